Context: an optimization exercise on an open-source flow, tuned for small area. The choices shown serve that exercise and are no tape-out recipe. At most, simulation tests tie the RTL to the original design; equivalence was not proved. Order is by start time. A run may have started before the one above it ended, and the first run may already hold edits. Some runs may be left out. An edit can pass the tests and still lose a function that they never use. Only the layout flow was run in runs 16, 20, 21, 23, 24, 33 and 34; the RTL was not checked for function there.

==> design/flow/config.mk <==
export PLATFORM = sky130hd
export DESIGN_NAME = FFT_8pt
export DESIGN_NICKNAME = FFT_8pt
export VERILOG_FILES = /design/flow/design.v
export SDC_FILE = /design/flow/constraint.sdc
export NUM_CORES = 4
export LEC_CHECK = 0
export CAP_MARGIN = 20
export CORE_MARGIN = 2
export CORE_UTILIZATION = 40
export SLEW_MARGIN = 20
==> design/flow/design.v <==
`timescale 1ns / 1ps
module FFT_8pt(
    input clk, reset,
    input [11:0] real_in, imag_in,
    input [2:0] addr_real, addr_imag,
    input wr_en_real, wr_en_imag,
    output [23:0] fft_real_out, fft_imag_out
);
    wire [11:0] mem_real_out, mem_imag_out;
    wire [11:0] parallel_real[0:7], parallel_imag[0:7];
    wire [23:0] fft_result_real[0:7], fft_result_imag[0:7];
    FFT_Memory memory_unit (
        .clk(clk),
        .real_in(real_in),
        .imag_in(imag_in),
        .addr_real(addr_real),
        .addr_imag(addr_imag),
        .wr_en_real(wr_en_real),
        .wr_en_imag(wr_en_imag),
        .real_out(mem_real_out),
        .imag_out(mem_imag_out)
    );
    S2P_Converter s2p_unit (
        .clk(clk),
        .reset(reset),
        .serial_real(mem_real_out),
        .serial_imag(mem_imag_out),
        .parallel_real_0(parallel_real[0]), .parallel_imag_0(parallel_imag[0]),
        .parallel_real_1(parallel_real[1]), .parallel_imag_1(parallel_imag[1]),
        .parallel_real_2(parallel_real[2]), .parallel_imag_2(parallel_imag[2]),
        .parallel_real_3(parallel_real[3]), .parallel_imag_3(parallel_imag[3]),
        .parallel_real_4(parallel_real[4]), .parallel_imag_4(parallel_imag[4]),
        .parallel_real_5(parallel_real[5]), .parallel_imag_5(parallel_imag[5]),
        .parallel_real_6(parallel_real[6]), .parallel_imag_6(parallel_imag[6]),
        .parallel_real_7(parallel_real[7]), .parallel_imag_7(parallel_imag[7])
    );
    FFT_Engine fft_core (
        .in0_real(parallel_real[0]), .in0_imag(parallel_imag[0]),
        .in1_real(parallel_real[1]), .in1_imag(parallel_imag[1]),
        .in2_real(parallel_real[2]), .in2_imag(parallel_imag[2]),
        .in3_real(parallel_real[3]), .in3_imag(parallel_imag[3]),
        .in4_real(parallel_real[4]), .in4_imag(parallel_imag[4]),
        .in5_real(parallel_real[5]), .in5_imag(parallel_imag[5]),
        .in6_real(parallel_real[6]), .in6_imag(parallel_imag[6]),
        .in7_real(parallel_real[7]), .in7_imag(parallel_imag[7]),
        .out0_real(fft_result_real[0]), .out0_imag(fft_result_imag[0]),
        .out1_real(fft_result_real[1]), .out1_imag(fft_result_imag[1]),
        .out2_real(fft_result_real[2]), .out2_imag(fft_result_imag[2]),
        .out3_real(fft_result_real[3]), .out3_imag(fft_result_imag[3]),
        .out4_real(fft_result_real[4]), .out4_imag(fft_result_imag[4]),
        .out5_real(fft_result_real[5]), .out5_imag(fft_result_imag[5]),
        .out6_real(fft_result_real[6]), .out6_imag(fft_result_imag[6]),
        .out7_real(fft_result_real[7]), .out7_imag(fft_result_imag[7])
    );
    P2S_Converter p2s_unit (
        .clk(clk),
        .reset(reset),
        .parallel_real_0(fft_result_real[0]), .parallel_imag_0(fft_result_imag[0]),
        .parallel_real_1(fft_result_real[1]), .parallel_imag_1(fft_result_imag[1]),
        .parallel_real_2(fft_result_real[2]), .parallel_imag_2(fft_result_imag[2]),
        .parallel_real_3(fft_result_real[3]), .parallel_imag_3(fft_result_imag[3]),
        .parallel_real_4(fft_result_real[4]), .parallel_imag_4(fft_result_imag[4]),
        .parallel_real_5(fft_result_real[5]), .parallel_imag_5(fft_result_imag[5]),
        .parallel_real_6(fft_result_real[6]), .parallel_imag_6(fft_result_imag[6]),
        .parallel_real_7(fft_result_real[7]), .parallel_imag_7(fft_result_imag[7]),
        .serial_real(fft_real_out),
        .serial_imag(fft_imag_out)
    );
endmodule
module FFT_Memory(
    input clk,
    input [11:0] real_in, imag_in,
    input [2:0] addr_real, addr_imag,
    input wr_en_real, wr_en_imag,
    output [11:0] real_out, imag_out
);
    reg [11:0] real_mem [0:7];
    reg [11:0] imag_mem [0:7];
    reg [2:0] read_addr_real, read_addr_imag;
    always @(posedge clk) begin
        if(wr_en_real) real_mem[addr_real] <= real_in;
        else read_addr_real <= addr_real;
        if(wr_en_imag) imag_mem[addr_imag] <= imag_in;
        else read_addr_imag <= addr_imag;
    end
    assign real_out = real_mem[read_addr_real];
    assign imag_out = imag_mem[read_addr_imag];
endmodule
module S2P_Converter(
    input clk, reset,
    input [11:0] serial_real, serial_imag,
    output [11:0] parallel_real_0, parallel_imag_0,
    output [11:0] parallel_real_1, parallel_imag_1,
    output [11:0] parallel_real_2, parallel_imag_2,
    output [11:0] parallel_real_3, parallel_imag_3,
    output [11:0] parallel_real_4, parallel_imag_4,
    output [11:0] parallel_real_5, parallel_imag_5,
    output [11:0] parallel_real_6, parallel_imag_6,
    output [11:0] parallel_real_7, parallel_imag_7
);
    reg [3:0] counter;
    reg [11:0] real_shift_reg [0:7];
    reg [11:0] imag_shift_reg [0:7];
    integer i;
    always @(posedge clk or posedge reset) begin
        if(reset) begin
            counter <= 0;
            for(i=0; i<8; i=i+1) begin
                real_shift_reg[i] <= 0;
                imag_shift_reg[i] <= 0;
            end
        end else if(counter < 8) begin
            for(i=7; i>0; i=i-1) begin
                real_shift_reg[i] <= real_shift_reg[i-1];
                imag_shift_reg[i] <= imag_shift_reg[i-1];
            end
            real_shift_reg[0] <= serial_real;
            imag_shift_reg[0] <= serial_imag;
            counter <= counter + 1;
        end
    end
    assign parallel_real_0 = real_shift_reg[7];
    assign parallel_imag_0 = imag_shift_reg[7];
    assign parallel_real_1 = real_shift_reg[6];
    assign parallel_imag_1 = imag_shift_reg[6];
    assign parallel_real_2 = real_shift_reg[5];
    assign parallel_imag_2 = imag_shift_reg[5];
    assign parallel_real_3 = real_shift_reg[4];
    assign parallel_imag_3 = imag_shift_reg[4];
    assign parallel_real_4 = real_shift_reg[3];
    assign parallel_imag_4 = imag_shift_reg[3];
    assign parallel_real_5 = real_shift_reg[2];
    assign parallel_imag_5 = imag_shift_reg[2];
    assign parallel_real_6 = real_shift_reg[1];
    assign parallel_imag_6 = imag_shift_reg[1];
    assign parallel_real_7 = real_shift_reg[0];
    assign parallel_imag_7 = imag_shift_reg[0];
endmodule
module FFT_Engine(
    input [11:0] in0_real, in0_imag,
    input [11:0] in1_real, in1_imag,
    input [11:0] in2_real, in2_imag,
    input [11:0] in3_real, in3_imag,
    input [11:0] in4_real, in4_imag,
    input [11:0] in5_real, in5_imag,
    input [11:0] in6_real, in6_imag,
    input [11:0] in7_real, in7_imag,
    output [23:0] out0_real, out0_imag,
    output [23:0] out1_real, out1_imag,
    output [23:0] out2_real, out2_imag,
    output [23:0] out3_real, out3_imag,
    output [23:0] out4_real, out4_imag,
    output [23:0] out5_real, out5_imag,
    output [23:0] out6_real, out6_imag,
    output [23:0] out7_real, out7_imag
);
    wire signed [12:0] s1_0r, s1_0i, s1_1r, s1_1i;   
    wire signed [12:0] s1_2r, s1_2i, s1_3r, s1_3i;   
    wire signed [12:0] s1_4r, s1_4i, s1_5r, s1_5i;   
    wire signed [12:0] s1_6r, s1_6i, s1_7r, s1_7i;   
    Butterfly_Stage1 bf1_0(
        .in_real_a(in0_real), .in_imag_a(in0_imag),
        .in_real_b(in4_real), .in_imag_b(in4_imag),
        .sum_real(s1_0r), .sum_imag(s1_0i),
        .diff_real(s1_1r), .diff_imag(s1_1i)
    );
    Butterfly_Stage1 bf1_1(
        .in_real_a(in2_real), .in_imag_a(in2_imag),
        .in_real_b(in6_real), .in_imag_b(in6_imag),
        .sum_real(s1_2r), .sum_imag(s1_2i),
        .diff_real(s1_3r), .diff_imag(s1_3i)
    );
    Butterfly_Stage1 bf1_2(
        .in_real_a(in1_real), .in_imag_a(in1_imag),
        .in_real_b(in5_real), .in_imag_b(in5_imag),
        .sum_real(s1_4r), .sum_imag(s1_4i),
        .diff_real(s1_5r), .diff_imag(s1_5i)
    );
    Butterfly_Stage1 bf1_3(
        .in_real_a(in3_real), .in_imag_a(in3_imag),
        .in_real_b(in7_real), .in_imag_b(in7_imag),
        .sum_real(s1_6r), .sum_imag(s1_6i),
        .diff_real(s1_7r), .diff_imag(s1_7i)
    );
    wire signed [13:0] e0r = s1_0r + s1_2r, e0i = s1_0i + s1_2i;
    wire signed [13:0] e2r = s1_0r - s1_2r, e2i = s1_0i - s1_2i;
    wire signed [13:0] e1r = s1_1r + s1_3i, e1i = s1_1i - s1_3r;   
    wire signed [13:0] e3r = s1_1r - s1_3i, e3i = s1_1i + s1_3r;
    wire signed [13:0] o0r = s1_4r + s1_6r, o0i = s1_4i + s1_6i;
    wire signed [13:0] o2r = s1_4r - s1_6r, o2i = s1_4i - s1_6i;
    wire signed [13:0] o1r = s1_5r + s1_7i, o1i = s1_5i - s1_7r;
    wire signed [13:0] o3r = s1_5r - s1_7i, o3i = s1_5i + s1_7r;
    wire signed [26:0] e0r_s = e0r <<< 11, e0i_s = e0i <<< 11;
    wire signed [26:0] e1r_s = e1r <<< 11, e1i_s = e1i <<< 11;
    wire signed [26:0] e2r_s = e2r <<< 11, e2i_s = e2i <<< 11;
    wire signed [26:0] e3r_s = e3r <<< 11, e3i_s = e3i <<< 11;
    wire signed [26:0] t0r = o0r <<< 11, t0i = o0i <<< 11;           
    wire signed [14:0] w1a = o1r + o1i, w1b = o1i - o1r;
    wire signed [26:0] t1r = w1a * 27'sd1448, t1i = w1b * 27'sd1448;  
    wire signed [26:0] t2r = o2i <<< 11, t2i = -(o2r <<< 11);        
    wire signed [14:0] w3a = o3i - o3r, w3b = -(o3r + o3i);
    wire signed [26:0] t3r = w3a * 27'sd1448, t3i = w3b * 27'sd1448;  
    wire signed [26:0] x0r = e0r_s + t0r, x0i = e0i_s + t0i;
    wire signed [26:0] x1r = e1r_s + t1r, x1i = e1i_s + t1i;
    wire signed [26:0] x2r = e2r_s + t2r, x2i = e2i_s + t2i;
    wire signed [26:0] x3r = e3r_s + t3r, x3i = e3i_s + t3i;
    wire signed [26:0] x4r = e0r_s - t0r, x4i = e0i_s - t0i;
    wire signed [26:0] x5r = e1r_s - t1r, x5i = e1i_s - t1i;
    wire signed [26:0] x6r = e2r_s - t2r, x6i = e2i_s - t2i;
    wire signed [26:0] x7r = e3r_s - t3r, x7i = e3i_s - t3i;
    assign out0_real = x0r[26:3]; assign out0_imag = x0i[26:3];
    assign out1_real = x1r[26:3]; assign out1_imag = x1i[26:3];
    assign out2_real = x2r[26:3]; assign out2_imag = x2i[26:3];
    assign out3_real = x3r[26:3]; assign out3_imag = x3i[26:3];
    assign out4_real = x4r[26:3]; assign out4_imag = x4i[26:3];
    assign out5_real = x5r[26:3]; assign out5_imag = x5i[26:3];
    assign out6_real = x6r[26:3]; assign out6_imag = x6i[26:3];
    assign out7_real = x7r[26:3]; assign out7_imag = x7i[26:3];
endmodule
module Butterfly_Stage1(
    input [11:0] in_real_a, in_imag_a,
    input [11:0] in_real_b, in_imag_b,
    output [12:0] sum_real, sum_imag,
    output [12:0] diff_real, diff_imag
);
    assign sum_real = $signed(in_real_a) + $signed(in_real_b);
    assign sum_imag = $signed(in_imag_a) + $signed(in_imag_b);
    assign diff_real = $signed(in_real_a) - $signed(in_real_b);
    assign diff_imag = $signed(in_imag_a) - $signed(in_imag_b);
endmodule
module P2S_Converter(
    input clk, reset,
    input [23:0] parallel_real_0, parallel_imag_0,
    input [23:0] parallel_real_1, parallel_imag_1,
    input [23:0] parallel_real_2, parallel_imag_2,
    input [23:0] parallel_real_3, parallel_imag_3,
    input [23:0] parallel_real_4, parallel_imag_4,
    input [23:0] parallel_real_5, parallel_imag_5,
    input [23:0] parallel_real_6, parallel_imag_6,
    input [23:0] parallel_real_7, parallel_imag_7,
    output reg [23:0] serial_real, serial_imag
);
    reg [2:0] count;
    always @(posedge clk or posedge reset) begin
        if(reset) count <= 0;
        else count <= (count == 7) ? 0 : count + 1;
    end
    always @(*) begin
        case(count)
            0: begin serial_real = parallel_real_0; serial_imag = parallel_imag_0; end
            1: begin serial_real = parallel_real_1; serial_imag = parallel_imag_1; end
            2: begin serial_real = parallel_real_2; serial_imag = parallel_imag_2; end
            3: begin serial_real = parallel_real_3; serial_imag = parallel_imag_3; end
            4: begin serial_real = parallel_real_4; serial_imag = parallel_imag_4; end
            5: begin serial_real = parallel_real_5; serial_imag = parallel_imag_5; end
            6: begin serial_real = parallel_real_6; serial_imag = parallel_imag_6; end
            7: begin serial_real = parallel_real_7; serial_imag = parallel_imag_7; end
        endcase
    end
endmodule
==> design/flow/run.sh <==
#!/bin/bash
# synth_recipe.tcl (not shown) runs the flow's synth.tcl, then flattens the netlist and writes it again
# the make line also repeats each setting of config.mk as NAME=value (left out here)
make -C /OpenROAD-flow-scripts/flow DESIGN_CONFIG=/design/flow/config.mk WORK_HOME=/design/flow/orfs CLKGATE_MAP_FILE= SYNTH_SCRIPT=/design/flow/synth_recipe.tcl finish
==> design/flow/constraint.sdc <==
create_clock -name core_clock -period 16.0 [get_ports {clk}]
set_input_delay 3.2000 -clock core_clock [delete_from_list [all_inputs] [get_ports {clk}]]
set_output_delay 3.2000 -clock core_clock [all_outputs]
set_load 0.01 [all_outputs]
==> impl.org, run 1 <==
** Run status
- Run status :: timing/DRC/antenna clean

** Global route
- The number of antenna violations at the first check in global routing is 2.
- Largest net degree at the start of global routing :: 208
- met2 is the most crowded layer.
- Number of global-route vias before repair :: 42863
- Global-route met1 utilization :: 33.6%
- The first global-routing pass estimated 261 mm of wire.
- Total gr overflow :: 0
- Global routing used 24.4% of the available tracks across all layers.
- M3 GR Usage :: 2.35%
- Met2 global-route usage :: 39.5%

** Synth
- Number of enable flip-flop cells after synthesis :: 198
- The most used flip-flop cell after synthesis is dfrtp_1.
- Library cells used by synthesis :: 103
- After synthesis, flip-flops and latches occupy 20.0% of the total area.
- Cell area after synthesis :: 54700 um2
- The synthesized design contains 397 register bits.
- Synthesized area per cell :: 8.79 um2
- Synthesis produced 6230 cells.
- Yosys warning count :: 6
- Of all flip-flops after synthesis, the portion carrying an async set or reset was 50.1%.

** Placed design
- Area after DPL :: 57700 um2
- Input and output buffers added on the ports amount to 81.
- Half-perimeter wire length of the detailed placement result :: 147 mm
- At the end of routability-driven placement, the weighted congestion stood at 0.995.
- Placed cell count :: 7996

** Clock network
- Counting the buffers created by CTS gives 45.
- The clock net in this run drives a total of 397 sinks.
- The H-tree generated during clock tree synthesis spans 2 levels.
- Hold_buf cts :: 0
- Clock-pin slew was measured on the worst setup and hold paths at 0.06 ns.
- Source-to-sink clock delay at the later pin of the worst-skew pair :: 0.60 ns
- TritonCTS clock tree :: done
- Number of buffers on the longest clock path :: 3
- Cell at the root of the clock tree :: clkbuf_16

** Timing
- Transition time at the pin with the least slew margin :: 1.14 ns
- Measured against its own limit, the worst slew margin works out to 23.4%.
- Fin crit share :: 96.2%
- Number of setup violations in the final report :: 0
- Setup clock skew after layout :: 0.0194 ns
- For the finished layout, the period the worst path requires is 15.40 ns.
- The max-slew violation count was 0.
- Total count of hold-check failures in the final report :: 0
- FMAX :: 0.0650 GHz

** Die
- # rows :: 135
- The core region is 136000 um2.
- Once the floorplan was initialized, standard cells occupied 40.4% of the core.
- The floorplan step defined a die boundary enclosing 140000 um2.
- The floorplan step set the die height to 374 um.
- Die width :: 374 um
- During I/O placement, the number of pins put on the boundary was 82.

** Worst setup path
- Crit path kind :: reg -> out
- Critical path's slowest cell :: clkdlybuf4s50_1
- The worst setup path is launched from a register.
- Delay contributed by the slowest stage of the critical path :: 0.59 ns
- Data on the critical path is required at its endpoint by 12.80 ns.
- Along the worst path, the maximum fanout reaches 14.
- The most numerous cell type found on the critical path is inv_1.
- Broken down by cell family, the worst path's largest delay share belongs to compound AO/OA/AOI/OAI gates.
- The number of buffers and inverters on the critical path is 8.
- For the worst setup path, the data arrival time is 12.20 ns.
- The worst setup path is captured at an output port.

** Routing
- DRC :: 0
- 1st-iter DRT viols :: 3618
- Number of iterations in the first detailed-routing pass :: 6
- WL final :: 174 mm
- Total via count after detailed routing :: 44162
- Dividing the detail-routed wire length by the instance count gives 21.5 um.
- Vias per std cell :: 5.46
- Post-route ant nets :: 0

** Finish
- Multi-input logic area :: 39500 um2
- The top cell types in the final layout, fill and taps aside, are 1073 x inv_1, 981 x ha_1, 516 x a21oi_1.
- 0 antenna diodes ended up in the layout.
- Nets :: 7493
- Layout cells sized above 1 :: 5.82%
- The finished layout holds 8084 standard cells, fillers aside.
- The sequential cells in the finished layout cover a total of 10900 um2.
- The filler cells instantiated in the layout total 13254.
- Measured on the finished design, the core utilization comes to 43.8%.
- Design Area, Final :: 59500 um2
- The area growth from synthesis to layout is 8.64%.
- Commonest non-fill, non-tap cell in the layout :: inv_1

** Run
- The tool flagged a number of max-cap violations equal to 0.

** Min path
- The path class of the tightest hold or removal check is reg -> reg.
[kinds of logic (layout without fill, tap and decap cells)]
group           Yosys count  in the layout  share of synthesized area, %
xor+xnor                634            634                          10.2
fa+ha+maj              1191           1191                          30.0
flops                   397            397                          20.0
simple gates           1040           1040                          8.94
mux                     154            154                          4.08
compound gates         1580           1580                          18.4
buf+inv                1234           1307                          8.50
[Yosys cell counts (all sizes together), types with 123 or more instances]
library cell	number	area share, %
inv	1077	7.4
ha	990	23
a21oi	523	4.8
xnor2	482	7.7
o21ai	330	3.0
nor2	328	2.2
nand2	300	2.1
o21bai	204	2.8
fa	201	7.4
dfrtp	199	9.1
edfxtp	198	11
xor2	151	2.4
clkbuf	123	0.85
[what timing repair did]
item                                    CTS  global route
endpoints found under the setup margin    0            16
buffers inserted                          0             5
gates resized for setup                   0            56
[final cells by class]
class                   count  share of cell area, %
clock buffers              58                   2.03
clock inverters            24                  0.423
inverters                1079                   6.82
multi-input cells        4599                   66.4
flip-flops and latches    397                   18.4
well taps                1781                   3.75
repair buffers            146                   2.24
[final timing paths]
| check | startpoint | end | slack (ns) | cells after the start |
|---|---|---|---|---|
| worst max-delay path | s2p_unit.real_shift_reg[4][0] | fft_real_out[23] | 0.60 | 51 |
| worst min-delay path | s2p_unit.counter[2] | s2p_unit.counter[2] | 0.50 | 1 |
| worst max register to register | memory_unit.read_addr_real[0] | s2p_unit.real_shift_reg[0][0] | 13.82 | 4 |
| worst min register to register | s2p_unit.counter[2] | s2p_unit.counter[2] | 0.50 | 1 |
| max in group asynchronous | reset | p2s_unit.count[2] | 11.52 | 3 |
| min in group asynchronous | reset | s2p_unit.counter[0] | 3.17 | 2 |
[metal layers]
layer	vias up	part of all wire [%]
li1	21195	-
met1	21443	45
met2	1292	44
met3	230	5.8
met4	2	4.3
met5	-	0.0075
[metrics by stage]
step / hold slack (ns) / setup WS, ns / TNS [ns]
finish: 0.495 / 0.605 / 0
CTS: 0.500 / 0.00816 / 0
global placement: 0.464 / 0.763 / 0
detailed placement: 0.489 / 0.713 / 0
floorplan: 0.446 / 2.76 / 0
global route: 0.515 / -0.00805 / -0.0149
Power of run 1 is not shown: default switching activity piles up to over one toggle a cycle in this logic, so the estimate is an artifact.
==> inputs of run 2 (changes only) <==
==> design/flow/design.v (replaced) <==
`timescale 1ns / 1ps
module FFT_8pt(
    input clk, reset,
    input [11:0] real_in, imag_in,
    input [2:0] addr_real, addr_imag,
    input wr_en_real, wr_en_imag,
    output [23:0] fft_real_out, fft_imag_out
);
    reg [11:0] real_mem [0:7];
    reg [11:0] imag_mem [0:7];
    reg [2:0] read_addr_real, read_addr_imag;
    always @(posedge clk) begin
        if (wr_en_real) real_mem[addr_real] <= real_in;
        else read_addr_real <= addr_real;
        if (wr_en_imag) imag_mem[addr_imag] <= imag_in;
        else read_addr_imag <= addr_imag;
    end
    wire [11:0] mem_real_out = real_mem[read_addr_real];
    wire [11:0] mem_imag_out = imag_mem[read_addr_imag];
    reg [2:0] k;
    reg run;
    always @(posedge clk or posedge reset) begin
        if (reset) begin
            k <= 3'd0;
            run <= 1'b0;
        end else begin
            k <= k + 3'd1;
            if (k == 3'd7) run <= 1'b1;
        end
    end
    reg [11:0] rr [0:7];
    reg [11:0] ri [0:7];
    integer q;
    always @(posedge clk) begin
        for (q = 0; q < 7; q = q + 1) begin
            rr[q] <= rr[q+1];
            ri[q] <= ri[q+1];
        end
        rr[7] <= run ? rr[0] : mem_real_out;
        ri[7] <= run ? ri[0] : mem_imag_out;
    end
    wire odd = k[0];
    wire [12:0] b0r, b0i, b1r, b1i, b2r, b2i, b3r, b3i;
    addsub #(13) s10r(.a({rr[0][11], rr[0]}), .b({rr[4][11], rr[4]}), .sub(odd), .s(b0r));
    addsub #(13) s10i(.a({ri[0][11], ri[0]}), .b({ri[4][11], ri[4]}), .sub(odd), .s(b0i));
    addsub #(13) s11r(.a({rr[1][11], rr[1]}), .b({rr[5][11], rr[5]}), .sub(odd), .s(b1r));
    addsub #(13) s11i(.a({ri[1][11], ri[1]}), .b({ri[5][11], ri[5]}), .sub(odd), .s(b1i));
    addsub #(13) s12r(.a({rr[2][11], rr[2]}), .b({rr[6][11], rr[6]}), .sub(odd), .s(b2r));
    addsub #(13) s12i(.a({ri[2][11], ri[2]}), .b({ri[6][11], ri[6]}), .sub(odd), .s(b2i));
    addsub #(13) s13r(.a({rr[3][11], rr[3]}), .b({rr[7][11], rr[7]}), .sub(odd), .s(b3r));
    addsub #(13) s13i(.a({ri[3][11], ri[3]}), .b({ri[7][11], ri[7]}), .sub(odd), .s(b3i));
    wire [12:0] m2r = odd ? b2i : b2r;
    wire [12:0] m2i = odd ? b2r : b2i;
    wire [12:0] m3r = odd ? b3i : b3r;
    wire [12:0] m3i = odd ? b3r : b3i;
    wire nr = k[1], ni = k[1] ^ k[0];
    wire [13:0] c0r, c0i, c1r, c1i;
    addsub #(14) s20r(.a({b0r[12], b0r}), .b({m2r[12], m2r}), .sub(nr), .s(c0r));
    addsub #(14) s20i(.a({b0i[12], b0i}), .b({m2i[12], m2i}), .sub(ni), .s(c0i));
    addsub #(14) s21r(.a({b1r[12], b1r}), .b({m3r[12], m3r}), .sub(nr), .s(c1r));
    addsub #(14) s21i(.a({b1i[12], b1i}), .b({m3i[12], m3i}), .sub(ni), .s(c1i));
    reg [1:0] r;
    always @(*) begin
        case (k)
            3'd0: r = 2'd0; 3'd1: r = 2'd1; 3'd2: r = 2'd3; 3'd3: r = 2'd2;
            3'd4: r = 2'd2; 3'd5: r = 2'd3; 3'd6: r = 2'd1; default: r = 2'd0;
        endcase
    end
    wire [13:0] er = r[0] ? c1i : c1r;
    wire [13:0] ei = r[0] ? c1r : c1i;
    wire ner = r[1], nei = r[1] ^ r[0];
    wire [14:0] dr, di;
    addsub #(15) s3r(.a({c0r[13], c0r}), .b(odd ? {c0i[13], c0i} : 15'd0), .sub(1'b0), .s(dr));
    addsub #(15) s3i(.a({c0i[13], c0i}), .b(odd ? {c0r[13], c0r} : 15'd0), .sub(odd), .s(di));
    wire ng = ~odd & k[1];
    wire [14:0] gr = (odd ? 15'd0 : dr) ^ {15{ng}};
    wire [14:0] gi = (odd ? 15'd0 : di) ^ {15{ng}};
    wire [15:0] ar, ai;
    addsub #(16) s4r(.a({gr[14], gr}), .b({er[13], er[13], er}), .sub(ner), .s(ar));
    addsub #(16) s4i(.a({gi[14], gi}), .b({ei[13], ei[13], ei}), .sub(nei), .s(ai));
    wire [14:0] br = odd ? dr : 15'd0;
    wire [14:0] bi = odd ? di : 15'd0;
    mac181 m_r(.b(br), .a(ar), .c(ng), .y(fft_real_out));
    mac181 m_i(.b(bi), .a(ai), .c(ng), .y(fft_imag_out));
endmodule
module addsub #(parameter W = 8) (
    input [W-1:0] a, b,
    input sub,
    output [W-1:0] s
);
    wire [W-1:0] bx = b ^ {W{sub}};
    wire [W:0] c;
    assign c[0] = sub;
    genvar i;
    generate for (i = 0; i < W; i = i + 1) begin : g
        assign s[i] = a[i] ^ bx[i] ^ c[i];
        assign c[i+1] = (a[i] & bx[i]) | (a[i] & c[i]) | (bx[i] & c[i]);
    end endgenerate
endmodule
module rca #(parameter W = 8) (
    input [W-1:0] a, b,
    input ci,
    output [W-1:0] s
);
    wire [W:0] c;
    assign c[0] = ci;
    genvar i;
    generate for (i = 0; i < W; i = i + 1) begin : g
        assign s[i] = a[i] ^ b[i] ^ c[i];
        assign c[i+1] = (a[i] & b[i]) | (a[i] & c[i]) | (b[i] & c[i]);
    end endgenerate
endmodule
module mac181(
    input [14:0] b,
    input [15:0] a,
    input c,
    output [23:0] y
);
    wire [17:0] t5;
    rca #(18) u0(.a({{3{b[14]}}, b}), .b({b[14], b, 2'b00}), .ci(1'b0), .s(t5));
    wire [20:0] t45;
    rca #(21) u1(.a({{3{t5[17]}}, t5}), .b({t5, 3'b000}), .ci(1'b0), .s(t45));
    wire [23:0] t181;
    rca #(22) u2(.a({t45[20], t45}), .b({{9{b[14]}}, b[14:2]}), .ci(1'b0), .s(t181[23:2]));
    assign t181[1:0] = b[1:0];
    assign y[7:0] = t181[7:0];
    rca #(16) u3(.a(t181[23:8]), .b(a), .ci(c), .s(y[23:8]));
endmodule
==> run 2 against run 1 <==
Compared with the run above: die area fell by 58%; the layout now fails its checks (negative setup slack); via count down 73%; synthesized cell count decreased by 74%; critical path depth shrank 13; critical path type unchanged; largest cell class unchanged.
==> impl.org, run 2 <==
** Run status
- Run status :: finished with violations
- Layout violations :: negative setup slack

** Finish
- The layout cell share with drive strength beyond 1 is 27.4% (+22 points).
- The area growth from synthesis to layout is 20.5%.
- The post-layout utilization of the core is 48.5% (+4.6 points).
- The final net count is 2165 (-71%).
- Diodes inserted :: 0 (unchanged)
- The top cell types in the final layout, fill and taps aside, are 198 x dfxtp_1, 198 x edfxtp_1, 178 x inv_1.
- Filler Cells Inserted :: 4901 (-63%)

** Global route
- Wire length of the first global-routing pass :: 73.4 mm (-72%)
- Total gr overflow :: 0 (unchanged)
- The via count of the first global-routing pass was 13347 (-69%).
- Largest net degree at the start of global routing :: 73 (-65%)
- All-layer global routing usage :: 16.2% (-8.2 points)
- Number of antenna violations at the first check in global routing :: 0 (-2)

** Min path
- Class of the tightest hold or removal check :: reg -> reg

** Timing
- Number of setup violations in the final report :: 4 (+4)
- The total count of hold-check failures in the final report was 0 (unchanged).
- Fin crit share :: 102% (+5.7 points)
- The highest achievable clock rate was 0.0613 GHz (-5.6%).
- Transition time at the pin with the least slew margin :: 0.988 ns (-0.153 ns)
- Final TNS setup :: -0.927 ns (-0.927 ns)
- The remaining max-slew budget at the tightest pin was 34.1% (+11 points).
- The final setup skew is 0.0195 ns (+0.0000812 ns).
- Setup repair after global routing could not meet its margin everywhere.
- Clock period minus worst slack :: 16.30 ns (+0.907 ns)
- The max-slew violation count was 0 (unchanged).
- Worst Setup Slack, final :: -0.302 ns (-0.907 ns)

** Die
- The area of the placeable core was 56200 um2 (-59%).
- The number of top-level design ports came to 82 (unchanged).
- Effective utilization at floorplan :: 40.2% (-0.11 points)
- The horizontal extent of the die is 242 um (-35%).
- Die boundary height :: 242 um (-35%)
- The count of standard-cell rows was 87 (-36%).
- The die area was 58400 um2 (-58%).

** Run
- The count of max-cap constraint violations came to 0 (unchanged).

** Routing
- WL final :: 46.1 mm (-73%)
- Total via count after detailed routing :: 11843 (-73%)
- 1st-iter DRT viols :: 508 (-86%)
- The remaining antenna violation count after routing came to 0 (unchanged).
- Number of iterations in the first detailed-routing pass :: 4 (-2)
- The average detailed-routed wire length per instance came to 17.8 um (-17%).
- The mean number of vias per cell is 4.57 (-16%).
- The number of design rule violations left after detail routing came to 0 (unchanged).

** Synth
- Dominant combinational cell family by area after synthesis :: adder cells
- Multiplexer fraction of the synthesized cell area :: 9.36% (+5.3 points)
- Portion of the post-synthesis area used by sequential elements :: 44.3% (+24 points)
- Post-synthesis simple-gate area fraction :: 3.50% (-5.4 points)
- The xor/xnor share of the synthesized area was 8.43% (-1.7 points).
- The average footprint of a synthesized cell was 14.2 um2 (+61%).
- By instance count, the leading cell after synthesis is fa_1.
- Library cells used by synthesis :: 37 (-64%)
- The fraction of registers with async set or reset after synthesis is 1.00% (-49 points).
- Fraction of synthesized cell area taken by the top area cell type :: 27.8% (+5.2 points)
- The number of flops mapped to enable cells by yosys was 198 (unchanged).
- The commonest cells after synthesis are 314 x fa_1, 201 x inv_1, 198 x dfxtp_1, 198 x edfxtp_1, 125 x xnor2_1.
- Yosys warning count :: 3 (-3)
- The synthesis-stage register bit count is 400 (+0.76%).
- The compound-gate portion of the synthesized area came to 1.42% (-17 points).
- Summed over all instances, the cell type with the most area after synthesis is fa_1.
- Gate count of the mapped netlist :: 1596 (-74%)
- For this run, the leading register cell type out of synthesis is edfxtp_1.
- The total standard cell area after synthesis was 22600 um2 (-59%).
- Main area contributors after synthesis :: fa_1 28%, edfxtp_1 26%, dfxtp_1 18%
- Area share of fa/ha/maj cells after synthesis :: 28.4% (-1.6 points)

** Worst setup path
- The endpoint identified for the worst register-to-register timing path is ri[7][0].
- The worst reg-to-reg path cell count came to 4 (unchanged).
- Startpoint Class :: register
- The critical path is of the reg -> out type.
- Endpoint type of the worst setup path :: output port
- Data required time of the critical path :: 12.80 ns (about the same)
- Arrival time at the worst endpoint :: 13.10 ns (+0.90 ns)
- Cell repeated most along the worst path :: fa_2
- Capture point of the worst path :: fft_imag_out[23]
- Flop2flop setup slack :: 13.94 ns (+0.12 ns)
- The worst-path maximum fanout was 6 (-8).
- CP Launch Point :: k[0]
- Delay contributed by the slowest stage of the critical path :: 0.58 ns (about the same)
- Among all stages on the critical path, the largest delay is contributed by fa_2.

** Clock network
- Number of buffers on the longest clock path :: 3 (unchanged)
- Clock transition time at the flip-flop clock pins of the worst setup and hold paths :: 0.06 ns (about the same)
- TritonCTS clock tree :: done
- The CTS sink count came to 400 (+0.76%).
- TritonCTS buffer count :: 41 (-8.9%)
- The clock latency on the worst-skew pair came to 0.54 ns (-0.06 ns).
- The cell sitting at the root of the clock tree is a clkbuf_16.
- Max H-tree Level :: 2 (unchanged)

** Placed design
- The placed wire-length estimate after detailed placement was 35.6 mm (-76%).
- The weighted congestion reported at the end of routability-driven placement is 0.861 (-13%).
- The count of port buffers added during placement came to 81 (unchanged).
==> run 2: cell types whose count changed after synthesis, moves of 113 or more <==
| cell | delta |
|---|---|
| ha_1 | -979 |
| inv_1 | -874 |
| a21oi_1 | -501 |
| xnor2_1 | -357 |
| o21ai_0 | -282 |
| nand2_1 | -250 |
| nor2_1 | -250 |
| o21bai_1 | -202 |
| dfxtp_1 | +198 |
| dfrtp_1 | -195 |
| fa_1 | +113 |
==> run 2: cell type report <==
| cell class | count | area [um2] | share of cell area [%] |
|---|---|---|---|
| Clock buffer | 59 | 1180 | 4.32 |
| Clock inverter | 16 | 141 | 0.519 |
| Inverter | 204 | 768 | 2.82 |
| Multi-Input combinational cell | 930 | 12300 | 45.0 |
| Sequential cell | 400 | 10000 | 36.8 |
| Tap cell | 756 | 946 | 3.47 |
| Timing Repair Buffer | 229 | 1940 | 7.11 |
==> run 2: worst min-delay path by stage <==
stage	start	to	slack (ns)	cells past startpoint
6_report	ri[6][7]	ri[5][7]	0.34	0
5_1_grt	ri[6][7]	ri[5][7]	0.36	0
4_1_cts	ri[6][7]	ri[5][7]	0.35	0
3_5_place_dp	ri[1][1]	ri[0][1]	0.34	0
3_3_place_gp	rr[2][1]	rr[1][1]	0.34	0
2_1_floorplan	ri[1][1]	ri[0][1]	0.33	0
==> run 2: per-stage QoR <==
stage                     worst slack (ns)  hold slack (ns)  instances  instance area [um2]
final                               -0.302            0.343       2594                27200
after global routing                -0.683            0.360       2594                27200
after CTS                           -0.503            0.346       2592                27200
after detailed placement            -0.791            0.339       2511                25500
after global placement              -0.667            0.339       2511                25500
after floorplan                   -0.00613            0.331       1596                23000
==> run 2: what timing repair did <==
action / CTS / global route
gates cloned: 0 / 0
setup buffers: 6 / 2
endpoints found under the hold margin: 0 / 0
gates resized for setup: 119 / 27
setup endpoints to repair: 9 / 8
hold buffers: 0 / 0
pin swaps: 69 / 20
==> run 2: worst max-delay path, delay by kind of cell (launching register included) <==
family,cells,cell delay [ns]
XOR/XNOR,4,0.63
adder cells (fa/ha/maj),26,10.56
buffers and inverters,5,0.38
flip-flops,1,0.56
multiplexers,1,0.19
AND/OR/NAND/NOR,2,0.23
==> run 2: kinds of logic (layout without fill, tap and decap cells) <==
logic type,after synthesis,in the layout
AOI/OAI and AO/OA,61,61
muxes,149,149
xor gates and xnor gates,216,216
adders and majority gates,325,325
DFF,400,400
buffers and inverters,266,508
and+or+nand+nor,179,179
==> run 2: layer usage <==
metal  share of wire (%)  GRT usage [%]  up-vias  routed length, um
met5                   0              0        -                  0
li1                    -              -     5540                  -
met3                 2.7           1.69       55               1230
met2                  50           27.8      178              23200
met1                  45           22.1     6070              20800
met4                 2.0           3.81        0                903
Power of run 2 is left out for the same reason.
==> inputs of run 3 (changes only) <==
==> design/flow/design.v (replaced) <==
`timescale 1ns / 1ps
module FFT_8pt(
    input clk, reset,
    input [11:0] real_in, imag_in,
    input [2:0] addr_real, addr_imag,
    input wr_en_real, wr_en_imag,
    output [23:0] fft_real_out, fft_imag_out
);
    reg [95:0] real_mem, imag_mem;
    reg [2:0] read_addr_real, read_addr_imag;
    integer a;
    always @(posedge clk) begin
        for (a = 0; a < 8; a = a + 1) begin
            if (wr_en_real && addr_real == a) real_mem[a*12 +: 12] <= real_in;
            if (wr_en_imag && addr_imag == a) imag_mem[a*12 +: 12] <= imag_in;
        end
        if (!wr_en_real) read_addr_real <= addr_real;
        if (!wr_en_imag) read_addr_imag <= addr_imag;
    end
    wire [11:0] mem_real_out = real_mem[read_addr_real*12 +: 12];
    wire [11:0] mem_imag_out = imag_mem[read_addr_imag*12 +: 12];
    reg [2:0] k;
    reg run;
    always @(posedge clk or posedge reset) begin
        if (reset) begin
            k <= 3'd0;
            run <= 1'b0;
        end else begin
            k <= k + 3'd1;
            if (k == 3'd7) run <= 1'b1;
        end
    end
    reg [11:0] rr [0:7];
    reg [11:0] ri [0:7];
    wire [11:0] er = run ? rr[0] : {~mem_real_out[11], mem_real_out[10:0]};
    wire [11:0] ei = run ? ri[0] : {~mem_imag_out[11], mem_imag_out[10:0]};
    integer q;
    always @(posedge clk) begin
        for (q = 0; q < 7; q = q + 1) begin
            rr[q] <= rr[q+1];
            ri[q] <= ri[q+1];
        end
        rr[7] <= er;
        ri[7] <= ei;
    end
    wire [2:0] j = k + 3'd1;
    wire [11:0] nr0 = rr[1];
    wire [11:0] nr1 = rr[2];
    wire [11:0] nr2 = rr[3];
    wire [11:0] nr3 = rr[4];
    wire [11:0] nr4 = rr[5];
    wire [11:0] nr5 = rr[6];
    wire [11:0] nr6 = rr[7];
    wire [11:0] nr7 = er;
    wire [11:0] ni0 = ri[1];
    wire [11:0] ni1 = ri[2];
    wire [11:0] ni2 = ri[3];
    wire [11:0] ni3 = ri[4];
    wire [11:0] ni4 = ri[5];
    wire [11:0] ni5 = ri[6];
    wire [11:0] ni6 = ri[7];
    wire [11:0] ni7 = ei;
    wire odd = j[0];                  
    wire nr = j[1], ni = j[1] ^ j[0];   
    wire r0 = j[0] ^ j[1];            
    wire r1 = j[1] ^ j[2];
    wire ner = r1, nei = r1 ^ r0;
    wire ng = ~j[0] & j[1];           
    wire [23:0] yr, yi;
    wire w0, w1, w2, w3, w4, w5, w6, w7, w8, w9, w10, w11, w12, w13, w14, w15, w16, w17, w18, w19, w20, w21, w22, w23, w24, w25, w26, w27, w28, w29, w30, w31, w32, w33, w34, w35, w36, w37, w38, w39, w40, w41, w42, w43, w44, w45, w46, w47, w48, w49, w50, w51, w52, w53, w54, w55, w56, w57, w58, w59, w60, w61, w62, w63, w64, w65, w66, w67, w68, w69, w70, w71, w72, w73, w74, w75, w76, w77, w78, w79, w80, w81, w82, w83, w84, w85, w86, w87, w88, w89, w90, w91, w92, w93, w94, w95, w96, w97, w98, w99, w100, w101, w102, w103, w104, w105, w106, w107, w108, w109, w110, w111, w112, w113, w114, w115, w116, w117, w118, w119, w120, w121, w122, w123, w124, w125, w126, w127, w128, w129, w130, w131, w132, w133, w134, w135, w136, w137, w138, w139, w140, w141, w142, w143, w144, w145, w146, w147, w148, w149, w150, w151, w152, w153, w154, w155, w156, w157, w158, w159, w160, w161, w162, w163, w164, w165, w166, w167, w168, w169, w170, w171, w172, w173, w174, w175, w176, w177, w178, w179, w180, w181, w182, w183, w184, w185, w186, w187, w188, w189, w190, w191, w192, w193, w194, w195, w196, w197, w198, w199, w200, w201, w202, w203, w204, w205, w206, w207, w208, w209, w210, w211, w212, w213, w214, w215, w216, w217, w218, w219, w220, w221, w222, w223, w224, w225, w226, w227, w228, w229, w230, w231, w232, w233, w234, w235, w236, w237, w238, w239, w240, w241, w242, w243, w244, w245, w246, w247, w248, w249, w250, w251, w252, w253, w254, w255, w256, w257, w258, w259, w260, w261, w262, w263, w264, w265, w266, w267, w268, w269, w270, w271, w272, w273, w274, w275, w276, w277, w278, w279, w280, w281, w282, w283, w284, w285, w286, w287, w288, w289, w290, w291, w292, w293, w294, w295, w296, w297, w298, w299, w300, w301, w302, w303, w304, w305, w306, w307, w308, w309, w310, w311, w312, w313, w314, w315, w316, w317, w318, w319, w320, w321, w322, w323, w324, w325, w326, w327, w328, w329, w330, w331, w332, w333, w334, w335, w336, w337, w338, w339, w340, w341, w342, w343, w344, w345, w346, w347, w348, w349, w350, w351, w352, w353, w354, w355, w356, w357, w358, w359, w360, w361, w362, w363, w364, w365, w366, w367, w368, w369, w370, w371, w372, w373, w374, w375, w376, w377, w378, w379, w380, w381, w382, w383, w384, w385, w386, w387, w388, w389, w390, w391, w392, w393, w394, w395, w396, w397, w398, w399, w400, w401, w402, w403, w404, w405, w406, w407, w408, w409, w410, w411, w412, w413, w414, w415, w416, w417, w418, w419, w420, w421, w422, w423, w424, w425, w426, w427, w428, w429, w430, w431, w432, w433, w434, w435, w436, w437, w438, w439, w440, w441, w442, w443, w444, w445, w446, w447, w448, w449, w450, w451, w452, w453, w454, w455, w456, w457, w458, w459, w460, w461, w462, w463, w464, w465, w466, w467, w468, w469, w470, w471, w472, w473, w474, w475, w476, w477, w478, w479, w480, w481, w482, w483, w484, w485, w486, w487, w488, w489, w490, w491, w492, w493, w494, w495, w496, w497, w498, w499, w500, w501, w502, w503, w504, w505, w506, w507, w508, w509, w510, w511, w512, w513, w514, w515, w516, w517, w518, w519, w520, w521, w522, w523, w524, w525, w526, w527, w528, w529, w530, w531, w532, w533, w534, w535, w536, w537, w538, w539, w540, w541, w542, w543, w544, w545, w546, w547, w548, w549, w550, w551, w552, w553, w554, w555, w556, w557, w558, w559, w560, w561, w562, w563, w564, w565, w566, w567, w568, w569, w570, w571, w572, w573, w574, w575, w576, w577, w578, w579, w580, w581, w582, w583, w584, w585, w586, w587, w588, w589, w590, w591, w592, w593, w594, w595, w596, w597, w598, w599, w600, w601, w602, w603, w604, w605, w606, w607, w608, w609, w610, w611, w612, w613, w614, w615, w616, w617, w618, w619, w620, w621, w622, w623, w624, w625, w626, w627, w628, w629, w630, w631, w632, w633, w634, w635, w636, w637, w638, w639, w640, w641, w642, w643, w644, w645, w646, w647, w648, w649, w650, w651, w652, w653, w654, w655, w656, w657, w658, w659, w660, w661, w662, w663, w664, w665, w666, w667, w668, w669, w670, w671, w672, w673, w674, w675, w676, w677, w678, w679, w680, w681, w682, w683, w684, w685, w686, w687, w688, w689, w690, w691, w692, w693, w694, w695, w696, w697, w698, w699, w700, w701, w702, w703, w704, w705, w706, w707, w708, w709, w710, w711, w712, w713, w714, w715, w716, w717, w718, w719, w720, w721, w722, w723, w724, w725, w726, w727, w728, w729, w730, w731, w732, w733, w734, w735, w736, w737, w738, w739, w740, w741, w742, w743, w744, w745, w746, w747, w748, w749, w750, w751, w752, w753, w754, w755, w756, w757, w758, w759, w760, w761, w762, w763, w764, w765, w766, w767, w768, w769, w770, w771, w772, w773, w774, w775, w776, w777, w778, w779, w780, w781, w782, w783, w784, w785, w786, w787, w788, w789, w790, w791, w792, w793, w794, w795, w796, w797, w798, w799, w800, w801, w802, w803, w804, w805, w806, w807, w808, w809, w810, w811, w812, w813, w814, w815, w816, w817, w818, w819, w820, w821, w822, w823, w824, w825, w826, w827, w828, w829, w830, w831, w832, w833, w834, w835, w836, w837, w838, w839, w840, w841, w842, w843, w844, w845, w846, w847, w848, w849, w850, w851, w852, w853, w854, w855, w856, w857, w858, w859, w860, w861, w862, w863, w864, w865, w866, w867, w868, w869, w870, w871, w872, w873, w874, w875, w876, w877, w878, w879, w880, w881, w882, w883, w884, w885, w886, w887, w888, w889, w890, w891, w892, w893, w894, w895, w896, w897, w898, w899, w900, w901, w902, w903, w904, w905, w906, w907, w908, w909, w910, w911, w912, w913, w914, w915, w916, w917, w918, w919, w920, w921, w922, w923, w924, w925, w926, w927, w928, w929, w930, w931, w932, w933, w934, w935, w936, w937, w938, w939, w940, w941, w942, w943, w944, w945, w946, w947, w948, w949, w950, w951, w952, w953, w954, w955, w956, w957, w958, w959, w960, w961, w962, w963, w964, w965, w966, w967, w968, w969, w970, w971, w972, w973, w974, w975, w976, w977, w978, w979, w980, w981, w982, w983, w984, w985, w986, w987, w988, w989, w990, w991, w992, w993, w994, w995, w996, w997, w998, w999, w1000, w1001, w1002, w1003, w1004, w1005, w1006, w1007, w1008, w1009, w1010, w1011, w1012, w1013, w1014, w1015, w1016, w1017, w1018, w1019, w1020, w1021, w1022;
    assign w0 = nr4[0] ^ odd;
    assign w1 = nr4[1] ^ odd;
    assign w2 = nr4[2] ^ odd;
    assign w3 = nr4[3] ^ odd;
    assign w4 = nr4[4] ^ odd;
    assign w5 = nr4[5] ^ odd;
    assign w6 = nr4[6] ^ odd;
    assign w7 = nr4[7] ^ odd;
    assign w8 = nr4[8] ^ odd;
    assign w9 = nr4[9] ^ odd;
    assign w10 = nr4[10] ^ odd;
    assign w11 = nr4[11] ^ odd;
    fft_fa uw12 (.a(nr0[0]), .b(w0), .c(odd), .s(w12), .co(w13));
    fft_fa uw14 (.a(nr0[1]), .b(w1), .c(w13), .s(w14), .co(w15));
    fft_fa uw16 (.a(nr0[2]), .b(w2), .c(w15), .s(w16), .co(w17));
    fft_fa uw18 (.a(nr0[3]), .b(w3), .c(w17), .s(w18), .co(w19));
    fft_fa uw20 (.a(nr0[4]), .b(w4), .c(w19), .s(w20), .co(w21));
    fft_fa uw22 (.a(nr0[5]), .b(w5), .c(w21), .s(w22), .co(w23));
    fft_fa uw24 (.a(nr0[6]), .b(w6), .c(w23), .s(w24), .co(w25));
    fft_fa uw26 (.a(nr0[7]), .b(w7), .c(w25), .s(w26), .co(w27));
    fft_fa uw28 (.a(nr0[8]), .b(w8), .c(w27), .s(w28), .co(w29));
    fft_fa uw30 (.a(nr0[9]), .b(w9), .c(w29), .s(w30), .co(w31));
    fft_fa uw32 (.a(nr0[10]), .b(w10), .c(w31), .s(w32), .co(w33));
    fft_fa uw34 (.a(nr0[11]), .b(w11), .c(w33), .s(w34), .co(w35));
    assign w36 = nr5[0] ^ odd;
    assign w37 = nr5[1] ^ odd;
    assign w38 = nr5[2] ^ odd;
    assign w39 = nr5[3] ^ odd;
    assign w40 = nr5[4] ^ odd;
    assign w41 = nr5[5] ^ odd;
    assign w42 = nr5[6] ^ odd;
    assign w43 = nr5[7] ^ odd;
    assign w44 = nr5[8] ^ odd;
    assign w45 = nr5[9] ^ odd;
    assign w46 = nr5[10] ^ odd;
    assign w47 = nr5[11] ^ odd;
    fft_fa uw48 (.a(nr1[0]), .b(w36), .c(odd), .s(w48), .co(w49));
    fft_fa uw50 (.a(nr1[1]), .b(w37), .c(w49), .s(w50), .co(w51));
    fft_fa uw52 (.a(nr1[2]), .b(w38), .c(w51), .s(w52), .co(w53));
    fft_fa uw54 (.a(nr1[3]), .b(w39), .c(w53), .s(w54), .co(w55));
    fft_fa uw56 (.a(nr1[4]), .b(w40), .c(w55), .s(w56), .co(w57));
    fft_fa uw58 (.a(nr1[5]), .b(w41), .c(w57), .s(w58), .co(w59));
    fft_fa uw60 (.a(nr1[6]), .b(w42), .c(w59), .s(w60), .co(w61));
    fft_fa uw62 (.a(nr1[7]), .b(w43), .c(w61), .s(w62), .co(w63));
    fft_fa uw64 (.a(nr1[8]), .b(w44), .c(w63), .s(w64), .co(w65));
    fft_fa uw66 (.a(nr1[9]), .b(w45), .c(w65), .s(w66), .co(w67));
    fft_fa uw68 (.a(nr1[10]), .b(w46), .c(w67), .s(w68), .co(w69));
    fft_fa uw70 (.a(nr1[11]), .b(w47), .c(w69), .s(w70), .co(w71));
    assign w72 = nr6[0] ^ odd;
    assign w73 = nr6[1] ^ odd;
    assign w74 = nr6[2] ^ odd;
    assign w75 = nr6[3] ^ odd;
    assign w76 = nr6[4] ^ odd;
    assign w77 = nr6[5] ^ odd;
    assign w78 = nr6[6] ^ odd;
    assign w79 = nr6[7] ^ odd;
    assign w80 = nr6[8] ^ odd;
    assign w81 = nr6[9] ^ odd;
    assign w82 = nr6[10] ^ odd;
    assign w83 = nr6[11] ^ odd;
    fft_fa uw84 (.a(nr2[0]), .b(w72), .c(odd), .s(w84), .co(w85));
    fft_fa uw86 (.a(nr2[1]), .b(w73), .c(w85), .s(w86), .co(w87));
    fft_fa uw88 (.a(nr2[2]), .b(w74), .c(w87), .s(w88), .co(w89));
    fft_fa uw90 (.a(nr2[3]), .b(w75), .c(w89), .s(w90), .co(w91));
    fft_fa uw92 (.a(nr2[4]), .b(w76), .c(w91), .s(w92), .co(w93));
    fft_fa uw94 (.a(nr2[5]), .b(w77), .c(w93), .s(w94), .co(w95));
    fft_fa uw96 (.a(nr2[6]), .b(w78), .c(w95), .s(w96), .co(w97));
    fft_fa uw98 (.a(nr2[7]), .b(w79), .c(w97), .s(w98), .co(w99));
    fft_fa uw100 (.a(nr2[8]), .b(w80), .c(w99), .s(w100), .co(w101));
    fft_fa uw102 (.a(nr2[9]), .b(w81), .c(w101), .s(w102), .co(w103));
    fft_fa uw104 (.a(nr2[10]), .b(w82), .c(w103), .s(w104), .co(w105));
    fft_fa uw106 (.a(nr2[11]), .b(w83), .c(w105), .s(w106), .co(w107));
    assign w108 = nr7[0] ^ odd;
    assign w109 = nr7[1] ^ odd;
    assign w110 = nr7[2] ^ odd;
    assign w111 = nr7[3] ^ odd;
    assign w112 = nr7[4] ^ odd;
    assign w113 = nr7[5] ^ odd;
    assign w114 = nr7[6] ^ odd;
    assign w115 = nr7[7] ^ odd;
    assign w116 = nr7[8] ^ odd;
    assign w117 = nr7[9] ^ odd;
    assign w118 = nr7[10] ^ odd;
    assign w119 = nr7[11] ^ odd;
    fft_fa uw120 (.a(nr3[0]), .b(w108), .c(odd), .s(w120), .co(w121));
    fft_fa uw122 (.a(nr3[1]), .b(w109), .c(w121), .s(w122), .co(w123));
    fft_fa uw124 (.a(nr3[2]), .b(w110), .c(w123), .s(w124), .co(w125));
    fft_fa uw126 (.a(nr3[3]), .b(w111), .c(w125), .s(w126), .co(w127));
    fft_fa uw128 (.a(nr3[4]), .b(w112), .c(w127), .s(w128), .co(w129));
    fft_fa uw130 (.a(nr3[5]), .b(w113), .c(w129), .s(w130), .co(w131));
    fft_fa uw132 (.a(nr3[6]), .b(w114), .c(w131), .s(w132), .co(w133));
    fft_fa uw134 (.a(nr3[7]), .b(w115), .c(w133), .s(w134), .co(w135));
    fft_fa uw136 (.a(nr3[8]), .b(w116), .c(w135), .s(w136), .co(w137));
    fft_fa uw138 (.a(nr3[9]), .b(w117), .c(w137), .s(w138), .co(w139));
    fft_fa uw140 (.a(nr3[10]), .b(w118), .c(w139), .s(w140), .co(w141));
    fft_fa uw142 (.a(nr3[11]), .b(w119), .c(w141), .s(w142), .co(w143));
    assign w144 = ni4[0] ^ odd;
    assign w145 = ni4[1] ^ odd;
    assign w146 = ni4[2] ^ odd;
    assign w147 = ni4[3] ^ odd;
    assign w148 = ni4[4] ^ odd;
    assign w149 = ni4[5] ^ odd;
    assign w150 = ni4[6] ^ odd;
    assign w151 = ni4[7] ^ odd;
    assign w152 = ni4[8] ^ odd;
    assign w153 = ni4[9] ^ odd;
    assign w154 = ni4[10] ^ odd;
    assign w155 = ni4[11] ^ odd;
    fft_fa uw156 (.a(ni0[0]), .b(w144), .c(odd), .s(w156), .co(w157));
    fft_fa uw158 (.a(ni0[1]), .b(w145), .c(w157), .s(w158), .co(w159));
    fft_fa uw160 (.a(ni0[2]), .b(w146), .c(w159), .s(w160), .co(w161));
    fft_fa uw162 (.a(ni0[3]), .b(w147), .c(w161), .s(w162), .co(w163));
    fft_fa uw164 (.a(ni0[4]), .b(w148), .c(w163), .s(w164), .co(w165));
    fft_fa uw166 (.a(ni0[5]), .b(w149), .c(w165), .s(w166), .co(w167));
    fft_fa uw168 (.a(ni0[6]), .b(w150), .c(w167), .s(w168), .co(w169));
    fft_fa uw170 (.a(ni0[7]), .b(w151), .c(w169), .s(w170), .co(w171));
    fft_fa uw172 (.a(ni0[8]), .b(w152), .c(w171), .s(w172), .co(w173));
    fft_fa uw174 (.a(ni0[9]), .b(w153), .c(w173), .s(w174), .co(w175));
    fft_fa uw176 (.a(ni0[10]), .b(w154), .c(w175), .s(w176), .co(w177));
    fft_fa uw178 (.a(ni0[11]), .b(w155), .c(w177), .s(w178), .co(w179));
    assign w180 = ni5[0] ^ odd;
    assign w181 = ni5[1] ^ odd;
    assign w182 = ni5[2] ^ odd;
    assign w183 = ni5[3] ^ odd;
    assign w184 = ni5[4] ^ odd;
    assign w185 = ni5[5] ^ odd;
    assign w186 = ni5[6] ^ odd;
    assign w187 = ni5[7] ^ odd;
    assign w188 = ni5[8] ^ odd;
    assign w189 = ni5[9] ^ odd;
    assign w190 = ni5[10] ^ odd;
    assign w191 = ni5[11] ^ odd;
    fft_fa uw192 (.a(ni1[0]), .b(w180), .c(odd), .s(w192), .co(w193));
    fft_fa uw194 (.a(ni1[1]), .b(w181), .c(w193), .s(w194), .co(w195));
    fft_fa uw196 (.a(ni1[2]), .b(w182), .c(w195), .s(w196), .co(w197));
    fft_fa uw198 (.a(ni1[3]), .b(w183), .c(w197), .s(w198), .co(w199));
    fft_fa uw200 (.a(ni1[4]), .b(w184), .c(w199), .s(w200), .co(w201));
    fft_fa uw202 (.a(ni1[5]), .b(w185), .c(w201), .s(w202), .co(w203));
    fft_fa uw204 (.a(ni1[6]), .b(w186), .c(w203), .s(w204), .co(w205));
    fft_fa uw206 (.a(ni1[7]), .b(w187), .c(w205), .s(w206), .co(w207));
    fft_fa uw208 (.a(ni1[8]), .b(w188), .c(w207), .s(w208), .co(w209));
    fft_fa uw210 (.a(ni1[9]), .b(w189), .c(w209), .s(w210), .co(w211));
    fft_fa uw212 (.a(ni1[10]), .b(w190), .c(w211), .s(w212), .co(w213));
    fft_fa uw214 (.a(ni1[11]), .b(w191), .c(w213), .s(w214), .co(w215));
    assign w216 = ni6[0] ^ odd;
    assign w217 = ni6[1] ^ odd;
    assign w218 = ni6[2] ^ odd;
    assign w219 = ni6[3] ^ odd;
    assign w220 = ni6[4] ^ odd;
    assign w221 = ni6[5] ^ odd;
    assign w222 = ni6[6] ^ odd;
    assign w223 = ni6[7] ^ odd;
    assign w224 = ni6[8] ^ odd;
    assign w225 = ni6[9] ^ odd;
    assign w226 = ni6[10] ^ odd;
    assign w227 = ni6[11] ^ odd;
    fft_fa uw228 (.a(ni2[0]), .b(w216), .c(odd), .s(w228), .co(w229));
    fft_fa uw230 (.a(ni2[1]), .b(w217), .c(w229), .s(w230), .co(w231));
    fft_fa uw232 (.a(ni2[2]), .b(w218), .c(w231), .s(w232), .co(w233));
    fft_fa uw234 (.a(ni2[3]), .b(w219), .c(w233), .s(w234), .co(w235));
    fft_fa uw236 (.a(ni2[4]), .b(w220), .c(w235), .s(w236), .co(w237));
    fft_fa uw238 (.a(ni2[5]), .b(w221), .c(w237), .s(w238), .co(w239));
    fft_fa uw240 (.a(ni2[6]), .b(w222), .c(w239), .s(w240), .co(w241));
    fft_fa uw242 (.a(ni2[7]), .b(w223), .c(w241), .s(w242), .co(w243));
    fft_fa uw244 (.a(ni2[8]), .b(w224), .c(w243), .s(w244), .co(w245));
    fft_fa uw246 (.a(ni2[9]), .b(w225), .c(w245), .s(w246), .co(w247));
    fft_fa uw248 (.a(ni2[10]), .b(w226), .c(w247), .s(w248), .co(w249));
    fft_fa uw250 (.a(ni2[11]), .b(w227), .c(w249), .s(w250), .co(w251));
    assign w252 = ni7[0] ^ odd;
    assign w253 = ni7[1] ^ odd;
    assign w254 = ni7[2] ^ odd;
    assign w255 = ni7[3] ^ odd;
    assign w256 = ni7[4] ^ odd;
    assign w257 = ni7[5] ^ odd;
    assign w258 = ni7[6] ^ odd;
    assign w259 = ni7[7] ^ odd;
    assign w260 = ni7[8] ^ odd;
    assign w261 = ni7[9] ^ odd;
    assign w262 = ni7[10] ^ odd;
    assign w263 = ni7[11] ^ odd;
    fft_fa uw264 (.a(ni3[0]), .b(w252), .c(odd), .s(w264), .co(w265));
    fft_fa uw266 (.a(ni3[1]), .b(w253), .c(w265), .s(w266), .co(w267));
    fft_fa uw268 (.a(ni3[2]), .b(w254), .c(w267), .s(w268), .co(w269));
    fft_fa uw270 (.a(ni3[3]), .b(w255), .c(w269), .s(w270), .co(w271));
    fft_fa uw272 (.a(ni3[4]), .b(w256), .c(w271), .s(w272), .co(w273));
    fft_fa uw274 (.a(ni3[5]), .b(w257), .c(w273), .s(w274), .co(w275));
    fft_fa uw276 (.a(ni3[6]), .b(w258), .c(w275), .s(w276), .co(w277));
    fft_fa uw278 (.a(ni3[7]), .b(w259), .c(w277), .s(w278), .co(w279));
    fft_fa uw280 (.a(ni3[8]), .b(w260), .c(w279), .s(w280), .co(w281));
    fft_fa uw282 (.a(ni3[9]), .b(w261), .c(w281), .s(w282), .co(w283));
    fft_fa uw284 (.a(ni3[10]), .b(w262), .c(w283), .s(w284), .co(w285));
    fft_fa uw286 (.a(ni3[11]), .b(w263), .c(w285), .s(w286), .co(w287));
    assign w288 = odd ? w228 : w84;
    assign w289 = odd ? w230 : w86;
    assign w290 = odd ? w232 : w88;
    assign w291 = odd ? w234 : w90;
    assign w292 = odd ? w236 : w92;
    assign w293 = odd ? w238 : w94;
    assign w294 = odd ? w240 : w96;
    assign w295 = odd ? w242 : w98;
    assign w296 = odd ? w244 : w100;
    assign w297 = odd ? w246 : w102;
    assign w298 = odd ? w248 : w104;
    assign w299 = odd ? w250 : w106;
    assign w300 = odd ? w251 : w107;
    assign w301 = odd ? w84 : w228;
    assign w302 = odd ? w86 : w230;
    assign w303 = odd ? w88 : w232;
    assign w304 = odd ? w90 : w234;
    assign w305 = odd ? w92 : w236;
    assign w306 = odd ? w94 : w238;
    assign w307 = odd ? w96 : w240;
    assign w308 = odd ? w98 : w242;
    assign w309 = odd ? w100 : w244;
    assign w310 = odd ? w102 : w246;
    assign w311 = odd ? w104 : w248;
    assign w312 = odd ? w106 : w250;
    assign w313 = odd ? w107 : w251;
    assign w314 = w288 ^ nr;
    assign w315 = w289 ^ nr;
    assign w316 = w290 ^ nr;
    assign w317 = w291 ^ nr;
    assign w318 = w292 ^ nr;
    assign w319 = w293 ^ nr;
    assign w320 = w294 ^ nr;
    assign w321 = w295 ^ nr;
    assign w322 = w296 ^ nr;
    assign w323 = w297 ^ nr;
    assign w324 = w298 ^ nr;
    assign w325 = w299 ^ nr;
    assign w326 = w300 ^ nr;
    fft_fa uw327 (.a(w12), .b(w314), .c(nr), .s(w327), .co(w328));
    fft_fa uw329 (.a(w14), .b(w315), .c(w328), .s(w329), .co(w330));
    fft_fa uw331 (.a(w16), .b(w316), .c(w330), .s(w331), .co(w332));
    fft_fa uw333 (.a(w18), .b(w317), .c(w332), .s(w333), .co(w334));
    fft_fa uw335 (.a(w20), .b(w318), .c(w334), .s(w335), .co(w336));
    fft_fa uw337 (.a(w22), .b(w319), .c(w336), .s(w337), .co(w338));
    fft_fa uw339 (.a(w24), .b(w320), .c(w338), .s(w339), .co(w340));
    fft_fa uw341 (.a(w26), .b(w321), .c(w340), .s(w341), .co(w342));
    fft_fa uw343 (.a(w28), .b(w322), .c(w342), .s(w343), .co(w344));
    fft_fa uw345 (.a(w30), .b(w323), .c(w344), .s(w345), .co(w346));
    fft_fa uw347 (.a(w32), .b(w324), .c(w346), .s(w347), .co(w348));
    fft_fa uw349 (.a(w34), .b(w325), .c(w348), .s(w349), .co(w350));
    fft_fa uw351 (.a(w35), .b(w326), .c(w350), .s(w351), .co(w352));
    assign w353 = w301 ^ ni;
    assign w354 = w302 ^ ni;
    assign w355 = w303 ^ ni;
    assign w356 = w304 ^ ni;
    assign w357 = w305 ^ ni;
    assign w358 = w306 ^ ni;
    assign w359 = w307 ^ ni;
    assign w360 = w308 ^ ni;
    assign w361 = w309 ^ ni;
    assign w362 = w310 ^ ni;
    assign w363 = w311 ^ ni;
    assign w364 = w312 ^ ni;
    assign w365 = w313 ^ ni;
    fft_fa uw366 (.a(w156), .b(w353), .c(ni), .s(w366), .co(w367));
    fft_fa uw368 (.a(w158), .b(w354), .c(w367), .s(w368), .co(w369));
    fft_fa uw370 (.a(w160), .b(w355), .c(w369), .s(w370), .co(w371));
    fft_fa uw372 (.a(w162), .b(w356), .c(w371), .s(w372), .co(w373));
    fft_fa uw374 (.a(w164), .b(w357), .c(w373), .s(w374), .co(w375));
    fft_fa uw376 (.a(w166), .b(w358), .c(w375), .s(w376), .co(w377));
    fft_fa uw378 (.a(w168), .b(w359), .c(w377), .s(w378), .co(w379));
    fft_fa uw380 (.a(w170), .b(w360), .c(w379), .s(w380), .co(w381));
    fft_fa uw382 (.a(w172), .b(w361), .c(w381), .s(w382), .co(w383));
    fft_fa uw384 (.a(w174), .b(w362), .c(w383), .s(w384), .co(w385));
    fft_fa uw386 (.a(w176), .b(w363), .c(w385), .s(w386), .co(w387));
    fft_fa uw388 (.a(w178), .b(w364), .c(w387), .s(w388), .co(w389));
    fft_fa uw390 (.a(w179), .b(w365), .c(w389), .s(w390), .co(w391));
    assign w392 = odd ? w264 : w120;
    assign w393 = odd ? w266 : w122;
    assign w394 = odd ? w268 : w124;
    assign w395 = odd ? w270 : w126;
    assign w396 = odd ? w272 : w128;
    assign w397 = odd ? w274 : w130;
    assign w398 = odd ? w276 : w132;
    assign w399 = odd ? w278 : w134;
    assign w400 = odd ? w280 : w136;
    assign w401 = odd ? w282 : w138;
    assign w402 = odd ? w284 : w140;
    assign w403 = odd ? w286 : w142;
    assign w404 = odd ? w287 : w143;
    assign w405 = odd ? w120 : w264;
    assign w406 = odd ? w122 : w266;
    assign w407 = odd ? w124 : w268;
    assign w408 = odd ? w126 : w270;
    assign w409 = odd ? w128 : w272;
    assign w410 = odd ? w130 : w274;
    assign w411 = odd ? w132 : w276;
    assign w412 = odd ? w134 : w278;
    assign w413 = odd ? w136 : w280;
    assign w414 = odd ? w138 : w282;
    assign w415 = odd ? w140 : w284;
    assign w416 = odd ? w142 : w286;
    assign w417 = odd ? w143 : w287;
    assign w418 = w392 ^ nr;
    assign w419 = w393 ^ nr;
    assign w420 = w394 ^ nr;
    assign w421 = w395 ^ nr;
    assign w422 = w396 ^ nr;
    assign w423 = w397 ^ nr;
    assign w424 = w398 ^ nr;
    assign w425 = w399 ^ nr;
    assign w426 = w400 ^ nr;
    assign w427 = w401 ^ nr;
    assign w428 = w402 ^ nr;
    assign w429 = w403 ^ nr;
    assign w430 = w404 ^ nr;
    fft_fa uw431 (.a(w48), .b(w418), .c(nr), .s(w431), .co(w432));
    fft_fa uw433 (.a(w50), .b(w419), .c(w432), .s(w433), .co(w434));
    fft_fa uw435 (.a(w52), .b(w420), .c(w434), .s(w435), .co(w436));
    fft_fa uw437 (.a(w54), .b(w421), .c(w436), .s(w437), .co(w438));
    fft_fa uw439 (.a(w56), .b(w422), .c(w438), .s(w439), .co(w440));
    fft_fa uw441 (.a(w58), .b(w423), .c(w440), .s(w441), .co(w442));
    fft_fa uw443 (.a(w60), .b(w424), .c(w442), .s(w443), .co(w444));
    fft_fa uw445 (.a(w62), .b(w425), .c(w444), .s(w445), .co(w446));
    fft_fa uw447 (.a(w64), .b(w426), .c(w446), .s(w447), .co(w448));
    fft_fa uw449 (.a(w66), .b(w427), .c(w448), .s(w449), .co(w450));
    fft_fa uw451 (.a(w68), .b(w428), .c(w450), .s(w451), .co(w452));
    fft_fa uw453 (.a(w70), .b(w429), .c(w452), .s(w453), .co(w454));
    fft_fa uw455 (.a(w71), .b(w430), .c(w454), .s(w455), .co(w456));
    assign w457 = w405 ^ ni;
    assign w458 = w406 ^ ni;
    assign w459 = w407 ^ ni;
    assign w460 = w408 ^ ni;
    assign w461 = w409 ^ ni;
    assign w462 = w410 ^ ni;
    assign w463 = w411 ^ ni;
    assign w464 = w412 ^ ni;
    assign w465 = w413 ^ ni;
    assign w466 = w414 ^ ni;
    assign w467 = w415 ^ ni;
    assign w468 = w416 ^ ni;
    assign w469 = w417 ^ ni;
    fft_fa uw470 (.a(w192), .b(w457), .c(ni), .s(w470), .co(w471));
    fft_fa uw472 (.a(w194), .b(w458), .c(w471), .s(w472), .co(w473));
    fft_fa uw474 (.a(w196), .b(w459), .c(w473), .s(w474), .co(w475));
    fft_fa uw476 (.a(w198), .b(w460), .c(w475), .s(w476), .co(w477));
    fft_fa uw478 (.a(w200), .b(w461), .c(w477), .s(w478), .co(w479));
    fft_fa uw480 (.a(w202), .b(w462), .c(w479), .s(w480), .co(w481));
    fft_fa uw482 (.a(w204), .b(w463), .c(w481), .s(w482), .co(w483));
    fft_fa uw484 (.a(w206), .b(w464), .c(w483), .s(w484), .co(w485));
    fft_fa uw486 (.a(w208), .b(w465), .c(w485), .s(w486), .co(w487));
    fft_fa uw488 (.a(w210), .b(w466), .c(w487), .s(w488), .co(w489));
    fft_fa uw490 (.a(w212), .b(w467), .c(w489), .s(w490), .co(w491));
    fft_fa uw492 (.a(w214), .b(w468), .c(w491), .s(w492), .co(w493));
    fft_fa uw494 (.a(w215), .b(w469), .c(w493), .s(w494), .co(w495));
    assign w496 = (r0 ? w470 : w431) ^ ner;
    assign w497 = (r0 ? w472 : w433) ^ ner;
    assign w498 = (r0 ? w474 : w435) ^ ner;
    assign w499 = (r0 ? w476 : w437) ^ ner;
    assign w500 = (r0 ? w478 : w439) ^ ner;
    assign w501 = (r0 ? w480 : w441) ^ ner;
    assign w502 = (r0 ? w482 : w443) ^ ner;
    assign w503 = (r0 ? w484 : w445) ^ ner;
    assign w504 = (r0 ? w486 : w447) ^ ner;
    assign w505 = (r0 ? w488 : w449) ^ ner;
    assign w506 = (r0 ? w490 : w451) ^ ner;
    assign w507 = (r0 ? w492 : w453) ^ ner;
    assign w508 = (r0 ? w494 : w455) ^ ner;
    assign w509 = (r0 ? w495 : w456) ^ ner;
    assign w510 = (r0 ? w431 : w470) ^ nei;
    assign w511 = (r0 ? w433 : w472) ^ nei;
    assign w512 = (r0 ? w435 : w474) ^ nei;
    assign w513 = (r0 ? w437 : w476) ^ nei;
    assign w514 = (r0 ? w439 : w478) ^ nei;
    assign w515 = (r0 ? w441 : w480) ^ nei;
    assign w516 = (r0 ? w443 : w482) ^ nei;
    assign w517 = (r0 ? w445 : w484) ^ nei;
    assign w518 = (r0 ? w447 : w486) ^ nei;
    assign w519 = (r0 ? w449 : w488) ^ nei;
    assign w520 = (r0 ? w451 : w490) ^ nei;
    assign w521 = (r0 ? w453 : w492) ^ nei;
    assign w522 = (r0 ? w455 : w494) ^ nei;
    assign w523 = (r0 ? w456 : w495) ^ nei;
    assign w524 = w327 ^ ng;
    assign w525 = w329 ^ ng;
    assign w526 = w331 ^ ng;
    assign w527 = w333 ^ ng;
    assign w528 = w335 ^ ng;
    assign w529 = w337 ^ ng;
    assign w530 = w339 ^ ng;
    assign w531 = w341 ^ ng;
    assign w532 = w343 ^ ng;
    assign w533 = w345 ^ ng;
    assign w534 = w347 ^ ng;
    assign w535 = w349 ^ ng;
    assign w536 = w351 ^ ng;
    assign w537 = w352 ^ ng;
    assign w538 = odd & w366;
    assign w539 = odd & w368;
    assign w540 = odd & w370;
    assign w541 = odd & w372;
    assign w542 = odd & w374;
    assign w543 = odd & w376;
    assign w544 = odd & w378;
    assign w545 = odd & w380;
    assign w546 = odd & w382;
    assign w547 = odd & w384;
    assign w548 = odd & w386;
    assign w549 = odd & w388;
    assign w550 = odd & w390;
    assign w551 = ~odd | w391;
    fft_fa uw552 (.a(w524), .b(w538), .c(ng), .s(w552), .co(w553));
    fft_fa uw554 (.a(w525), .b(w539), .c(w553), .s(w554), .co(w555));
    fft_fa uw556 (.a(w526), .b(w540), .c(w555), .s(w556), .co(w557));
    fft_fa uw558 (.a(w527), .b(w541), .c(w557), .s(w558), .co(w559));
    fft_fa uw560 (.a(w528), .b(w542), .c(w559), .s(w560), .co(w561));
    fft_fa uw562 (.a(w529), .b(w543), .c(w561), .s(w562), .co(w563));
    fft_fa uw564 (.a(w530), .b(w544), .c(w563), .s(w564), .co(w565));
    fft_fa uw566 (.a(w531), .b(w545), .c(w565), .s(w566), .co(w567));
    fft_fa uw568 (.a(w532), .b(w546), .c(w567), .s(w568), .co(w569));
    fft_fa uw570 (.a(w533), .b(w547), .c(w569), .s(w570), .co(w571));
    fft_fa uw572 (.a(w534), .b(w548), .c(w571), .s(w572), .co(w573));
    fft_fa uw574 (.a(w535), .b(w549), .c(w573), .s(w574), .co(w575));
    fft_fa uw576 (.a(w536), .b(w550), .c(w575), .s(w576), .co(w577));
    fft_fa uw578 (.a(w537), .b(w551), .c(w577), .s(w578), .co(w579));
    assign w580 = w366 ^ ng;
    assign w581 = w368 ^ ng;
    assign w582 = w370 ^ ng;
    assign w583 = w372 ^ ng;
    assign w584 = w374 ^ ng;
    assign w585 = w376 ^ ng;
    assign w586 = w378 ^ ng;
    assign w587 = w380 ^ ng;
    assign w588 = w382 ^ ng;
    assign w589 = w384 ^ ng;
    assign w590 = w386 ^ ng;
    assign w591 = w388 ^ ng;
    assign w592 = w390 ^ ng;
    assign w593 = w391 ^ ng;
    assign w594 = odd & ~w327;
    assign w595 = odd & ~w329;
    assign w596 = odd & ~w331;
    assign w597 = odd & ~w333;
    assign w598 = odd & ~w335;
    assign w599 = odd & ~w337;
    assign w600 = odd & ~w339;
    assign w601 = odd & ~w341;
    assign w602 = odd & ~w343;
    assign w603 = odd & ~w345;
    assign w604 = odd & ~w347;
    assign w605 = odd & ~w349;
    assign w606 = odd & ~w351;
    assign w607 = ~(odd & w352);
    assign w608 = ng | odd;
    fft_fa uw609 (.a(w580), .b(w594), .c(w608), .s(w609), .co(w610));
    fft_fa uw611 (.a(w581), .b(w595), .c(w610), .s(w611), .co(w612));
    fft_fa uw613 (.a(w582), .b(w596), .c(w612), .s(w613), .co(w614));
    fft_fa uw615 (.a(w583), .b(w597), .c(w614), .s(w615), .co(w616));
    fft_fa uw617 (.a(w584), .b(w598), .c(w616), .s(w617), .co(w618));
    fft_fa uw619 (.a(w585), .b(w599), .c(w618), .s(w619), .co(w620));
    fft_fa uw621 (.a(w586), .b(w600), .c(w620), .s(w621), .co(w622));
    fft_fa uw623 (.a(w587), .b(w601), .c(w622), .s(w623), .co(w624));
    fft_fa uw625 (.a(w588), .b(w602), .c(w624), .s(w625), .co(w626));
    fft_fa uw627 (.a(w589), .b(w603), .c(w626), .s(w627), .co(w628));
    fft_fa uw629 (.a(w590), .b(w604), .c(w628), .s(w629), .co(w630));
    fft_fa uw631 (.a(w591), .b(w605), .c(w630), .s(w631), .co(w632));
    fft_fa uw633 (.a(w592), .b(w606), .c(w632), .s(w633), .co(w634));
    fft_fa uw635 (.a(w593), .b(w607), .c(w634), .s(w635), .co(w636));
    assign w637 = odd & w552;
    assign w638 = odd & w554;
    assign w639 = odd & w556;
    assign w640 = odd & w558;
    assign w641 = odd & w560;
    assign w642 = odd & w562;
    assign w643 = odd & w564;
    assign w644 = odd & w566;
    assign w645 = odd & w568;
    assign w646 = odd & w570;
    assign w647 = odd & w572;
    assign w648 = odd & w574;
    assign w649 = odd & w576;
    assign w650 = odd & w578;
    assign w651 = odd & w579;
    fft_ha uw652 (.a(w639), .b(w637), .s(w652), .co(w653));
    fft_fa uw654 (.a(w640), .b(w638), .c(w653), .s(w654), .co(w655));
    fft_fa uw656 (.a(w641), .b(w639), .c(w655), .s(w656), .co(w657));
    fft_fa uw658 (.a(w642), .b(w640), .c(w657), .s(w658), .co(w659));
    fft_fa uw660 (.a(w643), .b(w641), .c(w659), .s(w660), .co(w661));
    fft_fa uw662 (.a(w644), .b(w642), .c(w661), .s(w662), .co(w663));
    fft_fa uw664 (.a(w645), .b(w643), .c(w663), .s(w664), .co(w665));
    fft_fa uw666 (.a(w646), .b(w644), .c(w665), .s(w666), .co(w667));
    fft_fa uw668 (.a(w647), .b(w645), .c(w667), .s(w668), .co(w669));
    fft_fa uw670 (.a(w648), .b(w646), .c(w669), .s(w670), .co(w671));
    fft_fa uw672 (.a(w649), .b(w647), .c(w671), .s(w672), .co(w673));
    fft_fa uw674 (.a(w650), .b(w648), .c(w673), .s(w674), .co(w675));
    fft_fa uw676 (.a(w651), .b(w649), .c(w675), .s(w676), .co(w677));
    fft_ha uw678 (.a(w650), .b(w677), .s(w678), .co(w679));
    fft_ha uw680 (.a(w651), .b(w679), .s(w680), .co(w681));
    assign w682 = ~w637;
    assign w683 = ~w638;
    assign w684 = ~w652;
    assign w685 = ~w654;
    assign w686 = ~w656;
    assign w687 = ~w658;
    assign w688 = ~w660;
    assign w689 = ~w662;
    assign w690 = ~w664;
    assign w691 = ~w666;
    assign w692 = ~w668;
    assign w693 = ~w670;
    assign w694 = ~w672;
    assign w695 = ~w674;
    assign w696 = ~w676;
    assign w697 = ~w678;
    assign w698 = ~w680;
    assign w699 = ~w681;
    assign w700 = (ner & ~odd) | (ner & odd);
    assign w701 = (~ner & odd) | (ner & odd);
    assign w702 = (~ner & odd) | (ner & odd);
    assign w703 = (~ner & odd) | (ner & odd);
    assign w704 = (~ner & odd) | (ner & odd);
    fft_ha uw705 (.a(w496), .b(w552), .s(w705), .co(w706));
    fft_ha uw707 (.a(w497), .b(w554), .s(w707), .co(w708));
    fft_ha uw709 (.a(w498), .b(w556), .s(w709), .co(w710));
    fft_ha uw711 (.a(w499), .b(w558), .s(w711), .co(w712));
    fft_ha uw713 (.a(w500), .b(w560), .s(w713), .co(w714));
    fft_ha uw715 (.a(w501), .b(w562), .s(w715), .co(w716));
    fft_fa uw717 (.a(w502), .b(w564), .c(w676), .s(w717), .co(w718));
    fft_fa uw719 (.a(w503), .b(w566), .c(w678), .s(w719), .co(w720));
    fft_ha uw721 (.a(w504), .b(w568), .s(w721), .co(w722));
    fft_fa uw723 (.a(w505), .b(w570), .c(w681), .s(w723), .co(w724));
    fft_ha uw725 (.a(w705), .b(w664), .s(w725), .co(w726));
    fft_fa uw727 (.a(w707), .b(w666), .c(w687), .s(w727), .co(w728));
    fft_fa uw729 (.a(w709), .b(w668), .c(w688), .s(w729), .co(w730));
    fft_fa uw731 (.a(w711), .b(w670), .c(w689), .s(w731), .co(w732));
    fft_fa uw733 (.a(w713), .b(w672), .c(w690), .s(w733), .co(w734));
    fft_fa uw735 (.a(w715), .b(w674), .c(w691), .s(w735), .co(w736));
    fft_fa uw737 (.a(w717), .b(w692), .c(w701), .s(w737), .co(w738));
    fft_fa uw739 (.a(w719), .b(w693), .c(w702), .s(w739), .co(w740));
    fft_fa uw741 (.a(w721), .b(w680), .c(w694), .s(w741), .co(w742));
    fft_fa uw743 (.a(w723), .b(w695), .c(w703), .s(w743), .co(w744));
    fft_fa uw745 (.a(w506), .b(w572), .c(w696), .s(w745), .co(w746));
    fft_ha uw747 (.a(w507), .b(w574), .s(w747), .co(w748));
    fft_fa uw749 (.a(w508), .b(w576), .c(w698), .s(w749), .co(w750));
    fft_fa uw751 (.a(w509), .b(w578), .c(w699), .s(w751), .co(w752));
    fft_ha uw753 (.a(w656), .b(w682), .s(w753), .co(w754));
    fft_ha uw755 (.a(w658), .b(w683), .s(w755), .co(w756));
    fft_ha uw757 (.a(w660), .b(w684), .s(w757), .co(w758));
    fft_ha uw759 (.a(w662), .b(w685), .s(w759), .co(w760));
    fft_fa uw761 (.a(w725), .b(w686), .c(w700), .s(w761), .co(w762));
    fft_fa uw763 (.a(w727), .b(w706), .c(w726), .s(w763), .co(w764));
    fft_fa uw765 (.a(w729), .b(w708), .c(w728), .s(w765), .co(w766));
    fft_fa uw767 (.a(w731), .b(w710), .c(w730), .s(w767), .co(w768));
    fft_fa uw769 (.a(w733), .b(w712), .c(w732), .s(w769), .co(w770));
    fft_fa uw771 (.a(w735), .b(w714), .c(w734), .s(w771), .co(w772));
    fft_fa uw773 (.a(w737), .b(w716), .c(w736), .s(w773), .co(w774));
    fft_fa uw775 (.a(w739), .b(w718), .c(w738), .s(w775), .co(w776));
    fft_fa uw777 (.a(w741), .b(w720), .c(w740), .s(w777), .co(w778));
    fft_fa uw779 (.a(w743), .b(w722), .c(w742), .s(w779), .co(w780));
    fft_fa uw781 (.a(w745), .b(w724), .c(w744), .s(w781), .co(w782));
    fft_fa uw783 (.a(w747), .b(w697), .c(w746), .s(w783), .co(w784));
    fft_fa uw785 (.a(w749), .b(w704), .c(w748), .s(w785), .co(w786));
    assign w787 = ~(w751 ^ w750);
    assign w788 = w751 | w750;
    assign w789 = ~(w579 ^ w752);
    assign w790 = w579 | w752;
    assign w791 = ~w753;
    fft_fa uw792 (.a(w755), .b(w754), .c(w753), .s(w792), .co(w793));
    fft_fa uw794 (.a(w757), .b(w756), .c(w793), .s(w794), .co(w795));
    fft_fa uw796 (.a(w759), .b(w758), .c(w795), .s(w796), .co(w797));
    fft_fa uw798 (.a(w761), .b(w760), .c(w797), .s(w798), .co(w799));
    fft_fa uw800 (.a(w763), .b(w762), .c(w799), .s(w800), .co(w801));
    fft_fa uw802 (.a(w765), .b(w764), .c(w801), .s(w802), .co(w803));
    fft_fa uw804 (.a(w767), .b(w766), .c(w803), .s(w804), .co(w805));
    fft_fa uw806 (.a(w769), .b(w768), .c(w805), .s(w806), .co(w807));
    fft_fa uw808 (.a(w771), .b(w770), .c(w807), .s(w808), .co(w809));
    fft_fa uw810 (.a(w773), .b(w772), .c(w809), .s(w810), .co(w811));
    fft_fa uw812 (.a(w775), .b(w774), .c(w811), .s(w812), .co(w813));
    fft_fa uw814 (.a(w777), .b(w776), .c(w813), .s(w814), .co(w815));
    fft_fa uw816 (.a(w779), .b(w778), .c(w815), .s(w816), .co(w817));
    fft_fa uw818 (.a(w781), .b(w780), .c(w817), .s(w818), .co(w819));
    fft_fa uw820 (.a(w783), .b(w782), .c(w819), .s(w820), .co(w821));
    fft_fa uw822 (.a(w785), .b(w784), .c(w821), .s(w822), .co(w823));
    fft_fa uw824 (.a(w787), .b(w786), .c(w823), .s(w824), .co(w825));
    fft_fa uw826 (.a(w789), .b(w788), .c(w825), .s(w826), .co(w827));
    fft_ha uw828 (.a(w790), .b(w827), .s(w828), .co(w829));
    assign yr[0] = w637;
    assign yr[1] = w638;
    assign yr[2] = w652;
    assign yr[3] = w654;
    assign yr[4] = w791;
    assign yr[5] = w792;
    assign yr[6] = w794;
    assign yr[7] = w796;
    assign yr[8] = w798;
    assign yr[9] = w800;
    assign yr[10] = w802;
    assign yr[11] = w804;
    assign yr[12] = w806;
    assign yr[13] = w808;
    assign yr[14] = w810;
    assign yr[15] = w812;
    assign yr[16] = w814;
    assign yr[17] = w816;
    assign yr[18] = w818;
    assign yr[19] = w820;
    assign yr[20] = w822;
    assign yr[21] = w824;
    assign yr[22] = w826;
    assign yr[23] = w828;
    assign w830 = odd & w609;
    assign w831 = odd & w611;
    assign w832 = odd & w613;
    assign w833 = odd & w615;
    assign w834 = odd & w617;
    assign w835 = odd & w619;
    assign w836 = odd & w621;
    assign w837 = odd & w623;
    assign w838 = odd & w625;
    assign w839 = odd & w627;
    assign w840 = odd & w629;
    assign w841 = odd & w631;
    assign w842 = odd & w633;
    assign w843 = odd & w635;
    assign w844 = odd & w636;
    fft_ha uw845 (.a(w832), .b(w830), .s(w845), .co(w846));
    fft_fa uw847 (.a(w833), .b(w831), .c(w846), .s(w847), .co(w848));
    fft_fa uw849 (.a(w834), .b(w832), .c(w848), .s(w849), .co(w850));
    fft_fa uw851 (.a(w835), .b(w833), .c(w850), .s(w851), .co(w852));
    fft_fa uw853 (.a(w836), .b(w834), .c(w852), .s(w853), .co(w854));
    fft_fa uw855 (.a(w837), .b(w835), .c(w854), .s(w855), .co(w856));
    fft_fa uw857 (.a(w838), .b(w836), .c(w856), .s(w857), .co(w858));
    fft_fa uw859 (.a(w839), .b(w837), .c(w858), .s(w859), .co(w860));
    fft_fa uw861 (.a(w840), .b(w838), .c(w860), .s(w861), .co(w862));
    fft_fa uw863 (.a(w841), .b(w839), .c(w862), .s(w863), .co(w864));
    fft_fa uw865 (.a(w842), .b(w840), .c(w864), .s(w865), .co(w866));
    fft_fa uw867 (.a(w843), .b(w841), .c(w866), .s(w867), .co(w868));
    fft_fa uw869 (.a(w844), .b(w842), .c(w868), .s(w869), .co(w870));
    fft_ha uw871 (.a(w843), .b(w870), .s(w871), .co(w872));
    fft_ha uw873 (.a(w844), .b(w872), .s(w873), .co(w874));
    assign w875 = ~w830;
    assign w876 = ~w831;
    assign w877 = ~w845;
    assign w878 = ~w847;
    assign w879 = ~w849;
    assign w880 = ~w851;
    assign w881 = ~w853;
    assign w882 = ~w855;
    assign w883 = ~w857;
    assign w884 = ~w859;
    assign w885 = ~w861;
    assign w886 = ~w863;
    assign w887 = ~w865;
    assign w888 = ~w867;
    assign w889 = ~w869;
    assign w890 = ~w871;
    assign w891 = ~w873;
    assign w892 = ~w874;
    assign w893 = (nei & ~odd) | (nei & odd);
    assign w894 = (~nei & odd) | (nei & odd);
    assign w895 = (~nei & odd) | (nei & odd);
    assign w896 = (~nei & odd) | (nei & odd);
    assign w897 = (~nei & odd) | (nei & odd);
    fft_ha uw898 (.a(w510), .b(w609), .s(w898), .co(w899));
    fft_ha uw900 (.a(w511), .b(w611), .s(w900), .co(w901));
    fft_ha uw902 (.a(w512), .b(w613), .s(w902), .co(w903));
    fft_ha uw904 (.a(w513), .b(w615), .s(w904), .co(w905));
    fft_ha uw906 (.a(w514), .b(w617), .s(w906), .co(w907));
    fft_ha uw908 (.a(w515), .b(w619), .s(w908), .co(w909));
    fft_fa uw910 (.a(w516), .b(w621), .c(w869), .s(w910), .co(w911));
    fft_fa uw912 (.a(w517), .b(w623), .c(w871), .s(w912), .co(w913));
    fft_ha uw914 (.a(w518), .b(w625), .s(w914), .co(w915));
    fft_fa uw916 (.a(w519), .b(w627), .c(w874), .s(w916), .co(w917));
    fft_ha uw918 (.a(w898), .b(w857), .s(w918), .co(w919));
    fft_fa uw920 (.a(w900), .b(w859), .c(w880), .s(w920), .co(w921));
    fft_fa uw922 (.a(w902), .b(w861), .c(w881), .s(w922), .co(w923));
    fft_fa uw924 (.a(w904), .b(w863), .c(w882), .s(w924), .co(w925));
    fft_fa uw926 (.a(w906), .b(w865), .c(w883), .s(w926), .co(w927));
    fft_fa uw928 (.a(w908), .b(w867), .c(w884), .s(w928), .co(w929));
    fft_fa uw930 (.a(w910), .b(w885), .c(w894), .s(w930), .co(w931));
    fft_fa uw932 (.a(w912), .b(w886), .c(w895), .s(w932), .co(w933));
    fft_fa uw934 (.a(w914), .b(w873), .c(w887), .s(w934), .co(w935));
    fft_fa uw936 (.a(w916), .b(w888), .c(w896), .s(w936), .co(w937));
    fft_fa uw938 (.a(w520), .b(w629), .c(w889), .s(w938), .co(w939));
    fft_ha uw940 (.a(w521), .b(w631), .s(w940), .co(w941));
    fft_fa uw942 (.a(w522), .b(w633), .c(w891), .s(w942), .co(w943));
    fft_fa uw944 (.a(w523), .b(w635), .c(w892), .s(w944), .co(w945));
    fft_ha uw946 (.a(w849), .b(w875), .s(w946), .co(w947));
    fft_ha uw948 (.a(w851), .b(w876), .s(w948), .co(w949));
    fft_ha uw950 (.a(w853), .b(w877), .s(w950), .co(w951));
    fft_ha uw952 (.a(w855), .b(w878), .s(w952), .co(w953));
    fft_fa uw954 (.a(w918), .b(w879), .c(w893), .s(w954), .co(w955));
    fft_fa uw956 (.a(w920), .b(w899), .c(w919), .s(w956), .co(w957));
    fft_fa uw958 (.a(w922), .b(w901), .c(w921), .s(w958), .co(w959));
    fft_fa uw960 (.a(w924), .b(w903), .c(w923), .s(w960), .co(w961));
    fft_fa uw962 (.a(w926), .b(w905), .c(w925), .s(w962), .co(w963));
    fft_fa uw964 (.a(w928), .b(w907), .c(w927), .s(w964), .co(w965));
    fft_fa uw966 (.a(w930), .b(w909), .c(w929), .s(w966), .co(w967));
    fft_fa uw968 (.a(w932), .b(w911), .c(w931), .s(w968), .co(w969));
    fft_fa uw970 (.a(w934), .b(w913), .c(w933), .s(w970), .co(w971));
    fft_fa uw972 (.a(w936), .b(w915), .c(w935), .s(w972), .co(w973));
    fft_fa uw974 (.a(w938), .b(w917), .c(w937), .s(w974), .co(w975));
    fft_fa uw976 (.a(w940), .b(w890), .c(w939), .s(w976), .co(w977));
    fft_fa uw978 (.a(w942), .b(w897), .c(w941), .s(w978), .co(w979));
    assign w980 = ~(w944 ^ w943);
    assign w981 = w944 | w943;
    assign w982 = ~(w636 ^ w945);
    assign w983 = w636 | w945;
    assign w984 = ~w946;
    fft_fa uw985 (.a(w948), .b(w947), .c(w946), .s(w985), .co(w986));
    fft_fa uw987 (.a(w950), .b(w949), .c(w986), .s(w987), .co(w988));
    fft_fa uw989 (.a(w952), .b(w951), .c(w988), .s(w989), .co(w990));
    fft_fa uw991 (.a(w954), .b(w953), .c(w990), .s(w991), .co(w992));
    fft_fa uw993 (.a(w956), .b(w955), .c(w992), .s(w993), .co(w994));
    fft_fa uw995 (.a(w958), .b(w957), .c(w994), .s(w995), .co(w996));
    fft_fa uw997 (.a(w960), .b(w959), .c(w996), .s(w997), .co(w998));
    fft_fa uw999 (.a(w962), .b(w961), .c(w998), .s(w999), .co(w1000));
    fft_fa uw1001 (.a(w964), .b(w963), .c(w1000), .s(w1001), .co(w1002));
    fft_fa uw1003 (.a(w966), .b(w965), .c(w1002), .s(w1003), .co(w1004));
    fft_fa uw1005 (.a(w968), .b(w967), .c(w1004), .s(w1005), .co(w1006));
    fft_fa uw1007 (.a(w970), .b(w969), .c(w1006), .s(w1007), .co(w1008));
    fft_fa uw1009 (.a(w972), .b(w971), .c(w1008), .s(w1009), .co(w1010));
    fft_fa uw1011 (.a(w974), .b(w973), .c(w1010), .s(w1011), .co(w1012));
    fft_fa uw1013 (.a(w976), .b(w975), .c(w1012), .s(w1013), .co(w1014));
    fft_fa uw1015 (.a(w978), .b(w977), .c(w1014), .s(w1015), .co(w1016));
    fft_fa uw1017 (.a(w980), .b(w979), .c(w1016), .s(w1017), .co(w1018));
    fft_fa uw1019 (.a(w982), .b(w981), .c(w1018), .s(w1019), .co(w1020));
    fft_ha uw1021 (.a(w983), .b(w1020), .s(w1021), .co(w1022));
    assign yi[0] = w830;
    assign yi[1] = w831;
    assign yi[2] = w845;
    assign yi[3] = w847;
    assign yi[4] = w984;
    assign yi[5] = w985;
    assign yi[6] = w987;
    assign yi[7] = w989;
    assign yi[8] = w991;
    assign yi[9] = w993;
    assign yi[10] = w995;
    assign yi[11] = w997;
    assign yi[12] = w999;
    assign yi[13] = w1001;
    assign yi[14] = w1003;
    assign yi[15] = w1005;
    assign yi[16] = w1007;
    assign yi[17] = w1009;
    assign yi[18] = w1011;
    assign yi[19] = w1013;
    assign yi[20] = w1015;
    assign yi[21] = w1017;
    assign yi[22] = w1019;
    assign yi[23] = w1021;
    reg [23:0] out_r, out_i;
    always @(posedge clk) begin
        out_r <= yr;
        out_i <= yi;
    end
    assign fft_real_out = out_r;
    assign fft_imag_out = out_i;
endmodule
module fft_fa(input a, b, c, output s, co);
    assign s = a ^ b ^ c;
    assign co = (a & b) | (a & c) | (b & c);
endmodule
module fft_ha(input a, b, output s, co);
    assign s = a ^ b;
    assign co = a & b;
endmodule
--- a/design/flow/config.mk
+++ b/design/flow/config.mk
@@ -10,2 +10,3 @@
 export CORE_UTILIZATION = 40
 export SLEW_MARGIN = 20
+export SYNTH_HIERARCHICAL = 1
==> run 3 against run 2 <==
Compared with the run above: the run now finishes clean; cell area fell by 5.7%; area after synthesis down 0.75%; critical path depth shrank 3; final cell count shrank 11%; worst setup slack gained 1.3 ns; sequential cell count grew 42; register-to-register slack worse by 13 ns; non-clock buffer count down 114; global-route usage up 0.37 points; via count shrank 8.6%; sequential share of layout area rose by 5.5 points; routed wire length hardly changed; critical endpoint is now out_i[23]; largest cell class unchanged.
==> impl.org, run 3 <==
** Placed design
- Half-perimeter wire length of the detailed placement result :: 35.6 mm (-0.17%)
- The weighted congestion reported at the end of routability-driven placement is 0.880 (+2.2%).
- The count of port buffers added during placement came to 81 (unchanged).

** Clock network
- Cell at the root of the clock tree :: clkbuf_16
- The maximum level of the CTS H-tree is 2 (unchanged).
- TritonCTS built the clock tree.
- TritonCTS buffer count :: 48 (+17%)
- The count of hold buffers inserted by post-cts repair is 0 (unchanged).
- Sinks on the clock net :: 442 (+11%)
- The number of gates resized after cts was 0 (-100%).
- Number of buffers on the longest clock path :: 3 (unchanged)
- Clock transition time at the flip-flop clock pins of the worst setup and hold paths :: 0.06 ns (about the same)
- Source-to-sink clock delay at the later pin of the worst-skew pair :: 0.59 ns (+0.05 ns)
- Postcts setup bufs :: 0 (-6)

** Routing
- The DRC violation total after the first TritonRoute iteration came to 680 (+34%).
- The remaining antenna violation count after routing came to 0 (unchanged).
- The mean number of vias per cell came to 4.66 (+2.1%).
- The routed wire length was 46.1 mm (about the same).
- Number of iterations in the first detailed-routing pass :: 4 (unchanged)
- Average detailed-routed wire length per instance :: 19.9 um (+12%)
- Total via count after detailed routing :: 10819 (-8.6%)
- The number of design rule violations left after detail routing came to 0 (unchanged).

** Synth
- Proportion of register bits with asynchronous set or reset after synthesis :: 0.905% (-0.095 points)
- Prevailing post-synth register cell :: dfxtp_1
- Portion of the post-synthesis area used by sequential elements :: 48.4% (+4.1 points)
- Summed over all instances, the cell type with the most area after synthesis is edfxtp_1.
- By count the netlist is led by 292 x fa_1, 240 x dfxtp_1, 198 x edfxtp_1.
- The synthesis-stage register bit count came to 442 (+11%).
- The average footprint of a synthesized cell came to 15.7 um2 (+11%).
- The number of flops mapped to enable cells by yosys is 198 (unchanged).
- Library cells used by synthesis :: 29 (-22%)
- Cell area after synthesis :: 22400 um2 (-0.75%)
- Leading cell type by number of instances after synthesis :: fa_1
- Main area contributors after synthesis :: edfxtp_1 26%, fa_1 26%, dfxtp_1 21%
- Yosys warning count :: 9 (+6)
- Gate count of the mapped netlist :: 1429 (-10%)
- The share of the synthesized area in the top cell type was 26.5% (-1.3 points).

** Finish
- The library cell used most frequently in the layout, excluding fill and tap cells, is fa_1.
- Multi-input logic area :: 11000 um2 (-10%)
- Compared with the post-synthesis result, the final layout area differs by 14.5%.
- The post-layout utilization of the core is 46.4% (-2.0 points).
- Layout cells sized above 1 :: 12.1% (-15 points)
- The number of fill cells in the layout came to 4953 (+1.1%).
- Commonest cells after routing, fill and taps aside :: 292 x fa_1, 240 x dfxtp_1, 198 x edfxtp_1
- Sequential cell area :: 10900 um2 (+8.4%)
- Nets :: 1902 (-12%)
- Diodes inserted :: 0 (unchanged)

** Die
- The number of top-level design ports was 82 (unchanged).
- Area of the core region :: 55300 um2 (-1.5%)
- Die boundary height :: 241 um (-0.37%)
- Die width :: 241 um (-0.37%)
- The effective utilization at floorplan was 40.6% (+0.32 points).
- The die area is 58000 um2 (-0.73%).
- The count of standard-cell rows came to 86 (-1.1%).

** Worst setup path
- The data arrival time of the critical path was 15.49 ns (+2.39 ns).
- CP delay by family, top :: adder cells
- Endpoint type of the worst setup path :: register
- The worst-path maximum fanout came to 20 (+14).
- Worst path bufs/invs :: 1 (-4)
- The worst setup path is of the reg -> reg kind.
- Data required time of the critical path :: 16.45 ns (+3.65 ns)
- Counting stages on the worst path, the most repeated cell is fa_1.
- Startpoint Class :: register
- Delay contributed by the slowest stage of the critical path :: 0.63 ns (+0.05 ns)
- On the critical path, the stage with the largest delay is an instance of dfrtp_4.

** Timing
- Clock period minus worst slack :: 15.04 ns (-1.26 ns)
- The max-slew violation count is 0 (unchanged).
- Worst rel slew slack :: 50.5% (+16 points)
- The actual slew at the worst max-slew pin is 0.743 ns (-0.245 ns).
- The highest achievable clock rate came to 0.0665 GHz (+8.4%).
- Fin Hold WS :: 0.361 ns (+0.0171 ns)
- Number of setup violations in the final report :: 0 (-4)
- Setup clock skew after layout :: 0.0333 ns (+0.0138 ns)
- Total count of hold-check failures in the final report :: 0 (unchanged)
- Fin crit share :: 94.0% (-7.9 points)
- Setup repair after global routing left no endpoint under its margin.
- Final TNS setup :: 0 ns (+0.927 ns)

** Global route
- The number of antenna violations at the first check in global routing was 0 (unchanged).
- The largest net degree at the start of global routing is 87 (+19%).
- Number of global-route vias before repair :: 11946 (-10%)
- Total gr overflow :: 0 (unchanged)
- All-layer global routing usage :: 16.5% (+0.37 points)
- The wire length of the first global-routing pass came to 70.3 mm (-4.2%).

** Run status
- The flow ran to the end and the layout has no timing, DRC or antenna violations.

** Run
- Maximum Capacitance Violations :: 0 (unchanged)

** Min path
- Class of the tightest hold or removal check :: reg -> reg
run 3: cell types whose count changed after synthesis, sizes merged, moves of 20 or more:
cell	before	now
dfxtp	198	240
xnor2	127	164
nand2b	36	6
nor2b	4	37
xor2	89	43
fa	314	292
inv	203	63
ha	11	42
a21oi	20	40
mux2i	94	64
run 3: area by class of cell:
type / count / area share (%)
Inverter: 63 / 0.921
Clock inverter: 18 / 0.633
Multi-Input combinational cell: 864 / 42.8
Sequential cell: 442 / 42.3
Timing Repair Buffer: 115 / 4.21
Clock buffer: 70 / 5.48
Tap cell: 748 / 3.64
run 3: worst paths after layout:
| check | from | slack (ns) | depth (start not counted) | to |
|---|---|---|---|---|
| max in group asynchronous | reset | 12.87 | 2 | k[0] |
| min reg2reg | rr[5][4] | 0.36 | 0 | rr[4][4] |
| max reg2reg | k[0] | 0.96 | 35 | out_i[23] |
| min | rr[5][4] | 0.36 | 0 | rr[4][4] |
| max | k[0] | 0.96 | 35 | out_i[23] |
| min in group asynchronous | reset | 2.85 | 2 | k[1] |
run 3: metal layers:
layer	share of wire, %	wire (um)	GRT usage [%]
met2	51	23500	29.0
met3	3.2	1480	2.34
met1	42	19500	20.8
met5	0	0	0
met4	3.4	1590	6.25
run 3: Yosys stat by module, one instance, submodules excluded:
module   flops+latches  area, um2  copies in the design
FFT_8pt            442      16200                     1
fft_ha               0       12.5                    34
fft_fa               0       20.0                   292
run 3: through the flow:
stage	cells	setup slack, ns	cell area [um2]
after floorplan	1429	1.34	22400
after global placement	2231	1.08	24100
after detailed placement	2231	0.940	24100
after CTS	2319	0.938	25700
after global routing	2320	0.475	25700
final	2320	0.958	25700
run 3: cells by family after synthesis:
| logic type | share of synthesized area [%] |
|---|---|
| and+or+nand+nor | 2.98 |
| adders and majority gates | 28.4 |
| xor gates and xnor gates | 8.11 |
| muxes | 7.77 |
| buffers and inverters | 2.68 |
| DFF | 48.4 |
| AOI/OAI and AO/OA | 1.70 |
Power of run 3 is left out for the same reason.
==> inputs of run 4 (changes only) <==
--- a/design/flow/design.v
+++ b/design/flow/design.v
@@ -44,21 +44,21 @@
         ri[7] <= ei;
     end
-    wire [2:0] j = k + 3'd1;
-    wire [11:0] nr0 = rr[1];
-    wire [11:0] nr1 = rr[2];
-    wire [11:0] nr2 = rr[3];
-    wire [11:0] nr3 = rr[4];
-    wire [11:0] nr4 = rr[5];
-    wire [11:0] nr5 = rr[6];
-    wire [11:0] nr6 = rr[7];
-    wire [11:0] nr7 = er;
-    wire [11:0] ni0 = ri[1];
-    wire [11:0] ni1 = ri[2];
-    wire [11:0] ni2 = ri[3];
-    wire [11:0] ni3 = ri[4];
-    wire [11:0] ni4 = ri[5];
-    wire [11:0] ni5 = ri[6];
-    wire [11:0] ni6 = ri[7];
-    wire [11:0] ni7 = ei;
+    wire [2:0] j = k;
+    wire [11:0] sr0 = rr[0];
+    wire [11:0] sr1 = rr[1];
+    wire [11:0] sr2 = rr[2];
+    wire [11:0] sr3 = rr[3];
+    wire [11:0] sr4 = rr[4];
+    wire [11:0] sr5 = rr[5];
+    wire [11:0] sr6 = rr[6];
+    wire [11:0] sr7 = rr[7];
+    wire [11:0] si0 = ri[0];
+    wire [11:0] si1 = ri[1];
+    wire [11:0] si2 = ri[2];
+    wire [11:0] si3 = ri[3];
+    wire [11:0] si4 = ri[4];
+    wire [11:0] si5 = ri[5];
+    wire [11:0] si6 = ri[6];
+    wire [11:0] si7 = ri[7];
     wire odd = j[0];                  
     wire nr = j[1], ni = j[1] ^ j[0];   
@@ -69,196 +69,196 @@
     wire [23:0] yr, yi;
     wire w0, w1, w2, w3, w4, w5, w6, w7, w8, w9, w10, w11, w12, w13, w14, w15, w16, w17, w18, w19, w20, w21, w22, w23, w24, w25, w26, w27, w28, w29, w30, w31, w32, w33, w34, w35, w36, w37, w38, w39, w40, w41, w42, w43, w44, w45, w46, w47, w48, w49, w50, w51, w52, w53, w54, w55, w56, w57, w58, w59, w60, w61, w62, w63, w64, w65, w66, w67, w68, w69, w70, w71, w72, w73, w74, w75, w76, w77, w78, w79, w80, w81, w82, w83, w84, w85, w86, w87, w88, w89, w90, w91, w92, w93, w94, w95, w96, w97, w98, w99, w100, w101, w102, w103, w104, w105, w106, w107, w108, w109, w110, w111, w112, w113, w114, w115, w116, w117, w118, w119, w120, w121, w122, w123, w124, w125, w126, w127, w128, w129, w130, w131, w132, w133, w134, w135, w136, w137, w138, w139, w140, w141, w142, w143, w144, w145, w146, w147, w148, w149, w150, w151, w152, w153, w154, w155, w156, w157, w158, w159, w160, w161, w162, w163, w164, w165, w166, w167, w168, w169, w170, w171, w172, w173, w174, w175, w176, w177, w178, w179, w180, w181, w182, w183, w184, w185, w186, w187, w188, w189, w190, w191, w192, w193, w194, w195, w196, w197, w198, w199, w200, w201, w202, w203, w204, w205, w206, w207, w208, w209, w210, w211, w212, w213, w214, w215, w216, w217, w218, w219, w220, w221, w222, w223, w224, w225, w226, w227, w228, w229, w230, w231, w232, w233, w234, w235, w236, w237, w238, w239, w240, w241, w242, w243, w244, w245, w246, w247, w248, w249, w250, w251, w252, w253, w254, w255, w256, w257, w258, w259, w260, w261, w262, w263, w264, w265, w266, w267, w268, w269, w270, w271, w272, w273, w274, w275, w276, w277, w278, w279, w280, w281, w282, w283, w284, w285, w286, w287, w288, w289, w290, w291, w292, w293, w294, w295, w296, w297, w298, w299, w300, w301, w302, w303, w304, w305, w306, w307, w308, w309, w310, w311, w312, w313, w314, w315, w316, w317, w318, w319, w320, w321, w322, w323, w324, w325, w326, w327, w328, w329, w330, w331, w332, w333, w334, w335, w336, w337, w338, w339, w340, w341, w342, w343, w344, w345, w346, w347, w348, w349, w350, w351, w352, w353, w354, w355, w356, w357, w358, w359, w360, w361, w362, w363, w364, w365, w366, w367, w368, w369, w370, w371, w372, w373, w374, w375, w376, w377, w378, w379, w380, w381, w382, w383, w384, w385, w386, w387, w388, w389, w390, w391, w392, w393, w394, w395, w396, w397, w398, w399, w400, w401, w402, w403, w404, w405, w406, w407, w408, w409, w410, w411, w412, w413, w414, w415, w416, w417, w418, w419, w420, w421, w422, w423, w424, w425, w426, w427, w428, w429, w430, w431, w432, w433, w434, w435, w436, w437, w438, w439, w440, w441, w442, w443, w444, w445, w446, w447, w448, w449, w450, w451, w452, w453, w454, w455, w456, w457, w458, w459, w460, w461, w462, w463, w464, w465, w466, w467, w468, w469, w470, w471, w472, w473, w474, w475, w476, w477, w478, w479, w480, w481, w482, w483, w484, w485, w486, w487, w488, w489, w490, w491, w492, w493, w494, w495, w496, w497, w498, w499, w500, w501, w502, w503, w504, w505, w506, w507, w508, w509, w510, w511, w512, w513, w514, w515, w516, w517, w518, w519, w520, w521, w522, w523, w524, w525, w526, w527, w528, w529, w530, w531, w532, w533, w534, w535, w536, w537, w538, w539, w540, w541, w542, w543, w544, w545, w546, w547, w548, w549, w550, w551, w552, w553, w554, w555, w556, w557, w558, w559, w560, w561, w562, w563, w564, w565, w566, w567, w568, w569, w570, w571, w572, w573, w574, w575, w576, w577, w578, w579, w580, w581, w582, w583, w584, w585, w586, w587, w588, w589, w590, w591, w592, w593, w594, w595, w596, w597, w598, w599, w600, w601, w602, w603, w604, w605, w606, w607, w608, w609, w610, w611, w612, w613, w614, w615, w616, w617, w618, w619, w620, w621, w622, w623, w624, w625, w626, w627, w628, w629, w630, w631, w632, w633, w634, w635, w636, w637, w638, w639, w640, w641, w642, w643, w644, w645, w646, w647, w648, w649, w650, w651, w652, w653, w654, w655, w656, w657, w658, w659, w660, w661, w662, w663, w664, w665, w666, w667, w668, w669, w670, w671, w672, w673, w674, w675, w676, w677, w678, w679, w680, w681, w682, w683, w684, w685, w686, w687, w688, w689, w690, w691, w692, w693, w694, w695, w696, w697, w698, w699, w700, w701, w702, w703, w704, w705, w706, w707, w708, w709, w710, w711, w712, w713, w714, w715, w716, w717, w718, w719, w720, w721, w722, w723, w724, w725, w726, w727, w728, w729, w730, w731, w732, w733, w734, w735, w736, w737, w738, w739, w740, w741, w742, w743, w744, w745, w746, w747, w748, w749, w750, w751, w752, w753, w754, w755, w756, w757, w758, w759, w760, w761, w762, w763, w764, w765, w766, w767, w768, w769, w770, w771, w772, w773, w774, w775, w776, w777, w778, w779, w780, w781, w782, w783, w784, w785, w786, w787, w788, w789, w790, w791, w792, w793, w794, w795, w796, w797, w798, w799, w800, w801, w802, w803, w804, w805, w806, w807, w808, w809, w810, w811, w812, w813, w814, w815, w816, w817, w818, w819, w820, w821, w822, w823, w824, w825, w826, w827, w828, w829, w830, w831, w832, w833, w834, w835, w836, w837, w838, w839, w840, w841, w842, w843, w844, w845, w846, w847, w848, w849, w850, w851, w852, w853, w854, w855, w856, w857, w858, w859, w860, w861, w862, w863, w864, w865, w866, w867, w868, w869, w870, w871, w872, w873, w874, w875, w876, w877, w878, w879, w880, w881, w882, w883, w884, w885, w886, w887, w888, w889, w890, w891, w892, w893, w894, w895, w896, w897, w898, w899, w900, w901, w902, w903, w904, w905, w906, w907, w908, w909, w910, w911, w912, w913, w914, w915, w916, w917, w918, w919, w920, w921, w922, w923, w924, w925, w926, w927, w928, w929, w930, w931, w932, w933, w934, w935, w936, w937, w938, w939, w940, w941, w942, w943, w944, w945, w946, w947, w948, w949, w950, w951, w952, w953, w954, w955, w956, w957, w958, w959, w960, w961, w962, w963, w964, w965, w966, w967, w968, w969, w970, w971, w972, w973, w974, w975, w976, w977, w978, w979, w980, w981, w982, w983, w984, w985, w986, w987, w988, w989, w990, w991, w992, w993, w994, w995, w996, w997, w998, w999, w1000, w1001, w1002, w1003, w1004, w1005, w1006, w1007, w1008, w1009, w1010, w1011, w1012, w1013, w1014, w1015, w1016, w1017, w1018, w1019, w1020, w1021, w1022;
-    assign w0 = nr4[0] ^ odd;
-    assign w1 = nr4[1] ^ odd;
-    assign w2 = nr4[2] ^ odd;
-    assign w3 = nr4[3] ^ odd;
-    assign w4 = nr4[4] ^ odd;
-    assign w5 = nr4[5] ^ odd;
-    assign w6 = nr4[6] ^ odd;
-    assign w7 = nr4[7] ^ odd;
-    assign w8 = nr4[8] ^ odd;
-    assign w9 = nr4[9] ^ odd;
-    assign w10 = nr4[10] ^ odd;
-    assign w11 = nr4[11] ^ odd;
-    fft_fa uw12 (.a(nr0[0]), .b(w0), .c(odd), .s(w12), .co(w13));
-    fft_fa uw14 (.a(nr0[1]), .b(w1), .c(w13), .s(w14), .co(w15));
-    fft_fa uw16 (.a(nr0[2]), .b(w2), .c(w15), .s(w16), .co(w17));
-    fft_fa uw18 (.a(nr0[3]), .b(w3), .c(w17), .s(w18), .co(w19));
-    fft_fa uw20 (.a(nr0[4]), .b(w4), .c(w19), .s(w20), .co(w21));
-    fft_fa uw22 (.a(nr0[5]), .b(w5), .c(w21), .s(w22), .co(w23));
-    fft_fa uw24 (.a(nr0[6]), .b(w6), .c(w23), .s(w24), .co(w25));
-    fft_fa uw26 (.a(nr0[7]), .b(w7), .c(w25), .s(w26), .co(w27));
-    fft_fa uw28 (.a(nr0[8]), .b(w8), .c(w27), .s(w28), .co(w29));
-    fft_fa uw30 (.a(nr0[9]), .b(w9), .c(w29), .s(w30), .co(w31));
-    fft_fa uw32 (.a(nr0[10]), .b(w10), .c(w31), .s(w32), .co(w33));
-    fft_fa uw34 (.a(nr0[11]), .b(w11), .c(w33), .s(w34), .co(w35));
-    assign w36 = nr5[0] ^ odd;
-    assign w37 = nr5[1] ^ odd;
-    assign w38 = nr5[2] ^ odd;
-    assign w39 = nr5[3] ^ odd;
-    assign w40 = nr5[4] ^ odd;
-    assign w41 = nr5[5] ^ odd;
-    assign w42 = nr5[6] ^ odd;
-    assign w43 = nr5[7] ^ odd;
-    assign w44 = nr5[8] ^ odd;
-    assign w45 = nr5[9] ^ odd;
-    assign w46 = nr5[10] ^ odd;
-    assign w47 = nr5[11] ^ odd;
-    fft_fa uw48 (.a(nr1[0]), .b(w36), .c(odd), .s(w48), .co(w49));
-    fft_fa uw50 (.a(nr1[1]), .b(w37), .c(w49), .s(w50), .co(w51));
-    fft_fa uw52 (.a(nr1[2]), .b(w38), .c(w51), .s(w52), .co(w53));
-    fft_fa uw54 (.a(nr1[3]), .b(w39), .c(w53), .s(w54), .co(w55));
-    fft_fa uw56 (.a(nr1[4]), .b(w40), .c(w55), .s(w56), .co(w57));
-    fft_fa uw58 (.a(nr1[5]), .b(w41), .c(w57), .s(w58), .co(w59));
-    fft_fa uw60 (.a(nr1[6]), .b(w42), .c(w59), .s(w60), .co(w61));
-    fft_fa uw62 (.a(nr1[7]), .b(w43), .c(w61), .s(w62), .co(w63));
-    fft_fa uw64 (.a(nr1[8]), .b(w44), .c(w63), .s(w64), .co(w65));
-    fft_fa uw66 (.a(nr1[9]), .b(w45), .c(w65), .s(w66), .co(w67));
-    fft_fa uw68 (.a(nr1[10]), .b(w46), .c(w67), .s(w68), .co(w69));
-    fft_fa uw70 (.a(nr1[11]), .b(w47), .c(w69), .s(w70), .co(w71));
-    assign w72 = nr6[0] ^ odd;
-    assign w73 = nr6[1] ^ odd;
-    assign w74 = nr6[2] ^ odd;
-    assign w75 = nr6[3] ^ odd;
-    assign w76 = nr6[4] ^ odd;
-    assign w77 = nr6[5] ^ odd;
-    assign w78 = nr6[6] ^ odd;
-    assign w79 = nr6[7] ^ odd;
-    assign w80 = nr6[8] ^ odd;
-    assign w81 = nr6[9] ^ odd;
-    assign w82 = nr6[10] ^ odd;
-    assign w83 = nr6[11] ^ odd;
-    fft_fa uw84 (.a(nr2[0]), .b(w72), .c(odd), .s(w84), .co(w85));
-    fft_fa uw86 (.a(nr2[1]), .b(w73), .c(w85), .s(w86), .co(w87));
-    fft_fa uw88 (.a(nr2[2]), .b(w74), .c(w87), .s(w88), .co(w89));
-    fft_fa uw90 (.a(nr2[3]), .b(w75), .c(w89), .s(w90), .co(w91));
-    fft_fa uw92 (.a(nr2[4]), .b(w76), .c(w91), .s(w92), .co(w93));
-    fft_fa uw94 (.a(nr2[5]), .b(w77), .c(w93), .s(w94), .co(w95));
-    fft_fa uw96 (.a(nr2[6]), .b(w78), .c(w95), .s(w96), .co(w97));
-    fft_fa uw98 (.a(nr2[7]), .b(w79), .c(w97), .s(w98), .co(w99));
-    fft_fa uw100 (.a(nr2[8]), .b(w80), .c(w99), .s(w100), .co(w101));
-    fft_fa uw102 (.a(nr2[9]), .b(w81), .c(w101), .s(w102), .co(w103));
-    fft_fa uw104 (.a(nr2[10]), .b(w82), .c(w103), .s(w104), .co(w105));
-    fft_fa uw106 (.a(nr2[11]), .b(w83), .c(w105), .s(w106), .co(w107));
-    assign w108 = nr7[0] ^ odd;
-    assign w109 = nr7[1] ^ odd;
-    assign w110 = nr7[2] ^ odd;
-    assign w111 = nr7[3] ^ odd;
-    assign w112 = nr7[4] ^ odd;
-    assign w113 = nr7[5] ^ odd;
-    assign w114 = nr7[6] ^ odd;
-    assign w115 = nr7[7] ^ odd;
-    assign w116 = nr7[8] ^ odd;
-    assign w117 = nr7[9] ^ odd;
-    assign w118 = nr7[10] ^ odd;
-    assign w119 = nr7[11] ^ odd;
-    fft_fa uw120 (.a(nr3[0]), .b(w108), .c(odd), .s(w120), .co(w121));
-    fft_fa uw122 (.a(nr3[1]), .b(w109), .c(w121), .s(w122), .co(w123));
-    fft_fa uw124 (.a(nr3[2]), .b(w110), .c(w123), .s(w124), .co(w125));
-    fft_fa uw126 (.a(nr3[3]), .b(w111), .c(w125), .s(w126), .co(w127));
-    fft_fa uw128 (.a(nr3[4]), .b(w112), .c(w127), .s(w128), .co(w129));
-    fft_fa uw130 (.a(nr3[5]), .b(w113), .c(w129), .s(w130), .co(w131));
-    fft_fa uw132 (.a(nr3[6]), .b(w114), .c(w131), .s(w132), .co(w133));
-    fft_fa uw134 (.a(nr3[7]), .b(w115), .c(w133), .s(w134), .co(w135));
-    fft_fa uw136 (.a(nr3[8]), .b(w116), .c(w135), .s(w136), .co(w137));
-    fft_fa uw138 (.a(nr3[9]), .b(w117), .c(w137), .s(w138), .co(w139));
-    fft_fa uw140 (.a(nr3[10]), .b(w118), .c(w139), .s(w140), .co(w141));
-    fft_fa uw142 (.a(nr3[11]), .b(w119), .c(w141), .s(w142), .co(w143));
-    assign w144 = ni4[0] ^ odd;
-    assign w145 = ni4[1] ^ odd;
-    assign w146 = ni4[2] ^ odd;
-    assign w147 = ni4[3] ^ odd;
-    assign w148 = ni4[4] ^ odd;
-    assign w149 = ni4[5] ^ odd;
-    assign w150 = ni4[6] ^ odd;
-    assign w151 = ni4[7] ^ odd;
-    assign w152 = ni4[8] ^ odd;
-    assign w153 = ni4[9] ^ odd;
-    assign w154 = ni4[10] ^ odd;
-    assign w155 = ni4[11] ^ odd;
-    fft_fa uw156 (.a(ni0[0]), .b(w144), .c(odd), .s(w156), .co(w157));
-    fft_fa uw158 (.a(ni0[1]), .b(w145), .c(w157), .s(w158), .co(w159));
-    fft_fa uw160 (.a(ni0[2]), .b(w146), .c(w159), .s(w160), .co(w161));
-    fft_fa uw162 (.a(ni0[3]), .b(w147), .c(w161), .s(w162), .co(w163));
-    fft_fa uw164 (.a(ni0[4]), .b(w148), .c(w163), .s(w164), .co(w165));
-    fft_fa uw166 (.a(ni0[5]), .b(w149), .c(w165), .s(w166), .co(w167));
-    fft_fa uw168 (.a(ni0[6]), .b(w150), .c(w167), .s(w168), .co(w169));
-    fft_fa uw170 (.a(ni0[7]), .b(w151), .c(w169), .s(w170), .co(w171));
-    fft_fa uw172 (.a(ni0[8]), .b(w152), .c(w171), .s(w172), .co(w173));
-    fft_fa uw174 (.a(ni0[9]), .b(w153), .c(w173), .s(w174), .co(w175));
-    fft_fa uw176 (.a(ni0[10]), .b(w154), .c(w175), .s(w176), .co(w177));
-    fft_fa uw178 (.a(ni0[11]), .b(w155), .c(w177), .s(w178), .co(w179));
-    assign w180 = ni5[0] ^ odd;
-    assign w181 = ni5[1] ^ odd;
-    assign w182 = ni5[2] ^ odd;
-    assign w183 = ni5[3] ^ odd;
-    assign w184 = ni5[4] ^ odd;
-    assign w185 = ni5[5] ^ odd;
-    assign w186 = ni5[6] ^ odd;
-    assign w187 = ni5[7] ^ odd;
-    assign w188 = ni5[8] ^ odd;
-    assign w189 = ni5[9] ^ odd;
-    assign w190 = ni5[10] ^ odd;
-    assign w191 = ni5[11] ^ odd;
-    fft_fa uw192 (.a(ni1[0]), .b(w180), .c(odd), .s(w192), .co(w193));
-    fft_fa uw194 (.a(ni1[1]), .b(w181), .c(w193), .s(w194), .co(w195));
-    fft_fa uw196 (.a(ni1[2]), .b(w182), .c(w195), .s(w196), .co(w197));
-    fft_fa uw198 (.a(ni1[3]), .b(w183), .c(w197), .s(w198), .co(w199));
-    fft_fa uw200 (.a(ni1[4]), .b(w184), .c(w199), .s(w200), .co(w201));
-    fft_fa uw202 (.a(ni1[5]), .b(w185), .c(w201), .s(w202), .co(w203));
-    fft_fa uw204 (.a(ni1[6]), .b(w186), .c(w203), .s(w204), .co(w205));
-    fft_fa uw206 (.a(ni1[7]), .b(w187), .c(w205), .s(w206), .co(w207));
-    fft_fa uw208 (.a(ni1[8]), .b(w188), .c(w207), .s(w208), .co(w209));
-    fft_fa uw210 (.a(ni1[9]), .b(w189), .c(w209), .s(w210), .co(w211));
-    fft_fa uw212 (.a(ni1[10]), .b(w190), .c(w211), .s(w212), .co(w213));
-    fft_fa uw214 (.a(ni1[11]), .b(w191), .c(w213), .s(w214), .co(w215));
-    assign w216 = ni6[0] ^ odd;
-    assign w217 = ni6[1] ^ odd;
-    assign w218 = ni6[2] ^ odd;
-    assign w219 = ni6[3] ^ odd;
-    assign w220 = ni6[4] ^ odd;
-    assign w221 = ni6[5] ^ odd;
-    assign w222 = ni6[6] ^ odd;
-    assign w223 = ni6[7] ^ odd;
-    assign w224 = ni6[8] ^ odd;
-    assign w225 = ni6[9] ^ odd;
-    assign w226 = ni6[10] ^ odd;
-    assign w227 = ni6[11] ^ odd;
-    fft_fa uw228 (.a(ni2[0]), .b(w216), .c(odd), .s(w228), .co(w229));
-    fft_fa uw230 (.a(ni2[1]), .b(w217), .c(w229), .s(w230), .co(w231));
-    fft_fa uw232 (.a(ni2[2]), .b(w218), .c(w231), .s(w232), .co(w233));
-    fft_fa uw234 (.a(ni2[3]), .b(w219), .c(w233), .s(w234), .co(w235));
-    fft_fa uw236 (.a(ni2[4]), .b(w220), .c(w235), .s(w236), .co(w237));
-    fft_fa uw238 (.a(ni2[5]), .b(w221), .c(w237), .s(w238), .co(w239));
-    fft_fa uw240 (.a(ni2[6]), .b(w222), .c(w239), .s(w240), .co(w241));
-    fft_fa uw242 (.a(ni2[7]), .b(w223), .c(w241), .s(w242), .co(w243));
-    fft_fa uw244 (.a(ni2[8]), .b(w224), .c(w243), .s(w244), .co(w245));
-    fft_fa uw246 (.a(ni2[9]), .b(w225), .c(w245), .s(w246), .co(w247));
-    fft_fa uw248 (.a(ni2[10]), .b(w226), .c(w247), .s(w248), .co(w249));
-    fft_fa uw250 (.a(ni2[11]), .b(w227), .c(w249), .s(w250), .co(w251));
-    assign w252 = ni7[0] ^ odd;
-    assign w253 = ni7[1] ^ odd;
-    assign w254 = ni7[2] ^ odd;
-    assign w255 = ni7[3] ^ odd;
-    assign w256 = ni7[4] ^ odd;
-    assign w257 = ni7[5] ^ odd;
-    assign w258 = ni7[6] ^ odd;
-    assign w259 = ni7[7] ^ odd;
-    assign w260 = ni7[8] ^ odd;
-    assign w261 = ni7[9] ^ odd;
-    assign w262 = ni7[10] ^ odd;
-    assign w263 = ni7[11] ^ odd;
-    fft_fa uw264 (.a(ni3[0]), .b(w252), .c(odd), .s(w264), .co(w265));
-    fft_fa uw266 (.a(ni3[1]), .b(w253), .c(w265), .s(w266), .co(w267));
-    fft_fa uw268 (.a(ni3[2]), .b(w254), .c(w267), .s(w268), .co(w269));
-    fft_fa uw270 (.a(ni3[3]), .b(w255), .c(w269), .s(w270), .co(w271));
-    fft_fa uw272 (.a(ni3[4]), .b(w256), .c(w271), .s(w272), .co(w273));
-    fft_fa uw274 (.a(ni3[5]), .b(w257), .c(w273), .s(w274), .co(w275));
-    fft_fa uw276 (.a(ni3[6]), .b(w258), .c(w275), .s(w276), .co(w277));
-    fft_fa uw278 (.a(ni3[7]), .b(w259), .c(w277), .s(w278), .co(w279));
-    fft_fa uw280 (.a(ni3[8]), .b(w260), .c(w279), .s(w280), .co(w281));
-    fft_fa uw282 (.a(ni3[9]), .b(w261), .c(w281), .s(w282), .co(w283));
-    fft_fa uw284 (.a(ni3[10]), .b(w262), .c(w283), .s(w284), .co(w285));
-    fft_fa uw286 (.a(ni3[11]), .b(w263), .c(w285), .s(w286), .co(w287));
+    assign w0 = sr4[0] ^ odd;
+    assign w1 = sr4[1] ^ odd;
+    assign w2 = sr4[2] ^ odd;
+    assign w3 = sr4[3] ^ odd;
+    assign w4 = sr4[4] ^ odd;
+    assign w5 = sr4[5] ^ odd;
+    assign w6 = sr4[6] ^ odd;
+    assign w7 = sr4[7] ^ odd;
+    assign w8 = sr4[8] ^ odd;
+    assign w9 = sr4[9] ^ odd;
+    assign w10 = sr4[10] ^ odd;
+    assign w11 = sr4[11] ^ odd;
+    fft_fa uw12 (.a(sr0[0]), .b(w0), .c(odd), .s(w12), .co(w13));
+    fft_fa uw14 (.a(sr0[1]), .b(w1), .c(w13), .s(w14), .co(w15));
+    fft_fa uw16 (.a(sr0[2]), .b(w2), .c(w15), .s(w16), .co(w17));
+    fft_fa uw18 (.a(sr0[3]), .b(w3), .c(w17), .s(w18), .co(w19));
+    fft_fa uw20 (.a(sr0[4]), .b(w4), .c(w19), .s(w20), .co(w21));
+    fft_fa uw22 (.a(sr0[5]), .b(w5), .c(w21), .s(w22), .co(w23));
+    fft_fa uw24 (.a(sr0[6]), .b(w6), .c(w23), .s(w24), .co(w25));
+    fft_fa uw26 (.a(sr0[7]), .b(w7), .c(w25), .s(w26), .co(w27));
+    fft_fa uw28 (.a(sr0[8]), .b(w8), .c(w27), .s(w28), .co(w29));
+    fft_fa uw30 (.a(sr0[9]), .b(w9), .c(w29), .s(w30), .co(w31));
+    fft_fa uw32 (.a(sr0[10]), .b(w10), .c(w31), .s(w32), .co(w33));
+    fft_fa uw34 (.a(sr0[11]), .b(w11), .c(w33), .s(w34), .co(w35));
+    assign w36 = sr5[0] ^ odd;
+    assign w37 = sr5[1] ^ odd;
+    assign w38 = sr5[2] ^ odd;
+    assign w39 = sr5[3] ^ odd;
+    assign w40 = sr5[4] ^ odd;
+    assign w41 = sr5[5] ^ odd;
+    assign w42 = sr5[6] ^ odd;
+    assign w43 = sr5[7] ^ odd;
+    assign w44 = sr5[8] ^ odd;
+    assign w45 = sr5[9] ^ odd;
+    assign w46 = sr5[10] ^ odd;
+    assign w47 = sr5[11] ^ odd;
+    fft_fa uw48 (.a(sr1[0]), .b(w36), .c(odd), .s(w48), .co(w49));
+    fft_fa uw50 (.a(sr1[1]), .b(w37), .c(w49), .s(w50), .co(w51));
+    fft_fa uw52 (.a(sr1[2]), .b(w38), .c(w51), .s(w52), .co(w53));
+    fft_fa uw54 (.a(sr1[3]), .b(w39), .c(w53), .s(w54), .co(w55));
+    fft_fa uw56 (.a(sr1[4]), .b(w40), .c(w55), .s(w56), .co(w57));
+    fft_fa uw58 (.a(sr1[5]), .b(w41), .c(w57), .s(w58), .co(w59));
+    fft_fa uw60 (.a(sr1[6]), .b(w42), .c(w59), .s(w60), .co(w61));
+    fft_fa uw62 (.a(sr1[7]), .b(w43), .c(w61), .s(w62), .co(w63));
+    fft_fa uw64 (.a(sr1[8]), .b(w44), .c(w63), .s(w64), .co(w65));
+    fft_fa uw66 (.a(sr1[9]), .b(w45), .c(w65), .s(w66), .co(w67));
+    fft_fa uw68 (.a(sr1[10]), .b(w46), .c(w67), .s(w68), .co(w69));
+    fft_fa uw70 (.a(sr1[11]), .b(w47), .c(w69), .s(w70), .co(w71));
+    assign w72 = sr6[0] ^ odd;
+    assign w73 = sr6[1] ^ odd;
+    assign w74 = sr6[2] ^ odd;
+    assign w75 = sr6[3] ^ odd;
+    assign w76 = sr6[4] ^ odd;
+    assign w77 = sr6[5] ^ odd;
+    assign w78 = sr6[6] ^ odd;
+    assign w79 = sr6[7] ^ odd;
+    assign w80 = sr6[8] ^ odd;
+    assign w81 = sr6[9] ^ odd;
+    assign w82 = sr6[10] ^ odd;
+    assign w83 = sr6[11] ^ odd;
+    fft_fa uw84 (.a(sr2[0]), .b(w72), .c(odd), .s(w84), .co(w85));
+    fft_fa uw86 (.a(sr2[1]), .b(w73), .c(w85), .s(w86), .co(w87));
+    fft_fa uw88 (.a(sr2[2]), .b(w74), .c(w87), .s(w88), .co(w89));
+    fft_fa uw90 (.a(sr2[3]), .b(w75), .c(w89), .s(w90), .co(w91));
+    fft_fa uw92 (.a(sr2[4]), .b(w76), .c(w91), .s(w92), .co(w93));
+    fft_fa uw94 (.a(sr2[5]), .b(w77), .c(w93), .s(w94), .co(w95));
+    fft_fa uw96 (.a(sr2[6]), .b(w78), .c(w95), .s(w96), .co(w97));
+    fft_fa uw98 (.a(sr2[7]), .b(w79), .c(w97), .s(w98), .co(w99));
+    fft_fa uw100 (.a(sr2[8]), .b(w80), .c(w99), .s(w100), .co(w101));
+    fft_fa uw102 (.a(sr2[9]), .b(w81), .c(w101), .s(w102), .co(w103));
+    fft_fa uw104 (.a(sr2[10]), .b(w82), .c(w103), .s(w104), .co(w105));
+    fft_fa uw106 (.a(sr2[11]), .b(w83), .c(w105), .s(w106), .co(w107));
+    assign w108 = sr7[0] ^ odd;
+    assign w109 = sr7[1] ^ odd;
+    assign w110 = sr7[2] ^ odd;
+    assign w111 = sr7[3] ^ odd;
+    assign w112 = sr7[4] ^ odd;
+    assign w113 = sr7[5] ^ odd;
+    assign w114 = sr7[6] ^ odd;
+    assign w115 = sr7[7] ^ odd;
+    assign w116 = sr7[8] ^ odd;
+    assign w117 = sr7[9] ^ odd;
+    assign w118 = sr7[10] ^ odd;
+    assign w119 = sr7[11] ^ odd;
+    fft_fa uw120 (.a(sr3[0]), .b(w108), .c(odd), .s(w120), .co(w121));
+    fft_fa uw122 (.a(sr3[1]), .b(w109), .c(w121), .s(w122), .co(w123));
+    fft_fa uw124 (.a(sr3[2]), .b(w110), .c(w123), .s(w124), .co(w125));
+    fft_fa uw126 (.a(sr3[3]), .b(w111), .c(w125), .s(w126), .co(w127));
+    fft_fa uw128 (.a(sr3[4]), .b(w112), .c(w127), .s(w128), .co(w129));
+    fft_fa uw130 (.a(sr3[5]), .b(w113), .c(w129), .s(w130), .co(w131));
+    fft_fa uw132 (.a(sr3[6]), .b(w114), .c(w131), .s(w132), .co(w133));
+    fft_fa uw134 (.a(sr3[7]), .b(w115), .c(w133), .s(w134), .co(w135));
+    fft_fa uw136 (.a(sr3[8]), .b(w116), .c(w135), .s(w136), .co(w137));
+    fft_fa uw138 (.a(sr3[9]), .b(w117), .c(w137), .s(w138), .co(w139));
+    fft_fa uw140 (.a(sr3[10]), .b(w118), .c(w139), .s(w140), .co(w141));
+    fft_fa uw142 (.a(sr3[11]), .b(w119), .c(w141), .s(w142), .co(w143));
+    assign w144 = si4[0] ^ odd;
+    assign w145 = si4[1] ^ odd;
+    assign w146 = si4[2] ^ odd;
+    assign w147 = si4[3] ^ odd;
+    assign w148 = si4[4] ^ odd;
+    assign w149 = si4[5] ^ odd;
+    assign w150 = si4[6] ^ odd;
+    assign w151 = si4[7] ^ odd;
+    assign w152 = si4[8] ^ odd;
+    assign w153 = si4[9] ^ odd;
+    assign w154 = si4[10] ^ odd;
+    assign w155 = si4[11] ^ odd;
+    fft_fa uw156 (.a(si0[0]), .b(w144), .c(odd), .s(w156), .co(w157));
+    fft_fa uw158 (.a(si0[1]), .b(w145), .c(w157), .s(w158), .co(w159));
+    fft_fa uw160 (.a(si0[2]), .b(w146), .c(w159), .s(w160), .co(w161));
+    fft_fa uw162 (.a(si0[3]), .b(w147), .c(w161), .s(w162), .co(w163));
+    fft_fa uw164 (.a(si0[4]), .b(w148), .c(w163), .s(w164), .co(w165));
+    fft_fa uw166 (.a(si0[5]), .b(w149), .c(w165), .s(w166), .co(w167));
+    fft_fa uw168 (.a(si0[6]), .b(w150), .c(w167), .s(w168), .co(w169));
+    fft_fa uw170 (.a(si0[7]), .b(w151), .c(w169), .s(w170), .co(w171));
+    fft_fa uw172 (.a(si0[8]), .b(w152), .c(w171), .s(w172), .co(w173));
+    fft_fa uw174 (.a(si0[9]), .b(w153), .c(w173), .s(w174), .co(w175));
+    fft_fa uw176 (.a(si0[10]), .b(w154), .c(w175), .s(w176), .co(w177));
+    fft_fa uw178 (.a(si0[11]), .b(w155), .c(w177), .s(w178), .co(w179));
+    assign w180 = si5[0] ^ odd;
+    assign w181 = si5[1] ^ odd;
+    assign w182 = si5[2] ^ odd;
+    assign w183 = si5[3] ^ odd;
+    assign w184 = si5[4] ^ odd;
+    assign w185 = si5[5] ^ odd;
+    assign w186 = si5[6] ^ odd;
+    assign w187 = si5[7] ^ odd;
+    assign w188 = si5[8] ^ odd;
+    assign w189 = si5[9] ^ odd;
+    assign w190 = si5[10] ^ odd;
+    assign w191 = si5[11] ^ odd;
+    fft_fa uw192 (.a(si1[0]), .b(w180), .c(odd), .s(w192), .co(w193));
+    fft_fa uw194 (.a(si1[1]), .b(w181), .c(w193), .s(w194), .co(w195));
+    fft_fa uw196 (.a(si1[2]), .b(w182), .c(w195), .s(w196), .co(w197));
+    fft_fa uw198 (.a(si1[3]), .b(w183), .c(w197), .s(w198), .co(w199));
+    fft_fa uw200 (.a(si1[4]), .b(w184), .c(w199), .s(w200), .co(w201));
+    fft_fa uw202 (.a(si1[5]), .b(w185), .c(w201), .s(w202), .co(w203));
+    fft_fa uw204 (.a(si1[6]), .b(w186), .c(w203), .s(w204), .co(w205));
+    fft_fa uw206 (.a(si1[7]), .b(w187), .c(w205), .s(w206), .co(w207));
+    fft_fa uw208 (.a(si1[8]), .b(w188), .c(w207), .s(w208), .co(w209));
+    fft_fa uw210 (.a(si1[9]), .b(w189), .c(w209), .s(w210), .co(w211));
+    fft_fa uw212 (.a(si1[10]), .b(w190), .c(w211), .s(w212), .co(w213));
+    fft_fa uw214 (.a(si1[11]), .b(w191), .c(w213), .s(w214), .co(w215));
+    assign w216 = si6[0] ^ odd;
+    assign w217 = si6[1] ^ odd;
+    assign w218 = si6[2] ^ odd;
+    assign w219 = si6[3] ^ odd;
+    assign w220 = si6[4] ^ odd;
+    assign w221 = si6[5] ^ odd;
+    assign w222 = si6[6] ^ odd;
+    assign w223 = si6[7] ^ odd;
+    assign w224 = si6[8] ^ odd;
+    assign w225 = si6[9] ^ odd;
+    assign w226 = si6[10] ^ odd;
+    assign w227 = si6[11] ^ odd;
+    fft_fa uw228 (.a(si2[0]), .b(w216), .c(odd), .s(w228), .co(w229));
+    fft_fa uw230 (.a(si2[1]), .b(w217), .c(w229), .s(w230), .co(w231));
+    fft_fa uw232 (.a(si2[2]), .b(w218), .c(w231), .s(w232), .co(w233));
+    fft_fa uw234 (.a(si2[3]), .b(w219), .c(w233), .s(w234), .co(w235));
+    fft_fa uw236 (.a(si2[4]), .b(w220), .c(w235), .s(w236), .co(w237));
+    fft_fa uw238 (.a(si2[5]), .b(w221), .c(w237), .s(w238), .co(w239));
+    fft_fa uw240 (.a(si2[6]), .b(w222), .c(w239), .s(w240), .co(w241));
+    fft_fa uw242 (.a(si2[7]), .b(w223), .c(w241), .s(w242), .co(w243));
+    fft_fa uw244 (.a(si2[8]), .b(w224), .c(w243), .s(w244), .co(w245));
+    fft_fa uw246 (.a(si2[9]), .b(w225), .c(w245), .s(w246), .co(w247));
+    fft_fa uw248 (.a(si2[10]), .b(w226), .c(w247), .s(w248), .co(w249));
+    fft_fa uw250 (.a(si2[11]), .b(w227), .c(w249), .s(w250), .co(w251));
+    assign w252 = si7[0] ^ odd;
+    assign w253 = si7[1] ^ odd;
+    assign w254 = si7[2] ^ odd;
+    assign w255 = si7[3] ^ odd;
+    assign w256 = si7[4] ^ odd;
+    assign w257 = si7[5] ^ odd;
+    assign w258 = si7[6] ^ odd;
+    assign w259 = si7[7] ^ odd;
+    assign w260 = si7[8] ^ odd;
+    assign w261 = si7[9] ^ odd;
+    assign w262 = si7[10] ^ odd;
+    assign w263 = si7[11] ^ odd;
+    fft_fa uw264 (.a(si3[0]), .b(w252), .c(odd), .s(w264), .co(w265));
+    fft_fa uw266 (.a(si3[1]), .b(w253), .c(w265), .s(w266), .co(w267));
+    fft_fa uw268 (.a(si3[2]), .b(w254), .c(w267), .s(w268), .co(w269));
+    fft_fa uw270 (.a(si3[3]), .b(w255), .c(w269), .s(w270), .co(w271));
+    fft_fa uw272 (.a(si3[4]), .b(w256), .c(w271), .s(w272), .co(w273));
+    fft_fa uw274 (.a(si3[5]), .b(w257), .c(w273), .s(w274), .co(w275));
+    fft_fa uw276 (.a(si3[6]), .b(w258), .c(w275), .s(w276), .co(w277));
+    fft_fa uw278 (.a(si3[7]), .b(w259), .c(w277), .s(w278), .co(w279));
+    fft_fa uw280 (.a(si3[8]), .b(w260), .c(w279), .s(w280), .co(w281));
+    fft_fa uw282 (.a(si3[9]), .b(w261), .c(w281), .s(w282), .co(w283));
+    fft_fa uw284 (.a(si3[10]), .b(w262), .c(w283), .s(w284), .co(w285));
+    fft_fa uw286 (.a(si3[11]), .b(w263), .c(w285), .s(w286), .co(w287));
     assign w288 = odd ? w228 : w84;
     assign w289 = odd ? w230 : w86;
@@ -814,11 +814,6 @@
     assign yi[22] = w1019;
     assign yi[23] = w1021;
-    reg [23:0] out_r, out_i;
-    always @(posedge clk) begin
-        out_r <= yr;
-        out_i <= yi;
-    end
-    assign fft_real_out = out_r;
-    assign fft_imag_out = out_i;
+    assign fft_real_out = yr;
+    assign fft_imag_out = yi;
 endmodule
 module fft_fa(input a, b, c, output s, co);
==> run 4 against run 3 <==
Compared with the run above: the layout now fails its checks (negative setup slack); final cell count grew 1.5%; routed wire length increased by 0.71%; area after synthesis down 1.8%; non-clock buffer count increased by 92; clock skew decreased by 0.026 ns; sequential share of layout area shrank 3.8 points; highest routed layer unchanged.
==> impl.org, run 4 <==
** Worst setup path
- The worst-path maximum fanout came to 5 (-75%).
- The worst register-to-register path begins at k[0].
- The critical path is of the reg -> out type.
- The worst reg-to-reg path cell count is 5 (-86%).
- Arrival time at the worst endpoint :: 14.48 ns (-1.01 ns)
- The required time at the worst-slack endpoint was 12.80 ns (-3.65 ns).
- Among the stages of the critical path, the cell type that occurs most often is fa_2.
- CP delay by family, top :: adder cells
- The number of gates on the worst path with buffers counted came to 37 (+5.7%).
- Endpoint type of the worst setup path :: output port
- The most critical setup path has its endpoint at fft_real_out[23].
- STA classifies the critical path startpoint as a register.
- RR Endpoint :: k[1]
- The number of buffers and inverters on the critical path is 1 (unchanged).
- Critical path's slowest cell :: fa_2
- Flop2flop setup slack :: 13.87 ns (+12.91 ns)
- Delay contributed by the slowest stage of the critical path :: 0.58 ns (-0.05 ns)
- CP Launch Point :: k[0]

** Clock network
- Max H-tree Level :: 2 (unchanged)
- The CTS sink count is 394 (-11%).
- The tree is rooted in a clkbuf_16.
- The clock-pin slew reported for the worst setup and hold paths after clock tree synthesis was 0.07 ns (about the same).
- The clock latency on the worst-skew pair came to 0.52 ns (-0.07 ns).
- TritonCTS buffer count :: 38 (-21%)
- TritonCTS clock tree :: done
- The largest buffer count on any clock path is 3 (unchanged).
- The count of hold buffers inserted by post-cts repair was 0 (unchanged).

** Placed design
- The count of port buffers added during placement came to 81 (unchanged).
- Half-perimeter wire length of the detailed placement result :: 36.9 mm (+3.7%)
- The weighted congestion reported at the end of routability-driven placement was 0.872 (-0.91%).

** Synth
- Yosys instantiated no cell more often than fa_1.
- Yosys warning count :: 9 (unchanged)
- The distinct cell type count after synthesis was 33 (+14%).
- The number of flops mapped to enable cells by yosys came to 198 (unchanged).
- Post-synthesis simple-gate area fraction :: 2.57% (-0.41 points)
- The multiplexer share of the synthesized area is 8.26% (+0.49 points).
- Dominant combinational cell family by area after synthesis :: adder cells
- Of all cell types, the one taking the most synthesized area is edfxtp_1.
- Proportion of register bits with asynchronous set or reset after synthesis :: 1.02% (+0.11 points)
- Main area contributors after synthesis :: edfxtp_1 27%, fa_1 27%, dfxtp_1 17%
- Prevailing post-synth register cell :: edfxtp_1
- Top cells by count, synth :: 292 x fa_1, 198 x edfxtp_1, 192 x dfxtp_1
- The register area share after synthesis was 44.9% (-3.5 points).
- The synthesis-stage register bit count was 394 (-11%).
- The total standard cell area after synthesis came to 22000 um2 (-1.8%).
- The adder-cell area share of the yosys netlist is 28.9% (+0.51 points).
- Synthesized area per cell :: 14.8 um2 (-5.5%)
- The compound-gate portion of the synthesized area is 2.59% (+0.89 points).
- Gate count of the mapped netlist :: 1485 (+3.9%)
- The xor/xnor share of the synthesized area came to 8.18% (+0.071 points).
- The share of the synthesized area in the top cell type came to 27.0% (+0.47 points).

** Die
- Die width :: 239 um (-0.87%)
- # rows :: 86 (unchanged)
- The die area is 57000 um2 (-1.7%).
- The area of the placeable core is 54800 um2 (-0.97%).
- Effective utilization at floorplan :: 40.2% (-0.32 points)
- The number of top-level design ports was 82 (unchanged).
- Die boundary height :: 239 um (-0.87%)

** Timing
- The worst hold slack came to 0.354 ns (-0.00639 ns).
- RSZ-0062 raised after global routing :: yes
- The time the worst path needs with I/O delays and setup is 17.68 ns (+2.64 ns).
- The setup-violating endpoint count in the final report is 12 (+12).
- Setup clock skew after layout :: 0.00776 ns (-0.0255 ns)
- Fin crit share :: 111% (+16 points)
- Total count of hold-check failures in the final report :: 0 (unchanged)
- FMAX :: 0.0566 GHz (-15%)
- The post-layout worst setup margin is -1.68 ns (-2.64 ns).
- The actual slew at the worst max-slew pin is 1.02 ns (+0.277 ns).
- Worst rel slew slack :: 31.7% (-19 points)
- The max-slew violation count is 0 (unchanged).

** Finish
- Commonest non-fill, non-tap cell in the layout :: edfxtp_1
- The layout cell share with drive strength beyond 1 is 24.4% (+12 points).
- Compared with the post-synthesis result, the final layout area differs by 16.5%.
- Nets :: 1989 (+4.6%)
- Diodes inserted :: 0 (unchanged)
- Commonest cells after routing, fill and taps aside :: 198 x edfxtp_1, 192 x dfxtp_1, 189 x fa_1

** Routing
- The average detailed-routed wire length per instance came to 19.7 um (-0.75%).
- The total via count in the routed design came to 11111 (+2.7%).
- The number of design rule violations left after detail routing is 0 (unchanged).
- The mean number of vias per cell came to 4.72 (+1.2%).
- 1st-iter DRT viols :: 532 (-22%)
- The remaining antenna violation count after routing came to 0 (unchanged).
- Number of iterations in the first detailed-routing pass :: 4 (unchanged)
- The routed wire length came to 46.4 mm (+0.71%).

** Global route
- The largest net degree at the start of global routing is 49 (-44%).
- M3 GR Usage :: 1.67% (-0.67 points)
- Global-route met1 utilization :: 21.3% (+0.44 points)
- The global routing usage summed across all routing layers is 16.8% (+0.29 points).
- Global route hottest layer :: met2
- The total grt overflow came to 0 (unchanged).
- The met2 usage in global routing was 31.1% (+2.2 points).
- Number of antenna violations at the first check in global routing :: 0 (unchanged)
- The wire length of the first global-routing pass is 71.9 mm (+2.2%).
- The via count of the first global-routing pass was 12546 (+5.0%).

** Min path
- In this run the worst hold path is classified as reg -> reg.

** Run status
- In this run the layout check failures are negative setup slack.
- The flow ran to the end, but the layout failed its checks.

** Run
- Maximum Capacitance Violations :: 0 (unchanged)
==> run 4: cell count changes after synthesis, moves of 40 or more <==
cell and change:
a21oi_1 -40, buf_4 +53, dfxtp_1 -48, mux2_2 +45
mux2i_1 +64, mux4_2 -48, xnor2_1 -84, xor2_1 +84
==> run 4: modules after synthesis, one instance, submodules excluded <==
module   times used  cell area (um2)  flops+latches
fft_fa          292             20.0              0
fft_ha           34             12.5              0
FFT_8pt           1            15800            394
==> run 4: cells by family after synthesis <==
kind of cell,count (synthesis)
flip-flops,394
XOR/XNOR,206
adder cells (fa/ha/maj),334
AND/OR/NAND/NOR,117
AO/OA/AOI/OAI,72
multiplexers,176
buffers and inverters,186
==> run 4: worst min-delay path by stage <==
stage / startpoint / to / slack [ns] / cells past startpoint
finish: ri[6][7] / ri[5][7] / 0.35 / 0
global route: rr[5][7] / rr[4][7] / 0.36 / 0
CTS: ri[6][7] / ri[5][7] / 0.36 / 0
detailed placement: ri[6][3] / ri[5][3] / 0.35 / 0
global placement: rr[5][0] / rr[4][0] / 0.35 / 0
floorplan: ri[4][0] / ri[3][0] / 0.35 / 0
==> run 4: repair_timing <==
action | 4_1_cts | 5_1_grt
gates cloned | 0 | 0
resized for setup | 73 | 25
pin swaps | 22 | 44
endpoints found under the setup margin | 15 | 16
endpoints found under the hold margin | 0 | 0
buffers inserted | 4 | 2
==> run 4: area by class of cell <==
class	instances	area [um2]
Clock buffer	59	1120
Clock inverter	10	109
Fill cell	4735	29100
Inverter	75	282
Multi-Input combinational cell	905	11600
Sequential cell	394	9890
Tap cell	704	881
Timing Repair Buffer	207	1790
==> run 4: through the flow <==
stage	util [%]	worst slack [ns]	instances	TNS [ns]	instance area, um2
finish	46.9	-1.68	2354	-11.29	25700
global route	46.9	-2.04	2354	-15.68	25700
CTS	46.7	-1.69	2352	-11.69	25600
detailed placement	44.4	-1.61	2279	-11.02	24300
global placement	44.4	-1.51	2279	-10.08	24300
floorplan	-	-1.04	1485	-5.47	22500
==> run 4: routing by layer <==
layer  up-vias  routed length (um)  share of wire, %
met3        50                1070               2.3
met4         0                 782               1.7
met1      5764               20000                43
met5         -                   0                 0
met2       136               24600                53
li1       5161                   -                 -
Power of run 4 is left out for the same reason.
==> inputs of run 5 (changes only) <==
==> design/flow/design.v: back to that of run 3 <==
--- a/design/flow/config.mk
+++ b/design/flow/config.mk
@@ -9,4 +9,5 @@
 export CORE_MARGIN = 2
 export CORE_UTILIZATION = 40
+export CTS_BUF_LIST = sky130_fd_sc_hd__clkbuf_8
 export SLEW_MARGIN = 20
 export SYNTH_HIERARCHICAL = 1
==> run 5 against run 4 <==
Compared with the run above: highest routed layer unchanged; core utilization is 0.19 points lower; the run now finishes clean; maximum frequency is 18% higher; die area is 1.8% higher; sequential cell count is 48 higher; worst setup slack better by 2.6 ns; final cell count is 0.72% higher; clock skew is 0.022 ns higher; sequential share of layout area is 3.5 points higher; critical path depth is 2 lower; non-clock buffer count is 92 lower; register-to-register slack worse by 13 ns; global-route usage hardly changed.
==> impl.org, run 5 <==
** Global route
- The total grt overflow is 0 (unchanged).
- Number of antenna violations at the first check in global routing :: 0 (unchanged)
- Largest net degree at the start of global routing :: 87 (+78%)
- The wire length of the first global-routing pass is 71.2 mm (-1.0%).
- Number of global-route vias before repair :: 12195 (-2.8%)
- The global routing usage summed across all routing layers came to 16.8% (-0.021 points).

** Worst setup path
- The data arrival time of the critical path came to 15.57 ns (+1.09 ns).
- The cell family contributing the most delay on the critical path is adder cells.
- The worst-path maximum fanout is 20 (+15).
- Cell repeated most along the worst path :: fa_1
- Among all stages on the critical path, the largest delay is contributed by dfrtp_4.
- Flop2flop setup slack :: 0.96 ns (-12.91 ns)
- The number of buffers and inverters on the critical path was 1 (unchanged).
- FF-to-FF path depth :: 35 (+30)
- Data required time of the critical path :: 16.54 ns (+3.74 ns)
- The critical path's largest stage delay came to 0.64 ns (+0.06 ns).
- The worst setup path is captured at a register.
- In this run the critical register-to-register path is launched from k[0].
- RR Endpoint :: out_i[23]
- Crit path kind :: reg -> reg
- The worst setup path is launched from a register.

** Finish
- Layout cells sized above 1 :: 14.1% (-10 points)
- Commonest non-fill, non-tap cell in the layout :: fa_1
- Relative to the synthesized area, the layout overhead comes to 15.2%.
- The count of placed standard cells in the final layout, fillers left out is 2371 (+0.72%).
- The number of antenna diodes was 0 (unchanged).
- The final net count is 1931 (-2.9%).
- Leaving out fill and tap cells, the most frequent cells in the layout are 292 x fa_1, 240 x dfxtp_1, 198 x edfxtp_1.

** Routing
- Vias per std cell :: 4.64 (-1.7%)
- The routed wire length was 46.6 mm (+0.43%).
- Total via count after detailed routing :: 11005 (-0.95%)
- DRC :: 0 (unchanged)
- Average detailed-routed wire length per instance :: 19.7 um (-0.29%)
- The remaining antenna violation count after routing came to 0 (unchanged).
- Number of iterations in the first detailed-routing pass :: 5 (+1)
- 1st-iter DRT viols :: 715 (+34%)

** Clock network
- Postcts setup bufs :: 0 (-4)
- Sinks on the clock net :: 442 (+12%)
- The largest buffer count on any clock path came to 3 (unchanged).
- TritonCTS buffer count :: 77 (+100%)
- Post-CTS sizing :: 0 (-100%)
- Hold_buf cts :: 0 (unchanged)
- Source-to-sink clock delay at the later pin of the worst-skew pair :: 0.66 ns (+0.14 ns)
- In this run the clock root is driven by a clkbuf_8.
- The clock-pin slew reported for the worst setup and hold paths after clock tree synthesis is 0.06 ns (about the same).
- The maximum level of the CTS H-tree is 3 (+1).
- TritonCTS clock tree :: done

** Synth
- In the synthesized netlist the dominant register cell turns out to be dfxtp_1.
- Among all cell types in the netlist, the one instantiated most often is fa_1.
- Top cells by count, synth :: 292 x fa_1, 240 x dfxtp_1, 198 x edfxtp_1
- Main area contributors after synthesis :: edfxtp_1 26%, fa_1 26%, dfxtp_1 21%
- The number of warnings printed during yosys synthesis came to 9 (unchanged).
- Library cells used by synthesis :: 29 (-12%)
- The biggest area contributor in the post-synthesis netlist is edfxtp_1.
- The synthesis-stage register bit count is 442 (+12%).
- Cell area after synthesis :: 22400 um2 (+1.8%)
- Portion of the post-synthesis area used by sequential elements :: 48.4% (+3.5 points)
- The share of the synthesized area in the top cell type came to 26.5% (-0.47 points).
- Proportion of register bits with asynchronous set or reset after synthesis :: 0.905% (-0.11 points)
- The number of flops mapped to enable cells by yosys came to 198 (unchanged).
- The synthesized netlist cell count is 1429 (-3.8%).
- Synthesized area per cell :: 15.7 um2 (+5.8%)

** Placed design
- The placed wire-length estimate after detailed placement was 35.6 mm (-3.6%).
- Pre-CTS setup slack :: 0.940 ns (+2.55 ns)
- The count of port buffers added during placement was 81 (unchanged).
- Placed cell count :: 2231 (-2.1%)
- RD Place Congestion :: 0.880 (+0.92%)

** Timing
- The final setup skew came to 0.0299 ns (+0.0222 ns).
- FMAX :: 0.0665 GHz (+18%)
- Worst Setup Slack, final :: 0.963 ns (+2.64 ns)
- The period utilization is 94.0% (-17 points).
- Transition time at the pin with the least slew margin :: 0.744 ns (-0.276 ns)
- The max-slew violation count is 0 (unchanged).
- Final TNS setup :: 0 ns (+11.29 ns)
- Number of setup violations in the final report :: 0 (-12)
- Worst rel slew slack :: 50.4% (+19 points)
- RSZ-0062 raised after global routing :: no
- The time the worst path needs with I/O delays and setup was 15.04 ns (-2.64 ns).
- Total count of hold-check failures in the final report :: 0 (unchanged)

** Run
- Maximum Capacitance Violations :: 0 (unchanged)

** Min path
- The startpoint identified for the worst hold timing path is ri[7][7].
- The worst hold path stage count was 0 (unchanged).
- Worst Hold Endpoint :: ri[6][7]
- Class of the tightest hold or removal check :: reg -> reg

** Die
- The effective utilization at floorplan was 40.6% (+0.32 points).
- Die width :: 241 um (+0.88%)
- Top-level port count :: 82 (unchanged)
- The floorplan die height is 241 um (+0.88%).
- Area of the core region :: 55300 um2 (+0.98%)
- The die area was 58000 um2 (+1.8%).
- The count of standard-cell rows was 86 (unchanged).

** Run status
- The flow ran to the end and the layout has no timing, DRC or antenna violations.
run 5: worst max path at each step:
stage / start / endpoint / slack, ns / cells after the start
2_1_floorplan: k[0] / out_i[23] / 1.34 / 39
3_3_place_gp: k[0] / out_r[23] / 1.08 / 35
3_5_place_dp: k[0] / out_r[23] / 0.94 / 36
4_1_cts: k[0] / out_r[23] / 0.90 / 36
5_1_grt: k[0] / out_i[23] / 0.49 / 35
6_report: k[0] / out_i[23] / 0.96 / 35
run 5: kinds of logic (layout without fill, tap and decap cells):
family,after synthesis,count (layout),share of synthesized area [%]
DFF,442,442,48.4
adders and majority gates,334,334,28.4
xor gates and xnor gates,207,207,8.11
and+or+nand+nor,147,147,2.98
buffers and inverters,123,317,2.68
muxes,114,114,7.77
AOI/OAI and AO/OA,62,62,1.70
run 5: worst register-to-register path, delay by kind of cell, from the launching register on:
kind,cells,cell delay (ns)
DFF,1,0.64
adders and majority gates,31,13.38
and+or+nand+nor,1,0.21
buffers and inverters,1,0.34
xor gates and xnor gates,2,0.39
run 5: area by class of cell:
cell class / count / area [um2]
Clock buffer: 94 / 1290
Multi-Input combinational cell: 864 / 11000
Sequential cell: 442 / 10900
Clock inverter: 45 / 430
Timing Repair Buffer: 115 / 1080
Fill cell: 4959 / 29500
Inverter: 63 / 236
Tap cell: 748 / 936
run 5: stage by stage:
stage | hold slack, ns | utilization (%) | cell area, um2
floorplan | 0.350 | - | 22400
global placement | 0.352 | 43.6 | 24100
detailed placement | 0.356 | 43.6 | 24100
CTS | 0.335 | 46.7 | 25800
global route | 0.338 | 46.7 | 25800
finish | 0.344 | 46.7 | 25800
run 5: Yosys stat by module (local to each module, per instance):
module	cells inside	cell area, um2	flip-flops and latches	times used
FFT_8pt	1103	16200	442	1
fft_fa	1	20.0	0	292
fft_ha	1	12.5	0	34
run 5: layer usage:
layer | routed length, um | up-vias | GRT usage, %
met5 | 0 | - | 0
met4 | 1630 | 0 | 7.05
met3 | 1930 | 88 | 3.48
met2 | 23500 | 233 | 29.0
met1 | 19600 | 5629 | 20.5
li1 | - | 5055 | -
Power of run 5 is left out for the same reason.
==> inputs of run 6 (changes only) <==
--- a/design/flow/config.mk
+++ b/design/flow/config.mk
@@ -9,5 +9,6 @@
 export CORE_MARGIN = 2
 export CORE_UTILIZATION = 40
-export CTS_BUF_LIST = sky130_fd_sc_hd__clkbuf_8
+export CTS_BUF_LIST = sky130_fd_sc_hd__clkbuf_4 sky130_fd_sc_hd__clkbuf_8
+export CTS_CLUSTER_SIZE = 16
 export SLEW_MARGIN = 20
 export SYNTH_HIERARCHICAL = 1
==> run 6 against run 5 <==
Compared with the run above: still clean; die area unchanged; final cell count unchanged; sequential share of layout area decreased by 0.097 points; critical path type unchanged; largest cell class unchanged; highest routed layer unchanged.
==> impl.org, run 6 <==
** Timing
- Setup repair after global routing left no endpoint under its margin.
- The final setup skew is 0.0308 ns (+0.000878 ns).
- The final total negative setup slack is 0 ns (unchanged).
- The highest achievable clock rate was 0.0665 GHz (about the same).
- Fin crit share :: 94.0% (about the same)
- The post-layout worst setup margin came to 0.960 ns (-0.00331 ns).
- Final Slew Violations :: 0 (unchanged)
- Worst rel slew slack :: 49.8% (-0.56 points)
- The total count of hold-check failures in the final report came to 0 (unchanged).
- The time the worst path needs with I/O delays and setup came to 15.04 ns (+0.00331 ns).
- The actual slew at the worst max-slew pin came to 0.753 ns (+0.00837 ns).
- Number of setup violations in the final report :: 0 (unchanged)

** Finish
- Layout cells sized above 1 :: 15.1% (+0.99 points)
- The number of antenna diodes is 0 (unchanged).
- The library cells used most frequently in the layout, excluding fill and tap cells, are 292 x fa_1, 240 x dfxtp_1, 198 x edfxtp_1.
- Commonest non-fill, non-tap cell in the layout :: fa_1
- The final net count is 1931 (unchanged).
- The area growth from synthesis to layout is 15.4%.
- The count of placed standard cells in the final layout, fillers left out was 2371 (unchanged).
- Filler Cells Inserted :: 4953 (-0.12%)

** Global route
- Total gr overflow :: 0 (unchanged)
- Wire length of the first global-routing pass :: 71.2 mm (about the same)
- Number of global-route vias before repair :: 12213 (+0.15%)
- The number of antenna violations at the first check in global routing was 0 (unchanged).
- The global routing usage summed across all routing layers was 16.8% (about the same).
- Largest net degree at the start of global routing :: 87 (unchanged)

** Min path
- The worst hold path stage count came to 0 (unchanged).
- The worst hold path begins at ri[7][7].
- Class of the tightest hold or removal check :: reg -> reg
- Worst Hold Endpoint :: ri[6][7]

** Routing
- The number of design rule violations left after detail routing is 0 (unchanged).
- 1st-iter DRT viols :: 661 (-7.6%)
- Average detailed-routed wire length per instance :: 19.7 um (+0.12%)
- WL final :: 46.7 mm (+0.12%)
- Total via count after detailed routing :: 11019 (+0.13%)
- Vias per std cell :: 4.65 (+0.13%)
- Number of iterations in the first detailed-routing pass :: 7 (+2)
- Post-route ant nets :: 0 (unchanged)

** Clock network
- The clock latency on the worst-skew pair is 0.66 ns (about the same).
- The maximum level of the CTS H-tree is 3 (unchanged).
- The count of hold buffers inserted by post-cts repair was 0 (unchanged).
- The number of buffers created by CTS came to 77 (unchanged).
- Clock transition time at the flip-flop clock pins of the worst setup and hold paths :: 0.06 ns (about the same)
- The buffer count from post-CTS setup fixing is 0 (unchanged).
- Cell at the root of the clock tree :: clkbuf_8
- Sinks on the clock net :: 442 (unchanged)
- Post-CTS sizing :: 0 (unchanged)
- TritonCTS clock tree :: done
- Number of buffers on the longest clock path :: 3 (unchanged)

** Placed design
- Count of input and output buffers :: 81 (unchanged)
- The weighted congestion reported at the end of routability-driven placement was 0.880 (unchanged).
- The pre-CTS setup slack came to 0.940 ns (unchanged).
- The placed wire-length estimate after detailed placement came to 35.6 mm (unchanged).
- The number of placed instances with taps included came to 2231 (unchanged).

** Die
- Die width :: 241 um (unchanged)
- The effective utilization at floorplan is 40.6% (unchanged).
- The die area came to 58000 um2 (unchanged).
- Top-level port count :: 82 (unchanged)
- # rows :: 86 (unchanged)
- Area of the core region :: 55300 um2 (unchanged)
- Die boundary height :: 241 um (unchanged)

** Synth
- The number of warnings printed during yosys synthesis was 9 (unchanged).
- After synthesis, the largest family of logic cells by area is adder cells.
- Proportion of register bits with asynchronous set or reset after synthesis :: 0.905% (unchanged)
- The multiplexer share of the synthesized area came to 7.77% (unchanged).
- Library cells used by synthesis :: 29 (unchanged)
- Number of enable flip-flop cells after synthesis :: 198 (unchanged)
- Fraction of synthesized cell area taken by the top area cell type :: 26.5% (unchanged)
- The most common cell in the synthesized netlist is fa_1.
- Post-synthesis simple-gate area fraction :: 2.98% (unchanged)
- Synthesized area per cell :: 15.7 um2 (unchanged)
- In the synthesized netlist, the cells that appear most often are 292 x fa_1, 240 x dfxtp_1, 198 x edfxtp_1.
- The register area share after synthesis was 48.4% (unchanged).
- Area share of fa/ha/maj cells after synthesis :: 28.4% (unchanged)
- The compound-gate portion of the synthesized area is 1.70% (unchanged).
- Prevailing post-synth register cell :: dfxtp_1
- The xor/xnor share of the synthesized area was 8.11% (unchanged).
- Post-synthesis register bit count :: 442 (unchanged)
- Cell type with the largest total area after synthesis :: edfxtp_1
- Gate count of the mapped netlist :: 1429 (unchanged)
- Main area contributors after synthesis :: edfxtp_1 26%, fa_1 26%, dfxtp_1 21%
- Cell area after synthesis :: 22400 um2 (unchanged)

** Run
- The count of max-cap constraint violations came to 0 (unchanged).

** Worst setup path
- The cell that appears most often on the critical path is fa_1.
- The slowest stage of the critical path belongs to the cell dfrtp_4.
- Delay contributed by the slowest stage of the critical path :: 0.64 ns (about the same)
- Maximum net fanout on the critical path :: 20 (unchanged)
- The worst setup path is launched from a register.
- In this run the critical register-to-register path is captured at out_i[23].
- In this run the critical register-to-register path is launched from k[0].
- Arrival time at the worst endpoint :: 15.58 ns (about the same)
- The number of gates on the worst path with buffers counted came to 35 (unchanged).
- The kind of cell with the highest combined delay along the critical path is adder cells.
- The setup path with the least slack is of type reg -> reg.
- FF-to-FF path depth :: 35 (unchanged)
- The required time at the worst-slack endpoint came to 16.54 ns (about the same).
- The worst-case register-to-register setup slack is 0.96 ns (about the same).
- The number of buffers and inverters on the critical path was 1 (unchanged).
- Endpoint type of the worst setup path :: register

** Run status
- Run status :: timing/DRC/antenna clean
==> run 6: worst max-delay path by stage <==
stage	start	end	slack (ns)
floorplan	k[0]	out_i[23]	1.34
global placement	k[0]	out_r[23]	1.08
detailed placement	k[0]	out_r[23]	0.94
CTS	k[0]	out_r[23]	0.91
global route	k[0]	out_i[23]	0.49
finish	k[0]	out_i[23]	0.96
==> run 6: cell families (layout without fill, tap and decap cells) <==
group / Yosys count / in the layout
buffers and inverters: 123 / 317
xor gates and xnor gates: 207 / 207
DFF: 442 / 442
muxes: 114 / 114
AOI/OAI and AO/OA: 62 / 62
and+or+nand+nor: 147 / 147
adders and majority gates: 334 / 334
==> run 6: worst register-to-register path: cells and delay by family, from the launching register on <==
kind,cells,cell delay (ns)
adders and majority gates,31,13.37
DFF,1,0.64
xor gates and xnor gates,2,0.39
buffers and inverters,1,0.34
and+or+nand+nor,1,0.21
==> run 6: layer usage <==
layer | track usage (%) | vias up | wire (um)
li1 | - | 5056 | -
met1 | 20.5 | 5631 | 19600
met2 | 29.0 | 243 | 23500
met3 | 3.48 | 89 | 1950
met4 | 7.05 | 0 | 1640
met5 | 0 | - | 0
==> run 6: final cells by class <==
class	instances	area (um2)	area share, %
clock buffers	110	1410	5.46
repair buffers	115	1080	4.18
clock inverters	29	370	1.43
inverters	63	236	0.913
well taps	748	936	3.61
multi-input cells	864	11000	42.5
flip-flops and latches	442	10900	41.9
==> run 6: per-module statistics from Yosys (local to each module, per instance) <==
| module | cells | copies in the design |
|---|---|---|
| FFT_8pt | 1103 | 1 |
| fft_fa | 1 | 292 |
| fft_ha | 1 | 34 |
==> run 6: metrics by stage <==
stage,hold WS (ns),cell area (um2),util (%)
2_1_floorplan,0.350,22400,-
3_3_place_gp,0.352,24100,43.6
3_5_place_dp,0.356,24100,43.6
4_1_cts,0.334,25900,46.8
5_1_grt,0.337,25900,46.8
6_report,0.341,25900,46.8
Power of run 6 is left out for the same reason.
==> inputs of run 7 (changes only) <==
--- a/design/flow/config.mk
+++ b/design/flow/config.mk
@@ -8,7 +8,7 @@
 export CAP_MARGIN = 20
 export CORE_MARGIN = 2
-export CORE_UTILIZATION = 40
-export CTS_BUF_LIST = sky130_fd_sc_hd__clkbuf_4 sky130_fd_sc_hd__clkbuf_8
-export CTS_CLUSTER_SIZE = 16
+export CORE_UTILIZATION = 65
+export CTS_CLUSTER_DIAMETER = 150
+export CTS_CLUSTER_SIZE = 30
 export SLEW_MARGIN = 20
 export SYNTH_HIERARCHICAL = 1
==> run 7 against run 6 <==
Compared with the run above: still clean; critical path depth unchanged; final cell count decreased by 17%; non-clock buffer count unchanged; core utilization increased by 24 points; worst setup slack got worse by 0.090 ns; via count decreased by 3.4%; maximum frequency decreased by 0.60%; die area decreased by 38%; synthesized cell count unchanged; sequential share of layout area increased by 2.8 points; register-to-register slack got worse by 0.09 ns; routed wire length decreased by 9.2%; critical endpoint is now out_r[23]; largest cell class unchanged; highest routed layer unchanged.
==> impl.org, run 7 <==
** Routing
- Number of iterations in the first detailed-routing pass :: 7 (unchanged)
- The average detailed-routed wire length per instance is 21.5 um (+9.4%).
- The mean number of vias per cell was 5.41 (+16%).
- The remaining antenna violation count after routing was 0 (unchanged).
- WL final :: 42.4 mm (-9.2%)
- The total via count in the routed design came to 10648 (-3.4%).
- The DRC violation total after the first TritonRoute iteration came to 475 (-28%).
- DRC :: 0 (unchanged)

** Synth
- Prevailing post-synth register cell :: dfxtp_1
- Yosys warning count :: 9 (unchanged)
- Library cells used by synthesis :: 29 (unchanged)
- By count the netlist is led by 292 x fa_1, 240 x dfxtp_1, 198 x edfxtp_1.
- Gate count of the mapped netlist :: 1429 (unchanged)
- The synthesis-stage register bit count is 442 (unchanged).
- Number of enable flip-flop cells after synthesis :: 198 (unchanged)
- The share of the synthesized area in the top cell type is 26.5% (unchanged).
- Proportion of register bits with asynchronous set or reset after synthesis :: 0.905% (unchanged)
- Main area contributors after synthesis :: edfxtp_1 26%, fa_1 26%, dfxtp_1 21%
- Cell area after synthesis :: 22400 um2 (unchanged)
- The synthesized design spends more area on one cell type than any other, namely edfxtp_1.
- Synthesized area per cell :: 15.7 um2 (unchanged)
- The register area share after synthesis came to 48.4% (unchanged).
- Leading cell type by number of instances after synthesis :: fa_1

** Clock network
- The CTS sink count is 442 (unchanged).
- The maximum level of the CTS H-tree is 1 (-2).
- The clock latency on the worst-skew pair is 0.56 ns (-0.10 ns).
- TritonCTS buffer count :: 18 (-77%)
- TritonCTS built the clock tree.
- The largest buffer count on any clock path came to 3 (unchanged).
- Cell at the root of the clock tree :: clkbuf_16
- The buffer count from post-CTS setup fixing is 0 (unchanged).
- The count of hold buffers inserted by post-cts repair was 0 (unchanged).
- Clock transition time at the flip-flop clock pins of the worst setup and hold paths :: 0.12 ns (+0.06 ns)
- Post-CTS sizing :: 0 (unchanged)

** Worst setup path
- Cell repeated most along the worst path :: fa_1
- FF-to-FF path depth :: 35 (unchanged)
- Among all stages on the critical path, the largest delay is contributed by dfrtp_4.
- The required time at the worst-slack endpoint is 16.43 ns (-0.11 ns).
- Endpoint type of the worst setup path :: register
- Maximum net fanout on the critical path :: 35 (+75%)
- The data arrival time of the critical path came to 15.56 ns (-0.02 ns).
- In this run the critical register-to-register path is captured at out_r[23].
- In this run the critical register-to-register path is launched from k[0].
- Crit path kind :: reg -> reg
- Flop2flop setup slack :: 0.87 ns (-0.09 ns)
- Delay contributed by the slowest stage of the critical path :: 0.63 ns (about the same)
- Startpoint Class :: register

** Timing
- Transition time at the pin with the least slew margin :: 0.805 ns (+0.0524 ns)
- Worst rel slew slack :: 46.3% (-3.5 points)
- The period utilization was 94.6% (+0.56 points).
- Total count of hold-check failures in the final report :: 0 (unchanged)
- The time the worst path needs with I/O delays and setup was 15.13 ns (+0.0902 ns).
- FMAX :: 0.0661 GHz (-0.60%)
- The post-layout worst setup margin came to 0.870 ns (-0.0902 ns).
- Final TNS setup :: 0 ns (unchanged)
- The max-slew violation count was 0 (unchanged).
- Fin Hold WS :: 0.354 ns (+0.0134 ns)
- RSZ-0062 raised after global routing :: no
- The final setup skew is 0.0408 ns (+0.00993 ns).
- Number of setup violations in the final report :: 0 (unchanged)

** Min path
- The startpoint identified for the worst hold timing path is ri[4][2].
- Class of the tightest hold or removal check :: reg -> reg
- Worst Hold Endpoint :: ri[3][2]
- The worst hold path stage count is 0 (unchanged).

** Finish
- Commonest non-fill, non-tap cell in the layout :: fa_1
- The top cell types in the final layout, fill and taps aside, are 292 x fa_1, 240 x dfxtp_1, 198 x edfxtp_1.
- Diodes inserted :: 0 (unchanged)
- The final non-filler cell area came to 24300 um2 (-6.4%).
- The number of fill cells in the layout came to 2304 (-53%).
- Relative to the synthesized area, the layout overhead comes to 8.07%.
- The layout cell share with drive strength beyond 1 was 8.66% (-6.4 points).
- The final net count is 1872 (-3.1%).
- Multi-input logic area :: 11000 um2 (unchanged)
- The storage element area came to 10900 um2 (unchanged).

** Global route
- Largest net degree at the start of global routing :: 60 (-31%)
- The total grt overflow is 0 (unchanged).
- The via count of the first global-routing pass is 11823 (-3.2%).
- Number of antenna violations at the first check in global routing :: 0 (unchanged)
- Wire length of the first global-routing pass :: 66.4 mm (-6.8%)
- The global routing usage summed across all routing layers is 24.9% (+8.1 points).

** Die
- Effective utilization at floorplan :: 65.4% (+25 points)
- # rows :: 68 (-21%)
- Die Footprint :: 36000 um2 (-38%)
- Top-level port count :: 82 (unchanged)
- Die boundary height :: 190 um (-21%)
- The area of the placeable core is 34300 um2 (-38%).
- Die width :: 190 um (-21%)

** Placed design
- The count of port buffers added during placement is 81 (unchanged).
- Area after DPL :: 23700 um2 (-1.5%)
- The placed wire-length estimate after detailed placement was 33.1 mm (-6.9%).
- Pre-CTS setup slack :: 0.812 ns (-0.128 ns)
- RD Place Congestion :: 0.857 (-2.6%)

** Run
- Maximum Capacitance Violations :: 0 (unchanged)

** Run status
- The run finished with no timing, DRC or antenna violations.
==> run 7: cell count changes in the layout (fill, tap and decap cells not counted), moves of 2 or more <==
cell | before | now
clkbuf_1 | 0 | 9
clkbuf_16 | 0 | 19
clkinv_1 | 5 | 0
bufinv_16 | 7 | 0
clkinv_2 | 10 | 0
clkbuf_4 | 16 | 0
buf_4 | 32 | 34
clkinv_8 | 2 | 0
inv_8 | 3 | 0
clkbuf_8 | 94 | 0
==> run 7: worst max path at each step <==
stage / start / cells after the start / end
6_report: k[0] / 35 / out_r[23]
5_1_grt: k[0] / 35 / out_r[23]
4_1_cts: k[0] / 35 / out_i[23]
3_5_place_dp: k[0] / 35 / out_i[23]
3_3_place_gp: k[0] / 35 / out_r[23]
2_1_floorplan: k[0] / 39 / out_i[23]
==> run 7: cells by family (layout without fill, tap and decap cells) <==
| group | count (synthesis) | after routing | synth area share (%) |
|---|---|---|---|
| compound gates | 62 | 62 | 1.70 |
| xor+xnor | 207 | 207 | 8.11 |
| fa+ha+maj | 334 | 334 | 28.4 |
| buf+inv | 123 | 207 | 2.68 |
| flops | 442 | 442 | 48.4 |
| mux | 114 | 114 | 7.77 |
| simple gates | 147 | 147 | 2.98 |
==> run 7: per-stage QoR <==
stage | std cells | utilization [%]
after floorplan | 1429 | -
after global placement | 1939 | 69.2
after detailed placement | 1939 | 69.2
after CTS | 1968 | 70.7
after global routing | 1968 | 70.7
final | 1968 | 70.7
==> run 7: cell type report <==
type | instances | area share, %
multi-input cells | 864 | 45.4
flip-flops and latches | 442 | 44.8
repair buffers | 115 | 4.40
well taps | 455 | 2.35
clock buffers | 28 | 2.10
inverters | 63 | 0.975
clock inverters | 1 | 0.0361
==> run 7: worst max-delay path, delay by kind of cell, from the launching register on <==
kind                       cells  cell delay, ns
adders and majority gates     31           13.19
DFF                            1            0.63
buffers and inverters          1            0.55
xor gates and xnor gates       2            0.42
and+or+nand+nor                1            0.21
==> run 7: layer usage <==
layer / routed length, um / GRT usage, % / up-vias
met1: 17000 / 31.1 / 5517
li1: - / - / 4884
met2: 22800 / 46.2 / 184
met5: 0 / 0 / -
met4: 1380 / 7.45 / 0
met3: 1250 / 2.34 / 63
==> run 7: per-module statistics from Yosys (local to each module, per instance) <==
module   times used  cell area (um2)  cells inside
fft_fa          292             20.0             1
FFT_8pt           1            16200          1103
fft_ha           34             12.5             1
Power of run 7 is left out for the same reason.
==> inputs of run 8 (changes only) <==
==> design/flow/flow/run.sh (new file) <==
#!/bin/bash
# Standard layout, with two changes: ports are buffered with the smallest
# buffer, and the clock tree uses larger sink clusters and no dummy loads.
set -euo pipefail
export BUFFER_PORTS_ARGS="-buffer_cell sky130_fd_sc_hd__buf_1"
export CTS_ARGS="-sink_clustering_enable -repair_clock_nets -dont_use_dummy_load -sink_clustering_size 30 -sink_clustering_max_diameter 150"
bash standard.sh > standard.log 2>&1
==> design/flow/standard.sh (new file) <==
#!/bin/bash
# synth_recipe.tcl (not shown) runs the flow's synth.tcl, then flattens the netlist and writes it again
# the make line also repeats each setting of config.mk as NAME=value (left out here)
make -C /OpenROAD-flow-scripts/flow DESIGN_CONFIG=/design/flow/config.mk WORK_HOME=/design/flow/orfs CLKGATE_MAP_FILE= SYNTH_SCRIPT=/design/flow/synth_recipe.tcl "${@:-finish}"
--- a/design/flow/config.mk
+++ b/design/flow/config.mk
@@ -9,6 +9,4 @@
 export CORE_MARGIN = 2
 export CORE_UTILIZATION = 65
-export CTS_CLUSTER_DIAMETER = 150
-export CTS_CLUSTER_SIZE = 30
 export SLEW_MARGIN = 20
 export SYNTH_HIERARCHICAL = 1
removed: design/flow/run.sh
==> run 8 against run 7 <==
Compared with the run above: die area did not move; non-clock buffer count fell by 3; sequential share of layout area rose by 1.1 points; cell area fell by 2.4%; register-to-register slack improved by 0.13 ns; global-route usage rose by 0.44 points; critical path depth rose by 2; via count fell by 0.97%; critical path type unchanged; worst hold slack improved by 0.0077 ns; largest cell class unchanged.
==> impl.org, run 8 <==
** Run status
- Run status :: timing/DRC/antenna clean

** Clock network
- The number of gates resized after cts came to 0 (unchanged).
- The clock latency on the worst-skew pair is 0.53 ns (-0.03 ns).
- Sinks on the clock net :: 442 (unchanged)
- TritonCTS buffer count :: 18 (unchanged)
- The clock-pin slew reported for the worst setup and hold paths after clock tree synthesis is 0.11 ns (about the same).
- TritonCTS built the clock tree.
- Hold_buf cts :: 0 (unchanged)
- Number of buffers on the longest clock path :: 3 (unchanged)
- The cell sitting at the root of the clock tree is a clkbuf_16.
- Max H-tree Level :: 1 (unchanged)
- The buffer count from post-CTS setup fixing was 0 (unchanged).

** Global route
- All-layer global routing usage :: 25.3% (+0.44 points)
- Number of global-route vias before repair :: 11848 (+0.21%)
- Total gr overflow :: 0 (unchanged)
- The largest net degree at the start of global routing came to 81 (+35%).
- The number of antenna violations at the first check in global routing came to 1 (+1).
- The wire length of the first global-routing pass was 67.3 mm (+1.4%).

** Timing
- Final Slew Violations :: 0 (unchanged)
- Transition time at the pin with the least slew margin :: 0.814 ns (+0.00878 ns)
- Total count of hold-check failures in the final report :: 0 (unchanged)
- The setup-violating endpoint count in the final report came to 0 (unchanged).
- The remaining max-slew budget at the tightest pin was 45.7% (-0.59 points).
- FMAX :: 0.0666 GHz (+0.84%)
- Setup clock skew after layout :: 0.0307 ns (-0.0100 ns)
- Fin crit share :: 93.8% (-0.78 points)
- RSZ-0062 raised after global routing :: no
- The time the worst path needs with I/O delays and setup was 15.00 ns (-0.125 ns).
- The final total negative setup slack came to 0 ns (unchanged).
- Worst Setup Slack, final :: 0.995 ns (+0.125 ns)

** Synth
- Yosys attributes the largest share of cell area to edfxtp_1 26%, fa_1 26%, dfxtp_1 21%.
- Leading cell type by number of instances after synthesis :: fa_1
- Ranked by instance count, the synthesized netlist is headed by 292 x fa_1, 240 x dfxtp_1, 198 x edfxtp_1.
- Library cells used by synthesis :: 29 (unchanged)
- Portion of the post-synthesis area used by sequential elements :: 48.4% (unchanged)
- Number of enable flip-flop cells after synthesis :: 198 (unchanged)
- Cell type with the largest total area after synthesis :: edfxtp_1
- In the synthesized netlist the dominant register cell turns out to be dfxtp_1.
- Synthesized area per cell :: 15.7 um2 (unchanged)
- Proportion of register bits with asynchronous set or reset after synthesis :: 0.905% (unchanged)
- Fraction of synthesized cell area taken by the top area cell type :: 26.5% (unchanged)
- Cell area after synthesis :: 22400 um2 (unchanged)
- Post-synthesis register bit count :: 442 (unchanged)
- Gate count of the mapped netlist :: 1429 (unchanged)
- The number of warnings printed during yosys synthesis is 9 (unchanged).

** Routing
- The remaining antenna violation count after routing is 0 (unchanged).
- The number of design rule violations left after detail routing is 0 (unchanged).
- Total via count after detailed routing :: 10545 (-0.97%)
- Number of iterations in the first detailed-routing pass :: 4 (-3)
- The mean number of vias per cell is 5.40 (-0.26%).
- The routed wire length was 42.9 mm (+1.1%).
- The average detailed-routed wire length per instance came to 21.9 um (+1.8%).
- The DRC violation total after the first TritonRoute iteration is 492 (+3.6%).

** Placed design
- Area after DPL :: 23200 um2 (-2.2%)
- RD Place Congestion :: 0.858 (about the same)
- The placed wire-length estimate after detailed placement is 33.7 mm (+1.9%).
- Count of input and output buffers :: 81 (unchanged)
- Pre-CTS setup slack :: 0.935 ns (+0.123 ns)

** Finish
- The layout cell share with drive strength beyond 1 is 8.47% (-0.19 points).
- P&R area growth vs syn :: 5.49%
- The final net count came to 1869 (-0.16%).
- Design Area, Final :: 23700 um2 (-2.4%)
- The library cell used most frequently in the layout, excluding fill and tap cells, is fa_1.
- Diodes inserted :: 0 (unchanged)
- The number of fill cells in the layout is 2444 (+6.1%).
- The top cell types in the final layout, fill and taps aside, are 292 x fa_1, 240 x dfxtp_1, 198 x edfxtp_1.

** Die
- Effective utilization at floorplan :: 65.4% (unchanged)
- Area of the core region :: 34300 um2 (unchanged)
- Die Footprint :: 36000 um2 (unchanged)
- Die width :: 190 um (unchanged)
- The count of standard-cell rows came to 68 (unchanged).
- Die boundary height :: 190 um (unchanged)
- Top-level port count :: 82 (unchanged)

** Worst setup path
- The critical path's largest stage delay was 0.59 ns (-0.04 ns).
- The required time at the worst-slack endpoint was 16.42 ns (about the same).
- The data arrival time of the critical path was 15.43 ns (-0.13 ns).
- In this design, the critical path's most frequently occurring cell is fa_1.
- STA classifies the critical path startpoint as a register.
- The worst setup path is of the reg -> reg kind.
- The slowest stage of the critical path is the fa_1 cell.
- STA classifies the critical path endpoint as a register.
- The worst-path maximum fanout came to 80 (+130%).
- The worst reg-to-reg path cell count was 37 (+5.7%).

** Run
- The count of max-cap constraint violations came to 0 (unchanged).

** Min path
- The worst hold path belongs to the class reg -> reg.
- Number of cells traversed by the worst hold path :: 0 (unchanged)
[run 8: cell types whose count changed in the layout (fill, tap and decap cells not counted), moves of 4 or more]
cell | before | now
buf_1 | 0 | 81
clkdlybuf4s50_1 | 81 | 0
clkbuf_1 | 9 | 0
buf_4 | 34 | 30
[run 8: cell families (layout without fill, tap and decap cells)]
group / after synthesis / in the layout / synth area share (%)
adder cells (fa/ha/maj): 334 / 334 / 28.4
flip-flops: 442 / 442 / 48.4
multiplexers: 114 / 114 / 7.77
AND/OR/NAND/NOR: 147 / 147 / 2.98
XOR/XNOR: 207 / 207 / 8.11
buffers and inverters: 123 / 193 / 2.68
AO/OA/AOI/OAI: 62 / 62 / 1.70
[run 8: critical path, delay by kind of cell, from the launching register on]
family | cells | cell delay, ns
AND/OR/NAND/NOR | 2 | 0.29
XOR/XNOR | 3 | 0.62
buffers and inverters | 1 | 0.38
flip-flops | 1 | 0.49
adder cells (fa/ha/maj) | 30 | 12.81
AO/OA/AOI/OAI | 1 | 0.22
[run 8: final timing paths]
path / startpoint / end / slack [ns]
setup reg to reg: k[0] / out_i[23] / 1.0
hold / removal: ri[7][5] / ri[6][5] / 0.36
hold reg to reg: ri[7][5] / ri[6][5] / 0.36
setup / recovery: k[0] / out_i[23] / 1.0
max in group asynchronous: reset / k[0] / 13.28
min in group asynchronous: reset / k[1] / 2.53
[run 8: cell type report]
| class | count | area [um2] | share of cell area, % |
|---|---|---|---|
| clock buffer | 18 | 450 | 1.90 |
| inverter | 63 | 236 | 0.999 |
| multi-input combinational | 864 | 11000 | 46.5 |
| sequential | 442 | 10900 | 45.9 |
| tap | 455 | 569 | 2.40 |
| timing repair buffer | 112 | 549 | 2.32 |
[run 8: per-module statistics from Yosys, one instance, submodules excluded]
module	area [um2]	times used	flops+latches	cells inside
FFT_8pt	16200	1	442	1103
fft_fa	20.0	292	0	1
fft_ha	12.5	34	0	1
[run 8: metal layers]
| layer | track usage [%] | share of wire [%] | wire length [um] |
|---|---|---|---|
| met5 | 0 | 0.030 | 13 |
| met1 | 32.3 | 41 | 17400 |
| met2 | 46.4 | 54 | 22900 |
| met4 | 7.57 | 3.2 | 1350 |
| met3 | 2.27 | 2.8 | 1190 |
[run 8: metrics by stage]
stage	utilization, %	instances	hold WS, ns
after CTS	69.0	1954	0.364
after global placement	67.7	1936	0.351
after global routing	69.0	1954	0.374
after detailed placement	67.7	1936	0.355
final	69.0	1954	0.362
after floorplan	-	1429	0.350
Power of run 8 is left out for the same reason.
==> inputs of run 9 (changes only) <==
==> design/flow/flow/run.sh (replaced) <==
#!/bin/bash
# Standard layout, with two changes: ports are buffered with the smallest
# buffer, and the clock tree uses larger sink clusters and no dummy loads.
set -euo pipefail
export BUFFER_PORTS_ARGS="-buffer_cell sky130_fd_sc_hd__buf_1"
export CTS_ARGS="-sink_clustering_enable -repair_clock_nets -dont_use_dummy_load -sink_clustering_size 24 -sink_clustering_max_diameter 120"
bash standard.sh > standard.log 2>&1
==> run 9 against run 8 <==
Compared with the run above: worst setup slack lost 0.015 ns; via count increased by 0.59%; non-clock buffer count did not move; clock skew is 0.0054 ns higher; count of clock-buffer cells in the layout up 4; synthesized cell count unchanged; sequential share of layout area decreased by 0.19 points.
==> impl.org, run 9 <==
** Synth
- The synthesis-stage register bit count is 442 (unchanged).
- The total standard cell area after synthesis is 22400 um2 (unchanged).
- The average footprint of a synthesized cell came to 15.7 um2 (unchanged).
- Leading cell type by number of instances after synthesis :: fa_1
- Fraction of synthesized cell area taken by the top area cell type :: 26.5% (unchanged)
- Number of enable flip-flop cells after synthesis :: 198 (unchanged)
- By area the synthesized netlist is led by edfxtp_1 26%, fa_1 26%, dfxtp_1 21%.
- Portion of the post-synthesis area used by sequential elements :: 48.4% (unchanged)
- Library cells used by synthesis :: 29 (unchanged)
- The synthesized netlist cell count was 1429 (unchanged).
- The fraction of registers with async set or reset after synthesis came to 0.905% (unchanged).
- By count the netlist is led by 292 x fa_1, 240 x dfxtp_1, 198 x edfxtp_1.
- In the synthesized netlist the dominant register cell turns out to be dfxtp_1.
- Yosys warning count :: 9 (unchanged)
- Cell type with the largest total area after synthesis :: edfxtp_1

** Routing
- The remaining antenna violation count after routing came to 0 (unchanged).
- Total via count after detailed routing :: 10607 (+0.59%)
- Vias per std cell :: 5.42 (+0.38%)
- The DRC violation total after the first TritonRoute iteration came to 527 (+7.1%).
- Average detailed-routed wire length per instance :: 22.1 um (+0.57%)
- The routed wire length is 43.2 mm (+0.77%).
- DRC :: 0 (unchanged)
- The number of detailed-route iterations in the first pass is 5 (+1).

** Global route
- Number of global-route vias before repair :: 11860 (+0.10%)
- The largest net degree at the start of global routing came to 81 (unchanged).
- Global route hottest layer :: met2
- The global routing usage summed across all routing layers came to 25.4% (+0.13 points).
- Total gr overflow :: 0 (unchanged)
- The met2 usage in global routing came to 46.4% (+0.056 points).
- Number of antenna violations at the first check in global routing :: 1 (unchanged)
- Wire length of the first global-routing pass :: 67.7 mm (+0.57%)
- M3 GR Usage :: 2.27% (unchanged)
- The met1 track demand over resource in global routing was 32.7% (+0.41 points).

** Worst setup path
- Cell repeated most along the worst path :: fa_1
- Critical path's slowest cell :: fa_1
- STA classifies the critical path endpoint as a register.
- The data arrival time of the critical path was 15.45 ns (+0.02 ns).
- The required time at the worst-slack endpoint is 16.43 ns (about the same).
- The worst-path maximum fanout is 7 (-91%).
- The critical path's largest stage delay was 0.61 ns (+0.02 ns).
- FF-to-FF path depth :: 37 (unchanged)
- STA classifies the critical path startpoint as a register.
- The critical path is of the reg -> reg type.

** Clock network
- The tree is rooted in a clkbuf_16.
- The count of hold buffers inserted by post-cts repair was 0 (unchanged).
- The number of buffers created by CTS is 22 (+4).
- TritonCTS clock tree :: done
- Source-to-sink clock delay at the later pin of the worst-skew pair :: 0.54 ns (about the same)
- Postcts setup bufs :: 0 (unchanged)
- The CTS sink count is 442 (unchanged).
- Number of buffers on the longest clock path :: 3 (unchanged)
- The maximum level of the CTS H-tree came to 1 (unchanged).
- The number of gates resized after cts came to 0 (unchanged).
- The clock-pin slew reported for the worst setup and hold paths after clock tree synthesis was 0.11 ns (about the same).

** Die
- The effective utilization at floorplan was 65.4% (unchanged).
- The die area came to 36000 um2 (unchanged).
- The floorplan die height was 190 um (unchanged).
- Area of the core region :: 34300 um2 (unchanged)
- # rows :: 68 (unchanged)
- Die width :: 190 um (unchanged)
- The number of top-level design ports is 82 (unchanged).

** Timing
- The post-layout worst setup margin was 0.980 ns (-0.0155 ns).
- FMAX :: 0.0666 GHz (-0.10%)
- Number of setup violations in the final report :: 0 (unchanged)
- The remaining max-slew budget at the tightest pin is 45.6% (-0.10 points).
- Clock period minus worst slack :: 15.02 ns (+0.0155 ns)
- The actual slew at the worst max-slew pin is 0.815 ns (+0.00157 ns).
- Final Slew Violations :: 0 (unchanged)
- RSZ-0062 raised after global routing :: no
- The final setup skew came to 0.0361 ns (+0.00542 ns).
- The final total negative setup slack came to 0 ns (unchanged).
- Total count of hold-check failures in the final report :: 0 (unchanged)
- Fin crit share :: 93.9% (+0.097 points)

** Placed design
- RD Place Congestion :: 0.858 (unchanged)
- The placed wire-length estimate after detailed placement was 33.7 mm (unchanged).
- Pre-CTS setup slack :: 0.935 ns (unchanged)
- The count of port buffers added during placement is 81 (unchanged).

** Finish
- P&R area growth vs syn :: 5.94%
- Filler Cells Inserted :: 2433 (-0.45%)
- Leaving out fill and tap cells, the most frequent cell in the layout is fa_1.
- Layout cells sized above 1 :: 8.72% (+0.24 points)
- Diodes inserted :: 0 (unchanged)
- Nets :: 1873 (+0.21%)
- Final cell utilization of the core :: 69.3% (+0.29 points)
- In the layout the commonest cells are 292 x fa_1, 240 x dfxtp_1, 198 x edfxtp_1.

** Run
- Maximum Capacitance Violations :: 0 (unchanged)

** Run status
- Run status :: timing/DRC/antenna clean

** Min path
- The min-delay analysis places its worst path in the category reg -> reg.
- The worst hold path stage count is 0 (unchanged).
==> run 9: cell counts after synthesis <==
No cell type changed its count.
==> run 9: routing by layer <==
| metal | share of wire, % | wire [um] |
|---|---|---|
| met5 | 0.030 | 13 |
| met3 | 2.8 | 1220 |
| met1 | 41 | 17600 |
| met4 | 3.2 | 1400 |
| met2 | 53 | 23000 |
==> run 9: through the flow <==
| step | instance area [um2] | cells | hold slack, ns |
|---|---|---|---|
| after floorplan | 22400 | 1429 | 0.350 |
| after global placement | 23200 | 1936 | 0.351 |
| after detailed placement | 23200 | 1936 | 0.355 |
| after CTS | 23800 | 1958 | 0.356 |
| after global routing | 23800 | 1958 | 0.372 |
| final | 23800 | 1958 | 0.348 |
==> run 9: cell type report <==
type                       count  area (um2)  area share [%]
sequential                   442       10900            45.7
clock buffer                  22         551            2.32
multi-input combinational    864       11000            46.3
inverter                      63         236           0.995
tap                          455         569            2.39
timing repair buffer         112         549            2.31
==> run 9: cell families after synthesis <==
family | synth area share, %
fa+ha+maj | 28.4
buf+inv | 2.68
simple gates | 2.98
compound gates | 1.70
xor+xnor | 8.11
mux | 7.77
flops | 48.4
==> run 9: path summary, 6_finish.rpt <==
| kind | startpoint | slack (ns) | to |
|---|---|---|---|
| min in group asynchronous | reset | 2.54 | k[0] |
| max in group asynchronous | reset | 13.27 | k[0] |
| setup / recovery | k[0] | 0.98 | out_i[23] |
| setup reg to reg | k[0] | 0.98 | out_i[23] |
| hold reg to reg | ri[7][5] | 0.35 | ri[6][5] |
| hold / removal | ri[7][5] | 0.35 | ri[6][5] |
==> run 9: critical path, delay by kind of cell, from the launching register on <==
kind                       cells  cell delay, ns
adders and majority gates     31           13.27
xor gates and xnor gates       3            0.60
DFF                            1            0.53
and+or+nand+nor                2            0.28
AOI/OAI and AO/OA              1            0.22
==> run 9: per-module statistics from Yosys, one instance, submodules excluded <==
| module | cells inside | copies in the design | flops+latches | cell area, um2 |
|---|---|---|---|---|
| FFT_8pt | 1103 | 1 | 442 | 16200 |
| fft_fa | 1 | 292 | 0 | 20.0 |
| fft_ha | 1 | 34 | 0 | 12.5 |
Power of run 9 is left out for the same reason.
==> run 10: too many edits to list; what changed since run 9 <==
design/flow/design.v: 831 -> 752 lines; modules unchanged: 2
  FFT_8pt: edited, 822 -> 743 lines, shown in part
==> module FFT_8pt, changes in run 10, first 46 of 1491 lines <==
@@ -11,12 +11,12 @@
     always @(posedge clk) begin
         for (a = 0; a < 8; a = a + 1) begin
-            if (wr_en_real && addr_real == a) real_mem[a*12 +: 12] <= real_in;
-            if (wr_en_imag && addr_imag == a) imag_mem[a*12 +: 12] <= imag_in;
+            if (wr_en_real && addr_real == a) real_mem[a*12 +: 12] <= {~real_in[11], real_in[10:0]};
+            if (wr_en_imag && addr_imag == a) imag_mem[a*12 +: 12] <= {~imag_in[11], imag_in[10:0]};
         end
         if (!wr_en_real) read_addr_real <= addr_real;
         if (!wr_en_imag) read_addr_imag <= addr_imag;
     end
-    wire [11:0] mem_real_out = real_mem[read_addr_real*12 +: 12];
-    wire [11:0] mem_imag_out = imag_mem[read_addr_imag*12 +: 12];
+    wire [11:0] mr = real_mem[read_addr_real*12 +: 12];
+    wire [11:0] mi = imag_mem[read_addr_imag*12 +: 12];
     reg [2:0] k;
     reg run;
@@ -30,8 +30,12 @@
         end
     end
+    wire sw = k[0] & k[1];
+    wire ng = k[2] & ~k[0];
+    wire [11:0] cr = sw ? mi : (mr ^ {12{ng}});
+    wire [11:0] ci = (sw ? mr : mi) ^ {12{sw | ng}};
     reg [11:0] rr [0:7];
     reg [11:0] ri [0:7];
-    wire [11:0] er = run ? rr[0] : {~mem_real_out[11], mem_real_out[10:0]};
-    wire [11:0] ei = run ? ri[0] : {~mem_imag_out[11], mem_imag_out[10:0]};
+    wire [11:0] er = run ? rr[0] : cr;
+    wire [11:0] ei = run ? ri[0] : ci;
     integer q;
     always @(posedge clk) begin
@@ -44,773 +48,690 @@
     end
     wire [2:0] j = k + 3'd1;
-    wire [11:0] nr0 = rr[1];
-    wire [11:0] nr1 = rr[2];
-    wire [11:0] nr2 = rr[3];
-    wire [11:0] nr3 = rr[4];
-    wire [11:0] nr4 = rr[5];
-    wire [11:0] nr5 = rr[6];
-    wire [11:0] nr6 = rr[7];
-    wire [11:0] nr7 = er;
-    wire [11:0] ni0 = ri[1];
-    wire [11:0] ni1 = ri[2];
-    wire [11:0] ni2 = ri[3];
==> run 10 against run 9 <==
Compared with the run above: die area fell by 3.9%; clock skew rose by 0.026 ns; worst setup slack got worse by 0.16 ns; count of clock-buffer cells in the layout did not move; cell area fell by 3.4%; final cell count fell by 7.3%; synthesized cell count fell by 10%; critical endpoint is now out_r[23].
==> impl.org, run 10 <==
** Run status
- The flow ran to the end and the layout has no timing, DRC or antenna violations.

** Global route
- The number of antenna violations at the first check in global routing is 0 (-1).
- Number of global-route vias before repair :: 10931 (-7.8%)
- Total gr overflow :: 0 (unchanged)
- The global routing usage summed across all routing layers came to 23.9% (-1.5 points).
- The largest net degree at the start of global routing is 43 (-47%).
- The wire length of the first global-routing pass is 60.6 mm (-10%).

** Die
- Die boundary height :: 186 um (-1.9%)
- The effective utilization at floorplan came to 66.1% (+0.64 points).
- Die Footprint :: 34600 um2 (-3.9%)
- The horizontal extent of the die was 186 um (-1.9%).
- The area of the placeable core is 32600 um2 (-4.9%).
- Top-level port count :: 82 (unchanged)
- The count of standard-cell rows is 66 (-2.9%).

** Timing
- The max-slew violation count came to 0 (unchanged).
- Setup repair after global routing left no endpoint under its margin.
- Setup clock skew after layout :: 0.0624 ns (+0.0263 ns)
- Worst rel slew slack :: 34.7% (-11 points)
- The period utilization was 94.9% (+0.99 points).
- Clock period minus worst slack :: 15.18 ns (+0.159 ns)
- FMAX :: 0.0659 GHz (-1.0%)
- Total count of hold-check failures in the final report :: 0 (unchanged)
- The final total negative setup slack was 0 ns (unchanged).
- Transition time at the pin with the least slew margin :: 0.979 ns (+0.164 ns)
- The setup-violating endpoint count in the final report is 0 (unchanged).

** Placed design
- The weighted congestion reported at the end of routability-driven placement was 0.826 (-3.7%).
- The placed wire-length estimate after detailed placement was 30.0 mm (-11%).
- The count of port buffers added during placement was 81 (unchanged).

** Finish
- The number of antenna diodes came to 0 (unchanged).
- Compared with the post-synthesis result, the final layout area differs by 6.51%.
- Nets :: 1729 (-7.7%)
- Commonest cells after routing, fill and taps aside :: 296 x fa_1, 240 x dfxtp_1, 198 x edfxtp_1
- Layout cells sized above 1 :: 10.2% (+1.5 points)
- The library cell used most frequently in the layout, excluding fill and tap cells, is fa_1.

** Synth
- Among all flip-flop cells after synthesis, the most frequent one is dfxtp_1.
- Gate count of the mapped netlist :: 1284 (-10%)
- Summed over all instances, the cell type with the most area after synthesis is edfxtp_1.
- The share of the synthesized area in the top cell type was 27.6% (+1.1 points).
- Post-synthesis register bit count :: 442 (unchanged)
- Main area contributors after synthesis :: edfxtp_1 28%, fa_1 27%, dfxtp_1 22%
- Leading cell type by number of instances after synthesis :: fa_1
- Synthesized area per cell :: 16.8 um2 (+6.9%)
- Cell area after synthesis :: 21600 um2 (-3.9%)
- Sorting the synthesized cells by how often they occur yields 296 x fa_1, 240 x dfxtp_1, 198 x edfxtp_1.
- Number of enable flip-flop cells after synthesis :: 198 (unchanged)
- Library cells used by synthesis :: 28 (-3.4%)
- The register area share after synthesis is 50.3% (+2.0 points).
- Yosys warning count :: 9 (unchanged)
- Proportion of register bits with asynchronous set or reset after synthesis :: 0.905% (unchanged)

** Worst setup path
- For this design, the slowest cell found on the critical path is fa_1.
- The data arrival time of the critical path came to 15.56 ns (+0.11 ns).
- Endpoint type of the worst setup path :: register
- Cell repeated most along the worst path :: fa_1
- Data required time of the critical path :: 16.38 ns (-0.05 ns)
- The worst-path maximum fanout was 6 (-1).
- The critical path is of the reg -> reg type.
- The critical path's largest stage delay came to 0.56 ns (-0.05 ns).
- The worst setup path is launched from a register.

** Run
- Maximum Capacitance Violations :: 0 (unchanged)

** Clock network
- TritonCTS built the clock tree.
- The CTS sink count was 442 (unchanged).
- The clock latency on the worst-skew pair came to 0.56 ns (+0.02 ns).
- The largest buffer count on any clock path is 3 (unchanged).
- Max H-tree Level :: 1 (unchanged)
- The clock-pin slew reported for the worst setup and hold paths after clock tree synthesis was 0.09 ns (-0.02 ns).
- The tree is rooted in a clkbuf_16.
- Post-CTS sizing :: 0 (unchanged)
- Hold_buf cts :: 0 (unchanged)
- TritonCTS buffer count :: 22 (unchanged)
- The buffer count from post-CTS setup fixing is 0 (unchanged).

** Routing
- Total via count after detailed routing :: 9750 (-8.1%)
- The mean number of vias per cell came to 5.37 (-0.89%).
- The number of design rule violations left after detail routing is 0 (unchanged).
- The number of detailed-route iterations in the first pass was 5 (unchanged).
- The routed wire length came to 38.3 mm (-11%).
- 1st-iter DRT viols :: 498 (-5.5%)
- The average detailed-routed wire length per instance is 21.1 um (-4.3%).
- The remaining antenna violation count after routing is 0 (unchanged).

** Min path
- In this run the worst hold path is classified as reg -> reg.
## run 10: changes by cell type after synthesis, sizes merged, moves of 23 or more
cell   before  now
nor2       67   13
xnor2     164   82
inv        63  109
buf        46   23
xor2       43   15
a21oi      40    0
## run 10: through the flow
stage / hold WS [ns] / setup slack (ns) / cell area (um2) / cells / util [%]
2_1_floorplan: 0.331 / 1.29 / 21600 / 1284 / -
3_3_place_gp: 0.335 / 1.08 / 22400 / 1794 / 68.7
3_5_place_dp: 0.335 / 0.913 / 22400 / 1794 / 68.7
4_1_cts: 0.314 / 0.793 / 23000 / 1816 / 70.4
5_1_grt: 0.327 / 0.338 / 23000 / 1816 / 70.4
6_report: 0.325 / 0.821 / 23000 / 1816 / 70.4
## run 10: layer usage
layer / part of all wire (%) / routed length [um] / GRT usage [%]
met5: 0 / 0 / 0
met4: 2.7 / 1020 / 5.86
met3: 3.0 / 1160 / 2.60
met2: 52 / 19800 / 41.8
met1: 43 / 16400 / 32.7
## run 10: worst paths after layout
check | slack [ns] | to | cells after the start | startpoint
min reg2reg | 0.32 | rr[4][6] | 0 | rr[5][6]
min in group asynchronous | 2.49 | run | 2 | reset
min | 0.32 | rr[4][6] | 0 | rr[5][6]
max | 0.82 | out_r[23] | 36 | k[0]
max reg2reg | 0.82 | out_r[23] | 36 | k[0]
max in group asynchronous | 13.31 | k[2] | 2 | reset
## run 10: critical path, delay by kind of cell, from the launching register on
| kind | cells | cell delay, ns |
|---|---|---|
| XOR/XNOR | 1 | 0.17 |
| adder cells (fa/ha/maj) | 32 | 13.70 |
| flip-flops | 1 | 0.48 |
| multiplexers | 1 | 0.37 |
| AND/OR/NAND/NOR | 2 | 0.29 |
## run 10: cells by family (layout without fill, tap and decap cells)
| family | after synthesis | count (layout) | synth area share (%) |
|---|---|---|---|
| adder cells (fa/ha/maj) | 319 | 319 | 28.8 |
| multiplexers | 128 | 128 | 9.88 |
| buffers and inverters | 151 | 241 | 2.97 |
| AO/OA/AOI/OAI | 12 | 12 | 0.836 |
| XOR/XNOR | 97 | 97 | 3.94 |
| flip-flops | 442 | 442 | 50.3 |
| AND/OR/NAND/NOR | 135 | 135 | 3.21 |
## run 10: final cells by class
cell class	count	area [um2]
Clock buffer	22	551
Fill cell	2192	9660
Inverter	109	409
Multi-Input combinational cell	691	10100
Sequential cell	442	10900
Tap cell	442	553
Timing Repair Buffer	110	522
## run 10: Yosys stat by module (local to each module, per instance)
| module | flops+latches | area (um2) | cells inside |
|---|---|---|---|
| FFT_8pt | 442 | 15500 | 974 |
| fft_fa | 0 | 20.0 | 1 |
| fft_ha | 0 | 12.5 | 1 |
Power of run 10 is left out for the same reason.
==> inputs of run 11 (changes only) <==
==> design/flow/flow/run.sh (replaced) <==
#!/bin/bash
# Standard layout, with two changes: ports are buffered with the smallest
# buffer, and the clock tree uses larger sink clusters and no dummy loads.
set -euo pipefail
export BUFFER_PORTS_ARGS="-buffer_cell sky130_fd_sc_hd__buf_1"
export CTS_ARGS="-sink_clustering_enable -repair_clock_nets -dont_use_dummy_load -sink_clustering_size 24 -sink_clustering_max_diameter 100 -buf_list {sky130_fd_sc_hd__clkbuf_8 sky130_fd_sc_hd__clkbuf_16}"
bash standard.sh > standard.log 2>&1
--- a/design/flow/config.mk
+++ b/design/flow/config.mk
@@ -8,5 +8,5 @@
 export CAP_MARGIN = 20
 export CORE_MARGIN = 2
-export CORE_UTILIZATION = 65
+export CORE_UTILIZATION = 80
 export SLEW_MARGIN = 20
 export SYNTH_HIERARCHICAL = 1
==> run 11 against run 10 <==
Compared with the run above: core utilization up 15 points; maximum frequency decreased by 0.58%; critical endpoint unchanged; first-iteration DRC count rose by 67%; final cell count is 5.6% lower; global-route usage up 8.8 points; critical path depth unchanged; highest routed layer unchanged; worst hold slack better by 0.016 ns; critical path type unchanged.
==> impl.org, run 11 <==
** Worst setup path
- Crit path kind :: reg -> reg
- Cell repeated most along the worst path :: fa_1
- Tracing the worst setup path back leads to its startpoint at k[0].
- The worst-case register-to-register setup slack was 0.73 ns (-0.09 ns).
- FF-to-FF path depth :: 36 (unchanged)
- R2R Path Start :: k[0]
- The required time at the worst-slack endpoint is 16.40 ns (+0.02 ns).
- The worst register-to-register path ends at out_r[23].
- The worst setup path is launched from a register.
- The largest individual stage delay along the critical path comes from the cell fa_1.
- Arrival time at the worst endpoint :: 15.67 ns (+0.11 ns)
- Delay contributed by the slowest stage of the critical path :: 0.56 ns (about the same)
- STA classifies the critical path endpoint as a register.
- The worst-path maximum fanout came to 7 (+1).

** Global route
- The number of antenna violations at the first check in global routing came to 0 (unchanged).
- All-layer global routing usage :: 32.7% (+8.8 points)
- Largest net degree at the start of global routing :: 43 (unchanged)
- Wire length of the first global-routing pass :: 67.6 mm (+11%)
- The via count of the first global-routing pass came to 11890 (+8.8%).
- Total gr overflow :: 0 (unchanged)

** Min path
- The tightest min-delay check is of the reg -> reg type.
- For hold timing, the worst endpoint is ri[6][7].
- Worst Hold Launch :: ri[7][7]
- Number of cells traversed by the worst hold path :: 0 (unchanged)

** Timing
- Worst rel slew slack :: 30.1% (-4.6 points)
- The post-layout worst setup margin was 0.732 ns (-0.0885 ns).
- The max-slew violation count came to 0 (unchanged).
- The period utilization was 95.4% (+0.55 points).
- Setup clock skew after layout :: 0.0464 ns (-0.0160 ns)
- The setup-violating endpoint count in the final report is 0 (unchanged).
- The worst hold slack was 0.341 ns (+0.0164 ns).
- Total count of hold-check failures in the final report :: 0 (unchanged)
- The highest achievable clock rate was 0.0655 GHz (-0.58%).
- Final TNS setup :: 0 ns (unchanged)
- RSZ-0062 raised after global routing :: no
- Transition time at the pin with the least slew margin :: 1.04 ns (+0.0609 ns)
- Clock period minus worst slack :: 15.27 ns (+0.0885 ns)

** Clock network
- The count of hold buffers inserted by post-cts repair was 0 (unchanged).
- Cell at the root of the clock tree :: clkbuf_16
- The clock latency on the worst-skew pair was 0.55 ns (about the same).
- Sinks on the clock net :: 442 (unchanged)
- The number of gates resized after cts is 0 (unchanged).
- Number of buffers on the longest clock path :: 3 (unchanged)
- The number of buffers created by CTS was 22 (unchanged).
- The maximum level of the CTS H-tree was 1 (unchanged).
- Clock transition time at the flip-flop clock pins of the worst setup and hold paths :: 0.10 ns (about the same)
- TritonCTS clock tree :: done
- The buffer count from post-CTS setup fixing came to 0 (unchanged).

** Run status
- Run status :: timing/DRC/antenna clean

** Synth
- Post-synthesis register bit count :: 442 (unchanged)
- Synthesized area per cell :: 16.8 um2 (unchanged)
- The register area share after synthesis was 50.3% (unchanged).
- The number of flops mapped to enable cells by yosys is 198 (unchanged).
- Among all flip-flop cells after synthesis, the most frequent one is dfxtp_1.
- The share of the synthesized area in the top cell type was 27.6% (unchanged).
- Gate count of the mapped netlist :: 1284 (unchanged)
- Of all cell types, the one taking the most synthesized area is edfxtp_1.
- Top cells by count, synth :: 296 x fa_1, 240 x dfxtp_1, 198 x edfxtp_1
- The distinct cell type count after synthesis came to 28 (unchanged).
- Cell area after synthesis :: 21600 um2 (unchanged)
- Yosys warning count :: 9 (unchanged)
- Leading cell type by number of instances after synthesis :: fa_1
- Proportion of register bits with asynchronous set or reset after synthesis :: 0.905% (unchanged)
- Sorting the synthesized cells by area gives the leading types as edfxtp_1 28%, fa_1 27%, dfxtp_1 22%.

** Die
- Effective utilization at floorplan :: 80.7% (+15 points)
- # rows :: 60 (-9.1%)
- Die boundary height :: 168 um (-9.6%)
- Top-level port count :: 82 (unchanged)
- Area of the core region :: 26700 um2 (-18%)
- The die area is 28300 um2 (-18%).
- Die width :: 168 um (-9.6%)

** Finish
- Multi-input logic area :: 10100 um2 (unchanged)
- Filler Cells Inserted :: 1176 (-46%)
- The library cell used most frequently in the layout, excluding fill and tap cells, is fa_1.
- The storage element area was 10900 um2 (unchanged).
- The post-layout utilization of the core is 85.4% (+15 points).
- P&R area growth vs syn :: 5.93%
- Layout cells sized above 1 :: 10.2% (unchanged)
- Commonest cells after routing, fill and taps aside :: 296 x fa_1, 240 x dfxtp_1, 198 x edfxtp_1
- Nets :: 1729 (unchanged)
- Diodes inserted :: 0 (unchanged)

** Routing
- The total via count in the routed design is 10471 (+7.4%).
- The routed wire length was 43.7 mm (+14%).
- Post-route ant nets :: 0 (unchanged)
- Vias per std cell :: 6.11 (+14%)
- Number of iterations in the first detailed-routing pass :: 5 (unchanged)
- DRC :: 0 (unchanged)
- The DRC violation total after the first TritonRoute iteration was 833 (+67%).
- Average detailed-routed wire length per instance :: 25.5 um (+21%)

** Placed design
- The placed wire-length estimate after detailed placement came to 31.9 mm (+6.3%).
- RD Place Congestion :: 0.869 (+5.2%)
- The pre-CTS setup slack is 0.819 ns (-0.0937 ns).
- Count of input and output buffers :: 81 (unchanged)

** Run
- Maximum Capacitance Violations :: 0 (unchanged)
run 11: cell counts after synthesis:
Identical to the previous run, type by type.
run 11: layer usage:
metal	vias to the layer above	part of all wire, %	GRT usage (%)
met5	-	0	0
met4	0	3.1	10.2
met3	64	5.4	3.95
met2	453	53	58.1
met1	5536	38	43.4
li1	4418	-	-
run 11: cells by family (layout without fill, tap and decap cells):
logic type	Yosys count	in the layout	share of synthesized area, %
flip-flops	442	442	50.3
adder cells (fa/ha/maj)	319	319	28.8
buffers and inverters	151	241	2.97
AND/OR/NAND/NOR	135	135	3.21
multiplexers	128	128	9.88
XOR/XNOR	97	97	3.94
AO/OA/AOI/OAI	12	12	0.836
run 11: worst max-delay path by stage:
stage                      endpoint  slack, ns
final                     out_r[23]       0.73
after global routing      out_i[23]       0.26
after CTS                 out_r[23]       0.74
after detailed placement  out_r[23]       0.82
after global placement    out_r[23]       1.11
after floorplan           out_i[23]       1.29
run 11: worst max-delay path: cells and delay by family, from the launching register on:
family | cells | cell delay [ns]
AND/OR/NAND/NOR | 2 | 0.30
multiplexers | 1 | 0.36
flip-flops | 1 | 0.50
XOR/XNOR | 1 | 0.25
adder cells (fa/ha/maj) | 32 | 13.70
run 11: modules after synthesis, one instance, submodules excluded:
module   area [um2]  flops+latches
FFT_8pt       15500            442
fft_fa         20.0              0
fft_ha         12.5              0
run 11: final cells by class:
cell class	count	share of cell area, %
well taps	341	1.87
clock buffers	22	2.41
inverters	109	1.79
multi-input cells	691	44.1
repair buffers	110	2.29
flip-flops and latches	442	47.5
run 11: through the flow:
stage,instances,cell area (um2)
4_1_cts,1715,22800
3_5_place_dp,1693,22300
5_1_grt,1715,22800
6_report,1715,22800
2_1_floorplan,1284,21600
3_3_place_gp,1693,22300
Power of run 11 is left out for the same reason.
==> inputs of run 12 (changes only) <==
==> design/flow/flow/run.sh (replaced) <==
#!/bin/bash
# Standard layout, with three changes: ports are buffered with the smallest
# buffer, the clock tree uses larger sink clusters and no dummy loads, and
# after global routing cells on paths with slack are downsized.
set -euo pipefail
export BUFFER_PORTS_ARGS="-buffer_cell sky130_fd_sc_hd__buf_1"
export CTS_ARGS="-sink_clustering_enable -repair_clock_nets -dont_use_dummy_load -sink_clustering_size 24 -sink_clustering_max_diameter 120"
export RECOVER_POWER=100
bash standard.sh > standard.log 2>&1
--- a/design/flow/config.mk
+++ b/design/flow/config.mk
@@ -8,5 +8,5 @@
 export CAP_MARGIN = 20
 export CORE_MARGIN = 2
-export CORE_UTILIZATION = 80
+export CORE_UTILIZATION = 65
 export SLEW_MARGIN = 20
 export SYNTH_HIERARCHICAL = 1
==> run 12 against run 11 <==
Compared with the run above: now fails the layout checks on max-capacitance violations, max-slew violations; die area rose by 22%; final cell count increased by 5.9%; count of clock-buffer cells in the layout did not move; area after synthesis is the same; highest routed layer unchanged.
==> impl.org, run 12 <==
** Finish
- The final non-filler cell area is 22800 um2 (-0.25%).
- Commonest non-fill, non-tap cell in the layout :: fa_1
- The final net count was 1729 (unchanged).
- The layout cell share with drive strength beyond 1 was 7.86% (-2.3 points).
- Compared with the post-synthesis result, the final layout area differs by 5.67%.
- The number of antenna diodes came to 0 (unchanged).
- Commonest cells after routing, fill and taps aside :: 296 x fa_1, 240 x dfxtp_1, 198 x edfxtp_1
- Filler Cells Inserted :: 2232 (+90%)

** Die
- Top-level port count :: 82 (unchanged)
- Die boundary height :: 186 um (+11%)
- Area of the core region :: 32600 um2 (+22%)
- Effective utilization at floorplan :: 66.1% (-15 points)
- Die width :: 186 um (+11%)
- Die Footprint :: 34600 um2 (+22%)
- The count of standard-cell rows is 66 (+10%).

** Clock network
- Number of buffers on the longest clock path :: 3 (unchanged)
- The tree is rooted in a clkbuf_16.
- TritonCTS built the clock tree.
- Sinks on the clock net :: 442 (unchanged)
- Postcts setup bufs :: 0 (unchanged)
- Post-CTS sizing :: 0 (unchanged)
- Max H-tree Level :: 1 (unchanged)
- The count of hold buffers inserted by post-cts repair is 0 (unchanged).
- TritonCTS buffer count :: 22 (unchanged)
- The clock-pin slew reported for the worst setup and hold paths after clock tree synthesis is 0.09 ns (about the same).
- The clock latency on the worst-skew pair is 0.56 ns (about the same).

** Routing
- The mean number of vias per cell was 5.35 (-12%).
- The DRC violation total after the first TritonRoute iteration came to 473 (-43%).
- DRC :: 0 (unchanged)
- The average detailed-routed wire length per instance was 21.2 um (-17%).
- Post-route ant nets :: 0 (unchanged)
- Number of iterations in the first detailed-routing pass :: 4 (-1)
- Total via count after detailed routing :: 9716 (-7.2%)
- WL final :: 38.5 mm (-12%)

** Timing
- Transition time at the pin with the least slew margin :: 2.04 ns (+0.999 ns)
- The max-slew violation count is 25 (+25).
- Setup clock skew after layout :: 0.0612 ns (+0.0148 ns)
- The highest achievable clock rate is 0.0659 GHz (+0.69%).
- Number of setup violations in the final report :: 0 (unchanged)
- RSZ-0062 raised after global routing :: no
- Total count of hold-check failures in the final report :: 0 (unchanged)
- The period utilization was 94.8% (-0.65 points).
- The final total negative setup slack was 0 ns (unchanged).
- Clock period minus worst slack :: 15.16 ns (-0.105 ns)
- The remaining max-slew budget at the tightest pin is -35.9% (-66 points).

** Placed design
- The placed wire-length estimate after detailed placement came to 30.0 mm (-5.9%).
- The total cell area at the placement stage is 22400 um2 (+0.57%).
- The weighted congestion reported at the end of routability-driven placement was 0.826 (-4.9%).
- The count of port buffers added during placement was 81 (unchanged).

** Synth
- Cell area after synthesis :: 21600 um2 (unchanged)
- Ranked by total cell area, the synthesized netlist is headed by edfxtp_1 28%, fa_1 27%, dfxtp_1 22%.
- The synthesis-stage register bit count is 442 (unchanged).
- Gate count of the mapped netlist :: 1284 (unchanged)
- Portion of the post-synthesis area used by sequential elements :: 50.3% (unchanged)
- The most common cell in the synthesized netlist is fa_1.
- Proportion of register bits with asynchronous set or reset after synthesis :: 0.905% (unchanged)
- Yosys warning count :: 9 (unchanged)
- Counting instances in the post-synthesis netlist gives the leading cell types as 296 x fa_1, 240 x dfxtp_1, 198 x edfxtp_1.
- The share of the synthesized area in the top cell type is 27.6% (unchanged).
- Number of enable flip-flop cells after synthesis :: 198 (unchanged)
- The distinct cell type count after synthesis was 28 (unchanged).
- Prevailing post-synth register cell :: dfxtp_1
- Cell type with the largest total area after synthesis :: edfxtp_1
- Synthesized area per cell :: 16.8 um2 (unchanged)

** Worst setup path
- Startpoint Class :: register
- The critical path in this run is classified as reg -> reg.
- Critical path's slowest cell :: fa_1
- Flop2flop setup slack :: 0.84 ns (+0.10 ns)
- Cell repeated most along the worst path :: fa_1
- FF-to-FF path depth :: 36 (unchanged)
- The worst register-to-register path ends at out_r[23].
- R2R Path Start :: k[0]
- Endpoint type of the worst setup path :: register
- Maximum net fanout on the critical path :: 6 (-1)
- Data required time of the critical path :: 16.39 ns (about the same)
- The critical path's largest stage delay came to 0.56 ns (about the same).
- The data arrival time of the critical path is 15.55 ns (-0.12 ns).

** Global route
- Wire length of the first global-routing pass :: 60.6 mm (-10%)
- The number of antenna violations at the first check in global routing came to 0 (unchanged).
- The largest net degree at the start of global routing is 43 (unchanged).
- All-layer global routing usage :: 23.9% (-8.8 points)
- The via count of the first global-routing pass is 10931 (-8.1%).
- The total grt overflow was 0 (unchanged).

** Run status
- The checks that failed: max-capacitance violations, max-slew violations.
- The run finished, with violations left.

** Min path
- The worst hold path stage count is 0 (unchanged).
- Worst Hold Endpoint :: rr[4][6]
- Class of the tightest hold or removal check :: reg -> reg
- The startpoint identified for the worst hold timing path is rr[5][6].

** Run
- Maximum Capacitance Violations :: 1 (+1)
## run 12: cell counts after synthesis
Identical to the previous run, type by type.
## run 12: area by class of cell
cell class              count  area (um2)  area share, %
flip-flops and latches    442       10900           47.6
multi-input cells         691        9950           43.7
clock buffers              22         551           2.42
inverters                 109         409           1.80
repair buffers            110         458           2.01
well taps                 442         553           2.43
## run 12: layer usage
metal / routed length, um / global-route usage, %
met1: 16500 / 32.7
met2: 19700 / 41.8
met3: 1220 / 2.60
met4: 1030 / 5.86
met5: 0 / 0
## run 12: modules after synthesis (local to each module, per instance)
module,cells,cell area [um2],copies in the design,flops+latches
FFT_8pt,974,15500,1,442
fft_ha,1,12.5,14,0
fft_fa,1,20.0,296,0
## run 12: worst max path at each step
stage                     from        end  slack [ns]  cells past startpoint
final                     k[0]  out_r[23]        0.84                     36
after global routing      k[0]  out_i[23]        0.34                     36
after CTS                 k[0]  out_r[23]        0.79                     36
after detailed placement  k[0]  out_r[23]        0.91                     36
after global placement    k[0]  out_r[23]        1.08                     36
after floorplan           k[0]  out_i[23]        1.29                     37
## run 12: logic make-up after synthesis
group           after synthesis  synth area share (%)
simple gates                135                  3.21
buf+inv                     151                  2.97
flops                       442                  50.3
xor+xnor                     97                  3.94
fa+ha+maj                   319                  28.8
mux                         128                  9.88
compound gates               12                 0.836
## run 12: worst max-delay path: cells and delay by family, from the launching register on
family,cells,cell delay (ns)
xor gates and xnor gates,1,0.17
adders and majority gates,32,13.68
DFF,1,0.48
muxes,1,0.37
and+or+nand+nor,2,0.29
## run 12: per-stage QoR
step / utilization (%) / hold WS, ns / std cells / worst slack (ns)
2_1_floorplan: - / 0.331 / 1284 / 1.29
3_3_place_gp: 68.7 / 0.335 / 1794 / 1.08
3_5_place_dp: 68.7 / 0.335 / 1794 / 0.913
4_1_cts: 70.4 / 0.314 / 1816 / 0.793
5_1_grt: 69.8 / 0.327 / 1816 / 0.338
6_report: 69.8 / 0.330 / 1816 / 0.837
Power of run 12 is left out for the same reason.
==> inputs of run 13 (changes only) <==
==> design/flow/flow/run.sh (replaced) <==
#!/bin/bash
# Standard layout, with two changes: ports are buffered with the smallest
# buffer, and the clock tree uses smaller buffers and no dummy loads.
set -euo pipefail
export BUFFER_PORTS_ARGS="-buffer_cell sky130_fd_sc_hd__buf_1"
export CTS_ARGS="-sink_clustering_enable -repair_clock_nets -dont_use_dummy_load -sink_clustering_size 16 -sink_clustering_max_diameter 80 -buf_list sky130_fd_sc_hd__clkbuf_8 -root_buf sky130_fd_sc_hd__clkbuf_16"
bash standard.sh > standard.log 2>&1
==> run 13 against run 12 <==
Compared with the run above: now clean on timing, DRC and antenna; die area unchanged; routed wire length down 0.57%; synthesized cell count unchanged; register-to-register slack better by 0.07 ns.
==> impl.org, run 13 <==
** Clock network
- The clock-pin slew reported for the worst setup and hold paths after clock tree synthesis was 0.10 ns (about the same).
- Sinks on the clock net :: 442 (unchanged)
- Cell at the root of the clock tree :: clkbuf_16
- Source-to-sink clock delay at the later pin of the worst-skew pair :: 0.52 ns (-0.04 ns)
- The count of hold buffers inserted by post-cts repair came to 0 (unchanged).
- Number of buffers on the longest clock path :: 3 (unchanged)
- The buffer count from post-CTS setup fixing was 0 (unchanged).
- The maximum level of the CTS H-tree came to 2 (+1).
- The number of buffers created by CTS is 35 (+59%).
- TritonCTS built the clock tree.
- Post-CTS sizing :: 0 (unchanged)

** Min path
- Worst Hold Launch :: rr[5][4]
- Number of cells traversed by the worst hold path :: 0 (unchanged)
- In this run the worst hold path is classified as reg -> reg.
- Worst Hold Endpoint :: rr[4][4]

** Die
- Area of the core region :: 32600 um2 (unchanged)
- The effective utilization at floorplan came to 66.1% (unchanged).
- The number of top-level design ports is 82 (unchanged).
- The die area is 34600 um2 (unchanged).
- # rows :: 66 (unchanged)
- Die boundary height :: 186 um (unchanged)
- Die width :: 186 um (unchanged)

** Worst setup path
- By startpoint and endpoint, the worst setup path is classified as reg -> reg.
- Among the stages of the critical path, the cell type that occurs most often is fa_1.
- In this design, the largest share of critical-path delay is due to adder cells.
- Flop2flop setup slack :: 0.91 ns (+0.07 ns)
- The critical path's largest stage delay came to 0.56 ns (about the same).
- The worst-path maximum fanout came to 6 (unchanged).
- R2R Path Start :: k[0]
- Crit. path cell count :: 36 (unchanged)
- The required time at the worst-slack endpoint is 16.38 ns (about the same).
- The data arrival time of the critical path is 15.47 ns (-0.08 ns).
- STA classifies the critical path startpoint as a register.
- The number of buffers and inverters on the critical path came to 0 (unchanged).
- RR Endpoint :: out_r[23]
- Critical path's slowest cell :: fa_1
- FF-to-FF path depth :: 36 (unchanged)
- Endpoint type of the worst setup path :: register

** Global route
- The largest net degree at the start of global routing was 43 (unchanged).
- The wire length of the first global-routing pass came to 60.4 mm (-0.28%).
- The global routing usage summed across all routing layers was 23.9% (+0.052 points).
- Total gr overflow :: 0 (unchanged)
- The via count of the first global-routing pass came to 10984 (+0.48%).
- The number of antenna violations at the first check in global routing came to 0 (unchanged).

** Finish
- The layout cell share with drive strength beyond 1 is 11.0% (+3.2 points).
- The number of fill cells in the layout was 2189 (-1.9%).
- Diodes inserted :: 0 (unchanged)
- Commonest non-fill, non-tap cell in the layout :: fa_1
- The final non-filler cell area came to 22900 um2 (+0.75%).
- Commonest cells after routing, fill and taps aside :: 296 x fa_1, 240 x dfxtp_1, 198 x edfxtp_1
- P&R area growth vs syn :: 6.46%
- Nets :: 1742 (+0.75%)

** Placed design
- The weighted congestion reported at the end of routability-driven placement is 0.826 (unchanged).
- The total cell area at the placement stage is 22400 um2 (unchanged).
- The pre-CTS setup slack came to 0.913 ns (unchanged).
- Half-perimeter wire length of the detailed placement result :: 30.0 mm (unchanged)
- The count of port buffers added during placement was 81 (unchanged).

** Synth
- The fraction of registers with async set or reset after synthesis came to 0.905% (unchanged).
- Cell type with the largest total area after synthesis :: edfxtp_1
- In the synthesized netlist the dominant register cell turns out to be dfxtp_1.
- Gate count of the mapped netlist :: 1284 (unchanged)
- By count the netlist is led by 296 x fa_1, 240 x dfxtp_1, 198 x edfxtp_1.
- Cell area after synthesis :: 21600 um2 (unchanged)
- Fraction of synthesized cell area taken by the top area cell type :: 27.6% (unchanged)
- Leading cell type by number of instances after synthesis :: fa_1
- Portion of the post-synthesis area used by sequential elements :: 50.3% (unchanged)
- Number of enable flip-flop cells after synthesis :: 198 (unchanged)
- The number of warnings printed during yosys synthesis was 9 (unchanged).
- Post-synthesis register bit count :: 442 (unchanged)
- After synthesis, the cell types taking the most area are edfxtp_1 28%, fa_1 27%, dfxtp_1 22%.
- The distinct cell type count after synthesis came to 28 (unchanged).
- Synthesized area per cell :: 16.8 um2 (unchanged)

** Timing
- RSZ-0062 raised after global routing :: no
- Final Slew Violations :: 0 (-100%)
- Transition time at the pin with the least slew margin :: 0.980 ns (-1.06 ns)
- Setup clock skew after layout :: 0.0706 ns (+0.00932 ns)
- Number of setup violations in the final report :: 0 (unchanged)
- The final total negative setup slack is 0 ns (unchanged).
- Worst Setup Slack, final :: 0.911 ns (+0.0736 ns)
- Worst rel slew slack :: 34.7% (+71 points)
- Fin crit share :: 94.3% (-0.46 points)
- The highest achievable clock rate came to 0.0663 GHz (+0.49%).
- The time the worst path needs with I/O delays and setup was 15.09 ns (-0.0736 ns).
- The total count of hold-check failures in the final report was 0 (unchanged).

** Routing
- The routed wire length was 38.3 mm (-0.57%).
- Average detailed-routed wire length per instance :: 20.9 um (-1.3%)
- Vias per std cell :: 5.32 (-0.57%)
- Total via count after detailed routing :: 9730 (+0.14%)
- The remaining antenna violation count after routing came to 0 (unchanged).
- The number of detailed-route iterations in the first pass came to 4 (unchanged).
- DRC :: 0 (unchanged)
- The DRC violation total after the first TritonRoute iteration was 436 (-7.8%).

** Run status
- The run finished with no timing, DRC or antenna violations.

** Run
- The count of max-cap constraint violations is 0 (-1).
## run 13: worst max path at each step
stage                     startpoint        end  slack, ns
after CTS                       k[0]  out_r[23]       0.88
after global placement          k[0]  out_r[23]       1.08
after detailed placement        k[0]  out_r[23]       0.91
final                           k[0]  out_r[23]       0.91
after global routing            k[0]  out_i[23]       0.39
after floorplan                 k[0]  out_i[23]       1.29
## run 13: Yosys stat by module (local to each module, per instance)
module   cells inside  flops+latches
FFT_8pt           974            442
fft_fa              1              0
fft_ha              1              0
## run 13: stage by stage
step | util, % | cells | hold WS (ns)
floorplan | - | 1284 | 0.331
global placement | 68.7 | 1794 | 0.335
detailed placement | 68.7 | 1794 | 0.335
CTS | 70.3 | 1829 | 0.334
global route | 70.3 | 1829 | 0.352
finish | 70.3 | 1829 | 0.329
## run 13: metal layers
metal | up-vias | global-route usage (%) | wire (um)
met5 | - | 0 | 0
met4 | 0 | 8.31 | 1330
met3 | 60 | 3.72 | 1480
met2 | 188 | 40.4 | 19300
met1 | 5048 | 32.3 | 16200
li1 | 4434 | - | -
## run 13: cell families after synthesis
logic type | after synthesis | share of synthesized area [%]
muxes | 128 | 9.88
buffers and inverters | 151 | 2.97
and+or+nand+nor | 135 | 3.21
AOI/OAI and AO/OA | 12 | 0.836
DFF | 442 | 50.3
adders and majority gates | 319 | 28.8
xor gates and xnor gates | 97 | 3.94
## run 13: worst register-to-register path, delay by kind of cell (launching register included)
family	cells	cell delay, ns
multiplexers	1	0.37
flip-flops	1	0.48
AND/OR/NAND/NOR	2	0.29
adder cells (fa/ha/maj)	32	13.67
XOR/XNOR	1	0.18
## run 13: cell type report
type / instances / area (um2) / area share, %
flip-flops and latches: 442 / 10900 / 47.3
multi-input cells: 691 / 10100 / 43.9
well taps: 442 / 553 / 2.41
inverters: 109 / 409 / 1.78
repair buffers: 110 / 522 / 2.27
clock buffers: 35 / 538 / 2.34
Power of run 13 is left out for the same reason.
==> inputs of run 14 (changes only) <==
==> design/flow/flow/run.sh (replaced) <==
#!/bin/bash
# Standard layout, with these changes: ports are buffered with the smallest
# buffer; the clock tree uses clkbuf_8 leaves and no dummy loads; buffers
# that synthesis added are removed and its upsized cells set back to drive 1
# after floorplanning (repair_design and repair_timing resize as needed).
set -euo pipefail
export BUFFER_PORTS_ARGS="-buffer_cell sky130_fd_sc_hd__buf_1"
export CTS_ARGS="-sink_clustering_enable -repair_clock_nets -dont_use_dummy_load -sink_clustering_size 16 -sink_clustering_max_diameter 80 -buf_list sky130_fd_sc_hd__clkbuf_8 -root_buf sky130_fd_sc_hd__clkbuf_16"
export REMOVE_ABC_BUFFERS=1
export POST_FLOORPLAN_TCL="$PWD/flow/downsize.tcl"
bash standard.sh > standard.log 2>&1
==> design/flow/flow/downsize.tcl (new file) <==
# Replace every combinational cell that synthesis sized up with the drive-1
# version of the same cell; placement's repair_design and repair_timing size
# back up what the layout needs.
set db [ord::get_db]
set block [ord::get_db_block]
set n 0
foreach inst [$block getInsts] {
  set name [[$inst getMaster] getName]
  if {[regexp {^(sky130_fd_sc_hd__[a-z0-9]+)_([0-9]+)$} $name -> base drv]} {
    if {$drv > 1 && ![string match "*__df*" $base] && ![string match "*__edf*" $base] \
        && ![string match "*clk*" $base] && ![string match "*conb*" $base]} {
      set new [$db findMaster ${base}_1]
      if {$new != "NULL" && $new != ""} {
        $inst swapMaster $new
        incr n
      }
    }
  }
}
puts "downsize.tcl: $n instances set to drive 1"
==> run 14 against run 13 <==
Compared with the run above: area after synthesis did not move; cell area fell by 0.70%; global-route usage rose by 0.18 points; via count rose by 0.72%; final cell count barely moved; routed wire length rose by 1.1%; register-to-register slack got worse by 0.35 ns; worst hold slack improved by 0.016 ns; count of clock-buffer cells in the layout fell by 1; sequential cell count did not move; core utilization fell by 0.49 points; worst setup slack got worse by 0.35 ns; largest cell class unchanged; highest routed layer unchanged.
==> impl.org, run 14 <==
** Synth
- The synthesis-stage register bit count was 442 (unchanged).
- Fraction of synthesized cell area taken by the top area cell type :: 27.6% (unchanged)
- The synthesized netlist cell count was 1284 (unchanged).
- Post-synthesis simple-gate area fraction :: 3.21% (unchanged)
- Yosys warning count :: 9 (unchanged)
- The xor/xnor share of the synthesized area came to 3.94% (unchanged).
- Top cells by count, synth :: 296 x fa_1, 240 x dfxtp_1, 198 x edfxtp_1
- The most used flip-flop cell after synthesis is dfxtp_1.
- Dominant combinational cell family by area after synthesis :: adder cells
- Synthesized area per cell :: 16.8 um2 (unchanged)
- The compound-gate portion of the synthesized area is 0.836% (unchanged).
- Ranked by total cell area, the synthesized netlist is headed by edfxtp_1 28%, fa_1 27%, dfxtp_1 22%.
- Cell area after synthesis :: 21600 um2 (unchanged)
- Cell type with the largest total area after synthesis :: edfxtp_1
- Portion of the post-synthesis area used by sequential elements :: 50.3% (unchanged)
- Number of enable flip-flop cells after synthesis :: 198 (unchanged)
- Library cells used by synthesis :: 28 (unchanged)
- The multiplexer share of the synthesized area came to 9.88% (unchanged).
- fa_1 is the most common cell in the netlist.
- The adder-cell area share of the yosys netlist came to 28.8% (unchanged).
- The fraction of registers with async set or reset after synthesis is 0.905% (unchanged).

** Global route
- The number of antenna violations at the first check in global routing came to 0 (unchanged).
- The via count of the first global-routing pass was 11000 (+0.15%).
- The global routing usage summed across all routing layers was 24.1% (+0.18 points).
- Wire length of the first global-routing pass :: 60.6 mm (+0.23%)
- The largest net degree at the start of global routing was 47 (+9.3%).
- Total gr overflow :: 0 (unchanged)

** Worst setup path
- Flop2flop setup slack :: 0.56 ns (-0.35 ns)
- Delay contributed by the slowest stage of the critical path :: 0.60 ns (+0.04 ns)
- The worst setup path is captured at a register.
- The required time at the worst-slack endpoint was 16.37 ns (about the same).
- Cell repeated most along the worst path :: fa_1
- Arrival time at the worst endpoint :: 15.81 ns (+0.34 ns)
- Maximum net fanout on the critical path :: 7 (+1)
- STA classifies the critical path startpoint as a register.
- Critical path's slowest cell :: fa_1
- The setup path with the least slack is of type reg -> reg.

** Die
- The number of top-level design ports is 82 (unchanged).
- Area of the core region :: 32600 um2 (unchanged)
- The die area was 34600 um2 (unchanged).
- The horizontal extent of the die came to 186 um (unchanged).
- The count of standard-cell rows is 66 (unchanged).
- The effective utilization at floorplan came to 66.1% (unchanged).
- The floorplan die height was 186 um (unchanged).

** Timing
- The final setup skew is 0.0752 ns (+0.00463 ns).
- The highest achievable clock rate came to 0.0648 GHz (-2.3%).
- The final total negative setup slack is 0 ns (unchanged).
- Total count of hold-check failures in the final report :: 0 (unchanged)
- Number of setup violations in the final report :: 0 (unchanged)
- Worst rel slew slack :: 37.4% (+2.8 points)
- Fin crit share :: 96.5% (+2.2 points)
- Clock period minus worst slack :: 15.44 ns (+0.348 ns)
- Final Slew Violations :: 0 (unchanged)
- Transition time at the pin with the least slew margin :: 0.939 ns (-0.0413 ns)
- Setup repair after global routing left no endpoint under its margin.

** Clock network
- The clock latency on the worst-skew pair is 0.53 ns (about the same).
- Hold_buf cts :: 0 (unchanged)
- Postcts setup bufs :: 0 (unchanged)
- TritonCTS clock tree :: done
- CTS placed an instance of clkbuf_16 at the clock tree root.
- The CTS sink count was 442 (unchanged).
- The maximum level of the CTS H-tree is 2 (unchanged).
- The largest buffer count on any clock path was 3 (unchanged).
- The number of gates resized after cts was 0 (unchanged).
- The clock-pin slew reported for the worst setup and hold paths after clock tree synthesis is 0.10 ns (about the same).
- The number of buffers created by CTS is 34 (-2.9%).

** Run
- The count of max-cap constraint violations was 0 (unchanged).

** Placed design
- RD Place Congestion :: 0.785 (-5.0%)
- The count of port buffers added during placement came to 81 (unchanged).
- The placed wire-length estimate after detailed placement was 30.0 mm (about the same).

** Run status
- The run finished with no timing, DRC or antenna violations.

** Finish
- From synthesis to final layout, the design area changed by 5.71%.
- The final net count came to 1741 (-0.057%).
- Commonest non-fill, non-tap cell in the layout :: fa_1
- Diodes inserted :: 0 (unchanged)
- Commonest cells after routing, fill and taps aside :: 296 x fa_1, 240 x dfxtp_1, 198 x edfxtp_1
- The layout cell share with drive strength beyond 1 came to 4.83% (-6.2 points).

** Routing
- DRC :: 0 (unchanged)
- Post-route ant nets :: 0 (unchanged)
- Total via count after detailed routing :: 9800 (+0.72%)
- Average detailed-routed wire length per instance :: 21.2 um (+1.2%)
- WL final :: 38.7 mm (+1.1%)
- Vias per std cell :: 5.36 (+0.77%)
- Number of iterations in the first detailed-routing pass :: 4 (unchanged)
- The DRC violation total after the first TritonRoute iteration is 431 (-1.1%).

** Min path
- Class of the tightest hold or removal check :: reg -> reg
==> run 14: cell types whose count changed in the layout (fill, tap and decap cells not counted), sizes merged <==
| cell | delta |
|---|---|
| clkbuf | -1 |
==> run 14: final cells by class <==
class	count	area, um2
Clock buffer	34	524
Timing Repair Buffer	110	522
Sequential cell	442	10900
Inverter	109	409
Tap cell	442	553
Fill cell	2229	9830
Multi-Input combinational cell	691	9930
==> run 14: logic make-up (layout without fill, tap and decap cells) <==
family	Yosys count	in the layout
DFF	442	442
xor gates and xnor gates	97	97
and+or+nand+nor	135	135
buffers and inverters	151	253
muxes	128	128
AOI/OAI and AO/OA	12	12
adders and majority gates	319	319
==> run 14: final timing paths <==
path	cells after the start	end	from
hold reg to reg	0	ri[4][5]	ri[5][5]
setup / recovery	36	out_r[23]	k[1]
hold / removal	0	ri[4][5]	ri[5][5]
max in group asynchronous	2	k[1]	reset
min in group asynchronous	2	run	reset
setup reg to reg	36	out_r[23]	k[1]
==> run 14: Yosys stat by module, one instance, submodules excluded <==
module	area, um2	copies in the design	cells	flops+latches
FFT_8pt	15500	1	974	442
fft_ha	12.5	14	1	0
fft_fa	20.0	296	1	0
==> run 14: layer usage <==
metal	wire length [um]	share of wire (%)	global-route usage [%]
met3	1290	3.3	3.50
met2	19300	50	40.3
met4	890	2.3	6.17
met5	0	0	0
met1	17300	45	34.0
==> run 14: through the flow <==
| stage | util, % | area (um2) | hold WS, ns | instances | setup WS (ns) |
|---|---|---|---|---|---|
| 5_1_grt | 69.9 | 22800 | 0.335 | 1828 | 0.136 |
| 4_1_cts | 69.9 | 22800 | 0.340 | 1828 | 0.496 |
| 6_report | 69.9 | 22800 | 0.345 | 1828 | 0.562 |
| 3_3_place_gp | 68.2 | 22300 | 0.335 | 1794 | 0.623 |
| 3_5_place_dp | 68.2 | 22300 | 0.335 | 1794 | 0.527 |
| 2_1_floorplan | - | 21300 | 0.331 | 1242 | 0.0694 |
==> run 14: worst max-delay path: cells and delay by family, from the launching register on <==
kind	cells	cell delay, ns
fa+ha+maj	32	14.02
flops	1	0.46
mux	1	0.33
simple gates	2	0.32
xor+xnor	1	0.18
Power of run 14 is left out for the same reason.
==> inputs of run 15 (changes only) <==
==> design/flow/flow/downsize.tcl (replaced) <==
# Set every combinational cell to the smallest-area drive strength of the
# same cell, and let placement's repair_design and repair_timing size back up
# what the layout needs.
set db [ord::get_db]
set block [ord::get_db_block]
set n 0
foreach inst [$block getInsts] {
  set m [$inst getMaster]
  set name [$m getName]
  if {![regexp {^(sky130_fd_sc_hd__[a-z0-9]+)_([0-9]+)$} $name -> base drv]} { continue }
  if {[string match "*__df*" $base] || [string match "*__edf*" $base] \
      || [string match "*clk*" $base] || [string match "*conb*" $base]} { continue }
  set best $m
  set barea [expr {[$m getWidth] * [$m getHeight]}]
  foreach d {0 1 2} {
    set c [$db findMaster ${base}_$d]
    if {$c == "NULL" || $c == ""} { continue }
    set a [expr {[$c getWidth] * [$c getHeight]}]
    if {$a < $barea} { set best $c; set barea $a }
  }
  if {$best != $m} {
    $inst swapMaster $best
    incr n
  }
}
puts "downsize.tcl: $n instances resized"
==> run 15 against run 14 <==
Compared with the run above: count of clock-buffer cells in the layout unchanged; sequential share of layout area up 0.37 points; register-to-register slack lost 0.02 ns; worst setup slack worse by 0.021 ns; maximum frequency shrank 0.14%; first-iteration DRC count grew 44%; sequential cell count did not move; critical path depth stayed put; critical path type unchanged; core utilization shrank 0.54 points; highest routed layer unchanged.
==> impl.org, run 15 <==
** Global route
- Number of global-route vias before repair :: 10699 (-2.7%)
- Global-route met1 utilization :: 35.0% (+0.96 points)
- Met2 global-route usage :: 39.0% (-1.3 points)
- The met3 capacity usage during global routing is 3.09% (-0.41 points).
- All-layer global routing usage :: 24.2% (+0.062 points)
- Wire length of the first global-routing pass :: 60.5 mm (-0.17%)
- Global route hottest layer :: met2
- The number of antenna violations at the first check in global routing is 0 (unchanged).
- Largest net degree at the start of global routing :: 47 (unchanged)
- Total gr overflow :: 0 (unchanged)

** Die
- Top-level port count :: 82 (unchanged)
- The area of the placeable core is 32600 um2 (unchanged).
- The effective utilization at floorplan is 66.1% (unchanged).
- # rows :: 66 (unchanged)
- Die Footprint :: 34600 um2 (unchanged)
- The horizontal extent of the die is 186 um (unchanged).
- Die boundary height :: 186 um (unchanged)

** Run
- Maximum Capacitance Violations :: 0 (unchanged)

** Synth
- The distinct cell type count after synthesis came to 28 (unchanged).
- In the post-synthesis netlist, the cell with the most instances is fa_1.
- Portion of the post-synthesis area used by sequential elements :: 50.3% (unchanged)
- Proportion of register bits with asynchronous set or reset after synthesis :: 0.905% (unchanged)
- Synthesized area per cell :: 16.8 um2 (unchanged)
- The synthesis-stage register bit count came to 442 (unchanged).
- The synthesized design spends more area on one cell type than any other, namely edfxtp_1.
- The total standard cell area after synthesis is 21600 um2 (unchanged).
- The number of warnings printed during yosys synthesis came to 9 (unchanged).
- Top cells by count, synth :: 296 x fa_1, 240 x dfxtp_1, 198 x edfxtp_1
- Among all flip-flop cells after synthesis, the most frequent one is dfxtp_1.
- The share of the synthesized area in the top cell type is 27.6% (unchanged).
- Gate count of the mapped netlist :: 1284 (unchanged)
- The number of flops mapped to enable cells by yosys came to 198 (unchanged).
- Main area contributors after synthesis :: edfxtp_1 28%, fa_1 27%, dfxtp_1 22%

** Timing
- Final Slew Violations :: 0 (unchanged)
- The setup-violating endpoint count in the final report came to 0 (unchanged).
- The actual slew at the worst max-slew pin was 0.917 ns (-0.0220 ns).
- Setup clock skew after layout :: 0.0402 ns (-0.0350 ns)
- The total count of hold-check failures in the final report is 0 (unchanged).
- The period utilization came to 96.6% (+0.13 points).
- The remaining max-slew budget at the tightest pin came to 38.9% (+1.5 points).
- FMAX :: 0.0647 GHz (-0.14%)
- Setup repair after global routing left no endpoint under its margin.
- Clock period minus worst slack :: 15.46 ns (+0.0211 ns)
- Final TNS setup :: 0 ns (unchanged)

** Min path
- The worst hold path stage count came to 0 (unchanged).
- Worst Hold Launch :: ri[7][8]
- In this run the worst hold path is classified as reg -> reg.

** Clock network
- Number of buffers on the longest clock path :: 3 (unchanged)
- Post-CTS sizing :: 0 (unchanged)
- The maximum level of the CTS H-tree came to 2 (unchanged).
- Sinks on the clock net :: 442 (unchanged)
- Source-to-sink clock delay at the later pin of the worst-skew pair :: 0.52 ns (about the same)
- TritonCTS built the clock tree.
- Clock transition time at the flip-flop clock pins of the worst setup and hold paths :: 0.10 ns (about the same)
- The number of buffers created by CTS is 34 (unchanged).
- Cell at the root of the clock tree :: clkbuf_16
- Hold_buf cts :: 0 (unchanged)
- Postcts setup bufs :: 0 (unchanged)

** Routing
- 1st-iter DRT viols :: 621 (+44%)
- Total via count after detailed routing :: 9686 (-1.2%)
- The routed wire length is 38.8 mm (about the same).
- The number of detailed-route iterations in the first pass is 4 (unchanged).
- The number of design rule violations left after detail routing is 0 (unchanged).
- The mean number of vias per cell is 5.30 (-1.2%).
- The average detailed-routed wire length per instance came to 21.2 um (about the same).
- Post-route ant nets :: 0 (unchanged)

** Worst setup path
- Endpoint type of the worst setup path :: register
- Arrival time at the worst endpoint :: 15.82 ns (about the same)
- The required time at the worst-slack endpoint was 16.36 ns (about the same).
- The worst reg-to-reg path cell count came to 36 (unchanged).
- The worst setup path is of the reg -> reg kind.
- R2R Path Start :: k[1]
- The critical path's largest stage delay was 0.61 ns (about the same).
- The worst-path maximum fanout was 7 (unchanged).
- Critical path's slowest cell :: fa_1
- STA classifies the critical path startpoint as a register.
- CP Launch Point :: k[1]
- Cell repeated most along the worst path :: fa_1

** Finish
- Diodes inserted :: 0 (unchanged)
- The final non-filler cell area was 22600 um2 (-0.77%).
- Layout cells sized above 1 :: 8.51% (+3.7 points)
- Nets :: 1741 (unchanged)
- Commonest non-fill, non-tap cell in the layout :: fa_1
- Final cell utilization of the core :: 69.3% (-0.54 points)
- Commonest cells after routing, fill and taps aside :: 296 x fa_1, 240 x dfxtp_1, 198 x edfxtp_1
- The area growth from synthesis to layout is 4.90%.

** Placed design
- Area after DPL :: 22100 um2 (-0.79%)
- Half-perimeter wire length of the detailed placement result :: 30.3 mm (+0.85%)
- Count of input and output buffers :: 81 (unchanged)
- RD Place Congestion :: 0.812 (+3.5%)

** Run status
- The flow ran to the end and the layout has no timing, DRC or antenna violations.
[run 15: logic make-up (layout without fill, tap and decap cells)]
kind of cell	after synthesis	after routing	synth area share, %
multiplexers	128	128	9.88
XOR/XNOR	97	97	3.94
adder cells (fa/ha/maj)	319	319	28.8
AO/OA/AOI/OAI	12	12	0.836
AND/OR/NAND/NOR	135	135	3.21
buffers and inverters	151	253	2.97
flip-flops	442	442	50.3
[run 15: layout make-up]
cell class                      count  area, um2
Clock buffer                       34        524
Sequential cell                   442      10900
Multi-Input combinational cell    691       9750
Fill cell                        2251      10000
Tap cell                          442        553
Inverter                          109        409
Timing Repair Buffer              110        522
[run 15: path summary, 6_finish.rpt]
check                            end  slack [ns]
max                        out_r[23]        0.54
min reg2reg                 ri[6][8]        0.34
max in group asynchronous       k[1]       13.32
max reg2reg                out_r[23]        0.54
min                         ri[6][8]        0.34
min in group asynchronous       k[0]        2.52
[run 15: Yosys stat by module (local to each module, per instance)]
module   times used  flip-flops and latches  cells  area (um2)
FFT_8pt           1                     442    974       15500
fft_fa          296                       0      1        20.0
fft_ha           14                       0      1        12.5
[run 15: metal layers]
metal / vias to the layer above / share of wire (%) / routed length (um)
li1: 4444 / - / -
met1: 5013 / 46 / 17700
met2: 175 / 49 / 18800
met3: 54 / 3.3 / 1270
met4: 0 / 2.5 / 969
met5: - / 0 / 0
[run 15: metrics by stage]
step	instances	worst slack (ns)	hold WS [ns]
3_5_place_dp	1794	0.563	0.335
2_1_floorplan	1242	0.0694	0.331
4_1_cts	1828	0.499	0.349
6_report	1828	0.541	0.345
3_3_place_gp	1794	0.666	0.336
5_1_grt	1828	0.106	0.362
[run 15: critical path: cells and delay by family (launching register included)]
| kind | cells | cell delay (ns) |
|---|---|---|
| xor gates and xnor gates | 1 | 0.18 |
| muxes | 1 | 0.33 |
| adders and majority gates | 32 | 13.98 |
| DFF | 1 | 0.48 |
| and+or+nand+nor | 2 | 0.32 |
Power of run 15 is left out for the same reason.
==> run 16: too many edits to list; what changed since run 15 <==
design/flow/design.v: 752 -> 765 lines; modules unchanged: 2
  FFT_8pt: edited, 743 -> 756 lines, shown in part
==> module FFT_8pt, changes in run 16, first 42 of 481 lines <==
@@ -47,21 +47,21 @@
         ri[7] <= ei;
     end
-    wire [2:0] j = k + 3'd1;
-    wire [11:0] sr0 = rr[1];
-    wire [11:0] sr1 = rr[2];
-    wire [11:0] sr2 = rr[3];
-    wire [11:0] sr3 = rr[4];
-    wire [11:0] sr4 = rr[5];
-    wire [11:0] sr5 = rr[6];
-    wire [11:0] sr6 = rr[7];
-    wire [11:0] sr7 = er;
-    wire [11:0] si0 = ri[1];
-    wire [11:0] si1 = ri[2];
-    wire [11:0] si2 = ri[3];
-    wire [11:0] si3 = ri[4];
-    wire [11:0] si4 = ri[5];
-    wire [11:0] si5 = ri[6];
-    wire [11:0] si6 = ri[7];
-    wire [11:0] si7 = ei;
+    wire [2:0] j = k;
+    wire [11:0] sr0 = rr[0];
+    wire [11:0] sr1 = rr[1];
+    wire [11:0] sr2 = rr[2];
+    wire [11:0] sr3 = rr[3];
+    wire [11:0] sr4 = rr[4];
+    wire [11:0] sr5 = rr[5];
+    wire [11:0] sr6 = rr[6];
+    wire [11:0] sr7 = rr[7];
+    wire [11:0] si0 = ri[0];
+    wire [11:0] si1 = ri[1];
+    wire [11:0] si2 = ri[2];
+    wire [11:0] si3 = ri[3];
+    wire [11:0] si4 = ri[4];
+    wire [11:0] si5 = ri[5];
+    wire [11:0] si6 = ri[6];
+    wire [11:0] si7 = ri[7];
     wire odd = j[0];
     wire sn = ~j[0] & (j[1] ^ j[2]);
@@ -104,5 +104,5 @@
     assign kc[3] = tab_kc3[j];
     wire [23:0] yr, yi;
==> run 16 against run 15 <==
Compared with the run above: the layout now fails its checks (negative setup slack); sequential share of layout area decreased by 5.8 points; sequential cell count down 48; clock skew is 0.014 ns lower; worst setup slack got worse by 2.3 ns; area after synthesis fell by 1.2%; first-iteration DRC count down 33%; register-to-register slack improved by 12 ns; core utilization rose by 3.1 points; count of clock-buffer cells in the layout decreased by 6; final cell count up 4.6%; worst hold slack improved by 0.0043 ns; cell area increased by 3.6%; critical endpoint is now fft_real_out[23]; largest cell class is now multi-input gates; highest routed layer unchanged.
==> impl.org, run 16 <==
** Global route
- The global routing usage summed across all routing layers came to 24.0% (-0.19 points).
- Largest net degree at the start of global routing :: 78 (+66%)
- Global route hottest layer :: met2
- The wire length of the first global-routing pass is 61.0 mm (+0.85%).
- M3 GR Usage :: 2.42% (-0.67 points)
- Number of global-route vias before repair :: 11360 (+6.2%)
- The total grt overflow was 0 (unchanged).
- The met2 usage in global routing was 42.5% (+3.4 points).
- The number of antenna violations at the first check in global routing is 0 (unchanged).
- Global-route met1 utilization :: 32.3% (-2.7 points)

** Die
- The number of top-level design ports came to 82 (unchanged).
- The die area is 34200 um2 (-1.2%).
- Effective utilization at floorplan :: 65.8% (-0.31 points)
- Die width :: 185 um (-0.60%)
- The count of standard-cell rows came to 66 (unchanged).
- The area of the placeable core was 32400 um2 (-0.76%).
- The floorplan die height was 185 um (-0.60%).

** Synth
- Cell type with the largest total area after synthesis :: fa_1
- The basic-gate share of the synthesized area counting and, or, nand and nor cells was 3.19% (-0.019 points).
- The adder-cell area share of the yosys netlist is 30.3% (+1.5 points).
- The average footprint of a synthesized cell was 16.3 um2 (-2.7%).
- Cell area after synthesis :: 21300 um2 (-1.2%)
- The number of warnings printed during yosys synthesis is 9 (unchanged).
- Gate count of the mapped netlist :: 1303 (+1.5%)
- Library cells used by synthesis :: 29 (+3.6%)
- Portion of the post-synthesis area used by sequential elements :: 46.5% (-3.9 points)
- Synth Area in Compound Gates :: 0.846% (+0.010 points)
- Number of enable flip-flop cells after synthesis :: 198 (unchanged)
- After synthesis, the largest family of logic cells by area is adder cells.
- Multiplexer fraction of the synthesized cell area :: 10.3% (+0.45 points)
- Leading cell type by number of instances after synthesis :: fa_1
- The xor/xnor share of the synthesized area came to 4.07% (+0.13 points).
- The share of the synthesized area in the top cell type is 28.0% (+0.44 points).
- Ranked by total cell area, the synthesized netlist is headed by fa_1 28%, edfxtp_1 28%, dfxtp_1 18%.
- The commonest cells after synthesis are 298 x fa_1, 198 x edfxtp_1, 192 x dfxtp_1.
- Post-synthesis register bit count :: 394 (-11%)
- Proportion of register bits with asynchronous set or reset after synthesis :: 1.02% (+0.11 points)
- Prevailing post-synth register cell :: edfxtp_1

** Min path
- The path class of the tightest hold or removal check is reg -> reg.

** Finish
- Filler Cells Inserted :: 2166 (-3.8%)
- Commonest non-fill, non-tap cell in the layout :: edfxtp_1
- Fin cells :: 1913 (+4.6%)
- The final net count was 1844 (+5.9%).
- Relative to the synthesized area, the layout overhead comes to 10.1%.
- The number of antenna diodes is 0 (unchanged).
- Layout cells sized above 1 :: 29.1% (+21 points)
- Commonest cells after routing, fill and taps aside :: 198 x edfxtp_1, 192 x dfxtp_1, 178 x fa_1

** Routing
- 1st-iter DRT viols :: 414 (-33%)
- DRC :: 0 (unchanged)
- The total via count in the routed design came to 10091 (+4.2%).
- The number of detailed-route iterations in the first pass came to 4 (unchanged).
- The routed wire length came to 38.8 mm (+0.19%).
- The mean number of vias per cell is 5.27 (-0.45%).
- Average detailed-routed wire length per instance :: 20.3 um (-4.3%)
- Post-route ant nets :: 0 (unchanged)

** Placed design
- RD Place Congestion :: 0.787 (-3.1%)
- The count of port buffers added during placement is 81 (unchanged).
- Half-perimeter wire length of the detailed placement result :: 30.5 mm (+0.69%)
- Placed cell count :: 1871 (+4.3%)

** Timing
- RSZ-0062 raised after global routing :: yes
- Worst rel slew slack :: 27.0% (-12 points)
- Setup clock skew after layout :: 0.0263 ns (-0.0139 ns)
- The worst hold slack is 0.349 ns (+0.00429 ns).
- The total count of hold-check failures in the final report came to 0 (unchanged).
- The time the worst path needs with I/O delays and setup is 17.80 ns (+2.34 ns).
- Final Slew Violations :: 0 (unchanged)
- Transition time at the pin with the least slew margin :: 1.09 ns (+0.175 ns)
- Fin crit share :: 111% (+15 points)
- Worst Setup Slack, final :: -1.80 ns (-2.34 ns)
- The setup-violating endpoint count in the final report came to 12 (+12).
- The highest achievable clock rate is 0.0562 GHz (-13%).

** Worst setup path
- For this design, the slowest cell found on the critical path is fa_2.
- Data required time of the critical path :: 12.80 ns (-3.56 ns)
- Endpoint type of the worst setup path :: output port
- The critical path's largest stage delay is 0.59 ns (-0.02 ns).
- Cell repeated most along the worst path :: fa_2
- Arrival time at the worst endpoint :: 14.60 ns (-1.22 ns)
- Worst path bufs/invs :: 3 (+3)
- The setup path with the least slack is of type reg -> out.
- Maximum net fanout on the critical path :: 2 (-5)
- CP delay by family, top :: adder cells
- STA classifies the critical path startpoint as a register.

** Run
- The count of max-cap constraint violations was 0 (unchanged).

** Clock network
- Max H-tree Level :: 1 (-1)
- Sinks on the clock net :: 394 (-11%)
- TritonCTS built the clock tree.
- Number of buffers on the longest clock path :: 3 (unchanged)
- Source-to-sink clock delay at the later pin of the worst-skew pair :: 0.53 ns (about the same)
- Cell at the root of the clock tree :: clkbuf_16
- Clock transition time at the flip-flop clock pins of the worst setup and hold paths :: 0.10 ns (about the same)
- TritonCTS buffer count :: 28 (-18%)

** Run status
- Run status :: finished with violations
- The run did not pass the layout checks because of negative setup slack.
==> run 16: final timing paths <==
kind                       slack [ns]  cells after the start  startpoint               end
setup / recovery                -1.80                     38        k[0]  fft_real_out[23]
hold / removal                   0.35                      0    rr[6][1]          rr[5][1]
setup reg to reg                12.12                      9        k[0]         ri[7][11]
hold reg to reg                  0.35                      0    rr[6][1]          rr[5][1]
max in group asynchronous       13.31                      2       reset              k[0]
min in group asynchronous        2.52                      2       reset              k[1]
==> run 16: logic make-up (layout without fill, tap and decap cells) <==
group	Yosys count	count (layout)
AO/OA/AOI/OAI	12	12
buffers and inverters	199	367
XOR/XNOR	98	98
multiplexers	128	128
flip-flops	394	394
adder cells (fa/ha/maj)	337	337
AND/OR/NAND/NOR	135	135
==> run 16: Yosys stat by module, one instance, submodules excluded <==
module,area [um2],cells,times used,flip-flops and latches
fft_ha,12.5,1,32,0
fft_fa,20.0,1,298,0
FFT_8pt,14900,973,1,394
==> run 16: area by class of cell <==
class | count | area, um2 | area share [%]
Timing Repair Buffer | 231 | 1550 | 6.63
Clock buffer | 28 | 419 | 1.79
Multi-Input combinational cell | 710 | 10600 | 45.3
Inverter | 108 | 408 | 1.74
Sequential cell | 394 | 9890 | 42.2
Tap cell | 442 | 553 | 2.36
==> run 16: stage by stage <==
step	cell area [um2]	setup slack (ns)	utilization, %	TNS [ns]
finish	23400	-1.80	72.4	-10.99
global route	23400	-2.09	72.4	-14.64
global placement	22200	-2.37	68.5	-14.82
detailed placement	22200	-2.49	68.6	-16.61
CTS	23100	-2.37	71.2	-16.22
floorplan	20700	-3.52	-	-36.18
==> run 16: repair_timing <==
item,CTS,global route
hold buffers,0,0
cloned,0,0
setup buffers,9,4
endpoints found under the setup margin,16,15
pin swaps,49,55
gates resized for setup,136,79
==> run 16: worst register-to-register path: cells and delay by family (launching register included) <==
family,cells,cell delay (ns)
simple gates,3,1.51
buf+inv,4,1.07
fa+ha+maj,1,0.43
flops,1,0.41
mux,1,0.36
==> run 16: layer usage <==
metal	wire (um)	up-vias
li1	-	4575
met4	991	0
met2	20200	179
met5	0	-
met3	1190	60
met1	16500	5277
Power of run 16 is left out for the same reason.
==> inputs of run 17 (changes only) <==
==> design/flow/design.v: back to that of run 10 <==
==> design/flow/flow/run.sh (replaced) <==
#!/bin/bash
# Standard layout, with these changes: ports are buffered with the smallest
# buffer; the clock tree uses clkbuf_4 leaves and no dummy loads; buffers
# that synthesis added are removed and its upsized cells set back to drive 1
# after floorplanning (repair_design and repair_timing resize as needed).
set -euo pipefail
export BUFFER_PORTS_ARGS="-buffer_cell sky130_fd_sc_hd__buf_1"
export CTS_ARGS="-sink_clustering_enable -repair_clock_nets -dont_use_dummy_load -sink_clustering_size 10 -sink_clustering_max_diameter 50 -buf_list sky130_fd_sc_hd__clkbuf_4 -root_buf sky130_fd_sc_hd__clkbuf_16"
export REMOVE_ABC_BUFFERS=1
export POST_FLOORPLAN_TCL="$PWD/flow/downsize.tcl"
bash standard.sh > standard.log 2>&1
--- a/design/flow/config.mk
+++ b/design/flow/config.mk
@@ -6,7 +6,7 @@
 export NUM_CORES = 4
 export LEC_CHECK = 0
-export CAP_MARGIN = 20
+export CAP_MARGIN = 10
 export CORE_MARGIN = 2
 export CORE_UTILIZATION = 65
-export SLEW_MARGIN = 20
+export SLEW_MARGIN = 10
 export SYNTH_HIERARCHICAL = 1
==> run 17 against run 16 <==
Compared with the run above: now clean on timing, DRC and antenna; maximum frequency increased by 15%; critical path depth decreased by 2; count of clock-buffer cells in the layout up 25; first-iteration DRC count increased by 29%; via count is 2.1% lower; non-clock buffer count fell by 121; sequential share of layout area rose by 5.9 points; worst hold slack got worse by 0.039 ns; clock skew is 0.032 ns higher; cell area shrank 3.7%; synthesized cell count decreased by 1.5%.
==> impl.org, run 17 <==
** Run status
- Run status :: timing/DRC/antenna clean

** Synth
- Yosys warning count :: 9 (unchanged)
- The share of the synthesized area in the top cell type is 27.6% (-0.44 points).
- The distinct cell type count after synthesis came to 28 (-3.4%).
- Top cells by count, synth :: 296 x fa_1, 240 x dfxtp_1, 198 x edfxtp_1
- Post-synthesis register bit count :: 442 (+12%)
- Portion of the post-synthesis area used by sequential elements :: 50.3% (+3.9 points)
- Proportion of register bits with asynchronous set or reset after synthesis :: 0.905% (-0.11 points)
- Yosys instantiated no cell more often than fa_1.
- Synthesized area per cell :: 16.8 um2 (+2.7%)
- In the synthesized netlist the dominant register cell turns out to be dfxtp_1.
- Number of enable flip-flop cells after synthesis :: 198 (unchanged)
- Cell area after synthesis :: 21600 um2 (+1.2%)
- Main area contributors after synthesis :: edfxtp_1 28%, fa_1 27%, dfxtp_1 22%
- Cell type with the largest total area after synthesis :: edfxtp_1
- Gate count of the mapped netlist :: 1284 (-1.5%)

** Die
- The horizontal extent of the die is 186 um (+0.61%).
- The floorplan die height is 186 um (+0.61%).
- # rows :: 66 (unchanged)
- Area of the core region :: 32600 um2 (+0.77%)
- Top-level port count :: 82 (unchanged)
- The die area is 34600 um2 (+1.2%).
- Effective utilization at floorplan :: 66.1% (+0.31 points)

** Timing
- The total count of hold-check failures in the final report is 0 (unchanged).
- The time the worst path needs with I/O delays and setup is 15.48 ns (-2.32 ns).
- The remaining max-slew budget at the tightest pin was 39.5% (+12 points).
- RSZ-0062 raised after global routing :: no
- FMAX :: 0.0646 GHz (+15%)
- The setup-violating endpoint count in the final report is 0 (-12).
- Transition time at the pin with the least slew margin :: 0.907 ns (-0.185 ns)
- Final TNS setup :: 0 ns (+10.99 ns)
- The max-slew violation count was 0 (unchanged).
- The final setup skew came to 0.0578 ns (+0.0315 ns).
- The period utilization was 96.8% (-14 points).

** Finish
- Relative to the synthesized area, the layout overhead comes to 4.72%.
- The layout cell share with drive strength beyond 1 came to 9.75% (-19 points).
- The library cells used most frequently in the layout, excluding fill and tap cells, are 296 x fa_1, 240 x dfxtp_1, 198 x edfxtp_1.
- The number of fill cells in the layout is 2256 (+4.2%).
- Nets :: 1760 (-4.6%)
- The number of antenna diodes is 0 (unchanged).
- Commonest non-fill, non-tap cell in the layout :: fa_1

** Routing
- 1st-iter DRT viols :: 532 (+29%)
- WL final :: 39.1 mm (+0.71%)
- DRC :: 0 (unchanged)
- Post-route ant nets :: 0 (unchanged)
- Total via count after detailed routing :: 9878 (-2.1%)
- Number of iterations in the first detailed-routing pass :: 5 (+1)
- The average detailed-routed wire length per instance is 21.2 um (+4.3%).
- The mean number of vias per cell came to 5.35 (+1.4%).

** Worst setup path
- The data arrival time of the critical path came to 15.84 ns (+1.24 ns).
- The required time at the worst-slack endpoint came to 16.35 ns (+3.55 ns).
- Crit path kind :: reg -> reg
- On the critical path, the stage with the largest delay is an instance of fa_1.
- Among the stages of the critical path, the cell type that occurs most often is fa_1.
- The worst-path maximum fanout came to 7 (+5).
- The critical path's largest stage delay was 0.61 ns (+0.02 ns).
- Startpoint Class :: register
- The worst setup path is captured at a register.

** Global route
- The total grt overflow was 0 (unchanged).
- The global routing usage summed across all routing layers is 24.4% (+0.42 points).
- Number of antenna violations at the first check in global routing :: 0 (unchanged)
- Wire length of the first global-routing pass :: 61.3 mm (+0.58%)
- Number of global-route vias before repair :: 10940 (-3.7%)
- The largest net degree at the start of global routing is 47 (-40%).

** Placed design
- RD Place Congestion :: 0.812 (+3.2%)
- Half-perimeter wire length of the detailed placement result :: 30.3 mm (-0.60%)
- Count of input and output buffers :: 81 (unchanged)

** Clock network
- The largest buffer count on any clock path is 3 (unchanged).
- Hold_buf cts :: 0 (unchanged)
- The clock-pin slew reported for the worst setup and hold paths after clock tree synthesis was 0.10 ns (about the same).
- The buffer count from post-CTS setup fixing is 0 (-9).
- The tree is rooted in a clkbuf_16.
- TritonCTS clock tree :: done
- The number of gates resized after cts came to 0 (-100%).
- The CTS sink count came to 442 (+12%).
- The clock latency on the worst-skew pair is 0.54 ns (about the same).
- Max H-tree Level :: 2 (+1)
- TritonCTS buffer count :: 53 (+89%)

** Min path
- Class of the tightest hold or removal check :: reg -> reg

** Run
- The count of max-cap constraint violations is 0 (unchanged).
-- run 17: cell count changes after synthesis, sizes merged, moves of 2 or more --
cell / before / now
nor2b: 25 / 53
ha: 39 / 23
xor2: 28 / 15
buf: 73 / 23
or2: 4 / 1
fa: 298 / 296
dfxtp: 192 / 240
and2: 26 / 0
nor2: 15 / 13
nand2b: 6 / 10
xnor2: 70 / 82
-- run 17: cell type report --
cell class	instances	area (um2)	area share, %
sequential	442	10900	48.1
tap	442	553	2.45
multi-input combinational	691	9750	43.2
clock buffer	53	485	2.15
inverter	109	409	1.81
timing repair buffer	110	522	2.31
-- run 17: metrics by stage --
stage          hold WS [ns]  std cells  setup slack [ns]  cell area (um2)  util [%]
2_1_floorplan         0.331       1242            0.0694            21300         -
3_3_place_gp          0.336       1794             0.666            22100      67.7
3_5_place_dp          0.335       1794             0.529            22100      67.7
4_1_cts               0.318       1847             0.481            22600      69.2
5_1_grt               0.321       1847            0.0895            22600      69.2
6_report              0.311       1847             0.517            22600      69.2
-- run 17: per-module statistics from Yosys (local to each module, per instance) --
module | area, um2 | flops+latches
fft_ha | 12.5 | 0
fft_fa | 20.0 | 0
FFT_8pt | 15500 | 442
-- run 17: per-layer routing --
metal	wire, um	vias up	global-route usage, %
met4	993	0	7.72
met3	1590	66	3.93
li1	-	4495	-
met2	19100	208	39.6
met5	0	-	0
met1	17400	5109	34.7
-- run 17: cell families after synthesis --
kind of cell | Yosys count | share of synthesized area, %
flops | 442 | 50.3
fa+ha+maj | 319 | 28.8
simple gates | 135 | 3.21
compound gates | 12 | 0.836
buf+inv | 151 | 2.97
mux | 128 | 9.88
xor+xnor | 97 | 3.94
-- run 17: final timing paths --
kind	depth (start not counted)	startpoint	slack (ns)	end
max reg2reg	36	k[1]	0.52	out_r[23]
min reg2reg	0	ri[5][6]	0.31	ri[4][6]
max in group asynchronous	2	reset	13.31	k[1]
min	0	ri[5][6]	0.31	ri[4][6]
max	36	k[1]	0.52	out_r[23]
min in group asynchronous	2	reset	2.50	run
-- run 17: critical path, delay by kind of cell (launching register included) --
family | cells | cell delay, ns
xor gates and xnor gates | 1 | 0.18
DFF | 1 | 0.46
adders and majority gates | 32 | 14.01
and+or+nand+nor | 2 | 0.33
muxes | 1 | 0.33
Power of run 17 is left out for the same reason.
==> inputs of run 18 (changes only) <==
--- a/design/flow/config.mk
+++ b/design/flow/config.mk
@@ -6,7 +6,7 @@
 export NUM_CORES = 4
 export LEC_CHECK = 0
-export CAP_MARGIN = 10
+export CAP_MARGIN = 0
 export CORE_MARGIN = 2
 export CORE_UTILIZATION = 65
-export SLEW_MARGIN = 10
+export SLEW_MARGIN = 0
 export SYNTH_HIERARCHICAL = 1
==> run 18 against run 17 <==
Compared with the run above: via count shrank 0.18%; register-to-register slack is essentially flat; global-route usage is the same; routed wire length is essentially flat; clock skew is essentially flat; non-clock buffer count is the same; core utilization is essentially flat; worst setup slack is essentially flat; sequential cell count is the same.
==> impl.org, run 18 <==
** Run status
- The flow ran to the end and the layout has no timing, DRC or antenna violations.

** Timing
- Setup repair after global routing left no endpoint under its margin.
- Worst rel slew slack :: 20.0% (-19 points)
- The setup-violating endpoint count in the final report is 0 (unchanged).
- Final TNS setup :: 0 ns (unchanged)
- The final setup skew is 0.0578 ns (-0.00000230 ns).
- The actual slew at the worst max-slew pin is 1.19 ns (+0.283 ns).
- FMAX :: 0.0646 GHz (about the same)
- Clock period minus worst slack :: 15.48 ns (+0.000309 ns)
- The period utilization was 96.8% (about the same).
- Total count of hold-check failures in the final report :: 0 (unchanged)
- The max-slew violation count came to 0 (unchanged).

** Worst setup path
- Cell repeated most along the worst path :: fa_1
- Crit path kind :: reg -> reg
- Maximum net fanout on the critical path :: 7 (unchanged)
- Grouping stages by cell kind, the critical path spends the most delay in adder cells.
- The worst setup path is captured at a register.
- On the critical path, the stage with the largest delay is an instance of fa_1.
- Delay contributed by the slowest stage of the critical path :: 0.61 ns (about the same)
- The data arrival time of the critical path is 15.84 ns (about the same).
- Data required time of the critical path :: 16.35 ns (about the same)
- The number of buffers and inverters on the critical path came to 0 (unchanged).
- Startpoint Class :: register

** Synth
- By instance count, the leading cell after synthesis is fa_1.
- The average footprint of a synthesized cell was 16.8 um2 (unchanged).
- Portion of the post-synthesis area used by sequential elements :: 50.3% (unchanged)
- Post-synthesis simple-gate area fraction :: 3.21% (unchanged)
- Sorting the synthesized cells by area gives the leading types as edfxtp_1 28%, fa_1 27%, dfxtp_1 22%.
- Cell area after synthesis :: 21600 um2 (unchanged)
- Cell type with the largest total area after synthesis :: edfxtp_1
- Library cells used by synthesis :: 28 (unchanged)
- The synthesis-stage register bit count was 442 (unchanged).
- The number of flops mapped to enable cells by yosys is 198 (unchanged).
- The compound-gate portion of the synthesized area is 0.836% (unchanged).
- The multiplexer share of the synthesized area was 9.88% (unchanged).
- Yosys warning count :: 9 (unchanged)
- The fraction of registers with async set or reset after synthesis is 0.905% (unchanged).
- In the synthesized netlist the dominant register cell turns out to be dfxtp_1.
- Area share of fa/ha/maj cells after synthesis :: 28.8% (unchanged)
- Fraction of synthesized cell area taken by the top area cell type :: 27.6% (unchanged)
- The xor/xnor share of the synthesized area came to 3.94% (unchanged).
- Dominant combinational cell family by area after synthesis :: adder cells
- The commonest cells after synthesis are 296 x fa_1, 240 x dfxtp_1, 198 x edfxtp_1.
- The synthesized netlist cell count is 1284 (unchanged).

** Routing
- The mean number of vias per cell was 5.34 (-0.18%).
- The number of design rule violations left after detail routing is 0 (unchanged).
- The routed wire length was 39.1 mm (about the same).
- Number of iterations in the first detailed-routing pass :: 5 (unchanged)
- 1st-iter DRT viols :: 549 (+3.2%)
- Post-route ant nets :: 0 (unchanged)
- Average detailed-routed wire length per instance :: 21.2 um (about the same)
- The total via count in the routed design was 9860 (-0.18%).

** Global route
- The wire length of the first global-routing pass came to 61.3 mm (unchanged).
- The total grt overflow is 0 (unchanged).
- The largest net degree at the start of global routing was 47 (unchanged).
- The global routing usage summed across all routing layers came to 24.4% (unchanged).
- Number of global-route vias before repair :: 10940 (unchanged)
- The number of antenna violations at the first check in global routing is 0 (unchanged).

** Finish
- The layout overhead on the synthesized area came to 4.70% (about the same).
- Filler Cells Inserted :: 2258 (+0.089%)
- Nets :: 1760 (unchanged)
- Commonest non-fill, non-tap cell in the layout :: fa_1
- The number of antenna diodes was 0 (unchanged).
- Commonest cells after routing, fill and taps aside :: 296 x fa_1, 240 x dfxtp_1, 198 x edfxtp_1
- Layout cells sized above 1 :: 9.68% (-0.071 points)

** Clock network
- TritonCTS clock tree :: done
- Hold_buf cts :: 0 (unchanged)
- The clock-pin slew reported for the worst setup and hold paths after clock tree synthesis is 0.10 ns (about the same).
- The largest buffer count on any clock path is 3 (unchanged).
- TritonCTS buffer count :: 53 (unchanged)
- Postcts setup bufs :: 0 (unchanged)
- Source-to-sink clock delay at the later pin of the worst-skew pair :: 0.54 ns (about the same)
- The tree is rooted in a clkbuf_16.
- The maximum level of the CTS H-tree is 2 (unchanged).
- The number of gates resized after cts is 0 (unchanged).
- The CTS sink count is 442 (unchanged).

** Placed design
- The count of port buffers added during placement came to 81 (unchanged).
- Half-perimeter wire length of the detailed placement result :: 30.3 mm (unchanged)
- The weighted congestion reported at the end of routability-driven placement was 0.812 (unchanged).

** Run
- The count of max-cap constraint violations was 0 (unchanged).

** Min path
- The tightest min-delay check is of the reg -> reg type.

** Die
- The effective utilization at floorplan is 66.1% (unchanged).
- Top-level port count :: 82 (unchanged)
- The horizontal extent of the die is 186 um (unchanged).
- The floorplan die height came to 186 um (unchanged).
- Area of the core region :: 32600 um2 (unchanged)
- The count of standard-cell rows came to 66 (unchanged).
- Die Footprint :: 34600 um2 (unchanged)
## run 18: metal layers
metal  global-route usage, %  vias to the layer above  share of wire, %
met5                       0                        -                 0
met2                    39.6                      226                49
li1                        -                     4496                 -
met3                    3.93                       60               4.3
met4                    7.72                        0               2.5
met1                    34.7                     5078                44
## run 18: modules after synthesis, one instance, submodules excluded
module / flip-flops and latches / area (um2) / copies in the design / cells inside
FFT_8pt: 442 / 15500 / 1 / 974
fft_fa: 0 / 20.0 / 296 / 1
fft_ha: 0 / 12.5 / 14 / 1
## run 18: worst paths after layout
check                           startpoint   endpoint  slack (ns)  cells past startpoint
min in group asynchronous            reset        run        2.50                      2
worst min register to register    ri[5][6]   ri[4][6]        0.31                      0
worst max-delay path                  k[1]  out_r[23]        0.52                     36
max in group asynchronous            reset       k[1]       13.31                      2
worst max register to register        k[1]  out_r[23]        0.52                     36
worst min-delay path              ri[5][6]   ri[4][6]        0.31                      0
## run 18: cells by family (layout without fill, tap and decap cells)
| logic type | after synthesis | after routing |
|---|---|---|
| flip-flops | 442 | 442 |
| adder cells (fa/ha/maj) | 319 | 319 |
| buffers and inverters | 151 | 272 |
| AND/OR/NAND/NOR | 135 | 135 |
| multiplexers | 128 | 128 |
| XOR/XNOR | 97 | 97 |
| AO/OA/AOI/OAI | 12 | 12 |
## run 18: layout make-up
cell class | count | area [um2] | share of cell area (%)
well taps | 442 | 553 | 2.45
inverters | 109 | 409 | 1.81
clock buffers | 53 | 485 | 2.15
repair buffers | 110 | 522 | 2.31
flip-flops and latches | 442 | 10900 | 48.1
multi-input cells | 691 | 9750 | 43.2
## run 18: worst reg2reg max path, delay by kind of cell, from the launching register on
kind | cells | cell delay (ns)
simple gates | 2 | 0.32
xor+xnor | 1 | 0.18
fa+ha+maj | 32 | 14.02
flops | 1 | 0.46
mux | 1 | 0.33
## run 18: stage by stage
step / hold WS [ns] / area, um2 / util [%] / instances / setup slack (ns)
after CTS: 0.318 / 22600 / 69.2 / 1847 / 0.481
after detailed placement: 0.335 / 22100 / 67.7 / 1794 / 0.529
after floorplan: 0.331 / 21300 / - / 1242 / 0.0694
after global placement: 0.336 / 22100 / 67.7 / 1794 / 0.666
final: 0.310 / 22600 / 69.2 / 1847 / 0.516
after global routing: 0.321 / 22600 / 69.2 / 1847 / 0.0895
Power of run 18 is left out for the same reason.
## Run 19: large edit since run 18, in outline
design/flow/design.v: 752 -> 782 lines; modules unchanged: 2
  FFT_8pt: edited, 743 -> 773 lines, shown in part
==> module FFT_8pt, changes in run 19, first 37 of 1412 lines <==
@@ -34,34 +34,215 @@
     wire [11:0] cr = sw ? mi : (mr ^ {12{ng}});
     wire [11:0] ci = (sw ? mr : mi) ^ {12{sw | ng}};
-    reg [11:0] rr [0:7];
-    reg [11:0] ri [0:7];
-    wire [11:0] er = run ? rr[0] : cr;
-    wire [11:0] ei = run ? ri[0] : ci;
+    wire ph1 = ~run & ~k[2];         
+    wire ph2 = ~run & k[2];          
+    wire nph1 = ~ph1, nrun = ~run;
+    wire cqr = ph2 & ~k[0];
+    wire cqi = ph2 & (~k[0] | k[1]);
+    wire cpc = k[0];
+    reg [12:0] qrr [0:3];
+    reg [12:0] qri [0:3];
+    reg [12:0] prr [0:3];
+    reg [12:0] pri [0:3];
+    wire [12:0] qer, qei, per, pei;    
     integer q;
     always @(posedge clk) begin
-        for (q = 0; q < 7; q = q + 1) begin
-            rr[q] <= rr[q+1];
-            ri[q] <= ri[q+1];
+        for (q = 0; q < 3; q = q + 1) begin
+            qrr[q] <= qrr[q+1];
+            qri[q] <= qri[q+1];
+            prr[q] <= prr[q+1];
+            pri[q] <= pri[q+1];
         end
-        rr[7] <= er;
-        ri[7] <= ei;
+        qrr[3] <= qer;
+        qri[3] <= qei;
+        prr[3] <= per;
+        pri[3] <= pei;
     end
+    wire [12:0] q0r = qrr[0], q0i = qri[0], p0r = prr[0], p0i = pri[0];
--- a/design/flow/config.mk
+++ b/design/flow/config.mk
@@ -6,7 +6,7 @@
 export NUM_CORES = 4
 export LEC_CHECK = 0
-export CAP_MARGIN = 0
+export CAP_MARGIN = 10
 export CORE_MARGIN = 2
 export CORE_UTILIZATION = 65
-export SLEW_MARGIN = 0
+export SLEW_MARGIN = 10
 export SYNTH_HIERARCHICAL = 1
==> run 19 against run 18 <==
Compared with the run above: non-clock buffer count grew 1; final cell count decreased by 1.7%; core utilization grew 0.90 points; critical path depth is 2 lower; worst setup slack better by 0.51 ns; critical path type unchanged; critical endpoint unchanged.
==> impl.org, run 19 <==
** Clock network
- Sinks on the clock net :: 458 (+3.6%)
- Cell at the root of the clock tree :: clkbuf_16
- The number of buffers created by CTS is 54 (+1.9%).
- Max H-tree Level :: 2 (unchanged)
- TritonCTS built the clock tree.
- Postcts setup bufs :: 0 (unchanged)
- The count of hold buffers inserted by post-cts repair is 0 (unchanged).
- The largest buffer count on any clock path came to 3 (unchanged).
- The clock latency on the worst-skew pair is 0.56 ns (+0.02 ns).
- Post-CTS sizing :: 0 (unchanged)
- The clock-pin slew reported for the worst setup and hold paths after clock tree synthesis came to 0.10 ns (about the same).

** Finish
- The area growth from synthesis to layout is 5.67%.
- The layout cell share with drive strength beyond 1 was 11.6% (+1.9 points).
- Commonest cells after routing, fill and taps aside :: 256 x dfxtp_1, 252 x fa_1, 198 x edfxtp_1
- Biggest registers after layout :: imag_mem: 96 flops, real_mem: 96 flops
- The final net count is 1729 (-1.8%).
- The number of antenna diodes was 0 (unchanged).
- Leaving out fill and tap cells, the most frequent cell in the layout is dfxtp_1.
- Filler Cells Inserted :: 2208 (-2.2%)

** Worst setup path
- The required time at the worst-slack endpoint came to 16.41 ns (+0.06 ns).
- The worst setup path is launched from a register.
- Delay contributed by the slowest stage of the critical path :: 0.87 ns (+0.26 ns)
- Critical path's slowest cell :: ha_1
- Flop2flop setup slack :: 1.02 ns (+0.51 ns)
- The worst-path maximum fanout came to 44 (+37).
- Arrival time at the worst endpoint :: 15.38 ns (-0.46 ns)
- By startpoint and endpoint, the worst setup path is classified as reg -> reg.
- Cell repeated most along the worst path :: fa_1
- Endpoint type of the worst setup path :: register
- The most critical setup path has its startpoint at k[0].
- R2R Path Start :: k[0]

** Timing
- Fin crit share :: 93.6% (-3.2 points)
- The actual slew at the worst max-slew pin came to 0.909 ns (-0.281 ns).
- Setup clock skew after layout :: 0.0854 ns (+0.0276 ns)
- The highest achievable clock rate was 0.0668 GHz (+3.4%).
- Total count of hold-check failures in the final report :: 0 (unchanged)
- Worst rel slew slack :: 39.4% (+19 points)
- The final total negative setup slack is 0 ns (unchanged).
- The max-slew violation count came to 0 (unchanged).
- RSZ-0062 raised after global routing :: no
- The setup-violating endpoint count in the final report is 0 (unchanged).
- The time the worst path needs with I/O delays and setup came to 14.98 ns (-0.508 ns).

** Routing
- The DRC violation total after the first TritonRoute iteration came to 648 (+18%).
- Post-route ant nets :: 0 (unchanged)
- DRC :: 0 (unchanged)
- The total via count in the routed design came to 9879 (+0.19%).
- The number of detailed-route iterations in the first pass came to 5 (unchanged).
- Average detailed-routed wire length per instance :: 20.6 um (-2.6%)
- The mean number of vias per cell was 5.44 (+1.9%).
- The routed wire length was 37.5 mm (-4.2%).

** Synth
- Leading cell type by number of instances after synthesis :: dfxtp_1
- The total standard cell area after synthesis was 21000 um2 (-2.7%).
- Prevailing post-synth register cell :: dfxtp_1
- Yosys warning count :: 11 (+2)
- Top cells by count, synth :: 256 x dfxtp_1, 252 x fa_1, 198 x edfxtp_1
- Fraction of synthesized cell area taken by the top area cell type :: 28.3% (+0.75 points)
- Library cells used by synthesis :: 29 (+3.6%)
- Main area contributors after synthesis :: edfxtp_1 28%, dfxtp_1 24%, fa_1 24%
- Proportion of register bits with asynchronous set or reset after synthesis :: 0.873% (-0.032 points)
- The synthesis-stage register bit count came to 458 (+3.6%).
- The number of flops mapped to enable cells by yosys came to 198 (unchanged).
- The largest total area in the synthesized netlist belongs to edfxtp_1.
- The average footprint of a synthesized cell is 16.1 um2 (-3.9%).
- Gate count of the mapped netlist :: 1300 (+1.2%)
- The register area share after synthesis was 53.2% (+2.9 points).

** Global route
- The wire length of the first global-routing pass was 60.1 mm (-2.0%).
- The global routing usage summed across all routing layers is 24.0% (-0.41 points).
- The largest net degree at the start of global routing is 55 (+17%).
- The via count of the first global-routing pass came to 11073 (+1.2%).
- Total gr overflow :: 0 (unchanged)
- The number of antenna violations at the first check in global routing came to 0 (unchanged).

** Placed design
- The count of port buffers added during placement was 81 (unchanged).
- RD Place Congestion :: 0.837 (+3.0%)
- The placed wire-length estimate after detailed placement was 28.0 mm (-7.7%).

** Run
- The count of max-cap constraint violations came to 0 (unchanged).

** Min path
- The worst hold path begins at qrr[3][8].
- The min-delay analysis places its worst path in the category reg -> reg.

** Die
- Die width :: 184 um (-1.3%)
- Effective utilization at floorplan :: 66.3% (+0.24 points)
- The die area was 33700 um2 (-2.6%).
- The number of top-level design ports is 82 (unchanged).
- The count of standard-cell rows was 65 (-1.5%).
- Area of the core region :: 31600 um2 (-3.0%)
- The floorplan die height was 184 um (-1.3%).

** Run status
- The run finished with no timing, DRC or antenna violations.
[run 19: changes by cell type in the layout (fill, tap and decap cells not counted), sizes merged, moves of 16 or more]
cell,previous run,this run
dfxtp,240,256
o21ai,0,38
nand2,42,89
mux2i,79,53
fa,296,252
mux2,1,24
inv,109,64
[run 19: layer usage]
layer	global-route usage [%]	wire length (um)
met5	0	0
met1	32.4	16200
met3	4.22	1690
met4	9.09	1130
met2	39.7	18500
[run 19: worst max-delay path: cells and delay by family (launching register included)]
kind / cells / cell delay, ns
XOR/XNOR: 1 / 0.21
adder cells (fa/ha/maj): 29 / 13.06
buffers and inverters: 3 / 0.90
flip-flops: 1 / 0.40
AND/OR/NAND/NOR: 1 / 0.23
[run 19: modules after synthesis (local to each module, per instance)]
module	cells inside	area, um2	times used	flops+latches
FFT_8pt	1031	15700	1	458
fft_fa	1	20.0	252	0
fft_ha	1	12.5	17	0
[run 19: cells by family after synthesis]
| family | after synthesis | share of synthesized area (%) |
|---|---|---|
| flops | 458 | 53.2 |
| simple gates | 186 | 4.26 |
| mux | 125 | 9.33 |
| xor+xnor | 86 | 3.59 |
| buf+inv | 115 | 2.43 |
| compound gates | 51 | 1.50 |
| fa+ha+maj | 279 | 25.7 |
[run 19: path summary, 6_finish.rpt]
path	depth (start not counted)	to
worst min-delay path	0	qrr[2][8]
max in group asynchronous	2	k[2]
min in group asynchronous	2	k[0]
worst max-delay path	34	out_r[23]
worst min register to register	0	qrr[2][8]
worst max register to register	34	out_r[23]
[run 19: per-stage QoR]
step           hold slack [ns]  std cells  worst slack [ns]  area, um2  utilization, %
2_1_floorplan            0.310       1249             0.321      20700               -
3_3_place_gp             0.310       1762              1.16      21700            68.5
3_5_place_dp             0.312       1762              1.04      21700            68.5
4_1_cts                  0.301       1816              1.01      22200            70.1
5_1_grt                  0.308       1816             0.653      22200            70.1
6_report                 0.308       1816              1.02      22200            70.1
[run 19: layout make-up]
cell class	count	area [um2]	area share (%)
Sequential cell	458	11200	50.4
Multi-Input combinational cell	727	9240	41.7
Timing Repair Buffer	111	529	2.39
Tap cell	402	503	2.27
Inverter	64	240	1.08
Clock buffer	54	493	2.22
Power of run 19 is left out for the same reason.
==> run 20: too many edits to list; what changed since run 19 <==
design/flow/design.v: 782 -> 792 lines; modules unchanged: 2
  FFT_8pt: edited, 773 -> 783 lines, shown in part
==> module FFT_8pt, changes in run 20, first 26 of 479 lines <==
@@ -236,13 +236,13 @@
     assign pei[11] = run ? ~p0i[11] : c170;
     assign pei[12] = run ? ~p0i[12] : c171;
-    wire [2:0] j = k + 3'd1;
-    wire [12:0] br0 = prr[1];
-    wire [12:0] br2 = prr[3];
-    wire [12:0] br1 = qrr[2];
-    wire [12:0] br3 = qer;
-    wire [12:0] bi0 = pri[1];
-    wire [12:0] bi2 = pri[3];
-    wire [12:0] bi1 = qri[2];
-    wire [12:0] bi3 = qei;
+    wire [2:0] j = k;
+    wire [12:0] br0 = prr[0];
+    wire [12:0] br2 = prr[2];
+    wire [12:0] br1 = qrr[1];
+    wire [12:0] br3 = qrr[3];
+    wire [12:0] bi0 = pri[0];
+    wire [12:0] bi2 = pri[2];
+    wire [12:0] bi1 = qri[1];
+    wire [12:0] bi3 = qri[3];
     wire odd = j[0];
     wire sn = ~j[0] & (j[1] ^ j[2]);
@@ -271,5 +271,5 @@
     assign kc[4] = tab_kc4[j];
     wire [23:0] yr, yi;
==> run 20 against run 19 <==
Compared with the run above: now fails the layout checks on negative setup slack; critical path depth rose by 3; critical path type is now reg -> out; cell area rose by 1.8%; register-to-register slack improved by 7.4 ns; non-clock buffer count is 92 higher; area after synthesis fell by 2.0%; global-route usage fell by 0.19 points; critical endpoint is now fft_imag_out[23].
==> impl.org, run 20 <==
** Run status
- Run status :: finished with violations
- A clean result was blocked by negative setup slack.

** Worst setup path
- Endpoint type of the worst setup path :: output port
- The required time at the worst-slack endpoint was 12.80 ns (-3.61 ns).
- Maximum net fanout on the critical path :: 2 (-95%)
- The slowest stage of the critical path belongs to the cell fa_2.
- Arrival time at the worst endpoint :: 13.59 ns (-1.79 ns)
- Cell repeated most along the worst path :: fa_2
- STA classifies the critical path startpoint as a register.
- The critical path's largest stage delay is 0.58 ns (-0.29 ns).
- The worst setup path is of the reg -> out kind.

** Routing
- WL final :: 37.0 mm (-1.4%)
- The average detailed-routed wire length per instance came to 19.8 um (-4.2%).
- DRC :: 0 (unchanged)
- The number of detailed-route iterations in the first pass was 4 (-1).
- The total via count in the routed design came to 9965 (+0.87%).
- Post-route ant nets :: 0 (unchanged)
- The DRC violation total after the first TritonRoute iteration was 438 (-32%).
- The mean number of vias per cell was 5.33 (-1.9%).

** Synth
- Synthesized area per cell :: 15.6 um2 (-3.1%)
- The distinct cell type count after synthesis came to 34 (+17%).
- In the post-synthesis netlist, the cell with the most instances is fa_1.
- Cell type with the largest total area after synthesis :: edfxtp_1
- Cell area after synthesis :: 20600 um2 (-2.0%)
- Among all flip-flop cells after synthesis, the most frequent one is dfxtp_1.
- Top cells by count, synth :: 253 x fa_1, 208 x dfxtp_1, 198 x edfxtp_1
- Number of enable flip-flop cells after synthesis :: 198 (unchanged)
- Proportion of register bits with asynchronous set or reset after synthesis :: 0.976% (+0.10 points)
- Post-synthesis register bit count :: 410 (-10%)
- Portion of the post-synthesis area used by sequential elements :: 49.7% (-3.6 points)
- The synthesized netlist cell count was 1315 (+1.2%).
- Yosys warning count :: 11 (unchanged)
- After synthesis, the cell types taking the most area are edfxtp_1 29%, fa_1 25%, dfxtp_1 20%.
- The share of the synthesized area in the top cell type came to 28.9% (+0.58 points).

** Timing
- The worst hold slack is 0.318 ns (+0.0108 ns).
- Setup clock skew after layout :: 0.0325 ns (-0.0529 ns)
- Transition time at the pin with the least slew margin :: 1.12 ns (+0.207 ns)
- Total count of hold-check failures in the final report :: 0 (unchanged)
- The time the worst path needs with I/O delays and setup came to 16.79 ns (+1.81 ns).
- The period utilization was 105% (+11 points).
- Final Slew Violations :: 0 (unchanged)
- Worst Setup Slack, final :: -0.786 ns (-1.81 ns)
- The setup-violating endpoint count in the final report is 6 (+6).
- FMAX :: 0.0596 GHz (-11%)
- The remaining max-slew budget at the tightest pin came to 25.6% (-14 points).
- Setup repair after global routing could not meet its margin everywhere.

** Finish
- Compared with the post-synthesis result, the final layout area differs by 9.72%.
- Final cell utilization of the core :: 71.9% (+1.8 points)
- Filler Cells Inserted :: 2103 (-4.8%)
- The count of placed standard cells in the final layout, fillers left out was 1868 (+2.9%).
- Commonest non-fill, non-tap cell in the layout :: dfxtp_1
- The final net count came to 1794 (+3.8%).
- Biggest registers after layout :: imag_mem: 96 flops, real_mem: 96 flops
- The number of antenna diodes came to 0 (unchanged).
- Commonest cells after routing, fill and taps aside :: 208 x dfxtp_1, 198 x edfxtp_1, 165 x fa_1
- The layout cell share with drive strength beyond 1 is 26.9% (+15 points).

** Clock network
- The count of hold buffers inserted by post-cts repair came to 0 (unchanged).
- TritonCTS clock tree :: done
- The clock latency on the worst-skew pair came to 0.50 ns (-0.06 ns).
- Max H-tree Level :: 2 (unchanged)
- TritonCTS buffer count :: 47 (-13%)
- Cell at the root of the clock tree :: clkbuf_16
- Sinks on the clock net :: 410 (-10%)
- The largest buffer count on any clock path was 3 (unchanged).
- Clock transition time at the flip-flop clock pins of the worst setup and hold paths :: 0.10 ns (about the same)

** Die
- The area of the placeable core is 31400 um2 (-0.77%).
- The horizontal extent of the die came to 182 um (-0.99%).
- Effective utilization at floorplan :: 65.5% (-0.82 points)
- The count of standard-cell rows is 65 (unchanged).
- Die boundary height :: 182 um (-0.99%)
- The die area was 33100 um2 (-2.0%).
- The number of top-level design ports came to 82 (unchanged).

** Placed design
- Count of input and output buffers :: 81 (unchanged)
- The weighted congestion reported at the end of routability-driven placement came to 0.844 (+0.85%).
- The placed wire-length estimate after detailed placement came to 27.7 mm (-1.1%).
- Placed cell count :: 1809 (+2.7%)

** Global route
- Wire length of the first global-routing pass :: 59.8 mm (-0.54%)
- The global routing usage summed across all routing layers is 23.8% (-0.19 points).
- The via count of the first global-routing pass is 11024 (-0.44%).
- The largest net degree at the start of global routing came to 70 (+27%).
- The total grt overflow came to 0 (unchanged).
- The number of antenna violations at the first check in global routing is 0 (unchanged).

** Min path
- Class of the tightest hold or removal check :: reg -> reg

** Run
- Maximum Capacitance Violations :: 0 (unchanged)
run 20: changes by cell type after synthesis, sizes merged, moves of 9 or more:
cell    before  now
dfxtp      256  208
clkbuf      31   22
buf         20   77
ha          27   39
and2         2   26
nor2b       53   24
run 20: what timing repair did:
action | in CTS | in global routing
resized for setup | 140 | 19
cloned | 0 | 0
pin swaps | 42 | 23
endpoints found under the setup margin | 11 | 8
buffers inserted | 9 | 3
run 20: cell families (layout without fill, tap and decap cells):
| logic type | Yosys count | after routing | share of synthesized area (%) |
|---|---|---|---|
| xor+xnor | 86 | 86 | 3.66 |
| fa+ha+maj | 292 | 292 | 27.0 |
| mux | 124 | 124 | 9.40 |
| buf+inv | 167 | 318 | 4.42 |
| flops | 410 | 410 | 49.7 |
| compound gates | 54 | 54 | 1.62 |
| simple gates | 182 | 182 | 4.25 |
run 20: worst max-delay path, delay by kind of cell (launching register included):
| kind | cells | cell delay [ns] |
|---|---|---|
| xor+xnor | 1 | 0.20 |
| simple gates | 2 | 0.27 |
| flops | 1 | 0.41 |
| fa+ha+maj | 31 | 11.96 |
| buf+inv | 3 | 0.26 |
run 20: final cells by class:
cell class	count	area, um2	share of cell area (%)
Multi-Input combinational cell	738	9900	43.9
Clock buffer	47	440	1.95
Sequential cell	410	10200	45.3
Tap cell	402	503	2.23
Timing Repair Buffer	203	1250	5.53
Inverter	68	255	1.13
run 20: Yosys stat by module (local to each module, per instance):
module	area, um2	cells inside	copies in the design	flip-flops and latches
fft_fa	20.0	1	253	0
fft_ha	12.5	1	32	0
FFT_8pt	15100	1030	1	410
run 20: path summary, 6_finish.rpt:
kind | start | to | slack (ns) | depth (start not counted)
worst max-delay path | k[2] | fft_imag_out[23] | -0.79 | 37
worst min-delay path | qri[2][6] | qri[1][6] | 0.32 | 0
worst max register to register | k[1] | qri[3][12] | 8.47 | 19
worst min register to register | qri[2][6] | qri[1][6] | 0.32 | 0
max in group asynchronous | reset | k[0] | 13.29 | 2
min in group asynchronous | reset | run | 2.54 | 2
run 20: routing by layer:
metal  part of all wire, %  vias up  track usage, %
met2                    50      181            40.5
li1                      -     4661               -
met1                    44     5076            33.1
met4                   2.4        0            6.74
met5                     0        -               0
met3                   3.2       47            2.91
run 20: stage by stage:
| stage | setup TNS, ns | cell area [um2] | setup WS (ns) |
|---|---|---|---|
| after global routing | -4.57 | 22600 | -1.10 |
| after global placement | -5.98 | 21500 | -1.45 |
| after detailed placement | -6.93 | 21500 | -1.56 |
| after floorplan | -28.92 | 19900 | -3.54 |
| final | -2.47 | 22600 | -0.786 |
| after CTS | -3.46 | 22500 | -0.945 |
Power of run 20 is left out for the same reason.
## Run 21: large edit since run 20, in outline
design/flow/design.v: 792 -> 821 lines; modules unchanged: 2
  FFT_8pt: edited, 783 -> 812 lines, shown in part
==> module FFT_8pt, changes in run 21, first 22 of 575 lines <==
@@ -259,17 +259,19 @@
     wire [7:0] tab_cc1i = 8'b01000100;
     wire cc1i = tab_cc1i[j];
-    wire [4:0] kc;
+    wire [5:0] kc;
     wire [7:0] tab_kc0 = 8'b00100000;
     assign kc[0] = tab_kc0[j];
-    wire [7:0] tab_kc1 = 8'b00100100;
+    wire [7:0] tab_kc1 = 8'b11011111;
     assign kc[1] = tab_kc1[j];
-    wire [7:0] tab_kc2 = 8'b10101010;
+    wire [7:0] tab_kc2 = 8'b00100100;
     assign kc[2] = tab_kc2[j];
-    wire [7:0] tab_kc3 = 8'b01010101;
+    wire [7:0] tab_kc3 = 8'b10101010;
     assign kc[3] = tab_kc3[j];
-    wire [7:0] tab_kc4 = 8'b00100110;
+    wire [7:0] tab_kc4 = 8'b01010101;
     assign kc[4] = tab_kc4[j];
+    wire [7:0] tab_kc5 = 8'b00100110;
+    assign kc[5] = tab_kc5[j];
     wire [23:0] yr, yi;
==> run 21 against run 20 <==
Compared with the run above: still fails the layout checks on negative setup slack; sequential cell count did not move; critical path depth shrank 1; first-iteration DRC count down 25%; worst setup slack better by 0.76 ns; global-route usage barely moved; core utilization decreased by 0.16 points; critical endpoint is now fft_imag_out[22]; highest routed layer unchanged.
==> impl.org, run 21 <==
** Run status
- Run status :: finished with violations
- Layout violations :: negative setup slack

** Timing
- Setup clock skew after layout :: 0.0456 ns (+0.0131 ns)
- The actual slew at the worst max-slew pin came to 1.15 ns (+0.0326 ns).
- The max-slew violation count came to 0 (unchanged).
- Worst rel slew slack :: 23.4% (-2.2 points)
- The setup-violating endpoint count in the final report was 2 (-4).
- The time the worst path needs with I/O delays and setup is 16.02 ns (-0.763 ns).
- The post-layout worst setup margin is -0.0233 ns (+0.763 ns).
- Fin crit share :: 100% (-4.8 points)
- Final TNS setup :: -0.0426 ns (+2.43 ns)
- The total count of hold-check failures in the final report was 0 (unchanged).
- Setup repair after global routing could not meet its margin everywhere.
- The highest achievable clock rate came to 0.0624 GHz (+4.8%).

** Placed design
- Pre-CTS setup slack :: -0.629 ns (+0.932 ns)
- RD Place Congestion :: 0.914 (+8.2%)
- The total cell area at the placement stage is 21900 um2 (+1.8%).
- The placed wire-length estimate after detailed placement is 28.5 mm (+2.9%).
- The count of port buffers added during placement was 81 (unchanged).

** Routing
- The average detailed-routed wire length per instance was 19.9 um (+0.81%).
- The number of design rule violations left after detail routing is 0 (unchanged).
- Vias per std cell :: 5.44 (+2.0%)
- Total via count after detailed routing :: 10313 (+3.5%)
- 1st-iter DRT viols :: 327 (-25%)
- Number of iterations in the first detailed-routing pass :: 4 (unchanged)
- WL final :: 37.8 mm (+2.3%)
- Post-route ant nets :: 0 (unchanged)

** Finish
- The layout cell share with drive strength beyond 1 is 23.9% (-3.0 points).
- Final cell utilization of the core :: 71.7% (-0.16 points)
- Commonest cells after routing, fill and taps aside :: 208 x dfxtp_1, 198 x edfxtp_1, 188 x fa_1
- Commonest non-fill, non-tap cell in the layout :: dfxtp_1
- Design Area, Final :: 22700 um2 (+0.82%)
- Diodes inserted :: 0 (unchanged)
- Biggest registers after layout :: imag_mem: 96 flops, real_mem: 96 flops
- Nets :: 1849 (+3.1%)
- From synthesis to final layout, the design area changed by 8.23%.

** Worst setup path
- RR Endpoint :: qri[3][12]
- Maximum net fanout on the critical path :: 2 (unchanged)
- Crit path kind :: reg -> out
- STA classifies the critical path startpoint as a register.
- The worst register-to-register path begins at k[1].
- Delay contributed by the slowest stage of the critical path :: 0.57 ns (about the same)
- By instance count, the cell type seen most on the critical path is fa_2.
- FF-to-FF path depth :: 19 (unchanged)
- Arrival time at the worst endpoint :: 12.82 ns (-0.77 ns)
- Critical path's slowest cell :: fa_2
- CP Launch Point :: k[1]
- Data required time of the critical path :: 12.80 ns (about the same)
- The worst setup path is captured at an output port.
- Flop2flop setup slack :: 8.41 ns (-0.06 ns)

** Synth
- The total standard cell area after synthesis came to 21000 um2 (+2.2%).
- Synthesized-area fraction occupied by xor and xnor cells :: 3.67% (+0.0044 points)
- The synthesized design spends more area on one cell type than any other, namely edfxtp_1.
- The multiplexer share of the synthesized area came to 9.19% (-0.20 points).
- The average footprint of a synthesized cell came to 15.6 um2 (-0.45%).
- Top cells by count, synth :: 271 x fa_1, 208 x dfxtp_1, 198 x edfxtp_1
- After synthesis, the largest family of logic cells by area is adder cells.
- Prevailing post-synth register cell :: dfxtp_1
- Proportion of register bits with asynchronous set or reset after synthesis :: 0.976% (unchanged)
- The number of warnings printed during yosys synthesis was 11 (unchanged).
- The register area share after synthesis is 48.6% (-1.1 points).
- Area share of fa/ha/maj cells after synthesis :: 28.7% (+1.7 points)
- Number of enable flip-flop cells after synthesis :: 198 (unchanged)
- The share of the synthesized area in the top cell type is 28.3% (-0.62 points).
- Synth Area in Compound Gates :: 1.60% (-0.023 points)
- The synthesis-stage register bit count is 410 (unchanged).
- The synthesized netlist cell count is 1350 (+2.7%).
- Library cells used by synthesis :: 33 (-2.9%)
- The basic-gate share of the synthesized area counting and, or, nand and nor cells was 3.85% (-0.40 points).
- Ranked by total cell area, the synthesized netlist is headed by edfxtp_1 28%, fa_1 26%, dfxtp_1 20%.
- Leading cell type by number of instances after synthesis :: fa_1

** Clock network
- The number of buffers created by CTS is 48 (+2.1%).
- Source-to-sink clock delay at the later pin of the worst-skew pair :: 0.51 ns (about the same)
- Number of buffers on the longest clock path :: 3 (unchanged)
- The maximum level of the CTS H-tree was 2 (unchanged).
- Cell at the root of the clock tree :: clkbuf_16
- The count of hold buffers inserted by post-cts repair is 0 (unchanged).
- Sinks on the clock net :: 410 (unchanged)
- The clock-pin slew reported for the worst setup and hold paths after clock tree synthesis was 0.10 ns (about the same).
- TritonCTS clock tree :: done

** Die
- The count of standard-cell rows is 65 (unchanged).
- Area of the core region :: 31700 um2 (+1.0%)
- Die width :: 184 um (+1.1%)
- Effective utilization at floorplan :: 66.3% (+0.76 points)
- The number of top-level design ports is 82 (unchanged).
- The die area was 33800 um2 (+2.2%).
- The floorplan die height came to 184 um (+1.1%).

** Global route
- All-layer global routing usage :: 23.8% (-0.025 points)
- Wire length of the first global-routing pass :: 60.7 mm (+1.4%)
- Number of antenna violations at the first check in global routing :: 0 (unchanged)
- The via count of the first global-routing pass came to 11526 (+4.6%).
- The total grt overflow was 0 (unchanged).
- The largest net degree at the start of global routing came to 78 (+11%).

** Min path
- Class of the tightest hold or removal check :: reg -> reg
- The worst hold path begins at qri[2][6].
- Number of cells traversed by the worst hold path :: 0 (unchanged)
- The path with the worst hold slack has its endpoint at qri[1][6].

** Run
- The count of max-cap constraint violations was 0 (unchanged).
-- run 21: metal layers --
metal	GRT usage (%)	part of all wire, %	wire length (um)	up-vias
li1	-	-	-	4756
met1	32.0	44	16500	5332
met2	41.6	51	19300	178
met3	3.19	3.4	1270	47
met4	5.89	1.8	681	0
met5	0	0	0	-
-- run 21: cell families after synthesis --
kind of cell             Yosys count
AO/OA/AOI/OAI                     54
XOR/XNOR                          88
adder cells (fa/ha/maj)          319
buffers and inverters            173
flip-flops                       410
multiplexers                     124
AND/OR/NAND/NOR                  182
-- run 21: repair_timing --
| action | in CTS | in global routing |
|---|---|---|
| endpoints found under the setup margin | 8 | 6 |
| pin swaps | 53 | 28 |
| hold endpoints to repair | 0 | 0 |
| resized for setup | 107 | 19 |
| setup buffers | 7 | 3 |
-- run 21: through the flow --
stage               std cells  hold slack (ns)
floorplan                1251            0.310
detailed placement       1838            0.312
finish                   1896            0.286
global placement         1838            0.310
global route             1896            0.287
CTS                      1893            0.290
-- run 21: how the worst max path moves through the flow --
stage	cells after the start	slack, ns	to
after floorplan	33	-2.78	fft_imag_out[23]
after global placement	37	-0.58	fft_imag_out[23]
after detailed placement	37	-0.63	fft_imag_out[23]
after CTS	37	-0.13	fft_real_out[23]
after global routing	36	-0.31	fft_imag_out[22]
final	36	-0.02	fft_imag_out[22]
-- run 21: critical path: cells and delay by family (launching register included) --
family	cells	cell delay [ns]
adders and majority gates	29	11.21
DFF	1	0.40
buffers and inverters	4	0.35
xor gates and xnor gates	1	0.19
and+or+nand+nor	2	0.18
-- run 21: final cells by class --
type / instances / area [um2]
Clock buffer: 48 / 448
Multi-Input combinational cell: 767 / 10100
Inverter: 74 / 278
Fill cell: 2120 / 8970
Tap cell: 402 / 503
Timing Repair Buffer: 195 / 1170
Sequential cell: 410 / 10200
-- run 21: Yosys stat by module, one instance, submodules excluded --
module   cell area (um2)  copies in the design  cells inside
FFT_8pt            15100                     1          1043
fft_fa              20.0                   271             1
fft_ha              12.5                    36             1
Power of run 21 is left out for the same reason.
==> inputs of run 22 (changes only) <==
==> design/flow/design.v: back to that of run 19 <==
--- a/design/flow/flow/run.sh
+++ b/design/flow/flow/run.sh
@@ -6,5 +6,5 @@
 set -euo pipefail
 export BUFFER_PORTS_ARGS="-buffer_cell sky130_fd_sc_hd__buf_1"
-export CTS_ARGS="-sink_clustering_enable -repair_clock_nets -dont_use_dummy_load -sink_clustering_size 10 -sink_clustering_max_diameter 50 -buf_list sky130_fd_sc_hd__clkbuf_4 -root_buf sky130_fd_sc_hd__clkbuf_16"
+export CTS_ARGS="-sink_clustering_enable -repair_clock_nets -dont_use_dummy_load -sink_clustering_size 8 -sink_clustering_max_diameter 45 -buf_list sky130_fd_sc_hd__clkbuf_4 -root_buf sky130_fd_sc_hd__clkbuf_16"
 export REMOVE_ABC_BUFFERS=1
 export POST_FLOORPLAN_TCL="$PWD/flow/downsize.tcl"
==> run 22 against run 21 <==
Compared with the run above: now clean on timing, DRC and antenna; final cell count shrank 3.5%; sequential share of layout area is 5.1 points higher; worst hold slack gained 0.025 ns; die area is 0.15% lower; via count fell by 3.6%; routed wire length about the same; highest routed layer unchanged.
==> impl.org, run 22 <==
** Synth
- For this run, the leading register cell type out of synthesis is dfxtp_1.
- Post-synthesis register bit count :: 458 (+12%)
- By count the netlist is led by 256 x dfxtp_1, 252 x fa_1, 198 x edfxtp_1.
- Leading cell type by number of instances after synthesis :: dfxtp_1
- Fraction of synthesized cell area taken by the top area cell type :: 28.3% (+0.044 points)
- The largest total area in the synthesized netlist belongs to edfxtp_1.
- The distinct cell type count after synthesis was 29 (-12%).
- The xor/xnor share of the synthesized area is 3.59% (-0.078 points).
- Yosys warning count :: 11 (unchanged)
- Multiplexer fraction of the synthesized cell area :: 9.33% (+0.13 points)
- By area the synthesized netlist is led by edfxtp_1 28%, dfxtp_1 24%, fa_1 24%.
- The synthesized netlist cell count is 1300 (-3.7%).
- Post-synthesis simple-gate area fraction :: 4.26% (+0.41 points)
- The fraction of registers with async set or reset after synthesis was 0.873% (-0.10 points).
- Portion of the post-synthesis area used by sequential elements :: 53.2% (+4.7 points)
- The average footprint of a synthesized cell came to 16.1 um2 (+3.7%).
- Synth Area in Compound Gates :: 1.50% (-0.093 points)
- Number of enable flip-flop cells after synthesis :: 198 (unchanged)
- After synthesis, the largest family of logic cells by area is adder cells.
- Area share of fa/ha/maj cells after synthesis :: 25.7% (-3.0 points)
- The total standard cell area after synthesis came to 21000 um2 (-0.15%).

** Global route
- All-layer global routing usage :: 24.3% (+0.48 points)
- The total grt overflow was 0 (unchanged).
- The wire length of the first global-routing pass is 60.6 mm (-0.11%).
- The via count of the first global-routing pass is 11189 (-2.9%).
- Number of antenna violations at the first check in global routing :: 0 (unchanged)
- Largest net degree at the start of global routing :: 55 (-29%)

** Timing
- Final TNS setup :: 0 ns (+0.0426 ns)
- Total count of hold-check failures in the final report :: 0 (unchanged)
- FMAX :: 0.0669 GHz (+7.2%)
- Transition time at the pin with the least slew margin :: 0.907 ns (-0.242 ns)
- Setup clock skew after layout :: 0.0474 ns (+0.00181 ns)
- The setup-violating endpoint count in the final report was 0 (-2).
- Setup repair after global routing left no endpoint under its margin.
- Fin crit share :: 93.4% (-6.7 points)
- The remaining max-slew budget at the tightest pin came to 39.5% (+16 points).
- Clock period minus worst slack :: 14.95 ns (-1.08 ns)
- Final Slew Violations :: 0 (unchanged)

** Die
- Die Footprint :: 33700 um2 (-0.15%)
- Die boundary height :: 184 um (about the same)
- The count of standard-cell rows was 65 (unchanged).
- Effective utilization at floorplan :: 66.3% (+0.067 points)
- Die width :: 184 um (about the same)
- The area of the placeable core was 31600 um2 (-0.26%).
- The number of top-level design ports came to 82 (unchanged).

** Clock network
- The tree is rooted in a clkbuf_16.
- Source-to-sink clock delay at the later pin of the worst-skew pair :: 0.54 ns (+0.03 ns)
- Number of buffers on the longest clock path :: 3 (unchanged)
- Hold_buf cts :: 0 (unchanged)
- TritonCTS buffer count :: 68 (+42%)
- Sinks on the clock net :: 458 (+12%)
- Max H-tree Level :: 3 (+1)
- The number of gates resized after cts is 0 (-100%).
- The clock-pin slew reported for the worst setup and hold paths after clock tree synthesis came to 0.09 ns (about the same).
- Postcts setup bufs :: 0 (-7)
- TritonCTS clock tree :: done

** Finish
- Commonest cells after routing, fill and taps aside :: 256 x dfxtp_1, 252 x fa_1, 198 x edfxtp_1
- Commonest non-fill, non-tap cell in the layout :: dfxtp_1
- Nets :: 1743 (-5.7%)
- The number of antenna diodes was 0 (unchanged).
- The layout cell share with drive strength beyond 1 came to 12.5% (-11 points).
- Biggest registers after layout :: imag_mem: 96 flops, real_mem: 96 flops
- P&R area growth vs syn :: 6.50%
- The post-layout utilization of the core was 70.6% (-1.1 points).
- Filler Cells Inserted :: 2194 (+3.5%)

** Worst setup path
- Tracing the worst setup path back leads to its startpoint at k[0].
- Crit path kind :: reg -> reg
- Capture point of the worst path :: out_r[23]
- FF-to-FF path depth :: 34 (+15)
- Startpoint Class :: register
- Arrival time at the worst endpoint :: 15.36 ns (+2.54 ns)
- Maximum net fanout on the critical path :: 44 (+42)
- The cell that appears most often on the critical path is fa_1.
- Endpoint type of the worst setup path :: register
- Data required time of the critical path :: 16.41 ns (+3.61 ns)
- Critical path's slowest cell :: ha_1
- The startpoint identified for the worst register-to-register timing path is k[0].
- In this run the critical register-to-register path is captured at out_r[23].
- The critical path's largest stage delay was 0.88 ns (+0.31 ns).
- The worst-case register-to-register setup slack is 1.05 ns (-7.36 ns).

** Routing
- Post-route ant nets :: 0 (unchanged)
- WL final :: 37.8 mm (about the same)
- Total via count after detailed routing :: 9938 (-3.6%)
- The average detailed-routed wire length per instance was 20.6 um (+3.6%).
- The number of detailed-route iterations in the first pass is 4 (unchanged).
- The mean number of vias per cell came to 5.43 (-0.16%).
- The number of design rule violations left after detail routing was 0 (unchanged).
- Met3 layer wire length in the routed design :: 1.67 mm (+31%)
- Top metal layer carrying routed signals :: met4
- The met1 routed wirelength after detailed routing came to 16.3 mm (-1.3%).
- The met2 routed wirelength was 18.6 mm (-3.9%).
- The DRC violation total after the first TritonRoute iteration is 551 (+69%).

** Run
- Maximum Capacitance Violations :: 0 (unchanged)

** Run status
- Run status :: timing/DRC/antenna clean

** Placed design
- The count of port buffers added during placement is 81 (unchanged).
- The placed wire-length estimate after detailed placement came to 28.0 mm (-1.7%).
- The weighted congestion reported at the end of routability-driven placement is 0.837 (-8.4%).

** Min path
- The worst hold path belongs to the class reg -> reg.
==> run 22: per-layer routing <==
layer | track usage (%) | vias to the layer above
li1 | - | 4617
met1 | 32.3 | 5022
met2 | 40.0 | 227
met3 | 4.60 | 72
met4 | 9.95 | 0
met5 | 0 | -
==> run 22: final cells by class <==
type / count / area, um2 / area share [%]
inverters: 64 / 240 / 1.08
repair buffers: 111 / 529 / 2.37
multi-input cells: 727 / 9240 / 41.3
well taps: 402 / 503 / 2.25
clock buffers: 68 / 668 / 2.99
flip-flops and latches: 458 / 11200 / 50.0
==> run 22: worst min path at each step <==
stage                  to        from  cells after the start
5_1_grt         qrr[2][8]   qrr[3][8]                      0
4_1_cts         qrr[2][8]   qrr[3][8]                      0
6_report        qrr[2][8]   qrr[3][8]                      0
3_3_place_gp   qrr[2][12]  qrr[3][12]                      0
3_5_place_dp    prr[1][3]   prr[2][3]                      0
2_1_floorplan   pri[1][0]   pri[2][0]                      0
==> run 22: worst max-delay path, delay by kind of cell (launching register included) <==
| kind | cells | cell delay (ns) |
|---|---|---|
| and+or+nand+nor | 1 | 0.24 |
| adders and majority gates | 29 | 13.07 |
| DFF | 1 | 0.39 |
| buffers and inverters | 3 | 0.91 |
| xor gates and xnor gates | 1 | 0.21 |
==> run 22: per-module statistics from Yosys (local to each module, per instance) <==
module	copies in the design	area, um2
fft_fa	252	20.0
fft_ha	17	12.5
FFT_8pt	1	15700
==> run 22: kinds of logic after synthesis <==
logic type,after synthesis
buffers and inverters,115
muxes,125
xor gates and xnor gates,86
DFF,458
AOI/OAI and AO/OA,51
adders and majority gates,279
and+or+nand+nor,186
==> run 22: through the flow <==
stage,worst slack [ns],cell area (um2),std cells,hold WS [ns]
finish,1.05,22300,1830,0.310
global route,0.644,22300,1830,0.313
CTS,1.03,22300,1830,0.305
detailed placement,1.04,21700,1762,0.312
global placement,1.16,21700,1762,0.310
floorplan,0.321,20700,1249,0.310
Power of run 22 is left out for the same reason.
==> inputs of run 23 (changes only) <==
--- a/design/flow/design.v
+++ b/design/flow/design.v
@@ -43,7 +43,8 @@
     reg [12:0] qrr [0:3];
     reg [12:0] qri [0:3];
-    reg [12:0] prr [0:3];
-    reg [12:0] pri [0:3];
-    wire [12:0] qer, qei, per, pei;    
+    reg [12:1] prr [0:3];
+    reg [12:1] pri [0:3];
+    wire [12:0] qer, qei;              
+    wire [12:1] per, pei;
     integer q;
     always @(posedge clk) begin
@@ -59,6 +60,7 @@
         pri[3] <= pei;
     end
-    wire [12:0] q0r = qrr[0], q0i = qri[0], p0r = prr[0], p0i = pri[0];
-    wire c0, c1, c2, c3, c4, c5, c6, c7, c8, c9, c10, c11, c12, c13, c14, c15, c16, c17, c18, c19, c20, c21, c22, c23, c24, c25, c26, c27, c28, c29, c30, c31, c32, c33, c34, c35, c36, c37, c38, c39, c40, c41, c42, c43, c44, c45, c46, c47, c48, c49, c50, c51, c52, c53, c54, c55, c56, c57, c58, c59, c60, c61, c62, c63, c64, c65, c66, c67, c68, c69, c70, c71, c72, c73, c74, c75, c76, c77, c78, c79, c80, c81, c82, c83, c84, c85, c86, c87, c88, c89, c90, c91, c92, c93, c94, c95, c96, c97, c98, c99, c100, c101, c102, c103, c104, c105, c106, c107, c108, c109, c110, c111, c112, c113, c114, c115, c116, c117, c118, c119, c120, c121, c122, c123, c124, c125, c126, c127, c128, c129, c130, c131, c132, c133, c134, c135, c136, c137, c138, c139, c140, c141, c142, c143, c144, c145, c146, c147, c148, c149, c150, c151, c152, c153, c154, c155, c156, c157, c158, c159, c160, c161, c162, c163, c164, c165, c166, c167, c168, c169, c170, c171;
+    wire [12:0] q0r = qrr[0], q0i = qri[0];
+    wire [12:1] p0r = prr[0], p0i = pri[0];
+    wire c0, c1, c2, c3, c4, c5, c6, c7, c8, c9, c10, c11, c12, c13, c14, c15, c16, c17, c18, c19, c20, c21, c22, c23, c24, c25, c26, c27, c28, c29, c30, c31, c32, c33, c34, c35, c36, c37, c38, c39, c40, c41, c42, c43, c44, c45, c46, c47, c48, c49, c50, c51, c52, c53, c54, c55, c56, c57, c58, c59, c60, c61, c62, c63, c64, c65, c66, c67, c68, c69, c70, c71, c72, c73, c74, c75, c76, c77, c78, c79, c80, c81, c82, c83, c84, c85, c86, c87, c88, c89, c90, c91, c92, c93, c94, c95, c96, c97, c98, c99, c100, c101, c102, c103, c104, c105, c106, c107, c108, c109, c110, c111, c112, c113, c114, c115, c116, c117, c118, c119, c120, c121, c122, c123, c124, c125, c126, c127, c128, c129, c130, c131, c132, c133, c134, c135, c136, c137, c138, c139, c140, c141, c142, c143, c144, c145, c146, c147, c148, c149, c150, c151, c152, c153, c154, c155, c156, c157, c158, c159, c160, c161, c162, c163, c164, c165, c166, c167, c168, c169, c170, c171, c172, c173, c174, c175;
     assign c0 = q0r[0] & nph1;
     assign c1 = q0r[1] & nph1;
@@ -111,16 +113,19 @@
     assign c60 = ~cr[10];
     assign c61 = ~cr[11];
-    fft_fa uc62 (.a(q0r[0]), .b(c50), .c(cpc), .s(c62), .co(c63));
-    fft_fa uc64 (.a(q0r[1]), .b(c51), .c(c63), .s(c64), .co(c65));
-    fft_fa uc66 (.a(q0r[2]), .b(c52), .c(c65), .s(c66), .co(c67));
-    fft_fa uc68 (.a(q0r[3]), .b(c53), .c(c67), .s(c68), .co(c69));
-    fft_fa uc70 (.a(q0r[4]), .b(c54), .c(c69), .s(c70), .co(c71));
-    fft_fa uc72 (.a(q0r[5]), .b(c55), .c(c71), .s(c72), .co(c73));
-    fft_fa uc74 (.a(q0r[6]), .b(c56), .c(c73), .s(c74), .co(c75));
-    fft_fa uc76 (.a(q0r[7]), .b(c57), .c(c75), .s(c76), .co(c77));
-    fft_fa uc78 (.a(q0r[8]), .b(c58), .c(c77), .s(c78), .co(c79));
-    fft_fa uc80 (.a(q0r[9]), .b(c59), .c(c79), .s(c80), .co(c81));
-    fft_fa uc82 (.a(q0r[10]), .b(c60), .c(c81), .s(c82), .co(c83));
-    fft_fa uc84 (.a(q0r[11]), .b(c61), .c(c83), .s(c84), .co(c85));
+    assign c62 = q0r[0] & c50;
+    assign c63 = q0r[0] | c50;
+    assign c64 = cpc & c63;
+    assign c65 = c62 | c64;
+    fft_fa uc66 (.a(q0r[1]), .b(c51), .c(c65), .s(c66), .co(c67));
+    fft_fa uc68 (.a(q0r[2]), .b(c52), .c(c67), .s(c68), .co(c69));
+    fft_fa uc70 (.a(q0r[3]), .b(c53), .c(c69), .s(c70), .co(c71));
+    fft_fa uc72 (.a(q0r[4]), .b(c54), .c(c71), .s(c72), .co(c73));
+    fft_fa uc74 (.a(q0r[5]), .b(c55), .c(c73), .s(c74), .co(c75));
+    fft_fa uc76 (.a(q0r[6]), .b(c56), .c(c75), .s(c76), .co(c77));
+    fft_fa uc78 (.a(q0r[7]), .b(c57), .c(c77), .s(c78), .co(c79));
+    fft_fa uc80 (.a(q0r[8]), .b(c58), .c(c79), .s(c80), .co(c81));
+    fft_fa uc82 (.a(q0r[9]), .b(c59), .c(c81), .s(c82), .co(c83));
+    fft_fa uc84 (.a(q0r[10]), .b(c60), .c(c83), .s(c84), .co(c85));
+    fft_fa uc86 (.a(q0r[11]), .b(c61), .c(c85), .s(c86), .co(c87));
     assign qer[0] = c24;
     assign qer[1] = c26;
@@ -136,112 +141,117 @@
     assign qer[11] = c46;
     assign qer[12] = c49;
-    assign per[0] = run ? ~p0r[0] : c62;
-    assign per[1] = run ? ~p0r[1] : c64;
-    assign per[2] = run ? ~p0r[2] : c66;
-    assign per[3] = run ? ~p0r[3] : c68;
-    assign per[4] = run ? ~p0r[4] : c70;
-    assign per[5] = run ? ~p0r[5] : c72;
-    assign per[6] = run ? ~p0r[6] : c74;
-    assign per[7] = run ? ~p0r[7] : c76;
-    assign per[8] = run ? ~p0r[8] : c78;
-    assign per[9] = run ? ~p0r[9] : c80;
-    assign per[10] = run ? ~p0r[10] : c82;
-    assign per[11] = run ? ~p0r[11] : c84;
-    assign per[12] = run ? ~p0r[12] : c85;
-    assign c86 = q0i[0] & nph1;
-    assign c87 = q0i[1] & nph1;
-    assign c88 = q0i[2] & nph1;
-    assign c89 = q0i[3] & nph1;
-    assign c90 = q0i[4] & nph1;
-    assign c91 = q0i[5] & nph1;
-    assign c92 = q0i[6] & nph1;
-    assign c93 = q0i[7] & nph1;
-    assign c94 = q0i[8] & nph1;
-    assign c95 = q0i[9] & nph1;
-    assign c96 = q0i[10] & nph1;
-    assign c97 = q0i[11] & nph1;
-    assign c98 = ci[0] & nrun;
-    assign c99 = ci[1] & nrun;
-    assign c100 = ci[2] & nrun;
-    assign c101 = ci[3] & nrun;
-    assign c102 = ci[4] & nrun;
-    assign c103 = ci[5] & nrun;
-    assign c104 = ci[6] & nrun;
-    assign c105 = ci[7] & nrun;
-    assign c106 = ci[8] & nrun;
-    assign c107 = ci[9] & nrun;
-    assign c108 = ci[10] & nrun;
-    assign c109 = ci[11] & nrun;
-    fft_fa uc110 (.a(c86), .b(c98), .c(cqi), .s(c110), .co(c111));
-    fft_fa uc112 (.a(c87), .b(c99), .c(c111), .s(c112), .co(c113));
-    fft_fa uc114 (.a(c88), .b(c100), .c(c113), .s(c114), .co(c115));
-    fft_fa uc116 (.a(c89), .b(c101), .c(c115), .s(c116), .co(c117));
-    fft_fa uc118 (.a(c90), .b(c102), .c(c117), .s(c118), .co(c119));
-    fft_fa uc120 (.a(c91), .b(c103), .c(c119), .s(c120), .co(c121));
-    fft_fa uc122 (.a(c92), .b(c104), .c(c121), .s(c122), .co(c123));
-    fft_fa uc124 (.a(c93), .b(c105), .c(c123), .s(c124), .co(c125));
-    fft_fa uc126 (.a(c94), .b(c106), .c(c125), .s(c126), .co(c127));
-    fft_fa uc128 (.a(c95), .b(c107), .c(c127), .s(c128), .co(c129));
-    fft_fa uc130 (.a(c96), .b(c108), .c(c129), .s(c130), .co(c131));
-    fft_fa uc132 (.a(c97), .b(c109), .c(c131), .s(c132), .co(c133));
-    assign c134 = q0i[12] & run;
-    assign c135 = c134 ^ c133;
-    assign c136 = ~ci[0];
-    assign c137 = ~ci[1];
-    assign c138 = ~ci[2];
-    assign c139 = ~ci[3];
-    assign c140 = ~ci[4];
-    assign c141 = ~ci[5];
-    assign c142 = ~ci[6];
-    assign c143 = ~ci[7];
-    assign c144 = ~ci[8];
-    assign c145 = ~ci[9];
-    assign c146 = ~ci[10];
-    assign c147 = ~ci[11];
-    fft_fa uc148 (.a(q0i[0]), .b(c136), .c(cpc), .s(c148), .co(c149));
-    fft_fa uc150 (.a(q0i[1]), .b(c137), .c(c149), .s(c150), .co(c151));
-    fft_fa uc152 (.a(q0i[2]), .b(c138), .c(c151), .s(c152), .co(c153));
-    fft_fa uc154 (.a(q0i[3]), .b(c139), .c(c153), .s(c154), .co(c155));
-    fft_fa uc156 (.a(q0i[4]), .b(c140), .c(c155), .s(c156), .co(c157));
-    fft_fa uc158 (.a(q0i[5]), .b(c141), .c(c157), .s(c158), .co(c159));
-    fft_fa uc160 (.a(q0i[6]), .b(c142), .c(c159), .s(c160), .co(c161));
-    fft_fa uc162 (.a(q0i[7]), .b(c143), .c(c161), .s(c162), .co(c163));
-    fft_fa uc164 (.a(q0i[8]), .b(c144), .c(c163), .s(c164), .co(c165));
-    fft_fa uc166 (.a(q0i[9]), .b(c145), .c(c165), .s(c166), .co(c167));
-    fft_fa uc168 (.a(q0i[10]), .b(c146), .c(c167), .s(c168), .co(c169));
-    fft_fa uc170 (.a(q0i[11]), .b(c147), .c(c169), .s(c170), .co(c171));
-    assign qei[0] = c110;
-    assign qei[1] = c112;
-    assign qei[2] = c114;
-    assign qei[3] = c116;
-    assign qei[4] = c118;
-    assign qei[5] = c120;
-    assign qei[6] = c122;
-    assign qei[7] = c124;
-    assign qei[8] = c126;
-    assign qei[9] = c128;
-    assign qei[10] = c130;
-    assign qei[11] = c132;
-    assign qei[12] = c135;
-    assign pei[0] = run ? ~p0i[0] : c148;
-    assign pei[1] = run ? ~p0i[1] : c150;
-    assign pei[2] = run ? ~p0i[2] : c152;
-    assign pei[3] = run ? ~p0i[3] : c154;
-    assign pei[4] = run ? ~p0i[4] : c156;
-    assign pei[5] = run ? ~p0i[5] : c158;
-    assign pei[6] = run ? ~p0i[6] : c160;
-    assign pei[7] = run ? ~p0i[7] : c162;
-    assign pei[8] = run ? ~p0i[8] : c164;
-    assign pei[9] = run ? ~p0i[9] : c166;
-    assign pei[10] = run ? ~p0i[10] : c168;
-    assign pei[11] = run ? ~p0i[11] : c170;
-    assign pei[12] = run ? ~p0i[12] : c171;
+    assign per[1] = run ? ~p0r[1] : c66;
+    assign per[2] = run ? ~p0r[2] : c68;
+    assign per[3] = run ? ~p0r[3] : c70;
+    assign per[4] = run ? ~p0r[4] : c72;
+    assign per[5] = run ? ~p0r[5] : c74;
+    assign per[6] = run ? ~p0r[6] : c76;
+    assign per[7] = run ? ~p0r[7] : c78;
+    assign per[8] = run ? ~p0r[8] : c80;
+    assign per[9] = run ? ~p0r[9] : c82;
+    assign per[10] = run ? ~p0r[10] : c84;
+    assign per[11] = run ? ~p0r[11] : c86;
+    assign per[12] = run ? ~p0r[12] : c87;
+    assign c88 = q0i[0] & nph1;
+    assign c89 = q0i[1] & nph1;
+    assign c90 = q0i[2] & nph1;
+    assign c91 = q0i[3] & nph1;
+    assign c92 = q0i[4] & nph1;
+    assign c93 = q0i[5] & nph1;
+    assign c94 = q0i[6] & nph1;
+    assign c95 = q0i[7] & nph1;
+    assign c96 = q0i[8] & nph1;
+    assign c97 = q0i[9] & nph1;
+    assign c98 = q0i[10] & nph1;
+    assign c99 = q0i[11] & nph1;
+    assign c100 = ci[0] & nrun;
+    assign c101 = ci[1] & nrun;
+    assign c102 = ci[2] & nrun;
+    assign c103 = ci[3] & nrun;
+    assign c104 = ci[4] & nrun;
+    assign c105 = ci[5] & nrun;
+    assign c106 = ci[6] & nrun;
+    assign c107 = ci[7] & nrun;
+    assign c108 = ci[8] & nrun;
+    assign c109 = ci[9] & nrun;
+    assign c110 = ci[10] & nrun;
+    assign c111 = ci[11] & nrun;
+    fft_fa uc112 (.a(c88), .b(c100), .c(cqi), .s(c112), .co(c113));
+    fft_fa uc114 (.a(c89), .b(c101), .c(c113), .s(c114), .co(c115));
+    fft_fa uc116 (.a(c90), .b(c102), .c(c115), .s(c116), .co(c117));
+    fft_fa uc118 (.a(c91), .b(c103), .c(c117), .s(c118), .co(c119));
+    fft_fa uc120 (.a(c92), .b(c104), .c(c119), .s(c120), .co(c121));
+    fft_fa uc122 (.a(c93), .b(c105), .c(c121), .s(c122), .co(c123));
+    fft_fa uc124 (.a(c94), .b(c106), .c(c123), .s(c124), .co(c125));
+    fft_fa uc126 (.a(c95), .b(c107), .c(c125), .s(c126), .co(c127));
+    fft_fa uc128 (.a(c96), .b(c108), .c(c127), .s(c128), .co(c129));
+    fft_fa uc130 (.a(c97), .b(c109), .c(c129), .s(c130), .co(c131));
+    fft_fa uc132 (.a(c98), .b(c110), .c(c131), .s(c132), .co(c133));
+    fft_fa uc134 (.a(c99), .b(c111), .c(c133), .s(c134), .co(c135));
+    assign c136 = q0i[12] & run;
+    assign c137 = c136 ^ c135;
+    assign c138 = ~ci[0];
+    assign c139 = ~ci[1];
+    assign c140 = ~ci[2];
+    assign c141 = ~ci[3];
+    assign c142 = ~ci[4];
+    assign c143 = ~ci[5];
+    assign c144 = ~ci[6];
+    assign c145 = ~ci[7];
+    assign c146 = ~ci[8];
+    assign c147 = ~ci[9];
+    assign c148 = ~ci[10];
+    assign c149 = ~ci[11];
+    assign c150 = q0i[0] & c138;
+    assign c151 = q0i[0] | c138;
+    assign c152 = cpc & c151;
+    assign c153 = c150 | c152;
+    fft_fa uc154 (.a(q0i[1]), .b(c139), .c(c153), .s(c154), .co(c155));
+    fft_fa uc156 (.a(q0i[2]), .b(c140), .c(c155), .s(c156), .co(c157));
+    fft_fa uc158 (.a(q0i[3]), .b(c141), .c(c157), .s(c158), .co(c159));
+    fft_fa uc160 (.a(q0i[4]), .b(c142), .c(c159), .s(c160), .co(c161));
+    fft_fa uc162 (.a(q0i[5]), .b(c143), .c(c161), .s(c162), .co(c163));
+    fft_fa uc164 (.a(q0i[6]), .b(c144), .c(c163), .s(c164), .co(c165));
+    fft_fa uc166 (.a(q0i[7]), .b(c145), .c(c165), .s(c166), .co(c167));
+    fft_fa uc168 (.a(q0i[8]), .b(c146), .c(c167), .s(c168), .co(c169));
+    fft_fa uc170 (.a(q0i[9]), .b(c147), .c(c169), .s(c170), .co(c171));
+    fft_fa uc172 (.a(q0i[10]), .b(c148), .c(c171), .s(c172), .co(c173));
+    fft_fa uc174 (.a(q0i[11]), .b(c149), .c(c173), .s(c174), .co(c175));
+    assign qei[0] = c112;
+    assign qei[1] = c114;
+    assign qei[2] = c116;
+    assign qei[3] = c118;
+    assign qei[4] = c120;
+    assign qei[5] = c122;
+    assign qei[6] = c124;
+    assign qei[7] = c126;
+    assign qei[8] = c128;
+    assign qei[9] = c130;
+    assign qei[10] = c132;
+    assign qei[11] = c134;
+    assign qei[12] = c137;
+    assign pei[1] = run ? ~p0i[1] : c154;
+    assign pei[2] = run ? ~p0i[2] : c156;
+    assign pei[3] = run ? ~p0i[3] : c158;
+    assign pei[4] = run ? ~p0i[4] : c160;
+    assign pei[5] = run ? ~p0i[5] : c162;
+    assign pei[6] = run ? ~p0i[6] : c164;
+    assign pei[7] = run ? ~p0i[7] : c166;
+    assign pei[8] = run ? ~p0i[8] : c168;
+    assign pei[9] = run ? ~p0i[9] : c170;
+    assign pei[10] = run ? ~p0i[10] : c172;
+    assign pei[11] = run ? ~p0i[11] : c174;
+    assign pei[12] = run ? ~p0i[12] : c175;
     wire [2:0] j = k + 3'd1;
-    wire [12:0] br0 = prr[1];
-    wire [12:0] br2 = prr[3];
+    wire [7:0] tab_lp0r = 8'b11110000;
+    wire [7:0] tab_lp2r = 8'b00111100;
+    wire [7:0] tab_lp0i = 8'b01111000;
+    wire [7:0] tab_lp2i = 8'b00011110;
+    wire [12:0] br0 = {prr[1], qrr[1][0] ^ tab_lp0r[j]};
+    wire [12:0] br2 = {prr[3], qrr[3][0] ^ tab_lp2r[j]};
     wire [12:0] br1 = qrr[2];
     wire [12:0] br3 = qer;
-    wire [12:0] bi0 = pri[1];
-    wire [12:0] bi2 = pri[3];
+    wire [12:0] bi0 = {pri[1], qri[1][0] ^ tab_lp0i[j]};
+    wire [12:0] bi2 = {pri[3], qri[3][0] ^ tab_lp2i[j]};
     wire [12:0] bi1 = qri[2];
     wire [12:0] bi3 = qei;
--- a/design/flow/flow/run.sh
+++ b/design/flow/flow/run.sh
@@ -6,5 +6,5 @@
 set -euo pipefail
 export BUFFER_PORTS_ARGS="-buffer_cell sky130_fd_sc_hd__buf_1"
-export CTS_ARGS="-sink_clustering_enable -repair_clock_nets -dont_use_dummy_load -sink_clustering_size 8 -sink_clustering_max_diameter 45 -buf_list sky130_fd_sc_hd__clkbuf_4 -root_buf sky130_fd_sc_hd__clkbuf_16"
+export CTS_ARGS="-sink_clustering_enable -repair_clock_nets -dont_use_dummy_load -sink_clustering_size 10 -sink_clustering_max_diameter 50 -buf_list sky130_fd_sc_hd__clkbuf_4 -root_buf sky130_fd_sc_hd__clkbuf_16"
 export REMOVE_ABC_BUFFERS=1
 export POST_FLOORPLAN_TCL="$PWD/flow/downsize.tcl"
==> run 23 against run 22 <==
Compared with the run above: still clean on timing, DRC and antenna; final cell count grew 2.7%; synthesized cell count grew 2.1%; global-route usage shrank 0.80 points.
==> impl.org, run 23 <==
** Routing
- The number of design rule violations left after detail routing was 0 (unchanged).
- The total via count in the routed design came to 9987 (+0.49%).
- WL final :: 37.7 mm (-0.23%)
- The DRC violation total after the first TritonRoute iteration came to 454 (-18%).
- The number of detailed-route iterations in the first pass came to 5 (+1).
- Average detailed-routed wire length per instance :: 20.1 um (-2.8%)
- The mean number of vias per cell came to 5.32 (-2.1%).
- The remaining antenna violation count after routing is 0 (unchanged).

** Synth
- Proportion of register bits with asynchronous set or reset after synthesis :: 0.889% (+0.016 points)
- Leading cell type by number of instances after synthesis :: fa_1
- Yosys warning count :: 11 (unchanged)
- The register area share after synthesis was 51.3% (-2.0 points).
- The compound-gate portion of the synthesized area is 2.11% (+0.61 points).
- For this run, the leading register cell type out of synthesis is dfxtp_1.
- Library cells used by synthesis :: 39 (+34%)
- The basic-gate share of the synthesized area counting and, or, nand and nor cells came to 3.18% (-1.1 points).
- The share of the synthesized area in the top cell type is 27.7% (-0.65 points).
- Post-synthesis register bit count :: 450 (-1.7%)
- Dominant combinational cell family by area after synthesis :: adder cells
- The multiplexer share of the synthesized area came to 10.7% (+1.3 points).
- The biggest area contributor in the post-synthesis netlist is edfxtp_1.
- The number of flops mapped to enable cells by yosys is 198 (unchanged).
- Synthesized-area fraction occupied by xor and xnor cells :: 4.73% (+1.1 points)
- Top cells by count, synth :: 250 x fa_1, 248 x dfxtp_1, 198 x edfxtp_1
- Gate count of the mapped netlist :: 1327 (+2.1%)
- The adder-cell area share of the yosys netlist was 24.9% (-0.71 points).
- The total standard cell area after synthesis was 21500 um2 (+2.3%).
- By area the synthesized netlist is led by edfxtp_1 28%, fa_1 23%, dfxtp_1 23%.
- The average footprint of a synthesized cell came to 16.2 um2 (+0.26%).

** Worst setup path
- Startpoint Class :: register
- Data required time of the critical path :: 16.41 ns (about the same)
- The slowest stage of the critical path belongs to the cell fa_1.
- FF-to-FF path depth :: 37 (+8.8%)
- Delay contributed by the slowest stage of the critical path :: 0.58 ns (-0.30 ns)
- Maximum net fanout on the critical path :: 11 (-75%)
- Arrival time at the worst endpoint :: 15.49 ns (+0.13 ns)
- The critical path is of the reg -> reg type.
- The cell that appears most often on the critical path is fa_1.
- Endpoint type of the worst setup path :: register

** Timing
- RSZ-0062 raised after global routing :: no
- The max-slew violation count is 0 (unchanged).
- The total count of hold-check failures in the final report came to 0 (unchanged).
- The setup-violating endpoint count in the final report is 0 (unchanged).
- Worst rel slew slack :: 37.4% (-2.2 points)
- FMAX :: 0.0663 GHz (-0.85%)
- The actual slew at the worst max-slew pin came to 0.913 ns (+0.00664 ns).
- The post-layout worst setup margin is 0.926 ns (-0.129 ns).
- Clock period minus worst slack :: 15.07 ns (+0.129 ns)
- Fin crit share :: 94.2% (+0.81 points)
- Setup clock skew after layout :: 0.0477 ns (+0.000240 ns)

** Placed design
- The weighted congestion reported at the end of routability-driven placement was 0.920 (+9.9%).
- Placed cell count :: 1827 (+3.7%)
- The total cell area at the placement stage is 21900 um2 (+1.1%).
- Pre-CTS setup slack :: 0.849 ns (-0.195 ns)
- Count of input and output buffers :: 81 (unchanged)
- Half-perimeter wire length of the detailed placement result :: 28.0 mm (+0.15%)

** Global route
- Number of global-route vias before repair :: 10872 (-2.8%)
- The total grt overflow was 0 (unchanged).
- The number of antenna violations at the first check in global routing came to 0 (unchanged).
- Largest net degree at the start of global routing :: 62 (+13%)
- The global routing usage summed across all routing layers is 23.5% (-0.80 points).
- The wire length of the first global-routing pass was 59.8 mm (-1.2%).

** Die
- The number of top-level design ports came to 82 (unchanged).
- The effective utilization at floorplan is 66.0% (-0.33 points).
- The die area is 34500 um2 (+2.3%).
- The horizontal extent of the die was 186 um (+1.1%).
- The area of the placeable core came to 32500 um2 (+2.8%).
- The floorplan die height is 186 um (+1.1%).
- The count of standard-cell rows came to 66 (+1.5%).

** Clock network
- Max H-tree Level :: 2 (-1)
- TritonCTS buffer count :: 52 (-24%)
- The number of gates resized after cts is 0 (unchanged).
- The buffer count from post-CTS setup fixing was 0 (unchanged).
- The clock-pin slew reported for the worst setup and hold paths after clock tree synthesis is 0.12 ns (+0.03 ns).
- The largest buffer count on any clock path was 3 (unchanged).
- The cell sitting at the root of the clock tree is a clkbuf_16.
- TritonCTS built the clock tree.
- Sinks on the clock net :: 450 (-1.7%)
- The count of hold buffers inserted by post-cts repair was 0 (unchanged).
- Source-to-sink clock delay at the later pin of the worst-skew pair :: 0.56 ns (+0.02 ns)

** Min path
- The worst hold path stage count was 0 (unchanged).
- Class of the tightest hold or removal check :: reg -> reg

** Finish
- The final net count is 1751 (+0.46%).
- Fin cells :: 1879 (+2.7%)
- Commonest cells after routing, fill and taps aside :: 250 x fa_1, 248 x dfxtp_1, 198 x edfxtp_1
- Leaving out fill and tap cells, the most frequent cell in the layout is fa_1.
- The number of antenna diodes was 0 (unchanged).
- The final non-filler cell area is 22400 um2 (+0.26%).
- Biggest registers after layout :: imag_mem: 96 flops, real_mem: 96 flops
- The layout cell share with drive strength beyond 1 came to 9.67% (-2.8 points).
- From synthesis to final layout, the design area changed by 4.34%.

** Run
- The count of max-cap constraint violations came to 0 (unchanged).

** Run status
- Run status :: timing/DRC/antenna clean
-- run 23: cell type report --
| class | count | area [um2] |
|---|---|---|
| flip-flops and latches | 450 | 11000 |
| fillers | 2252 | 10100 |
| clock buffers | 52 | 478 |
| repair buffers | 112 | 537 |
| multi-input cells | 735 | 9490 |
| inverters | 88 | 330 |
| well taps | 442 | 553 |
-- run 23: critical path, delay by kind of cell (launching register included) --
family,cells,cell delay (ns)
fa+ha+maj,32,13.66
xor+xnor,2,0.35
buf+inv,1,0.09
flops,1,0.50
simple gates,2,0.33
-- run 23: kinds of logic (layout without fill, tap and decap cells) --
kind of cell             after synthesis  count (layout)
flip-flops                           450             450
adder cells (fa/ha/maj)              278             278
AND/OR/NAND/NOR                      139             139
multiplexers                         138             138
buffers and inverters                142             252
XOR/XNOR                             116             116
AO/OA/AOI/OAI                         64              64
-- run 23: worst paths after layout --
| kind | end | slack, ns | startpoint |
|---|---|---|---|
| worst max-delay path | out_i[23] | 0.93 | k[0] |
| worst min-delay path | qrr[2][8] | 0.30 | qrr[3][8] |
| worst max register to register | out_i[23] | 0.93 | k[0] |
| worst min register to register | qrr[2][8] | 0.30 | qrr[3][8] |
| max in group asynchronous | k[0] | 13.31 | reset |
| min in group asynchronous | k[1] | 2.50 | reset |
-- run 23: per-layer routing --
| metal | GRT usage (%) | share of wire [%] |
|---|---|---|
| met3 | 4.93 | 4.5 |
| met4 | 7.56 | 3.2 |
| met5 | 0 | 0 |
| met1 | 32.1 | 44 |
| met2 | 38.2 | 48 |
-- run 23: metrics by stage --
step	setup TNS [ns]	utilization, %	hold slack (ns)
6_report	0	68.9	0.298
5_1_grt	0	68.9	0.312
4_1_cts	0	68.9	0.301
3_5_place_dp	0	67.4	0.312
3_3_place_gp	0	67.4	0.310
2_1_floorplan	-0.666	-	0.310
-- run 23: per-module statistics from Yosys (local to each module, per instance) --
module | cells inside | copies in the design | area [um2] | flops+latches
FFT_8pt | 1060 | 1 | 16300 | 450
fft_fa | 1 | 250 | 20.0 | 0
fft_ha | 1 | 17 | 12.5 | 0
Power of run 23 is left out for the same reason.
--- run 24: outline of the changes from run 23 ---
design/flow/design.v: 792 -> 750 lines; modules unchanged: 2
  FFT_8pt: edited, 783 -> 732 lines, shown in part
  fft_mxn: new, 3 lines
  fft_pmx: new, 3 lines
  fft_axr: new, 3 lines
==> module FFT_8pt, changes in run 24, first 39 of 882 lines <==
@@ -32,6 +32,11 @@
     wire sw = k[0] & k[1];
     wire ng = k[2] & ~k[0];
-    wire [11:0] cr = sw ? mi : (mr ^ {12{ng}});
-    wire [11:0] ci = (sw ? mr : mi) ^ {12{sw | ng}};
+    wire swng = sw | ng;
+    wire [11:0] cr, ci;
+    genvar gb;
+    generate for (gb = 0; gb < 12; gb = gb + 1) begin : rot
+        fft_mxn ur(.s(sw), .a(mr[gb]), .b(mi[gb]), .x(ng), .y(cr[gb]));
+        fft_mxn ui(.s(sw), .a(mi[gb]), .b(mr[gb]), .x(swng), .y(ci[gb]));
+    end endgenerate
     wire ph1 = ~run & ~k[2];         
     wire ph2 = ~run & k[2];          
@@ -140,16 +145,16 @@
     assign qer[11] = c46;
     assign qer[12] = c49;
-    assign per[1] = run ? ~p0r[1] : c66;
-    assign per[2] = run ? ~p0r[2] : c68;
-    assign per[3] = run ? ~p0r[3] : c70;
-    assign per[4] = run ? ~p0r[4] : c72;
-    assign per[5] = run ? ~p0r[5] : c74;
-    assign per[6] = run ? ~p0r[6] : c76;
-    assign per[7] = run ? ~p0r[7] : c78;
-    assign per[8] = run ? ~p0r[8] : c80;
-    assign per[9] = run ? ~p0r[9] : c82;
-    assign per[10] = run ? ~p0r[10] : c84;
-    assign per[11] = run ? ~p0r[11] : c86;
-    assign per[12] = run ? ~p0r[12] : c87;
+    fft_pmx upr1 (.r(run), .p(p0r[1]), .d(c66), .y(per[1]));
+    fft_pmx upr2 (.r(run), .p(p0r[2]), .d(c68), .y(per[2]));
+    fft_pmx upr3 (.r(run), .p(p0r[3]), .d(c70), .y(per[3]));
+    fft_pmx upr4 (.r(run), .p(p0r[4]), .d(c72), .y(per[4]));
+    fft_pmx upr5 (.r(run), .p(p0r[5]), .d(c74), .y(per[5]));
+    fft_pmx upr6 (.r(run), .p(p0r[6]), .d(c76), .y(per[6]));
+    fft_pmx upr7 (.r(run), .p(p0r[7]), .d(c78), .y(per[7]));
+    fft_pmx upr8 (.r(run), .p(p0r[8]), .d(c80), .y(per[8]));
+    fft_pmx upr9 (.r(run), .p(p0r[9]), .d(c82), .y(per[9]));
+    fft_pmx upr10 (.r(run), .p(p0r[10]), .d(c84), .y(per[10]));
==> module fft_mxn as of run 24 <==
module fft_mxn(input s, a, b, x, output y);
    assign y = (s ? b : a) ^ x;
endmodule
==> module fft_pmx as of run 24 <==
module fft_pmx(input r, p, d, output y);
    assign y = r ? ~p : d;
endmodule
==> module fft_axr as of run 24 <==
module fft_axr(input a, g, x, output y);
    assign y = (a & g) ^ x;
endmodule
==> run 24 against run 23 <==
Compared with the run above: register-to-register slack got worse by 0.08 ns; worst hold slack got worse by 0.026 ns; non-clock buffer count fell by 2; critical path type unchanged.
==> impl.org, run 24 <==
** Synth
- Synthesized area per cell :: 16.4 um2 (+1.1%)
- Cell type with the largest total area after synthesis :: edfxtp_1
- The number of flops mapped to enable cells by yosys is 198 (unchanged).
- Top cells by count, synth :: 250 x fa_1, 248 x dfxtp_1, 198 x edfxtp_1
- In the synthesized netlist the dominant register cell turns out to be dfxtp_1.
- Sorting the synthesized cells by area gives the leading types as edfxtp_1 28%, fa_1 24%, dfxtp_1 24%.
- Leading cell type by number of instances after synthesis :: fa_1
- The share of the synthesized area in the top cell type came to 28.3% (+0.66 points).
- The synthesized netlist cell count was 1282 (-3.4%).
- The synthesis-stage register bit count was 450 (unchanged).
- The number of warnings printed during yosys synthesis is 11 (unchanged).
- The distinct cell type count after synthesis was 25 (-36%).
- The fraction of registers with async set or reset after synthesis was 0.889% (unchanged).
- The total standard cell area after synthesis was 21000 um2 (-2.3%).
- The register area share after synthesis came to 52.5% (+1.2 points).

** Timing
- The remaining max-slew budget at the tightest pin was 24.0% (-13 points).
- Fin crit share :: 94.7% (+0.51 points)
- The max-slew violation count was 0 (unchanged).
- Setup repair after global routing left no endpoint under its margin.
- Final TNS setup :: 0 ns (unchanged)
- The final setup skew came to 0.0731 ns (+0.0254 ns).
- Transition time at the pin with the least slew margin :: 1.14 ns (+0.227 ns)
- The setup-violating endpoint count in the final report came to 0 (unchanged).
- Clock period minus worst slack :: 15.15 ns (+0.0809 ns)
- Total count of hold-check failures in the final report :: 0 (unchanged)
- The highest achievable clock rate was 0.0660 GHz (-0.53%).

** Routing
- Met2 Routed Length :: 18.5 mm (+2.2%)
- DRC :: 0 (unchanged)
- 1st-iter DRT viols :: 512 (+13%)
- Number of iterations in the first detailed-routing pass :: 5 (unchanged)
- The average detailed-routed wire length per instance came to 20.3 um (+1.2%).
- In this run the top signal layer used is met4.
- The met1 routed wirelength after detailed routing is 15.9 mm (-4.9%).
- The remaining antenna violation count after routing was 0 (unchanged).
- The mean number of vias per cell came to 5.37 (+0.97%).
- The total via count in the routed design is 9767 (-2.2%).
- Met3 layer wire length in the routed design :: 1.57 mm (-6.9%)
- The routed wire length is 37.0 mm (-2.0%).

** Worst setup path
- Data required time of the critical path :: 16.40 ns (about the same)
- The setup path with the least slack is of type reg -> reg.
- The worst setup path is launched from a register.
- Critical path's slowest cell :: fa_1
- The data arrival time of the critical path was 15.56 ns (+0.07 ns).
- Endpoint type of the worst setup path :: register
- The critical path's largest stage delay came to 0.59 ns (about the same).
- Maximum net fanout on the critical path :: 37 (+26)
- Cell repeated most along the worst path :: fa_1

** Die
- The horizontal extent of the die was 184 um (-1.1%).
- The number of top-level design ports came to 82 (unchanged).
- The floorplan die height is 184 um (-1.1%).
- Area of the core region :: 31600 um2 (-2.8%)
- The count of standard-cell rows is 65 (-1.5%).
- Die Footprint :: 33700 um2 (-2.3%)
- The effective utilization at floorplan was 66.3% (+0.29 points).

** Finish
- Layout cells sized above 1 :: 11.1% (+1.5 points)
- In the final layout, the registers with the most flip-flops are imag_mem: 96 flops, real_mem: 96 flops.
- The number of antenna diodes was 0 (unchanged).
- The final net count was 1732 (-1.1%).
- Commonest non-fill, non-tap cell in the layout :: fa_1
- In the layout the commonest cells are 250 x fa_1, 248 x dfxtp_1, 198 x edfxtp_1.
- P&R area growth vs syn :: 5.70%

** Clock network
- Hold_buf cts :: 0 (unchanged)
- Number of buffers on the longest clock path :: 3 (unchanged)
- TritonCTS clock tree :: done
- Clock transition time at the flip-flop clock pins of the worst setup and hold paths :: 0.11 ns (about the same)
- The number of buffers created by CTS came to 52 (unchanged).
- Post-CTS sizing :: 0 (unchanged)
- Source-to-sink clock delay at the later pin of the worst-skew pair :: 0.53 ns (-0.03 ns)
- Postcts setup bufs :: 0 (unchanged)
- Cell at the root of the clock tree :: clkbuf_16
- Sinks on the clock net :: 450 (unchanged)
- Max H-tree Level :: 2 (unchanged)

** Global route
- The via count of the first global-routing pass was 10795 (-0.71%).
- All-layer global routing usage :: 23.8% (+0.33 points)
- Total gr overflow :: 0 (unchanged)
- Wire length of the first global-routing pass :: 59.9 mm (about the same)
- The number of antenna violations at the first check in global routing is 0 (unchanged).
- The largest net degree at the start of global routing is 45 (-27%).

** Placed design
- RD Place Congestion :: 0.884 (-3.9%)
- The count of port buffers added during placement was 81 (unchanged).
- Half-perimeter wire length of the detailed placement result :: 27.8 mm (-0.86%)

** Min path
- The tightest min-delay check is of the reg -> reg type.

** Run
- Maximum Capacitance Violations :: 0 (unchanged)

** Run status
- The run finished with no timing, DRC or antenna violations.
-- run 24: cell count changes after synthesis, sizes merged, moves of 11 or more --
cell    previous run  this run
nand2             52        40
buf               31        13
mux2               0        24
a21oi             13         2
xor2              38         2
o21bai            11         0
xnor2             78       112
o21a              11         0
o21ba             11         0
o21ai             13         1
mux2i             90        76
inv               88       113
nor2              21        39
-- run 24: cell type report --
class / count / area (um2)
tap: 402 / 503
sequential: 450 / 11000
clock buffer: 52 / 478
timing repair buffer: 110 / 522
inverter: 113 / 424
fill: 2170 / 9470
multi-input combinational: 693 / 9230
-- run 24: Yosys stat by module, one instance, submodules excluded --
module	times used	cells	cell area [um2]
FFT_8pt	1	807	14100
fft_axr	28	2	12.5
fft_fa	250	1	20.0
fft_ha	17	1	12.5
fft_mxn	52	2	18.8
fft_pmx	24	2	13.8
-- run 24: cell families after synthesis --
kind of cell | synth area share (%)
xor+xnor | 4.76
simple gates | 3.45
flops | 52.5
mux | 10.8
buf+inv | 2.74
compound gates | 0.0716
fa+ha+maj | 25.6
-- run 24: metrics by stage --
step	area (um2)	setup slack [ns]	hold WS, ns	std cells	util [%]
after CTS	22200	0.791	0.277	1820	70.1
after floorplan	20800	0.420	0.310	1256	-
final	22200	0.845	0.272	1820	70.1
after detailed placement	21700	0.800	0.312	1768	68.6
after global routing	22200	0.323	0.272	1820	70.1
after global placement	21700	0.868	0.310	1768	68.6
-- run 24: layer usage --
| metal | track usage (%) | vias up |
|---|---|---|
| li1 | - | 4505 |
| met1 | 32.3 | 4991 |
| met2 | 40.3 | 209 |
| met3 | 3.74 | 62 |
| met4 | 7.33 | 0 |
| met5 | 0 | - |
-- run 24: critical path, delay by kind of cell (launching register included) --
kind	cells	cell delay, ns
buffers and inverters	3	0.58
xor gates and xnor gates	2	0.36
adders and majority gates	31	13.43
and+or+nand+nor	2	0.33
DFF	1	0.36
-- run 24: path summary, 6_finish.rpt --
check	from	cells after the start	slack [ns]	to
worst max-delay path	k[0]	38	0.85	out_i[23]
worst min-delay path	pri[2][4]	0	0.27	pri[1][4]
worst max register to register	k[0]	38	0.85	out_i[23]
worst min register to register	pri[2][4]	0	0.27	pri[1][4]
max in group asynchronous	reset	2	13.29	run
min in group asynchronous	reset	2	2.53	run
Power of run 24 is left out for the same reason.
==> inputs of run 25 (changes only) <==
--- a/design/flow/design.v
+++ b/design/flow/design.v
@@ -46,4 +46,5 @@
     wire cqi = ph2 & (~k[0] | k[1]);
     wire cpc = k[0];
+    wire ncpc = ~k[0];
     reg [12:0] qrr [0:3];
     reg [12:0] qri [0:3];
@@ -106,31 +107,31 @@
     assign c48 = q0r[12] & run;
     assign c49 = c48 ^ c47;
-    assign c50 = ~cr[0];
-    assign c51 = ~cr[1];
-    assign c52 = ~cr[2];
-    assign c53 = ~cr[3];
-    assign c54 = ~cr[4];
-    assign c55 = ~cr[5];
-    assign c56 = ~cr[6];
-    assign c57 = ~cr[7];
-    assign c58 = ~cr[8];
-    assign c59 = ~cr[9];
-    assign c60 = ~cr[10];
-    assign c61 = ~cr[11];
-    assign c62 = q0r[0] & c50;
-    assign c63 = q0r[0] | c50;
-    assign c64 = cpc & c63;
+    assign c50 = ~q0r[0];
+    assign c51 = ~q0r[1];
+    assign c52 = ~q0r[2];
+    assign c53 = ~q0r[3];
+    assign c54 = ~q0r[4];
+    assign c55 = ~q0r[5];
+    assign c56 = ~q0r[6];
+    assign c57 = ~q0r[7];
+    assign c58 = ~q0r[8];
+    assign c59 = ~q0r[9];
+    assign c60 = ~q0r[10];
+    assign c61 = ~q0r[11];
+    assign c62 = c50 & cr[0];
+    assign c63 = c50 | cr[0];
+    assign c64 = ncpc & c63;
     assign c65 = c62 | c64;
-    fft_fa uc66 (.a(q0r[1]), .b(c51), .c(c65), .s(c66), .co(c67));
-    fft_fa uc68 (.a(q0r[2]), .b(c52), .c(c67), .s(c68), .co(c69));
-    fft_fa uc70 (.a(q0r[3]), .b(c53), .c(c69), .s(c70), .co(c71));
-    fft_fa uc72 (.a(q0r[4]), .b(c54), .c(c71), .s(c72), .co(c73));
-    fft_fa uc74 (.a(q0r[5]), .b(c55), .c(c73), .s(c74), .co(c75));
-    fft_fa uc76 (.a(q0r[6]), .b(c56), .c(c75), .s(c76), .co(c77));
-    fft_fa uc78 (.a(q0r[7]), .b(c57), .c(c77), .s(c78), .co(c79));
-    fft_fa uc80 (.a(q0r[8]), .b(c58), .c(c79), .s(c80), .co(c81));
-    fft_fa uc82 (.a(q0r[9]), .b(c59), .c(c81), .s(c82), .co(c83));
-    fft_fa uc84 (.a(q0r[10]), .b(c60), .c(c83), .s(c84), .co(c85));
-    fft_fa uc86 (.a(q0r[11]), .b(c61), .c(c85), .s(c86), .co(c87));
+    fft_fa uc66 (.a(c51), .b(cr[1]), .c(c65), .s(c66), .co(c67));
+    fft_fa uc68 (.a(c52), .b(cr[2]), .c(c67), .s(c68), .co(c69));
+    fft_fa uc70 (.a(c53), .b(cr[3]), .c(c69), .s(c70), .co(c71));
+    fft_fa uc72 (.a(c54), .b(cr[4]), .c(c71), .s(c72), .co(c73));
+    fft_fa uc74 (.a(c55), .b(cr[5]), .c(c73), .s(c74), .co(c75));
+    fft_fa uc76 (.a(c56), .b(cr[6]), .c(c75), .s(c76), .co(c77));
+    fft_fa uc78 (.a(c57), .b(cr[7]), .c(c77), .s(c78), .co(c79));
+    fft_fa uc80 (.a(c58), .b(cr[8]), .c(c79), .s(c80), .co(c81));
+    fft_fa uc82 (.a(c59), .b(cr[9]), .c(c81), .s(c82), .co(c83));
+    fft_fa uc84 (.a(c60), .b(cr[10]), .c(c83), .s(c84), .co(c85));
+    fft_fa uc86 (.a(c61), .b(cr[11]), .c(c85), .s(c86), .co(c87));
     assign qer[0] = c24;
     assign qer[1] = c26;
@@ -146,16 +147,16 @@
     assign qer[11] = c46;
     assign qer[12] = c49;
-    fft_pmx upr1 (.r(run), .p(p0r[1]), .d(c66), .y(per[1]));
-    fft_pmx upr2 (.r(run), .p(p0r[2]), .d(c68), .y(per[2]));
-    fft_pmx upr3 (.r(run), .p(p0r[3]), .d(c70), .y(per[3]));
-    fft_pmx upr4 (.r(run), .p(p0r[4]), .d(c72), .y(per[4]));
-    fft_pmx upr5 (.r(run), .p(p0r[5]), .d(c74), .y(per[5]));
-    fft_pmx upr6 (.r(run), .p(p0r[6]), .d(c76), .y(per[6]));
-    fft_pmx upr7 (.r(run), .p(p0r[7]), .d(c78), .y(per[7]));
-    fft_pmx upr8 (.r(run), .p(p0r[8]), .d(c80), .y(per[8]));
-    fft_pmx upr9 (.r(run), .p(p0r[9]), .d(c82), .y(per[9]));
-    fft_pmx upr10 (.r(run), .p(p0r[10]), .d(c84), .y(per[10]));
-    fft_pmx upr11 (.r(run), .p(p0r[11]), .d(c86), .y(per[11]));
-    fft_pmx upr12 (.r(run), .p(p0r[12]), .d(c87), .y(per[12]));
+    fft_pmx upr1 (.r(run), .p(p0r[1]), .dn(c66), .y(per[1]));
+    fft_pmx upr2 (.r(run), .p(p0r[2]), .dn(c68), .y(per[2]));
+    fft_pmx upr3 (.r(run), .p(p0r[3]), .dn(c70), .y(per[3]));
+    fft_pmx upr4 (.r(run), .p(p0r[4]), .dn(c72), .y(per[4]));
+    fft_pmx upr5 (.r(run), .p(p0r[5]), .dn(c74), .y(per[5]));
+    fft_pmx upr6 (.r(run), .p(p0r[6]), .dn(c76), .y(per[6]));
+    fft_pmx upr7 (.r(run), .p(p0r[7]), .dn(c78), .y(per[7]));
+    fft_pmx upr8 (.r(run), .p(p0r[8]), .dn(c80), .y(per[8]));
+    fft_pmx upr9 (.r(run), .p(p0r[9]), .dn(c82), .y(per[9]));
+    fft_pmx upr10 (.r(run), .p(p0r[10]), .dn(c84), .y(per[10]));
+    fft_pmx upr11 (.r(run), .p(p0r[11]), .dn(c86), .y(per[11]));
+    fft_pmx upr12 (.r(run), .p(p0r[12]), .dn(c87), .y(per[12]));
     assign c88 = q0i[0] & nph1;
     assign c89 = q0i[1] & nph1;
@@ -196,31 +197,31 @@
     assign c136 = q0i[12] & run;
     assign c137 = c136 ^ c135;
-    assign c138 = ~ci[0];
-    assign c139 = ~ci[1];
-    assign c140 = ~ci[2];
-    assign c141 = ~ci[3];
-    assign c142 = ~ci[4];
-    assign c143 = ~ci[5];
-    assign c144 = ~ci[6];
-    assign c145 = ~ci[7];
-    assign c146 = ~ci[8];
-    assign c147 = ~ci[9];
-    assign c148 = ~ci[10];
-    assign c149 = ~ci[11];
-    assign c150 = q0i[0] & c138;
-    assign c151 = q0i[0] | c138;
-    assign c152 = cpc & c151;
+    assign c138 = ~q0i[0];
+    assign c139 = ~q0i[1];
+    assign c140 = ~q0i[2];
+    assign c141 = ~q0i[3];
+    assign c142 = ~q0i[4];
+    assign c143 = ~q0i[5];
+    assign c144 = ~q0i[6];
+    assign c145 = ~q0i[7];
+    assign c146 = ~q0i[8];
+    assign c147 = ~q0i[9];
+    assign c148 = ~q0i[10];
+    assign c149 = ~q0i[11];
+    assign c150 = c138 & ci[0];
+    assign c151 = c138 | ci[0];
+    assign c152 = ncpc & c151;
     assign c153 = c150 | c152;
-    fft_fa uc154 (.a(q0i[1]), .b(c139), .c(c153), .s(c154), .co(c155));
-    fft_fa uc156 (.a(q0i[2]), .b(c140), .c(c155), .s(c156), .co(c157));
-    fft_fa uc158 (.a(q0i[3]), .b(c141), .c(c157), .s(c158), .co(c159));
-    fft_fa uc160 (.a(q0i[4]), .b(c142), .c(c159), .s(c160), .co(c161));
-    fft_fa uc162 (.a(q0i[5]), .b(c143), .c(c161), .s(c162), .co(c163));
-    fft_fa uc164 (.a(q0i[6]), .b(c144), .c(c163), .s(c164), .co(c165));
-    fft_fa uc166 (.a(q0i[7]), .b(c145), .c(c165), .s(c166), .co(c167));
-    fft_fa uc168 (.a(q0i[8]), .b(c146), .c(c167), .s(c168), .co(c169));
-    fft_fa uc170 (.a(q0i[9]), .b(c147), .c(c169), .s(c170), .co(c171));
-    fft_fa uc172 (.a(q0i[10]), .b(c148), .c(c171), .s(c172), .co(c173));
-    fft_fa uc174 (.a(q0i[11]), .b(c149), .c(c173), .s(c174), .co(c175));
+    fft_fa uc154 (.a(c139), .b(ci[1]), .c(c153), .s(c154), .co(c155));
+    fft_fa uc156 (.a(c140), .b(ci[2]), .c(c155), .s(c156), .co(c157));
+    fft_fa uc158 (.a(c141), .b(ci[3]), .c(c157), .s(c158), .co(c159));
+    fft_fa uc160 (.a(c142), .b(ci[4]), .c(c159), .s(c160), .co(c161));
+    fft_fa uc162 (.a(c143), .b(ci[5]), .c(c161), .s(c162), .co(c163));
+    fft_fa uc164 (.a(c144), .b(ci[6]), .c(c163), .s(c164), .co(c165));
+    fft_fa uc166 (.a(c145), .b(ci[7]), .c(c165), .s(c166), .co(c167));
+    fft_fa uc168 (.a(c146), .b(ci[8]), .c(c167), .s(c168), .co(c169));
+    fft_fa uc170 (.a(c147), .b(ci[9]), .c(c169), .s(c170), .co(c171));
+    fft_fa uc172 (.a(c148), .b(ci[10]), .c(c171), .s(c172), .co(c173));
+    fft_fa uc174 (.a(c149), .b(ci[11]), .c(c173), .s(c174), .co(c175));
     assign qei[0] = c112;
     assign qei[1] = c114;
@@ -236,16 +237,16 @@
     assign qei[11] = c134;
     assign qei[12] = c137;
-    fft_pmx upi1 (.r(run), .p(p0i[1]), .d(c154), .y(pei[1]));
-    fft_pmx upi2 (.r(run), .p(p0i[2]), .d(c156), .y(pei[2]));
-    fft_pmx upi3 (.r(run), .p(p0i[3]), .d(c158), .y(pei[3]));
-    fft_pmx upi4 (.r(run), .p(p0i[4]), .d(c160), .y(pei[4]));
-    fft_pmx upi5 (.r(run), .p(p0i[5]), .d(c162), .y(pei[5]));
-    fft_pmx upi6 (.r(run), .p(p0i[6]), .d(c164), .y(pei[6]));
-    fft_pmx upi7 (.r(run), .p(p0i[7]), .d(c166), .y(pei[7]));
-    fft_pmx upi8 (.r(run), .p(p0i[8]), .d(c168), .y(pei[8]));
-    fft_pmx upi9 (.r(run), .p(p0i[9]), .d(c170), .y(pei[9]));
-    fft_pmx upi10 (.r(run), .p(p0i[10]), .d(c172), .y(pei[10]));
-    fft_pmx upi11 (.r(run), .p(p0i[11]), .d(c174), .y(pei[11]));
-    fft_pmx upi12 (.r(run), .p(p0i[12]), .d(c175), .y(pei[12]));
+    fft_pmx upi1 (.r(run), .p(p0i[1]), .dn(c154), .y(pei[1]));
+    fft_pmx upi2 (.r(run), .p(p0i[2]), .dn(c156), .y(pei[2]));
+    fft_pmx upi3 (.r(run), .p(p0i[3]), .dn(c158), .y(pei[3]));
+    fft_pmx upi4 (.r(run), .p(p0i[4]), .dn(c160), .y(pei[4]));
+    fft_pmx upi5 (.r(run), .p(p0i[5]), .dn(c162), .y(pei[5]));
+    fft_pmx upi6 (.r(run), .p(p0i[6]), .dn(c164), .y(pei[6]));
+    fft_pmx upi7 (.r(run), .p(p0i[7]), .dn(c166), .y(pei[7]));
+    fft_pmx upi8 (.r(run), .p(p0i[8]), .dn(c168), .y(pei[8]));
+    fft_pmx upi9 (.r(run), .p(p0i[9]), .dn(c170), .y(pei[9]));
+    fft_pmx upi10 (.r(run), .p(p0i[10]), .dn(c172), .y(pei[10]));
+    fft_pmx upi11 (.r(run), .p(p0i[11]), .dn(c174), .y(pei[11]));
+    fft_pmx upi12 (.r(run), .p(p0i[12]), .dn(c175), .y(pei[12]));
     wire [2:0] j = k + 3'd1;
     wire [7:0] tab_lp0r = 8'b11110000;
@@ -739,6 +740,6 @@
     assign y = (s ? b : a) ^ x;
 endmodule
-module fft_pmx(input r, p, d, output y);
-    assign y = r ? ~p : d;
+module fft_pmx(input r, p, dn, output y);
+    assign y = ~(r ? p : dn);
 endmodule
 module fft_axr(input a, g, x, output y);
==> run 25 against run 24 <==
Compared with the run above: still clean; area after synthesis shrank 0.43%; sequential share of layout area rose by 0.24 points; count of clock-buffer cells in the layout decreased by 1; critical path depth is the same; worst setup slack better by 0.18 ns; maximum frequency rose by 1.2%; critical endpoint is now out_r[23]; highest routed layer unchanged.
==> impl.org, run 25 <==
** Timing
- The setup-violating endpoint count in the final report came to 0 (unchanged).
- The time the worst path needs with I/O delays and setup is 14.97 ns (-0.183 ns).
- FMAX :: 0.0668 GHz (+1.2%)
- The actual slew at the worst max-slew pin is 1.05 ns (-0.0859 ns).
- RSZ-0062 raised after global routing :: no
- The remaining max-slew budget at the tightest pin came to 29.7% (+5.7 points).
- Fin crit share :: 93.6% (-1.1 points)
- Total count of hold-check failures in the final report :: 0 (unchanged)
- Setup clock skew after layout :: 0.0842 ns (+0.0111 ns)
- The max-slew violation count came to 0 (unchanged).
- The final total negative setup slack came to 0 ns (unchanged).

** Global route
- Largest net degree at the start of global routing :: 50 (+11%)
- All-layer global routing usage :: 23.4% (-0.44 points)
- Total gr overflow :: 0 (unchanged)
- The number of antenna violations at the first check in global routing came to 0 (unchanged).
- Wire length of the first global-routing pass :: 58.7 mm (-1.9%)
- Number of global-route vias before repair :: 10728 (-0.62%)

** Finish
- Commonest non-fill, non-tap cell in the layout :: fa_1
- The area of combinational cells with multiple inputs was 9230 um2 (unchanged).
- Filler Cells Inserted :: 2156 (-0.65%)
- Final cell utilization of the core :: 69.7% (-0.33 points)
- Diodes inserted :: 0 (unchanged)
- Biggest registers after layout :: imag_mem: 96 flops, real_mem: 96 flops
- Sequential cell area :: 11000 um2 (unchanged)
- The library cells used most frequently in the layout, excluding fill and tap cells, are 250 x fa_1, 248 x dfxtp_1, 198 x edfxtp_1.
- Design Area, Final :: 22100 um2 (-0.47%)
- The layout cell share with drive strength beyond 1 came to 11.2% (+0.064 points).
- P&R area growth vs syn :: 5.66% (about the same)
- Nets :: 1706 (-1.5%)

** Synth
- Prevailing post-synth register cell :: dfxtp_1
- The synthesized design spends more area on one cell type than any other, namely edfxtp_1.
- Top cells by count, synth :: 250 x fa_1, 248 x dfxtp_1, 198 x edfxtp_1
- Cell area after synthesis :: 20900 um2 (-0.43%)
- The distinct cell type count after synthesis is 25 (unchanged).
- Post-synthesis register bit count :: 450 (unchanged)
- Number of enable flip-flop cells after synthesis :: 198 (unchanged)
- Sorting the synthesized cells by area gives the leading types as edfxtp_1 28%, fa_1 24%, dfxtp_1 24%.
- Yosys warning count :: 11 (unchanged)
- Among all cell types in the netlist, the one instantiated most often is fa_1.
- Proportion of register bits with asynchronous set or reset after synthesis :: 0.889% (unchanged)
- The synthesized netlist cell count came to 1258 (-1.9%).
- The average footprint of a synthesized cell was 16.6 um2 (+1.5%).
- The register area share after synthesis is 52.7% (+0.23 points).
- Fraction of synthesized cell area taken by the top area cell type :: 28.5% (+0.12 points)

** Routing
- Number of iterations in the first detailed-routing pass :: 7 (+2)
- 1st-iter DRT viols :: 505 (-1.4%)
- The remaining antenna violation count after routing came to 0 (unchanged).
- The total via count in the routed design was 9679 (-0.90%).
- Average detailed-routed wire length per instance :: 20.4 um (+0.52%)
- The mean number of vias per cell is 5.40 (+0.54%).
- The routed wire length was 36.6 mm (-0.92%).
- DRC :: 0 (unchanged)

** Clock network
- The number of buffers created by CTS is 51 (-1.9%).
- The number of gates resized after cts is 0 (unchanged).
- Postcts setup bufs :: 0 (unchanged)
- Source-to-sink clock delay at the later pin of the worst-skew pair :: 0.55 ns (+0.02 ns)
- The largest buffer count on any clock path came to 3 (unchanged).
- The CTS sink count is 450 (unchanged).
- TritonCTS built the clock tree.
- The maximum level of the CTS H-tree came to 2 (unchanged).
- The clock-pin slew reported for the worst setup and hold paths after clock tree synthesis was 0.11 ns (about the same).
- The count of hold buffers inserted by post-cts repair is 0 (unchanged).
- In this run the clock root is driven by a clkbuf_16.

** Die
- Effective utilization at floorplan :: 66.0% (-0.28 points)
- The area of the placeable core is 31600 um2 (unchanged).
- Die boundary height :: 183 um (-0.21%)
- The count of standard-cell rows came to 65 (unchanged).
- Top-level port count :: 82 (unchanged)
- Die Footprint :: 33600 um2 (-0.42%)
- Die width :: 183 um (-0.21%)

** Worst setup path
- STA classifies the critical path startpoint as a register.
- Endpoint type of the worst setup path :: register
- In this run the critical register-to-register path is launched from k[0].
- The worst-case register-to-register setup slack was 1.03 ns (+0.18 ns).
- Critical path's slowest cell :: fa_1
- The data arrival time of the critical path is 15.38 ns (-0.18 ns).
- CP Launch Point :: k[0]
- The critical path's largest stage delay was 0.58 ns (about the same).
- Data required time of the critical path :: 16.40 ns (about the same)
- Crit path kind :: reg -> reg
- Cell repeated most along the worst path :: fa_1
- The worst-path maximum fanout came to 49 (+32%).

** Min path
- Worst Hold Launch :: prr[2][1]
- The tightest min-delay check is of the reg -> reg type.

** Placed design
- The total cell area at the placement stage is 21600 um2 (-0.45%).
- Count of input and output buffers :: 81 (unchanged)
- The placed wire-length estimate after detailed placement came to 27.5 mm (-1.1%).
- RD Place Congestion :: 0.834 (-5.6%)

** Run status
- The flow ran to the end and the layout has no timing, DRC or antenna violations.

** Run
- Maximum Capacitance Violations :: 0 (unchanged)
==> run 25: changes by cell type after synthesis <==
cell   delta
inv_1    -24
==> run 25: final timing paths <==
kind | end | cells past startpoint
worst min-delay path | prr[1][1] | 0
worst min register to register | prr[1][1] | 0
max in group asynchronous | run | 2
worst max-delay path | out_r[23] | 38
worst max register to register | out_r[23] | 38
min in group asynchronous | k[1] | 2
==> run 25: kinds of logic after synthesis <==
| group | after synthesis | share of synthesized area [%] |
|---|---|---|
| adders and majority gates | 280 | 25.7 |
| muxes | 148 | 10.9 |
| AOI/OAI and AO/OA | 3 | 0.0719 |
| buffers and inverters | 115 | 2.32 |
| DFF | 450 | 52.7 |
| and+or+nand+nor | 148 | 3.47 |
| xor gates and xnor gates | 114 | 4.78 |
==> run 25: per-stage QoR <==
| stage | setup slack, ns | instances | hold slack (ns) |
|---|---|---|---|
| after global routing | 0.508 | 1794 | 0.321 |
| after detailed placement | 0.901 | 1743 | 0.312 |
| after floorplan | 0.441 | 1232 | 0.310 |
| after CTS | 0.915 | 1794 | 0.324 |
| final | 1.03 | 1794 | 0.325 |
| after global placement | 1.08 | 1743 | 0.310 |
==> run 25: routing by layer <==
layer | wire [um] | global-route usage [%] | vias to the layer above
met3 | 1510 | 3.69 | 74
li1 | - | - | 4453
met5 | 0 | 0 | -
met4 | 977 | 7.26 | 0
met2 | 18500 | 39.9 | 217
met1 | 15700 | 31.3 | 4935
==> run 25: final cells by class <==
type	count	area share, %
clock buffer	51	2.13
inverter	89	1.51
tap	402	2.28
multi-input combinational	693	41.8
sequential	450	49.9
timing repair buffer	109	2.33
==> run 25: Yosys stat by module (local to each module, per instance) <==
module | flip-flops and latches | times used
fft_axr | 0 | 28
FFT_8pt | 450 | 1
fft_mxn | 0 | 52
fft_pmx | 0 | 24
fft_ha | 0 | 17
fft_fa | 0 | 250
==> run 25: critical path: cells and delay by family (launching register included) <==
kind / cells / cell delay (ns)
DFF: 1 / 0.48
buffers and inverters: 2 / 0.63
AOI/OAI and AO/OA: 1 / 0.16
xor gates and xnor gates: 2 / 0.31
adders and majority gates: 30 / 12.91
and+or+nand+nor: 3 / 0.38
Power of run 25 is left out for the same reason.
==> inputs of run 26 (changes only) <==
==> design/flow/flow/run.sh (replaced) <==
#!/bin/bash
# Standard layout, with these changes: ports are buffered with the smallest
# buffer; the clock tree uses clkbuf_8 leaves and no dummy loads; buffers
# that synthesis added are removed and its upsized cells set back to drive 1
# after floorplanning (repair_design and repair_timing resize as needed).
set -euo pipefail
export BUFFER_PORTS_ARGS="-buffer_cell sky130_fd_sc_hd__buf_1"
export CTS_ARGS="-sink_clustering_enable -repair_clock_nets -dont_use_dummy_load -sink_clustering_size 16 -sink_clustering_max_diameter 80 -buf_list sky130_fd_sc_hd__clkbuf_8 -root_buf sky130_fd_sc_hd__clkbuf_16"
export REMOVE_ABC_BUFFERS=1
export POST_FLOORPLAN_TCL="$PWD/flow/downsize.tcl"
bash standard.sh > standard.log 2>&1
==> run 26 against run 25 <==
Compared with the run above: sequential share of layout area is 0.12 points lower; global-route usage is 0.42 points lower; cell area grew 0.24%; via count decreased by 0.74%; register-to-register slack hardly changed; core utilization is 0.17 points higher; critical path type unchanged.
==> impl.org, run 26 <==
** Run status
- The run finished with no timing, DRC or antenna violations.

** Routing
- Post-route ant nets :: 0 (unchanged)
- The number of detailed-route iterations in the first pass is 4 (-3).
- 1st-iter DRT viols :: 480 (-5.0%)
- The number of design rule violations left after detail routing came to 0 (unchanged).
- Vias per std cell :: 5.41 (+0.21%)
- Total via count after detailed routing :: 9607 (-0.74%)
- The average detailed-routed wire length per instance is 20.4 um (about the same).
- The routed wire length was 36.3 mm (-0.91%).

** Worst setup path
- Delay contributed by the slowest stage of the critical path :: 0.58 ns (about the same)
- Crit path kind :: reg -> reg
- Data required time of the critical path :: 16.38 ns (-0.02 ns)
- CP Launch Point :: k[0]
- Flop2flop setup slack :: 1.03 ns (about the same)
- The worst-path maximum fanout is 49 (unchanged).
- FF-to-FF path depth :: 38 (unchanged)
- The worst register-to-register path ends at out_r[23].
- R2R Path Start :: k[0]
- The data arrival time of the critical path is 15.35 ns (-0.03 ns).
- Counting stages on the worst path, the most repeated cell is fa_1.
- Capture point of the worst path :: out_r[23]
- Endpoint type of the worst setup path :: register
- Startpoint Class :: register
- The slowest stage of the critical path is the fa_1 cell.

** Finish
- From synthesis to final layout, the design area changed by 5.91%.
- The number of antenna diodes was 0 (unchanged).
- The layout cell share with drive strength beyond 1 is 10.1% (-1.1 points).
- Commonest cells after routing, fill and taps aside :: 250 x fa_1, 248 x dfxtp_1, 198 x edfxtp_1
- The library cell used most frequently in the layout, excluding fill and tap cells, is fa_1.
- Final cell utilization of the core :: 69.9% (+0.17 points)
- Fin cells :: 1777 (-0.95%)
- The largest registers in the layout are imag_mem: 96 flops, real_mem: 96 flops.
- Nets :: 1689 (-1.0%)

** Clock network
- The CTS sink count is 450 (unchanged).
- TritonCTS buffer count :: 34 (-33%)
- Cell at the root of the clock tree :: clkbuf_16
- The clock-pin slew reported for the worst setup and hold paths after clock tree synthesis is 0.10 ns (about the same).
- The buffer count from post-CTS setup fixing was 0 (unchanged).
- TritonCTS built the clock tree.
- Number of buffers on the longest clock path :: 3 (unchanged)
- The maximum level of the CTS H-tree was 2 (unchanged).
- The clock latency on the worst-skew pair was 0.49 ns (-0.06 ns).
- The number of gates resized after cts was 0 (unchanged).
- The count of hold buffers inserted by post-cts repair was 0 (unchanged).

** Global route
- The number of antenna violations at the first check in global routing is 0 (unchanged).
- The wire length of the first global-routing pass came to 58.0 mm (-1.2%).
- Total gr overflow :: 0 (unchanged)
- The largest net degree at the start of global routing was 50 (unchanged).
- Number of global-route vias before repair :: 10549 (-1.7%)
- The global routing usage summed across all routing layers came to 22.9% (-0.42 points).

** Die
- # rows :: 65 (unchanged)
- Die Footprint :: 33600 um2 (unchanged)
- Top-level port count :: 82 (unchanged)
- Effective utilization at floorplan :: 66.0% (unchanged)
- The area of the placeable core is 31600 um2 (unchanged).
- Die width :: 183 um (unchanged)
- Die boundary height :: 183 um (unchanged)

** Placed design
- RD Place Congestion :: 0.834 (unchanged)
- Half-perimeter wire length of the detailed placement result :: 27.5 mm (unchanged)
- The number of placed instances with taps included came to 1743 (unchanged).
- Count of input and output buffers :: 81 (unchanged)

** Synth
- The total standard cell area after synthesis came to 20900 um2 (unchanged).
- Top cells by count, synth :: 250 x fa_1, 248 x dfxtp_1, 198 x edfxtp_1
- Leading cell type by number of instances after synthesis :: fa_1
- Prevailing post-synth register cell :: dfxtp_1
- The register area share after synthesis came to 52.7% (unchanged).
- The synthesis-stage register bit count was 450 (unchanged).
- Library cells used by synthesis :: 25 (unchanged)
- Yosys warning count :: 11 (unchanged)
- The number of flops mapped to enable cells by yosys was 198 (unchanged).
- Of all cell types, the one taking the most synthesized area is edfxtp_1.
- The synthesized netlist cell count is 1258 (unchanged).
- Synthesized area per cell :: 16.6 um2 (unchanged)
- Main area contributors after synthesis :: edfxtp_1 28%, fa_1 24%, dfxtp_1 24%
- Proportion of register bits with asynchronous set or reset after synthesis :: 0.889% (unchanged)
- Fraction of synthesized cell area taken by the top area cell type :: 28.5% (unchanged)

** Timing
- The actual slew at the worst max-slew pin came to 1.06 ns (+0.000751 ns).
- The highest achievable clock rate was 0.0668 GHz (about the same).
- The final total negative setup slack came to 0 ns (unchanged).
- Fin Hold WS :: 0.325 ns (+0.000232 ns)
- The total count of hold-check failures in the final report came to 0 (unchanged).
- Setup clock skew after layout :: 0.0438 ns (-0.0404 ns)
- The setup-violating endpoint count in the final report came to 0 (unchanged).
- Fin crit share :: 93.6% (about the same)
- The max-slew violation count was 0 (unchanged).
- Setup repair after global routing left no endpoint under its margin.
- Clock period minus worst slack :: 14.97 ns (-0.00163 ns)
- Worst rel slew slack :: 29.6% (-0.050 points)

** Run
- The count of max-cap constraint violations came to 0 (unchanged).

** Min path
- The path class of the tightest hold or removal check is reg -> reg.
[run 26: cell types whose count changed in the layout (fill, tap and decap cells not counted)]
| cell | change |
|---|---|
| clkbuf_8 | +29 |
| clkbuf_4 | -46 |
[run 26: final cells by class]
| type | count | area (um2) |
|---|---|---|
| well taps | 402 | 503 |
| inverters | 89 | 334 |
| fillers | 2150 | 9520 |
| repair buffers | 109 | 514 |
| multi-input cells | 693 | 9230 |
| clock buffers | 34 | 524 |
| flip-flops and latches | 450 | 11000 |
[run 26: how the worst min path moves through the flow]
stage	cells after the start	start	endpoint	slack, ns
floorplan	0	pri[2][10]	pri[1][10]	0.31
global placement	0	qri[1][9]	qri[0][9]	0.31
detailed placement	0	pri[2][10]	pri[1][10]	0.31
CTS	0	qri[3][11]	qri[2][11]	0.32
global route	0	qri[3][11]	qri[2][11]	0.33
finish	0	qri[3][11]	qri[2][11]	0.32
[run 26: worst max-delay path: cells and delay by family (launching register included)]
kind                       cells  cell delay [ns]
buffers and inverters          2             0.63
xor gates and xnor gates       2             0.31
DFF                            1             0.48
and+or+nand+nor                3             0.38
AOI/OAI and AO/OA              1             0.16
adders and majority gates     30            12.91
[run 26: logic make-up (layout without fill, tap and decap cells)]
kind of cell	after synthesis	count (layout)	share of synthesized area, %
DFF	450	450	52.7
adders and majority gates	280	280	25.7
muxes	148	148	10.9
and+or+nand+nor	148	148	3.47
buffers and inverters	115	232	2.32
xor gates and xnor gates	114	114	4.78
AOI/OAI and AO/OA	3	3	0.0719
[run 26: modules after synthesis (local to each module, per instance)]
module   copies in the design  flops+latches  cells
FFT_8pt                     1            450    807
fft_fa                    250              0      1
fft_mxn                    52              0      2
fft_axr                    28              0      2
fft_ha                     17              0      1
fft_pmx                    24              0      1
[run 26: metal layers]
metal,global-route usage (%),vias to the layer above,wire length [um]
met5,0,-,0
met4,6.14,0,835
met3,3.00,58,1210
met2,39.8,191,18600
met1,31.1,4956,15700
li1,-,4402,-
[run 26: metrics by stage]
step                cell area [um2]  worst slack [ns]
detailed placement            21600             0.901
global route                  22100             0.493
CTS                           22100             0.910
global placement              21600              1.08
finish                        22100              1.03
floorplan                     20700             0.441
Power of run 26 is left out for the same reason.
==> inputs of run 27 (changes only) <==
==> design/flow/flow/run.sh (replaced) <==
#!/bin/bash
# Standard layout, with these changes: ports are buffered with the smallest
# buffer; the clock tree uses clkbuf_4 leaves and no dummy loads; buffers
# that synthesis added are removed and its upsized cells set back to drive 1
# after floorplanning (repair_design and repair_timing resize as needed).
set -euo pipefail
export BUFFER_PORTS_ARGS="-buffer_cell sky130_fd_sc_hd__buf_1"
export CTS_ARGS="-sink_clustering_enable -repair_clock_nets -dont_use_dummy_load -sink_clustering_size 9 -sink_clustering_max_diameter 45 -buf_list sky130_fd_sc_hd__clkbuf_4 -root_buf sky130_fd_sc_hd__clkbuf_16"
export REMOVE_ABC_BUFFERS=1
export POST_FLOORPLAN_TCL="$PWD/flow/downsize.tcl"
bash standard.sh > standard.log 2>&1
==> run 27 against run 26 <==
Compared with the run above: still clean; largest cell class unchanged; final cell count rose by 1.4%; sequential cell count did not move; clock skew rose by 0.0045 ns; area after synthesis did not move.
==> impl.org, run 27 <==
** Clock network
- Postcts setup bufs :: 0 (unchanged)
- Sinks on the clock net :: 450 (unchanged)
- TritonCTS buffer count :: 58 (+71%)
- Number of buffers on the longest clock path :: 3 (unchanged)
- The tree is rooted in a clkbuf_16.
- Hold_buf cts :: 0 (unchanged)
- The clock latency on the worst-skew pair came to 0.55 ns (+0.06 ns).
- The maximum level of the CTS H-tree came to 2 (unchanged).
- The clock-pin slew reported for the worst setup and hold paths after clock tree synthesis was 0.10 ns (about the same).
- TritonCTS built the clock tree.
- The number of gates resized after cts was 0 (unchanged).

** Timing
- RSZ-0062 raised after global routing :: no
- The actual slew at the worst max-slew pin was 1.05 ns (-0.0102 ns).
- Setup clock skew after layout :: 0.0483 ns (+0.00449 ns)
- The final total negative setup slack is 0 ns (unchanged).
- The remaining max-slew budget at the tightest pin was 30.3% (+0.68 points).
- The post-layout worst setup margin is 0.968 ns (-0.0617 ns).
- The setup-violating endpoint count in the final report is 0 (unchanged).
- Final Slew Violations :: 0 (unchanged)
- The period utilization is 94.0% (+0.39 points).
- The total count of hold-check failures in the final report came to 0 (unchanged).
- The highest achievable clock rate came to 0.0665 GHz (-0.41%).
- The time the worst path needs with I/O delays and setup was 15.03 ns (+0.0617 ns).

** Worst setup path
- CP Launch Point :: k[0]
- Critical path's slowest cell :: fa_1
- Worst path bufs/invs :: 2 (unchanged)
- Data required time of the critical path :: 16.40 ns (+0.02 ns)
- Capture point of the worst path :: out_r[23]
- The worst-case register-to-register setup slack came to 0.97 ns (-0.06 ns).
- Crit path kind :: reg -> reg
- FF-to-FF path depth :: 38 (unchanged)
- R2R Path Start :: k[0]
- Startpoint Class :: register
- Cell repeated most along the worst path :: fa_1
- The worst-path maximum fanout was 49 (unchanged).
- The data arrival time of the critical path was 15.43 ns (+0.08 ns).
- The critical path's largest stage delay was 0.58 ns (about the same).
- Crit. path cell count :: 38 (unchanged)
- STA classifies the critical path endpoint as a register.
- Among cell families on the critical path, the largest total delay comes from adder cells.
- In this run the critical register-to-register path is captured at out_r[23].

** Placed design
- The count of port buffers added during placement is 81 (unchanged).
- The weighted congestion reported at the end of routability-driven placement is 0.834 (unchanged).
- Pre-CTS setup slack :: 0.901 ns (unchanged)
- Half-perimeter wire length of the detailed placement result :: 27.5 mm (unchanged)
- Area after DPL :: 21600 um2 (unchanged)

** Die
- Die Footprint :: 33600 um2 (unchanged)
- The floorplan die height was 183 um (unchanged).
- Die width :: 183 um (unchanged)
- The area of the placeable core was 31600 um2 (unchanged).
- The count of standard-cell rows is 65 (unchanged).
- The effective utilization at floorplan is 66.0% (unchanged).
- Top-level port count :: 82 (unchanged)

** Global route
- The wire length of the first global-routing pass came to 58.8 mm (+1.3%).
- The via count of the first global-routing pass is 10775 (+2.1%).
- The global routing usage summed across all routing layers is 23.5% (+0.54 points).
- The largest net degree at the start of global routing came to 50 (unchanged).
- Number of antenna violations at the first check in global routing :: 0 (unchanged)
- The total grt overflow was 0 (unchanged).

** Synth
- Cell area after synthesis :: 20900 um2 (unchanged)
- By area the synthesized netlist is led by edfxtp_1 28%, fa_1 24%, dfxtp_1 24%.
- The synthesis-stage register bit count came to 450 (unchanged).
- The number of flops mapped to enable cells by yosys is 198 (unchanged).
- Yosys instantiated no cell more often than fa_1.
- The fraction of registers with async set or reset after synthesis came to 0.889% (unchanged).
- Synthesized area per cell :: 16.6 um2 (unchanged)
- The share of the synthesized area in the top cell type was 28.5% (unchanged).
- Prevailing post-synth register cell :: dfxtp_1
- The distinct cell type count after synthesis is 25 (unchanged).
- Cell type with the largest total area after synthesis :: edfxtp_1
- Portion of the post-synthesis area used by sequential elements :: 52.7% (unchanged)
- Gate count of the mapped netlist :: 1258 (unchanged)
- Yosys warning count :: 11 (unchanged)
- The commonest cells after synthesis are 250 x fa_1, 248 x dfxtp_1, 198 x edfxtp_1.

** Routing
- The remaining antenna violation count after routing is 0 (unchanged).
- The total via count in the routed design came to 9738 (+1.4%).
- DRC :: 0 (unchanged)
- The average detailed-routed wire length per instance is 20.3 um (-0.51%).
- The number of detailed-route iterations in the first pass is 4 (unchanged).
- The DRC violation total after the first TritonRoute iteration came to 513 (+6.9%).
- The mean number of vias per cell was 5.41 (about the same).
- WL final :: 36.6 mm (+0.83%)

** Finish
- Layout cells sized above 1 :: 11.7% (+1.5 points)
- The library cell used most frequently in the layout, excluding fill and tap cells, is fa_1.
- The top cell types in the final layout, fill and taps aside, are 250 x fa_1, 248 x dfxtp_1, 198 x edfxtp_1.
- The final net count came to 1713 (+1.4%).
- P&R area growth vs syn :: 5.91% (about the same)
- Biggest registers after layout :: imag_mem: 96 flops, real_mem: 96 flops
- Diodes inserted :: 0 (unchanged)
- Design Area, Final :: 22100 um2 (about the same)

** Run
- Maximum Capacitance Violations :: 0 (unchanged)

** Run status
- Run status :: timing/DRC/antenna clean

** Min path
- Class of the tightest hold or removal check :: reg -> reg
## run 27: cell count changes in the layout (fill, tap and decap cells not counted)
cell	delta
clkbuf_4	+53
clkbuf_8	-29
## run 27: layout make-up
type | instances | area [um2]
Sequential cell | 450 | 11000
Fill cell | 2159 | 9520
Multi-Input combinational cell | 693 | 9230
Clock buffer | 58 | 523
Timing Repair Buffer | 109 | 514
Tap cell | 402 | 503
Inverter | 89 | 334
## run 27: per-layer routing
| layer | track usage, % | share of wire, % | wire length, um | vias to the layer above |
|---|---|---|---|---|
| li1 | - | - | - | 4472 |
| met1 | 31.1 | 42 | 15500 | 4981 |
| met4 | 8.64 | 2.8 | 1020 | 0 |
| met5 | 0 | 0 | 0 | - |
| met2 | 39.9 | 50 | 18400 | 217 |
| met3 | 3.73 | 4.5 | 1650 | 68 |
## run 27: worst register-to-register path: cells and delay by family, from the launching register on
kind	cells	cell delay [ns]
adder cells (fa/ha/maj)	30	12.94
AND/OR/NAND/NOR	3	0.38
buffers and inverters	2	0.64
XOR/XNOR	2	0.32
flip-flops	1	0.48
AO/OA/AOI/OAI	1	0.16
## run 27: how the worst min path moves through the flow
stage / slack, ns / to / from / cells after the start
6_report: 0.30 / qrr[2][10] / qrr[3][10] / 0
3_5_place_dp: 0.31 / pri[1][10] / pri[2][10] / 0
4_1_cts: 0.30 / qrr[2][10] / qrr[3][10] / 0
3_3_place_gp: 0.31 / qri[0][9] / qri[1][9] / 0
5_1_grt: 0.30 / qrr[2][10] / qrr[3][10] / 0
2_1_floorplan: 0.31 / pri[1][10] / pri[2][10] / 0
## run 27: per-module statistics from Yosys, one instance, submodules excluded
module | cell area (um2) | flip-flops and latches | times used
fft_pmx | 10.0 | 0 | 24
fft_mxn | 18.8 | 0 | 52
fft_fa | 20.0 | 0 | 250
FFT_8pt | 14100 | 450 | 1
fft_axr | 12.5 | 0 | 28
fft_ha | 12.5 | 0 | 17
## run 27: metrics by stage
stage          std cells  utilization [%]  hold WS [ns]
3_3_place_gp        1743             68.3         0.310
5_1_grt             1801             69.9         0.299
4_1_cts             1801             69.9         0.299
2_1_floorplan       1232                -         0.310
6_report            1801             69.9         0.299
3_5_place_dp        1743             68.3         0.312
## run 27: kinds of logic (layout without fill, tap and decap cells)
kind of cell	after synthesis	after routing	synth area share, %
muxes	148	148	10.9
buffers and inverters	115	256	2.32
AOI/OAI and AO/OA	3	3	0.0719
and+or+nand+nor	148	148	3.47
xor gates and xnor gates	114	114	4.78
DFF	450	450	52.7
adders and majority gates	280	280	25.7
Power of run 27 is left out for the same reason.
==> inputs of run 28 (changes only) <==
--- a/design/flow/config.mk
+++ b/design/flow/config.mk
@@ -9,4 +9,6 @@
 export CORE_MARGIN = 2
 export CORE_UTILIZATION = 65
+export GPL_ROUTABILITY_DRIVEN = 0
+export GPL_TIMING_DRIVEN = 0
 export SLEW_MARGIN = 10
 export SYNTH_HIERARCHICAL = 1
==> run 28 against run 27 <==
Compared with the run above: still clean on timing, DRC and antenna; cell area rose by 0.41%; die area did not move; critical path depth fell by 1; sequential cell count did not move; maximum frequency fell by 2.7%; core utilization rose by 0.28 points; count of clock-buffer cells in the layout did not move; routed wire length fell by 2.6%; worst setup slack got worse by 0.42 ns; critical path type unchanged; highest routed layer unchanged.
==> impl.org, run 28 <==
** Run status
- The flow ran to the end and the layout has no timing, DRC or antenna violations.

** Timing
- The final total negative setup slack came to 0 ns (unchanged).
- The worst hold slack is 0.314 ns (+0.0144 ns).
- Setup repair after global routing left no endpoint under its margin.
- Total count of hold-check failures in the final report :: 0 (unchanged)
- The period utilization came to 96.6% (+2.6 points).
- The max-slew violation count was 0 (unchanged).
- Transition time at the pin with the least slew margin :: 1.15 ns (+0.106 ns)
- The setup-violating endpoint count in the final report was 0 (unchanged).
- The remaining max-slew budget at the tightest pin is 23.2% (-7.1 points).
- Clock period minus worst slack :: 15.45 ns (+0.421 ns)
- FMAX :: 0.0647 GHz (-2.7%)
- Worst Setup Slack, final :: 0.547 ns (-0.421 ns)
- Setup clock skew after layout :: 0.0766 ns (+0.0283 ns)

** Placed design
- Half-perimeter wire length of the detailed placement result :: 26.8 mm (-2.6%)
- The count of port buffers added during placement was 81 (unchanged).
- The pre-CTS setup slack is -0.0775 ns (-0.979 ns).

** Worst setup path
- Arrival time at the worst endpoint :: 15.83 ns (+0.40 ns)
- The worst-path maximum fanout is 36 (-27%).
- Worst path bufs/invs :: 1 (-1)
- The worst-case register-to-register setup slack was 0.55 ns (-0.42 ns).
- The number of gates on the worst path with buffers counted was 37 (-2.6%).
- Critical path's slowest cell :: dfrtp_4
- The most numerous cell type found on the critical path is fa_1.
- CP delay by family, top :: adder cells
- Data required time of the critical path :: 16.37 ns (-0.03 ns)
- The worst reg-to-reg path cell count is 37 (-2.6%).
- R2R Path Start :: k[0]
- The worst setup path is captured at a register.
- Startpoint Class :: register
- The critical path starts at k[0].
- RR Endpoint :: out_i[23]
- Delay contributed by the slowest stage of the critical path :: 0.75 ns (+0.17 ns)
- Crit path kind :: reg -> reg
- Capture point of the worst path :: out_i[23]

** Routing
- The total via count in the routed design came to 9601 (-1.4%).
- The number of design rule violations left after detail routing is 0 (unchanged).
- The DRC violation total after the first TritonRoute iteration came to 402 (-22%).
- Number of iterations in the first detailed-routing pass :: 5 (+1)
- Post-route ant nets :: 0 (unchanged)
- WL final :: 35.7 mm (-2.6%)
- The average detailed-routed wire length per instance is 19.9 um (-1.8%).
- Vias per std cell :: 5.37 (-0.69%)

** Clock network
- Clock transition time at the flip-flop clock pins of the worst setup and hold paths :: 0.10 ns (about the same)
- The number of buffers created by CTS is 58 (unchanged).
- Max H-tree Level :: 2 (unchanged)
- TritonCTS built the clock tree.
- Source-to-sink clock delay at the later pin of the worst-skew pair :: 0.55 ns (about the same)
- The buffer count from post-CTS setup fixing was 0 (unchanged).
- Sinks on the clock net :: 450 (unchanged)
- CTS placed an instance of clkbuf_16 at the clock tree root.
- The largest buffer count on any clock path was 3 (unchanged).

** Min path
- The tightest min-delay check is of the reg -> reg type.
- Number of cells traversed by the worst hold path :: 0 (unchanged)

** Finish
- Diodes inserted :: 0 (unchanged)
- Leaving out fill and tap cells, the most frequent cell in the layout is fa_1.
- From synthesis to final layout, the design area changed by 6.34%.
- Commonest cells after routing, fill and taps aside :: 250 x fa_1, 248 x dfxtp_1, 198 x edfxtp_1
- Layout cells sized above 1 :: 12.2% (+0.54 points)
- The largest registers in the layout are imag_mem: 96 flops, real_mem: 96 flops.
- The final net count is 1700 (-0.76%).

** Synth
- The biggest area contributor in the post-synthesis netlist is edfxtp_1.
- The register area share after synthesis was 52.7% (unchanged).
- The number of flops mapped to enable cells by yosys came to 198 (unchanged).
- Synthesized area per cell :: 16.6 um2 (unchanged)
- Proportion of register bits with asynchronous set or reset after synthesis :: 0.889% (unchanged)
- Cell area after synthesis :: 20900 um2 (unchanged)
- Ranked by total cell area, the synthesized netlist is headed by edfxtp_1 28%, fa_1 24%, dfxtp_1 24%.
- Post-synthesis register bit count :: 450 (unchanged)
- Gate count of the mapped netlist :: 1258 (unchanged)
- The share of the synthesized area in the top cell type came to 28.5% (unchanged).
- Library cells used by synthesis :: 25 (unchanged)
- Leading cell type by number of instances after synthesis :: fa_1
- The number of warnings printed during yosys synthesis was 11 (unchanged).
- Ranked by instance count, the synthesized netlist is headed by 250 x fa_1, 248 x dfxtp_1, 198 x edfxtp_1.
- Prevailing post-synth register cell :: dfxtp_1

** Global route
- The largest net degree at the start of global routing is 55 (+10%).
- The total grt overflow was 0 (unchanged).
- The global routing usage summed across all routing layers was 22.9% (-0.56 points).
- Number of antenna violations at the first check in global routing :: 0 (unchanged)
- The wire length of the first global-routing pass was 57.6 mm (-2.0%).
- Number of global-route vias before repair :: 10766 (-0.084%)

** Die
- Effective utilization at floorplan :: 66.0% (unchanged)
- The die area is 33600 um2 (unchanged).
- The count of standard-cell rows came to 65 (unchanged).
- Die width :: 183 um (unchanged)
- The area of the placeable core is 31600 um2 (unchanged).
- The floorplan die height was 183 um (unchanged).
- The number of top-level design ports came to 82 (unchanged).

** Run
- Maximum Capacitance Violations :: 0 (unchanged)
[run 28: worst min-delay path by stage]
stage | start | end
floorplan | pri[2][10] | pri[1][10]
global placement | pri[2][1] | pri[1][1]
detailed placement | qri[3][10] | qri[2][10]
CTS | qrr[1][9] | qrr[0][9]
global route | qri[3][7] | qri[2][7]
finish | qrr[1][9] | qrr[0][9]
[run 28: timing repair]
action / CTS / global route
endpoints found under the setup margin: 2 / 2
resized for setup: 1 / 2
hold buffers: 0 / 0
gates cloned: 0 / 0
[run 28: cells by family after synthesis]
kind of cell             after synthesis  share of synthesized area, %
adder cells (fa/ha/maj)              280                          25.7
AO/OA/AOI/OAI                          3                        0.0719
flip-flops                           450                          52.7
multiplexers                         148                          10.9
buffers and inverters                115                          2.32
XOR/XNOR                             114                          4.78
AND/OR/NAND/NOR                      148                          3.47
[run 28: modules after synthesis (local to each module, per instance)]
module / flip-flops and latches / cells inside
fft_axr: 0 / 2
fft_fa: 0 / 1
fft_pmx: 0 / 1
fft_mxn: 0 / 2
FFT_8pt: 450 / 807
fft_ha: 0 / 1
[run 28: layout make-up]
class                      count  area [um2]
timing repair buffer          96         532
multi-input combinational    693        9300
fill                        2196        9430
clock buffer                  58         523
sequential                   450       11000
inverter                      89         334
tap                          402         503
[run 28: through the flow]
stage	instances	utilization (%)	cell area [um2]
finish	1788	70.2	22200
detailed placement	1730	68.5	21700
global route	1788	70.2	22200
global placement	1715	67.6	21400
CTS	1788	70.2	22200
floorplan	1232	-	20700
[run 28: layer usage]
metal | part of all wire, % | vias up | wire length (um) | global-route usage (%)
li1 | - | 4448 | - | -
met1 | 43 | 4901 | 15300 | 30.7
met2 | 51 | 195 | 18100 | 39.0
met3 | 4.0 | 57 | 1430 | 3.55
met4 | 2.4 | 0 | 839 | 7.62
met5 | 0 | - | 0 | 0
Power of run 28 is left out for the same reason.
==> inputs of run 29 (changes only) <==
--- a/design/flow/config.mk
+++ b/design/flow/config.mk
@@ -8,7 +8,6 @@
 export CAP_MARGIN = 10
 export CORE_MARGIN = 2
-export CORE_UTILIZATION = 65
-export GPL_ROUTABILITY_DRIVEN = 0
-export GPL_TIMING_DRIVEN = 0
+export CORE_UTILIZATION = 50
+export PLACE_DENSITY = 0.8
 export SLEW_MARGIN = 10
 export SYNTH_HIERARCHICAL = 1
==> run 29 against run 28 <==
Compared with the run above: still clean on timing, DRC and antenna; global-route usage is 5.2 points lower; synthesized cell count stayed put; routed wire length is 4.1% higher; clock skew is 0.011 ns lower; critical endpoint is now out_r[23]; highest routed layer unchanged.
==> impl.org, run 29 <==
** Run status
- Run status :: timing/DRC/antenna clean

** Worst setup path
- Startpoint Class :: register
- The worst reg-to-reg path cell count is 39 (+5.4%).
- On the critical path, the stage with the largest delay is an instance of fa_1.
- Flop2flop setup slack :: 0.92 ns (+0.37 ns)
- R2R Path Start :: k[0]
- In this run the critical register-to-register path is captured at out_r[23].
- Maximum net fanout on the critical path :: 43 (+19%)
- The worst setup path is captured at a register.
- Cell repeated most along the worst path :: fa_1
- The critical path is of the reg -> reg type.
- The data arrival time of the critical path was 15.51 ns (-0.32 ns).
- Delay contributed by the slowest stage of the critical path :: 0.55 ns (-0.20 ns)
- Data required time of the critical path :: 16.42 ns (+0.05 ns)

** Die
- The count of standard-cell rows came to 74 (+14%).
- The area of the placeable core is 41000 um2 (+30%).
- The number of top-level design ports is 82 (unchanged).
- Die Footprint :: 43400 um2 (+29%)
- Die boundary height :: 208 um (+14%)
- The horizontal extent of the die is 208 um (+14%).
- Effective utilization at floorplan :: 50.9% (-15 points)

** Placed design
- The total cell area at the placement stage was 21800 um2 (+0.46%).
- Half-perimeter wire length of the detailed placement result :: 27.6 mm (+3.3%)
- Count of input and output buffers :: 81 (unchanged)
- RD Place Congestion :: 0.817

** Clock network
- The clock-pin slew reported for the worst setup and hold paths after clock tree synthesis is 0.10 ns (about the same).
- Post-CTS sizing :: 0 (-1)
- Max H-tree Level :: 2 (unchanged)
- Sinks on the clock net :: 450 (unchanged)
- Postcts setup bufs :: 0 (unchanged)
- TritonCTS buffer count :: 59 (+1.7%)
- In this run the clock root is driven by a clkbuf_16.
- Hold_buf cts :: 0 (unchanged)
- TritonCTS clock tree :: done
- The clock latency on the worst-skew pair came to 0.54 ns (about the same).
- Number of buffers on the longest clock path :: 3 (unchanged)

** Finish
- The area of combinational cells with multiple inputs was 9230 um2 (-0.71%).
- The final non-filler cell area came to 22300 um2 (+0.39%).
- The top cell types in the final layout, fill and taps aside, are 250 x fa_1, 248 x dfxtp_1, 198 x edfxtp_1.
- Layout cells sized above 1 :: 11.8% (-0.42 points)
- The largest registers in the layout are imag_mem: 96 flops, real_mem: 96 flops.
- Commonest non-fill, non-tap cell in the layout :: fa_1
- The storage element area was 11000 um2 (about the same).
- P&R area growth vs syn :: 6.76%
- Nets :: 1715 (+0.88%)
- Diodes inserted :: 0 (unchanged)
- The number of fill cells in the layout came to 3235 (+47%).

** Min path
- Worst Hold Endpoint :: qrr[2][10]
- The worst hold path stage count is 0 (unchanged).
- Class of the tightest hold or removal check :: reg -> reg
- Worst Hold Launch :: qrr[3][10]

** Routing
- Average detailed-routed wire length per instance :: 19.2 um (-3.7%)
- The number of design rule violations left after detail routing was 0 (unchanged).
- Total via count after detailed routing :: 9771 (+1.8%)
- The remaining antenna violation count after routing was 0 (unchanged).
- Number of iterations in the first detailed-routing pass :: 4 (-1)
- The mean number of vias per cell came to 5.05 (-5.9%).
- The DRC violation total after the first TritonRoute iteration came to 465 (+16%).
- WL final :: 37.1 mm (+4.1%)

** Global route
- The largest net degree at the start of global routing came to 55 (unchanged).
- The global routing usage summed across all routing layers is 17.8% (-5.2 points).
- Wire length of the first global-routing pass :: 59.7 mm (+3.7%)
- The total grt overflow came to 0 (unchanged).
- The global routing stage identified its most utilized layer as met2.
- M3 GR Usage :: 3.46% (-0.098 points)
- Met2 global-route usage :: 29.4% (-9.6 points)
- Global-route met1 utilization :: 24.5% (-6.3 points)
- The via count of the first global-routing pass was 11028 (+2.4%).
- The number of antenna violations at the first check in global routing was 0 (unchanged).

** Timing
- The max-slew violation count came to 0 (unchanged).
- The remaining max-slew budget at the tightest pin was 36.2% (+13 points).
- The actual slew at the worst max-slew pin is 0.956 ns (-0.195 ns).
- The total count of hold-check failures in the final report came to 0 (unchanged).
- Number of setup violations in the final report :: 0 (unchanged)
- The time the worst path needs with I/O delays and setup is 15.08 ns (-0.369 ns).
- The final total negative setup slack came to 0 ns (unchanged).
- The final setup skew is 0.0654 ns (-0.0112 ns).
- The period utilization is 94.3% (-2.3 points).
- FMAX :: 0.0663 GHz (+2.4%)
- RSZ-0062 raised after global routing :: no

** Synth
- The distinct cell type count after synthesis is 25 (unchanged).
- The share of the synthesized area in the top cell type is 28.5% (unchanged).
- Cell type with the largest total area after synthesis :: edfxtp_1
- Post-synthesis register bit count :: 450 (unchanged)
- Proportion of register bits with asynchronous set or reset after synthesis :: 0.889% (unchanged)
- Yosys attributes the largest share of cell area to edfxtp_1 28%, fa_1 24%, dfxtp_1 24%.
- The synthesized netlist cell count is 1258 (unchanged).
- The total standard cell area after synthesis is 20900 um2 (unchanged).
- Yosys instantiated no cell more often than fa_1.
- For this run, the leading register cell type out of synthesis is dfxtp_1.
- Number of enable flip-flop cells after synthesis :: 198 (unchanged)
- In the synthesized netlist, the cells that appear most often are 250 x fa_1, 248 x dfxtp_1, 198 x edfxtp_1.
- Yosys warning count :: 11 (unchanged)
- The average footprint of a synthesized cell came to 16.6 um2 (unchanged).
- The register area share after synthesis is 52.7% (unchanged).

** Run
- Maximum Capacitance Violations :: 0 (unchanged)
==> run 29: routing by layer <==
layer	up-vias	wire [um]	part of all wire [%]
met3	47	1490	4.0
met4	0	637	1.7
li1	4451	-	-
met5	-	0	0
met1	5088	16700	45
met2	185	18300	49
==> run 29: layout make-up <==
| class | instances | area share (%) |
|---|---|---|
| repair buffers | 110 | 2.34 |
| flip-flops and latches | 450 | 49.4 |
| clock buffers | 59 | 2.38 |
| well taps | 532 | 2.99 |
| inverters | 89 | 1.50 |
| multi-input cells | 693 | 41.4 |
==> run 29: kinds of logic (layout without fill, tap and decap cells) <==
family / count (synthesis) / after routing / synth area share (%)
XOR/XNOR: 114 / 114 / 4.78
AO/OA/AOI/OAI: 3 / 3 / 0.0719
multiplexers: 148 / 148 / 10.9
flip-flops: 450 / 450 / 52.7
AND/OR/NAND/NOR: 148 / 148 / 3.47
buffers and inverters: 115 / 258 / 2.32
adder cells (fa/ha/maj): 280 / 280 / 25.7
==> run 29: worst max path at each step <==
stage / startpoint / end / depth (start not counted)
finish: k[0] / out_r[23] / 39
global placement: k[0] / out_r[23] / 39
CTS: k[0] / out_r[23] / 39
detailed placement: k[0] / out_r[23] / 39
floorplan: k[0] / out_i[23] / 32
global route: k[0] / out_r[23] / 39
==> run 29: modules after synthesis (local to each module, per instance) <==
| module | copies in the design | cells inside | flip-flops and latches | area [um2] |
|---|---|---|---|---|
| fft_pmx | 24 | 1 | 0 | 10.0 |
| FFT_8pt | 1 | 807 | 450 | 14100 |
| fft_fa | 250 | 1 | 0 | 20.0 |
| fft_ha | 17 | 1 | 0 | 12.5 |
| fft_mxn | 52 | 2 | 0 | 18.8 |
| fft_axr | 28 | 2 | 0 | 12.5 |
==> run 29: critical path, delay by kind of cell (launching register included) <==
family | cells | cell delay, ns
adder cells (fa/ha/maj) | 30 | 12.70
buffers and inverters | 3 | 0.97
flip-flops | 1 | 0.47
AND/OR/NAND/NOR | 3 | 0.36
XOR/XNOR | 2 | 0.28
AO/OA/AOI/OAI | 1 | 0.16
==> run 29: metrics by stage <==
stage / util [%] / instances / worst slack, ns / hold slack (ns)
after floorplan: - / 1232 / 0.441 / 0.310
after global placement: 53.1 / 1874 / 1.08 / 0.310
after detailed placement: 53.1 / 1874 / 0.826 / 0.312
after CTS: 54.4 / 1933 / 0.823 / 0.296
after global routing: 54.4 / 1933 / 0.378 / 0.295
final: 54.4 / 1933 / 0.916 / 0.292
Power of run 29 is left out for the same reason.
==> inputs of run 30 (changes only) <==
--- a/design/flow/flow/run.sh
+++ b/design/flow/flow/run.sh
@@ -6,5 +6,5 @@
 set -euo pipefail
 export BUFFER_PORTS_ARGS="-buffer_cell sky130_fd_sc_hd__buf_1"
-export CTS_ARGS="-sink_clustering_enable -repair_clock_nets -dont_use_dummy_load -sink_clustering_size 9 -sink_clustering_max_diameter 45 -buf_list sky130_fd_sc_hd__clkbuf_4 -root_buf sky130_fd_sc_hd__clkbuf_16"
+export CTS_ARGS="-sink_clustering_enable -repair_clock_nets -dont_use_dummy_load -sink_clustering_size 9 -sink_clustering_max_diameter 45 -buf_list sky130_fd_sc_hd__clkbuf_4 -root_buf sky130_fd_sc_hd__clkbuf_8"
 export REMOVE_ABC_BUFFERS=1
 export POST_FLOORPLAN_TCL="$PWD/flow/downsize.tcl"
--- a/design/flow/config.mk
+++ b/design/flow/config.mk
@@ -8,6 +8,5 @@
 export CAP_MARGIN = 10
 export CORE_MARGIN = 2
-export CORE_UTILIZATION = 50
-export PLACE_DENSITY = 0.8
+export CORE_UTILIZATION = 65
 export SLEW_MARGIN = 10
 export SYNTH_HIERARCHICAL = 1
==> run 30 against run 29 <==
Compared with the run above: still clean on timing, DRC and antenna; non-clock buffer count down 1; sequential share of layout area up 0.52 points; via count down 0.33%; sequential cell count unchanged; synthesized cell count unchanged; maximum frequency up 0.41%; worst setup slack better by 0.062 ns; die area down 23%; worst hold slack better by 0.0079 ns; clock skew down 0.021 ns; first-iteration DRC count unchanged.
==> impl.org, run 30 <==
** Timing
- The highest achievable clock rate came to 0.0666 GHz (+0.41%).
- The post-layout worst setup margin was 0.978 ns (+0.0621 ns).
- Setup repair after global routing left no endpoint under its margin.
- Number of setup violations in the final report :: 0 (unchanged)
- The total count of hold-check failures in the final report is 0 (unchanged).
- The period utilization came to 93.9% (-0.39 points).
- Transition time at the pin with the least slew margin :: 1.05 ns (+0.0928 ns)
- Final Slew Violations :: 0 (unchanged)
- Clock period minus worst slack :: 15.02 ns (-0.0621 ns)
- The worst hold slack is 0.300 ns (+0.00786 ns).
- The remaining max-slew budget at the tightest pin was 30.1% (-6.2 points).
- The final setup skew is 0.0439 ns (-0.0215 ns).
- Final TNS setup :: 0 ns (unchanged)

** Finish
- Leaving out fill and tap cells, the most frequent cell in the layout is fa_1.
- The layout cell share with drive strength beyond 1 is 11.7% (-0.13 points).
- In the layout the commonest cells are 250 x fa_1, 248 x dfxtp_1, 198 x edfxtp_1.
- Nets :: 1713 (-0.12%)
- The largest registers in the layout are imag_mem: 96 flops, real_mem: 96 flops.
- P&R area growth vs syn :: 5.64%
- Filler Cells Inserted :: 2159 (-33%)
- Diodes inserted :: 0 (unchanged)

** Worst setup path
- The critical path's largest stage delay was 0.58 ns (+0.03 ns).
- STA classifies the critical path startpoint as a register.
- On the critical path, the stage with the largest delay is an instance of fa_1.
- The data arrival time of the critical path came to 15.49 ns (-0.02 ns).
- The worst-path maximum fanout was 49 (+14%).
- Worst path bufs/invs :: 2 (-1)
- CP delay by family, top :: adder cells
- The critical path is of the reg -> reg type.
- The worst setup path is captured at a register.
- The required time at the worst-slack endpoint came to 16.46 ns (+0.04 ns).
- Cell repeated most along the worst path :: fa_1

** Clock network
- The clock-pin slew reported for the worst setup and hold paths after clock tree synthesis came to 0.10 ns (about the same).
- Sinks on the clock net :: 450 (unchanged)
- Hold_buf cts :: 0 (unchanged)
- Postcts setup bufs :: 0 (unchanged)
- The number of gates resized after cts was 0 (unchanged).
- Max H-tree Level :: 2 (unchanged)
- TritonCTS built the clock tree.
- The clock latency on the worst-skew pair was 0.61 ns (+0.07 ns).
- Cell at the root of the clock tree :: clkbuf_8
- Number of buffers on the longest clock path :: 3 (unchanged)
- The number of buffers created by CTS is 58 (-1.7%).

** Synth
- Portion of the post-synthesis area used by sequential elements :: 52.7% (unchanged)
- By count the netlist is led by 250 x fa_1, 248 x dfxtp_1, 198 x edfxtp_1.
- Gate count of the mapped netlist :: 1258 (unchanged)
- The number of flops mapped to enable cells by yosys came to 198 (unchanged).
- The share of the synthesized area in the top cell type came to 28.5% (unchanged).
- Cell area after synthesis :: 20900 um2 (unchanged)
- Leading cell type by number of instances after synthesis :: fa_1
- Main area contributors after synthesis :: edfxtp_1 28%, fa_1 24%, dfxtp_1 24%
- Yosys warning count :: 11 (unchanged)
- The average footprint of a synthesized cell was 16.6 um2 (unchanged).
- Cell type with the largest total area after synthesis :: edfxtp_1
- Post-synthesis register bit count :: 450 (unchanged)
- The distinct cell type count after synthesis is 25 (unchanged).
- The fraction of registers with async set or reset after synthesis is 0.889% (unchanged).
- Among all flip-flop cells after synthesis, the most frequent one is dfxtp_1.

** Die
- The count of standard-cell rows came to 65 (-12%).
- Die width :: 183 um (-12%)
- The floorplan die height came to 183 um (-12%).
- Die Footprint :: 33600 um2 (-23%)
- The number of top-level design ports was 82 (unchanged).
- The effective utilization at floorplan was 66.0% (+15 points).
- Area of the core region :: 31600 um2 (-23%)

** Placed design
- Half-perimeter wire length of the detailed placement result :: 27.5 mm (-0.60%)
- The count of port buffers added during placement came to 81 (unchanged).
- Pre-CTS setup slack :: 0.901 ns (+0.0749 ns)
- The weighted congestion reported at the end of routability-driven placement was 0.834 (+2.0%).

** Global route
- The global routing usage summed across all routing layers came to 23.4% (+5.7 points).
- The via count of the first global-routing pass is 10774 (-2.3%).
- The number of antenna violations at the first check in global routing came to 0 (unchanged).
- The largest net degree at the start of global routing was 50 (-9.1%).
- Total gr overflow :: 0 (unchanged)
- The wire length of the first global-routing pass is 58.7 mm (-1.7%).

** Routing
- Average detailed-routed wire length per instance :: 20.2 um (+5.2%)
- WL final :: 36.4 mm (-2.0%)
- 1st-iter DRT viols :: 465 (unchanged)
- The remaining antenna violation count after routing came to 0 (unchanged).
- DRC :: 0 (unchanged)
- Vias per std cell :: 5.41 (+7.0%)
- Total via count after detailed routing :: 9739 (-0.33%)
- The number of detailed-route iterations in the first pass came to 7 (+3).

** Run status
- The flow ran to the end and the layout has no timing, DRC or antenna violations.

** Run
- The count of max-cap constraint violations was 0 (unchanged).

** Min path
- The worst hold path belongs to the class reg -> reg.
## run 30: cells by family (layout without fill, tap and decap cells)
kind of cell,after synthesis,count (layout),synth area share [%]
flip-flops,450,450,52.7
adder cells (fa/ha/maj),280,280,25.7
multiplexers,148,148,10.9
AND/OR/NAND/NOR,148,148,3.47
buffers and inverters,115,256,2.32
XOR/XNOR,114,114,4.78
AO/OA/AOI/OAI,3,3,0.0719
## run 30: final timing paths
path                            start    endpoint  slack, ns  cells past startpoint
max                              k[0]   out_r[23]       0.98                     38
min                        qrr[3][10]  qrr[2][10]       0.30                      0
max in group asynchronous       reset         run      13.38                      2
min in group asynchronous       reset        k[0]       2.43                      2
max reg2reg                      k[0]   out_r[23]       0.98                     38
min reg2reg                qrr[3][10]  qrr[2][10]       0.30                      0
## run 30: Yosys stat by module (local to each module, per instance)
module | area [um2] | cells inside
fft_mxn | 18.8 | 2
fft_pmx | 10.0 | 1
FFT_8pt | 14100 | 807
fft_fa | 20.0 | 1
fft_axr | 12.5 | 2
fft_ha | 12.5 | 1
## run 30: through the flow
| stage | instance area (um2) | util, % | instances |
|---|---|---|---|
| after CTS | 22100 | 69.7 | 1801 |
| final | 22100 | 69.7 | 1801 |
| after global routing | 22100 | 69.7 | 1801 |
| after global placement | 21600 | 68.3 | 1743 |
| after detailed placement | 21600 | 68.3 | 1743 |
| after floorplan | 20700 | - | 1232 |
## run 30: routing by layer
layer  vias up  global-route usage [%]  wire length [um]
li1       4471                       -                 -
met1      4984                    31.0             15600
met2       222                    39.7             18400
met3        62                    4.65              1580
met4         0                    7.20               829
met5         -                       0                 0
## run 30: area by class of cell
cell class / instances / area [um2] / share of cell area (%)
clock buffer: 58 / 467 / 2.12
inverter: 89 / 334 / 1.51
multi-input combinational: 693 / 9230 / 41.8
sequential: 450 / 11000 / 49.9
tap: 402 / 503 / 2.28
timing repair buffer: 109 / 514 / 2.33
Power of run 30 is left out for the same reason.
==> inputs of run 31 (changes only) <==
--- a/design/flow/flow/run.sh
+++ b/design/flow/flow/run.sh
@@ -9,3 +9,4 @@
 export REMOVE_ABC_BUFFERS=1
 export POST_FLOORPLAN_TCL="$PWD/flow/downsize.tcl"
+export RECOVER_POWER=100
 bash standard.sh > standard.log 2>&1
==> run 31 against run 30 <==
Compared with the run above: now fails the layout checks on max-capacitance violations, max-slew violations; cell area shrank 0.29%; synthesized cell count is the same; register-to-register slack lost 0.02 ns; die area is the same; critical path type unchanged; highest routed layer unchanged.
==> impl.org, run 31 <==
** Die
- The area of the placeable core was 31600 um2 (unchanged).
- Effective utilization at floorplan :: 66.0% (unchanged)
- Die width :: 183 um (unchanged)
- # rows :: 65 (unchanged)
- The die area came to 33600 um2 (unchanged).
- The floorplan die height came to 183 um (unchanged).
- The number of top-level design ports is 82 (unchanged).

** Clock network
- Cell at the root of the clock tree :: clkbuf_8
- Sinks on the clock net :: 450 (unchanged)
- Hold_buf cts :: 0 (unchanged)
- Source-to-sink clock delay at the later pin of the worst-skew pair :: 0.61 ns (about the same)
- The maximum level of the CTS H-tree came to 2 (unchanged).
- Post-CTS sizing :: 0 (unchanged)
- The clock-pin slew reported for the worst setup and hold paths after clock tree synthesis is 0.10 ns (about the same).
- The largest buffer count on any clock path came to 3 (unchanged).
- The buffer count from post-CTS setup fixing was 0 (unchanged).
- TritonCTS built the clock tree.
- The number of buffers created by CTS is 58 (unchanged).

** Finish
- Layout cells sized above 1 :: 10.3% (-1.4 points)
- Relative to the synthesized area, the layout overhead comes to 5.33%.
- Fin cells :: 1801 (unchanged)
- The final non-filler cell area came to 22000 um2 (-0.29%).
- The library cells used most frequently in the layout, excluding fill and tap cells, are 250 x fa_1, 248 x dfxtp_1, 198 x edfxtp_1.
- The final net count came to 1713 (unchanged).
- The number of antenna diodes is 0 (unchanged).
- Commonest non-fill, non-tap cell in the layout :: fa_1
- Biggest registers after layout :: imag_mem: 96 flops, real_mem: 96 flops

** Global route
- The wire length of the first global-routing pass came to 58.7 mm (unchanged).
- Number of antenna violations at the first check in global routing :: 0 (unchanged)
- Largest net degree at the start of global routing :: 50 (unchanged)
- Number of global-route vias before repair :: 10774 (unchanged)
- The global routing usage summed across all routing layers is 23.4% (unchanged).
- The total grt overflow was 0 (unchanged).

** Worst setup path
- Cell repeated most along the worst path :: fa_1
- Endpoint type of the worst setup path :: register
- STA classifies the critical path startpoint as a register.
- The data arrival time of the critical path is 15.51 ns (+0.02 ns).
- Critical path's slowest cell :: fa_1
- The number of buffers and inverters on the critical path is 2 (unchanged).
- Flop2flop setup slack :: 0.96 ns (-0.02 ns)
- In this run the critical register-to-register path is launched from k[0].
- The critical path's largest stage delay was 0.58 ns (about the same).
- The worst-path maximum fanout was 49 (unchanged).
- By startpoint and endpoint, the worst setup path is classified as reg -> reg.
- The most critical setup path has its startpoint at k[0].
- Data required time of the critical path :: 16.47 ns (about the same)
- CP delay by family, top :: adder cells

** Timing
- Final Slew Violations :: 25 (+25)
- The remaining max-slew budget at the tightest pin was -35.4% (-65 points).
- Fin crit share :: 94.0% (+0.12 points)
- Final TNS setup :: 0 ns (unchanged)
- Total count of hold-check failures in the final report :: 0 (unchanged)
- The time the worst path needs with I/O delays and setup is 15.04 ns (+0.0185 ns).
- The final setup skew came to 0.0448 ns (+0.000862 ns).
- The highest achievable clock rate was 0.0665 GHz (-0.12%).
- Transition time at the pin with the least slew margin :: 2.03 ns (+0.982 ns)
- RSZ-0062 raised after global routing :: no
- Number of setup violations in the final report :: 0 (unchanged)

** Routing
- The number of detailed-route iterations in the first pass is 4 (-3).
- The mean number of vias per cell was 5.40 (about the same).
- The number of design rule violations left after detail routing was 0 (unchanged).
- The average detailed-routed wire length per instance came to 20.3 um (+0.43%).
- WL final :: 36.5 mm (+0.43%)
- Total via count after detailed routing :: 9730 (-0.092%)
- Post-route ant nets :: 0 (unchanged)
- 1st-iter DRT viols :: 520 (+12%)

** Run status
- The flow ran to the end, but the layout failed its checks.
- Layout violations :: max-capacitance violations, max-slew violations

** Placed design
- Half-perimeter wire length of the detailed placement result :: 27.5 mm (unchanged)
- Area after DPL :: 21600 um2 (unchanged)
- RD Place Congestion :: 0.834 (unchanged)
- Count of input and output buffers :: 81 (unchanged)
- The number of placed instances with taps included is 1743 (unchanged).

** Synth
- By count the netlist is led by 250 x fa_1, 248 x dfxtp_1, 198 x edfxtp_1.
- Gate count of the mapped netlist :: 1258 (unchanged)
- Synthesized area per cell :: 16.6 um2 (unchanged)
- In the post-synthesis netlist, the cell with the most instances is fa_1.
- The fraction of registers with async set or reset after synthesis came to 0.889% (unchanged).
- Number of enable flip-flop cells after synthesis :: 198 (unchanged)
- The register area share after synthesis came to 52.7% (unchanged).
- Among all flip-flop cells after synthesis, the most frequent one is dfxtp_1.
- The synthesis-stage register bit count was 450 (unchanged).
- Yosys warning count :: 11 (unchanged)
- Library cells used by synthesis :: 25 (unchanged)
- Fraction of synthesized cell area taken by the top area cell type :: 28.5% (unchanged)
- The total standard cell area after synthesis was 20900 um2 (unchanged).
- The largest total area in the synthesized netlist belongs to edfxtp_1.
- Main area contributors after synthesis :: edfxtp_1 28%, fa_1 24%, dfxtp_1 24%

** Min path
- Worst Hold Launch :: qrr[3][10]
- The path class of the tightest hold or removal check is reg -> reg.

** Run
- The count of max-cap constraint violations is 1 (+1).
## run 31: cell counts after synthesis
No cell type changed its count.
## run 31: final cells by class
cell class | instances | area (um2)
Tap cell | 402 | 503
Inverter | 89 | 334
Clock buffer | 58 | 467
Multi-Input combinational cell | 693 | 9230
Fill cell | 2182 | 9640
Sequential cell | 450 | 11000
Timing Repair Buffer | 109 | 450
## run 31: cells by family after synthesis
kind of cell             after synthesis  share of synthesized area (%)
XOR/XNOR                             114                           4.78
AO/OA/AOI/OAI                          3                         0.0719
AND/OR/NAND/NOR                      148                           3.47
flip-flops                           450                           52.7
buffers and inverters                115                           2.32
adder cells (fa/ha/maj)              280                           25.7
multiplexers                         148                           10.9
## run 31: worst reg2reg max path, delay by kind of cell, from the launching register on
family,cells,cell delay [ns]
AOI/OAI and AO/OA,1,0.16
xor gates and xnor gates,2,0.32
adders and majority gates,30,12.92
buffers and inverters,2,0.66
DFF,1,0.48
and+or+nand+nor,3,0.38
## run 31: routing by layer
metal	track usage, %	vias to the layer above	share of wire, %
li1	-	4466	-
met1	31.0	4964	43
met2	39.7	236	50
met3	4.65	64	4.7
met4	7.20	0	2.4
met5	0	-	0
## run 31: stage by stage
step           setup WS, ns  hold slack, ns  utilization [%]
4_1_cts               0.869           0.299             69.7
6_report              0.960           0.300             69.5
3_3_place_gp           1.08           0.310             68.3
3_5_place_dp          0.901           0.312             68.3
5_1_grt               0.431           0.300             69.5
2_1_floorplan         0.441           0.310                -
## run 31: modules after synthesis (local to each module, per instance)
| module | flip-flops and latches | copies in the design | area, um2 |
|---|---|---|---|
| fft_mxn | 0 | 52 | 18.8 |
| fft_ha | 0 | 17 | 12.5 |
| fft_axr | 0 | 28 | 12.5 |
| FFT_8pt | 450 | 1 | 14100 |
| fft_fa | 0 | 250 | 20.0 |
| fft_pmx | 0 | 24 | 10.0 |
## run 31: final timing paths
check | endpoint | cells past startpoint
min in group asynchronous | k[0] | 2
max in group asynchronous | run | 2
min | qrr[2][10] | 0
max | out_r[23] | 38
max reg2reg | out_r[23] | 38
min reg2reg | qrr[2][10] | 0
Power of run 31 is left out for the same reason.
==> inputs of run 32 (changes only) <==
--- a/design/flow/flow/run.sh
+++ b/design/flow/flow/run.sh
@@ -9,4 +9,4 @@
 export REMOVE_ABC_BUFFERS=1
 export POST_FLOORPLAN_TCL="$PWD/flow/downsize.tcl"
-export RECOVER_POWER=100
+export RECOVER_POWER=50
 bash standard.sh > standard.log 2>&1
--- a/design/flow/config.mk
+++ b/design/flow/config.mk
@@ -6,7 +6,7 @@
 export NUM_CORES = 4
 export LEC_CHECK = 0
-export CAP_MARGIN = 10
+export CAP_MARGIN = 25
 export CORE_MARGIN = 2
 export CORE_UTILIZATION = 65
-export SLEW_MARGIN = 10
+export SLEW_MARGIN = 25
 export SYNTH_HIERARCHICAL = 1
==> run 32 against run 31 <==
Compared with the run above: area after synthesis is the same; count of clock-buffer cells in the layout unchanged; critical path type unchanged; register-to-register slack better by 0.02 ns; largest cell class unchanged; highest routed layer unchanged; routed wire length down 0.21%; still fails the layout checks on max-capacitance violations, max-slew violations; clock skew about the same; global-route usage unchanged; cell area is 0.28% higher; via count is 0.13% higher; first-iteration DRC count shrank 13%.
==> impl.org, run 32 <==
** Run status
- The run finished, with violations left.
- Layout violations :: max-capacitance violations, max-slew violations

** Timing
- The max-slew violation count came to 25 (unchanged).
- The total count of hold-check failures in the final report was 0 (unchanged).
- Setup clock skew after layout :: 0.0445 ns (-0.000241 ns)
- Clock period minus worst slack :: 15.02 ns (-0.0209 ns)
- Setup repair after global routing left no endpoint under its margin.
- The setup-violating endpoint count in the final report came to 0 (unchanged).
- Transition time at the pin with the least slew margin :: 2.04 ns (+0.0136 ns)
- The final total negative setup slack is 0 ns (unchanged).
- Worst rel slew slack :: -36.3% (-0.91 points)
- Fin crit share :: 93.9% (-0.13 points)
- The highest achievable clock rate came to 0.0666 GHz (+0.14%).

** Worst setup path
- FF-to-FF path depth :: 38 (unchanged)
- Delay contributed by the slowest stage of the critical path :: 0.58 ns (about the same)
- Counting stages on the worst path, the most repeated cell is fa_1.
- The required time at the worst-slack endpoint came to 16.46 ns (about the same).
- The data arrival time of the critical path was 15.48 ns (-0.03 ns).
- Critical path's slowest cell :: fa_1
- Crit path kind :: reg -> reg
- Endpoint type of the worst setup path :: register
- Maximum net fanout on the critical path :: 49 (unchanged)
- STA classifies the critical path startpoint as a register.

** Clock network
- TritonCTS buffer count :: 58 (unchanged)
- TritonCTS built the clock tree.
- The count of hold buffers inserted by post-cts repair was 0 (unchanged).
- The clock-pin slew reported for the worst setup and hold paths after clock tree synthesis was 0.10 ns (about the same).
- The buffer count from post-CTS setup fixing was 0 (unchanged).
- The clock latency on the worst-skew pair is 0.61 ns (about the same).
- The number of gates resized after cts is 0 (unchanged).
- The CTS sink count is 450 (unchanged).
- The maximum level of the CTS H-tree was 2 (unchanged).
- The root buffer cell chosen for the clock tree is clkbuf_8.
- The largest buffer count on any clock path came to 3 (unchanged).

** Synth
- Proportion of register bits with asynchronous set or reset after synthesis :: 0.889% (unchanged)
- The share of the synthesized area in the top cell type is 28.5% (unchanged).
- Library cells used by synthesis :: 25 (unchanged)
- The most used flip-flop cell after synthesis is dfxtp_1.
- The total standard cell area after synthesis was 20900 um2 (unchanged).
- The synthesis-stage register bit count came to 450 (unchanged).
- edfxtp_1 takes more of the synthesized area than any other cell.
- Main area contributors after synthesis :: edfxtp_1 28%, fa_1 24%, dfxtp_1 24%
- Portion of the post-synthesis area used by sequential elements :: 52.7% (unchanged)
- Ranked by instance count, the synthesized netlist is headed by 250 x fa_1, 248 x dfxtp_1, 198 x edfxtp_1.
- Leading cell type by number of instances after synthesis :: fa_1
- The average footprint of a synthesized cell is 16.6 um2 (unchanged).
- The number of flops mapped to enable cells by yosys is 198 (unchanged).
- Yosys warning count :: 11 (unchanged)
- The synthesized netlist cell count was 1258 (unchanged).

** Finish
- The final net count was 1713 (unchanged).
- The layout cell share with drive strength beyond 1 was 11.7% (+1.4 points).
- P&R area growth vs syn :: 5.63%
- The library cell used most frequently in the layout, excluding fill and tap cells, is fa_1.
- The number of fill cells in the layout is 2160 (-1.0%).
- Diodes inserted :: 0 (unchanged)
- Biggest registers after layout :: imag_mem: 96 flops, real_mem: 96 flops
- The library cells used most frequently in the layout, excluding fill and tap cells, are 250 x fa_1, 248 x dfxtp_1, 198 x edfxtp_1.

** Die
- The horizontal extent of the die came to 183 um (unchanged).
- The count of standard-cell rows came to 65 (unchanged).
- Die Footprint :: 33600 um2 (unchanged)
- Effective utilization at floorplan :: 66.0% (unchanged)
- The number of top-level design ports is 82 (unchanged).
- Area of the core region :: 31600 um2 (unchanged)
- Die boundary height :: 183 um (unchanged)

** Routing
- Number of iterations in the first detailed-routing pass :: 5 (+1)
- The number of design rule violations left after detail routing was 0 (unchanged).
- Post-route ant nets :: 0 (unchanged)
- The average detailed-routed wire length per instance was 20.2 um (-0.21%).
- The total via count in the routed design came to 9743 (+0.13%).
- WL final :: 36.5 mm (-0.21%)
- The DRC violation total after the first TritonRoute iteration was 452 (-13%).
- Vias per std cell :: 5.41 (+0.13%)

** Run
- Maximum Capacitance Violations :: 1 (unchanged)

** Global route
- All-layer global routing usage :: 23.4% (unchanged)
- Wire length of the first global-routing pass :: 58.7 mm (unchanged)
- The via count of the first global-routing pass is 10774 (unchanged).
- The total grt overflow came to 0 (unchanged).
- Number of antenna violations at the first check in global routing :: 0 (unchanged)
- The largest net degree at the start of global routing is 50 (unchanged).

** Placed design
- Count of input and output buffers :: 81 (unchanged)
- Half-perimeter wire length of the detailed placement result :: 27.5 mm (unchanged)
- The weighted congestion reported at the end of routability-driven placement is 0.834 (unchanged).

** Min path
- Class of the tightest hold or removal check :: reg -> reg
- The worst hold path stage count was 0 (unchanged).
==> run 32: cell counts after synthesis <==
Identical to the previous run, type by type.
==> run 32: logic make-up (layout without fill, tap and decap cells) <==
group	after synthesis	in the layout	synth area share (%)
compound gates	3	3	0.0719
mux	148	148	10.9
simple gates	148	148	3.47
xor+xnor	114	114	4.78
flops	450	450	52.7
buf+inv	115	256	2.32
fa+ha+maj	280	280	25.7
==> run 32: path summary, 6_finish.rpt <==
kind	startpoint	end	slack, ns
max in group asynchronous	reset	run	13.38
worst min-delay path	qrr[3][10]	qrr[2][10]	0.30
worst max register to register	k[0]	out_r[23]	0.98
worst min register to register	qrr[3][10]	qrr[2][10]	0.30
min in group asynchronous	reset	k[0]	2.43
worst max-delay path	k[0]	out_r[23]	0.98
==> run 32: area by class of cell <==
type                       count  area (um2)  share of cell area [%]
sequential                   450       11000                    49.9
clock buffer                  58         467                    2.12
inverter                      89         334                    1.51
tap                          402         503                    2.28
timing repair buffer         109         510                    2.31
multi-input combinational    693        9230                    41.9
==> run 32: per-layer routing <==
| metal | wire length, um | share of wire (%) | vias to the layer above | track usage, % |
|---|---|---|---|---|
| li1 | - | - | 4467 | - |
| met3 | 1640 | 4.5 | 66 | 4.65 |
| met5 | 0 | 0 | - | 0 |
| met4 | 867 | 2.4 | 0 | 7.20 |
| met1 | 15600 | 43 | 4973 | 31.0 |
| met2 | 18300 | 50 | 237 | 39.7 |
==> run 32: per-stage QoR <==
stage	utilization, %	hold WS, ns	setup slack, ns	std cells	cell area [um2]
6_report	69.7	0.301	0.980	1801	22100
3_5_place_dp	68.3	0.312	0.901	1743	21600
4_1_cts	69.7	0.299	0.869	1801	22100
5_1_grt	69.7	0.300	0.453	1801	22100
3_3_place_gp	68.3	0.310	1.08	1743	21600
2_1_floorplan	-	0.310	0.441	1232	20700
==> run 32: critical path: cells and delay by family, from the launching register on <==
| family | cells | cell delay [ns] |
|---|---|---|
| adder cells (fa/ha/maj) | 30 | 12.91 |
| buffers and inverters | 2 | 0.63 |
| flip-flops | 1 | 0.48 |
| AND/OR/NAND/NOR | 3 | 0.38 |
| XOR/XNOR | 2 | 0.31 |
| AO/OA/AOI/OAI | 1 | 0.16 |
==> run 32: Yosys stat by module, one instance, submodules excluded <==
module   times used  cells
fft_fa          250      1
FFT_8pt           1    807
fft_mxn          52      2
fft_axr          28      2
fft_pmx          24      1
fft_ha           17      1
Power of run 32 is left out for the same reason.
==> inputs of run 33 (changes only) <==
--- a/design/flow/design.v
+++ b/design/flow/design.v
@@ -249,17 +249,17 @@
     fft_pmx upi11 (.r(run), .p(p0i[11]), .dn(c174), .y(pei[11]));
     fft_pmx upi12 (.r(run), .p(p0i[12]), .dn(c175), .y(pei[12]));
-    wire [2:0] j = k + 3'd1;
+    wire [2:0] j = k;
     wire [7:0] tab_lp0r = 8'b11110000;
     wire [7:0] tab_lp2r = 8'b00111100;
     wire [7:0] tab_lp0i = 8'b01111000;
     wire [7:0] tab_lp2i = 8'b00011110;
-    wire [12:0] br0 = {prr[1], qrr[1][0] ^ tab_lp0r[j]};
-    wire [12:0] br2 = {prr[3], qrr[3][0] ^ tab_lp2r[j]};
-    wire [12:0] br1 = qrr[2];
-    wire [12:0] br3 = qer;
-    wire [12:0] bi0 = {pri[1], qri[1][0] ^ tab_lp0i[j]};
-    wire [12:0] bi2 = {pri[3], qri[3][0] ^ tab_lp2i[j]};
-    wire [12:0] bi1 = qri[2];
-    wire [12:0] bi3 = qei;
+    wire [12:0] br0 = {prr[0], qrr[0][0] ^ tab_lp0r[j]};
+    wire [12:0] br2 = {prr[2], qrr[2][0] ^ tab_lp2r[j]};
+    wire [12:0] br1 = qrr[1];
+    wire [12:0] br3 = qrr[3];
+    wire [12:0] bi0 = {pri[0], qri[0][0] ^ tab_lp0i[j]};
+    wire [12:0] bi2 = {pri[2], qri[2][0] ^ tab_lp2i[j]};
+    wire [12:0] bi1 = qri[1];
+    wire [12:0] bi3 = qri[3];
     wire odd = j[0];
     wire sn = ~j[0] & (j[1] ^ j[2]);
@@ -725,11 +725,6 @@
     assign yi[22] = w605;
     assign yi[23] = w607;
-    reg [23:0] out_r, out_i;
-    always @(posedge clk) begin
-        out_r <= yr;
-        out_i <= yi;
-    end
-    assign fft_real_out = out_r;
-    assign fft_imag_out = out_i;
+    assign fft_real_out = yr;
+    assign fft_imag_out = yi;
 endmodule
 module fft_fa(input a, b, c, output s, co);
--- a/design/flow/flow/run.sh
+++ b/design/flow/flow/run.sh
@@ -9,4 +9,3 @@
 export REMOVE_ABC_BUFFERS=1
 export POST_FLOORPLAN_TCL="$PWD/flow/downsize.tcl"
-export RECOVER_POWER=50
 bash standard.sh > standard.log 2>&1
--- a/design/flow/config.mk
+++ b/design/flow/config.mk
@@ -6,7 +6,7 @@
 export NUM_CORES = 4
 export LEC_CHECK = 0
-export CAP_MARGIN = 25
+export CAP_MARGIN = 10
 export CORE_MARGIN = 2
 export CORE_UTILIZATION = 65
-export SLEW_MARGIN = 25
+export SLEW_MARGIN = 10
 export SYNTH_HIERARCHICAL = 1
==> run 33 against run 32 <==
Compared with the run above: the layout fails its checks (negative setup slack); final cell count up 2.7%; maximum frequency down 11%; clock skew down 0.0051 ns; area after synthesis down 2.9%; critical path type is now reg -> out.
==> impl.org, run 33 <==
** Die
- The number of top-level design ports is 82 (unchanged).
- Die boundary height :: 181 um (-1.4%)
- Effective utilization at floorplan :: 66.1% (+0.13 points)
- The die area was 32600 um2 (-2.8%).
- The count of standard-cell rows is 64 (-1.5%).
- Die width :: 181 um (-1.4%)
- Area of the core region :: 30700 um2 (-3.1%)

** Routing
- WL final :: 36.2 mm (-0.87%)
- Vias per std cell :: 5.27 (-2.6%)
- The number of design rule violations left after detail routing is 0 (unchanged).
- 1st-iter DRT viols :: 384 (-15%)
- Average detailed-routed wire length per instance :: 19.6 um (-3.4%)
- Post-route ant nets :: 0 (unchanged)
- Number of iterations in the first detailed-routing pass :: 4 (-1)
- Total via count after detailed routing :: 9747 (+0.041%)

** Synth
- The synthesized netlist cell count was 1257 (-0.079%).
- Synthesized area per cell :: 16.1 um2 (-2.8%)
- Cell type with the largest total area after synthesis :: edfxtp_1
- The synthesis-stage register bit count was 402 (-11%).
- The share of the synthesized area in the top cell type is 29.3% (+0.84 points).
- After synthesis, the cell types taking the most area are edfxtp_1 29%, fa_1 25%, dfxtp_1 20%.
- The number of warnings printed during yosys synthesis was 11 (unchanged).
- Proportion of register bits with asynchronous set or reset after synthesis :: 0.995% (+0.11 points)
- The register area share after synthesis came to 49.5% (-3.2 points).
- The distinct cell type count after synthesis came to 26 (+4.0%).
- The total standard cell area after synthesis is 20300 um2 (-2.9%).
- Top cells by count, synth :: 250 x fa_1, 200 x dfxtp_1, 198 x edfxtp_1
- The number of flops mapped to enable cells by yosys came to 198 (unchanged).
- fa_1 is the most common cell in the netlist.
- In the synthesized netlist the dominant register cell turns out to be dfxtp_1.

** Placed design
- Half-perimeter wire length of the detailed placement result :: 27.4 mm (-0.38%)
- The weighted congestion reported at the end of routability-driven placement is 0.798 (-4.3%).
- Area after DPL :: 21300 um2 (-1.3%)
- The count of port buffers added during placement was 81 (unchanged).

** Finish
- Layout cells sized above 1 :: 28.9% (+17 points)
- In the final layout, the registers with the most flip-flops are imag_mem: 96 flops, real_mem: 96 flops.
- Commonest cells after routing, fill and taps aside :: 200 x dfxtp_1, 198 x edfxtp_1, 159 x fa_1
- Design Area, Final :: 22400 um2 (+1.6%)
- From synthesis to final layout, the design area changed by 10.5%.
- Commonest non-fill, non-tap cell in the layout :: dfxtp_1
- Diodes inserted :: 0 (unchanged)
- Final cell utilization of the core :: 73.1% (+3.4 points)
- The number of fill cells in the layout came to 1997 (-7.5%).
- Nets :: 1767 (+3.2%)

** Timing
- Worst rel slew slack :: 42.6% (+79 points)
- The setup-violating endpoint count in the final report was 6 (+6).
- The actual slew at the worst max-slew pin is 0.861 ns (-1.18 ns).
- The max-slew violation count was 0 (-100%).
- The post-layout worst setup margin is -0.897 ns (-1.88 ns).
- Setup repair after global routing could not meet its margin everywhere.
- The period utilization was 106% (+12 points).
- The time the worst path needs with I/O delays and setup is 16.90 ns (+1.88 ns).
- The total count of hold-check failures in the final report came to 0 (unchanged).
- Setup clock skew after layout :: 0.0395 ns (-0.00508 ns)
- The highest achievable clock rate came to 0.0592 GHz (-11%).

** Worst setup path
- STA classifies the critical path endpoint as an output port.
- Among the stages of the critical path, the cell type that occurs most often is fa_2.
- Startpoint Class :: register
- The worst-path maximum fanout was 4 (-92%).
- The data arrival time of the critical path came to 13.70 ns (-1.78 ns).
- The critical path in this run is classified as reg -> out.
- The startpoint identified for the worst register-to-register timing path is read_addr_imag[0].
- The critical path starts at k[0].
- Data required time of the critical path :: 12.80 ns (-3.66 ns)
- The slowest stage of the critical path belongs to the cell fa_2.
- Flop2flop setup slack :: 8.63 ns (+7.65 ns)
- Delay contributed by the slowest stage of the critical path :: 0.59 ns (about the same)

** Global route
- The wire length of the first global-routing pass came to 58.8 mm (+0.26%).
- Number of antenna violations at the first check in global routing :: 0 (unchanged)
- Number of global-route vias before repair :: 11202 (+4.0%)
- Largest net degree at the start of global routing :: 71 (+42%)
- Total gr overflow :: 0 (unchanged)
- All-layer global routing usage :: 23.4% (about the same)

** Run status
- Run status :: finished with violations
- Layout violations :: negative setup slack

** Clock network
- The maximum level of the CTS H-tree is 2 (unchanged).
- TritonCTS buffer count :: 51 (-12%)
- Clock transition time at the flip-flop clock pins of the worst setup and hold paths :: 0.09 ns (about the same)
- The largest buffer count on any clock path was 3 (unchanged).
- The CTS sink count was 402 (-11%).
- CTS placed an instance of clkbuf_8 at the clock tree root.
- TritonCTS clock tree :: done
- Source-to-sink clock delay at the later pin of the worst-skew pair :: 0.55 ns (-0.06 ns)

** Run
- Maximum Capacitance Violations :: 0 (-1)

** Min path
- In this run the worst hold path is classified as reg -> reg.
- Worst Hold Launch :: prr[1][2]
-- run 33: changes by cell type in the layout (fill, tap and decap cells not counted), sizes merged, moves of 2 or more --
cell and delta:
a21o +2, a21oi -2, and2 +28, buf +134, clkbuf -30, dfxtp -48, nand2b -2, nor2b -29
-- run 33: worst paths after layout --
check,end,depth (start not counted)
min,prr[0][2],0
max reg2reg,qrr[3][12],19
min reg2reg,prr[0][2],0
max in group asynchronous,run,2
min in group asynchronous,k[2],2
max,fft_real_out[23],38
-- run 33: area by class of cell --
type                       count  area (um2)  area share [%]
sequential                   402       10100            44.8
tap                          396         495            2.21
timing repair buffer         220        1400            6.23
clock buffer                  51         414            1.85
inverter                      88         333            1.48
multi-input combinational    692        9730            43.4
-- run 33: logic make-up after synthesis --
kind of cell               count (synthesis)  synth area share [%]
buffers and inverters                    163                  4.17
adders and majority gates                280                  26.5
DFF                                      402                  49.5
muxes                                    149                  11.3
AOI/OAI and AO/OA                          4                 0.123
and+or+nand+nor                          145                  3.48
xor gates and xnor gates                 114                  4.92
-- run 33: per-module statistics from Yosys (local to each module, per instance) --
module / cell area, um2 / flops+latches
FFT_8pt: 13500 / 402
fft_axr: 12.5 / 0
fft_fa: 20.0 / 0
fft_ha: 12.5 / 0
fft_mxn: 18.8 / 0
fft_pmx: 10.0 / 0
-- run 33: worst max-delay path, delay by kind of cell (launching register included) --
kind	cells	cell delay (ns)
fa+ha+maj	30	11.65
flops	1	0.48
xor+xnor	2	0.31
simple gates	2	0.28
buf+inv	3	0.26
mux	1	0.17
-- run 33: repair_timing --
action | CTS | global route
pin swaps | 41 | 44
hold endpoints to repair | 0 | 0
resized for setup | 146 | 23
endpoints found under the setup margin | 11 | 8
buffers inserted | 14 | 5
hold buffers | 0 | 0
-- run 33: layer usage --
layer  up-vias  global-route usage, %  share of wire [%]
met4         0                   6.55                2.4
met2       180                   40.9                 52
met1      4993                   31.1                 43
met5         -                      0                  0
li1       4527                      -                  -
met3        47                   3.23                3.2
-- run 33: per-stage QoR --
step | worst slack, ns | TNS [ns] | hold slack [ns] | std cells
floorplan | -3.37 | -30.05 | 0.310 | 1182
global placement | -1.60 | -6.48 | 0.310 | 1779
detailed placement | -1.65 | -7.19 | 0.312 | 1779
CTS | -1.05 | -4.11 | 0.331 | 1844
global route | -1.23 | -5.81 | 0.336 | 1849
finish | -0.897 | -3.42 | 0.326 | 1849
Power of run 33 is left out for the same reason.
==> inputs of run 34 (changes only) <==
--- a/design/flow/design.v
+++ b/design/flow/design.v
@@ -288,5 +288,5 @@
     assign kc[4] = tab_kc4[j];
     wire [23:0] yr, yi;
-    wire w0, w1, w2, w3, w4, w5, w6, w7, w8, w9, w10, w11, w12, w13, w14, w15, w16, w17, w18, w19, w20, w21, w22, w23, w24, w25, w26, w27, w28, w29, w30, w31, w32, w33, w34, w35, w36, w37, w38, w39, w40, w41, w42, w43, w44, w45, w46, w47, w48, w49, w50, w51, w52, w53, w54, w55, w56, w57, w58, w59, w60, w61, w62, w63, w64, w65, w66, w67, w68, w69, w70, w71, w72, w73, w74, w75, w76, w77, w78, w79, w80, w81, w82, w83, w84, w85, w86, w87, w88, w89, w90, w91, w92, w93, w94, w95, w96, w97, w98, w99, w100, w101, w102, w103, w104, w105, w106, w107, w108, w109, w110, w111, w112, w113, w114, w115, w116, w117, w118, w119, w120, w121, w122, w123, w124, w125, w126, w127, w128, w129, w130, w131, w132, w133, w134, w135, w136, w137, w138, w139, w140, w141, w142, w143, w144, w145, w146, w147, w148, w149, w150, w151, w152, w153, w154, w155, w156, w157, w158, w159, w160, w161, w162, w163, w164, w165, w166, w167, w168, w169, w170, w171, w172, w173, w174, w175, w176, w177, w178, w179, w180, w181, w182, w183, w184, w185, w186, w187, w188, w189, w190, w191, w192, w193, w194, w195, w196, w197, w198, w199, w200, w201, w202, w203, w204, w205, w206, w207, w208, w209, w210, w211, w212, w213, w214, w215, w216, w217, w218, w219, w220, w221, w222, w223, w224, w225, w226, w227, w228, w229, w230, w231, w232, w233, w234, w235, w236, w237, w238, w239, w240, w241, w242, w243, w244, w245, w246, w247, w248, w249, w250, w251, w252, w253, w254, w255, w256, w257, w258, w259, w260, w261, w262, w263, w264, w265, w266, w267, w268, w269, w270, w271, w272, w273, w274, w275, w276, w277, w278, w279, w280, w281, w282, w283, w284, w285, w286, w287, w288, w289, w290, w291, w292, w293, w294, w295, w296, w297, w298, w299, w300, w301, w302, w303, w304, w305, w306, w307, w308, w309, w310, w311, w312, w313, w314, w315, w316, w317, w318, w319, w320, w321, w322, w323, w324, w325, w326, w327, w328, w329, w330, w331, w332, w333, w334, w335, w336, w337, w338, w339, w340, w341, w342, w343, w344, w345, w346, w347, w348, w349, w350, w351, w352, w353, w354, w355, w356, w357, w358, w359, w360, w361, w362, w363, w364, w365, w366, w367, w368, w369, w370, w371, w372, w373, w374, w375, w376, w377, w378, w379, w380, w381, w382, w383, w384, w385, w386, w387, w388, w389, w390, w391, w392, w393, w394, w395, w396, w397, w398, w399, w400, w401, w402, w403, w404, w405, w406, w407, w408, w409, w410, w411, w412, w413, w414, w415, w416, w417, w418, w419, w420, w421, w422, w423, w424, w425, w426, w427, w428, w429, w430, w431, w432, w433, w434, w435, w436, w437, w438, w439, w440, w441, w442, w443, w444, w445, w446, w447, w448, w449, w450, w451, w452, w453, w454, w455, w456, w457, w458, w459, w460, w461, w462, w463, w464, w465, w466, w467, w468, w469, w470, w471, w472, w473, w474, w475, w476, w477, w478, w479, w480, w481, w482, w483, w484, w485, w486, w487, w488, w489, w490, w491, w492, w493, w494, w495, w496, w497, w498, w499, w500, w501, w502, w503, w504, w505, w506, w507, w508, w509, w510, w511, w512, w513, w514, w515, w516, w517, w518, w519, w520, w521, w522, w523, w524, w525, w526, w527, w528, w529, w530, w531, w532, w533, w534, w535, w536, w537, w538, w539, w540, w541, w542, w543, w544, w545, w546, w547, w548, w549, w550, w551, w552, w553, w554, w555, w556, w557, w558, w559, w560, w561, w562, w563, w564, w565, w566, w567, w568, w569, w570, w571, w572, w573, w574, w575, w576, w577, w578, w579, w580, w581, w582, w583, w584, w585, w586, w587, w588, w589, w590, w591, w592, w593, w594, w595, w596, w597, w598, w599, w600, w601, w602, w603, w604, w605, w606, w607, w608;
+    wire w0, w1, w2, w3, w4, w5, w6, w7, w8, w9, w10, w11, w12, w13, w14, w15, w16, w17, w18, w19, w20, w21, w22, w23, w24, w25, w26, w27, w28, w29, w30, w31, w32, w33, w34, w35, w36, w37, w38, w39, w40, w41, w42, w43, w44, w45, w46, w47, w48, w49, w50, w51, w52, w53, w54, w55, w56, w57, w58, w59, w60, w61, w62, w63, w64, w65, w66, w67, w68, w69, w70, w71, w72, w73, w74, w75, w76, w77, w78, w79, w80, w81, w82, w83, w84, w85, w86, w87, w88, w89, w90, w91, w92, w93, w94, w95, w96, w97, w98, w99, w100, w101, w102, w103, w104, w105, w106, w107, w108, w109, w110, w111, w112, w113, w114, w115, w116, w117, w118, w119, w120, w121, w122, w123, w124, w125, w126, w127, w128, w129, w130, w131, w132, w133, w134, w135, w136, w137, w138, w139, w140, w141, w142, w143, w144, w145, w146, w147, w148, w149, w150, w151, w152, w153, w154, w155, w156, w157, w158, w159, w160, w161, w162, w163, w164, w165, w166, w167, w168, w169, w170, w171, w172, w173, w174, w175, w176, w177, w178, w179, w180, w181, w182, w183, w184, w185, w186, w187, w188, w189, w190, w191, w192, w193, w194, w195, w196, w197, w198, w199, w200, w201, w202, w203, w204, w205, w206, w207, w208, w209, w210, w211, w212, w213, w214, w215, w216, w217, w218, w219, w220, w221, w222, w223, w224, w225, w226, w227, w228, w229, w230, w231, w232, w233, w234, w235, w236, w237, w238, w239, w240, w241, w242, w243, w244, w245, w246, w247, w248, w249, w250, w251, w252, w253, w254, w255, w256, w257, w258, w259, w260, w261, w262, w263, w264, w265, w266, w267, w268, w269, w270, w271, w272, w273, w274, w275, w276, w277, w278, w279, w280, w281, w282, w283, w284, w285, w286, w287, w288, w289, w290, w291, w292, w293, w294, w295, w296, w297, w298, w299, w300, w301, w302, w303, w304, w305, w306, w307, w308, w309, w310, w311, w312, w313, w314, w315, w316, w317, w318, w319, w320, w321, w322, w323, w324, w325, w326, w327, w328, w329, w330, w331, w332, w333, w334, w335, w336, w337, w338, w339, w340, w341, w342, w343, w344, w345, w346, w347, w348, w349, w350, w351, w352, w353, w354, w355, w356, w357, w358, w359, w360, w361, w362, w363, w364, w365, w366, w367, w368, w369, w370, w371, w372, w373, w374, w375, w376, w377, w378, w379, w380, w381, w382, w383, w384, w385, w386, w387, w388, w389, w390, w391, w392, w393, w394, w395, w396, w397, w398, w399, w400, w401, w402, w403, w404, w405, w406, w407, w408, w409, w410, w411, w412, w413, w414, w415, w416, w417, w418, w419, w420, w421, w422, w423, w424, w425, w426, w427, w428, w429, w430, w431, w432, w433, w434, w435, w436, w437, w438, w439, w440, w441, w442, w443, w444, w445, w446, w447, w448, w449, w450, w451, w452, w453, w454, w455, w456, w457, w458, w459, w460, w461, w462, w463, w464, w465, w466, w467, w468, w469, w470, w471, w472, w473, w474, w475, w476, w477, w478, w479, w480, w481, w482, w483, w484, w485, w486, w487, w488, w489, w490, w491, w492, w493, w494, w495, w496, w497, w498, w499, w500, w501, w502, w503, w504, w505, w506, w507, w508, w509, w510, w511, w512, w513, w514, w515, w516, w517, w518, w519, w520, w521, w522, w523, w524, w525, w526, w527, w528, w529, w530, w531, w532, w533, w534, w535, w536, w537, w538, w539, w540, w541, w542, w543, w544, w545, w546, w547, w548, w549, w550, w551, w552, w553, w554, w555, w556, w557, w558, w559, w560, w561, w562, w563, w564, w565, w566, w567, w568, w569, w570, w571, w572, w573, w574, w575, w576, w577, w578, w579, w580, w581, w582, w583, w584, w585, w586, w587, w588, w589, w590, w591, w592, w593, w594, w595, w596, w597, w598, w599, w600, w601, w602, w603, w604, w605, w606, w607, w608, w609, w610, w611, w612, w613, w614, w615, w616, w617, w618, w619, w620, w621, w622, w623, w624, w625, w626, w627, w628, w629, w630, w631, w632, w633, w634, w635, w636, w637, w638, w639, w640, w641, w642, w643, w644, w645, w646, w647, w648, w649, w650, w651, w652, w653, w654, w655, w656, w657, w658, w659, w660, w661, w662;
     fft_fa uw0 (.a(br0[0]), .b(br2[0]), .c(cc0r), .s(w0), .co(w1));
     fft_fa uw2 (.a(br0[1]), .b(br2[1]), .c(w1), .s(w2), .co(w3));
@@ -565,116 +565,154 @@
     fft_fa uw416 (.a(w344), .b(w346), .c(w415), .s(w416), .co(w417));
     fft_fa uw418 (.a(w348), .b(w350), .c(w417), .s(w418), .co(w419));
-    fft_ha uw420 (.a(w356), .b(w419), .s(w420), .co(w421));
-    fft_fa uw422 (.a(w360), .b(w362), .c(w421), .s(w422), .co(w423));
-    fft_ha uw424 (.a(w368), .b(w423), .s(w424), .co(w425));
-    fft_fa uw426 (.a(w372), .b(w374), .c(w425), .s(w426), .co(w427));
-    fft_fa uw428 (.a(w376), .b(w378), .c(w427), .s(w428), .co(w429));
-    fft_ha uw430 (.a(w382), .b(w429), .s(w430), .co(w431));
-    fft_fa uw432 (.a(w384), .b(w386), .c(w431), .s(w432), .co(w433));
-    fft_fa uw434 (.a(w388), .b(w390), .c(w433), .s(w434), .co(w435));
-    fft_fa uw436 (.a(w391), .b(w392), .c(w435), .s(w436), .co(w437));
-    fft_fa uw438 (.a(kc[3]), .b(w393), .c(w437), .s(w438), .co(w439));
-    assign w440 = w229 & odd;
-    assign w441 = w231 & odd;
-    assign w442 = w233 & odd;
-    assign w443 = w235 & odd;
-    assign w444 = w237 & odd;
-    assign w445 = w239 & odd;
-    assign w446 = w241 & odd;
-    assign w447 = w243 & odd;
-    assign w448 = w245 & odd;
-    assign w449 = w247 & odd;
-    assign w450 = w249 & odd;
-    assign w451 = w251 & odd;
-    assign w452 = w253 & odd;
-    assign w453 = w255 & odd;
-    assign w454 = w256 & odd;
-    fft_ha uw455 (.a(w442), .b(w440), .s(w455), .co(w456));
-    fft_fa uw457 (.a(w443), .b(w441), .c(w456), .s(w457), .co(w458));
-    fft_fa uw459 (.a(w444), .b(w442), .c(w458), .s(w459), .co(w460));
-    fft_fa uw461 (.a(w445), .b(w443), .c(w460), .s(w461), .co(w462));
-    fft_fa uw463 (.a(w446), .b(w444), .c(w462), .s(w463), .co(w464));
-    fft_fa uw465 (.a(w447), .b(w445), .c(w464), .s(w465), .co(w466));
-    fft_fa uw467 (.a(w448), .b(w446), .c(w466), .s(w467), .co(w468));
-    fft_fa uw469 (.a(w449), .b(w447), .c(w468), .s(w469), .co(w470));
-    fft_fa uw471 (.a(w450), .b(w448), .c(w470), .s(w471), .co(w472));
-    fft_fa uw473 (.a(w451), .b(w449), .c(w472), .s(w473), .co(w474));
-    fft_fa uw475 (.a(w452), .b(w450), .c(w474), .s(w475), .co(w476));
-    fft_fa uw477 (.a(w453), .b(w451), .c(w476), .s(w477), .co(w478));
-    fft_fa uw479 (.a(w454), .b(w452), .c(w478), .s(w479), .co(w480));
-    fft_ha uw481 (.a(w453), .b(w480), .s(w481), .co(w482));
-    fft_ha uw483 (.a(w454), .b(w482), .s(w483), .co(w484));
-    assign w485 = ~w440;
-    assign w486 = ~w441;
-    assign w487 = ~w455;
-    assign w488 = ~w457;
-    assign w489 = ~w459;
-    assign w490 = ~w461;
-    assign w491 = ~w463;
-    assign w492 = ~w465;
-    assign w493 = ~w467;
-    assign w494 = ~w469;
-    assign w495 = ~w471;
-    assign w496 = ~w473;
-    assign w497 = ~w475;
-    assign w498 = ~w477;
-    assign w499 = ~w479;
-    assign w500 = ~w481;
-    assign w501 = ~w483;
-    assign w502 = ~w484;
-    assign w503 = ~(w459 ^ w485);
-    assign w504 = w459 | w485;
-    fft_fa uw505 (.a(w461), .b(w486), .c(w504), .s(w505), .co(w506));
-    fft_fa uw507 (.a(w463), .b(w487), .c(w506), .s(w507), .co(w508));
-    fft_fa uw509 (.a(w465), .b(w488), .c(w508), .s(w509), .co(w510));
-    fft_fa uw511 (.a(w131), .b(w229), .c(w467), .s(w511), .co(w512));
-    fft_fa uw513 (.a(w489), .b(kc[4]), .c(w510), .s(w513), .co(w514));
-    fft_fa uw515 (.a(w132), .b(w231), .c(w469), .s(w515), .co(w516));
-    fft_fa uw517 (.a(w490), .b(w512), .c(w514), .s(w517), .co(w518));
-    fft_fa uw519 (.a(w133), .b(w233), .c(w471), .s(w519), .co(w520));
-    fft_fa uw521 (.a(w491), .b(w516), .c(w518), .s(w521), .co(w522));
-    fft_fa uw523 (.a(w134), .b(w235), .c(w473), .s(w523), .co(w524));
-    fft_fa uw525 (.a(w492), .b(w520), .c(w522), .s(w525), .co(w526));
-    fft_fa uw527 (.a(w135), .b(w237), .c(w475), .s(w527), .co(w528));
-    fft_fa uw529 (.a(w493), .b(w524), .c(w526), .s(w529), .co(w530));
-    fft_fa uw531 (.a(w136), .b(w239), .c(w477), .s(w531), .co(w532));
-    fft_fa uw533 (.a(w494), .b(w528), .c(w530), .s(w533), .co(w534));
-    fft_fa uw535 (.a(w137), .b(w241), .c(w479), .s(w535), .co(w536));
-    fft_fa uw537 (.a(w495), .b(kc[2]), .c(w532), .s(w537), .co(w538));
-    fft_fa uw539 (.a(w534), .b(w535), .c(w537), .s(w539), .co(w540));
-    fft_fa uw541 (.a(w138), .b(w243), .c(w481), .s(w541), .co(w542));
-    fft_fa uw543 (.a(w496), .b(kc[2]), .c(w536), .s(w543), .co(w544));
-    fft_fa uw545 (.a(w538), .b(w540), .c(w541), .s(w545), .co(w546));
-    fft_fa uw547 (.a(w139), .b(w245), .c(w483), .s(w547), .co(w548));
-    fft_fa uw549 (.a(w497), .b(w542), .c(w544), .s(w549), .co(w550));
-    fft_fa uw551 (.a(w546), .b(w547), .c(w549), .s(w551), .co(w552));
-    fft_fa uw553 (.a(w140), .b(w247), .c(w484), .s(w553), .co(w554));
-    fft_fa uw555 (.a(w498), .b(kc[2]), .c(w548), .s(w555), .co(w556));
-    fft_fa uw557 (.a(w550), .b(w552), .c(w553), .s(w557), .co(w558));
-    fft_fa uw559 (.a(w141), .b(w249), .c(w499), .s(w559), .co(w560));
-    fft_fa uw561 (.a(w554), .b(w556), .c(w558), .s(w561), .co(w562));
-    fft_fa uw563 (.a(w142), .b(w251), .c(w500), .s(w563), .co(w564));
-    fft_fa uw565 (.a(w560), .b(w562), .c(w563), .s(w565), .co(w566));
-    fft_fa uw567 (.a(w143), .b(w253), .c(w501), .s(w567), .co(w568));
-    fft_fa uw569 (.a(kc[2]), .b(w564), .c(w566), .s(w569), .co(w570));
-    fft_fa uw571 (.a(w144), .b(w255), .c(w502), .s(w571), .co(w572));
-    fft_fa uw573 (.a(kc[2]), .b(w568), .c(w570), .s(w573), .co(w574));
-    fft_fa uw575 (.a(w256), .b(kc[2]), .c(w572), .s(w575), .co(w576));
-    fft_ha uw577 (.a(w511), .b(w513), .s(w577), .co(w578));
-    fft_fa uw579 (.a(w515), .b(w517), .c(w578), .s(w579), .co(w580));
-    fft_fa uw581 (.a(w519), .b(w521), .c(w580), .s(w581), .co(w582));
-    fft_fa uw583 (.a(w523), .b(w525), .c(w582), .s(w583), .co(w584));
-    fft_fa uw585 (.a(w527), .b(w529), .c(w584), .s(w585), .co(w586));
-    fft_fa uw587 (.a(w531), .b(w533), .c(w586), .s(w587), .co(w588));
-    fft_ha uw589 (.a(w539), .b(w588), .s(w589), .co(w590));
-    fft_fa uw591 (.a(w543), .b(w545), .c(w590), .s(w591), .co(w592));
-    fft_ha uw593 (.a(w551), .b(w592), .s(w593), .co(w594));
-    fft_fa uw595 (.a(w555), .b(w557), .c(w594), .s(w595), .co(w596));
-    fft_fa uw597 (.a(w559), .b(w561), .c(w596), .s(w597), .co(w598));
-    fft_ha uw599 (.a(w565), .b(w598), .s(w599), .co(w600));
-    fft_fa uw601 (.a(w567), .b(w569), .c(w600), .s(w601), .co(w602));
-    fft_fa uw603 (.a(w571), .b(w573), .c(w602), .s(w603), .co(w604));
-    fft_fa uw605 (.a(w574), .b(w575), .c(w604), .s(w605), .co(w606));
-    fft_fa uw607 (.a(kc[3]), .b(w576), .c(w606), .s(w607), .co(w608));
+    fft_ha uw420 (.a(w360), .b(w362), .s(w420), .co(w421));
+    fft_ha uw422 (.a(w368), .b(w421), .s(w422), .co(w423));
+    fft_fa uw424 (.a(w372), .b(w374), .c(w423), .s(w424), .co(w425));
+    fft_fa uw426 (.a(w376), .b(w378), .c(w425), .s(w426), .co(w427));
+    fft_ha uw428 (.a(w382), .b(w427), .s(w428), .co(w429));
+    fft_fa uw430 (.a(w384), .b(w386), .c(w429), .s(w430), .co(w431));
+    fft_fa uw432 (.a(w388), .b(w390), .c(w431), .s(w432), .co(w433));
+    fft_fa uw434 (.a(w391), .b(w392), .c(w433), .s(w434), .co(w435));
+    fft_fa uw436 (.a(kc[3]), .b(w393), .c(w435), .s(w436), .co(w437));
+    assign w438 = ~w356;
+    fft_fa uw439 (.a(w360), .b(w362), .c(w356), .s(w439), .co(w440));
+    fft_ha uw441 (.a(w368), .b(w440), .s(w441), .co(w442));
+    fft_fa uw443 (.a(w372), .b(w374), .c(w442), .s(w443), .co(w444));
+    fft_fa uw445 (.a(w376), .b(w378), .c(w444), .s(w445), .co(w446));
+    fft_ha uw447 (.a(w382), .b(w446), .s(w447), .co(w448));
+    fft_fa uw449 (.a(w384), .b(w386), .c(w448), .s(w449), .co(w450));
+    fft_fa uw451 (.a(w388), .b(w390), .c(w450), .s(w451), .co(w452));
+    fft_fa uw453 (.a(w391), .b(w392), .c(w452), .s(w453), .co(w454));
+    fft_fa uw455 (.a(kc[3]), .b(w393), .c(w454), .s(w455), .co(w456));
+    assign w457 = w419 ? w438 : w356;
+    assign w458 = w419 ? w439 : w420;
+    assign w459 = w419 ? w441 : w422;
+    assign w460 = w419 ? w443 : w424;
+    assign w461 = w419 ? w445 : w426;
+    assign w462 = w419 ? w447 : w428;
+    assign w463 = w419 ? w449 : w430;
+    assign w464 = w419 ? w451 : w432;
+    assign w465 = w419 ? w453 : w434;
+    assign w466 = w419 ? w455 : w436;
+    assign w467 = w229 & odd;
+    assign w468 = w231 & odd;
+    assign w469 = w233 & odd;
+    assign w470 = w235 & odd;
+    assign w471 = w237 & odd;
+    assign w472 = w239 & odd;
+    assign w473 = w241 & odd;
+    assign w474 = w243 & odd;
+    assign w475 = w245 & odd;
+    assign w476 = w247 & odd;
+    assign w477 = w249 & odd;
+    assign w478 = w251 & odd;
+    assign w479 = w253 & odd;
+    assign w480 = w255 & odd;
+    assign w481 = w256 & odd;
+    fft_ha uw482 (.a(w469), .b(w467), .s(w482), .co(w483));
+    fft_fa uw484 (.a(w470), .b(w468), .c(w483), .s(w484), .co(w485));
+    fft_fa uw486 (.a(w471), .b(w469), .c(w485), .s(w486), .co(w487));
+    fft_fa uw488 (.a(w472), .b(w470), .c(w487), .s(w488), .co(w489));
+    fft_fa uw490 (.a(w473), .b(w471), .c(w489), .s(w490), .co(w491));
+    fft_fa uw492 (.a(w474), .b(w472), .c(w491), .s(w492), .co(w493));
+    fft_fa uw494 (.a(w475), .b(w473), .c(w493), .s(w494), .co(w495));
+    fft_fa uw496 (.a(w476), .b(w474), .c(w495), .s(w496), .co(w497));
+    fft_fa uw498 (.a(w477), .b(w475), .c(w497), .s(w498), .co(w499));
+    fft_fa uw500 (.a(w478), .b(w476), .c(w499), .s(w500), .co(w501));
+    fft_fa uw502 (.a(w479), .b(w477), .c(w501), .s(w502), .co(w503));
+    fft_fa uw504 (.a(w480), .b(w478), .c(w503), .s(w504), .co(w505));
+    fft_fa uw506 (.a(w481), .b(w479), .c(w505), .s(w506), .co(w507));
+    fft_ha uw508 (.a(w480), .b(w507), .s(w508), .co(w509));
+    fft_ha uw510 (.a(w481), .b(w509), .s(w510), .co(w511));
+    assign w512 = ~w467;
+    assign w513 = ~w468;
+    assign w514 = ~w482;
+    assign w515 = ~w484;
+    assign w516 = ~w486;
+    assign w517 = ~w488;
+    assign w518 = ~w490;
+    assign w519 = ~w492;
+    assign w520 = ~w494;
+    assign w521 = ~w496;
+    assign w522 = ~w498;
+    assign w523 = ~w500;
+    assign w524 = ~w502;
+    assign w525 = ~w504;
+    assign w526 = ~w506;
+    assign w527 = ~w508;
+    assign w528 = ~w510;
+    assign w529 = ~w511;
+    assign w530 = ~(w486 ^ w512);
+    assign w531 = w486 | w512;
+    fft_fa uw532 (.a(w488), .b(w513), .c(w531), .s(w532), .co(w533));
+    fft_fa uw534 (.a(w490), .b(w514), .c(w533), .s(w534), .co(w535));
+    fft_fa uw536 (.a(w492), .b(w515), .c(w535), .s(w536), .co(w537));
+    fft_fa uw538 (.a(w131), .b(w229), .c(w494), .s(w538), .co(w539));
+    fft_fa uw540 (.a(w516), .b(kc[4]), .c(w537), .s(w540), .co(w541));
+    fft_fa uw542 (.a(w132), .b(w231), .c(w496), .s(w542), .co(w543));
+    fft_fa uw544 (.a(w517), .b(w539), .c(w541), .s(w544), .co(w545));
+    fft_fa uw546 (.a(w133), .b(w233), .c(w498), .s(w546), .co(w547));
+    fft_fa uw548 (.a(w518), .b(w543), .c(w545), .s(w548), .co(w549));
+    fft_fa uw550 (.a(w134), .b(w235), .c(w500), .s(w550), .co(w551));
+    fft_fa uw552 (.a(w519), .b(w547), .c(w549), .s(w552), .co(w553));
+    fft_fa uw554 (.a(w135), .b(w237), .c(w502), .s(w554), .co(w555));
+    fft_fa uw556 (.a(w520), .b(w551), .c(w553), .s(w556), .co(w557));
+    fft_fa uw558 (.a(w136), .b(w239), .c(w504), .s(w558), .co(w559));
+    fft_fa uw560 (.a(w521), .b(w555), .c(w557), .s(w560), .co(w561));
+    fft_fa uw562 (.a(w137), .b(w241), .c(w506), .s(w562), .co(w563));
+    fft_fa uw564 (.a(w522), .b(kc[2]), .c(w559), .s(w564), .co(w565));
+    fft_fa uw566 (.a(w561), .b(w562), .c(w564), .s(w566), .co(w567));
+    fft_fa uw568 (.a(w138), .b(w243), .c(w508), .s(w568), .co(w569));
+    fft_fa uw570 (.a(w523), .b(kc[2]), .c(w563), .s(w570), .co(w571));
+    fft_fa uw572 (.a(w565), .b(w567), .c(w568), .s(w572), .co(w573));
+    fft_fa uw574 (.a(w139), .b(w245), .c(w510), .s(w574), .co(w575));
+    fft_fa uw576 (.a(w524), .b(w569), .c(w571), .s(w576), .co(w577));
+    fft_fa uw578 (.a(w573), .b(w574), .c(w576), .s(w578), .co(w579));
+    fft_fa uw580 (.a(w140), .b(w247), .c(w511), .s(w580), .co(w581));
+    fft_fa uw582 (.a(w525), .b(kc[2]), .c(w575), .s(w582), .co(w583));
+    fft_fa uw584 (.a(w577), .b(w579), .c(w580), .s(w584), .co(w585));
+    fft_fa uw586 (.a(w141), .b(w249), .c(w526), .s(w586), .co(w587));
+    fft_fa uw588 (.a(w581), .b(w583), .c(w585), .s(w588), .co(w589));
+    fft_fa uw590 (.a(w142), .b(w251), .c(w527), .s(w590), .co(w591));
+    fft_fa uw592 (.a(w587), .b(w589), .c(w590), .s(w592), .co(w593));
+    fft_fa uw594 (.a(w143), .b(w253), .c(w528), .s(w594), .co(w595));
+    fft_fa uw596 (.a(kc[2]), .b(w591), .c(w593), .s(w596), .co(w597));
+    fft_fa uw598 (.a(w144), .b(w255), .c(w529), .s(w598), .co(w599));
+    fft_fa uw600 (.a(kc[2]), .b(w595), .c(w597), .s(w600), .co(w601));
+    fft_fa uw602 (.a(w256), .b(kc[2]), .c(w599), .s(w602), .co(w603));
+    fft_ha uw604 (.a(w538), .b(w540), .s(w604), .co(w605));
+    fft_fa uw606 (.a(w542), .b(w544), .c(w605), .s(w606), .co(w607));
+    fft_fa uw608 (.a(w546), .b(w548), .c(w607), .s(w608), .co(w609));
+    fft_fa uw610 (.a(w550), .b(w552), .c(w609), .s(w610), .co(w611));
+    fft_fa uw612 (.a(w554), .b(w556), .c(w611), .s(w612), .co(w613));
+    fft_fa uw614 (.a(w558), .b(w560), .c(w613), .s(w614), .co(w615));
+    fft_ha uw616 (.a(w570), .b(w572), .s(w616), .co(w617));
+    fft_ha uw618 (.a(w578), .b(w617), .s(w618), .co(w619));
+    fft_fa uw620 (.a(w582), .b(w584), .c(w619), .s(w620), .co(w621));
+    fft_fa uw622 (.a(w586), .b(w588), .c(w621), .s(w622), .co(w623));
+    fft_ha uw624 (.a(w592), .b(w623), .s(w624), .co(w625));
+    fft_fa uw626 (.a(w594), .b(w596), .c(w625), .s(w626), .co(w627));
+    fft_fa uw628 (.a(w598), .b(w600), .c(w627), .s(w628), .co(w629));
+    fft_fa uw630 (.a(w601), .b(w602), .c(w629), .s(w630), .co(w631));
+    fft_fa uw632 (.a(kc[3]), .b(w603), .c(w631), .s(w632), .co(w633));
+    assign w634 = ~w566;
+    fft_fa uw635 (.a(w570), .b(w572), .c(w566), .s(w635), .co(w636));
+    fft_ha uw637 (.a(w578), .b(w636), .s(w637), .co(w638));
+    fft_fa uw639 (.a(w582), .b(w584), .c(w638), .s(w639), .co(w640));
+    fft_fa uw641 (.a(w586), .b(w588), .c(w640), .s(w641), .co(w642));
+    fft_ha uw643 (.a(w592), .b(w642), .s(w643), .co(w644));
+    fft_fa uw645 (.a(w594), .b(w596), .c(w644), .s(w645), .co(w646));
+    fft_fa uw647 (.a(w598), .b(w600), .c(w646), .s(w647), .co(w648));
+    fft_fa uw649 (.a(w601), .b(w602), .c(w648), .s(w649), .co(w650));
+    fft_fa uw651 (.a(kc[3]), .b(w603), .c(w650), .s(w651), .co(w652));
+    assign w653 = w615 ? w634 : w566;
+    assign w654 = w615 ? w635 : w616;
+    assign w655 = w615 ? w637 : w618;
+    assign w656 = w615 ? w639 : w620;
+    assign w657 = w615 ? w641 : w622;
+    assign w658 = w615 ? w643 : w624;
+    assign w659 = w615 ? w645 : w626;
+    assign w660 = w615 ? w647 : w628;
+    assign w661 = w615 ? w649 : w630;
+    assign w662 = w615 ? w651 : w632;
     assign yr[0] = w257;
     assign yr[1] = w394;
@@ -691,38 +729,38 @@
     assign yr[12] = w416;
     assign yr[13] = w418;
-    assign yr[14] = w420;
-    assign yr[15] = w422;
-    assign yr[16] = w424;
-    assign yr[17] = w426;
-    assign yr[18] = w428;
-    assign yr[19] = w430;
-    assign yr[20] = w432;
-    assign yr[21] = w434;
-    assign yr[22] = w436;
-    assign yr[23] = w438;
-    assign yi[0] = w440;
-    assign yi[1] = w441;
-    assign yi[2] = w455;
-    assign yi[3] = w457;
-    assign yi[4] = w503;
-    assign yi[5] = w505;
-    assign yi[6] = w507;
-    assign yi[7] = w509;
-    assign yi[8] = w577;
-    assign yi[9] = w579;
-    assign yi[10] = w581;
-    assign yi[11] = w583;
-    assign yi[12] = w585;
-    assign yi[13] = w587;
-    assign yi[14] = w589;
-    assign yi[15] = w591;
-    assign yi[16] = w593;
-    assign yi[17] = w595;
-    assign yi[18] = w597;
-    assign yi[19] = w599;
-    assign yi[20] = w601;
-    assign yi[21] = w603;
-    assign yi[22] = w605;
-    assign yi[23] = w607;
+    assign yr[14] = w457;
+    assign yr[15] = w458;
+    assign yr[16] = w459;
+    assign yr[17] = w460;
+    assign yr[18] = w461;
+    assign yr[19] = w462;
+    assign yr[20] = w463;
+    assign yr[21] = w464;
+    assign yr[22] = w465;
+    assign yr[23] = w466;
+    assign yi[0] = w467;
+    assign yi[1] = w468;
+    assign yi[2] = w482;
+    assign yi[3] = w484;
+    assign yi[4] = w530;
+    assign yi[5] = w532;
+    assign yi[6] = w534;
+    assign yi[7] = w536;
+    assign yi[8] = w604;
+    assign yi[9] = w606;
+    assign yi[10] = w608;
+    assign yi[11] = w610;
+    assign yi[12] = w612;
+    assign yi[13] = w614;
+    assign yi[14] = w653;
+    assign yi[15] = w654;
+    assign yi[16] = w655;
+    assign yi[17] = w656;
+    assign yi[18] = w657;
+    assign yi[19] = w658;
+    assign yi[20] = w659;
+    assign yi[21] = w660;
+    assign yi[22] = w661;
+    assign yi[23] = w662;
     assign fft_real_out = yr;
     assign fft_imag_out = yi;
==> run 34 against run 33 <==
Compared with the run above: still fails the layout checks on negative setup slack; sequential share of layout area decreased by 1.3 points; cell area rose by 2.9%; synthesized cell count grew 3.0%; core utilization about the same; area after synthesis up 2.5%; final cell count increased by 2.3%; critical path type unchanged; critical endpoint unchanged; largest cell class is now multi-input gates.
==> impl.org, run 34 <==
** Run status
- Run status :: finished with violations
- In this run the layout check failures are negative setup slack.

** Finish
- The area of combinational cells with multiple inputs came to 10400 um2 (+6.5%).
- Filler Cells Inserted :: 2056 (+3.0%)
- Commonest cells after routing, fill and taps aside :: 200 x dfxtp_1, 198 x edfxtp_1, 155 x fa_1
- Fin cells :: 1892 (+2.3%)
- The layout cell share with drive strength beyond 1 was 31.1% (+2.2 points).
- Compared with the post-synthesis result, the final layout area differs by 11.0%.
- The storage element area came to 10100 um2 (unchanged).
- The library cell used most frequently in the layout, excluding fill and tap cells, is dfxtp_1.
- The largest registers in the layout are imag_mem: 96 flops, real_mem: 96 flops.
- Diodes inserted :: 0 (unchanged)
- The final net count was 1820 (+3.0%).

** Timing
- The remaining max-slew budget at the tightest pin is 24.7% (-18 points).
- The highest achievable clock rate was 0.0583 GHz (-1.5%).
- Transition time at the pin with the least slew margin :: 1.12 ns (+0.260 ns)
- The total count of hold-check failures in the final report came to 0 (unchanged).
- Final Slew Violations :: 0 (unchanged)
- Fin crit share :: 107% (+1.6 points)
- The worst hold slack was 0.326 ns (-0.000437 ns).
- The final total negative setup slack is -4.77 ns (-1.36 ns).
- Number of setup violations in the final report :: 8 (+2)
- The post-layout worst setup margin is -1.15 ns (-0.255 ns).
- Setup clock skew after layout :: 0.0391 ns (-0.000410 ns)
- Clock period minus worst slack :: 17.15 ns (+0.255 ns)
- Setup repair after global routing could not meet its margin everywhere.

** Worst setup path
- The worst setup path is launched from a register.
- The worst-case register-to-register setup slack is 8.77 ns (+0.14 ns).
- Endpoint type of the worst setup path :: output port
- By startpoint and endpoint, the worst setup path is classified as reg -> out.
- Delay contributed by the slowest stage of the critical path :: 0.61 ns (+0.02 ns)
- In this design, the critical path's most frequently occurring cell is fa_2.
- Maximum net fanout on the critical path :: 5 (+1)
- The slowest stage of the critical path is the fa_2 cell.
- Data required time of the critical path :: 12.80 ns (about the same)
- Arrival time at the worst endpoint :: 13.95 ns (+0.25 ns)

** Synth
- The number of warnings printed during yosys synthesis came to 11 (unchanged).
- Library cells used by synthesis :: 27 (+3.8%)
- For this run, the leading register cell type out of synthesis is dfxtp_1.
- Portion of the post-synthesis area used by sequential elements :: 48.3% (-1.2 points)
- The share of the synthesized area in the top cell type came to 28.6% (-0.72 points).
- By count the netlist is led by 262 x fa_1, 200 x dfxtp_1, 198 x edfxtp_1.
- Gate count of the mapped netlist :: 1295 (+3.0%)
- The fraction of registers with async set or reset after synthesis was 0.995% (unchanged).
- Number of enable flip-flop cells after synthesis :: 198 (unchanged)
- Cell area after synthesis :: 20800 um2 (+2.5%)
- Main area contributors after synthesis :: edfxtp_1 29%, fa_1 25%, dfxtp_1 19%
- The average footprint of a synthesized cell is 16.1 um2 (-0.48%).
- Leading cell type by number of instances after synthesis :: fa_1
- Cell type with the largest total area after synthesis :: edfxtp_1
- The synthesis-stage register bit count came to 402 (unchanged).

** Global route
- The number of antenna violations at the first check in global routing is 0 (unchanged).
- The largest net degree at the start of global routing came to 73 (+2.8%).
- Number of global-route vias before repair :: 11424 (+2.0%)
- Met2 global-route usage :: 41.9% (+0.93 points)
- Total gr overflow :: 0 (unchanged)
- All-layer global routing usage :: 23.7% (+0.30 points)
- M3 GR Usage :: 3.12% (-0.12 points)
- The wire length of the first global-routing pass came to 60.0 mm (+2.0%).
- Global route hottest layer :: met2
- Global-route met1 utilization :: 31.3% (+0.22 points)

** Die
- Die Footprint :: 33400 um2 (+2.5%)
- The effective utilization at floorplan came to 65.9% (-0.23 points).
- Die width :: 183 um (+1.2%)
- Die boundary height :: 183 um (+1.2%)
- The number of top-level design ports is 82 (unchanged).
- Area of the core region :: 31600 um2 (+2.9%)
- The count of standard-cell rows was 65 (+1.6%).

** Clock network
- TritonCTS clock tree :: done
- Number of buffers on the longest clock path :: 3 (unchanged)
- Cell at the root of the clock tree :: clkbuf_8
- Source-to-sink clock delay at the later pin of the worst-skew pair :: 0.56 ns (about the same)
- TritonCTS buffer count :: 50 (-2.0%)
- The CTS sink count is 402 (unchanged).
- The maximum level of the CTS H-tree came to 2 (unchanged).
- Clock transition time at the flip-flop clock pins of the worst setup and hold paths :: 0.09 ns (about the same)

** Routing
- Vias per std cell :: 5.36 (+1.6%)
- DRC :: 0 (unchanged)
- Post-route ant nets :: 0 (unchanged)
- Number of iterations in the first detailed-routing pass :: 4 (unchanged)
- The average detailed-routed wire length per instance was 20.0 um (+2.3%).
- The routed wire length was 37.8 mm (+4.7%).
- Total via count after detailed routing :: 10133 (+4.0%)
- The DRC violation total after the first TritonRoute iteration is 394 (+2.6%).

** Placed design
- The number of placed instances with taps included came to 1825 (+2.6%).
- RD Place Congestion :: 0.799 (+0.13%)
- Pre-CTS setup slack :: -1.89 ns (-0.240 ns)
- Half-perimeter wire length of the detailed placement result :: 28.4 mm (+3.8%)
- The count of port buffers added during placement is 81 (unchanged).

** Min path
- Class of the tightest hold or removal check :: reg -> reg

** Run
- Maximum Capacitance Violations :: 0 (unchanged)
==> run 34: cell types whose count changed after synthesis, sizes merged, moves of 2 or more <==
cell	delta
mux2	+19
fa	+12
ha	+4
clkbuf	+2
xor2	+2
==> run 34: logic make-up (layout without fill, tap and decap cells) <==
kind of cell    after synthesis  in the layout  share of synthesized area, %
flops                       402            402                          48.3
fa+ha+maj                   296            296                          27.2
mux                         167            167                          11.9
buf+inv                     165            360                          4.10
simple gates                145            145                          3.39
xor+xnor                    116            116                          4.89
compound gates                4              4                         0.108
==> run 34: repair_timing <==
item / in CTS / in global routing
cloned: 0 / 0
pin swaps: 44 / 40
setup endpoints to repair: 13 / 9
gates resized for setup: 166 / 42
hold buffers: 0 / 0
setup buffers: 10 / 9
==> run 34: through the flow <==
stage	cell area [um2]	utilization, %
floorplan	20300	-
global placement	21900	69.3
detailed placement	21900	69.3
CTS	22900	72.5
global route	23100	73.1
finish	23100	73.1
==> run 34: worst max-delay path: cells and delay by family (launching register included) <==
family                   cells  cell delay [ns]
buffers and inverters        2             0.24
AND/OR/NAND/NOR              3             0.30
flip-flops                   1             0.49
AO/OA/AOI/OAI                1             0.15
multiplexers                 1             0.27
adder cells (fa/ha/maj)     30            11.68
XOR/XNOR                     2             0.27
==> run 34: final timing paths <==
kind	cells after the start	to	startpoint
worst max-delay path	39	fft_real_out[23]	k[0]
worst min-delay path	0	prr[2][12]	prr[3][12]
worst max register to register	18	qrr[3][12]	read_addr_real[0]
worst min register to register	0	prr[2][12]	prr[3][12]
max in group asynchronous	2	k[0]	reset
min in group asynchronous	2	run	reset
==> run 34: cell type report <==
cell class,count,area share [%]
Clock buffer,50,1.76
Inverter,88,1.44
Timing Repair Buffer,222,6.16
Sequential cell,402,43.6
Tap cell,402,2.18
Multi-Input combinational cell,728,44.9
==> run 34: modules after synthesis, one instance, submodules excluded <==
module   area, um2  cells inside  flops+latches  times used
fft_pmx       10.0             1              0          24
FFT_8pt      13700           828            402           1
fft_fa        20.0             1              0         262
fft_mxn       18.8             2              0          52
fft_axr       12.5             2              0          28
fft_ha        12.5             1              0          21
==> run 34: per-layer routing <==
| metal | vias up | routed length, um |
|---|---|---|
| li1 | 4652 | - |
| met1 | 5217 | 16000 |
| met2 | 208 | 19400 |
| met3 | 56 | 1460 |
| met4 | 0 | 936 |
| met5 | - | 0 |
Power of run 34 is left out for the same reason.

[static timing again, ports no longer ideal]
In the flow no input, the clock included, has a driving cell. The finished layouts below were timed again as built, in two steps.
Step 1: set_driving_cell puts a clkbuf_16 on clk and a buf_2 on each other input, an assumption about the parent block.
Step 2 times the ports against the registers' clock, not the clock port: input delays grow and output delays shrink by t, the midpoint of the rising clock arrivals with the driver on.
Three values: no drivers, after step 1, after step 2; two values: the first two.
run	shift t [ns]	setup slack, ns	hold slack, ns	slew at the worst register clock pin (ns)	worst slew at a driven data input, ns
run 1	0.653	0.605 / 0.543 / 1.197	0.495 / 0.495 / 0.495	0.08 / 0.08	0.04
run 2	0.580	-0.302 / -0.355 / 0.225	0.343 / 0.343 / 0.343	0.06 / 0.06	0.08
run 3	0.637	0.958 / 0.958 / 0.958	0.361 / 0.361 / 0.361	0.06 / 0.06	0.07
run 4	0.576	-1.681 / -1.736 / -1.160	0.354 / 0.354 / 0.354	0.07 / 0.07	0.05
run 5	0.699	0.963 / 0.963 / 0.963	0.344 / 0.344 / 0.344	0.07 / 0.07	0.06
run 6	0.698	0.960 / 0.960 / 0.960	0.341 / 0.341 / 0.341	0.07 / 0.07	0.06
run 7	0.587	0.870 / 0.870 / 0.870	0.354 / 0.354 / 0.354	0.12 / 0.12	0.05
run 8	0.574	0.995 / 0.995 / 0.995	0.362 / 0.362 / 0.362	0.12 / 0.12	0.06
run 9	0.579	0.980 / 0.980 / 0.980	0.348 / 0.348 / 0.348	0.11 / 0.11	0.06
run 10	0.580	0.821 / 0.821 / 0.821	0.325 / 0.325 / 0.325	0.10 / 0.10	0.05
run 11	0.580	0.732 / 0.732 / 0.732	0.341 / 0.341 / 0.341	0.10 / 0.10	0.05
run 12	0.578	0.837 / 0.837 / 0.837	0.330 / 0.330 / 0.330	0.10 / 0.10	0.05
run 13	0.536	0.911 / 0.911 / 0.911	0.329 / 0.329 / 0.329	0.10 / 0.10	0.05
run 14	0.545	0.562 / 0.562 / 0.562	0.345 / 0.345 / 0.345	0.10 / 0.10	0.05
run 15	0.561	0.541 / 0.541 / 0.541	0.345 / 0.345 / 0.345	0.10 / 0.10	0.05
run 16	0.560	-1.803 / -1.849 / -1.288	0.349 / 0.349 / 0.349	0.10 / 0.10	0.05
run 17	0.559	0.517 / 0.517 / 0.517	0.311 / 0.311 / 0.311	0.11 / 0.11	0.05
run 18	0.560	0.516 / 0.516 / 0.516	0.310 / 0.310 / 0.310	0.11 / 0.11	0.05
run 19	0.567	1.024 / 1.024 / 1.024	0.308 / 0.308 / 0.308	0.12 / 0.12	0.05
run 20	0.536	-0.786 / -0.836 / -0.301	0.318 / 0.318 / 0.318	0.11 / 0.11	0.06
run 21	0.542	-0.023 / -0.075 / 0.468	0.286 / 0.286 / 0.286	0.11 / 0.11	0.05
run 22	0.573	1.055 / 1.055 / 1.055	0.310 / 0.310 / 0.310	0.10 / 0.10	0.04
run 23	0.586	0.926 / 0.926 / 0.926	0.298 / 0.298 / 0.298	0.12 / 0.12	0.06
run 24	0.546	0.845 / 0.845 / 0.845	0.272 / 0.272 / 0.272	0.11 / 0.11	0.05
run 25	0.565	1.028 / 1.028 / 1.028	0.325 / 0.325 / 0.325	0.12 / 0.12	0.05
run 26	0.530	1.030 / 1.030 / 1.030	0.325 / 0.325 / 0.325	0.10 / 0.10	0.05
run 27	0.573	0.968 / 0.968 / 0.968	0.299 / 0.299 / 0.299	0.10 / 0.10	0.06
run 28	0.568	0.547 / 0.547 / 0.547	0.314 / 0.314 / 0.314	0.10 / 0.10	0.06
run 29	0.559	0.916 / 0.916 / 0.916	0.292 / 0.292 / 0.292	0.11 / 0.11	0.06
run 30	0.639	0.978 / 0.978 / 0.978	0.300 / 0.300 / 0.300	0.10 / 0.10	0.05
run 31	0.638	0.960 / 0.960 / 0.960	0.300 / 0.300 / 0.300	0.10 / 0.10	0.05
run 32	0.639	0.980 / 0.980 / 0.980	0.301 / 0.301 / 0.301	0.10 / 0.10	0.05
run 33	0.579	-0.897 / -0.945 / -0.366	0.326 / 0.326 / 0.326	0.10 / 0.10	0.05
run 34	0.585	-1.152 / -1.199 / -0.613	0.326 / 0.326 / 0.326	0.10 / 0.10	0.05
